This is an optimization exercise on Yosys and OpenROAD, whose aim is small area, a short achievable clock period and few clock cycles per item, not a production implementation.
Where RTL was checked, it was by simulation tests only, not by an equivalence proof against the original.
Order is by start time. A run may have started before the one above it ended, and the first run may already hold edits.
Not every run is shown, and edits may drop behaviour that the tests do not exercise.
Only the layout flow was run in runs 2 to 5, 10, 13, 19 and 22; the RTL was not checked for function there.
No activity file was given, so power comes from the tool's default toggle rates.

==> run.sh <==
#!/bin/bash
# synth_recipe.tcl (not shown) runs the flow's synth.tcl, then flattens the netlist and writes it again
# the make line also repeats each setting of config.mk as NAME=value (left out here)
make -C /OpenROAD-flow-scripts/flow DESIGN_CONFIG=/design/flow/config.mk WORK_HOME=/design/flow/orfs CLKGATE_MAP_FILE= SYNTH_SCRIPT=/design/flow/synth_recipe.tcl finish
==> config.mk <==
export PLATFORM = sky130hd
export DESIGN_NAME = popcount256
export DESIGN_NICKNAME = popcount256
export VERILOG_FILES = /design/flow/design.v
export SDC_FILE = /design/flow/constraint.sdc
export NUM_CORES = 4
export LEC_CHECK = 0
export CAP_MARGIN = 20
export CORE_MARGIN = 2
export CORE_UTILIZATION = 40
export SLEW_MARGIN = 20
==> constraint.sdc <==
create_clock -name core_clock -period 9.5 [get_ports {clk_i}]
set_input_delay 1.9000 -clock core_clock [delete_from_list [all_inputs] [get_ports {clk_i}]]
set_output_delay 1.9000 -clock core_clock [all_outputs]
set_load 0.01 [all_outputs]
==> design.v <==
module popcount #(
    parameter int unsigned INPUT_WIDTH = 256,
    localparam int unsigned PopcountWidth = $clog2(INPUT_WIDTH)+1
) (
    input logic [INPUT_WIDTH-1:0]     data_i,
    output logic [PopcountWidth-1:0] popcount_o
);
   localparam int unsigned PaddedWidth = 1 << $clog2(INPUT_WIDTH);
   logic [PaddedWidth-1:0]           padded_input;
   logic [PopcountWidth-2:0]         left_child_result, right_child_result;
   always_comb begin
     padded_input = '0;
     padded_input[INPUT_WIDTH-1:0] = data_i;
   end
   if (INPUT_WIDTH == 1) begin : single_node
     assign left_child_result  = 1'b0;
     assign right_child_result = padded_input[0];
   end else if (INPUT_WIDTH == 2) begin : leaf_node
     assign left_child_result  = padded_input[1];
     assign right_child_result = padded_input[0];
   end else begin : non_leaf_node
     popcount #(.INPUT_WIDTH(PaddedWidth / 2))
         left_child(
                    .data_i(padded_input[PaddedWidth-1:PaddedWidth/2]),
                    .popcount_o(left_child_result));
     popcount #(.INPUT_WIDTH(PaddedWidth / 2))
         right_child(
                     .data_i(padded_input[PaddedWidth/2-1:0]),
                     .popcount_o(right_child_result));
   end
   assign popcount_o = left_child_result + right_child_result;
endmodule : popcount
module popcount256 (
  input  logic         clk_i,
  input  logic         rst_ni,
  input  logic         valid_i,
  input  logic [255:0] data_i,
  output logic         valid_o,
  output logic [8:0]   popcount_o
);
  logic [8:0] count;
  popcount #(.INPUT_WIDTH(256)) u_popcount (
    .data_i    (data_i),
    .popcount_o(count)
  );
  always_ff @(posedge clk_i or negedge rst_ni) begin
    if (!rst_ni) begin
      valid_o <= 1'b0;
    end else begin
      valid_o <= valid_i;
    end
  end
  always_ff @(posedge clk_i) begin
    popcount_o <= count;
  end
endmodule
==> results of run 1 <==
sequential cells by signal (all words and copies together), names as in the netlist:
signal,count
popcount_o,9
valid_o,1
synth_stat cells:
library cell	instances	share of area
dfxtp_1	9	0.025
xnor2_1	5	0.0062
inv_1	363	0.19
o21ai_1	1	0.00071
nor3b_2	1	0.0018
a21oi_1	4	0.0028
fa_1	242	0.68
nor2b_1	2	0.0018
xor2_1	1	0.0012
nor2_1	4	0.0021
nand2_1	3	0.0016
a311oi_2	1	0.0021
ha_1	39	0.069
o21ai_0	1	0.00071
nor4bb_1	1	0.0014
dfrtp_1	1	0.0035
a21oi_2	1	0.0012
o21a_1	1	0.0011
final timing paths:
check	slack, ns	cells after the start	endpoint
setup / recovery	0.36	24	popcount_o[7]
hold / removal	1.80	1	valid_o
max in group asynchronous	7.60	1	valid_o
min in group core_clock	2.10	1	valid_o
metrics by stage:
stage,std cells,hold WS [ns],setup slack [ns]
floorplan,680,1.60,0.616
global placement,1176,2.05,-0.0323
detailed placement,1176,2.05,-0.133
CTS,1180,1.80,0.107
global route,1180,1.81,-0.00361
finish,1180,1.80,0.362
worst max-delay path: stages:
cell and delay (ns):
clkdlybuf4s50_1 0.45, inv_1 0.05, fa_1 0.52, inv_1 0.05, fa_1 0.39, fa_1 0.57, fa_1 0.45, fa_2 0.57
inv_1 0.05, fa_1 0.48, inv_1 0.06, fa_1 0.54, fa_1 0.45, fa_1 0.52, fa_1 0.55, inv_1 0.06
fa_1 0.55, inv_1 0.05, ha_1 0.27, a21oi_1 0.12, nor2b_1 0.08, a311oi_2 0.29, a21oi_2 0.10, xor2_1 0.15
routing by layer:
metal / GRT usage / part of all wire / vias to the layer above
met2: 0.288 / 0.52 / 137
met1: 0.210 / 0.40 / 2255
met5: 0 / 0 / -
met3: 0.0248 / 0.067 / 11
li1: - / - / 2279
met4: 0.0178 / 0.011 / 0
what timing repair did:
| item | 4_1_cts | 5_1_grt |
|---|---|---|
| endpoints found under the setup margin | 0 | 3 |
| gates resized for setup | 0 | 12 |
| endpoints found under the hold margin | 0 | 0 |
cells by family after synthesis:
kind of cell / Yosys count
flops: 10
compound gates: 9
buf+inv: 363
fa+ha+maj: 281
simple gates: 11
xor+xnor: 6
area by class of cell:
| class | count | area share |
|---|---|---|
| Sequential cell | 10 | 0.0201 |
| Clock buffer | 4 | 0.00871 |
| Timing Repair Buffer | 271 | 0.265 |
| Inverter | 363 | 0.134 |
| Multi-Input combinational cell | 307 | 0.545 |
| Tap cell | 225 | 0.0276 |
==> results.tsv, run 1 <==
metric	value	unit
start_util	0.409	
start_kind	input pin	
yosysWarnings	9	
path_max_fanout	2	
synth.net_count	1220	
muxShareOfSynthArea	0	
grt_overflow_total	0	
drtIter0Drc	59	
synth.distinct_cells	18	
wire_per_inst	12.0	um
setup_violations	0	
io_pins	269	
htreeDepth	1	
mostFrequentLayoutCells	inv_1 (363), clkdlybuf4s50_1 (268), fa_1 (236)	
drc	0	
synthXorXnorAreaFrac	0.00743	
synth_cells	680	
drv_cap	0	
synth_top_family_by_area	adder cells	
slew_headroom	0.792	
clk_pin_slew	0.04	ns
synth-simple-area-share	0.00866	
via_per_inst	3.97	
fin_util	0.589	
dieArea	18800	sq um
grt_max_degree	7	
syn-cell-area	7080	sq um
hp-class	in -> async	
startpoint	data_i[149]	
n_antenna_cell	0	
coreArea	17300	sq um
cts-hold-fix-buffers	0	
synthToLayoutAreaGrowth	44.1	%
synth.avg_cell_area	10.4	sq um
worstMarginPinSlew	0.312	ns
dp_hpwl	14.3	mm
multi_input_area	5550	sq um
worstPathArrival	9.26	ns
cts_setup_buffers	0	
final_common_cell	inv_1	
end_kind	flip-flop	
yosysSeqAreaShare	0.0290	
fin_area	10200	sq um
finalMaxSlewViolations	0	
drive_above_1_share	0.0230	
clk_path_buf_depth	2	
post-route-min-period	9.14	ns
gp_congestion	0.773	
vias	4682	
synth_fa_ha_area_frac	0.754	
io_buffers	268	
grt_usage	0.160	
hold_violations	0	
placed_cell_area	10100	sq um
cts_sinks	10	
cts-root-buf	clkbuf_16	
rows	48	
first_pass_iters	4	
die_y	137	um
fin_crit_sh	0.962	
antenna_found_initial	0	
cts_tree	done	
cts_buffers	3	
ant_nets	0	
wl	14.1	mm
fillers	1553	
fmax	109	MHz
die_w	137	um
status	timing/DRC/antenna clean	
critPathKind	in -> reg	
final_nets	1496	
grt_pass1_wl	23.9	mm
synth_compound_area_frac	0.00866	
setup_tns	0	ns
ff_latch_area	205	sq um
ys_ff_latch	10	
grt_pass1_vias	5456	
crit_required	9.62	ns
Testbench counts, summed over its fixed seeds: cycles 16,000, items 16,000.
Power of run 1 is left out: the tool's default activity adds up to more than one toggle a clock period on the data nets, which glitch-free logic cannot reach.
==> inputs of run 2 (changes only) <==
==> design.v (replaced) <==
module popcount_pipe (
  input  logic         clk_i,
  input  logic [255:0] data_i,
  output logic [8:0]   count_o
);
  logic s0_1;
  logic c0_2;
  logic s0_3;
  logic c0_4;
  logic s0_5;
  logic c0_6;
  logic s0_7;
  logic c0_8;
  logic s0_9;
  logic c0_10;
  logic s0_11;
  logic c0_12;
  logic s0_13;
  logic c0_14;
  logic s0_15;
  logic c0_16;
  logic s0_17;
  logic c0_18;
  logic s0_19;
  logic c0_20;
  logic s0_21;
  logic c0_22;
  logic s0_23;
  logic c0_24;
  logic s0_25;
  logic c0_26;
  logic s0_27;
  logic c0_28;
  logic s0_29;
  logic c0_30;
  logic s0_31;
  logic c0_32;
  logic s0_33;
  logic c0_34;
  logic s0_35;
  logic c0_36;
  logic s0_37;
  logic c0_38;
  logic s0_39;
  logic c0_40;
  logic s0_41;
  logic c0_42;
  logic s0_43;
  logic c0_44;
  logic s0_45;
  logic c0_46;
  logic s0_47;
  logic c0_48;
  logic s0_49;
  logic c0_50;
  logic s0_51;
  logic c0_52;
  logic s0_53;
  logic c0_54;
  logic s0_55;
  logic c0_56;
  logic s0_57;
  logic c0_58;
  logic s0_59;
  logic c0_60;
  logic s0_61;
  logic c0_62;
  logic s0_63;
  logic c0_64;
  logic s0_65;
  logic c0_66;
  logic s0_67;
  logic c0_68;
  logic s0_69;
  logic c0_70;
  logic s0_71;
  logic c0_72;
  logic s0_73;
  logic c0_74;
  logic s0_75;
  logic c0_76;
  logic s0_77;
  logic c0_78;
  logic s0_79;
  logic c0_80;
  logic s0_81;
  logic c0_82;
  logic s0_83;
  logic c0_84;
  logic s0_85;
  logic c0_86;
  logic s0_87;
  logic c0_88;
  logic s0_89;
  logic c0_90;
  logic s0_91;
  logic c0_92;
  logic s0_93;
  logic c0_94;
  logic s0_95;
  logic c0_96;
  logic s0_97;
  logic c0_98;
  logic s0_99;
  logic c0_100;
  logic s0_101;
  logic c0_102;
  logic s0_103;
  logic c0_104;
  logic s0_105;
  logic c0_106;
  logic s0_107;
  logic c0_108;
  logic s0_109;
  logic c0_110;
  logic s0_111;
  logic c0_112;
  logic s0_113;
  logic c0_114;
  logic s0_115;
  logic c0_116;
  logic s0_117;
  logic c0_118;
  logic s0_119;
  logic c0_120;
  logic s0_121;
  logic c0_122;
  logic s0_123;
  logic c0_124;
  logic s0_125;
  logic c0_126;
  logic s0_127;
  logic c0_128;
  logic s0_129;
  logic c0_130;
  logic s0_131;
  logic c0_132;
  logic s0_133;
  logic c0_134;
  logic s0_135;
  logic c0_136;
  logic s0_137;
  logic c0_138;
  logic s0_139;
  logic c0_140;
  logic s0_141;
  logic c0_142;
  logic s0_143;
  logic c0_144;
  logic s0_145;
  logic c0_146;
  logic s0_147;
  logic c0_148;
  logic s0_149;
  logic c0_150;
  logic s0_151;
  logic c0_152;
  logic s0_153;
  logic c0_154;
  logic s0_155;
  logic c0_156;
  logic s0_157;
  logic c0_158;
  logic s0_159;
  logic c0_160;
  logic s0_161;
  logic c0_162;
  logic s0_163;
  logic c0_164;
  logic s0_165;
  logic c0_166;
  logic s0_167;
  logic c0_168;
  logic s0_169;
  logic c0_170;
  logic s0_171;
  logic c0_172;
  logic s0_173;
  logic c0_174;
  logic s0_175;
  logic c0_176;
  logic s0_177;
  logic c0_178;
  logic s0_179;
  logic c0_180;
  logic s0_181;
  logic c0_182;
  logic s0_183;
  logic c0_184;
  logic s0_185;
  logic c0_186;
  logic s0_187;
  logic c0_188;
  logic s0_189;
  logic c0_190;
  logic s0_191;
  logic c0_192;
  logic s0_193;
  logic c0_194;
  logic s0_195;
  logic c0_196;
  logic s0_197;
  logic c0_198;
  logic s0_199;
  logic c0_200;
  logic s0_201;
  logic c0_202;
  logic s0_203;
  logic c0_204;
  logic s0_205;
  logic c0_206;
  logic s0_207;
  logic c0_208;
  logic s0_209;
  logic c0_210;
  logic s0_211;
  logic c0_212;
  logic s0_213;
  logic c0_214;
  logic s0_215;
  logic c0_216;
  logic s0_217;
  logic c0_218;
  logic s0_219;
  logic c0_220;
  logic s0_221;
  logic c0_222;
  logic s0_223;
  logic c0_224;
  logic s0_225;
  logic c0_226;
  logic s0_227;
  logic c0_228;
  logic s0_229;
  logic c0_230;
  logic s0_231;
  logic c0_232;
  logic s0_233;
  logic c0_234;
  logic s0_235;
  logic c0_236;
  logic s0_237;
  logic c0_238;
  logic s0_239;
  logic c0_240;
  logic s0_241;
  logic c0_242;
  logic s0_243;
  logic c0_244;
  logic s0_245;
  logic c0_246;
  logic s0_247;
  logic c0_248;
  logic s0_249;
  logic c0_250;
  logic s0_251;
  logic c0_252;
  logic s0_253;
  logic c0_254;
  logic s0_255;
  logic c0_256;
  logic s0_257;
  logic c0_258;
  logic s0_259;
  logic c0_260;
  logic s0_261;
  logic c0_262;
  logic s0_263;
  logic c0_264;
  logic s0_265;
  logic c0_266;
  logic s0_267;
  logic c0_268;
  logic s0_269;
  logic c0_270;
  logic s0_271;
  logic c0_272;
  logic s0_273;
  logic c0_274;
  logic s0_275;
  logic c0_276;
  logic s0_277;
  logic c0_278;
  logic s0_279;
  logic c0_280;
  logic s0_281;
  logic c0_282;
  logic [114:0] p0_q;
  logic s1_283;
  logic c1_284;
  logic s1_285;
  logic c1_286;
  logic s1_287;
  logic c1_288;
  logic s1_289;
  logic c1_290;
  logic s1_291;
  logic c1_292;
  logic s1_293;
  logic c1_294;
  logic s1_295;
  logic c1_296;
  logic s1_297;
  logic c1_298;
  logic s1_299;
  logic c1_300;
  logic s1_301;
  logic c1_302;
  logic s1_303;
  logic c1_304;
  logic s1_305;
  logic c1_306;
  logic s1_307;
  logic c1_308;
  logic s1_309;
  logic c1_310;
  logic s1_311;
  logic c1_312;
  logic s1_313;
  logic c1_314;
  logic s1_315;
  logic c1_316;
  logic s1_317;
  logic c1_318;
  logic s1_319;
  logic c1_320;
  logic s1_321;
  logic c1_322;
  logic s1_323;
  logic c1_324;
  logic s1_325;
  logic c1_326;
  logic s1_327;
  logic c1_328;
  logic s1_329;
  logic c1_330;
  logic s1_331;
  logic c1_332;
  logic s1_333;
  logic c1_334;
  logic s1_335;
  logic c1_336;
  logic s1_337;
  logic c1_338;
  logic s1_339;
  logic c1_340;
  logic s1_341;
  logic c1_342;
  logic s1_343;
  logic c1_344;
  logic s1_345;
  logic c1_346;
  logic s1_347;
  logic c1_348;
  logic s1_349;
  logic c1_350;
  logic s1_351;
  logic c1_352;
  logic s1_353;
  logic c1_354;
  logic s1_355;
  logic c1_356;
  logic s1_357;
  logic c1_358;
  logic s1_359;
  logic c1_360;
  logic s1_361;
  logic c1_362;
  logic s1_363;
  logic c1_364;
  logic s1_365;
  logic c1_366;
  logic s1_367;
  logic c1_368;
  logic s1_369;
  logic c1_370;
  logic s1_371;
  logic c1_372;
  logic s1_373;
  logic c1_374;
  logic s1_375;
  logic c1_376;
  logic s1_377;
  logic c1_378;
  logic s1_379;
  logic c1_380;
  logic s1_381;
  logic c1_382;
  logic s1_383;
  logic c1_384;
  logic s1_385;
  logic c1_386;
  logic s1_387;
  logic c1_388;
  logic s1_389;
  logic c1_390;
  logic s1_391;
  logic c1_392;
  logic s1_393;
  logic c1_394;
  logic s1_395;
  logic c1_396;
  logic s1_397;
  logic c1_398;
  logic s1_399;
  logic c1_400;
  logic s1_401;
  logic c1_402;
  logic s1_403;
  logic c1_404;
  logic s1_405;
  logic c1_406;
  logic s1_407;
  logic c1_408;
  logic s1_409;
  logic c1_410;
  logic s1_411;
  logic c1_412;
  logic s1_413;
  logic c1_414;
  logic s1_415;
  logic c1_416;
  logic s1_417;
  logic c1_418;
  logic s1_419;
  logic c1_420;
  logic s1_421;
  logic c1_422;
  logic s1_423;
  logic c1_424;
  logic s1_425;
  logic c1_426;
  logic s1_427;
  logic c1_428;
  logic s1_429;
  logic c1_430;
  logic s1_431;
  logic c1_432;
  logic s1_433;
  logic c1_434;
  logic s1_435;
  logic c1_436;
  logic s1_437;
  logic c1_438;
  logic s1_439;
  logic c1_440;
  logic s1_441;
  logic c1_442;
  logic s1_443;
  logic c1_444;
  logic s1_445;
  logic c1_446;
  logic s1_447;
  logic c1_448;
  logic s1_449;
  logic c1_450;
  logic s1_451;
  logic c1_452;
  logic s1_453;
  logic c1_454;
  logic s1_455;
  logic c1_456;
  logic s1_457;
  logic c1_458;
  logic s1_459;
  logic c1_460;
  logic s1_461;
  logic c1_462;
  logic s1_463;
  logic c1_464;
  logic s1_465;
  logic c1_466;
  logic s1_467;
  logic c1_468;
  logic [21:0] p1_q;
  logic s2_469;
  logic c2_470;
  logic s2_471;
  logic c2_472;
  logic s2_473;
  logic c2_474;
  logic s2_475;
  logic c2_476;
  logic s2_477;
  logic c2_478;
  logic s2_479;
  logic c2_480;
  logic s2_481;
  logic c2_482;
  logic s2_483;
  logic c2_484;
  logic s2_485;
  logic c2_486;
  logic s2_487;
  logic c2_488;
  logic s2_489;
  logic c2_490;
  logic s2_491;
  logic c2_492;
  logic [9:0] p2_q;
  logic s3_493;
  logic c3_494;
  logic [8:0] row_a, row_b;
  fa u_fa2 (.a(data_i[0]), .b(data_i[100]), .c(data_i[101]), .s(s0_1), .co(c0_2));
  fa u_fa4 (.a(data_i[102]), .b(data_i[103]), .c(data_i[104]), .s(s0_3), .co(c0_4));
  fa u_fa6 (.a(data_i[105]), .b(data_i[106]), .c(data_i[107]), .s(s0_5), .co(c0_6));
  fa u_fa8 (.a(data_i[108]), .b(data_i[109]), .c(data_i[10]), .s(s0_7), .co(c0_8));
  fa u_fa10 (.a(data_i[110]), .b(data_i[111]), .c(data_i[112]), .s(s0_9), .co(c0_10));
  fa u_fa12 (.a(data_i[113]), .b(data_i[114]), .c(data_i[115]), .s(s0_11), .co(c0_12));
  fa u_fa14 (.a(data_i[116]), .b(data_i[117]), .c(data_i[118]), .s(s0_13), .co(c0_14));
  fa u_fa16 (.a(data_i[119]), .b(data_i[11]), .c(data_i[120]), .s(s0_15), .co(c0_16));
  fa u_fa18 (.a(data_i[121]), .b(data_i[122]), .c(data_i[123]), .s(s0_17), .co(c0_18));
  fa u_fa20 (.a(data_i[124]), .b(data_i[125]), .c(data_i[126]), .s(s0_19), .co(c0_20));
  fa u_fa22 (.a(data_i[127]), .b(data_i[128]), .c(data_i[129]), .s(s0_21), .co(c0_22));
  fa u_fa24 (.a(data_i[12]), .b(data_i[130]), .c(data_i[131]), .s(s0_23), .co(c0_24));
  fa u_fa26 (.a(data_i[132]), .b(data_i[133]), .c(data_i[134]), .s(s0_25), .co(c0_26));
  fa u_fa28 (.a(data_i[135]), .b(data_i[136]), .c(data_i[137]), .s(s0_27), .co(c0_28));
  fa u_fa30 (.a(data_i[138]), .b(data_i[139]), .c(data_i[13]), .s(s0_29), .co(c0_30));
  fa u_fa32 (.a(data_i[140]), .b(data_i[141]), .c(data_i[142]), .s(s0_31), .co(c0_32));
  fa u_fa34 (.a(data_i[143]), .b(data_i[144]), .c(data_i[145]), .s(s0_33), .co(c0_34));
  fa u_fa36 (.a(data_i[146]), .b(data_i[147]), .c(data_i[148]), .s(s0_35), .co(c0_36));
  fa u_fa38 (.a(data_i[149]), .b(data_i[14]), .c(data_i[150]), .s(s0_37), .co(c0_38));
  fa u_fa40 (.a(data_i[151]), .b(data_i[152]), .c(data_i[153]), .s(s0_39), .co(c0_40));
  fa u_fa42 (.a(data_i[154]), .b(data_i[155]), .c(data_i[156]), .s(s0_41), .co(c0_42));
  fa u_fa44 (.a(data_i[157]), .b(data_i[158]), .c(data_i[159]), .s(s0_43), .co(c0_44));
  fa u_fa46 (.a(data_i[15]), .b(data_i[160]), .c(data_i[161]), .s(s0_45), .co(c0_46));
  fa u_fa48 (.a(data_i[162]), .b(data_i[163]), .c(data_i[164]), .s(s0_47), .co(c0_48));
  fa u_fa50 (.a(data_i[165]), .b(data_i[166]), .c(data_i[167]), .s(s0_49), .co(c0_50));
  fa u_fa52 (.a(data_i[168]), .b(data_i[169]), .c(data_i[16]), .s(s0_51), .co(c0_52));
  fa u_fa54 (.a(data_i[170]), .b(data_i[171]), .c(data_i[172]), .s(s0_53), .co(c0_54));
  fa u_fa56 (.a(data_i[173]), .b(data_i[174]), .c(data_i[175]), .s(s0_55), .co(c0_56));
  fa u_fa58 (.a(data_i[176]), .b(data_i[177]), .c(data_i[178]), .s(s0_57), .co(c0_58));
  fa u_fa60 (.a(data_i[179]), .b(data_i[17]), .c(data_i[180]), .s(s0_59), .co(c0_60));
  fa u_fa62 (.a(data_i[181]), .b(data_i[182]), .c(data_i[183]), .s(s0_61), .co(c0_62));
  fa u_fa64 (.a(data_i[184]), .b(data_i[185]), .c(data_i[186]), .s(s0_63), .co(c0_64));
  fa u_fa66 (.a(data_i[187]), .b(data_i[188]), .c(data_i[189]), .s(s0_65), .co(c0_66));
  fa u_fa68 (.a(data_i[18]), .b(data_i[190]), .c(data_i[191]), .s(s0_67), .co(c0_68));
  fa u_fa70 (.a(data_i[192]), .b(data_i[193]), .c(data_i[194]), .s(s0_69), .co(c0_70));
  fa u_fa72 (.a(data_i[195]), .b(data_i[196]), .c(data_i[197]), .s(s0_71), .co(c0_72));
  fa u_fa74 (.a(data_i[198]), .b(data_i[199]), .c(data_i[19]), .s(s0_73), .co(c0_74));
  fa u_fa76 (.a(data_i[1]), .b(data_i[200]), .c(data_i[201]), .s(s0_75), .co(c0_76));
  fa u_fa78 (.a(data_i[202]), .b(data_i[203]), .c(data_i[204]), .s(s0_77), .co(c0_78));
  fa u_fa80 (.a(data_i[205]), .b(data_i[206]), .c(data_i[207]), .s(s0_79), .co(c0_80));
  fa u_fa82 (.a(data_i[208]), .b(data_i[209]), .c(data_i[20]), .s(s0_81), .co(c0_82));
  fa u_fa84 (.a(data_i[210]), .b(data_i[211]), .c(data_i[212]), .s(s0_83), .co(c0_84));
  fa u_fa86 (.a(data_i[213]), .b(data_i[214]), .c(data_i[215]), .s(s0_85), .co(c0_86));
  fa u_fa88 (.a(data_i[216]), .b(data_i[217]), .c(data_i[218]), .s(s0_87), .co(c0_88));
  fa u_fa90 (.a(data_i[219]), .b(data_i[21]), .c(data_i[220]), .s(s0_89), .co(c0_90));
  fa u_fa92 (.a(data_i[221]), .b(data_i[222]), .c(data_i[223]), .s(s0_91), .co(c0_92));
  fa u_fa94 (.a(data_i[224]), .b(data_i[225]), .c(data_i[226]), .s(s0_93), .co(c0_94));
  fa u_fa96 (.a(data_i[227]), .b(data_i[228]), .c(data_i[229]), .s(s0_95), .co(c0_96));
  fa u_fa98 (.a(data_i[22]), .b(data_i[230]), .c(data_i[231]), .s(s0_97), .co(c0_98));
  fa u_fa100 (.a(data_i[232]), .b(data_i[233]), .c(data_i[234]), .s(s0_99), .co(c0_100));
  fa u_fa102 (.a(data_i[235]), .b(data_i[236]), .c(data_i[237]), .s(s0_101), .co(c0_102));
  fa u_fa104 (.a(data_i[238]), .b(data_i[239]), .c(data_i[23]), .s(s0_103), .co(c0_104));
  fa u_fa106 (.a(data_i[240]), .b(data_i[241]), .c(data_i[242]), .s(s0_105), .co(c0_106));
  fa u_fa108 (.a(data_i[243]), .b(data_i[244]), .c(data_i[245]), .s(s0_107), .co(c0_108));
  fa u_fa110 (.a(data_i[246]), .b(data_i[247]), .c(data_i[248]), .s(s0_109), .co(c0_110));
  fa u_fa112 (.a(data_i[249]), .b(data_i[24]), .c(data_i[250]), .s(s0_111), .co(c0_112));
  fa u_fa114 (.a(data_i[251]), .b(data_i[252]), .c(data_i[253]), .s(s0_113), .co(c0_114));
  fa u_fa116 (.a(data_i[254]), .b(data_i[255]), .c(data_i[25]), .s(s0_115), .co(c0_116));
  fa u_fa118 (.a(data_i[26]), .b(data_i[27]), .c(data_i[28]), .s(s0_117), .co(c0_118));
  fa u_fa120 (.a(data_i[29]), .b(data_i[2]), .c(data_i[30]), .s(s0_119), .co(c0_120));
  fa u_fa122 (.a(data_i[31]), .b(data_i[32]), .c(data_i[33]), .s(s0_121), .co(c0_122));
  fa u_fa124 (.a(data_i[34]), .b(data_i[35]), .c(data_i[36]), .s(s0_123), .co(c0_124));
  fa u_fa126 (.a(data_i[37]), .b(data_i[38]), .c(data_i[39]), .s(s0_125), .co(c0_126));
  fa u_fa128 (.a(data_i[3]), .b(data_i[40]), .c(data_i[41]), .s(s0_127), .co(c0_128));
  fa u_fa130 (.a(data_i[42]), .b(data_i[43]), .c(data_i[44]), .s(s0_129), .co(c0_130));
  fa u_fa132 (.a(data_i[45]), .b(data_i[46]), .c(data_i[47]), .s(s0_131), .co(c0_132));
  fa u_fa134 (.a(data_i[48]), .b(data_i[49]), .c(data_i[4]), .s(s0_133), .co(c0_134));
  fa u_fa136 (.a(data_i[50]), .b(data_i[51]), .c(data_i[52]), .s(s0_135), .co(c0_136));
  fa u_fa138 (.a(data_i[53]), .b(data_i[54]), .c(data_i[55]), .s(s0_137), .co(c0_138));
  fa u_fa140 (.a(data_i[56]), .b(data_i[57]), .c(data_i[58]), .s(s0_139), .co(c0_140));
  fa u_fa142 (.a(data_i[59]), .b(data_i[5]), .c(data_i[60]), .s(s0_141), .co(c0_142));
  fa u_fa144 (.a(data_i[61]), .b(data_i[62]), .c(data_i[63]), .s(s0_143), .co(c0_144));
  fa u_fa146 (.a(data_i[64]), .b(data_i[65]), .c(data_i[66]), .s(s0_145), .co(c0_146));
  fa u_fa148 (.a(data_i[67]), .b(data_i[68]), .c(data_i[69]), .s(s0_147), .co(c0_148));
  fa u_fa150 (.a(data_i[6]), .b(data_i[70]), .c(data_i[71]), .s(s0_149), .co(c0_150));
  fa u_fa152 (.a(data_i[72]), .b(data_i[73]), .c(data_i[74]), .s(s0_151), .co(c0_152));
  fa u_fa154 (.a(data_i[75]), .b(data_i[76]), .c(data_i[77]), .s(s0_153), .co(c0_154));
  fa u_fa156 (.a(data_i[78]), .b(data_i[79]), .c(data_i[7]), .s(s0_155), .co(c0_156));
  fa u_fa158 (.a(data_i[80]), .b(data_i[81]), .c(data_i[82]), .s(s0_157), .co(c0_158));
  fa u_fa160 (.a(data_i[83]), .b(data_i[84]), .c(data_i[85]), .s(s0_159), .co(c0_160));
  fa u_fa162 (.a(data_i[86]), .b(data_i[87]), .c(data_i[88]), .s(s0_161), .co(c0_162));
  fa u_fa164 (.a(data_i[89]), .b(data_i[8]), .c(data_i[90]), .s(s0_163), .co(c0_164));
  fa u_fa166 (.a(data_i[91]), .b(data_i[92]), .c(data_i[93]), .s(s0_165), .co(c0_166));
  fa u_fa168 (.a(data_i[94]), .b(data_i[95]), .c(data_i[96]), .s(s0_167), .co(c0_168));
  fa u_fa170 (.a(data_i[97]), .b(data_i[98]), .c(data_i[99]), .s(s0_169), .co(c0_170));
  fa u_fa172 (.a(data_i[9]), .b(s0_1), .c(s0_101), .s(s0_171), .co(c0_172));
  fa u_fa174 (.a(s0_103), .b(s0_105), .c(s0_107), .s(s0_173), .co(c0_174));
  fa u_fa176 (.a(s0_109), .b(s0_11), .c(s0_111), .s(s0_175), .co(c0_176));
  fa u_fa178 (.a(s0_113), .b(s0_115), .c(s0_117), .s(s0_177), .co(c0_178));
  fa u_fa180 (.a(s0_119), .b(s0_121), .c(s0_123), .s(s0_179), .co(c0_180));
  fa u_fa182 (.a(s0_125), .b(s0_127), .c(s0_129), .s(s0_181), .co(c0_182));
  fa u_fa184 (.a(s0_13), .b(s0_131), .c(s0_133), .s(s0_183), .co(c0_184));
  fa u_fa186 (.a(s0_135), .b(s0_137), .c(s0_139), .s(s0_185), .co(c0_186));
  fa u_fa188 (.a(s0_141), .b(s0_143), .c(s0_145), .s(s0_187), .co(c0_188));
  fa u_fa190 (.a(s0_147), .b(s0_149), .c(s0_15), .s(s0_189), .co(c0_190));
  fa u_fa192 (.a(s0_151), .b(s0_153), .c(s0_155), .s(s0_191), .co(c0_192));
  fa u_fa194 (.a(s0_157), .b(s0_159), .c(s0_161), .s(s0_193), .co(c0_194));
  fa u_fa196 (.a(s0_163), .b(s0_165), .c(s0_167), .s(s0_195), .co(c0_196));
  fa u_fa198 (.a(s0_169), .b(s0_17), .c(s0_19), .s(s0_197), .co(c0_198));
  fa u_fa200 (.a(s0_21), .b(s0_23), .c(s0_25), .s(s0_199), .co(c0_200));
  fa u_fa202 (.a(s0_27), .b(s0_29), .c(s0_3), .s(s0_201), .co(c0_202));
  fa u_fa204 (.a(s0_31), .b(s0_33), .c(s0_35), .s(s0_203), .co(c0_204));
  fa u_fa206 (.a(s0_37), .b(s0_39), .c(s0_41), .s(s0_205), .co(c0_206));
  fa u_fa208 (.a(s0_43), .b(s0_45), .c(s0_47), .s(s0_207), .co(c0_208));
  fa u_fa210 (.a(s0_49), .b(s0_5), .c(s0_51), .s(s0_209), .co(c0_210));
  fa u_fa212 (.a(s0_53), .b(s0_55), .c(s0_57), .s(s0_211), .co(c0_212));
  fa u_fa214 (.a(s0_59), .b(s0_61), .c(s0_63), .s(s0_213), .co(c0_214));
  fa u_fa216 (.a(s0_65), .b(s0_67), .c(s0_69), .s(s0_215), .co(c0_216));
  fa u_fa218 (.a(s0_7), .b(s0_71), .c(s0_73), .s(s0_217), .co(c0_218));
  fa u_fa220 (.a(s0_75), .b(s0_77), .c(s0_79), .s(s0_219), .co(c0_220));
  fa u_fa222 (.a(s0_81), .b(s0_83), .c(s0_85), .s(s0_221), .co(c0_222));
  fa u_fa224 (.a(s0_87), .b(s0_89), .c(s0_9), .s(s0_223), .co(c0_224));
  fa u_fa226 (.a(s0_91), .b(s0_93), .c(s0_95), .s(s0_225), .co(c0_226));
  fa u_fa228 (.a(c0_10), .b(c0_100), .c(c0_102), .s(s0_227), .co(c0_228));
  fa u_fa230 (.a(c0_104), .b(c0_106), .c(c0_108), .s(s0_229), .co(c0_230));
  fa u_fa232 (.a(c0_110), .b(c0_112), .c(c0_114), .s(s0_231), .co(c0_232));
  fa u_fa234 (.a(c0_116), .b(c0_118), .c(c0_12), .s(s0_233), .co(c0_234));
  fa u_fa236 (.a(c0_120), .b(c0_122), .c(c0_124), .s(s0_235), .co(c0_236));
  fa u_fa238 (.a(c0_126), .b(c0_128), .c(c0_130), .s(s0_237), .co(c0_238));
  fa u_fa240 (.a(c0_132), .b(c0_134), .c(c0_136), .s(s0_239), .co(c0_240));
  fa u_fa242 (.a(c0_138), .b(c0_14), .c(c0_140), .s(s0_241), .co(c0_242));
  fa u_fa244 (.a(c0_142), .b(c0_144), .c(c0_146), .s(s0_243), .co(c0_244));
  fa u_fa246 (.a(c0_148), .b(c0_150), .c(c0_152), .s(s0_245), .co(c0_246));
  fa u_fa248 (.a(c0_154), .b(c0_156), .c(c0_158), .s(s0_247), .co(c0_248));
  fa u_fa250 (.a(c0_16), .b(c0_160), .c(c0_162), .s(s0_249), .co(c0_250));
  fa u_fa252 (.a(c0_164), .b(c0_166), .c(c0_168), .s(s0_251), .co(c0_252));
  fa u_fa254 (.a(c0_170), .b(c0_18), .c(c0_2), .s(s0_253), .co(c0_254));
  fa u_fa256 (.a(c0_20), .b(c0_22), .c(c0_24), .s(s0_255), .co(c0_256));
  fa u_fa258 (.a(c0_26), .b(c0_28), .c(c0_30), .s(s0_257), .co(c0_258));
  fa u_fa260 (.a(c0_32), .b(c0_34), .c(c0_36), .s(s0_259), .co(c0_260));
  fa u_fa262 (.a(c0_38), .b(c0_4), .c(c0_40), .s(s0_261), .co(c0_262));
  fa u_fa264 (.a(c0_42), .b(c0_44), .c(c0_46), .s(s0_263), .co(c0_264));
  fa u_fa266 (.a(c0_48), .b(c0_50), .c(c0_52), .s(s0_265), .co(c0_266));
  fa u_fa268 (.a(c0_54), .b(c0_56), .c(c0_58), .s(s0_267), .co(c0_268));
  fa u_fa270 (.a(c0_6), .b(c0_60), .c(c0_62), .s(s0_269), .co(c0_270));
  fa u_fa272 (.a(c0_64), .b(c0_66), .c(c0_68), .s(s0_271), .co(c0_272));
  fa u_fa274 (.a(c0_70), .b(c0_72), .c(c0_74), .s(s0_273), .co(c0_274));
  fa u_fa276 (.a(c0_76), .b(c0_78), .c(c0_8), .s(s0_275), .co(c0_276));
  fa u_fa278 (.a(c0_80), .b(c0_82), .c(c0_84), .s(s0_277), .co(c0_278));
  fa u_fa280 (.a(c0_86), .b(c0_88), .c(c0_90), .s(s0_279), .co(c0_280));
  fa u_fa282 (.a(c0_92), .b(c0_94), .c(c0_96), .s(s0_281), .co(c0_282));
  fa u_fa284 (.a(p0_q[0]), .b(p0_q[10]), .c(p0_q[11]), .s(s1_283), .co(c1_284));
  fa u_fa286 (.a(p0_q[12]), .b(p0_q[13]), .c(p0_q[14]), .s(s1_285), .co(c1_286));
  fa u_fa288 (.a(p0_q[15]), .b(p0_q[16]), .c(p0_q[17]), .s(s1_287), .co(c1_288));
  fa u_fa290 (.a(p0_q[18]), .b(p0_q[19]), .c(p0_q[1]), .s(s1_289), .co(c1_290));
  fa u_fa292 (.a(p0_q[20]), .b(p0_q[21]), .c(p0_q[22]), .s(s1_291), .co(c1_292));
  fa u_fa294 (.a(p0_q[23]), .b(p0_q[24]), .c(p0_q[25]), .s(s1_293), .co(c1_294));
  fa u_fa296 (.a(p0_q[26]), .b(p0_q[27]), .c(p0_q[28]), .s(s1_295), .co(c1_296));
  fa u_fa298 (.a(p0_q[29]), .b(p0_q[2]), .c(p0_q[3]), .s(s1_297), .co(c1_298));
  fa u_fa300 (.a(p0_q[4]), .b(p0_q[5]), .c(p0_q[6]), .s(s1_299), .co(c1_300));
  fa u_fa302 (.a(p0_q[7]), .b(p0_q[8]), .c(p0_q[9]), .s(s1_301), .co(c1_302));
  fa u_fa304 (.a(s1_283), .b(s1_285), .c(s1_287), .s(s1_303), .co(c1_304));
  fa u_fa306 (.a(s1_289), .b(s1_291), .c(s1_293), .s(s1_305), .co(c1_306));
  fa u_fa308 (.a(s1_295), .b(s1_297), .c(s1_299), .s(s1_307), .co(c1_308));
  fa u_fa310 (.a(s1_301), .b(s1_303), .c(s1_305), .s(s1_309), .co(c1_310));
  fa u_fa312 (.a(p0_q[30]), .b(p0_q[31]), .c(p0_q[32]), .s(s1_311), .co(c1_312));
  fa u_fa314 (.a(p0_q[33]), .b(p0_q[34]), .c(p0_q[35]), .s(s1_313), .co(c1_314));
  fa u_fa316 (.a(p0_q[36]), .b(p0_q[37]), .c(p0_q[38]), .s(s1_315), .co(c1_316));
  fa u_fa318 (.a(p0_q[39]), .b(p0_q[40]), .c(p0_q[41]), .s(s1_317), .co(c1_318));
  fa u_fa320 (.a(p0_q[42]), .b(p0_q[43]), .c(p0_q[44]), .s(s1_319), .co(c1_320));
  fa u_fa322 (.a(p0_q[45]), .b(p0_q[46]), .c(p0_q[47]), .s(s1_321), .co(c1_322));
  fa u_fa324 (.a(p0_q[48]), .b(p0_q[49]), .c(p0_q[50]), .s(s1_323), .co(c1_324));
  fa u_fa326 (.a(p0_q[51]), .b(p0_q[52]), .c(p0_q[53]), .s(s1_325), .co(c1_326));
  fa u_fa328 (.a(p0_q[54]), .b(p0_q[55]), .c(p0_q[56]), .s(s1_327), .co(c1_328));
  fa u_fa330 (.a(p0_q[57]), .b(p0_q[58]), .c(p0_q[59]), .s(s1_329), .co(c1_330));
  fa u_fa332 (.a(p0_q[60]), .b(p0_q[61]), .c(p0_q[62]), .s(s1_331), .co(c1_332));
  fa u_fa334 (.a(p0_q[63]), .b(p0_q[64]), .c(p0_q[65]), .s(s1_333), .co(c1_334));
  fa u_fa336 (.a(p0_q[66]), .b(p0_q[67]), .c(p0_q[68]), .s(s1_335), .co(c1_336));
  fa u_fa338 (.a(p0_q[69]), .b(p0_q[70]), .c(p0_q[71]), .s(s1_337), .co(c1_338));
  fa u_fa340 (.a(p0_q[72]), .b(p0_q[73]), .c(p0_q[74]), .s(s1_339), .co(c1_340));
  fa u_fa342 (.a(p0_q[75]), .b(p0_q[76]), .c(p0_q[77]), .s(s1_341), .co(c1_342));
  fa u_fa344 (.a(p0_q[78]), .b(p0_q[79]), .c(p0_q[80]), .s(s1_343), .co(c1_344));
  fa u_fa346 (.a(p0_q[81]), .b(p0_q[82]), .c(p0_q[83]), .s(s1_345), .co(c1_346));
  fa u_fa348 (.a(p0_q[84]), .b(p0_q[85]), .c(p0_q[86]), .s(s1_347), .co(c1_348));
  fa u_fa350 (.a(c1_284), .b(c1_286), .c(c1_288), .s(s1_349), .co(c1_350));
  fa u_fa352 (.a(c1_290), .b(c1_292), .c(c1_294), .s(s1_351), .co(c1_352));
  fa u_fa354 (.a(c1_296), .b(c1_298), .c(c1_300), .s(s1_353), .co(c1_354));
  fa u_fa356 (.a(c1_302), .b(s1_311), .c(s1_313), .s(s1_355), .co(c1_356));
  fa u_fa358 (.a(s1_315), .b(s1_317), .c(s1_319), .s(s1_357), .co(c1_358));
  fa u_fa360 (.a(s1_321), .b(s1_323), .c(s1_325), .s(s1_359), .co(c1_360));
  fa u_fa362 (.a(s1_327), .b(s1_329), .c(s1_331), .s(s1_361), .co(c1_362));
  fa u_fa364 (.a(s1_333), .b(s1_335), .c(s1_337), .s(s1_363), .co(c1_364));
  fa u_fa366 (.a(s1_339), .b(s1_341), .c(s1_343), .s(s1_365), .co(c1_366));
  fa u_fa368 (.a(s1_345), .b(s1_347), .c(c1_304), .s(s1_367), .co(c1_368));
  fa u_fa370 (.a(c1_306), .b(c1_308), .c(s1_349), .s(s1_369), .co(c1_370));
  fa u_fa372 (.a(s1_351), .b(s1_353), .c(s1_355), .s(s1_371), .co(c1_372));
  fa u_fa374 (.a(s1_357), .b(s1_359), .c(s1_361), .s(s1_373), .co(c1_374));
  fa u_fa376 (.a(s1_363), .b(s1_365), .c(c1_310), .s(s1_375), .co(c1_376));
  fa u_fa378 (.a(s1_367), .b(s1_369), .c(s1_371), .s(s1_377), .co(c1_378));
  fa u_fa380 (.a(p0_q[100]), .b(p0_q[101]), .c(p0_q[102]), .s(s1_379), .co(c1_380));
  fa u_fa382 (.a(p0_q[103]), .b(p0_q[104]), .c(p0_q[105]), .s(s1_381), .co(c1_382));
  fa u_fa384 (.a(p0_q[106]), .b(p0_q[107]), .c(p0_q[108]), .s(s1_383), .co(c1_384));
  fa u_fa386 (.a(p0_q[109]), .b(p0_q[110]), .c(p0_q[111]), .s(s1_385), .co(c1_386));
  fa u_fa388 (.a(p0_q[112]), .b(p0_q[113]), .c(p0_q[114]), .s(s1_387), .co(c1_388));
  fa u_fa390 (.a(p0_q[87]), .b(p0_q[88]), .c(p0_q[89]), .s(s1_389), .co(c1_390));
  fa u_fa392 (.a(p0_q[90]), .b(p0_q[91]), .c(p0_q[92]), .s(s1_391), .co(c1_392));
  fa u_fa394 (.a(p0_q[93]), .b(p0_q[94]), .c(p0_q[95]), .s(s1_393), .co(c1_394));
  fa u_fa396 (.a(p0_q[96]), .b(p0_q[97]), .c(p0_q[98]), .s(s1_395), .co(c1_396));
  fa u_fa398 (.a(p0_q[99]), .b(c1_312), .c(c1_314), .s(s1_397), .co(c1_398));
  fa u_fa400 (.a(c1_316), .b(c1_318), .c(c1_320), .s(s1_399), .co(c1_400));
  fa u_fa402 (.a(c1_322), .b(c1_324), .c(c1_326), .s(s1_401), .co(c1_402));
  fa u_fa404 (.a(c1_328), .b(c1_330), .c(c1_332), .s(s1_403), .co(c1_404));
  fa u_fa406 (.a(c1_334), .b(c1_336), .c(c1_338), .s(s1_405), .co(c1_406));
  fa u_fa408 (.a(c1_340), .b(c1_342), .c(c1_344), .s(s1_407), .co(c1_408));
  fa u_fa410 (.a(c1_346), .b(c1_348), .c(s1_379), .s(s1_409), .co(c1_410));
  fa u_fa412 (.a(s1_381), .b(s1_383), .c(s1_385), .s(s1_411), .co(c1_412));
  fa u_fa414 (.a(s1_387), .b(s1_389), .c(s1_391), .s(s1_413), .co(c1_414));
  fa u_fa416 (.a(s1_393), .b(s1_395), .c(c1_350), .s(s1_415), .co(c1_416));
  fa u_fa418 (.a(c1_352), .b(c1_354), .c(c1_356), .s(s1_417), .co(c1_418));
  fa u_fa420 (.a(c1_358), .b(c1_360), .c(c1_362), .s(s1_419), .co(c1_420));
  fa u_fa422 (.a(c1_364), .b(c1_366), .c(s1_397), .s(s1_421), .co(c1_422));
  fa u_fa424 (.a(s1_399), .b(s1_401), .c(s1_403), .s(s1_423), .co(c1_424));
  fa u_fa426 (.a(s1_405), .b(s1_407), .c(s1_409), .s(s1_425), .co(c1_426));
  fa u_fa428 (.a(s1_411), .b(s1_413), .c(c1_368), .s(s1_427), .co(c1_428));
  fa u_fa430 (.a(c1_370), .b(s1_415), .c(c1_372), .s(s1_429), .co(c1_430));
  fa u_fa432 (.a(c1_374), .b(s1_417), .c(s1_419), .s(s1_431), .co(c1_432));
  fa u_fa434 (.a(s1_421), .b(s1_423), .c(s1_425), .s(s1_433), .co(c1_434));
  fa u_fa436 (.a(c1_376), .b(s1_427), .c(c1_378), .s(s1_435), .co(c1_436));
  fa u_fa438 (.a(c1_380), .b(c1_382), .c(c1_384), .s(s1_437), .co(c1_438));
  fa u_fa440 (.a(c1_386), .b(c1_388), .c(c1_390), .s(s1_439), .co(c1_440));
  fa u_fa442 (.a(c1_392), .b(c1_394), .c(c1_396), .s(s1_441), .co(c1_442));
  fa u_fa444 (.a(c1_398), .b(c1_400), .c(c1_402), .s(s1_443), .co(c1_444));
  fa u_fa446 (.a(c1_404), .b(c1_406), .c(c1_408), .s(s1_445), .co(c1_446));
  fa u_fa448 (.a(c1_410), .b(c1_412), .c(c1_414), .s(s1_447), .co(c1_448));
  fa u_fa450 (.a(s1_437), .b(s1_439), .c(s1_441), .s(s1_449), .co(c1_450));
  fa u_fa452 (.a(c1_416), .b(c1_418), .c(c1_420), .s(s1_451), .co(c1_452));
  fa u_fa454 (.a(c1_422), .b(c1_424), .c(s1_443), .s(s1_453), .co(c1_454));
  fa u_fa456 (.a(s1_445), .b(c1_426), .c(s1_447), .s(s1_455), .co(c1_456));
  fa u_fa458 (.a(s1_449), .b(c1_428), .c(c1_430), .s(s1_457), .co(c1_458));
  fa u_fa460 (.a(c1_432), .b(s1_451), .c(s1_453), .s(s1_459), .co(c1_460));
  fa u_fa462 (.a(c1_438), .b(c1_440), .c(c1_442), .s(s1_461), .co(c1_462));
  fa u_fa464 (.a(c1_444), .b(c1_446), .c(c1_448), .s(s1_463), .co(c1_464));
  fa u_fa466 (.a(c1_450), .b(s1_461), .c(c1_452), .s(s1_465), .co(c1_466));
  fa u_fa468 (.a(c1_454), .b(c1_456), .c(s1_463), .s(s1_467), .co(c1_468));
  fa u_fa470 (.a(p1_q[2]), .b(p1_q[3]), .c(p1_q[4]), .s(s2_469), .co(c2_470));
  fa u_fa472 (.a(p1_q[5]), .b(p1_q[6]), .c(p1_q[7]), .s(s2_471), .co(c2_472));
  fa u_fa474 (.a(p1_q[8]), .b(c2_470), .c(s2_471), .s(s2_473), .co(c2_474));
  fa u_fa476 (.a(p1_q[10]), .b(p1_q[11]), .c(p1_q[12]), .s(s2_475), .co(c2_476));
  fa u_fa478 (.a(p1_q[13]), .b(p1_q[9]), .c(c2_472), .s(s2_477), .co(c2_478));
  fa u_fa480 (.a(s2_475), .b(c2_474), .c(s2_477), .s(s2_479), .co(c2_480));
  fa u_fa482 (.a(p1_q[14]), .b(p1_q[15]), .c(p1_q[16]), .s(s2_481), .co(c2_482));
  fa u_fa484 (.a(p1_q[17]), .b(c2_476), .c(s2_481), .s(s2_483), .co(c2_484));
  fa u_fa486 (.a(c2_478), .b(s2_483), .c(c2_480), .s(s2_485), .co(c2_486));
  fa u_fa488 (.a(p1_q[18]), .b(p1_q[19]), .c(p1_q[20]), .s(s2_487), .co(c2_488));
  fa u_fa490 (.a(p1_q[21]), .b(c2_482), .c(s2_487), .s(s2_489), .co(c2_490));
  fa u_fa492 (.a(c2_484), .b(s2_489), .c(c2_486), .s(s2_491), .co(c2_492));
  fa u_fa494 (.a(p2_q[7]), .b(p2_q[8]), .c(p2_q[9]), .s(s3_493), .co(c3_494));
  assign row_a = {1'b0, c3_494, s3_493, p2_q[6], p2_q[5], p2_q[4], p2_q[3], p2_q[2], p2_q[0]};
  assign row_b = {1'b0, 1'b0, 1'b0, 1'b0, 1'b0, 1'b0, 1'b0, 1'b0, p2_q[1]};
  assign count_o = row_a + row_b;
  always_ff @(posedge clk_i) begin
    p0_q[0] <= s0_97;
    p0_q[1] <= s0_99;
    p0_q[2] <= s0_171;
    p0_q[3] <= s0_173;
    p0_q[4] <= s0_175;
    p0_q[5] <= s0_177;
    p0_q[6] <= s0_179;
    p0_q[7] <= s0_181;
    p0_q[8] <= s0_183;
    p0_q[9] <= s0_185;
    p0_q[10] <= s0_187;
    p0_q[11] <= s0_189;
    p0_q[12] <= s0_191;
    p0_q[13] <= s0_193;
    p0_q[14] <= s0_195;
    p0_q[15] <= s0_197;
    p0_q[16] <= s0_199;
    p0_q[17] <= s0_201;
    p0_q[18] <= s0_203;
    p0_q[19] <= s0_205;
    p0_q[20] <= s0_207;
    p0_q[21] <= s0_209;
    p0_q[22] <= s0_211;
    p0_q[23] <= s0_213;
    p0_q[24] <= s0_215;
    p0_q[25] <= s0_217;
    p0_q[26] <= s0_219;
    p0_q[27] <= s0_221;
    p0_q[28] <= s0_223;
    p0_q[29] <= s0_225;
    p0_q[30] <= c0_98;
    p0_q[31] <= c0_172;
    p0_q[32] <= c0_174;
    p0_q[33] <= c0_176;
    p0_q[34] <= c0_178;
    p0_q[35] <= c0_180;
    p0_q[36] <= c0_182;
    p0_q[37] <= c0_184;
    p0_q[38] <= c0_186;
    p0_q[39] <= c0_188;
    p0_q[40] <= c0_190;
    p0_q[41] <= c0_192;
    p0_q[42] <= c0_194;
    p0_q[43] <= c0_196;
    p0_q[44] <= c0_198;
    p0_q[45] <= c0_200;
    p0_q[46] <= c0_202;
    p0_q[47] <= c0_204;
    p0_q[48] <= c0_206;
    p0_q[49] <= c0_208;
    p0_q[50] <= c0_210;
    p0_q[51] <= c0_212;
    p0_q[52] <= c0_214;
    p0_q[53] <= c0_216;
    p0_q[54] <= c0_218;
    p0_q[55] <= c0_220;
    p0_q[56] <= c0_222;
    p0_q[57] <= c0_224;
    p0_q[58] <= c0_226;
    p0_q[59] <= s0_227;
    p0_q[60] <= s0_229;
    p0_q[61] <= s0_231;
    p0_q[62] <= s0_233;
    p0_q[63] <= s0_235;
    p0_q[64] <= s0_237;
    p0_q[65] <= s0_239;
    p0_q[66] <= s0_241;
    p0_q[67] <= s0_243;
    p0_q[68] <= s0_245;
    p0_q[69] <= s0_247;
    p0_q[70] <= s0_249;
    p0_q[71] <= s0_251;
    p0_q[72] <= s0_253;
    p0_q[73] <= s0_255;
    p0_q[74] <= s0_257;
    p0_q[75] <= s0_259;
    p0_q[76] <= s0_261;
    p0_q[77] <= s0_263;
    p0_q[78] <= s0_265;
    p0_q[79] <= s0_267;
    p0_q[80] <= s0_269;
    p0_q[81] <= s0_271;
    p0_q[82] <= s0_273;
    p0_q[83] <= s0_275;
    p0_q[84] <= s0_277;
    p0_q[85] <= s0_279;
    p0_q[86] <= s0_281;
    p0_q[87] <= c0_228;
    p0_q[88] <= c0_230;
    p0_q[89] <= c0_232;
    p0_q[90] <= c0_234;
    p0_q[91] <= c0_236;
    p0_q[92] <= c0_238;
    p0_q[93] <= c0_240;
    p0_q[94] <= c0_242;
    p0_q[95] <= c0_244;
    p0_q[96] <= c0_246;
    p0_q[97] <= c0_248;
    p0_q[98] <= c0_250;
    p0_q[99] <= c0_252;
    p0_q[100] <= c0_254;
    p0_q[101] <= c0_256;
    p0_q[102] <= c0_258;
    p0_q[103] <= c0_260;
    p0_q[104] <= c0_262;
    p0_q[105] <= c0_264;
    p0_q[106] <= c0_266;
    p0_q[107] <= c0_268;
    p0_q[108] <= c0_270;
    p0_q[109] <= c0_272;
    p0_q[110] <= c0_274;
    p0_q[111] <= c0_276;
    p0_q[112] <= c0_278;
    p0_q[113] <= c0_280;
    p0_q[114] <= c0_282;
  end
  always_ff @(posedge clk_i) begin
    p1_q[0] <= s1_307;
    p1_q[1] <= s1_309;
    p1_q[2] <= s1_373;
    p1_q[3] <= s1_375;
    p1_q[4] <= s1_377;
    p1_q[5] <= s1_429;
    p1_q[6] <= s1_431;
    p1_q[7] <= s1_433;
    p1_q[8] <= s1_435;
    p1_q[9] <= c1_434;
    p1_q[10] <= s1_455;
    p1_q[11] <= s1_457;
    p1_q[12] <= s1_459;
    p1_q[13] <= c1_436;
    p1_q[14] <= c1_458;
    p1_q[15] <= c1_460;
    p1_q[16] <= s1_465;
    p1_q[17] <= s1_467;
    p1_q[18] <= c1_462;
    p1_q[19] <= c1_464;
    p1_q[20] <= c1_466;
    p1_q[21] <= c1_468;
  end
  always_ff @(posedge clk_i) begin
    p2_q[0] <= p1_q[0];
    p2_q[1] <= p1_q[1];
    p2_q[2] <= s2_469;
    p2_q[3] <= s2_473;
    p2_q[4] <= s2_479;
    p2_q[5] <= s2_485;
    p2_q[6] <= s2_491;
    p2_q[7] <= c2_488;
    p2_q[8] <= c2_490;
    p2_q[9] <= c2_492;
  end
endmodule
module fa (
  input  logic a, b, c,
  output logic s, co
);
  assign s  = a ^ b ^ c;
  assign co = (a & b) | (c & (a ^ b));
endmodule
module popcount256 (
  input  logic         clk_i,
  input  logic         rst_ni,
  input  logic         valid_i,
  input  logic [255:0] data_i,
  output logic         valid_o,
  output logic [8:0]   popcount_o
);
  localparam int unsigned Latency = 4;
  logic [8:0] count;
  popcount_pipe u_popcount (
    .clk_i  (clk_i),
    .data_i (data_i),
    .count_o(count)
  );
  logic [Latency-1:0] valid_q;
  always_ff @(posedge clk_i or negedge rst_ni) begin
    if (!rst_ni) begin
      valid_q <= '0;
    end else begin
      valid_q <= {valid_q[Latency-2:0], valid_i};
    end
  end
  assign valid_o = valid_q[Latency-1];
  always_ff @(posedge clk_i) begin
    popcount_o <= count;
  end
endmodule
--- a/config.mk
+++ b/config.mk
@@ -10,2 +10,3 @@
 export CORE_UTILIZATION = 40
 export SLEW_MARGIN = 20
+export SYNTH_HIERARCHICAL = 1
==> run 2 against run 1 <==
Maximum frequency grew to 2.8 times the previous value; wire length rose by 27%; count of clock-buffer cells in the layout up 16; first-iteration DRC count up 24%; final cell count down 16%; global-route usage rose by 2.1 points; critical path depth down 21; critical endpoint is now u_popcount.p0_q[2]; largest cell class unchanged; highest routed layer unchanged.
==> results.tsv, run 2 <==
metric	value	unit	change
cts-root-buf	clkbuf_16		
status	timing/DRC/antenna clean		
muxShareOfSynthArea	0		unchanged
io_buffers	268		unchanged
critPathKind	in -> reg		
ys_ff_latch	160		+150
start_kind	input pin		
cp_slowest_cell	fa_1		
fillers	1592		+2.5%
final_common_cell	clkdlybuf4s50_1		
drtIter0Drc	73		+24%
grt_pass1_vias	5648		+3.5%
ant_nets	0		unchanged
crit_path_frequent_cell	fa_1		
synth-simple-area-share	0.00573		-0.00293
hold_violations	0		unchanged
cts-hold-fix-buffers	0		unchanged
cp_num_buf_inv	1		-6
cts_buffers	17		+14
grt_usage	0.181		+0.0212
synth_top_area_frac	0.596		-0.0884
drive_above_1_share	0.0442		+0.0212
post-route-min-period	3.25	ns	-5.89 ns
ys_top_cells_by_area	fa_1 (60%), dfxtp_1 (38%), dfrtp_1 (1.2%)		
slew_headroom	0.828		+0.0366
syn-cell-area	8290	sq um	+17%
mostFrequentLayoutCells	clkdlybuf4s50_1 (268), fa_1 (247), dfxtp_1 (156)		
synthToLayoutAreaGrowth	44.2	%	
drv_cap	0		unchanged
die_y	148	um	+8.0%
async_reset_ff_frac	0.0250		-0.0750
synth_most_common_cell	fa_1		
dp_hpwl	16.5	mm	+15%
irDropWorstVdd	0.000192	V	
synth_cells	424		-38%
synth_top_family_by_area	adder cells		
worstMarginPinSlew	0.257	ns	-0.0551 ns
fin_util	0.589		about the same
synth.avg_cell_area	19.6	sq um	+88%
path_max_fanout	1		-1
synth_compound_area_frac	0		-0.00866
path_delay_family	adder cells		
synth_ff_type	dfxtp_1		
clock_skew	0.00982	ns	
wire_per_inst	18.0	um	+51%
fmax	308	MHz	+180%
synthXorXnorAreaFrac	0.00634		-0.00109
yosysWarnings	8		-1
grt_pass1_wl	29.0	mm	+21%
setup_violations	0		unchanged
setup_tns	0	ns	unchanged
gp_congestion	0.760		-1.7%
clk_path_buf_depth	2		unchanged
fin_crit_sh	0.342		-0.620
ys_top_cells_by_count	fa_1 (247), dfxtp_1 (156), xnor2_1 (5)		
grt_max_degree	17		+10
synth_edf_count	0		unchanged
crit_required	9.79	ns	+0.17 ns
cts_sinks	160		+150
grt_overflow_total	0		unchanged
power_density	325	nW/um^2	
htreeDepth	4		+3
synth_fa_ha_area_frac	0.599		-0.154
end_kind	flip-flop		
coreArea	20300	sq um	+17%
power.total	3890	uW	
die_w	148	um	+8.0%
worstPathArrival	3.53	ns	-5.73 ns
synth.distinct_cells	12		-6
largest_reg_flops	115		+106
clk_pin_slew	0.06	ns	+0.02 ns
via_per_inst	4.31		+8.5%
start_util	0.409		-0.000541
first_pass_iters	3		-1
drc	0		unchanged
rows	52		+8.3%
finalMaxSlewViolations	0		unchanged
io_pins	269		unchanged
final_nets	1219		-19%
reg_top3	u_popcount.p0_q: 115 flops, u_popcount.p1_q: 22 flops, u_popcount.p2_q: 10 flops		
hold_slack	0.332	ns	-1.47 ns
cts_resized	0		unchanged
critPathMaxStageDelay	0.70	ns	+0.13 ns
top_register	u_popcount.p0_q		
crit_chain	clkdlybuf4s50_1 > fa_1 > fa_1		
rsz0062_at_grt	no		
cts_tree	done		
synth.net_count	932		-24%
hp-class	reg -> reg		
antenna_found_initial	0		unchanged
n_antenna_cell	0		unchanged
synth_top_cell_by_area	fa_1		
clk_latency	0.42	ns	
dieArea	21900	sq um	+17%
p_leak	0.00458	uW	
vias	4280		-8.6%
yosysSeqAreaShare	0.389		+0.360
wl	17.9	mm	+27%
cts_setup_buffers	0		unchanged
## run 2: kinds of logic (layout without fill, tap and decap cells)
kind of cell               count (synthesis)  after routing
xor gates and xnor gates                   6              6
and+or+nand+nor                            9              9
buffers and inverters                      0            300
DFF                                      160            160
adders and majority gates                249            249
## run 2: layout make-up
| class | instances | area, sq um | area share |
|---|---|---|---|
| clock buffer | 20 | 478 | 0.0400 |
| clock inverter | 12 | 170 | 0.0142 |
| multi-input combinational | 264 | 5070 | 0.424 |
| sequential | 160 | 3220 | 0.269 |
| tap | 270 | 338 | 0.0282 |
| timing repair buffer | 268 | 2680 | 0.224 |
## run 2: per-module statistics from Yosys, one instance, submodules excluded
module         area, sq um  times used  flip-flops and latches  cells
fa                    20.0         247                       0      1
popcount_pipe         3070           1                     147    164
popcount256            280           1                      13     13
## run 2: metrics by stage
stage          std cells  worst slack (ns)  instance area (sq um)
2_1_floorplan        424              6.51                   8290
3_3_place_gp         962              5.81                  11300
3_5_place_dp         962              5.78                  11300
4_1_cts              994              6.23                  12000
5_1_grt              994              6.24                  12000
6_report             994              6.25                  12000
## run 2: per-layer routing
| metal | GRT usage | wire length [um] | vias up | part of all wire |
|---|---|---|---|---|
| met5 | 0 | 0 | - | 0 |
| met4 | 0.0329 | 121 | 0 | 0.0067 |
| met3 | 0.0451 | 823 | 11 | 0.046 |
| met2 | 0.331 | 10200 | 131 | 0.57 |
| met1 | 0.220 | 6800 | 2262 | 0.38 |
| li1 | - | - | 1876 | - |
## run 2: worst paths after layout
check | from | to | slack, ns | cells after the start
min | u_popcount.p1_q[0] | u_popcount.p2_q[0] | 0.33 | 0
max reg2reg | u_popcount.p0_q[45] | u_popcount.p1_q[12] | 6.56 | 5
min reg2reg | u_popcount.p1_q[0] | u_popcount.p2_q[0] | 0.33 | 0
min in group asynchronous | rst_ni | valid_q[2] | 1.68 | 1
max | data_i[0] | u_popcount.p0_q[2] | 6.25 | 3
max in group asynchronous | rst_ni | valid_q[3] | 7.66 | 1
## run 2: where the power goes
part	internal (uW)	total [uW]	leakage [uW]	switching [uW]
registers	975	1100	0.00136	123
clock network	450	728	0.000320	278
logic	1030	2060	0.00290	1030
## run 2: worst register-to-register path, cell delays in order, from the launching register on
cell and delay, ns:
dfxtp_1 0.32, fa_1 0.53, fa_1 0.57, fa_1 0.45
fa_1 0.46, fa_1 0.49
==> inputs of run 3 (changes only) <==
--- a/config.mk
+++ b/config.mk
@@ -8,5 +8,5 @@
 export CAP_MARGIN = 20
 export CORE_MARGIN = 2
-export CORE_UTILIZATION = 40
+export CORE_UTILIZATION = 65
 export SLEW_MARGIN = 20
 export SYNTH_HIERARCHICAL = 1
==> run 3 against run 2 <==
Synthesized cell count is the same; area after synthesis did not move; the run now fails in clock tree synthesis.
==> results.tsv, run 3 <==
metric	value	unit	change
status	did not finish		
lastStage	clock tree synthesis		
tool.error	[ERROR DPL-0033] detailed placement checks failed during check placement.		
synth.avg_cell_area	19.6	sq um	unchanged
cts_buffers	17		unchanged
rows	41		-21%
ys_ff_latch	160		unchanged
synth.net_count	932		unchanged
synth_top_cell_by_area	fa_1		
cts-hold-fix-buffers	0		unchanged
yosysSeqAreaShare	0.389		unchanged
clk_path_buf_depth	2		unchanged
die_y	117	um	-21%
cts_resized	0		unchanged
cts_sinks	160		unchanged
cts_setup_buffers	0		unchanged
start_util	0.663		+0.254
gp_congestion	0.834		+9.7%
synth_top_area_frac	0.596		unchanged
synth_edf_count	0		unchanged
io_buffers	268		unchanged
io_pins	269		unchanged
yosysWarnings	8		unchanged
ys_top_cells_by_count	fa_1 (247), dfxtp_1 (156), xnor2_1 (5)		
synth_cells	424		unchanged
dp_hpwl	18.9	mm	+14%
async_reset_ff_frac	0.0250		unchanged
syn-cell-area	8290	sq um	unchanged
ys_top_cells_by_area	fa_1 (60%), dfxtp_1 (38%), dfrtp_1 (1.2%)		
synth_ff_type	dfxtp_1		
htreeDepth	4		unchanged
die_w	117	um	-21%
synth_most_common_cell	fa_1		
synth.distinct_cells	12		unchanged
cts-root-buf	clkbuf_16		
placed_cell_area	11200	sq um	-1.1%
## run 3: worst max path at each step
stage,start,to,slack (ns),cells after the start
after detailed placement,data_i[0],u_popcount.p0_q[2],5.88,3
after global placement,data_i[0],u_popcount.p0_q[2],5.89,3
after floorplan,data_i[59],u_popcount.p0_q[10],6.51,2
## run 3: per-module statistics from Yosys (local to each module, per instance)
module,flops+latches,area (sq um),times used
fa,0,20.0,247
popcount_pipe,147,3070,1
popcount256,13,280,1
## run 3: cell families after synthesis
family / count (synthesis) / synth area share
XOR/XNOR: 6 / 0.00634
flip-flops: 160 / 0.389
AND/OR/NAND/NOR: 9 / 0.00573
adder cells (fa/ha/maj): 249 / 0.599
## run 3: through the flow
step	std cells	util	worst slack [ns]
floorplan	424	-	6.51
global placement	864	0.894	5.89
detailed placement	864	0.894	5.88
==> inputs of run 4 (changes only) <==
==> flow/run.sh (new file) <==
#!/bin/bash
# Own layout flow: the standard ORFS flow, with plain sky130 buf_1 cells
# as the port buffers and a clock tree without dummy balancing loads.
set -euo pipefail
cat >> config.mk <<'EOT'
export BUFFER_PORTS_ARGS = -buffer_cell sky130_fd_sc_hd__buf_1
export CTS_ARGS = -sink_clustering_enable -repair_clock_nets -dont_use_dummy_load
EOT
bash standard.sh finish > standard.log 2>&1
==> standard.sh (new file) <==
#!/bin/bash
# synth_recipe.tcl (not shown) runs the flow's synth.tcl, then flattens the netlist and writes it again
# the make line also repeats each setting of config.mk as NAME=value (left out here)
make -C /OpenROAD-flow-scripts/flow DESIGN_CONFIG=/design/flow/config.mk WORK_HOME=/design/flow/orfs CLKGATE_MAP_FILE= SYNTH_SCRIPT=/design/flow/synth_recipe.tcl "${@:-finish}"
--- a/config.mk
+++ b/config.mk
@@ -8,5 +8,7 @@
 export CAP_MARGIN = 20
 export CORE_MARGIN = 2
-export CORE_UTILIZATION = 65
+export CORE_UTILIZATION = 50
 export SLEW_MARGIN = 20
 export SYNTH_HIERARCHICAL = 1
+export BUFFER_PORTS_ARGS = -buffer_cell sky130_fd_sc_hd__buf_1
+export CTS_ARGS = -sink_clustering_enable -repair_clock_nets -dont_use_dummy_load
removed: run.sh
==> run 4 against run 3 <==
Now clean on timing, DRC and antenna; area after synthesis stayed put; synthesized cell count stayed put.
==> results.tsv, run 4 <==
metric	value	unit	change
path_delay_family	adder cells		
mostFrequentLayoutCells	buf_1 (268), fa_1 (247), dfxtp_1 (156)		
die_w	133	um	+14%
drtIter0Drc	119		
start_kind	flip-flop		
syn-cell-area	8290	sq um	unchanged
dieArea	17600	sq um	
grt_pass1_wl	25.8	mm	
p_int	2220	uW	
synth.avg_cell_area	19.6	sq um	unchanged
synth_top_area_frac	0.596		unchanged
clk_path_buf_depth	2		unchanged
yosysSeqAreaShare	0.389		unchanged
cts-hold-fix-buffers	0		unchanged
grt_usage	0.200		
synthToLayoutAreaGrowth	20.6	%	
worstPathArrival	3.25	ns	
coreArea	16400	sq um	
drc	0		
cts_tree	done		
p_clk_frac	0.148		
largest_reg_flops	115		
drive_above_1_share	0.0240		
drv_cap	0		
setup_violations	0		
via_per_inst	4.48		
top_register	u_popcount.p0_q		
holdCritStartpoint	u_popcount.p1_q[1]		
synth.distinct_cells	12		unchanged
combPwrFrac	0.544		
grt_max_degree	17		
htreeDepth	4		unchanged
clk_pin_slew	0.06	ns	
path_max_fanout	1		
first_pass_iters	4		
synth_cells	424		unchanged
clock_skew	0.0183	ns	
r2r-start	u_popcount.p0_q[36]		
wl	15.5	mm	
hp-class	reg -> reg		
ys_ff_latch	160		unchanged
ant_nets	0		
die_y	133	um	+14%
p_seq_frac	0.308		
ys_top_cells_by_count	fa_1 (247), dfxtp_1 (156), xnor2_1 (5)		
final_common_cell	buf_1		
clk_latency	0.41	ns	
cp_slowest_cell	fa_1		
reg_top3	u_popcount.p0_q: 115 flops, u_popcount.p1_q: 22 flops, u_popcount.p2_q: 10 flops		
cp_num_buf_inv	0		
dp_hpwl	14.3	mm	-25%
slew_headroom	0.809		
synth_edf_count	0		unchanged
start_util	0.505		-0.157
grt_overflow_total	0		
status	timing/DRC/antenna clean		
gp_congestion	0.764		-8.4%
p_leak	0.00374	uW	
crit_required	9.78	ns	
fmax	337	MHz	
io_buffers	268		unchanged
rows	47		+15%
crit_path_frequent_cell	fa_1		
end_kind	flip-flop		
cts_setup_buffers	0		unchanged
critPathMaxStageDelay	0.56	ns	
power_density	356	nW/um^2	
pre_cts_slack	6.16	ns	+0.283 ns
switching_share	0.377		
synth_top_cell_by_area	fa_1		
worstMarginPinSlew	0.286	ns	
setup_tns	0	ns	
critPathKind	reg -> reg		
cts-root-buf	clkbuf_16		
cts_resized	0		unchanged
p_switching	1340	uW	
synth_most_common_cell	fa_1		
antenna_found_initial	0		
crit_chain	fa_1 > fa_1 > fa_1 > fa_1 > fa_1		
io_pins	269		unchanged
grt_pass1_vias	5403		
synth_ff_type	dfxtp_1		
post-route-min-period	2.97	ns	
cts_sinks	160		unchanged
wire_per_inst	16.7	um	
rsz0062_at_grt	no		
async_reset_ff_frac	0.0250		unchanged
ys_top_cells_by_area	fa_1 (60%), dfxtp_1 (38%), dfrtp_1 (1.2%)		
n_antenna_cell	0		
fin_crit_sh	0.312		
vias	4162		
setup_slack	6.53	ns	
startpoint	u_popcount.p0_q[36]		
finalMaxSlewViolations	0		
hold_violations	0		
synth.net_count	932		unchanged
yosysWarnings	8		unchanged
cts_buffers	17		unchanged
irDropWorstVdd	0.000206	V	
final_nets	1219		
## run 4: cell counts after synthesis
Identical to the previous run, type by type.
## run 4: per-stage QoR
step                      cells  hold WS (ns)   util  cell area (sq um)  total power (uW)
after floorplan             424         0.310      -               8290              2390
after global placement      912         0.317  0.584               9570              3000
after detailed placement    912         0.315  0.584               9570              3100
after CTS                   929         0.322  0.609              10000              3650
after global routing        929         0.317  0.609              10000              4000
final                       929         0.321  0.609              10000              3560
## run 4: power groups by stage
| stage | registers [uW] | logic [uW] | clock network, uW |
|---|---|---|---|
| floorplan | 1090 | 1290 | 0 |
| global placement | 1110 | 1880 | 0 |
| detailed placement | 1110 | 1980 | 0 |
| CTS | 1100 | 2000 | 542 |
| global route | 1130 | 2300 | 573 |
| finish | 1100 | 1940 | 529 |
## run 4: area by class of cell
type                            count  area (sq um)
Fill cell                        1314          6410
Tap cell                          220           275
Timing Repair Buffer              268          1010
Multi-Input combinational cell    264          5070
Clock buffer                       17           425
Sequential cell                   160          3220
## run 4: worst reg2reg max path, delay by kind of cell (launching register included)
kind	cells	cell delay, ns
adder cells (fa/ha/maj)	5	2.52
flip-flops	1	0.32
## run 4: logic make-up (layout without fill, tap and decap cells)
logic type / Yosys count / after routing / synth area share
flip-flops: 160 / 160 / 0.389
adder cells (fa/ha/maj): 249 / 249 / 0.599
AND/OR/NAND/NOR: 9 / 9 / 0.00573
buffers and inverters: 0 / 285 / 0
XOR/XNOR: 6 / 6 / 0.00634
## run 4: modules after synthesis, one instance, submodules excluded
module | cells inside | flip-flops and latches | copies in the design
popcount_pipe | 164 | 147 | 1
popcount256 | 13 | 13 | 1
fa | 1 | 0 | 247
## run 4: final timing paths
check / endpoint / slack, ns / cells after the start
min reg2reg: u_popcount.p2_q[1] / 0.32 / 0
min in group asynchronous: valid_q[3] / 1.30 / 1
max: u_popcount.p1_q[12] / 6.53 / 5
max reg2reg: u_popcount.p1_q[12] / 6.53 / 5
max in group asynchronous: valid_q[1] / 8.03 / 1
min: u_popcount.p2_q[1] / 0.32 / 0
## run 4: metal layers
metal,GRT usage,vias up,share of wire
met4,0.0675,0,0.021
met5,0,-,0
met3,0.0437,18,0.057
met1,0.244,2117,0.39
met2,0.355,172,0.53
li1,-,1855,-
==> inputs of run 5 (changes only) <==
==> run.sh (new file) <==
#!/bin/bash
# synth_recipe.tcl (not shown) runs the flow's synth.tcl, then flattens the netlist and writes it again
# the make line also repeats each setting of config.mk as NAME=value (left out here)
make -C /OpenROAD-flow-scripts/flow DESIGN_CONFIG=/design/flow/config.mk WORK_HOME=/design/flow/orfs CLKGATE_MAP_FILE= SYNTH_SCRIPT=/design/flow/synth_recipe.tcl finish
==> config.mk (replaced) <==
export PLATFORM = sky130hd
export DESIGN_NAME = popcount256
export DESIGN_NICKNAME = popcount256
export VERILOG_FILES = /design/flow/design.v
export SDC_FILE = /design/flow/constraint.sdc
export NUM_CORES = 4
export LEC_CHECK = 0
export CAP_MARGIN = 20
export CORE_MARGIN = 2
export CORE_UTILIZATION = 55
export CTS_BUF_LIST = sky130_fd_sc_hd__clkbuf_8
export CTS_CLUSTER_SIZE = 24
export SLEW_MARGIN = 20
export SYNTH_HIERARCHICAL = 1
removed: flow/run.sh
removed: standard.sh
==> run 5 against run 4 <==
Clock power up 15%; area after synthesis did not move; worst hold slack improved by 0.0057 ns; global-route usage grew 4.1 points; sequential share of layout area shrank 4.7 points; critical path type is now reg -> out; critical endpoint is now popcount_o[0]; synthesized cell count did not move.
==> results.tsv, run 5 <==
metric	value	unit	change
async_reset_ff_frac	0.0250		unchanged
fmax	313	MHz	-7.1%
synth_top_cell_by_area	fa_1		
antenna_found_initial	0		unchanged
io_pins	269		unchanged
path_max_fanout	1		unchanged
clk_pin_slew	0.08	ns	+0.02 ns
grt_max_degree	17		unchanged
dpl.cell_count	876		-3.9%
critPathKind	reg -> out		
io_buffers	268		unchanged
cts-root-buf	clkbuf_8		
multi_input_area	5070	sq um	unchanged
die_y	127	um	-4.5%
met2_length	9.84	mm	+19%
first_pass_iters	4		unchanged
post-route-min-period	3.19	ns	+0.226 ns
wire_per_inst	19.0	um	+14%
die_w	127	um	-4.5%
synth_ff_type	dfxtp_1		
drc	0		unchanged
gp_congestion	0.808		+5.9%
synth_cells	424		unchanged
end_kind	primary output		
grt_usage	0.241		+0.0412
synth_most_common_cell	fa_1		
p_leak	0.00452	uW	+21%
ys_top_cells_by_count	fa_1 (247), dfxtp_1 (156), xnor2_1 (5)		
rows	44		-6.4%
hold_violations	0		unchanged
setup_tns	0	ns	unchanged
drv_cap	0		unchanged
r2r_end	u_popcount.p1_q[12]		
final_common_cell	clkdlybuf4s50_1		
dr.max_layer_used	met4		
drtIter0Drc	99		-17%
start_kind	flip-flop		
syn-cell-area	8290	sq um	unchanged
synth_edf_count	0		unchanged
yosysWarnings	8		unchanged
htreeDepth	4		unchanged
rsz0062_at_grt	no		
hp-class	reg -> reg		
grt_pass1_vias	5564		+3.0%
synth.avg_cell_area	19.6	sq um	unchanged
crit_end	popcount_o[0]		
start_util	0.566		+0.0608
grt_pass1_wl	28.1	mm	+8.7%
fillers	777		-41%
clock_skew	0.00764	ns	-0.0107 ns
startpoint	popcount_o[0]		
yosysSeqAreaShare	0.389		unchanged
reg_top3	u_popcount.p0_q: 115 flops, u_popcount.p1_q: 22 flops, u_popcount.p2_q: 10 flops		
drive_above_1_share	0.0401		+0.0161
wl_met3	950	um	+7.8%
cts_buffers	17		unchanged
cp_slowest_cell	clkdlybuf4s50_1		
r2r-start	u_popcount.p0_q[36]		
ys_top_cells_by_area	fa_1 (60%), dfxtp_1 (38%), dfrtp_1 (1.2%)		
worstMarginPinSlew	0.239	ns	-0.0475 ns
top_register	u_popcount.p0_q		
vias	4310		+3.6%
fin_crit_sh	0.336		+0.0238
finalMaxSlewViolations	0		unchanged
worst-path-stages	1		-4
clk_path_buf_depth	2		unchanged
power.total	3870	uW	+8.6%
cts_tree	done		
slew_headroom	0.841		+0.0317
worstPathArrival	1.29	ns	-1.96 ns
crit_chain	clkdlybuf4s50_1		
status	timing/DRC/antenna clean		
synth_top_area_frac	0.596		unchanged
cts_resized	0		unchanged
critPathMaxStageDelay	0.53	ns	-0.03 ns
cts_sinks	160		unchanged
irDropWorstVdd	0.000309	V	+50%
ff2ff_path_depth	5		unchanged
largest_reg_flops	115		unchanged
setup_violations	0		unchanged
synth.distinct_cells	12		unchanged
cts_setup_buffers	0		unchanged
mostFrequentLayoutCells	clkdlybuf4s50_1 (268), fa_1 (247), dfxtp_1 (156)		
grt_overflow_total	0		unchanged
path_delay_family	buffers and inverters		
ys_ff_latch	160		unchanged
coreArea	14600	sq um	-11%
synth.net_count	932		unchanged
ant_nets	0		unchanged
wl_met1	6.15	mm	+2.2%
dieArea	16100	sq um	-8.8%
crit_required	7.60	ns	-2.18 ns
n_antenna_cell	0		unchanged
fin_cells	907		-2.4%
final_nets	1219		unchanged
cp_num_buf_inv	1		+1
synthToLayoutAreaGrowth	41.2	%	
via_per_inst	4.75		+6.1%
ff_latch_area	3220	sq um	unchanged
dp_hpwl	15.4	mm	+7.8%
power_density	331	nW/um^2	-7.2%
fin_util	0.799		+0.190
reg2reg_slack	6.53	ns	about the same
cts-hold-fix-buffers	0		unchanged
clk_latency	0.44	ns	+0.03 ns
wl	17.2	mm	+11%
run 5: cell count changes in the layout (fill, tap and decap cells not counted), sizes merged:
cell | before | now
buf | 268 | 0
clkdlybuf4s50 | 0 | 268
bufinv | 0 | 7
clkbuf | 17 | 19
clkinv | 0 | 2
inv | 0 | 2
clkinvlp | 0 | 1
run 5: final cells by class:
type / count / area share
Timing Repair Buffer: 268 / 0.229
Multi-Input combinational cell: 264 / 0.433
Sequential cell: 160 / 0.275
Tap cell: 184 / 0.0197
Clock inverter: 12 / 0.0204
Clock buffer: 19 / 0.0223
run 5: kinds of logic after synthesis:
group | Yosys count | synth area share
XOR/XNOR | 6 | 0.00634
adder cells (fa/ha/maj) | 249 | 0.599
flip-flops | 160 | 0.389
AND/OR/NAND/NOR | 9 | 0.00573
run 5: worst min-delay path by stage:
stage	from	end	slack [ns]	cells after the start
final	u_popcount.p1_q[1]	u_popcount.p2_q[1]	0.33	0
after global routing	u_popcount.p1_q[0]	u_popcount.p2_q[0]	0.33	0
after detailed placement	u_popcount.p1_q[0]	u_popcount.p2_q[0]	0.31	0
after global placement	u_popcount.p1_q[1]	u_popcount.p2_q[1]	0.32	0
after CTS	u_popcount.p1_q[0]	u_popcount.p2_q[0]	0.33	0
after floorplan	u_popcount.p1_q[0]	u_popcount.p2_q[0]	0.31	0
run 5: power by group:
part	leakage (uW)	internal [uW]	switching [uW]	total (uW)
combinational	0.00290	1080	1080	2160
sequential	0.00136	974	127	1100
clock	0.000254	376	233	609
total	0.00452	2430	1440	3870
run 5: through the flow:
| stage | cell area [sq um] | setup WS (ns) | hold slack (ns) |
|---|---|---|---|
| 4_1_cts | 11700 | 6.27 | 0.326 |
| 3_3_place_gp | 11200 | 5.88 | 0.315 |
| 2_1_floorplan | 8290 | 6.51 | 0.310 |
| 5_1_grt | 11700 | 6.23 | 0.332 |
| 6_report | 11700 | 6.31 | 0.327 |
| 3_5_place_dp | 11200 | 5.86 | 0.314 |
run 5: routing by layer:
layer	vias to the layer above	track usage
met3	20	0.0540
met5	-	0
li1	1869	-
met1	2264	0.283
met2	157	0.448
met4	0	0.0685
run 5: modules after synthesis, one instance, submodules excluded:
module / times used / flops+latches / cells
popcount_pipe: 1 / 147 / 164
popcount256: 1 / 13 / 13
fa: 247 / 0 / 1
==> inputs of run 6 (changes only) <==
--- a/design.v
+++ b/design.v
@@ -465,13 +465,13 @@
   logic s1_459;
   logic c1_460;
-  logic s1_461;
-  logic c1_462;
-  logic s1_463;
-  logic c1_464;
-  logic s1_465;
-  logic c1_466;
-  logic s1_467;
-  logic c1_468;
-  logic [21:0] p1_q;
+  logic [25:0] p1_q;
+  logic s2_461;
+  logic c2_462;
+  logic s2_463;
+  logic c2_464;
+  logic s2_465;
+  logic c2_466;
+  logic s2_467;
+  logic c2_468;
   logic s2_469;
   logic c2_470;
@@ -496,7 +496,7 @@
   logic s2_489;
   logic c2_490;
-  logic s2_491;
-  logic c2_492;
-  logic [9:0] p2_q;
+  logic [10:0] p2_q;
+  logic s3_491;
+  logic c3_492;
   logic s3_493;
   logic c3_494;
@@ -689,6 +689,6 @@
   fa u_fa372 (.a(s1_351), .b(s1_353), .c(s1_355), .s(s1_371), .co(c1_372));
   fa u_fa374 (.a(s1_357), .b(s1_359), .c(s1_361), .s(s1_373), .co(c1_374));
-  fa u_fa376 (.a(s1_363), .b(s1_365), .c(c1_310), .s(s1_375), .co(c1_376));
-  fa u_fa378 (.a(s1_367), .b(s1_369), .c(s1_371), .s(s1_377), .co(c1_378));
+  fa u_fa376 (.a(s1_363), .b(s1_365), .c(s1_367), .s(s1_375), .co(c1_376));
+  fa u_fa378 (.a(c1_310), .b(s1_369), .c(s1_371), .s(s1_377), .co(c1_378));
   fa u_fa380 (.a(p0_q[100]), .b(p0_q[101]), .c(p0_q[102]), .s(s1_379), .co(c1_380));
   fa u_fa382 (.a(p0_q[103]), .b(p0_q[104]), .c(p0_q[105]), .s(s1_381), .co(c1_382));
@@ -710,44 +710,44 @@
   fa u_fa414 (.a(s1_387), .b(s1_389), .c(s1_391), .s(s1_413), .co(c1_414));
   fa u_fa416 (.a(s1_393), .b(s1_395), .c(c1_350), .s(s1_415), .co(c1_416));
-  fa u_fa418 (.a(c1_352), .b(c1_354), .c(c1_356), .s(s1_417), .co(c1_418));
-  fa u_fa420 (.a(c1_358), .b(c1_360), .c(c1_362), .s(s1_419), .co(c1_420));
-  fa u_fa422 (.a(c1_364), .b(c1_366), .c(s1_397), .s(s1_421), .co(c1_422));
+  fa u_fa418 (.a(c1_352), .b(c1_354), .c(s1_397), .s(s1_417), .co(c1_418));
+  fa u_fa420 (.a(c1_356), .b(c1_358), .c(c1_360), .s(s1_419), .co(c1_420));
+  fa u_fa422 (.a(c1_362), .b(c1_364), .c(c1_366), .s(s1_421), .co(c1_422));
   fa u_fa424 (.a(s1_399), .b(s1_401), .c(s1_403), .s(s1_423), .co(c1_424));
   fa u_fa426 (.a(s1_405), .b(s1_407), .c(s1_409), .s(s1_425), .co(c1_426));
   fa u_fa428 (.a(s1_411), .b(s1_413), .c(c1_368), .s(s1_427), .co(c1_428));
-  fa u_fa430 (.a(c1_370), .b(s1_415), .c(c1_372), .s(s1_429), .co(c1_430));
-  fa u_fa432 (.a(c1_374), .b(s1_417), .c(s1_419), .s(s1_431), .co(c1_432));
+  fa u_fa430 (.a(s1_415), .b(c1_370), .c(c1_372), .s(s1_429), .co(c1_430));
+  fa u_fa432 (.a(s1_417), .b(s1_419), .c(c1_374), .s(s1_431), .co(c1_432));
   fa u_fa434 (.a(s1_421), .b(s1_423), .c(s1_425), .s(s1_433), .co(c1_434));
-  fa u_fa436 (.a(c1_376), .b(s1_427), .c(c1_378), .s(s1_435), .co(c1_436));
-  fa u_fa438 (.a(c1_380), .b(c1_382), .c(c1_384), .s(s1_437), .co(c1_438));
-  fa u_fa440 (.a(c1_386), .b(c1_388), .c(c1_390), .s(s1_439), .co(c1_440));
-  fa u_fa442 (.a(c1_392), .b(c1_394), .c(c1_396), .s(s1_441), .co(c1_442));
-  fa u_fa444 (.a(c1_398), .b(c1_400), .c(c1_402), .s(s1_443), .co(c1_444));
-  fa u_fa446 (.a(c1_404), .b(c1_406), .c(c1_408), .s(s1_445), .co(c1_446));
-  fa u_fa448 (.a(c1_410), .b(c1_412), .c(c1_414), .s(s1_447), .co(c1_448));
-  fa u_fa450 (.a(s1_437), .b(s1_439), .c(s1_441), .s(s1_449), .co(c1_450));
-  fa u_fa452 (.a(c1_416), .b(c1_418), .c(c1_420), .s(s1_451), .co(c1_452));
-  fa u_fa454 (.a(c1_422), .b(c1_424), .c(s1_443), .s(s1_453), .co(c1_454));
-  fa u_fa456 (.a(s1_445), .b(c1_426), .c(s1_447), .s(s1_455), .co(c1_456));
-  fa u_fa458 (.a(s1_449), .b(c1_428), .c(c1_430), .s(s1_457), .co(c1_458));
-  fa u_fa460 (.a(c1_432), .b(s1_451), .c(s1_453), .s(s1_459), .co(c1_460));
-  fa u_fa462 (.a(c1_438), .b(c1_440), .c(c1_442), .s(s1_461), .co(c1_462));
-  fa u_fa464 (.a(c1_444), .b(c1_446), .c(c1_448), .s(s1_463), .co(c1_464));
-  fa u_fa466 (.a(c1_450), .b(s1_461), .c(c1_452), .s(s1_465), .co(c1_466));
-  fa u_fa468 (.a(c1_454), .b(c1_456), .c(s1_463), .s(s1_467), .co(c1_468));
-  fa u_fa470 (.a(p1_q[2]), .b(p1_q[3]), .c(p1_q[4]), .s(s2_469), .co(c2_470));
-  fa u_fa472 (.a(p1_q[5]), .b(p1_q[6]), .c(p1_q[7]), .s(s2_471), .co(c2_472));
-  fa u_fa474 (.a(p1_q[8]), .b(c2_470), .c(s2_471), .s(s2_473), .co(c2_474));
-  fa u_fa476 (.a(p1_q[10]), .b(p1_q[11]), .c(p1_q[12]), .s(s2_475), .co(c2_476));
-  fa u_fa478 (.a(p1_q[13]), .b(p1_q[9]), .c(c2_472), .s(s2_477), .co(c2_478));
-  fa u_fa480 (.a(s2_475), .b(c2_474), .c(s2_477), .s(s2_479), .co(c2_480));
-  fa u_fa482 (.a(p1_q[14]), .b(p1_q[15]), .c(p1_q[16]), .s(s2_481), .co(c2_482));
-  fa u_fa484 (.a(p1_q[17]), .b(c2_476), .c(s2_481), .s(s2_483), .co(c2_484));
-  fa u_fa486 (.a(c2_478), .b(s2_483), .c(c2_480), .s(s2_485), .co(c2_486));
-  fa u_fa488 (.a(p1_q[18]), .b(p1_q[19]), .c(p1_q[20]), .s(s2_487), .co(c2_488));
-  fa u_fa490 (.a(p1_q[21]), .b(c2_482), .c(s2_487), .s(s2_489), .co(c2_490));
-  fa u_fa492 (.a(c2_484), .b(s2_489), .c(c2_486), .s(s2_491), .co(c2_492));
-  fa u_fa494 (.a(p2_q[7]), .b(p2_q[8]), .c(p2_q[9]), .s(s3_493), .co(c3_494));
-  assign row_a = {1'b0, c3_494, s3_493, p2_q[6], p2_q[5], p2_q[4], p2_q[3], p2_q[2], p2_q[0]};
+  fa u_fa436 (.a(c1_380), .b(c1_382), .c(c1_384), .s(s1_435), .co(c1_436));
+  fa u_fa438 (.a(c1_386), .b(c1_388), .c(c1_390), .s(s1_437), .co(c1_438));
+  fa u_fa440 (.a(c1_392), .b(c1_394), .c(c1_396), .s(s1_439), .co(c1_440));
+  fa u_fa442 (.a(c1_398), .b(c1_400), .c(c1_402), .s(s1_441), .co(c1_442));
+  fa u_fa444 (.a(c1_404), .b(c1_406), .c(c1_408), .s(s1_443), .co(c1_444));
+  fa u_fa446 (.a(c1_410), .b(c1_412), .c(c1_414), .s(s1_445), .co(c1_446));
+  fa u_fa448 (.a(s1_435), .b(s1_437), .c(s1_439), .s(s1_447), .co(c1_448));
+  fa u_fa450 (.a(c1_416), .b(c1_418), .c(c1_420), .s(s1_449), .co(c1_450));
+  fa u_fa452 (.a(s1_441), .b(c1_422), .c(c1_424), .s(s1_451), .co(c1_452));
+  fa u_fa454 (.a(c1_426), .b(s1_443), .c(s1_445), .s(s1_453), .co(c1_454));
+  fa u_fa456 (.a(c1_436), .b(c1_438), .c(c1_440), .s(s1_455), .co(c1_456));
+  fa u_fa458 (.a(c1_442), .b(c1_444), .c(c1_446), .s(s1_457), .co(c1_458));
+  fa u_fa460 (.a(c1_448), .b(s1_455), .c(c1_450), .s(s1_459), .co(c1_460));
+  fa u_fa462 (.a(p1_q[2]), .b(p1_q[3]), .c(p1_q[4]), .s(s2_461), .co(c2_462));
+  fa u_fa464 (.a(p1_q[10]), .b(p1_q[5]), .c(p1_q[6]), .s(s2_463), .co(c2_464));
+  fa u_fa466 (.a(p1_q[7]), .b(p1_q[8]), .c(p1_q[9]), .s(s2_465), .co(c2_466));
+  fa u_fa468 (.a(c2_462), .b(s2_463), .c(s2_465), .s(s2_467), .co(c2_468));
+  fa u_fa470 (.a(p1_q[11]), .b(p1_q[12]), .c(p1_q[13]), .s(s2_469), .co(c2_470));
+  fa u_fa472 (.a(p1_q[14]), .b(p1_q[15]), .c(p1_q[16]), .s(s2_471), .co(c2_472));
+  fa u_fa474 (.a(p1_q[17]), .b(p1_q[18]), .c(c2_464), .s(s2_473), .co(c2_474));
+  fa u_fa476 (.a(c2_466), .b(s2_469), .c(s2_471), .s(s2_475), .co(c2_476));
+  fa u_fa478 (.a(s2_473), .b(c2_468), .c(s2_475), .s(s2_477), .co(c2_478));
+  fa u_fa480 (.a(p1_q[19]), .b(p1_q[20]), .c(p1_q[21]), .s(s2_479), .co(c2_480));
+  fa u_fa482 (.a(p1_q[22]), .b(c2_470), .c(c2_472), .s(s2_481), .co(c2_482));
+  fa u_fa484 (.a(s2_479), .b(c2_474), .c(s2_481), .s(s2_483), .co(c2_484));
+  fa u_fa486 (.a(c2_476), .b(c2_478), .c(s2_483), .s(s2_485), .co(c2_486));
+  fa u_fa488 (.a(p1_q[23]), .b(p1_q[24]), .c(p1_q[25]), .s(s2_487), .co(c2_488));
+  fa u_fa490 (.a(c2_480), .b(s2_487), .c(c2_482), .s(s2_489), .co(c2_490));
+  fa u_fa492 (.a(p2_q[6]), .b(p2_q[7]), .c(p2_q[8]), .s(s3_491), .co(c3_492));
+  fa u_fa494 (.a(p2_q[10]), .b(p2_q[9]), .c(c3_492), .s(s3_493), .co(c3_494));
+  assign row_a = {1'b0, c3_494, s3_493, s3_491, p2_q[5], p2_q[4], p2_q[3], p2_q[2], p2_q[0]};
   assign row_b = {1'b0, 1'b0, 1'b0, 1'b0, 1'b0, 1'b0, 1'b0, 1'b0, p2_q[1]};
   assign count_o = row_a + row_b;
@@ -875,33 +875,38 @@
     p1_q[3] <= s1_375;
     p1_q[4] <= s1_377;
-    p1_q[5] <= s1_429;
-    p1_q[6] <= s1_431;
-    p1_q[7] <= s1_433;
-    p1_q[8] <= s1_435;
-    p1_q[9] <= c1_434;
-    p1_q[10] <= s1_455;
-    p1_q[11] <= s1_457;
-    p1_q[12] <= s1_459;
-    p1_q[13] <= c1_436;
-    p1_q[14] <= c1_458;
-    p1_q[15] <= c1_460;
-    p1_q[16] <= s1_465;
-    p1_q[17] <= s1_467;
-    p1_q[18] <= c1_462;
-    p1_q[19] <= c1_464;
-    p1_q[20] <= c1_466;
-    p1_q[21] <= c1_468;
+    p1_q[5] <= c1_376;
+    p1_q[6] <= s1_427;
+    p1_q[7] <= s1_429;
+    p1_q[8] <= c1_378;
+    p1_q[9] <= s1_431;
+    p1_q[10] <= s1_433;
+    p1_q[11] <= s1_447;
+    p1_q[12] <= c1_428;
+    p1_q[13] <= c1_430;
+    p1_q[14] <= s1_449;
+    p1_q[15] <= c1_432;
+    p1_q[16] <= s1_451;
+    p1_q[17] <= c1_434;
+    p1_q[18] <= s1_453;
+    p1_q[19] <= c1_452;
+    p1_q[20] <= s1_457;
+    p1_q[21] <= c1_454;
+    p1_q[22] <= s1_459;
+    p1_q[23] <= c1_456;
+    p1_q[24] <= c1_458;
+    p1_q[25] <= c1_460;
   end
   always_ff @(posedge clk_i) begin
     p2_q[0] <= p1_q[0];
     p2_q[1] <= p1_q[1];
-    p2_q[2] <= s2_469;
-    p2_q[3] <= s2_473;
-    p2_q[4] <= s2_479;
+    p2_q[2] <= s2_461;
+    p2_q[3] <= s2_467;
+    p2_q[4] <= s2_477;
     p2_q[5] <= s2_485;
-    p2_q[6] <= s2_491;
-    p2_q[7] <= c2_488;
-    p2_q[8] <= c2_490;
-    p2_q[9] <= c2_492;
+    p2_q[6] <= c2_484;
+    p2_q[7] <= s2_489;
+    p2_q[8] <= c2_486;
+    p2_q[9] <= c2_488;
+    p2_q[10] <= c2_490;
   end
 endmodule
==> flow/run.sh (new file) <==
#!/bin/bash
# Own layout flow: the standard ORFS flow (standard.sh, standard synthesis
# unchanged), with sky130 buf_1 cells as the port buffers and a clock tree
# built without dummy balancing loads. Each tool's output is in the ORFS logs
# (orfs/logs/...); make's own output goes to standard.log.
set -euo pipefail
cat >> config.mk <<'EOF2'
export BUFFER_PORTS_ARGS = -buffer_cell sky130_fd_sc_hd__buf_1
export CTS_ARGS = -sink_clustering_enable -repair_clock_nets -dont_use_dummy_load 
EOF2
bash standard.sh finish > standard.log 2>&1
==> standard.sh (new file) <==
#!/bin/bash
# synth_recipe.tcl (not shown) runs the flow's synth.tcl, then flattens the netlist and writes it again
# the make line also repeats each setting of config.mk as NAME=value (left out here)
make -C /OpenROAD-flow-scripts/flow DESIGN_CONFIG=/design/flow/config.mk WORK_HOME=/design/flow/orfs CLKGATE_MAP_FILE= SYNTH_SCRIPT=/design/flow/synth_recipe.tcl "${@:-finish}"
--- a/config.mk
+++ b/config.mk
@@ -9,6 +9,6 @@
 export CORE_MARGIN = 2
 export CORE_UTILIZATION = 55
-export CTS_BUF_LIST = sky130_fd_sc_hd__clkbuf_8
-export CTS_CLUSTER_SIZE = 24
 export SLEW_MARGIN = 20
 export SYNTH_HIERARCHICAL = 1
+export BUFFER_PORTS_ARGS = -buffer_cell sky130_fd_sc_hd__buf_1
+export CTS_ARGS = -sink_clustering_enable -repair_clock_nets -dont_use_dummy_load 
removed: run.sh
==> run 6 against run 5 <==
Global-route usage down 3.0 points; worst hold slack worse by 0.0027 ns; final cell count down 0.55%; critical path type is now in -> reg; area after synthesis up 1.2%; register-to-register slack better by 0.23 ns; first-iteration DRC count up 17%; clock skew up 0.013 ns; die area up 1.2%; sequential cell count up 5; still clean on timing, DRC and antenna.
==> results.tsv, run 6 <==
metric	value	unit	change
status	timing/DRC/antenna clean		
die_w	128	um	+0.58%
cts_resized	0		unchanged
ff2ff_path_depth	5		unchanged
wire_per_inst	17.1	um	-9.8%
cts-root-buf	clkbuf_16		
clk_path_buf_depth	2		unchanged
critPathKind	in -> reg		
end_kind	flip-flop		
synthToLayoutAreaGrowth	19.9	%	
synth_top_cell_by_area	fa_1		
path_max_fanout	1		unchanged
cts_tree	done		
top_register	u_popcount.p0_q		
synth_top_area_frac	0.589		-0.00711
drive_above_1_share	0.0238		-0.0163
worstHoldPathCells	0		unchanged
dp_hpwl	14.3	mm	-6.9%
grt_max_degree	18		+1
synth.avg_cell_area	19.6	sq um	about the same
die_y	128	um	+0.58%
yosysSeqAreaShare	0.396		+0.00729
grt_usage	0.211		-0.0298
ant_nets	0		unchanged
r2r-start	u_popcount.p0_q[26]		
final_common_cell	buf_1		
power_density	350	nW/um^2	+6.0%
synth_edf_count	0		unchanged
start_kind	input pin		
synth.distinct_cells	12		unchanged
drv_cap	0		unchanged
p_leak	0.00378	uW	-16%
placed_cell_area	9630	sq um	-14%
ys_top_cells_by_count	fa_1 (247), dfxtp_1 (161), xnor2_1 (5)		
worstPathArrival	3.13	ns	+1.84 ns
irDropWorstVdd	0.000198	V	-36%
hold_violations	0		unchanged
slew_headroom	0.836		-0.00430
fillers	1156		+49%
worst_hold_path.endpoint	u_popcount.p2_q[1]		
ys_ff_latch	165		+3.1%
io_buffers	268		unchanged
clock_skew	0.0202	ns	+0.0125 ns
yosysWarnings	8		unchanged
hold_slack	0.324	ns	-0.00267 ns
start_util	0.558		-0.00800
io_pins	269		unchanged
mostFrequentLayoutCells	buf_1 (268), fa_1 (247), dfxtp_1 (161)		
setup_tns	0	ns	unchanged
htreeDepth	4		unchanged
synth.net_count	937		+0.54%
worstMarginPinSlew	0.245	ns	+0.00644 ns
ys_top_cells_by_area	fa_1 (59%), dfxtp_1 (38%), dfrtp_1 (1.2%)		
hp-class	reg -> reg		
setup_violations	0		unchanged
clk_latency	0.42	ns	-0.02 ns
post-route-min-period	2.85	ns	-0.346 ns
grt_pass1_wl	24.7	mm	-12%
rows	45		+2.3%
r2r_end	u_popcount.p1_q[22]		
cts-hold-fix-buffers	0		unchanged
fmax	351	MHz	+12%
rsz0062_at_grt	no		
fin_crit_sh	0.300		-0.0364
synth_most_common_cell	fa_1		
first_pass_iters	4		unchanged
largest_reg_flops	115		unchanged
fin_area	10100	sq um	-14%
n_antenna_cell	0		unchanged
wl	15.5	mm	-10%
drtIter0Drc	116		+17%
cts_setup_buffers	0		unchanged
drc	0		unchanged
synth_ff_type	dfxtp_1		
clk_pin_slew	0.07	ns	about the same
dieArea	16300	sq um	+1.2%
finalMaxSlewViolations	0		unchanged
syn-cell-area	8390	sq um	+1.2%
holdCritStartpoint	u_popcount.p1_q[1]		
gp_congestion	0.829		+2.6%
reg2reg_slack	6.76	ns	+0.23 ns
crit_required	9.78	ns	+2.18 ns
coreArea	15000	sq um	+2.7%
cts_buffers	17		unchanged
final_nets	1224		+0.41%
reg_top3	u_popcount.p0_q: 115 flops, u_popcount.p1_q: 26 flops, u_popcount.p2_q: 11 flops		
via_per_inst	4.69		-1.3%
async_reset_ff_frac	0.0242		-0.000758
synth_cells	429		+1.2%
grt_pass1_vias	5172		-7.0%
cts_sinks	165		+3.1%
vias	4232		-1.8%
antenna_found_initial	0		unchanged
grt_overflow_total	0		unchanged
-- run 6: cell count changes in the layout (fill, tap and decap cells not counted) --
cell,previous run,this run
inv_1,2,0
bufinv_16,7,0
clkdlybuf4s50_1,268,0
buf_1,0,268
clkbuf_8,19,0
clkbuf_16,0,17
clkinv_4,1,0
clkinv_2,1,0
dfxtp_1,156,161
clkinvlp_4,1,0
-- run 6: logic make-up (layout without fill, tap and decap cells) --
| logic type | Yosys count | in the layout | synth area share |
|---|---|---|---|
| fa+ha+maj | 249 | 249 | 0.592 |
| flops | 165 | 165 | 0.396 |
| simple gates | 9 | 9 | 0.00567 |
| xor+xnor | 6 | 6 | 0.00626 |
| buf+inv | 0 | 285 | 0 |
-- run 6: layer usage --
metal | vias up | routed length [um] | part of all wire | global-route usage
met2 | 195 | 7950 | 0.51 | 0.359
met5 | - | 0 | 0 | 0
met3 | 22 | 930 | 0.060 | 0.0427
met1 | 2143 | 6280 | 0.41 | 0.276
met4 | 0 | 295 | 0.019 | 0.0730
li1 | 1872 | - | - | -
-- run 6: final cells by class --
| cell class | instances | area, sq um | share of cell area |
|---|---|---|---|
| clock buffers | 17 | 425 | 0.0423 |
| well taps | 188 | 235 | 0.0234 |
| repair buffers | 268 | 1010 | 0.100 |
| multi-input cells | 264 | 5070 | 0.504 |
| flip-flops and latches | 165 | 3320 | 0.330 |
-- run 6: power by group --
| group | internal [uW] | leakage, uW | switching, uW |
|---|---|---|---|
| registers | 1000 | 0.00140 | 129 |
| clock network | 310 | 0.000209 | 228 |
| logic | 893 | 0.00217 | 963 |
-- run 6: per-stage QoR --
stage	cells	setup WS, ns	utilization	power, uW
2_1_floorplan	429	6.51	-	2300
3_3_place_gp	885	6.22	0.641	3000
3_5_place_dp	885	6.24	0.641	3070
4_1_cts	902	6.67	0.669	3620
5_1_grt	902	6.66	0.669	3850
6_report	902	6.65	0.669	3520
-- run 6: per-module statistics from Yosys, one instance, submodules excluded --
module         flops+latches  cell area, sq um  copies in the design
fa                         0              20.0                   247
popcount256               13               280                     1
popcount_pipe            152              3170                     1
-- run 6: worst max-delay path by stage --
stage                           to       start
3_3_place_gp    u_popcount.p0_q[2]   data_i[0]
3_5_place_dp    u_popcount.p0_q[2]   data_i[0]
4_1_cts         u_popcount.p0_q[2]   data_i[0]
2_1_floorplan  u_popcount.p0_q[10]  data_i[59]
6_report        u_popcount.p0_q[2]   data_i[0]
5_1_grt         u_popcount.p0_q[2]   data_i[0]
-- run 6: worst max-delay path: stages --
cell	delay [ns]
buf_1	0.09
fa_1	0.68
fa_1	0.45
Testbench counts for the RTL of run 6, summed over its fixed seeds: cycles 16,024, items 16,000.
==> inputs of run 7 (changes only) <==
--- a/flow/run.sh
+++ b/flow/run.sh
@@ -7,5 +7,5 @@
 cat >> config.mk <<'EOF2'
 export BUFFER_PORTS_ARGS = -buffer_cell sky130_fd_sc_hd__buf_1
-export CTS_ARGS = -sink_clustering_enable -repair_clock_nets -dont_use_dummy_load 
+export CTS_ARGS = -sink_clustering_enable -repair_clock_nets -dont_use_dummy_load -buf_list sky130_fd_sc_hd__clkbuf_8 -sink_clustering_size 20
 EOF2
 bash standard.sh finish > standard.log 2>&1
--- a/config.mk
+++ b/config.mk
@@ -8,7 +8,7 @@
 export CAP_MARGIN = 20
 export CORE_MARGIN = 2
-export CORE_UTILIZATION = 55
+export CORE_UTILIZATION = 68
 export SLEW_MARGIN = 20
 export SYNTH_HIERARCHICAL = 1
 export BUFFER_PORTS_ARGS = -buffer_cell sky130_fd_sc_hd__buf_1
-export CTS_ARGS = -sink_clustering_enable -repair_clock_nets -dont_use_dummy_load 
+export CTS_ARGS = -sink_clustering_enable -repair_clock_nets -dont_use_dummy_load -buf_list sky130_fd_sc_hd__clkbuf_8 -sink_clustering_size 20
==> run 7 against run 6 <==
Clock power decreased by 33%; first-iteration DRC count fell by 1.7%; count of clock-buffer cells in the layout did not move; synthesized cell count did not move; sequential share of layout area grew 0.82 points; utilization rose by 15 points; clock skew is 0.0028 ns higher; power is 6.3% lower; non-clock buffer count did not move; largest cell class unchanged; highest routed layer unchanged.
==> results.tsv, run 7 <==
metric	value	unit	change
cts_tree	done		
setup_violations	0		unchanged
synthToLayoutAreaGrowth	17.0	%	
cts_buffers	17		unchanged
setup_slack	6.66	ns	+0.00414 ns
p_switching	1270	uW	-3.8%
synth.distinct_cells	12		unchanged
worstMarginPinSlew	0.270	ns	+0.0244 ns
clock_skew	0.0230	ns	+0.00279 ns
die_w	115	um	-9.8%
reg_top3	u_popcount.p0_q: 115 flops, u_popcount.p1_q: 26 flops, u_popcount.p2_q: 11 flops		
cts-hold-fix-buffers	0		unchanged
ff_latch_area	3320	sq um	unchanged
final_common_cell	buf_1		
io_buffers	268		unchanged
mostFrequentLayoutCells	buf_1 (268), fa_1 (247), dfxtp_1 (161)		
worst_hold_path.endpoint	u_popcount.p2_q[1]		
clk_pin_slew	0.07	ns	about the same
p_seq_frac	0.342		+0.021
ys_top_cells_by_count	fa_1 (247), dfxtp_1 (161), xnor2_1 (5)		
wire_per_inst	18.0	um	+5.1%
ant_nets	0		unchanged
drtIter0Drc	114		-1.7%
yosysWarnings	8		unchanged
hp-class	reg -> reg		
ys_top_cells_by_area	fa_1 (59%), dfxtp_1 (38%), dfrtp_1 (1.2%)		
first_pass_iters	4		unchanged
power_density	336	nW/um^2	-3.9%
synth_cells	429		unchanged
cts_setup_buffers	0		unchanged
setup_tns	0	ns	unchanged
worstHoldPathCells	0		unchanged
top_register	u_popcount.p0_q		
multi_input_area	5070	sq um	unchanged
crit_path_frequent_cell	fa_1		
rows	40		-11%
cp_num_buf_inv	1		unchanged
vias	4282		+1.2%
power.total	3300	uW	-6.3%
post-route-min-period	2.84	ns	-0.00414 ns
coreArea	12000	sq um	-20%
status	timing/DRC/antenna clean		
ys_ff_latch	165		unchanged
gp_congestion	0.786		-5.2%
dpl.cell_count	844		-4.6%
clk_latency	0.43	ns	about the same
end_kind	flip-flop		
fin_cells	861		-4.5%
cts_sinks	165		unchanged
r2r-start	u_popcount.p0_q[20]		
worstPathArrival	3.15	ns	+0.02 ns
start_util	0.699		+0.140
cts_resized	0		unchanged
start_kind	input pin		
grt_pass1_wl	24.7	mm	about the same
largest_reg_flops	115		unchanged
cts-root-buf	clkbuf_8		
async_reset_ff_frac	0.0242		unchanged
pre_cts_slack	6.21	ns	-0.0271 ns
dp_hpwl	14.0	mm	-2.0%
fillers	645		-44%
finalMaxSlewViolations	0		unchanged
htreeDepth	4		unchanged
fin_crit_sh	0.299		-0.000436
rsz0062_at_grt	no		
synth_top_cell_by_area	fa_1		
switching_share	0.384		+0.00983
final_nets	1224		unchanged
hold_violations	0		unchanged
combPwrFrac	0.549		+0.022
wl	15.5	mm	+0.32%
synth_most_common_cell	fa_1		
die_y	115	um	-9.8%
n_antenna_cell	0		unchanged
grt_usage	0.264		+0.0528
ff2ff_path_depth	5		unchanged
p_clk_frac	0.109		-0.044
reg2reg_slack	6.78	ns	+0.02 ns
p_leak	0.00370	uW	-2.3%
slew_headroom	0.820		-0.0163
irDropWorstVdd	0.000232	V	+17%
synth_ff_type	dfxtp_1		
crit_chain	buf_1 > fa_1 > fa_1		
grt_overflow_total	0		unchanged
grt_max_degree	17		-1
synth_top_area_frac	0.589		unchanged
drv_cap	0		unchanged
holdCritStartpoint	u_popcount.p1_q[1]		
drive_above_1_share	0.0238		unchanged
via_per_inst	4.97		+6.0%
io_pins	269		unchanged
p_int	2030	uW	-7.7%
crit_required	9.81	ns	+0.03 ns
fmax	352	MHz	+0.15%
clk_path_buf_depth	2		unchanged
critPathKind	in -> reg		
synth.avg_cell_area	19.6	sq um	unchanged
grt_pass1_vias	5063		-2.1%
path_max_fanout	1		unchanged
r2r_end	u_popcount.p1_q[22]		
syn-cell-area	8390	sq um	unchanged
drc	0		unchanged
synth_edf_count	0		unchanged
antenna_found_initial	0		unchanged
cp_slowest_cell	fa_1		
path_delay_family	adder cells		
critPathMaxStageDelay	0.70	ns	+0.02 ns
synth.net_count	937		unchanged
dieArea	13200	sq um	-19%
yosysSeqAreaShare	0.396		unchanged
-- run 7: cell types whose count changed in the layout (fill, tap and decap cells not counted) --
cell,before,now
clkbuf_16,17,0
clkbuf_8,0,17
-- run 7: logic make-up after synthesis --
logic type / Yosys count / synth area share
adders and majority gates: 249 / 0.592
DFF: 165 / 0.396
and+or+nand+nor: 9 / 0.00567
xor gates and xnor gates: 6 / 0.00626
-- run 7: power by group through the flow --
stage               logic, uW  clock network [uW]  registers (uW)
CTS                      1870                 368            1140
detailed placement       1860                   0            1150
floorplan                1170                   0            1130
global placement         1740                   0            1140
finish                   1810                 361            1130
global route             2080                 396            1160
-- run 7: worst max-delay path by stage --
stage / end / startpoint / depth (start not counted) / slack (ns)
floorplan: u_popcount.p0_q[10] / data_i[59] / 2 / 6.51
global placement: u_popcount.p0_q[2] / data_i[0] / 3 / 6.24
detailed placement: u_popcount.p0_q[2] / data_i[0] / 3 / 6.21
CTS: popcount_o[7] / popcount_o[7] / 1 / 6.66
global route: valid_o / valid_q[3] / 1 / 6.64
finish: u_popcount.p0_q[2] / data_i[0] / 3 / 6.66
-- run 7: metal layers --
metal | share of wire | track usage
met5 | 0 | 0
met3 | 0.048 | 0.0432
met2 | 0.55 | 0.465
met4 | 0.017 | 0.0835
met1 | 0.38 | 0.344
-- run 7: per-stage QoR --
step | hold slack, ns | util | instance area, sq um
6_report | 0.318 | 0.817 | 9820
5_1_grt | 0.329 | 0.817 | 9820
4_1_cts | 0.319 | 0.817 | 9820
3_5_place_dp | 0.314 | 0.798 | 9580
3_3_place_gp | 0.315 | 0.798 | 9580
2_1_floorplan | 0.310 | - | 8390
-- run 7: Yosys stat by module (local to each module, per instance) --
module / times used / flip-flops and latches
popcount_pipe: 1 / 152
popcount256: 1 / 13
fa: 247 / 0
-- run 7: area by class of cell --
type                    instances  area share
well taps                     147      0.0187
clock buffers                  17      0.0238
repair buffers                268       0.102
multi-input cells             264       0.516
flip-flops and latches        165       0.339
==> inputs of run 8 (changes only) <==
--- a/flow/run.sh
+++ b/flow/run.sh
@@ -7,5 +7,5 @@
 cat >> config.mk <<'EOF2'
 export BUFFER_PORTS_ARGS = -buffer_cell sky130_fd_sc_hd__buf_1
-export CTS_ARGS = -sink_clustering_enable -repair_clock_nets -dont_use_dummy_load -buf_list sky130_fd_sc_hd__clkbuf_8 -sink_clustering_size 20
+export CTS_ARGS = -sink_clustering_enable -repair_clock_nets -dont_use_dummy_load -buf_list sky130_fd_sc_hd__clkbuf_8 -sink_clustering_size 40
 EOF2
 bash standard.sh finish > standard.log 2>&1
--- a/config.mk
+++ b/config.mk
@@ -8,7 +8,7 @@
 export CAP_MARGIN = 20
 export CORE_MARGIN = 2
-export CORE_UTILIZATION = 68
+export CORE_UTILIZATION = 60
 export SLEW_MARGIN = 20
 export SYNTH_HIERARCHICAL = 1
 export BUFFER_PORTS_ARGS = -buffer_cell sky130_fd_sc_hd__buf_1
-export CTS_ARGS = -sink_clustering_enable -repair_clock_nets -dont_use_dummy_load -buf_list sky130_fd_sc_hd__clkbuf_8 -sink_clustering_size 20
+export CTS_ARGS = -sink_clustering_enable -repair_clock_nets -dont_use_dummy_load -buf_list sky130_fd_sc_hd__clkbuf_8 -sink_clustering_size 40
==> run 8 against run 7 <==
First-iteration DRC count decreased by 26%; area after synthesis unchanged; setup slack improved by 0.018 ns; via count decreased by 0.91%; maximum frequency increased by 0.65%; die area increased by 13%; non-clock buffer count unchanged; clock skew decreased by 0.0093 ns; power decreased by 1.4%; largest cell class unchanged.
==> results.tsv, run 8 <==
metric	value	unit	change
start_kind	input pin		
first_pass_iters	4		unchanged
rows	43		+7.5%
via_per_inst	4.75		-4.6%
synth_edf_count	0		unchanged
synth_most_common_cell	fa_1		
worstPathArrival	3.13	ns	-0.02 ns
synth_top_area_frac	0.589		unchanged
wl	15.2	mm	-2.2%
die_w	122	um	+6.2%
fin_util	0.716		-0.102
synth_ff_type	dfxtp_1		
ys_ff_latch	165		unchanged
cts_tree	done		
grt_max_degree	17		unchanged
hold_slack	0.327	ns	+0.00950 ns
post-route-min-period	2.82	ns	-0.0182 ns
dp_hpwl	14.0	mm	about the same
gp_congestion	0.826		+5.0%
dieArea	15000	sq um	+13%
grt_pass1_wl	24.1	mm	-2.6%
hp-class	reg -> reg		
synth_top_cell_by_area	fa_1		
yosysWarnings	8		unchanged
grt_use_met2	0.389		-0.0762
setup_violations	0		unchanged
fmax	354	MHz	+0.65%
met1_usage	0.292		-0.0522
status	timing/DRC/antenna clean		
drive_above_1_share	0.0238		unchanged
cts-root-buf	clkbuf_8		
cts_sinks	165		unchanged
async_reset_ff_frac	0.0242		unchanged
mostFrequentLayoutCells	buf_1 (268), fa_1 (247), dfxtp_1 (161)		
vias	4243		-0.91%
drc	0		unchanged
cts_buffers	17		unchanged
reg_top3	u_popcount.p0_q: 115 flops, u_popcount.p1_q: 26 flops, u_popcount.p2_q: 11 flops		
critPathKind	in -> reg		
cts_resized	0		unchanged
power_density	331	nW/um^2	-1.8%
grt_overflow_total	0		unchanged
cts-hold-fix-buffers	0		unchanged
worstHoldPathCells	0		unchanged
grt_busiest_layer	met2		
setup_slack	6.68	ns	+0.0182 ns
worstMarginPinSlew	0.242	ns	-0.0274 ns
grt_usage	0.226		-0.0379
final_common_cell	buf_1		
top_register	u_popcount.p0_q		
synth.distinct_cells	12		unchanged
gr-usage-met3	0.0479		+0.00464
synth_cells	429		unchanged
start_util	0.609		-0.0894
n_antenna_cell	0		unchanged
finalMaxSlewViolations	0		unchanged
yosysSeqAreaShare	0.396		unchanged
clock_skew	0.0136	ns	-0.00935 ns
ant_nets	0		unchanged
grt_pass1_vias	5092		+0.57%
hold_violations	0		unchanged
htreeDepth	4		unchanged
pre_cts_slack	6.24	ns	+0.0304 ns
slew_headroom	0.838		+0.0183
crit_required	9.80	ns	about the same
wire_per_inst	17.0	um	-5.8%
path_max_fanout	1		unchanged
clk_pin_slew	0.07	ns	about the same
rsz0062_at_grt	no		
clk_path_buf_depth	2		unchanged
drv_cap	0		unchanged
synthToLayoutAreaGrowth	17.5	%	
largest_reg_flops	115		unchanged
dpl.cell_count	877		+3.9%
fin_crit_sh	0.297		-0.00192
syn-cell-area	8390	sq um	unchanged
synth.avg_cell_area	19.6	sq um	unchanged
ys_top_cells_by_count	fa_1 (247), dfxtp_1 (161), xnor2_1 (5)		
ys_top_cells_by_area	fa_1 (59%), dfxtp_1 (38%), dfrtp_1 (1.2%)		
irDropWorstVdd	0.000201	V	-13%
antenna_found_initial	0		unchanged
drtIter0Drc	84		-26%
die_y	122	um	+6.2%
fin_cells	894		+3.8%
setup_tns	0	ns	unchanged
p_leak	0.00370	uW	unchanged
coreArea	13800	sq um	+15%
io_pins	269		unchanged
synth.net_count	937		unchanged
ff2ff_path_depth	5		unchanged
cts_setup_buffers	0		unchanged
clk_latency	0.43	ns	about the same
end_kind	flip-flop		
io_buffers	268		unchanged
final_nets	1224		unchanged
run 8: cell counts after synthesis:
No cell type changed its count.
run 8: path summary, 6_finish.rpt:
check / from / to / slack, ns
max reg2reg: u_popcount.p0_q[7] / u_popcount.p1_q[22] / 6.77
max in group asynchronous: rst_ni / valid_q[2] / 8.02
min: u_popcount.p1_q[1] / u_popcount.p2_q[1] / 0.33
min reg2reg: u_popcount.p1_q[1] / u_popcount.p2_q[1] / 0.33
max: data_i[0] / u_popcount.p0_q[2] / 6.68
min in group asynchronous: rst_ni / valid_q[1] / 1.29
run 8: cell type report:
class / count / area (sq um)
clock buffer: 17 / 234
fill: 930 / 3920
multi-input combinational: 264 / 5070
sequential: 165 / 3320
tap: 180 / 225
timing repair buffer: 268 / 1010
run 8: per-module statistics from Yosys (local to each module, per instance):
module | area (sq um) | times used
fa | 20.0 | 247
popcount_pipe | 3170 | 1
popcount256 | 280 | 1
run 8: cells by family after synthesis:
group         after synthesis  share of synthesized area
xor+xnor                    6                    0.00626
simple gates                9                    0.00567
fa+ha+maj                 249                      0.592
flops                     165                      0.396
run 8: power breakdown:
part | internal, uW | switching [uW]
clock | 158 | 201
sequential | 1000 | 129
combinational | 852 | 918
total | 2010 | 1250
run 8: stage by stage:
stage | power [uW] | instance area, sq um
after floorplan | 2300 | 8390
after detailed placement | 2980 | 9620
after global placement | 2920 | 9620
final | 3260 | 9860
after CTS | 3340 | 9860
after global routing | 3600 | 9860
run 8: layer usage:
metal  wire length (um)  up-vias
li1                   -     1873
met2               8050      171
met4                210        0
met3                918       18
met5                  0        -
met1               5980     2181
run 8: critical path, stage by stage:
cell   delay (ns)
buf_1        0.09
fa_1         0.68
fa_1         0.46
==> inputs of run 9 (changes only) <==
--- a/flow/run.sh
+++ b/flow/run.sh
@@ -7,5 +7,5 @@
 cat >> config.mk <<'EOF2'
 export BUFFER_PORTS_ARGS = -buffer_cell sky130_fd_sc_hd__buf_1
-export CTS_ARGS = -sink_clustering_enable -repair_clock_nets -dont_use_dummy_load -buf_list sky130_fd_sc_hd__clkbuf_8 -sink_clustering_size 40
+export CTS_ARGS = -sink_clustering_enable -repair_clock_nets -dont_use_dummy_load -buf_list sky130_fd_sc_hd__clkbuf_8 -sink_clustering_size 20
 EOF2
 bash standard.sh finish > standard.log 2>&1
--- a/config.mk
+++ b/config.mk
@@ -8,7 +8,7 @@
 export CAP_MARGIN = 20
 export CORE_MARGIN = 2
-export CORE_UTILIZATION = 60
+export CORE_UTILIZATION = 55
 export SLEW_MARGIN = 20
 export SYNTH_HIERARCHICAL = 1
 export BUFFER_PORTS_ARGS = -buffer_cell sky130_fd_sc_hd__buf_1
-export CTS_ARGS = -sink_clustering_enable -repair_clock_nets -dont_use_dummy_load -buf_list sky130_fd_sc_hd__clkbuf_8 -sink_clustering_size 40
+export CTS_ARGS = -sink_clustering_enable -repair_clock_nets -dont_use_dummy_load -buf_list sky130_fd_sc_hd__clkbuf_8 -sink_clustering_size 20
==> run 9 against run 8 <==
Maximum frequency shrank 0.51%; still clean on timing, DRC and antenna; setup slack lost 0.015 ns; design area increased by 0.10%; area after synthesis unchanged; die area is 8.8% higher.
==> results.tsv, run 9 <==
metric	value	unit	change
grt_usage	0.212		-0.0147
yosysWarnings	8		unchanged
synth_top_cell_by_area	fa_1		
finalMaxSlewViolations	0		unchanged
coreArea	15000	sq um	+9.1%
p_leak	0.00370	uW	unchanged
grt_max_degree	18		+1
largest_reg_flops	115		unchanged
setup_tns	0	ns	unchanged
die_w	128	um	+4.3%
rsz0062_at_grt	no		
end_kind	primary output		
vias	4214		-0.68%
status	timing/DRC/antenna clean		
synth.avg_cell_area	19.6	sq um	unchanged
critPathMaxStageDelay	0.33	ns	-0.35 ns
critPathKind	reg -> out		
synth_ff_type	dfxtp_1		
clk_pin_slew	0.09	ns	+0.02 ns
via_per_inst	4.67		-1.6%
hold_slack	0.321	ns	-0.00666 ns
synthToLayoutAreaGrowth	17.6	%	
gp_congestion	0.829		+0.40%
wire_per_inst	17.0	um	+0.35%
path_delay_family	flip-flops		
synth.net_count	937		unchanged
crit_chain	buf_1		
pre_cts_slack	6.24	ns	-0.00329 ns
top_register	u_popcount.p0_q		
fmax	352	MHz	-0.51%
start_util	0.558		-0.0511
irDropWorstVdd	0.000181	V	-10%
drc	0		unchanged
io_buffers	268		unchanged
dp_hpwl	14.3	mm	+2.1%
grt_pass1_vias	5133		+0.81%
hp-class	reg -> reg		
ant_nets	0		unchanged
clk_latency	0.46	ns	+0.03 ns
ys_top_cells_by_count	fa_1 (247), dfxtp_1 (161), xnor2_1 (5)		
fin_crit_sh	0.299		+0.00153
cts_resized	0		unchanged
ys_top_cells_by_area	fa_1 (59%), dfxtp_1 (38%), dfrtp_1 (1.2%)		
ys_ff_latch	165		unchanged
cts_setup_buffers	0		unchanged
cts_sinks	165		unchanged
antenna_found_initial	0		unchanged
setup_violations	0		unchanged
cts_tree	done		
final_nets	1224		unchanged
slew_headroom	0.836		-0.00268
final_common_cell	buf_1		
setup_slack	6.66	ns	-0.0146 ns
first_pass_iters	4		unchanged
cp_slowest_cell	dfxtp_1		
async_reset_ff_frac	0.0242		unchanged
n_antenna_cell	0		unchanged
synth.distinct_cells	12		unchanged
clk_path_buf_depth	2		unchanged
hold_violations	0		unchanged
wl	15.3	mm	+1.2%
crit_required	7.60	ns	-2.20 ns
die_y	128	um	+4.3%
reg_top3	u_popcount.p0_q: 115 flops, u_popcount.p1_q: 26 flops, u_popcount.p2_q: 11 flops		
grt_overflow_total	0		unchanged
grt_pass1_wl	24.6	mm	+2.3%
synth_top_area_frac	0.589		unchanged
drive_above_1_share	0.0238		unchanged
drtIter0Drc	143		+70%
io_pins	269		unchanged
worstMarginPinSlew	0.246	ns	+0.00402 ns
mostFrequentLayoutCells	buf_1 (268), fa_1 (247), dfxtp_1 (161)		
dieArea	16300	sq um	+8.8%
fin_cells	902		+0.89%
fin_util	0.656		-0.0593
cts-root-buf	clkbuf_8		
drv_cap	0		unchanged
synth_most_common_cell	fa_1		
synth_cells	429		unchanged
path_max_fanout	1		unchanged
dpl.cell_count	885		+0.91%
start_kind	flip-flop		
htreeDepth	4		unchanged
rows	45		+4.7%
synth_edf_count	0		unchanged
clock_skew	0.0318	ns	+0.0182 ns
cts-hold-fix-buffers	0		unchanged
post-route-min-period	2.84	ns	+0.0146 ns
power_density	338	nW/um^2	+2.3%
worstPathArrival	0.94	ns	-2.19 ns
syn-cell-area	8390	sq um	unchanged
yosysSeqAreaShare	0.396		unchanged
cp_num_buf_inv	1		unchanged
cts_buffers	17		unchanged
[run 9: cell type report]
cell class | count | area (sq um)
clock buffers | 17 | 234
well taps | 188 | 235
repair buffers | 268 | 1010
flip-flops and latches | 165 | 3320
fillers | 1175 | 5160
multi-input cells | 264 | 5070
[run 9: power breakdown]
group / internal [uW] / switching (uW)
Sequential: 1000 / 127
Clock: 158 / 206
Combinational: 891 / 957
[run 9: worst paths after layout]
path,start,to,slack (ns),cells past startpoint
min in group asynchronous,rst_ni,valid_q[3],1.26,1
worst max-delay path,popcount_o[8],popcount_o[8],6.66,1
worst min register to register,u_popcount.p1_q[1],u_popcount.p2_q[1],0.32,0
worst min-delay path,u_popcount.p1_q[1],u_popcount.p2_q[1],0.32,0
worst max register to register,u_popcount.p0_q[26],u_popcount.p1_q[22],6.76,5
max in group asynchronous,rst_ni,valid_q[0],8.08,1
[run 9: modules after synthesis, one instance, submodules excluded]
module / times used / flops+latches / area, sq um
fa: 247 / 0 / 20.0
popcount_pipe: 1 / 152 / 3170
popcount256: 1 / 13 / 280
[run 9: cells by family (layout without fill, tap and decap cells)]
group / Yosys count / count (layout) / share of synthesized area
DFF: 165 / 165 / 0.396
xor gates and xnor gates: 6 / 6 / 0.00626
adders and majority gates: 249 / 249 / 0.592
buffers and inverters: 0 / 285 / 0
and+or+nand+nor: 9 / 9 / 0.00567
[run 9: through the flow]
step / power, uW / area [sq um]
final: 3340 / 9870
after CTS: 3440 / 9870
after detailed placement: 3070 / 9630
after global routing: 3670 / 9870
after floorplan: 2300 / 8390
after global placement: 3000 / 9630
[run 9: layer usage]
metal	GRT usage	up-vias	share of wire
met4	0.0692	0	0.014
met2	0.359	187	0.52
met1	0.276	2139	0.40
li1	-	1868	-
met5	0	-	0
met3	0.0461	20	0.064
==> inputs of run 10 (changes only) <==
==> design.v (replaced) <==
module popcount_pipe (
  input  logic         clk_i,
  input  logic [255:0] data_i,
  output logic [8:0]   count_o
);
  logic s0_1;
  logic c0_2;
  logic s0_3;
  logic c0_4;
  logic s0_5;
  logic c0_6;
  logic s0_7;
  logic c0_8;
  logic s0_9;
  logic c0_10;
  logic s0_11;
  logic c0_12;
  logic s0_13;
  logic c0_14;
  logic s0_15;
  logic c0_16;
  logic s0_17;
  logic c0_18;
  logic s0_19;
  logic c0_20;
  logic s0_21;
  logic c0_22;
  logic s0_23;
  logic c0_24;
  logic s0_25;
  logic c0_26;
  logic s0_27;
  logic c0_28;
  logic s0_29;
  logic c0_30;
  logic s0_31;
  logic c0_32;
  logic s0_33;
  logic c0_34;
  logic s0_35;
  logic c0_36;
  logic s0_37;
  logic c0_38;
  logic s0_39;
  logic c0_40;
  logic s0_41;
  logic c0_42;
  logic s0_43;
  logic c0_44;
  logic s0_45;
  logic c0_46;
  logic s0_47;
  logic c0_48;
  logic s0_49;
  logic c0_50;
  logic s0_51;
  logic c0_52;
  logic s0_53;
  logic c0_54;
  logic s0_55;
  logic c0_56;
  logic s0_57;
  logic c0_58;
  logic s0_59;
  logic c0_60;
  logic s0_61;
  logic c0_62;
  logic s0_63;
  logic c0_64;
  logic s0_65;
  logic c0_66;
  logic s0_67;
  logic c0_68;
  logic s0_69;
  logic c0_70;
  logic s0_71;
  logic c0_72;
  logic s0_73;
  logic c0_74;
  logic s0_75;
  logic c0_76;
  logic s0_77;
  logic c0_78;
  logic s0_79;
  logic c0_80;
  logic s0_81;
  logic c0_82;
  logic s0_83;
  logic c0_84;
  logic s0_85;
  logic c0_86;
  logic s0_87;
  logic c0_88;
  logic s0_89;
  logic c0_90;
  logic s0_91;
  logic c0_92;
  logic s0_93;
  logic c0_94;
  logic s0_95;
  logic c0_96;
  logic s0_97;
  logic c0_98;
  logic s0_99;
  logic c0_100;
  logic s0_101;
  logic c0_102;
  logic s0_103;
  logic c0_104;
  logic s0_105;
  logic c0_106;
  logic s0_107;
  logic c0_108;
  logic s0_109;
  logic c0_110;
  logic s0_111;
  logic c0_112;
  logic s0_113;
  logic c0_114;
  logic s0_115;
  logic c0_116;
  logic s0_117;
  logic c0_118;
  logic s0_119;
  logic c0_120;
  logic s0_121;
  logic c0_122;
  logic s0_123;
  logic c0_124;
  logic s0_125;
  logic c0_126;
  logic s0_127;
  logic c0_128;
  logic s0_129;
  logic c0_130;
  logic s0_131;
  logic c0_132;
  logic s0_133;
  logic c0_134;
  logic s0_135;
  logic c0_136;
  logic s0_137;
  logic c0_138;
  logic s0_139;
  logic c0_140;
  logic s0_141;
  logic c0_142;
  logic s0_143;
  logic c0_144;
  logic s0_145;
  logic c0_146;
  logic s0_147;
  logic c0_148;
  logic s0_149;
  logic c0_150;
  logic s0_151;
  logic c0_152;
  logic s0_153;
  logic c0_154;
  logic s0_155;
  logic c0_156;
  logic s0_157;
  logic c0_158;
  logic s0_159;
  logic c0_160;
  logic s0_161;
  logic c0_162;
  logic s0_163;
  logic c0_164;
  logic s0_165;
  logic c0_166;
  logic s0_167;
  logic c0_168;
  logic s0_169;
  logic c0_170;
  logic s0_171;
  logic c0_172;
  logic s0_173;
  logic c0_174;
  logic s0_175;
  logic c0_176;
  logic s0_177;
  logic c0_178;
  logic s0_179;
  logic c0_180;
  logic s0_181;
  logic c0_182;
  logic s0_183;
  logic c0_184;
  logic s0_185;
  logic c0_186;
  logic s0_187;
  logic c0_188;
  logic s0_189;
  logic c0_190;
  logic s0_191;
  logic c0_192;
  logic s0_193;
  logic c0_194;
  logic s0_195;
  logic c0_196;
  logic s0_197;
  logic c0_198;
  logic s0_199;
  logic c0_200;
  logic s0_201;
  logic c0_202;
  logic s0_203;
  logic c0_204;
  logic s0_205;
  logic c0_206;
  logic s0_207;
  logic c0_208;
  logic s0_209;
  logic c0_210;
  logic s0_211;
  logic c0_212;
  logic s0_213;
  logic c0_214;
  logic s0_215;
  logic c0_216;
  logic s0_217;
  logic c0_218;
  logic s0_219;
  logic c0_220;
  logic s0_221;
  logic c0_222;
  logic s0_223;
  logic c0_224;
  logic s0_225;
  logic c0_226;
  logic s0_227;
  logic c0_228;
  logic s0_229;
  logic c0_230;
  logic s0_231;
  logic c0_232;
  logic s0_233;
  logic c0_234;
  logic s0_235;
  logic c0_236;
  logic s0_237;
  logic c0_238;
  logic s0_239;
  logic c0_240;
  logic s0_241;
  logic c0_242;
  logic s0_243;
  logic c0_244;
  logic s0_245;
  logic c0_246;
  logic s0_247;
  logic c0_248;
  logic s0_249;
  logic c0_250;
  logic s0_251;
  logic c0_252;
  logic s0_253;
  logic c0_254;
  logic s0_255;
  logic c0_256;
  logic s0_257;
  logic c0_258;
  logic s0_259;
  logic c0_260;
  logic s0_261;
  logic c0_262;
  logic s0_263;
  logic c0_264;
  logic s0_265;
  logic c0_266;
  logic s0_267;
  logic c0_268;
  logic s0_269;
  logic c0_270;
  logic s0_271;
  logic c0_272;
  logic s0_273;
  logic c0_274;
  logic s0_275;
  logic c0_276;
  logic s0_277;
  logic c0_278;
  logic s0_279;
  logic c0_280;
  logic s0_281;
  logic c0_282;
  logic [114:0] p0_q;
  logic s1_283;
  logic c1_284;
  logic s1_285;
  logic c1_286;
  logic s1_287;
  logic c1_288;
  logic s1_289;
  logic c1_290;
  logic s1_291;
  logic c1_292;
  logic s1_293;
  logic c1_294;
  logic s1_295;
  logic c1_296;
  logic s1_297;
  logic c1_298;
  logic s1_299;
  logic c1_300;
  logic s1_301;
  logic c1_302;
  logic s1_303;
  logic c1_304;
  logic s1_305;
  logic c1_306;
  logic s1_307;
  logic c1_308;
  logic s1_309;
  logic c1_310;
  logic s1_311;
  logic c1_312;
  logic s1_313;
  logic c1_314;
  logic s1_315;
  logic c1_316;
  logic s1_317;
  logic c1_318;
  logic s1_319;
  logic c1_320;
  logic s1_321;
  logic c1_322;
  logic s1_323;
  logic c1_324;
  logic s1_325;
  logic c1_326;
  logic s1_327;
  logic c1_328;
  logic s1_329;
  logic c1_330;
  logic s1_331;
  logic c1_332;
  logic s1_333;
  logic c1_334;
  logic s1_335;
  logic c1_336;
  logic s1_337;
  logic c1_338;
  logic s1_339;
  logic c1_340;
  logic s1_341;
  logic c1_342;
  logic s1_343;
  logic c1_344;
  logic s1_345;
  logic c1_346;
  logic s1_347;
  logic c1_348;
  logic s1_349;
  logic c1_350;
  logic s1_351;
  logic c1_352;
  logic s1_353;
  logic c1_354;
  logic s1_355;
  logic c1_356;
  logic s1_357;
  logic c1_358;
  logic s1_359;
  logic c1_360;
  logic s1_361;
  logic c1_362;
  logic s1_363;
  logic c1_364;
  logic s1_365;
  logic c1_366;
  logic s1_367;
  logic c1_368;
  logic s1_369;
  logic c1_370;
  logic s1_371;
  logic c1_372;
  logic s1_373;
  logic c1_374;
  logic s1_375;
  logic c1_376;
  logic s1_377;
  logic c1_378;
  logic s1_379;
  logic c1_380;
  logic s1_381;
  logic c1_382;
  logic s1_383;
  logic c1_384;
  logic s1_385;
  logic c1_386;
  logic s1_387;
  logic c1_388;
  logic s1_389;
  logic c1_390;
  logic s1_391;
  logic c1_392;
  logic s1_393;
  logic c1_394;
  logic s1_395;
  logic c1_396;
  logic s1_397;
  logic c1_398;
  logic s1_399;
  logic c1_400;
  logic s1_401;
  logic c1_402;
  logic s1_403;
  logic c1_404;
  logic s1_405;
  logic c1_406;
  logic s1_407;
  logic c1_408;
  logic s1_409;
  logic c1_410;
  logic s1_411;
  logic c1_412;
  logic s1_413;
  logic c1_414;
  logic s1_415;
  logic c1_416;
  logic s1_417;
  logic c1_418;
  logic s1_419;
  logic c1_420;
  logic s1_421;
  logic c1_422;
  logic s1_423;
  logic c1_424;
  logic s1_425;
  logic c1_426;
  logic s1_427;
  logic c1_428;
  logic s1_429;
  logic c1_430;
  logic s1_431;
  logic c1_432;
  logic s1_433;
  logic c1_434;
  logic s1_435;
  logic c1_436;
  logic s1_437;
  logic c1_438;
  logic s1_439;
  logic c1_440;
  logic s1_441;
  logic c1_442;
  logic s1_443;
  logic c1_444;
  logic s1_445;
  logic c1_446;
  logic s1_447;
  logic c1_448;
  logic s1_449;
  logic c1_450;
  logic s1_451;
  logic c1_452;
  logic s1_453;
  logic c1_454;
  logic s1_455;
  logic c1_456;
  logic s1_457;
  logic c1_458;
  logic s1_459;
  logic c1_460;
  logic [25:0] p1_q;
  logic s2_461;
  logic c2_462;
  logic s2_463;
  logic c2_464;
  logic s2_465;
  logic c2_466;
  logic s2_467;
  logic c2_468;
  logic s2_469;
  logic c2_470;
  logic s2_471;
  logic c2_472;
  logic s2_473;
  logic c2_474;
  logic s2_475;
  logic c2_476;
  logic s2_477;
  logic c2_478;
  logic s2_479;
  logic c2_480;
  logic s2_481;
  logic c2_482;
  logic s2_483;
  logic c2_484;
  logic s2_485;
  logic c2_486;
  logic s2_487;
  logic c2_488;
  logic s2_489;
  logic c2_490;
  logic [10:0] p2_q;
  logic s3_491;
  logic c3_492;
  logic s3_493;
  logic c3_494;
  logic [8:0] row_a, row_b;
  fa u_fa2 (.a(data_i[0]), .b(data_i[1]), .c(data_i[2]), .s(s0_1), .co(c0_2));
  fa u_fa4 (.a(data_i[3]), .b(data_i[4]), .c(data_i[5]), .s(s0_3), .co(c0_4));
  fa u_fa6 (.a(data_i[6]), .b(data_i[7]), .c(data_i[8]), .s(s0_5), .co(c0_6));
  fa u_fa8 (.a(data_i[9]), .b(data_i[10]), .c(data_i[11]), .s(s0_7), .co(c0_8));
  fa u_fa10 (.a(data_i[12]), .b(data_i[13]), .c(data_i[14]), .s(s0_9), .co(c0_10));
  fa u_fa12 (.a(data_i[15]), .b(data_i[16]), .c(data_i[17]), .s(s0_11), .co(c0_12));
  fa u_fa14 (.a(data_i[18]), .b(data_i[19]), .c(data_i[20]), .s(s0_13), .co(c0_14));
  fa u_fa16 (.a(data_i[21]), .b(data_i[22]), .c(data_i[23]), .s(s0_15), .co(c0_16));
  fa u_fa18 (.a(data_i[24]), .b(data_i[25]), .c(data_i[26]), .s(s0_17), .co(c0_18));
  fa u_fa20 (.a(data_i[27]), .b(data_i[28]), .c(data_i[29]), .s(s0_19), .co(c0_20));
  fa u_fa22 (.a(data_i[30]), .b(data_i[31]), .c(data_i[32]), .s(s0_21), .co(c0_22));
  fa u_fa24 (.a(data_i[33]), .b(data_i[34]), .c(data_i[35]), .s(s0_23), .co(c0_24));
  fa u_fa26 (.a(data_i[36]), .b(data_i[37]), .c(data_i[38]), .s(s0_25), .co(c0_26));
  fa u_fa28 (.a(data_i[39]), .b(data_i[40]), .c(data_i[41]), .s(s0_27), .co(c0_28));
  fa u_fa30 (.a(data_i[42]), .b(data_i[43]), .c(data_i[44]), .s(s0_29), .co(c0_30));
  fa u_fa32 (.a(data_i[45]), .b(data_i[46]), .c(data_i[47]), .s(s0_31), .co(c0_32));
  fa u_fa34 (.a(data_i[48]), .b(data_i[49]), .c(data_i[50]), .s(s0_33), .co(c0_34));
  fa u_fa36 (.a(data_i[51]), .b(data_i[52]), .c(data_i[53]), .s(s0_35), .co(c0_36));
  fa u_fa38 (.a(data_i[54]), .b(data_i[55]), .c(data_i[56]), .s(s0_37), .co(c0_38));
  fa u_fa40 (.a(data_i[57]), .b(data_i[58]), .c(data_i[59]), .s(s0_39), .co(c0_40));
  fa u_fa42 (.a(data_i[60]), .b(data_i[61]), .c(data_i[62]), .s(s0_41), .co(c0_42));
  fa u_fa44 (.a(data_i[63]), .b(data_i[64]), .c(data_i[65]), .s(s0_43), .co(c0_44));
  fa u_fa46 (.a(data_i[66]), .b(data_i[67]), .c(data_i[68]), .s(s0_45), .co(c0_46));
  fa u_fa48 (.a(data_i[69]), .b(data_i[70]), .c(data_i[71]), .s(s0_47), .co(c0_48));
  fa u_fa50 (.a(data_i[72]), .b(data_i[73]), .c(data_i[74]), .s(s0_49), .co(c0_50));
  fa u_fa52 (.a(data_i[75]), .b(data_i[76]), .c(data_i[77]), .s(s0_51), .co(c0_52));
  fa u_fa54 (.a(data_i[78]), .b(data_i[79]), .c(data_i[80]), .s(s0_53), .co(c0_54));
  fa u_fa56 (.a(data_i[81]), .b(data_i[82]), .c(data_i[83]), .s(s0_55), .co(c0_56));
  fa u_fa58 (.a(data_i[84]), .b(data_i[85]), .c(data_i[86]), .s(s0_57), .co(c0_58));
  fa u_fa60 (.a(data_i[87]), .b(data_i[88]), .c(data_i[89]), .s(s0_59), .co(c0_60));
  fa u_fa62 (.a(data_i[90]), .b(data_i[91]), .c(data_i[92]), .s(s0_61), .co(c0_62));
  fa u_fa64 (.a(data_i[93]), .b(data_i[94]), .c(data_i[95]), .s(s0_63), .co(c0_64));
  fa u_fa66 (.a(data_i[96]), .b(data_i[97]), .c(data_i[98]), .s(s0_65), .co(c0_66));
  fa u_fa68 (.a(data_i[99]), .b(data_i[100]), .c(data_i[101]), .s(s0_67), .co(c0_68));
  fa u_fa70 (.a(data_i[102]), .b(data_i[103]), .c(data_i[104]), .s(s0_69), .co(c0_70));
  fa u_fa72 (.a(data_i[105]), .b(data_i[106]), .c(data_i[107]), .s(s0_71), .co(c0_72));
  fa u_fa74 (.a(data_i[108]), .b(data_i[109]), .c(data_i[110]), .s(s0_73), .co(c0_74));
  fa u_fa76 (.a(data_i[111]), .b(data_i[112]), .c(data_i[113]), .s(s0_75), .co(c0_76));
  fa u_fa78 (.a(data_i[114]), .b(data_i[115]), .c(data_i[116]), .s(s0_77), .co(c0_78));
  fa u_fa80 (.a(data_i[117]), .b(data_i[118]), .c(data_i[119]), .s(s0_79), .co(c0_80));
  fa u_fa82 (.a(data_i[120]), .b(data_i[121]), .c(data_i[122]), .s(s0_81), .co(c0_82));
  fa u_fa84 (.a(data_i[123]), .b(data_i[124]), .c(data_i[125]), .s(s0_83), .co(c0_84));
  fa u_fa86 (.a(data_i[126]), .b(data_i[127]), .c(data_i[128]), .s(s0_85), .co(c0_86));
  fa u_fa88 (.a(data_i[129]), .b(data_i[130]), .c(data_i[131]), .s(s0_87), .co(c0_88));
  fa u_fa90 (.a(data_i[132]), .b(data_i[133]), .c(data_i[134]), .s(s0_89), .co(c0_90));
  fa u_fa92 (.a(data_i[135]), .b(data_i[136]), .c(data_i[137]), .s(s0_91), .co(c0_92));
  fa u_fa94 (.a(data_i[138]), .b(data_i[139]), .c(data_i[140]), .s(s0_93), .co(c0_94));
  fa u_fa96 (.a(data_i[141]), .b(data_i[142]), .c(data_i[143]), .s(s0_95), .co(c0_96));
  fa u_fa98 (.a(data_i[144]), .b(data_i[145]), .c(data_i[146]), .s(s0_97), .co(c0_98));
  fa u_fa100 (.a(data_i[147]), .b(data_i[148]), .c(data_i[149]), .s(s0_99), .co(c0_100));
  fa u_fa102 (.a(data_i[150]), .b(data_i[151]), .c(data_i[152]), .s(s0_101), .co(c0_102));
  fa u_fa104 (.a(data_i[153]), .b(data_i[154]), .c(data_i[155]), .s(s0_103), .co(c0_104));
  fa u_fa106 (.a(data_i[156]), .b(data_i[157]), .c(data_i[158]), .s(s0_105), .co(c0_106));
  fa u_fa108 (.a(data_i[159]), .b(data_i[160]), .c(data_i[161]), .s(s0_107), .co(c0_108));
  fa u_fa110 (.a(data_i[162]), .b(data_i[163]), .c(data_i[164]), .s(s0_109), .co(c0_110));
  fa u_fa112 (.a(data_i[165]), .b(data_i[166]), .c(data_i[167]), .s(s0_111), .co(c0_112));
  fa u_fa114 (.a(data_i[168]), .b(data_i[169]), .c(data_i[170]), .s(s0_113), .co(c0_114));
  fa u_fa116 (.a(data_i[171]), .b(data_i[172]), .c(data_i[173]), .s(s0_115), .co(c0_116));
  fa u_fa118 (.a(data_i[174]), .b(data_i[175]), .c(data_i[176]), .s(s0_117), .co(c0_118));
  fa u_fa120 (.a(data_i[177]), .b(data_i[178]), .c(data_i[179]), .s(s0_119), .co(c0_120));
  fa u_fa122 (.a(data_i[180]), .b(data_i[181]), .c(data_i[182]), .s(s0_121), .co(c0_122));
  fa u_fa124 (.a(data_i[183]), .b(data_i[184]), .c(data_i[185]), .s(s0_123), .co(c0_124));
  fa u_fa126 (.a(data_i[186]), .b(data_i[187]), .c(data_i[188]), .s(s0_125), .co(c0_126));
  fa u_fa128 (.a(data_i[189]), .b(data_i[190]), .c(data_i[191]), .s(s0_127), .co(c0_128));
  fa u_fa130 (.a(data_i[192]), .b(data_i[193]), .c(data_i[194]), .s(s0_129), .co(c0_130));
  fa u_fa132 (.a(data_i[195]), .b(data_i[196]), .c(data_i[197]), .s(s0_131), .co(c0_132));
  fa u_fa134 (.a(data_i[198]), .b(data_i[199]), .c(data_i[200]), .s(s0_133), .co(c0_134));
  fa u_fa136 (.a(data_i[201]), .b(data_i[202]), .c(data_i[203]), .s(s0_135), .co(c0_136));
  fa u_fa138 (.a(data_i[204]), .b(data_i[205]), .c(data_i[206]), .s(s0_137), .co(c0_138));
  fa u_fa140 (.a(data_i[207]), .b(data_i[208]), .c(data_i[209]), .s(s0_139), .co(c0_140));
  fa u_fa142 (.a(data_i[210]), .b(data_i[211]), .c(data_i[212]), .s(s0_141), .co(c0_142));
  fa u_fa144 (.a(data_i[213]), .b(data_i[214]), .c(data_i[215]), .s(s0_143), .co(c0_144));
  fa u_fa146 (.a(data_i[216]), .b(data_i[217]), .c(data_i[218]), .s(s0_145), .co(c0_146));
  fa u_fa148 (.a(data_i[219]), .b(data_i[220]), .c(data_i[221]), .s(s0_147), .co(c0_148));
  fa u_fa150 (.a(data_i[222]), .b(data_i[223]), .c(data_i[224]), .s(s0_149), .co(c0_150));
  fa u_fa152 (.a(data_i[225]), .b(data_i[226]), .c(data_i[227]), .s(s0_151), .co(c0_152));
  fa u_fa154 (.a(data_i[228]), .b(data_i[229]), .c(data_i[230]), .s(s0_153), .co(c0_154));
  fa u_fa156 (.a(data_i[231]), .b(data_i[232]), .c(data_i[233]), .s(s0_155), .co(c0_156));
  fa u_fa158 (.a(data_i[234]), .b(data_i[235]), .c(data_i[236]), .s(s0_157), .co(c0_158));
  fa u_fa160 (.a(data_i[237]), .b(data_i[238]), .c(data_i[239]), .s(s0_159), .co(c0_160));
  fa u_fa162 (.a(data_i[240]), .b(data_i[241]), .c(data_i[242]), .s(s0_161), .co(c0_162));
  fa u_fa164 (.a(data_i[243]), .b(data_i[244]), .c(data_i[245]), .s(s0_163), .co(c0_164));
  fa u_fa166 (.a(data_i[246]), .b(data_i[247]), .c(data_i[248]), .s(s0_165), .co(c0_166));
  fa u_fa168 (.a(data_i[249]), .b(data_i[250]), .c(data_i[251]), .s(s0_167), .co(c0_168));
  fa u_fa170 (.a(data_i[252]), .b(data_i[253]), .c(data_i[254]), .s(s0_169), .co(c0_170));
  fa u_fa172 (.a(data_i[255]), .b(s0_1), .c(s0_3), .s(s0_171), .co(c0_172));
  fa u_fa174 (.a(s0_5), .b(s0_7), .c(s0_9), .s(s0_173), .co(c0_174));
  fa u_fa176 (.a(s0_11), .b(s0_13), .c(s0_15), .s(s0_175), .co(c0_176));
  fa u_fa178 (.a(s0_17), .b(s0_19), .c(s0_21), .s(s0_177), .co(c0_178));
  fa u_fa180 (.a(s0_23), .b(s0_25), .c(s0_27), .s(s0_179), .co(c0_180));
  fa u_fa182 (.a(s0_29), .b(s0_31), .c(s0_33), .s(s0_181), .co(c0_182));
  fa u_fa184 (.a(s0_35), .b(s0_37), .c(s0_39), .s(s0_183), .co(c0_184));
  fa u_fa186 (.a(s0_41), .b(s0_43), .c(s0_45), .s(s0_185), .co(c0_186));
  fa u_fa188 (.a(s0_47), .b(s0_49), .c(s0_51), .s(s0_187), .co(c0_188));
  fa u_fa190 (.a(s0_53), .b(s0_55), .c(s0_57), .s(s0_189), .co(c0_190));
  fa u_fa192 (.a(s0_59), .b(s0_61), .c(s0_63), .s(s0_191), .co(c0_192));
  fa u_fa194 (.a(s0_65), .b(s0_67), .c(s0_69), .s(s0_193), .co(c0_194));
  fa u_fa196 (.a(s0_71), .b(s0_73), .c(s0_75), .s(s0_195), .co(c0_196));
  fa u_fa198 (.a(s0_77), .b(s0_79), .c(s0_81), .s(s0_197), .co(c0_198));
  fa u_fa200 (.a(s0_83), .b(s0_85), .c(s0_87), .s(s0_199), .co(c0_200));
  fa u_fa202 (.a(s0_89), .b(s0_91), .c(s0_93), .s(s0_201), .co(c0_202));
  fa u_fa204 (.a(s0_95), .b(s0_97), .c(s0_99), .s(s0_203), .co(c0_204));
  fa u_fa206 (.a(s0_101), .b(s0_103), .c(s0_105), .s(s0_205), .co(c0_206));
  fa u_fa208 (.a(s0_107), .b(s0_109), .c(s0_111), .s(s0_207), .co(c0_208));
  fa u_fa210 (.a(s0_113), .b(s0_115), .c(s0_117), .s(s0_209), .co(c0_210));
  fa u_fa212 (.a(s0_119), .b(s0_121), .c(s0_123), .s(s0_211), .co(c0_212));
  fa u_fa214 (.a(s0_125), .b(s0_127), .c(s0_129), .s(s0_213), .co(c0_214));
  fa u_fa216 (.a(s0_131), .b(s0_133), .c(s0_135), .s(s0_215), .co(c0_216));
  fa u_fa218 (.a(s0_137), .b(s0_139), .c(s0_141), .s(s0_217), .co(c0_218));
  fa u_fa220 (.a(s0_143), .b(s0_145), .c(s0_147), .s(s0_219), .co(c0_220));
  fa u_fa222 (.a(s0_149), .b(s0_151), .c(s0_153), .s(s0_221), .co(c0_222));
  fa u_fa224 (.a(s0_155), .b(s0_157), .c(s0_159), .s(s0_223), .co(c0_224));
  fa u_fa226 (.a(s0_161), .b(s0_163), .c(s0_165), .s(s0_225), .co(c0_226));
  fa u_fa228 (.a(c0_2), .b(c0_4), .c(c0_6), .s(s0_227), .co(c0_228));
  fa u_fa230 (.a(c0_8), .b(c0_10), .c(c0_12), .s(s0_229), .co(c0_230));
  fa u_fa232 (.a(c0_14), .b(c0_16), .c(c0_18), .s(s0_231), .co(c0_232));
  fa u_fa234 (.a(c0_20), .b(c0_22), .c(c0_24), .s(s0_233), .co(c0_234));
  fa u_fa236 (.a(c0_26), .b(c0_28), .c(c0_30), .s(s0_235), .co(c0_236));
  fa u_fa238 (.a(c0_32), .b(c0_34), .c(c0_36), .s(s0_237), .co(c0_238));
  fa u_fa240 (.a(c0_38), .b(c0_40), .c(c0_42), .s(s0_239), .co(c0_240));
  fa u_fa242 (.a(c0_44), .b(c0_46), .c(c0_48), .s(s0_241), .co(c0_242));
  fa u_fa244 (.a(c0_50), .b(c0_52), .c(c0_54), .s(s0_243), .co(c0_244));
  fa u_fa246 (.a(c0_56), .b(c0_58), .c(c0_60), .s(s0_245), .co(c0_246));
  fa u_fa248 (.a(c0_62), .b(c0_64), .c(c0_66), .s(s0_247), .co(c0_248));
  fa u_fa250 (.a(c0_68), .b(c0_70), .c(c0_72), .s(s0_249), .co(c0_250));
  fa u_fa252 (.a(c0_74), .b(c0_76), .c(c0_78), .s(s0_251), .co(c0_252));
  fa u_fa254 (.a(c0_80), .b(c0_82), .c(c0_84), .s(s0_253), .co(c0_254));
  fa u_fa256 (.a(c0_86), .b(c0_88), .c(c0_90), .s(s0_255), .co(c0_256));
  fa u_fa258 (.a(c0_92), .b(c0_94), .c(c0_96), .s(s0_257), .co(c0_258));
  fa u_fa260 (.a(c0_98), .b(c0_100), .c(c0_102), .s(s0_259), .co(c0_260));
  fa u_fa262 (.a(c0_104), .b(c0_106), .c(c0_108), .s(s0_261), .co(c0_262));
  fa u_fa264 (.a(c0_110), .b(c0_112), .c(c0_114), .s(s0_263), .co(c0_264));
  fa u_fa266 (.a(c0_116), .b(c0_118), .c(c0_120), .s(s0_265), .co(c0_266));
  fa u_fa268 (.a(c0_122), .b(c0_124), .c(c0_126), .s(s0_267), .co(c0_268));
  fa u_fa270 (.a(c0_128), .b(c0_130), .c(c0_132), .s(s0_269), .co(c0_270));
  fa u_fa272 (.a(c0_134), .b(c0_136), .c(c0_138), .s(s0_271), .co(c0_272));
  fa u_fa274 (.a(c0_140), .b(c0_142), .c(c0_144), .s(s0_273), .co(c0_274));
  fa u_fa276 (.a(c0_146), .b(c0_148), .c(c0_150), .s(s0_275), .co(c0_276));
  fa u_fa278 (.a(c0_152), .b(c0_154), .c(c0_156), .s(s0_277), .co(c0_278));
  fa u_fa280 (.a(c0_158), .b(c0_160), .c(c0_162), .s(s0_279), .co(c0_280));
  fa u_fa282 (.a(c0_164), .b(c0_166), .c(c0_168), .s(s0_281), .co(c0_282));
  fa u_fa284 (.a(p0_q[0]), .b(p0_q[1]), .c(p0_q[2]), .s(s1_283), .co(c1_284));
  fa u_fa286 (.a(p0_q[3]), .b(p0_q[4]), .c(p0_q[5]), .s(s1_285), .co(c1_286));
  fa u_fa288 (.a(p0_q[6]), .b(p0_q[7]), .c(p0_q[8]), .s(s1_287), .co(c1_288));
  fa u_fa290 (.a(p0_q[9]), .b(p0_q[10]), .c(p0_q[11]), .s(s1_289), .co(c1_290));
  fa u_fa292 (.a(p0_q[12]), .b(p0_q[13]), .c(p0_q[14]), .s(s1_291), .co(c1_292));
  fa u_fa294 (.a(p0_q[15]), .b(p0_q[16]), .c(p0_q[17]), .s(s1_293), .co(c1_294));
  fa u_fa296 (.a(p0_q[18]), .b(p0_q[19]), .c(p0_q[20]), .s(s1_295), .co(c1_296));
  fa u_fa298 (.a(p0_q[21]), .b(p0_q[22]), .c(p0_q[23]), .s(s1_297), .co(c1_298));
  fa u_fa300 (.a(p0_q[24]), .b(p0_q[25]), .c(p0_q[26]), .s(s1_299), .co(c1_300));
  fa u_fa302 (.a(p0_q[27]), .b(p0_q[28]), .c(p0_q[29]), .s(s1_301), .co(c1_302));
  fa u_fa304 (.a(s1_283), .b(s1_285), .c(s1_287), .s(s1_303), .co(c1_304));
  fa u_fa306 (.a(s1_289), .b(s1_291), .c(s1_293), .s(s1_305), .co(c1_306));
  fa u_fa308 (.a(s1_295), .b(s1_297), .c(s1_299), .s(s1_307), .co(c1_308));
  fa u_fa310 (.a(s1_301), .b(s1_303), .c(s1_305), .s(s1_309), .co(c1_310));
  fa u_fa312 (.a(p0_q[30]), .b(p0_q[31]), .c(p0_q[32]), .s(s1_311), .co(c1_312));
  fa u_fa314 (.a(p0_q[33]), .b(p0_q[34]), .c(p0_q[35]), .s(s1_313), .co(c1_314));
  fa u_fa316 (.a(p0_q[36]), .b(p0_q[37]), .c(p0_q[38]), .s(s1_315), .co(c1_316));
  fa u_fa318 (.a(p0_q[39]), .b(p0_q[40]), .c(p0_q[41]), .s(s1_317), .co(c1_318));
  fa u_fa320 (.a(p0_q[42]), .b(p0_q[43]), .c(p0_q[44]), .s(s1_319), .co(c1_320));
  fa u_fa322 (.a(p0_q[45]), .b(p0_q[46]), .c(p0_q[47]), .s(s1_321), .co(c1_322));
  fa u_fa324 (.a(p0_q[48]), .b(p0_q[49]), .c(p0_q[50]), .s(s1_323), .co(c1_324));
  fa u_fa326 (.a(p0_q[51]), .b(p0_q[52]), .c(p0_q[53]), .s(s1_325), .co(c1_326));
  fa u_fa328 (.a(p0_q[54]), .b(p0_q[55]), .c(p0_q[56]), .s(s1_327), .co(c1_328));
  fa u_fa330 (.a(p0_q[57]), .b(p0_q[58]), .c(p0_q[59]), .s(s1_329), .co(c1_330));
  fa u_fa332 (.a(p0_q[60]), .b(p0_q[61]), .c(p0_q[62]), .s(s1_331), .co(c1_332));
  fa u_fa334 (.a(p0_q[63]), .b(p0_q[64]), .c(p0_q[65]), .s(s1_333), .co(c1_334));
  fa u_fa336 (.a(p0_q[66]), .b(p0_q[67]), .c(p0_q[68]), .s(s1_335), .co(c1_336));
  fa u_fa338 (.a(p0_q[69]), .b(p0_q[70]), .c(p0_q[71]), .s(s1_337), .co(c1_338));
  fa u_fa340 (.a(p0_q[72]), .b(p0_q[73]), .c(p0_q[74]), .s(s1_339), .co(c1_340));
  fa u_fa342 (.a(p0_q[75]), .b(p0_q[76]), .c(p0_q[77]), .s(s1_341), .co(c1_342));
  fa u_fa344 (.a(p0_q[78]), .b(p0_q[79]), .c(p0_q[80]), .s(s1_343), .co(c1_344));
  fa u_fa346 (.a(p0_q[81]), .b(p0_q[82]), .c(p0_q[83]), .s(s1_345), .co(c1_346));
  fa u_fa348 (.a(p0_q[84]), .b(p0_q[85]), .c(p0_q[86]), .s(s1_347), .co(c1_348));
  fa u_fa350 (.a(c1_284), .b(c1_286), .c(c1_288), .s(s1_349), .co(c1_350));
  fa u_fa352 (.a(c1_290), .b(c1_292), .c(c1_294), .s(s1_351), .co(c1_352));
  fa u_fa354 (.a(c1_296), .b(c1_298), .c(c1_300), .s(s1_353), .co(c1_354));
  fa u_fa356 (.a(c1_302), .b(s1_311), .c(s1_313), .s(s1_355), .co(c1_356));
  fa u_fa358 (.a(s1_315), .b(s1_317), .c(s1_319), .s(s1_357), .co(c1_358));
  fa u_fa360 (.a(s1_321), .b(s1_323), .c(s1_325), .s(s1_359), .co(c1_360));
  fa u_fa362 (.a(s1_327), .b(s1_329), .c(s1_331), .s(s1_361), .co(c1_362));
  fa u_fa364 (.a(s1_333), .b(s1_335), .c(s1_337), .s(s1_363), .co(c1_364));
  fa u_fa366 (.a(s1_339), .b(s1_341), .c(s1_343), .s(s1_365), .co(c1_366));
  fa u_fa368 (.a(s1_345), .b(s1_347), .c(c1_304), .s(s1_367), .co(c1_368));
  fa u_fa370 (.a(s1_349), .b(c1_306), .c(s1_351), .s(s1_369), .co(c1_370));
  fa u_fa372 (.a(c1_308), .b(s1_353), .c(s1_355), .s(s1_371), .co(c1_372));
  fa u_fa374 (.a(s1_357), .b(s1_359), .c(s1_361), .s(s1_373), .co(c1_374));
  fa u_fa376 (.a(s1_363), .b(s1_365), .c(s1_367), .s(s1_375), .co(c1_376));
  fa u_fa378 (.a(c1_310), .b(s1_369), .c(s1_371), .s(s1_377), .co(c1_378));
  fa u_fa380 (.a(p0_q[87]), .b(p0_q[88]), .c(p0_q[89]), .s(s1_379), .co(c1_380));
  fa u_fa382 (.a(p0_q[90]), .b(p0_q[91]), .c(p0_q[92]), .s(s1_381), .co(c1_382));
  fa u_fa384 (.a(p0_q[93]), .b(p0_q[94]), .c(p0_q[95]), .s(s1_383), .co(c1_384));
  fa u_fa386 (.a(p0_q[96]), .b(p0_q[97]), .c(p0_q[98]), .s(s1_385), .co(c1_386));
  fa u_fa388 (.a(p0_q[99]), .b(p0_q[100]), .c(p0_q[101]), .s(s1_387), .co(c1_388));
  fa u_fa390 (.a(p0_q[102]), .b(p0_q[103]), .c(p0_q[104]), .s(s1_389), .co(c1_390));
  fa u_fa392 (.a(p0_q[105]), .b(p0_q[106]), .c(p0_q[107]), .s(s1_391), .co(c1_392));
  fa u_fa394 (.a(p0_q[108]), .b(p0_q[109]), .c(p0_q[110]), .s(s1_393), .co(c1_394));
  fa u_fa396 (.a(p0_q[111]), .b(p0_q[112]), .c(p0_q[113]), .s(s1_395), .co(c1_396));
  fa u_fa398 (.a(p0_q[114]), .b(c1_312), .c(c1_314), .s(s1_397), .co(c1_398));
  fa u_fa400 (.a(c1_316), .b(c1_318), .c(c1_320), .s(s1_399), .co(c1_400));
  fa u_fa402 (.a(c1_322), .b(c1_324), .c(c1_326), .s(s1_401), .co(c1_402));
  fa u_fa404 (.a(c1_328), .b(c1_330), .c(c1_332), .s(s1_403), .co(c1_404));
  fa u_fa406 (.a(c1_334), .b(c1_336), .c(c1_338), .s(s1_405), .co(c1_406));
  fa u_fa408 (.a(c1_340), .b(c1_342), .c(c1_344), .s(s1_407), .co(c1_408));
  fa u_fa410 (.a(c1_346), .b(c1_348), .c(s1_379), .s(s1_409), .co(c1_410));
  fa u_fa412 (.a(s1_381), .b(s1_383), .c(s1_385), .s(s1_411), .co(c1_412));
  fa u_fa414 (.a(s1_387), .b(s1_389), .c(s1_391), .s(s1_413), .co(c1_414));
  fa u_fa416 (.a(s1_393), .b(s1_395), .c(c1_350), .s(s1_415), .co(c1_416));
  fa u_fa418 (.a(c1_352), .b(c1_354), .c(s1_397), .s(s1_417), .co(c1_418));
  fa u_fa420 (.a(c1_356), .b(c1_358), .c(s1_399), .s(s1_419), .co(c1_420));
  fa u_fa422 (.a(c1_360), .b(s1_401), .c(c1_362), .s(s1_421), .co(c1_422));
  fa u_fa424 (.a(s1_403), .b(c1_364), .c(s1_405), .s(s1_423), .co(c1_424));
  fa u_fa426 (.a(c1_366), .b(s1_407), .c(s1_409), .s(s1_425), .co(c1_426));
  fa u_fa428 (.a(s1_411), .b(s1_413), .c(c1_368), .s(s1_427), .co(c1_428));
  fa u_fa430 (.a(s1_415), .b(c1_370), .c(s1_417), .s(s1_429), .co(c1_430));
  fa u_fa432 (.a(c1_372), .b(s1_419), .c(c1_374), .s(s1_431), .co(c1_432));
  fa u_fa434 (.a(s1_421), .b(s1_423), .c(s1_425), .s(s1_433), .co(c1_434));
  fa u_fa436 (.a(c1_380), .b(c1_382), .c(c1_384), .s(s1_435), .co(c1_436));
  fa u_fa438 (.a(c1_386), .b(c1_388), .c(c1_390), .s(s1_437), .co(c1_438));
  fa u_fa440 (.a(c1_392), .b(c1_394), .c(c1_396), .s(s1_439), .co(c1_440));
  fa u_fa442 (.a(c1_398), .b(c1_400), .c(c1_402), .s(s1_441), .co(c1_442));
  fa u_fa444 (.a(c1_404), .b(c1_410), .c(c1_406), .s(s1_443), .co(c1_444));
  fa u_fa446 (.a(c1_408), .b(s1_435), .c(c1_412), .s(s1_445), .co(c1_446));
  fa u_fa448 (.a(s1_437), .b(c1_414), .c(s1_439), .s(s1_447), .co(c1_448));
  fa u_fa450 (.a(c1_416), .b(c1_418), .c(c1_420), .s(s1_449), .co(c1_450));
  fa u_fa452 (.a(s1_441), .b(c1_422), .c(s1_443), .s(s1_451), .co(c1_452));
  fa u_fa454 (.a(c1_424), .b(c1_426), .c(s1_445), .s(s1_453), .co(c1_454));
  fa u_fa456 (.a(c1_436), .b(c1_438), .c(c1_440), .s(s1_455), .co(c1_456));
  fa u_fa458 (.a(c1_442), .b(c1_444), .c(c1_446), .s(s1_457), .co(c1_458));
  fa u_fa460 (.a(s1_455), .b(c1_448), .c(c1_450), .s(s1_459), .co(c1_460));
  fa u_fa462 (.a(p1_q[2]), .b(p1_q[3]), .c(p1_q[4]), .s(s2_461), .co(c2_462));
  fa u_fa464 (.a(p1_q[5]), .b(p1_q[6]), .c(p1_q[7]), .s(s2_463), .co(c2_464));
  fa u_fa466 (.a(p1_q[8]), .b(p1_q[9]), .c(p1_q[10]), .s(s2_465), .co(c2_466));
  fa u_fa468 (.a(c2_462), .b(s2_463), .c(s2_465), .s(s2_467), .co(c2_468));
  fa u_fa470 (.a(p1_q[11]), .b(p1_q[12]), .c(p1_q[13]), .s(s2_469), .co(c2_470));
  fa u_fa472 (.a(p1_q[14]), .b(p1_q[15]), .c(p1_q[16]), .s(s2_471), .co(c2_472));
  fa u_fa474 (.a(p1_q[17]), .b(p1_q[18]), .c(c2_464), .s(s2_473), .co(c2_474));
  fa u_fa476 (.a(c2_466), .b(s2_469), .c(s2_471), .s(s2_475), .co(c2_476));
  fa u_fa478 (.a(s2_473), .b(c2_468), .c(s2_475), .s(s2_477), .co(c2_478));
  fa u_fa480 (.a(p1_q[19]), .b(p1_q[20]), .c(p1_q[21]), .s(s2_479), .co(c2_480));
  fa u_fa482 (.a(p1_q[22]), .b(c2_470), .c(c2_472), .s(s2_481), .co(c2_482));
  fa u_fa484 (.a(s2_479), .b(c2_474), .c(s2_481), .s(s2_483), .co(c2_484));
  fa u_fa486 (.a(c2_476), .b(c2_478), .c(s2_483), .s(s2_485), .co(c2_486));
  fa u_fa488 (.a(p1_q[23]), .b(p1_q[24]), .c(p1_q[25]), .s(s2_487), .co(c2_488));
  fa u_fa490 (.a(c2_480), .b(s2_487), .c(c2_482), .s(s2_489), .co(c2_490));
  fa u_fa492 (.a(p2_q[6]), .b(p2_q[7]), .c(p2_q[8]), .s(s3_491), .co(c3_492));
  fa u_fa494 (.a(p2_q[9]), .b(p2_q[10]), .c(c3_492), .s(s3_493), .co(c3_494));
  assign row_a = {1'b0, c3_494, s3_493, s3_491, p2_q[5], p2_q[4], p2_q[3], p2_q[2], p2_q[0]};
  assign row_b = {1'b0, 1'b0, 1'b0, 1'b0, 1'b0, 1'b0, 1'b0, 1'b0, p2_q[1]};
  assign count_o = row_a + row_b;
  always_ff @(posedge clk_i) begin
    p0_q[0] <= s0_173;
    p0_q[1] <= s0_175;
    p0_q[2] <= s0_177;
    p0_q[3] <= s0_179;
    p0_q[4] <= s0_181;
    p0_q[5] <= s0_183;
    p0_q[6] <= s0_185;
    p0_q[7] <= s0_187;
    p0_q[8] <= s0_189;
    p0_q[9] <= s0_171;
    p0_q[10] <= s0_191;
    p0_q[11] <= s0_193;
    p0_q[12] <= s0_195;
    p0_q[13] <= s0_197;
    p0_q[14] <= s0_199;
    p0_q[15] <= s0_201;
    p0_q[16] <= s0_203;
    p0_q[17] <= s0_205;
    p0_q[18] <= s0_207;
    p0_q[19] <= s0_209;
    p0_q[20] <= s0_211;
    p0_q[21] <= s0_213;
    p0_q[22] <= s0_215;
    p0_q[23] <= s0_217;
    p0_q[24] <= s0_219;
    p0_q[25] <= s0_221;
    p0_q[26] <= s0_223;
    p0_q[27] <= s0_225;
    p0_q[28] <= s0_167;
    p0_q[29] <= s0_169;
    p0_q[30] <= s0_227;
    p0_q[31] <= c0_174;
    p0_q[32] <= s0_229;
    p0_q[33] <= c0_176;
    p0_q[34] <= s0_231;
    p0_q[35] <= c0_178;
    p0_q[36] <= s0_233;
    p0_q[37] <= c0_180;
    p0_q[38] <= s0_235;
    p0_q[39] <= c0_182;
    p0_q[40] <= s0_237;
    p0_q[41] <= c0_184;
    p0_q[42] <= s0_239;
    p0_q[43] <= c0_186;
    p0_q[44] <= s0_241;
    p0_q[45] <= c0_188;
    p0_q[46] <= s0_243;
    p0_q[47] <= c0_190;
    p0_q[48] <= s0_245;
    p0_q[49] <= c0_172;
    p0_q[50] <= c0_192;
    p0_q[51] <= s0_247;
    p0_q[52] <= c0_194;
    p0_q[53] <= s0_249;
    p0_q[54] <= c0_196;
    p0_q[55] <= s0_251;
    p0_q[56] <= c0_198;
    p0_q[57] <= s0_253;
    p0_q[58] <= c0_200;
    p0_q[59] <= s0_255;
    p0_q[60] <= c0_202;
    p0_q[61] <= s0_257;
    p0_q[62] <= c0_204;
    p0_q[63] <= s0_259;
    p0_q[64] <= c0_206;
    p0_q[65] <= s0_261;
    p0_q[66] <= c0_208;
    p0_q[67] <= s0_263;
    p0_q[68] <= c0_210;
    p0_q[69] <= s0_265;
    p0_q[70] <= c0_212;
    p0_q[71] <= s0_267;
    p0_q[72] <= c0_214;
    p0_q[73] <= s0_269;
    p0_q[74] <= c0_216;
    p0_q[75] <= s0_271;
    p0_q[76] <= c0_218;
    p0_q[77] <= s0_273;
    p0_q[78] <= c0_220;
    p0_q[79] <= s0_275;
    p0_q[80] <= c0_222;
    p0_q[81] <= s0_277;
    p0_q[82] <= c0_224;
    p0_q[83] <= s0_279;
    p0_q[84] <= c0_226;
    p0_q[85] <= s0_281;
    p0_q[86] <= c0_170;
    p0_q[87] <= c0_228;
    p0_q[88] <= c0_230;
    p0_q[89] <= c0_232;
    p0_q[90] <= c0_234;
    p0_q[91] <= c0_236;
    p0_q[92] <= c0_238;
    p0_q[93] <= c0_240;
    p0_q[94] <= c0_242;
    p0_q[95] <= c0_244;
    p0_q[96] <= c0_246;
    p0_q[97] <= c0_248;
    p0_q[98] <= c0_250;
    p0_q[99] <= c0_252;
    p0_q[100] <= c0_254;
    p0_q[101] <= c0_256;
    p0_q[102] <= c0_258;
    p0_q[103] <= c0_260;
    p0_q[104] <= c0_262;
    p0_q[105] <= c0_264;
    p0_q[106] <= c0_266;
    p0_q[107] <= c0_268;
    p0_q[108] <= c0_270;
    p0_q[109] <= c0_272;
    p0_q[110] <= c0_274;
    p0_q[111] <= c0_276;
    p0_q[112] <= c0_278;
    p0_q[113] <= c0_280;
    p0_q[114] <= c0_282;
  end
  always_ff @(posedge clk_i) begin
    p1_q[0] <= s1_309;
    p1_q[1] <= s1_307;
    p1_q[2] <= s1_373;
    p1_q[3] <= s1_377;
    p1_q[4] <= s1_375;
    p1_q[5] <= s1_431;
    p1_q[6] <= s1_429;
    p1_q[7] <= s1_427;
    p1_q[8] <= c1_378;
    p1_q[9] <= s1_433;
    p1_q[10] <= c1_376;
    p1_q[11] <= c1_432;
    p1_q[12] <= s1_451;
    p1_q[13] <= s1_449;
    p1_q[14] <= c1_430;
    p1_q[15] <= c1_428;
    p1_q[16] <= c1_434;
    p1_q[17] <= s1_453;
    p1_q[18] <= s1_447;
    p1_q[19] <= c1_452;
    p1_q[20] <= s1_457;
    p1_q[21] <= s1_459;
    p1_q[22] <= c1_454;
    p1_q[23] <= c1_458;
    p1_q[24] <= c1_456;
    p1_q[25] <= c1_460;
  end
  always_ff @(posedge clk_i) begin
    p2_q[0] <= p1_q[0];
    p2_q[1] <= p1_q[1];
    p2_q[2] <= s2_461;
    p2_q[3] <= s2_467;
    p2_q[4] <= s2_477;
    p2_q[5] <= s2_485;
    p2_q[6] <= s2_489;
    p2_q[7] <= c2_484;
    p2_q[8] <= c2_486;
    p2_q[9] <= c2_488;
    p2_q[10] <= c2_490;
  end
endmodule
module fa (
  input  logic a, b, c,
  output logic s, co
);
  assign s  = a ^ b ^ c;
  assign co = (a & b) | (c & (a ^ b));
endmodule
module popcount256 (
  input  logic         clk_i,
  input  logic         rst_ni,
  input  logic         valid_i,
  input  logic [255:0] data_i,
  output logic         valid_o,
  output logic [8:0]   popcount_o
);
  localparam int unsigned Latency = 4;
  logic [8:0] count;
  popcount_pipe u_popcount (
    .clk_i  (clk_i),
    .data_i (data_i),
    .count_o(count)
  );
  logic [Latency-1:0] valid_q;
  always_ff @(posedge clk_i or negedge rst_ni) begin
    if (!rst_ni) begin
      valid_q <= '0;
    end else begin
      valid_q <= {valid_q[Latency-2:0], valid_i};
    end
  end
  assign valid_o = valid_q[Latency-1];
  always_ff @(posedge clk_i) begin
    popcount_o <= count;
  end
endmodule
--- a/flow/run.sh
+++ b/flow/run.sh
@@ -7,5 +7,5 @@
 cat >> config.mk <<'EOF2'
 export BUFFER_PORTS_ARGS = -buffer_cell sky130_fd_sc_hd__buf_1
-export CTS_ARGS = -sink_clustering_enable -repair_clock_nets -dont_use_dummy_load -buf_list sky130_fd_sc_hd__clkbuf_8 -sink_clustering_size 20
+export CTS_ARGS = -sink_clustering_enable -repair_clock_nets -dont_use_dummy_load -buf_list sky130_fd_sc_hd__clkbuf_8
 EOF2
 bash standard.sh finish > standard.log 2>&1
--- a/config.mk
+++ b/config.mk
@@ -12,3 +12,3 @@
 export SYNTH_HIERARCHICAL = 1
 export BUFFER_PORTS_ARGS = -buffer_cell sky130_fd_sc_hd__buf_1
-export CTS_ARGS = -sink_clustering_enable -repair_clock_nets -dont_use_dummy_load -buf_list sky130_fd_sc_hd__clkbuf_8 -sink_clustering_size 20
+export CTS_ARGS = -sink_clustering_enable -repair_clock_nets -dont_use_dummy_load -buf_list sky130_fd_sc_hd__clkbuf_8
==> run 10 against run 9 <==
Still clean on timing, DRC and antenna; power is 3.5% lower; sequential cell count stayed put; worst hold slack worse by 0.0041 ns; maximum frequency is 1.1% higher; synthesized cell count stayed put; combinational power is 6% lower; non-clock buffer count stayed put; utilization stayed put; critical path type unchanged; highest routed layer unchanged.
==> results.tsv, run 10 <==
metric	value	unit	change
power_density	326	nW/um^2	-3.5%
reg_top3	u_popcount.p0_q: 115 flops, u_popcount.p1_q: 26 flops, u_popcount.p2_q: 11 flops		
cts-hold-fix-buffers	0		unchanged
cp_slowest_cell	dfrtp_1		
p_int	2000	uW	-2.4%
synthToLayoutAreaGrowth	17.6	%	unchanged
grt_overflow_total	0		unchanged
cts_tree	done		
first_pass_iters	4		unchanged
drive_above_1_share	0.0238		unchanged
fmax	356	MHz	+1.1%
dpl.cell_count	885		unchanged
yosysSeqAreaShare	0.396		unchanged
antenna_found_initial	0		unchanged
rsz0062_at_grt	no		
synth_most_common_cell	fa_1		
worstMarginPinSlew	0.193	ns	-0.0528 ns
worstPathArrival	0.91	ns	-0.03 ns
placed_cell_area	9630	sq um	unchanged
vias	4144		-1.7%
synth_top_cell_by_area	fa_1		
cp_num_buf_inv	1		unchanged
dieArea	16300	sq um	unchanged
ff2ff_path_depth	5		unchanged
ff_latch_area	3320	sq um	unchanged
io_pins	269		unchanged
holdCritStartpoint	u_popcount.p1_q[1]		
hold_slack	0.317	ns	-0.00406 ns
grt_max_degree	17		-1
fin_crit_sh	0.296		-0.00320
p_switching	1220	uW	-5.1%
p_clk_frac	0.112		+0.003
rows	45		unchanged
fillers	1148		-2.3%
finalMaxSlewViolations	0		unchanged
path_max_fanout	1		unchanged
gp_congestion	0.761		-8.2%
clock_skew	0.0304	ns	-0.00136 ns
start_kind	flip-flop		
htreeDepth	4		unchanged
synth_cells	429		unchanged
post-route-min-period	2.81	ns	-0.0304 ns
crit_required	7.60	ns	about the same
drc	0		unchanged
worst_hold_path.endpoint	u_popcount.p2_q[1]		
crit_chain	buf_1		
p_leak	0.00370	uW	unchanged
die_y	128	um	unchanged
hold_violations	0		unchanged
setup_tns	0	ns	unchanged
fin_area	9870	sq um	unchanged
wl	13.8	mm	-9.9%
clk_pin_slew	0.08	ns	about the same
wire_per_inst	15.3	um	-9.9%
ys_top_cells_by_area	fa_1 (59%), dfxtp_1 (38%), dfrtp_1 (1.2%)		
setup_violations	0		unchanged
final_nets	1224		unchanged
cts-root-buf	clkbuf_8		
switching_share	0.380		-0.00658
grt_usage	0.194		-0.0176
fin_cells	902		unchanged
worstHoldPathCells	0		unchanged
combPwrFrac	0.539		-0.014
clk_path_buf_depth	2		unchanged
n_antenna_cell	0		unchanged
synth.net_count	937		unchanged
path_delay_family	flip-flops		
ys_ff_latch	165		unchanged
power.total	3220	uW	-3.5%
ys_top_cells_by_count	fa_1 (247), dfxtp_1 (161), xnor2_1 (5)		
io_buffers	268		unchanged
critPathMaxStageDelay	0.36	ns	+0.03 ns
cts_buffers	17		unchanged
r2r_end	u_popcount.p1_q[21]		
ant_nets	0		unchanged
syn-cell-area	8390	sq um	unchanged
yosysWarnings	8		unchanged
top_register	u_popcount.p0_q		
drv_cap	0		unchanged
dp_hpwl	12.8	mm	-11%
synth_ff_type	dfxtp_1		
synth.distinct_cells	12		unchanged
p_seq_frac	0.349		+0.011
cts_setup_buffers	0		unchanged
multi_input_area	5070	sq um	unchanged
r2r-start	u_popcount.p0_q[9]		
drtIter0Drc	106		-26%
coreArea	15000	sq um	unchanged
grt_pass1_wl	23.0	mm	-6.5%
async_reset_ff_frac	0.0242		unchanged
slew_headroom	0.871		+0.0354
status	timing/DRC/antenna clean		
via_per_inst	4.59		-1.7%
mostFrequentLayoutCells	buf_1 (268), fa_1 (247), dfxtp_1 (161)		
largest_reg_flops	115		unchanged
grt_pass1_vias	4983		-2.9%
critPathKind	reg -> out		
reg2reg_slack	6.71	ns	-0.05 ns
hp-class	reg -> reg		
synth_top_area_frac	0.589		unchanged
end_kind	primary output		
cts_resized	0		unchanged
start_util	0.558		unchanged
irDropWorstVdd	0.000146	V	-20%
final_common_cell	buf_1		
die_w	128	um	unchanged
clk_latency	0.44	ns	-0.02 ns
synth_edf_count	0		unchanged
synth.avg_cell_area	19.6	sq um	unchanged
cts_sinks	165		unchanged
-- run 10: cell counts in the layout (fill, tap and decap cells not counted) --
No cell type changed its count.
-- run 10: power by group through the flow --
| stage | Combinational, uW | Clock [uW] | Sequential (uW) |
|---|---|---|---|
| after floorplan | 1180 | 0 | 1130 |
| after global placement | 1750 | 0 | 1140 |
| after detailed placement | 1810 | 0 | 1150 |
| after CTS | 1810 | 377 | 1130 |
| after global routing | 2060 | 402 | 1160 |
| final | 1740 | 361 | 1130 |
-- run 10: final cells by class --
type                    instances  area share
well taps                     188      0.0238
repair buffers                268       0.102
clock buffers                  17      0.0237
flip-flops and latches        165       0.337
multi-input cells             264       0.514
-- run 10: modules after synthesis, one instance, submodules excluded --
module	area (sq um)	times used	cells
fa	20.0	247	1
popcount_pipe	3170	1	169
popcount256	280	1	13
-- run 10: worst max path at each step --
stage | from | end | slack, ns | cells after the start
3_5_place_dp | data_i[0] | u_popcount.p0_q[9] | 6.32 | 3
6_report | valid_q[3] | valid_o | 6.69 | 1
5_1_grt | popcount_o[7] | popcount_o[7] | 6.62 | 1
3_3_place_gp | data_i[0] | u_popcount.p0_q[9] | 6.31 | 3
4_1_cts | popcount_o[7] | popcount_o[7] | 6.64 | 1
2_1_floorplan | data_i[6] | u_popcount.p0_q[0] | 6.51 | 2
-- run 10: per-layer routing --
metal	share of wire	wire (um)	GRT usage
met1	0.41	5690	0.258
met2	0.53	7270	0.331
met3	0.055	759	0.0440
met4	0.0077	106	0.0465
met5	0	0	0
-- run 10: stage by stage --
stage	util	worst slack, ns
2_1_floorplan	-	6.51
3_3_place_gp	0.641	6.31
3_5_place_dp	0.641	6.32
4_1_cts	0.656	6.64
5_1_grt	0.656	6.62
6_report	0.656	6.69
-- run 10: cell families (layout without fill, tap and decap cells) --
family,count (synthesis),after routing,share of synthesized area
adders and majority gates,249,249,0.592
buffers and inverters,0,285,0
and+or+nand+nor,9,9,0.00567
DFF,165,165,0.396
xor gates and xnor gates,6,6,0.00626
-- run 10: worst reg2reg max path, delay by kind of cell (launching register included) --
family | cells | cell delay (ns)
adder cells (fa/ha/maj) | 5 | 2.33
flip-flops | 1 | 0.33
==> inputs of run 11 (changes only) <==
--- a/design.v
+++ b/design.v
@@ -926,5 +926,5 @@
   output logic [8:0]   popcount_o
 );
-  localparam int unsigned Latency = 4;
+  localparam integer Latency = 4;
   logic [8:0] count;
   popcount_pipe u_popcount (
--- a/config.mk
+++ b/config.mk
@@ -8,5 +8,5 @@
 export CAP_MARGIN = 20
 export CORE_MARGIN = 2
-export CORE_UTILIZATION = 55
+export CORE_UTILIZATION = 65
 export SLEW_MARGIN = 20
 export SYNTH_HIERARCHICAL = 1
==> run 11 against run 10 <==
Still clean on timing, DRC and antenna; register-to-register slack improved by 0.06 ns; via count is 0.22% higher; sequential share of layout area is 0.068 points higher; worst hold slack better by 0.012 ns; clock skew is 0.015 ns lower; design area decreased by 0.20%; combinational power barely moved; critical path depth up 2; maximum frequency is 1.8% lower; utilization increased by 12 points; area after synthesis is the same; sequential power is essentially flat; largest power group unchanged; highest routed layer unchanged.
==> results.tsv, run 11 <==
metric	value	unit	change
wl	14.4	mm	+4.1%
yosysSeqAreaShare	0.396		unchanged
synth.net_count	937		unchanged
synth_edf_count	0		unchanged
critPathMaxStageDelay	0.53	ns	+0.17 ns
async_reset_ff_frac	0.0242		unchanged
cts_tree	done		
first_pass_iters	4		unchanged
worstMarginPinSlew	0.235	ns	+0.0418 ns
final_nets	1224		unchanged
die_y	118	um	-7.8%
grt_busiest_layer	met2		
io_buffers	268		unchanged
cts_buffers	17		unchanged
irDropWorstVdd	0.000239	V	+64%
fillers	792		-31%
ys_ff_latch	165		unchanged
largest_reg_flops	115		unchanged
drive_above_1_share	0.0238		unchanged
rsz0062_at_grt	no		
drc	0		unchanged
crit_path_frequent_cell	fa_1		
ant_nets	0		unchanged
cts_sinks	165		unchanged
synthToLayoutAreaGrowth	17.3	%	
ff_latch_area	3320	sq um	unchanged
startpoint	data_i[151]		
synth_cells	429		unchanged
dp_hpwl	12.8	mm	about the same
via_per_inst	4.69		+2.0%
power_density	326	nW/um^2	-0.17%
setup_violations	0		unchanged
wire_per_inst	16.2	um	+6.0%
slew_headroom	0.843		-0.0279
start_util	0.665		+0.107
cts-root-buf	clkbuf_8		
drtIter0Drc	135		+27%
clk_latency	0.43	ns	about the same
reg2reg_slack	6.77	ns	+0.06 ns
holdCritStartpoint	u_popcount.p1_q[1]		
clock_skew	0.0156	ns	-0.0149 ns
synth.distinct_cells	12		unchanged
antenna_found_initial	0		unchanged
top_register	u_popcount.p0_q		
cts_resized	0		unchanged
syn-cell-area	8390	sq um	unchanged
grt_use_met2	0.424		+0.0928
placed_cell_area	9610	sq um	-0.21%
gr-usage-met3	0.0591		+0.0151
drv_cap	0		unchanged
grt_usage	0.244		+0.0502
p_leak	0.00370	uW	unchanged
synth_most_common_cell	fa_1		
n_antenna_cell	0		unchanged
r2r-start	u_popcount.p0_q[36]		
final_common_cell	buf_1		
clk_path_buf_depth	2		unchanged
synth_ff_type	dfxtp_1		
grt_overflow_total	0		unchanged
met1_usage	0.316		+0.0583
end_kind	flip-flop		
vias	4153		+0.22%
grt_pass1_wl	25.0	mm	+8.8%
gp_congestion	0.786		+3.3%
die_w	118	um	-7.8%
reg_top3	u_popcount.p0_q: 115 flops, u_popcount.p1_q: 26 flops, u_popcount.p2_q: 11 flops		
synth_top_cell_by_area	fa_1		
multi_input_area	5070	sq um	unchanged
synth.avg_cell_area	19.6	sq um	unchanged
ys_top_cells_by_count	fa_1 (247), dfxtp_1 (161), xnor2_1 (5)		
start_kind	input pin		
path_max_fanout	1		unchanged
synth_top_area_frac	0.589		unchanged
cts-hold-fix-buffers	0		unchanged
critPathKind	in -> reg		
fin_crit_sh	0.301		+0.00541
rows	41		-8.9%
grt_pass1_vias	5363		+7.6%
power.total	3210	uW	-0.37%
ys_top_cells_by_area	fa_1 (59%), dfxtp_1 (38%), dfrtp_1 (1.2%)		
finalMaxSlewViolations	0		unchanged
setup_tns	0	ns	unchanged
post-route-min-period	2.86	ns	+0.0514 ns
htreeDepth	4		unchanged
worstPathArrival	3.16	ns	+2.25 ns
clk_pin_slew	0.07	ns	about the same
crit_chain	buf_1 > fa_1 > fa_1		
path_delay_family	adder cells		
hp-class	reg -> reg		
mostFrequentLayoutCells	buf_1 (268), fa_1 (247), dfxtp_1 (161)		
cp_slowest_cell	fa_1		
grt_max_degree	17		unchanged
coreArea	12600	sq um	-16%
fmax	350	MHz	-1.8%
crit_required	9.80	ns	+2.20 ns
cts_setup_buffers	0		unchanged
status	timing/DRC/antenna clean		
io_pins	269		unchanged
cp_num_buf_inv	1		unchanged
dieArea	13800	sq um	-15%
yosysWarnings	8		unchanged
hold_violations	0		unchanged
fin_area	9850	sq um	-0.20%
[run 11: cell counts after synthesis]
Identical to the previous run, type by type.
[run 11: where the power goes]
part	internal, uW	switching, uW
clock	158	199
combinational	841	883
sequential	1000	129
[run 11: path summary, 6_finish.rpt]
kind,to,cells past startpoint
min in group asynchronous,valid_q[3],1
worst max-delay path,u_popcount.p0_q[17],3
worst min register to register,u_popcount.p2_q[1],0
worst min-delay path,u_popcount.p2_q[1],0
max in group asynchronous,valid_q[2],1
worst max register to register,u_popcount.p1_q[21],5
[run 11: cell families (layout without fill, tap and decap cells)]
group / after synthesis / count (layout) / share of synthesized area
adder cells (fa/ha/maj): 249 / 249 / 0.592
buffers and inverters: 0 / 285 / 0
flip-flops: 165 / 165 / 0.396
AND/OR/NAND/NOR: 9 / 9 / 0.00567
XOR/XNOR: 6 / 6 / 0.00626
[run 11: cell type report]
class                           count  share of cell area
Timing Repair Buffer              268               0.102
Clock buffer                       17              0.0238
Sequential cell                   165               0.337
Tap cell                          172              0.0219
Multi-Input combinational cell    264               0.515
[run 11: worst register-to-register path, cell delays in order, from the launching register on]
cell and delay, ns:
dfxtp_1 0.32, fa_1 0.55, fa_1 0.48, fa_1 0.43, fa_1 0.41, fa_1 0.43
[run 11: per-stage QoR]
step / cells / hold slack [ns] / setup WS [ns] / util
floorplan: 429 / 0.310 / 6.51 / -
global placement: 869 / 0.314 / 6.33 / 0.762
detailed placement: 869 / 0.313 / 6.32 / 0.762
CTS: 886 / 0.329 / 6.61 / 0.780
global route: 886 / 0.334 / 6.61 / 0.780
finish: 886 / 0.329 / 6.64 / 0.780
[run 11: modules after synthesis (local to each module, per instance)]
module / flip-flops and latches / area [sq um] / cells
fa: 0 / 20.0 / 1
popcount256: 13 / 280 / 13
popcount_pipe: 152 / 3170 / 169
[run 11: routing by layer]
layer / vias up / part of all wire
met5: - / 0
met4: 0 / 0.011
met3: 10 / 0.052
met2: 150 / 0.55
met1: 2124 / 0.39
li1: 1869 / -
Testbench counts for the RTL of run 11, summed over its fixed seeds: cycles 16,024, items 16,000.
==> inputs of run 12 (changes only) <==
--- a/flow/run.sh
+++ b/flow/run.sh
@@ -7,5 +7,5 @@
 cat >> config.mk <<'EOF2'
 export BUFFER_PORTS_ARGS = -buffer_cell sky130_fd_sc_hd__buf_1
-export CTS_ARGS = -sink_clustering_enable -repair_clock_nets -dont_use_dummy_load -buf_list sky130_fd_sc_hd__clkbuf_8
+export CTS_ARGS = -sink_clustering_enable -repair_clock_nets -dont_use_dummy_load -buf_list "sky130_fd_sc_hd__clkbuf_4 sky130_fd_sc_hd__clkbuf_8"
 EOF2
 bash standard.sh finish > standard.log 2>&1
--- a/config.mk
+++ b/config.mk
@@ -8,7 +8,7 @@
 export CAP_MARGIN = 20
 export CORE_MARGIN = 2
-export CORE_UTILIZATION = 65
+export CORE_UTILIZATION = 55
 export SLEW_MARGIN = 20
 export SYNTH_HIERARCHICAL = 1
 export BUFFER_PORTS_ARGS = -buffer_cell sky130_fd_sc_hd__buf_1
-export CTS_ARGS = -sink_clustering_enable -repair_clock_nets -dont_use_dummy_load -buf_list sky130_fd_sc_hd__clkbuf_8
+export CTS_ARGS = -sink_clustering_enable -repair_clock_nets -dont_use_dummy_load -buf_list "sky130_fd_sc_hd__clkbuf_4 sky130_fd_sc_hd__clkbuf_8"
==> run 12 against run 11 <==
Via count is 0.22% lower; clock power rose by 1%; largest power group unchanged; still clean on timing, DRC and antenna; worst hold slack lost 0.012 ns; setup slack improved by 0.051 ns; final cell count is 1.8% higher; sequential power about the same; critical path depth is 2 lower.
==> results.tsv, run 12 <==
metric	value	unit	change
slew_headroom	0.871		+0.0279
ant_nets	0		unchanged
hp-class	reg -> reg		
grt_usage	0.194		-0.0502
end_kind	primary output		
ys_top_cells_by_count	fa_1 (247), dfxtp_1 (161), xnor2_1 (5)		
path_max_fanout	1		unchanged
worst-path-stages	1		-2
die_y	128	um	+8.4%
drive_above_1_share	0.0238		unchanged
cp_num_buf_inv	1		unchanged
yosysSeqAreaShare	0.396		unchanged
fin_util	0.656		-0.124
r2r_end	u_popcount.p1_q[21]		
drv_cap	0		unchanged
grt_max_degree	17		unchanged
synth_cells	429		unchanged
grt_overflow_total	0		unchanged
cts_setup_buffers	0		unchanged
async_reset_ff_frac	0.0242		unchanged
crit_required	7.60	ns	-2.20 ns
irDropWorstVdd	0.000146	V	-39%
hold_violations	0		unchanged
synth_most_common_cell	fa_1		
synthToLayoutAreaGrowth	17.6	%	
top_register	u_popcount.p0_q		
worstMarginPinSlew	0.193	ns	-0.0418 ns
critPathKind	reg -> out		
cts_resized	0		unchanged
clk_pin_slew	0.08	ns	about the same
cts_tree	done		
die_w	128	um	+8.4%
power_density	326	nW/um^2	+0.17%
clk_latency	0.44	ns	about the same
crit_end	valid_o		
p_int	2000	uW	about the same
grt_pass1_vias	4983		-7.1%
final_nets	1224		unchanged
vias	4144		-0.22%
clock_skew	0.0304	ns	+0.0149 ns
io_buffers	268		unchanged
via_per_inst	4.59		-2.0%
finalMaxSlewViolations	0		unchanged
mostFrequentLayoutCells	buf_1 (268), fa_1 (247), dfxtp_1 (161)		
fmax	356	MHz	+1.8%
fin_area	9870	sq um	+0.20%
final_common_cell	buf_1		
synth.net_count	937		unchanged
synth_ff_type	dfxtp_1		
ff2ff_path_depth	5		unchanged
synth_top_cell_by_area	fa_1		
dpl.cell_count	885		+1.8%
reg2reg_slack	6.71	ns	-0.06 ns
critPathMaxStageDelay	0.36	ns	-0.17 ns
post-route-min-period	2.81	ns	-0.0514 ns
rsz0062_at_grt	no		
p_switching	1220	uW	+1.1%
ys_top_cells_by_area	fa_1 (59%), dfxtp_1 (38%), dfrtp_1 (1.2%)		
cts-hold-fix-buffers	0		unchanged
antenna_found_initial	0		unchanged
combPwrFrac	0.539		+0.002
rows	45		+9.8%
synth.distinct_cells	12		unchanged
synth_edf_count	0		unchanged
r2r-start	u_popcount.p0_q[9]		
synth_top_area_frac	0.589		unchanged
p_clk_frac	0.112		about the same
dieArea	16300	sq um	+18%
start_kind	flip-flop		
path_delay_family	flip-flops		
wire_per_inst	15.3	um	-5.7%
startpoint	valid_q[3]		
wl	13.8	mm	-4.0%
largest_reg_flops	115		unchanged
yosysWarnings	8		unchanged
gp_congestion	0.761		-3.2%
drtIter0Drc	106		-21%
placed_cell_area	9630	sq um	+0.21%
cp_slowest_cell	dfrtp_1		
fin_crit_sh	0.296		-0.00541
cts_buffers	17		unchanged
first_pass_iters	4		unchanged
coreArea	15000	sq um	+19%
reg_top3	u_popcount.p0_q: 115 flops, u_popcount.p1_q: 26 flops, u_popcount.p2_q: 11 flops		
io_pins	269		unchanged
synth.avg_cell_area	19.6	sq um	unchanged
drc	0		unchanged
n_antenna_cell	0		unchanged
setup_tns	0	ns	unchanged
worstPathArrival	0.91	ns	-2.25 ns
htreeDepth	4		unchanged
cts-root-buf	clkbuf_8		
grt_pass1_wl	23.0	mm	-8.1%
p_seq_frac	0.349		-0.003
ys_ff_latch	165		unchanged
start_util	0.558		-0.107
dp_hpwl	12.8	mm	about the same
status	timing/DRC/antenna clean		
fin_cells	902		+1.8%
cts_sinks	165		unchanged
crit_chain	buf_1		
switching_share	0.380		+0.00261
setup_violations	0		unchanged
power.total	3220	uW	+0.37%
p_leak	0.00370	uW	unchanged
clk_path_buf_depth	2		unchanged
syn-cell-area	8390	sq um	unchanged
run 12: worst min-delay path by stage:
| stage | start | endpoint | slack, ns | cells past startpoint |
|---|---|---|---|---|
| after floorplan | u_popcount.p1_q[0] | u_popcount.p2_q[0] | 0.31 | 0 |
| after global placement | u_popcount.p1_q[1] | u_popcount.p2_q[1] | 0.31 | 0 |
| after detailed placement | u_popcount.p1_q[1] | u_popcount.p2_q[1] | 0.31 | 0 |
| after CTS | u_popcount.p1_q[1] | u_popcount.p2_q[1] | 0.32 | 0 |
| after global routing | u_popcount.p1_q[1] | u_popcount.p2_q[1] | 0.33 | 0 |
| final | u_popcount.p1_q[1] | u_popcount.p2_q[1] | 0.32 | 0 |
run 12: final cells by class:
type | count | area [sq um]
Clock buffer | 17 | 234
Fill cell | 1148 | 5160
Multi-Input combinational cell | 264 | 5070
Sequential cell | 165 | 3320
Tap cell | 188 | 235
Timing Repair Buffer | 268 | 1010
run 12: kinds of logic after synthesis:
family | synth area share
XOR/XNOR | 0.00626
adder cells (fa/ha/maj) | 0.592
flip-flops | 0.396
AND/OR/NAND/NOR | 0.00567
run 12: power groups by stage:
stage	Clock (uW)	Combinational, uW	Sequential, uW
after global routing	402	2060	1160
after CTS	377	1810	1130
after floorplan	0	1180	1130
after detailed placement	0	1810	1150
after global placement	0	1750	1140
final	361	1740	1130
run 12: Yosys stat by module (local to each module, per instance):
module / flip-flops and latches / area, sq um / copies in the design
popcount256: 13 / 280 / 1
fa: 0 / 20.0 / 247
popcount_pipe: 152 / 3170 / 1
run 12: metrics by stage:
step           worst slack [ns]  hold WS (ns)
2_1_floorplan              6.51         0.310
3_3_place_gp               6.31         0.315
3_5_place_dp               6.32         0.314
4_1_cts                    6.64         0.320
5_1_grt                    6.62         0.327
6_report                   6.69         0.317
run 12: metal layers:
layer,GRT usage,up-vias,share of wire
met5,0,-,0
met4,0.0465,0,0.0077
li1,-,1868,-
met2,0.331,142,0.53
met1,0.258,2128,0.41
met3,0.0440,6,0.055
==> inputs of run 13 (changes only) <==
--- a/design.v
+++ b/design.v
@@ -463,7 +463,7 @@
   logic s1_457;
   logic c1_458;
-  logic s1_459;
-  logic c1_460;
-  logic [25:0] p1_q;
+  logic [26:0] p1_q;
+  logic s2_459;
+  logic c2_460;
   logic s2_461;
   logic c2_462;
@@ -731,20 +731,20 @@
   fa u_fa456 (.a(c1_436), .b(c1_438), .c(c1_440), .s(s1_455), .co(c1_456));
   fa u_fa458 (.a(c1_442), .b(c1_444), .c(c1_446), .s(s1_457), .co(c1_458));
-  fa u_fa460 (.a(s1_455), .b(c1_448), .c(c1_450), .s(s1_459), .co(c1_460));
-  fa u_fa462 (.a(p1_q[2]), .b(p1_q[3]), .c(p1_q[4]), .s(s2_461), .co(c2_462));
-  fa u_fa464 (.a(p1_q[5]), .b(p1_q[6]), .c(p1_q[7]), .s(s2_463), .co(c2_464));
-  fa u_fa466 (.a(p1_q[8]), .b(p1_q[9]), .c(p1_q[10]), .s(s2_465), .co(c2_466));
-  fa u_fa468 (.a(c2_462), .b(s2_463), .c(s2_465), .s(s2_467), .co(c2_468));
-  fa u_fa470 (.a(p1_q[11]), .b(p1_q[12]), .c(p1_q[13]), .s(s2_469), .co(c2_470));
-  fa u_fa472 (.a(p1_q[14]), .b(p1_q[15]), .c(p1_q[16]), .s(s2_471), .co(c2_472));
-  fa u_fa474 (.a(p1_q[17]), .b(p1_q[18]), .c(c2_464), .s(s2_473), .co(c2_474));
-  fa u_fa476 (.a(c2_466), .b(s2_469), .c(s2_471), .s(s2_475), .co(c2_476));
-  fa u_fa478 (.a(s2_473), .b(c2_468), .c(s2_475), .s(s2_477), .co(c2_478));
-  fa u_fa480 (.a(p1_q[19]), .b(p1_q[20]), .c(p1_q[21]), .s(s2_479), .co(c2_480));
-  fa u_fa482 (.a(p1_q[22]), .b(c2_470), .c(c2_472), .s(s2_481), .co(c2_482));
-  fa u_fa484 (.a(s2_479), .b(c2_474), .c(s2_481), .s(s2_483), .co(c2_484));
-  fa u_fa486 (.a(c2_476), .b(c2_478), .c(s2_483), .s(s2_485), .co(c2_486));
-  fa u_fa488 (.a(p1_q[23]), .b(p1_q[24]), .c(p1_q[25]), .s(s2_487), .co(c2_488));
-  fa u_fa490 (.a(c2_480), .b(s2_487), .c(c2_482), .s(s2_489), .co(c2_490));
+  fa u_fa460 (.a(p1_q[2]), .b(p1_q[3]), .c(p1_q[4]), .s(s2_459), .co(c2_460));
+  fa u_fa462 (.a(p1_q[5]), .b(p1_q[6]), .c(p1_q[7]), .s(s2_461), .co(c2_462));
+  fa u_fa464 (.a(p1_q[8]), .b(p1_q[9]), .c(p1_q[10]), .s(s2_463), .co(c2_464));
+  fa u_fa466 (.a(c2_460), .b(s2_461), .c(s2_463), .s(s2_465), .co(c2_466));
+  fa u_fa468 (.a(p1_q[11]), .b(p1_q[12]), .c(p1_q[13]), .s(s2_467), .co(c2_468));
+  fa u_fa470 (.a(p1_q[14]), .b(p1_q[15]), .c(p1_q[16]), .s(s2_469), .co(c2_470));
+  fa u_fa472 (.a(p1_q[17]), .b(p1_q[18]), .c(c2_462), .s(s2_471), .co(c2_472));
+  fa u_fa474 (.a(c2_464), .b(s2_467), .c(s2_469), .s(s2_473), .co(c2_474));
+  fa u_fa476 (.a(s2_471), .b(c2_466), .c(s2_473), .s(s2_475), .co(c2_476));
+  fa u_fa478 (.a(p1_q[19]), .b(p1_q[20]), .c(p1_q[21]), .s(s2_477), .co(c2_478));
+  fa u_fa480 (.a(p1_q[22]), .b(p1_q[23]), .c(p1_q[24]), .s(s2_479), .co(c2_480));
+  fa u_fa482 (.a(c2_468), .b(c2_470), .c(s2_477), .s(s2_481), .co(c2_482));
+  fa u_fa484 (.a(s2_479), .b(c2_472), .c(c2_474), .s(s2_483), .co(c2_484));
+  fa u_fa486 (.a(s2_481), .b(c2_476), .c(s2_483), .s(s2_485), .co(c2_486));
+  fa u_fa488 (.a(p1_q[25]), .b(p1_q[26]), .c(c2_478), .s(s2_487), .co(c2_488));
+  fa u_fa490 (.a(c2_480), .b(c2_482), .c(s2_487), .s(s2_489), .co(c2_490));
   fa u_fa492 (.a(p2_q[6]), .b(p2_q[7]), .c(p2_q[8]), .s(s3_491), .co(c3_492));
   fa u_fa494 (.a(p2_q[9]), .b(p2_q[10]), .c(c3_492), .s(s3_493), .co(c3_494));
@@ -891,20 +891,21 @@
     p1_q[19] <= c1_452;
     p1_q[20] <= s1_457;
-    p1_q[21] <= s1_459;
-    p1_q[22] <= c1_454;
-    p1_q[23] <= c1_458;
-    p1_q[24] <= c1_456;
-    p1_q[25] <= c1_460;
+    p1_q[21] <= c1_450;
+    p1_q[22] <= s1_455;
+    p1_q[23] <= c1_454;
+    p1_q[24] <= c1_448;
+    p1_q[25] <= c1_458;
+    p1_q[26] <= c1_456;
   end
   always_ff @(posedge clk_i) begin
     p2_q[0] <= p1_q[0];
     p2_q[1] <= p1_q[1];
-    p2_q[2] <= s2_461;
-    p2_q[3] <= s2_467;
-    p2_q[4] <= s2_477;
+    p2_q[2] <= s2_459;
+    p2_q[3] <= s2_465;
+    p2_q[4] <= s2_475;
     p2_q[5] <= s2_485;
     p2_q[6] <= s2_489;
-    p2_q[7] <= c2_484;
-    p2_q[8] <= c2_486;
+    p2_q[7] <= c2_486;
+    p2_q[8] <= c2_484;
     p2_q[9] <= c2_488;
     p2_q[10] <= c2_490;
--- a/flow/run.sh
+++ b/flow/run.sh
@@ -7,5 +7,5 @@
 cat >> config.mk <<'EOF2'
 export BUFFER_PORTS_ARGS = -buffer_cell sky130_fd_sc_hd__buf_1
-export CTS_ARGS = -sink_clustering_enable -repair_clock_nets -dont_use_dummy_load -buf_list "sky130_fd_sc_hd__clkbuf_4 sky130_fd_sc_hd__clkbuf_8"
+export CTS_ARGS = -sink_clustering_enable -repair_clock_nets -dont_use_dummy_load -buf_list sky130_fd_sc_hd__clkbuf_8
 EOF2
 bash standard.sh finish > standard.log 2>&1
--- a/config.mk
+++ b/config.mk
@@ -12,3 +12,3 @@
 export SYNTH_HIERARCHICAL = 1
 export BUFFER_PORTS_ARGS = -buffer_cell sky130_fd_sc_hd__buf_1
-export CTS_ARGS = -sink_clustering_enable -repair_clock_nets -dont_use_dummy_load -buf_list "sky130_fd_sc_hd__clkbuf_4 sky130_fd_sc_hd__clkbuf_8"
+export CTS_ARGS = -sink_clustering_enable -repair_clock_nets -dont_use_dummy_load -buf_list sky130_fd_sc_hd__clkbuf_8
==> run 13 against run 12 <==
Still clean; setup slack worse by 0.0040 ns; die area up 0.24%; sequential share of layout area up 0.13 points; critical path depth unchanged; non-clock buffer count unchanged; sequential cell count up 1; power down 0.52%; final cell count up 0.11%; register-to-register slack better by 0.29 ns; utilization down 0.11 points.
==> results.tsv, run 13 <==
metric	value	unit	change
htreeDepth	4		unchanged
io_pins	269		unchanged
fillers	1166		+1.6%
cts-root-buf	clkbuf_8		
syn-cell-area	8410	sq um	+0.24%
synth.distinct_cells	12		unchanged
yosysSeqAreaShare	0.397		+0.00144
die_y	128	um	+0.12%
p_clk_frac	0.112		about the same
mostFrequentLayoutCells	buf_1 (268), fa_1 (247), dfxtp_1 (162)		
worst-path-stages	1		unchanged
clock_skew	0.0230	ns	-0.00743 ns
final_common_cell	buf_1		
crit_chain	buf_1		
power.total	3210	uW	-0.52%
cts_tree	done		
finalMaxSlewViolations	0		unchanged
wire_per_inst	15.3	um	about the same
antenna_found_initial	0		unchanged
coreArea	15100	sq um	+0.37%
setup_violations	0		unchanged
gp_congestion	0.786		+3.3%
hold_violations	0		unchanged
cp_slowest_cell	dfrtp_1		
path_max_fanout	1		unchanged
cts-hold-fix-buffers	0		unchanged
drv_cap	0		unchanged
die_w	128	um	+0.12%
cts_buffers	17		unchanged
cts_resized	0		unchanged
start_util	0.558		-0.000757
grt_max_degree	17		unchanged
grt_overflow_total	0		unchanged
worstMarginPinSlew	0.245	ns	+0.0514 ns
cts_setup_buffers	0		unchanged
switching_share	0.379		-0.00106
hold_slack	0.316	ns	-0.000960 ns
combPwrFrac	0.533		-0.006
drive_above_1_share	0.0238		-0.0000333
p_leak	0.00370	uW	+0.23%
start_kind	flip-flop		
rows	45		unchanged
post-route-min-period	2.81	ns	+0.00399 ns
top_register	u_popcount.p0_q		
synth_top_area_frac	0.588		-0.00140
grt_pass1_vias	5020		+0.74%
power_density	324	nW/um^2	-0.72%
path_delay_family	flip-flops		
reg_top3	u_popcount.p0_q: 115 flops, u_popcount.p1_q: 27 flops, u_popcount.p2_q: 11 flops		
end_kind	primary output		
yosysWarnings	8		unchanged
vias	4157		+0.31%
crit_required	7.60	ns	about the same
clk_latency	0.44	ns	about the same
synth_edf_count	0		unchanged
dp_hpwl	12.8	mm	+0.43%
worstPathArrival	0.91	ns	about the same
wl	13.8	mm	+0.16%
ys_top_cells_by_area	fa_1 (59%), dfxtp_1 (39%), dfrtp_1 (1.2%)		
first_pass_iters	4		unchanged
via_per_inst	4.60		+0.20%
drtIter0Drc	78		-26%
synth.net_count	938		+0.11%
final_nets	1225		+0.082%
synth_ff_type	dfxtp_1		
synthToLayoutAreaGrowth	17.5	%	about the same
ant_nets	0		unchanged
irDropWorstVdd	0.000174	V	+19%
grt_pass1_wl	23.3	mm	+1.0%
ys_top_cells_by_count	fa_1 (247), dfxtp_1 (162), xnor2_1 (5)		
dieArea	16300	sq um	+0.24%
ys_ff_latch	166		+0.61%
synth_most_common_cell	fa_1		
drc	0		unchanged
slew_headroom	0.837		-0.0343
setup_tns	0	ns	unchanged
synth_cells	430		+0.23%
synth_top_cell_by_area	fa_1		
p_int	1990	uW	-0.35%
hp-class	reg -> reg		
worstHoldPathCells	0		unchanged
pre_cts_slack	6.31	ns	-0.00896 ns
p_seq_frac	0.354		+0.005
setup_slack	6.69	ns	-0.00399 ns
clk_path_buf_depth	2		unchanged
n_antenna_cell	0		unchanged
cp_num_buf_inv	1		unchanged
fmax	356	MHz	-0.14%
grt_usage	0.194		+0.000437
clk_pin_slew	0.08	ns	about the same
largest_reg_flops	115		unchanged
status	timing/DRC/antenna clean		
synth.avg_cell_area	19.6	sq um	about the same
async_reset_ff_frac	0.0241		-0.000146
rsz0062_at_grt	no		
p_switching	1210	uW	-0.79%
critPathKind	reg -> out		
ff2ff_path_depth	4		-1
critPathMaxStageDelay	0.36	ns	about the same
cts_sinks	166		+0.61%
io_buffers	268		unchanged
fin_crit_sh	0.296		+0.000420
run 13: changes by cell type in the layout (fill, tap and decap cells not counted), sizes merged:
| cell | change |
|---|---|
| dfxtp | +1 |
run 13: per-stage QoR:
step                       util  instances  area (sq um)
final                     0.655        903          9890
after global routing      0.655        903          9890
after CTS                 0.655        903          9890
after detailed placement  0.640        886          9650
after global placement    0.640        886          9650
after floorplan               -        430          8410
run 13: path summary, 6_finish.rpt:
kind / from / end / slack [ns]
setup / recovery: valid_q[3] / valid_o / 6.69
hold / removal: u_popcount.p1_q[1] / u_popcount.p2_q[1] / 0.32
setup reg to reg: u_popcount.p0_q[54] / u_popcount.p1_q[9] / 7.00
hold reg to reg: u_popcount.p1_q[1] / u_popcount.p2_q[1] / 0.32
max in group asynchronous: rst_ni / valid_q[1] / 8.06
min in group asynchronous: rst_ni / valid_q[3] / 1.27
run 13: metal layers:
metal | part of all wire | track usage
met2 | 0.52 | 0.333
met5 | 0 | 0
met3 | 0.055 | 0.0434
met1 | 0.42 | 0.260
met4 | 0.0085 | 0.0446
run 13: cell families after synthesis:
| group | after synthesis | synth area share |
|---|---|---|
| xor+xnor | 6 | 0.00625 |
| fa+ha+maj | 249 | 0.591 |
| flops | 166 | 0.397 |
| simple gates | 9 | 0.00565 |
run 13: cell type report:
class	count	area (sq um)	area share
timing repair buffer	268	1010	0.102
sequential	166	3340	0.338
multi-input combinational	264	5070	0.513
tap	188	235	0.0238
clock buffer	17	234	0.0237
run 13: Yosys stat by module, one instance, submodules excluded:
module	flops+latches	area, sq um	cells inside
popcount_pipe	153	3190	170
fa	0	20.0	1
popcount256	13	280	13
run 13: power by group through the flow:
| stage | Clock, uW | Combinational (uW) | Sequential (uW) |
|---|---|---|---|
| 5_1_grt | 400 | 2050 | 1170 |
| 3_3_place_gp | 0 | 1740 | 1150 |
| 2_1_floorplan | 0 | 1180 | 1130 |
| 6_report | 360 | 1710 | 1140 |
| 3_5_place_dp | 0 | 1780 | 1160 |
| 4_1_cts | 374 | 1790 | 1140 |
==> inputs of run 14 (changes only) <==
==> design.v: back to that of run 11 <==
==> flow/run.sh (replaced) <==
#!/bin/bash
# Own layout flow: the standard ORFS flow (standard.sh, standard synthesis
# unchanged), with sky130 buf_1 cells as the input port buffers, buf_2 as the
# output port buffers (flow/pre_global_place.tcl), and a clock tree
# built without dummy balancing loads. Each tool's output is in the ORFS logs
# (orfs/logs/...); make's own output goes to standard.log.
set -euo pipefail
cat >> config.mk <<EOF2
export BUFFER_PORTS_ARGS = -inputs -buffer_cell sky130_fd_sc_hd__buf_1
export PRE_GLOBAL_PLACE_TCL = $PWD/flow/pre_global_place.tcl
export CTS_ARGS = -sink_clustering_enable -repair_clock_nets -dont_use_dummy_load -buf_list sky130_fd_sc_hd__clkbuf_8
EOF2
bash standard.sh finish > standard.log 2>&1
==> flow/pre_global_place.tcl (new file) <==
# Buffer the output ports with buf_2 (the inputs get buf_1 from the
# flow's own buffer_ports call right after this hook).
buffer_ports -outputs -buffer_cell sky130_fd_sc_hd__buf_4
--- a/config.mk
+++ b/config.mk
@@ -11,4 +11,5 @@
 export SLEW_MARGIN = 20
 export SYNTH_HIERARCHICAL = 1
-export BUFFER_PORTS_ARGS = -buffer_cell sky130_fd_sc_hd__buf_1
+export BUFFER_PORTS_ARGS = -inputs -buffer_cell sky130_fd_sc_hd__buf_1
+export PRE_GLOBAL_PLACE_TCL = /design/flow/flow/pre_global_place.tcl
 export CTS_ARGS = -sink_clustering_enable -repair_clock_nets -dont_use_dummy_load -buf_list sky130_fd_sc_hd__clkbuf_8
==> run 14 against run 13 <==
Still clean; area after synthesis fell by 0.24%; maximum frequency up 0.80%; wire length is essentially flat; critical path type is now reg -> reg.
==> results.tsv, run 14 <==
metric	value	unit	change
vias	4144		-0.31%
start_kind	flip-flop		
rsz0062_at_grt	no		
io_buffers	268		unchanged
reg2reg_slack	6.71	ns	-0.29 ns
worstPathArrival	3.09	ns	+2.18 ns
wire_per_inst	15.5	um	+1.1%
p_int	1990	uW	+0.14%
post-route-min-period	2.79	ns	-0.0223 ns
cts_tree	done		
end_kind	flip-flop		
synth_most_common_cell	fa_1		
reg_top3	u_popcount.p0_q: 115 flops, u_popcount.p1_q: 26 flops, u_popcount.p2_q: 11 flops		
final_common_cell	buf_1		
slew_headroom	0.863		+0.0259
hold_violations	0		unchanged
via_per_inst	4.65		+0.92%
synthToLayoutAreaGrowth	17.1	%	
path_max_fanout	1		unchanged
start_util	0.558		+0.000757
fin_cells	892		-1.2%
synth_ff_type	dfxtp_1		
worstMarginPinSlew	0.206	ns	-0.0388 ns
r2r_end	u_popcount.p1_q[21]		
p_switching	1230	uW	+1.3%
syn-cell-area	8390	sq um	-0.24%
p_clk_frac	0.113		about the same
critPathMaxStageDelay	0.51	ns	+0.15 ns
r2r-start	u_popcount.p0_q[9]		
async_reset_ff_frac	0.0242		+0.000146
ys_top_cells_by_area	fa_1 (59%), dfxtp_1 (38%), dfrtp_1 (1.2%)		
top_register	u_popcount.p0_q		
ant_nets	0		unchanged
clk_path_buf_depth	2		unchanged
grt_overflow_total	0		unchanged
final_nets	1214		-0.90%
largest_reg_flops	115		unchanged
p_leak	0.00368	uW	-0.55%
synth.net_count	937		-0.11%
rows	45		unchanged
cts_buffers	17		unchanged
finalMaxSlewViolations	0		unchanged
die_w	128	um	-0.12%
wl	13.8	mm	about the same
cts-hold-fix-buffers	0		unchanged
worstHoldPathCells	0		unchanged
coreArea	15000	sq um	-0.37%
gp_congestion	0.771		-1.9%
holdCritStartpoint	u_popcount.p1_q[1]		
mostFrequentLayoutCells	buf_1 (258), fa_1 (247), dfxtp_1 (161)		
switching_share	0.381		+0.00263
crit_chain	fa_1 > fa_1 > fa_1 > fa_1 > fa_1		
synth_edf_count	0		unchanged
yosysWarnings	8		unchanged
first_pass_iters	4		unchanged
yosysSeqAreaShare	0.396		-0.00144
synth.avg_cell_area	19.6	sq um	about the same
clock_skew	0.0193	ns	-0.00370 ns
clk_pin_slew	0.08	ns	about the same
n_antenna_cell	0		unchanged
io_pins	269		unchanged
dieArea	16300	sq um	-0.23%
drv_cap	0		unchanged
die_y	128	um	-0.12%
cts_setup_buffers	0		unchanged
combPwrFrac	0.534		about the same
drive_above_1_share	0.0241		+0.000372
crit_required	9.80	ns	+2.20 ns
grt_usage	0.200		+0.00511
dpl.cell_count	875		-1.2%
grt_pass1_vias	5144		+2.5%
cts_resized	0		unchanged
clk_latency	0.44	ns	about the same
cp_slowest_cell	fa_1		
synth_top_area_frac	0.589		+0.00140
power_density	328	nW/um^2	+1.1%
crit_path_frequent_cell	fa_1		
synth.distinct_cells	12		unchanged
path_delay_family	adder cells		
setup_tns	0	ns	unchanged
grt_pass1_wl	23.7	mm	+1.9%
setup_violations	0		unchanged
fin_crit_sh	0.294		-0.00235
antenna_found_initial	0		unchanged
worst-path-stages	5		+4
ys_ff_latch	165		-0.60%
p_seq_frac	0.352		-0.002
dp_hpwl	12.8	mm	-0.64%
ff2ff_path_depth	5		+1
grt_max_degree	17		unchanged
hp-class	reg -> reg		
cp_num_buf_inv	0		-1
cts_sinks	165		-0.60%
hold_slack	0.332	ns	+0.0163 ns
synth_top_cell_by_area	fa_1		
worst_hold_path.endpoint	u_popcount.p2_q[1]		
cts-root-buf	clkbuf_8		
critPathKind	reg -> reg		
ys_top_cells_by_count	fa_1 (247), dfxtp_1 (161), xnor2_1 (5)		
status	timing/DRC/antenna clean		
drc	0		unchanged
htreeDepth	4		unchanged
drtIter0Drc	97		+24%
fmax	358	MHz	+0.80%
irDropWorstVdd	0.000183	V	+5.6%
synth_cells	429		-0.23%
## run 14: layer usage
layer / GRT usage / wire [um] / part of all wire
met5: 0 / 0 / 0
met4: 0.0685 / 224 / 0.016
met3: 0.0448 / 696 / 0.050
met2: 0.337 / 7210 / 0.52
met1: 0.259 / 5700 / 0.41
## run 14: how the worst max path moves through the flow
stage	startpoint	to	slack (ns)
after floorplan	data_i[6]	u_popcount.p0_q[0]	6.51
after global placement	data_i[0]	u_popcount.p0_q[9]	6.31
after detailed placement	data_i[0]	u_popcount.p0_q[9]	6.34
after CTS	u_popcount.p0_q[9]	u_popcount.p1_q[21]	6.69
after global routing	u_popcount.p0_q[9]	u_popcount.p1_q[21]	6.63
final	u_popcount.p0_q[9]	u_popcount.p1_q[21]	6.71
## run 14: final cells by class
| type | instances | area, sq um |
|---|---|---|
| clock buffers | 17 | 234 |
| fillers | 1140 | 5200 |
| multi-input cells | 264 | 5070 |
| flip-flops and latches | 165 | 3320 |
| well taps | 188 | 235 |
| repair buffers | 258 | 968 |
## run 14: worst reg2reg max path: cells and delay by family, from the launching register on
| kind | cells | cell delay (ns) |
|---|---|---|
| adder cells (fa/ha/maj) | 5 | 2.32 |
| flip-flops | 1 | 0.33 |
## run 14: logic make-up after synthesis
logic type	count (synthesis)	share of synthesized area
simple gates	9	0.00567
xor+xnor	6	0.00626
fa+ha+maj	249	0.592
flops	165	0.396
## run 14: stage by stage
stage / util / instance area, sq um / power, uW / worst slack [ns]
3_5_place_dp: 0.638 / 9600 / 2950 / 6.34
2_1_floorplan: - / 8390 / 2300 / 6.51
6_report: 0.654 / 9830 / 3220 / 6.71
5_1_grt: 0.654 / 9830 / 3650 / 6.63
3_3_place_gp: 0.638 / 9600 / 2880 / 6.31
4_1_cts: 0.654 / 9830 / 3320 / 6.69
## run 14: modules after synthesis, one instance, submodules excluded
| module | times used | flip-flops and latches | cells |
|---|---|---|---|
| fa | 247 | 0 | 1 |
| popcount256 | 1 | 13 | 13 |
| popcount_pipe | 1 | 152 | 169 |
## run 14: power by group through the flow
stage               Clock, uW  Sequential [uW]  Combinational [uW]
floorplan                   0             1130                1180
global placement            0             1160                1730
detailed placement          0             1160                1800
CTS                       380             1140                1800
global route              404             1170                2080
finish                    365             1140                1720
Testbench counts for the RTL of run 14, summed over its fixed seeds: cycles 16,024, items 16,000.
==> inputs of run 15 (changes only) <==
==> flow/pre_global_place.tcl (replaced) <==
# Buffer the output ports with buf_2 (the inputs get buf_1 from the
# flow's own buffer_ports call right after this hook).
buffer_ports -outputs -buffer_cell sky130_fd_sc_hd__buf_2
==> run 15 against run 14 <==
Still clean on timing, DRC and antenna; wire length unchanged; count of clock-buffer cells in the layout unchanged; sequential share of layout area stayed put; worst hold slack unchanged; design area is the same; synthesized cell count did not move; die area is the same; final cell count unchanged; critical endpoint unchanged; largest power group unchanged.
==> results.tsv, run 15 <==
metric	value	unit	change
io_buffers	268		unchanged
muxShareOfSynthArea	0		unchanged
setup_tns	0	ns	unchanged
r2r_end	u_popcount.p1_q[21]		
ff2ff_path_depth	5		unchanged
setup_violations	0		unchanged
cts_resized	0		unchanged
io_pins	269		unchanged
cts-root-buf	clkbuf_8		
start_kind	flip-flop		
gp_congestion	0.771		unchanged
ys_top_cells_by_area	fa_1 (59%), dfxtp_1 (38%), dfrtp_1 (1.2%)		
fillers	1140		unchanged
critPathMaxStageDelay	0.51	ns	about the same
synth_top_family_by_area	adder cells		
synth.net_count	937		unchanged
cts_tree	done		
wl	13.8	mm	unchanged
reg2reg_slack	6.71	ns	about the same
power.total	3220	uW	unchanged
yosysSeqAreaShare	0.396		unchanged
worst_hold_path.endpoint	u_popcount.p2_q[1]		
die_y	128	um	unchanged
combPwrFrac	0.534		about the same
ys_ff_latch	165		unchanged
synth_top_cell_by_area	fa_1		
die_w	128	um	unchanged
synth_compound_area_frac	0		unchanged
yosysWarnings	8		unchanged
crit_chain	fa_1 > fa_1 > fa_1 > fa_1 > fa_1		
ys_top_cells_by_count	fa_1 (247), dfxtp_1 (161), xnor2_1 (5)		
cts_buffers	17		unchanged
slew_headroom	0.863		unchanged
irDropWorstVdd	0.000183	V	unchanged
cts-hold-fix-buffers	0		unchanged
largest_reg_flops	115		unchanged
synth-simple-area-share	0.00566		unchanged
worstPathArrival	3.09	ns	about the same
p_leak	0.00368	uW	unchanged
p_seq_frac	0.352		about the same
first_pass_iters	4		unchanged
grt_pass1_vias	5144		unchanged
wire_per_inst	15.5	um	unchanged
cp_num_buf_inv	0		unchanged
drive_above_1_share	0.0241		unchanged
coreArea	15000	sq um	unchanged
fin_cells	892		unchanged
p_int	1990	uW	unchanged
start_util	0.558		unchanged
cp_slowest_cell	fa_1		
synth_cells	429		unchanged
antenna_found_initial	0		unchanged
crit_required	9.80	ns	about the same
synth_fa_ha_area_frac	0.592		unchanged
grt_usage	0.200		unchanged
n_antenna_cell	0		unchanged
worstMarginPinSlew	0.206	ns	unchanged
switching_share	0.381		unchanged
syn-cell-area	8390	sq um	unchanged
dp_hpwl	12.8	mm	unchanged
cts_sinks	165		unchanged
dpl.cell_count	875		unchanged
grt_overflow_total	0		unchanged
vias	4144		unchanged
via_per_inst	4.65		unchanged
mostFrequentLayoutCells	buf_1 (258), fa_1 (247), dfxtp_1 (161)		
setup_slack	6.71	ns	unchanged
ant_nets	0		unchanged
synth_most_common_cell	fa_1		
clock_skew	0.0193	ns	unchanged
synthXorXnorAreaFrac	0.00626		unchanged
fin_util	0.654		unchanged
critPathKind	reg -> reg		
end_kind	flip-flop		
ff_latch_area	3320	sq um	unchanged
drtIter0Drc	97		unchanged
multi_input_area	5070	sq um	unchanged
hp-class	reg -> reg		
worst-path-stages	5		unchanged
fmax	358	MHz	unchanged
path_delay_family	adder cells		
post-route-min-period	2.79	ns	unchanged
p_clk_frac	0.113		about the same
synth_ff_type	dfxtp_1		
dieArea	16300	sq um	unchanged
path_max_fanout	1		unchanged
rsz0062_at_grt	no		
crit_path_frequent_cell	fa_1		
drc	0		unchanged
finalMaxSlewViolations	0		unchanged
final_common_cell	buf_1		
clk_pin_slew	0.08	ns	about the same
fin_crit_sh	0.294		unchanged
htreeDepth	4		unchanged
worstHoldPathCells	0		unchanged
r2r-start	u_popcount.p0_q[9]		
status	timing/DRC/antenna clean		
synth.avg_cell_area	19.6	sq um	unchanged
clk_path_buf_depth	2		unchanged
clk_latency	0.44	ns	about the same
async_reset_ff_frac	0.0242		unchanged
synthToLayoutAreaGrowth	17.1	%	unchanged
grt_max_degree	17		unchanged
power_density	328	nW/um^2	unchanged
rows	45		unchanged
drv_cap	0		unchanged
holdCritStartpoint	u_popcount.p1_q[1]		
synth_top_area_frac	0.589		unchanged
p_switching	1230	uW	unchanged
synth_edf_count	0		unchanged
final_nets	1214		unchanged
cts_setup_buffers	0		unchanged
grt_pass1_wl	23.7	mm	unchanged
pre_cts_slack	6.34	ns	unchanged
synth.distinct_cells	12		unchanged
reg_top3	u_popcount.p0_q: 115 flops, u_popcount.p1_q: 26 flops, u_popcount.p2_q: 11 flops		
hold_violations	0		unchanged
top_register	u_popcount.p0_q		
## run 15: per-module statistics from Yosys, one instance, submodules excluded
module | cells inside | cell area (sq um) | copies in the design | flops+latches
popcount_pipe | 169 | 3170 | 1 | 152
popcount256 | 13 | 280 | 1 | 13
fa | 1 | 20.0 | 247 | 0
## run 15: power groups by stage
stage | registers (uW) | logic (uW) | clock network [uW]
floorplan | 1130 | 1180 | 0
global placement | 1160 | 1730 | 0
detailed placement | 1160 | 1800 | 0
CTS | 1140 | 1800 | 380
global route | 1170 | 2080 | 404
finish | 1140 | 1720 | 365
## run 15: worst max-delay path by stage
stage | from | endpoint | slack, ns
after CTS | u_popcount.p0_q[9] | u_popcount.p1_q[21] | 6.69
after floorplan | data_i[6] | u_popcount.p0_q[0] | 6.51
after global placement | data_i[0] | u_popcount.p0_q[9] | 6.31
final | u_popcount.p0_q[9] | u_popcount.p1_q[21] | 6.71
after global routing | u_popcount.p0_q[9] | u_popcount.p1_q[21] | 6.63
after detailed placement | data_i[0] | u_popcount.p0_q[9] | 6.34
## run 15: layout make-up
type | instances | area share
Timing Repair Buffer | 258 | 0.0985
Multi-Input combinational cell | 264 | 0.516
Tap cell | 188 | 0.0239
Sequential cell | 165 | 0.338
Clock buffer | 17 | 0.0238
## run 15: worst reg2reg max path, stage by stage, from the launching register on
cell,delay (ns)
dfxtp_1,0.33
fa_1,0.47
fa_1,0.51
fa_1,0.46
fa_1,0.43
fa_1,0.45
## run 15: layer usage
layer | vias up | wire length [um] | share of wire | track usage
li1 | 1847 | - | - | -
met1 | 2136 | 5700 | 0.41 | 0.259
met2 | 143 | 7210 | 0.52 | 0.337
met3 | 18 | 696 | 0.050 | 0.0448
met4 | 0 | 224 | 0.016 | 0.0685
met5 | - | 0 | 0 | 0
## run 15: stage by stage
| step | cell area (sq um) | hold WS [ns] |
|---|---|---|
| 6_report | 9830 | 0.332 |
| 5_1_grt | 9830 | 0.339 |
| 4_1_cts | 9830 | 0.333 |
| 3_5_place_dp | 9600 | 0.314 |
| 3_3_place_gp | 9600 | 0.315 |
| 2_1_floorplan | 8390 | 0.310 |
## run 15: cell families (layout without fill, tap and decap cells)
logic type / after synthesis / count (layout)
and+or+nand+nor: 9 / 9
xor gates and xnor gates: 6 / 6
buffers and inverters: 0 / 275
DFF: 165 / 165
adders and majority gates: 249 / 249
==> inputs of run 16 (changes only) <==
==> flow/run.sh (replaced) <==
#!/bin/bash
# Own layout flow: the standard ORFS flow (standard.sh, standard synthesis
# unchanged), with sky130 buf_1 cells as the port buffers and a clock tree
# built without dummy balancing loads. Each tool's output is in the ORFS logs
# (orfs/logs/...); make's own output goes to standard.log.
set -euo pipefail
cat >> config.mk <<'EOF2'
export BUFFER_PORTS_ARGS = -buffer_cell sky130_fd_sc_hd__buf_1
export CTS_ARGS = -sink_clustering_enable -repair_clock_nets -dont_use_dummy_load -buf_list sky130_fd_sc_hd__clkbuf_8
EOF2
bash standard.sh finish > standard.log 2>&1
--- a/config.mk
+++ b/config.mk
@@ -11,5 +11,4 @@
 export SLEW_MARGIN = 20
 export SYNTH_HIERARCHICAL = 1
-export BUFFER_PORTS_ARGS = -inputs -buffer_cell sky130_fd_sc_hd__buf_1
-export PRE_GLOBAL_PLACE_TCL = /design/flow/flow/pre_global_place.tcl
+export BUFFER_PORTS_ARGS = -buffer_cell sky130_fd_sc_hd__buf_1
 export CTS_ARGS = -sink_clustering_enable -repair_clock_nets -dont_use_dummy_load -buf_list sky130_fd_sc_hd__clkbuf_8
removed: flow/pre_global_place.tcl
==> run 16 against run 15 <==
Still clean; final cell count rose by 1.1%; global-route usage fell by 0.55 points; power barely moved; maximum frequency fell by 0.65%; non-clock buffer count rose by 10; critical path type is now reg -> out; largest power group unchanged.
==> results.tsv, run 16 <==
metric	value	unit	change
status	timing/DRC/antenna clean		
grt_usage	0.194		-0.00555
rsz0062_at_grt	no		
reg_top3	u_popcount.p0_q: 115 flops, u_popcount.p1_q: 26 flops, u_popcount.p2_q: 11 flops		
grt_pass1_vias	4983		-3.1%
clk_path_buf_depth	2		unchanged
p_switching	1220	uW	-0.45%
p_int	2000	uW	+0.21%
grt_busiest_layer	met2		
dieArea	16300	sq um	unchanged
grt_max_degree	17		unchanged
ys_top_cells_by_area	fa_1 (59%), dfxtp_1 (38%), dfrtp_1 (1.2%)		
clk_latency	0.44	ns	about the same
die_w	128	um	unchanged
synth.distinct_cells	12		unchanged
worstPathArrival	0.91	ns	-2.18 ns
synth_edf_count	0		unchanged
io_buffers	268		unchanged
antenna_found_initial	0		unchanged
irDropWorstVdd	0.000146	V	-21%
gp_congestion	0.761		-1.3%
worstMarginPinSlew	0.193	ns	-0.0126 ns
setup_slack	6.69	ns	-0.0183 ns
wire_per_inst	15.3	um	-1.2%
fin_area	9870	sq um	+0.38%
die_y	128	um	unchanged
hp-class	reg -> reg		
synth.net_count	937		unchanged
crit_chain	buf_1		
fillers	1148		+0.70%
drive_above_1_share	0.0238		-0.000338
n_antenna_cell	0		unchanged
end_kind	primary output		
crit_required	7.60	ns	-2.20 ns
io_pins	269		unchanged
grt_overflow_total	0		unchanged
start_kind	flip-flop		
switching_share	0.380		-0.00157
clock_skew	0.0304	ns	+0.0111 ns
p_leak	0.00370	uW	+0.32%
critPathKind	reg -> out		
p_clk_frac	0.112		about the same
placed_cell_area	9630	sq um	+0.39%
drc	0		unchanged
met1_usage	0.258		-0.00126
cts-hold-fix-buffers	0		unchanged
wl	13.8	mm	about the same
synth_most_common_cell	fa_1		
pre_cts_slack	6.32	ns	-0.0147 ns
final_nets	1224		+0.82%
yosysSeqAreaShare	0.396		unchanged
ant_nets	0		unchanged
synth_top_area_frac	0.589		unchanged
critPathMaxStageDelay	0.36	ns	-0.15 ns
slew_headroom	0.871		+0.00840
yosysWarnings	8		unchanged
clk_pin_slew	0.08	ns	about the same
path_max_fanout	1		unchanged
htreeDepth	4		unchanged
drv_cap	0		unchanged
async_reset_ff_frac	0.0242		unchanged
ys_ff_latch	165		unchanged
setup_violations	0		unchanged
synthToLayoutAreaGrowth	17.6	%	
fin_crit_sh	0.296		+0.00193
post-route-min-period	2.81	ns	+0.0183 ns
grt_pass1_wl	23.0	mm	-2.9%
synth_top_cell_by_area	fa_1		
cts_tree	done		
dp_hpwl	12.8	mm	+0.21%
top_register	u_popcount.p0_q		
gr-usage-met3	0.0440		-0.000838
power_density	326	nW/um^2	-0.42%
cp_num_buf_inv	1		+1
combPwrFrac	0.539		+0.005
cts_setup_buffers	0		unchanged
mostFrequentLayoutCells	buf_1 (268), fa_1 (247), dfxtp_1 (161)		
via_per_inst	4.59		-1.1%
cts_buffers	17		unchanged
drtIter0Drc	106		+9.3%
synth_ff_type	dfxtp_1		
finalMaxSlewViolations	0		unchanged
syn-cell-area	8390	sq um	unchanged
fmax	356	MHz	-0.65%
hold_violations	0		unchanged
coreArea	15000	sq um	unchanged
final_common_cell	buf_1		
largest_reg_flops	115		unchanged
path_delay_family	flip-flops		
vias	4144		unchanged
synth.avg_cell_area	19.6	sq um	unchanged
ys_top_cells_by_count	fa_1 (247), dfxtp_1 (161), xnor2_1 (5)		
cts_resized	0		unchanged
synth_cells	429		unchanged
rows	45		unchanged
cts_sinks	165		unchanged
start_util	0.558		unchanged
p_seq_frac	0.349		-0.003
cts-root-buf	clkbuf_8		
cp_slowest_cell	dfrtp_1		
setup_tns	0	ns	unchanged
grt_use_met2	0.331		-0.00598
first_pass_iters	4		unchanged
==> run 16: cell counts after synthesis <==
Identical to the previous run, type by type.
==> run 16: metal layers <==
metal / wire length [um] / vias up / part of all wire
met5: 0 / - / 0
met4: 106 / 0 / 0.0077
met3: 759 / 6 / 0.055
met2: 7270 / 142 / 0.53
met1: 5690 / 2128 / 0.41
li1: - / 1868 / -
==> run 16: power groups by stage <==
stage / Combinational, uW / Sequential, uW / Clock [uW]
global placement: 1750 / 1140 / 0
CTS: 1810 / 1130 / 377
global route: 2060 / 1160 / 402
detailed placement: 1810 / 1150 / 0
finish: 1740 / 1130 / 361
floorplan: 1180 / 1130 / 0
==> run 16: cell type report <==
type,count,area [sq um],share of cell area
Multi-Input combinational cell,264,5070,0.514
Tap cell,188,235,0.0238
Timing Repair Buffer,268,1010,0.102
Sequential cell,165,3320,0.337
Clock buffer,17,234,0.0237
==> run 16: cell families (layout without fill, tap and decap cells) <==
family,Yosys count,in the layout,synth area share
xor+xnor,6,6,0.00626
simple gates,9,9,0.00567
flops,165,165,0.396
buf+inv,0,285,0
fa+ha+maj,249,249,0.592
==> run 16: per-stage QoR <==
stage	utilization	cells	hold slack, ns	total power, uW
floorplan	-	429	0.310	2300
global placement	0.641	885	0.315	2890
detailed placement	0.641	885	0.314	2960
CTS	0.656	902	0.320	3320
global route	0.656	902	0.327	3620
finish	0.656	902	0.317	3220
==> run 16: modules after synthesis, one instance, submodules excluded <==
module | cells inside | copies in the design | flip-flops and latches | cell area (sq um)
popcount256 | 13 | 1 | 13 | 280
fa | 1 | 247 | 0 | 20.0
popcount_pipe | 169 | 1 | 152 | 3170
==> run 16: final timing paths <==
| check | end | from | slack [ns] | cells past startpoint |
|---|---|---|---|---|
| worst min-delay path | u_popcount.p2_q[1] | u_popcount.p1_q[1] | 0.32 | 0 |
| worst max-delay path | valid_o | valid_q[3] | 6.69 | 1 |
| min in group asynchronous | valid_q[0] | rst_ni | 1.27 | 1 |
| max in group asynchronous | valid_q[3] | rst_ni | 8.07 | 1 |
| worst min register to register | u_popcount.p2_q[1] | u_popcount.p1_q[1] | 0.32 | 0 |
| worst max register to register | u_popcount.p1_q[21] | u_popcount.p0_q[9] | 6.71 | 5 |
==> inputs of run 17 (changes only) <==
--- a/flow/run.sh
+++ b/flow/run.sh
@@ -7,5 +7,5 @@
 cat >> config.mk <<'EOF2'
 export BUFFER_PORTS_ARGS = -buffer_cell sky130_fd_sc_hd__buf_1
-export CTS_ARGS = -sink_clustering_enable -repair_clock_nets -dont_use_dummy_load -buf_list sky130_fd_sc_hd__clkbuf_8
+export CTS_ARGS = -sink_clustering_enable -repair_clock_nets -dont_use_dummy_load -buf_list sky130_fd_sc_hd__clkbuf_16 -sink_clustering_size 30 -sink_clustering_max_diameter 100
 EOF2
 bash standard.sh finish > standard.log 2>&1
--- a/config.mk
+++ b/config.mk
@@ -12,3 +12,3 @@
 export SYNTH_HIERARCHICAL = 1
 export BUFFER_PORTS_ARGS = -buffer_cell sky130_fd_sc_hd__buf_1
-export CTS_ARGS = -sink_clustering_enable -repair_clock_nets -dont_use_dummy_load -buf_list sky130_fd_sc_hd__clkbuf_8
+export CTS_ARGS = -sink_clustering_enable -repair_clock_nets -dont_use_dummy_load -buf_list sky130_fd_sc_hd__clkbuf_16 -sink_clustering_size 30 -sink_clustering_max_diameter 100
==> run 17 against run 16 <==
Still clean on timing, DRC and antenna; critical path depth increased by 4; wire length increased by 0.76%; synthesized cell count unchanged; final cell count unchanged; design area increased by 1.9%; highest routed layer unchanged.
==> results.tsv, run 17 <==
metric	value	unit	change
fin_cells	902		unchanged
cts-hold-fix-buffers	0		unchanged
drv_cap	0		unchanged
final_nets	1224		unchanged
end_kind	flip-flop		
dieArea	16300	sq um	unchanged
vias	4168		+0.58%
synth_ff_type	dfxtp_1		
worstHoldPathCells	0		unchanged
synthToLayoutAreaGrowth	19.9	%	
synth_most_common_cell	fa_1		
ys_top_cells_by_area	fa_1 (59%), dfxtp_1 (38%), dfrtp_1 (1.2%)		
n_antenna_cell	0		unchanged
synth.avg_cell_area	19.6	sq um	unchanged
grt_usage	0.196		+0.00162
mostFrequentLayoutCells	buf_1 (268), fa_1 (247), dfxtp_1 (161)		
cts-root-buf	clkbuf_16		
yosysWarnings	8		unchanged
synth_cells	429		unchanged
irDropWorstVdd	0.000155	V	+6.3%
start_kind	flip-flop		
critPathKind	reg -> reg		
hold_violations	0		unchanged
setup_violations	0		unchanged
cts_sinks	165		unchanged
clk_path_buf_depth	2		unchanged
ys_top_cells_by_count	fa_1 (247), dfxtp_1 (161), xnor2_1 (5)		
async_reset_ff_frac	0.0242		unchanged
cts_resized	0		unchanged
slew_headroom	0.875		+0.00371
syn-cell-area	8390	sq um	unchanged
worstPathArrival	3.06	ns	+2.15 ns
top_register	u_popcount.p0_q		
grt_pass1_wl	23.2	mm	+0.69%
cp_slowest_cell	fa_1		
synth_top_cell_by_area	fa_1		
post-route-min-period	2.79	ns	-0.0173 ns
start_util	0.558		unchanged
synth.net_count	937		unchanged
via_per_inst	4.62		+0.58%
grt_pass1_vias	4997		+0.28%
largest_reg_flops	115		unchanged
dp_hpwl	12.8	mm	unchanged
path_max_fanout	1		unchanged
die_y	128	um	unchanged
hp-class	reg -> reg		
crit_path_frequent_cell	fa_1		
rsz0062_at_grt	no		
worstMarginPinSlew	0.188	ns	-0.00556 ns
reg_top3	u_popcount.p0_q: 115 flops, u_popcount.p1_q: 26 flops, u_popcount.p2_q: 11 flops		
setup_tns	0	ns	unchanged
grt_max_degree	17		unchanged
grt_overflow_total	0		unchanged
crit_required	9.77	ns	+2.17 ns
clk_pin_slew	0.06	ns	-0.02 ns
rows	45		unchanged
power.total	3400	uW	+5.5%
die_w	128	um	unchanged
io_buffers	268		unchanged
cts_tree	done		
clk_latency	0.42	ns	-0.02 ns
cts_setup_buffers	0		unchanged
antenna_found_initial	0		unchanged
synth_top_area_frac	0.589		unchanged
cts_buffers	17		unchanged
drtIter0Drc	92		-13%
finalMaxSlewViolations	0		unchanged
clock_skew	0.0200	ns	-0.0104 ns
yosysSeqAreaShare	0.396		unchanged
wire_per_inst	15.4	um	+0.76%
drc	0		unchanged
wl	13.9	mm	+0.76%
fmax	358	MHz	+0.62%
htreeDepth	4		unchanged
synth_edf_count	0		unchanged
coreArea	15000	sq um	unchanged
crit_chain	fa_1 > fa_1 > fa_1 > fa_1 > fa_1		
dpl.cell_count	885		unchanged
synth.distinct_cells	12		unchanged
drive_above_1_share	0.0238		unchanged
power_density	338	nW/um^2	+3.5%
p_leak	0.00378	uW	+2.4%
fin_crit_sh	0.294		-0.00182
first_pass_iters	4		unchanged
ant_nets	0		unchanged
ys_ff_latch	165		unchanged
final_common_cell	buf_1		
status	timing/DRC/antenna clean		
io_pins	269		unchanged
critPathMaxStageDelay	0.52	ns	+0.16 ns
ff2ff_path_depth	5		unchanged
gp_congestion	0.761		unchanged
hold_slack	0.317	ns	+0.0000180 ns
## run 17: cell types whose count changed in the layout (fill, tap and decap cells not counted)
cell / before / now
clkbuf_8: 17 / 0
clkbuf_16: 0 / 17
## run 17: kinds of logic after synthesis
group         Yosys count  synth area share
simple gates            9           0.00567
xor+xnor                6           0.00626
flops                 165             0.396
fa+ha+maj             249             0.592
## run 17: report_power, final
group	total (uW)	switching (uW)	internal [uW]
clock	538	228	310
combinational	1740	896	840
sequential	1130	125	1000
total	3400	1250	2150
## run 17: metrics by stage
stage                     instance area [sq um]   util  setup slack, ns
after global placement                     9630  0.641             6.31
after global routing                      10100  0.669             6.62
after detailed placement                   9630  0.641             6.32
after floorplan                            8390      -             6.51
final                                     10100  0.669             6.71
after CTS                                 10100  0.669             6.68
## run 17: cell type report
cell class                      instances  area (sq um)
Fill cell                            1122          4970
Multi-Input combinational cell        264          5070
Tap cell                              188           235
Timing Repair Buffer                  268          1010
Clock buffer                           17           425
Sequential cell                       165          3320
## run 17: critical path: cells and delay by family, from the launching register on
family     cells  cell delay, ns
fa+ha+maj      5            2.33
flops          1            0.32
## run 17: worst paths after layout
path                       slack (ns)             endpoint               start
setup / recovery                 6.71  u_popcount.p1_q[21]  u_popcount.p0_q[9]
hold / removal                   0.32   u_popcount.p2_q[1]  u_popcount.p1_q[1]
setup reg to reg                 6.71  u_popcount.p1_q[21]  u_popcount.p0_q[9]
hold reg to reg                  0.32   u_popcount.p2_q[1]  u_popcount.p1_q[1]
max in group asynchronous        8.05           valid_q[2]              rst_ni
min in group asynchronous        1.29           valid_q[3]              rst_ni
## run 17: Yosys stat by module (local to each module, per instance)
module	cells	flip-flops and latches	cell area, sq um
popcount_pipe	169	152	3170
fa	1	0	20.0
popcount256	13	13	280
## run 17: per-layer routing
layer	GRT usage	vias up	routed length [um]
met1	0.258	2148	5710
met3	0.0440	10	718
met2	0.335	140	7360
met5	0	-	0
met4	0.0504	0	134
li1	-	1870	-
==> inputs of run 18 (changes only) <==
--- a/flow/run.sh
+++ b/flow/run.sh
@@ -7,5 +7,5 @@
 cat >> config.mk <<'EOF2'
 export BUFFER_PORTS_ARGS = -buffer_cell sky130_fd_sc_hd__buf_1
-export CTS_ARGS = -sink_clustering_enable -repair_clock_nets -dont_use_dummy_load -buf_list sky130_fd_sc_hd__clkbuf_16 -sink_clustering_size 30 -sink_clustering_max_diameter 100
+export CTS_ARGS = -sink_clustering_enable -repair_clock_nets -dont_use_dummy_load -buf_list sky130_fd_sc_hd__clkbuf_8 -sink_clustering_size 30 -sink_clustering_max_diameter 100 -sink_clustering_levels 1
 EOF2
 bash standard.sh finish > standard.log 2>&1
--- a/config.mk
+++ b/config.mk
@@ -12,3 +12,3 @@
 export SYNTH_HIERARCHICAL = 1
 export BUFFER_PORTS_ARGS = -buffer_cell sky130_fd_sc_hd__buf_1
-export CTS_ARGS = -sink_clustering_enable -repair_clock_nets -dont_use_dummy_load -buf_list sky130_fd_sc_hd__clkbuf_16 -sink_clustering_size 30 -sink_clustering_max_diameter 100
+export CTS_ARGS = -sink_clustering_enable -repair_clock_nets -dont_use_dummy_load -buf_list sky130_fd_sc_hd__clkbuf_8 -sink_clustering_size 30 -sink_clustering_max_diameter 100 -sink_clustering_levels 1
==> run 18 against run 17 <==
Area after synthesis did not move; still clean; count of clock-buffer cells in the layout did not move; sequential cell count did not move; worst hold slack barely moved; sequential share of layout area rose by 0.64 points; global-route usage fell by 0.16 points; synthesized cell count did not move; non-clock buffer count did not move; final cell count did not move; combinational power barely moved; maximum frequency fell by 0.62%; largest power group unchanged.
==> results.tsv, run 18 <==
metric	value	unit	change
wire_per_inst	15.3	um	-0.75%
muxShareOfSynthArea	0		unchanged
drv_cap	0		unchanged
final_nets	1224		unchanged
synth-simple-area-share	0.00566		unchanged
start_kind	flip-flop		
grt_pass1_wl	23.0	mm	-0.69%
antenna_found_initial	0		unchanged
synth_ff_type	dfxtp_1		
gp_congestion	0.761		unchanged
cts-hold-fix-buffers	0		unchanged
crit_chain	buf_1		
synthToLayoutAreaGrowth	17.6	%	
cts_resized	0		unchanged
fin_util	0.656		-0.0127
startpoint	valid_q[3]		
largest_reg_flops	115		unchanged
n_antenna_cell	0		unchanged
cts_tree	done		
coreArea	15000	sq um	unchanged
fmax	356	MHz	-0.62%
start_util	0.558		unchanged
critPathKind	reg -> out		
fin_crit_sh	0.296		+0.00182
fin_cells	902		unchanged
drtIter0Drc	106		+15%
synth_fa_ha_area_frac	0.592		unchanged
yosysWarnings	8		unchanged
path_delay_family	flip-flops		
yosysSeqAreaShare	0.396		unchanged
grt_max_degree	17		unchanged
synth_edf_count	0		unchanged
post-route-min-period	2.81	ns	+0.0173 ns
path_max_fanout	1		unchanged
ys_top_cells_by_area	fa_1 (59%), dfxtp_1 (38%), dfrtp_1 (1.2%)		
synth_most_common_cell	fa_1		
ys_ff_latch	165		unchanged
ant_nets	0		unchanged
worstMarginPinSlew	0.193	ns	+0.00556 ns
drc	0		unchanged
status	timing/DRC/antenna clean		
async_reset_ff_frac	0.0242		unchanged
ys_top_cells_by_count	fa_1 (247), dfxtp_1 (161), xnor2_1 (5)		
multi_input_area	5070	sq um	unchanged
dieArea	16300	sq um	unchanged
hold_slack	0.317	ns	-0.0000180 ns
reg_top3	u_popcount.p0_q: 115 flops, u_popcount.p1_q: 26 flops, u_popcount.p2_q: 11 flops		
via_per_inst	4.59		-0.58%
dp_hpwl	12.8	mm	unchanged
cts-root-buf	clkbuf_8		
grt_overflow_total	0		unchanged
clk_pin_slew	0.08	ns	+0.02 ns
io_pins	269		unchanged
grt_usage	0.194		-0.00162
hp-class	reg -> reg		
p_leak	0.00370	uW	-2.3%
cts_sinks	165		unchanged
vias	4144		-0.58%
drive_above_1_share	0.0238		unchanged
cts_buffers	17		unchanged
power_density	326	nW/um^2	-3.4%
synthXorXnorAreaFrac	0.00626		unchanged
cp_slowest_cell	dfrtp_1		
grt_pass1_vias	4983		-0.28%
clk_latency	0.44	ns	+0.02 ns
top_register	u_popcount.p0_q		
hold_violations	0		unchanged
synth_cells	429		unchanged
synth_top_family_by_area	adder cells		
clk_path_buf_depth	2		unchanged
critPathMaxStageDelay	0.36	ns	-0.16 ns
worstPathArrival	0.91	ns	-2.15 ns
first_pass_iters	4		unchanged
holdCritStartpoint	u_popcount.p1_q[1]		
die_w	128	um	unchanged
clock_skew	0.0304	ns	+0.0104 ns
fillers	1148		+2.3%
synth.distinct_cells	12		unchanged
synth_top_cell_by_area	fa_1		
r2r-start	u_popcount.p0_q[9]		
final_common_cell	buf_1		
rows	45		unchanged
htreeDepth	4		unchanged
wl	13.8	mm	-0.75%
synth_compound_area_frac	0		unchanged
power.total	3220	uW	-5.3%
slew_headroom	0.871		-0.00371
synth_top_area_frac	0.589		unchanged
syn-cell-area	8390	sq um	unchanged
setup_tns	0	ns	unchanged
io_buffers	268		unchanged
rsz0062_at_grt	no		
finalMaxSlewViolations	0		unchanged
dpl.cell_count	885		unchanged
die_y	128	um	unchanged
setup_violations	0		unchanged
synth.avg_cell_area	19.6	sq um	unchanged
cts_setup_buffers	0		unchanged
ff_latch_area	3320	sq um	unchanged
irDropWorstVdd	0.000146	V	-5.9%
mostFrequentLayoutCells	buf_1 (268), fa_1 (247), dfxtp_1 (161)		
cp_num_buf_inv	1		+1
synth.net_count	937		unchanged
crit_required	7.60	ns	-2.17 ns
end_kind	primary output		
[run 18: per-stage QoR]
step | setup WS (ns) | cell area (sq um)
floorplan | 6.51 | 8390
CTS | 6.64 | 9870
finish | 6.69 | 9870
detailed placement | 6.32 | 9630
global placement | 6.31 | 9630
global route | 6.62 | 9870
[run 18: kinds of logic after synthesis]
family / count (synthesis)
xor+xnor: 6
fa+ha+maj: 249
flops: 165
simple gates: 9
[run 18: per-layer routing]
layer | global-route usage | up-vias | part of all wire
met5 | 0 | - | 0
met4 | 0.0465 | 0 | 0.0077
met3 | 0.0440 | 6 | 0.055
met2 | 0.331 | 142 | 0.53
met1 | 0.258 | 2128 | 0.41
li1 | - | 1868 | -
[run 18: where the power goes]
| part | internal, uW | switching, uW |
|---|---|---|
| sequential | 1000 | 125 |
| clock | 158 | 203 |
| combinational | 840 | 896 |
| total | 2000 | 1220 |
[run 18: modules after synthesis (local to each module, per instance)]
| module | flip-flops and latches | area [sq um] | copies in the design |
|---|---|---|---|
| fa | 0 | 20.0 | 247 |
| popcount256 | 13 | 280 | 1 |
| popcount_pipe | 152 | 3170 | 1 |
[run 18: cell type report]
class	count	area share
clock buffer	17	0.0237
timing repair buffer	268	0.102
tap	188	0.0238
multi-input combinational	264	0.514
sequential	165	0.337
[run 18: worst paths after layout]
| kind | endpoint | slack, ns | depth (start not counted) |
|---|---|---|---|
| max | valid_o | 6.69 | 1 |
| min | u_popcount.p2_q[1] | 0.32 | 0 |
| max reg2reg | u_popcount.p1_q[21] | 6.71 | 5 |
| min reg2reg | u_popcount.p2_q[1] | 0.32 | 0 |
| max in group asynchronous | valid_q[3] | 8.07 | 1 |
| min in group asynchronous | valid_q[0] | 1.27 | 1 |
==> inputs of run 19 (changes only) <==
==> design.v: back to that of run 13 <==
==> flow/run.sh (replaced) <==
#!/bin/bash
# Own layout flow: the standard ORFS flow (standard.sh, standard synthesis
# unchanged), with sky130 buf_1 cells as the port buffers (buf_2 on the
# outputs, flow/pre_resize.tcl) and a clock tree
# built without dummy balancing loads. Each tool's output is in the ORFS logs
# (orfs/logs/...); make's own output goes to standard.log.
set -euo pipefail
cat >> config.mk <<EOF2
export BUFFER_PORTS_ARGS = -buffer_cell sky130_fd_sc_hd__buf_1
export PRE_RESIZE_TCL = $PWD/flow/pre_resize.tcl
export CTS_ARGS = -sink_clustering_enable -repair_clock_nets -dont_use_dummy_load -buf_list sky130_fd_sc_hd__clkbuf_8
EOF2
bash standard.sh finish > standard.log 2>&1
==> flow/pre_resize.tcl (new file) <==
# Drive each output port with a buf_2 instead of the buf_1 that
# buffer_ports gave it (outputs see 10 fF and an output delay).
foreach bterm [[ord::get_db_block] getBTerms] {
  if { [$bterm getIoType] != "OUTPUT" } { continue }
  foreach it [[$bterm getNet] getITerms] {
    if { [$it isOutputSignal] } {
      set inst [$it getInst]
      if { [[$inst getMaster] getName] == "sky130_fd_sc_hd__buf_1" } {
        replace_cell [$inst getName] sky130_fd_sc_hd__buf_2
      }
    }
  }
}
--- a/config.mk
+++ b/config.mk
@@ -12,3 +12,4 @@
 export SYNTH_HIERARCHICAL = 1
 export BUFFER_PORTS_ARGS = -buffer_cell sky130_fd_sc_hd__buf_1
-export CTS_ARGS = -sink_clustering_enable -repair_clock_nets -dont_use_dummy_load -buf_list sky130_fd_sc_hd__clkbuf_8 -sink_clustering_size 30 -sink_clustering_max_diameter 100 -sink_clustering_levels 1
+export PRE_RESIZE_TCL = /design/flow/flow/pre_resize.tcl
+export CTS_ARGS = -sink_clustering_enable -repair_clock_nets -dont_use_dummy_load -buf_list sky130_fd_sc_hd__clkbuf_8
==> run 19 against run 18 <==
Clock skew down 0.0057 ns; die area rose by 0.24%; design area grew 0.33%; largest cell class unchanged.
==> results.tsv, run 19 <==
metric	value	unit	change
p_leak	0.00373	uW	+1.0%
hp-class	reg -> reg		
synth_fa_ha_area_frac	0.591		-0.00141
grt_max_degree	17		unchanged
clock_skew	0.0248	ns	-0.00565 ns
ff_latch_area	3340	sq um	+0.60%
synth_cells	430		+0.23%
rows	45		unchanged
grt_pass1_vias	4977		-0.12%
coreArea	15100	sq um	+0.37%
finalMaxSlewViolations	0		unchanged
drtIter0Drc	105		-0.94%
final_common_cell	buf_1		
start_kind	flip-flop		
grt_overflow_total	0		unchanged
hold_violations	0		unchanged
r2r-start	u_popcount.p0_q[0]		
gp_congestion	0.786		+3.3%
dieArea	16300	sq um	+0.24%
startpoint	valid_q[3]		
drv_cap	0		unchanged
htreeDepth	4		unchanged
clk_path_buf_depth	2		unchanged
drive_above_1_share	0.0378		+0.0140
worstPathArrival	0.92	ns	about the same
wl	13.9	mm	+0.42%
final_nets	1225		+0.082%
synth.avg_cell_area	19.6	sq um	about the same
hold_slack	0.327	ns	+0.0103 ns
vias	4162		+0.43%
critPathKind	reg -> out		
yosysWarnings	8		unchanged
fin_cells	903		+0.11%
cts_setup_buffers	0		unchanged
reg_top3	u_popcount.p0_q: 115 flops, u_popcount.p1_q: 27 flops, u_popcount.p2_q: 11 flops		
setup_tns	0	ns	unchanged
synth.distinct_cells	12		unchanged
start_util	0.558		-0.000757
die_y	128	um	+0.12%
mostFrequentLayoutCells	buf_1 (258), fa_1 (247), dfxtp_1 (162)		
rsz0062_at_grt	no		
dp_hpwl	12.9	mm	+0.76%
synth_ff_type	dfxtp_1		
status	timing/DRC/antenna clean		
cts_buffers	17		unchanged
antenna_found_initial	0		unchanged
holdCritStartpoint	u_popcount.p1_q[1]		
ant_nets	0		unchanged
largest_reg_flops	115		unchanged
irDropWorstVdd	0.000174	V	+19%
path_max_fanout	1		unchanged
cts_sinks	166		+0.61%
cp_slowest_cell	dfrtp_1		
post-route-min-period	2.82	ns	+0.0145 ns
crit_chain	buf_2		
critPathMaxStageDelay	0.36	ns	about the same
n_antenna_cell	0		unchanged
cts-hold-fix-buffers	0		unchanged
fin_util	0.656		about the same
first_pass_iters	4		unchanged
fmax	354	MHz	-0.51%
cts_tree	done		
die_w	128	um	+0.12%
cts_resized	0		unchanged
cts-root-buf	clkbuf_8		
syn-cell-area	8410	sq um	+0.24%
synth_compound_area_frac	0		unchanged
setup_violations	0		unchanged
grt_usage	0.195		+0.00144
synth_most_common_cell	fa_1		
top_register	u_popcount.p0_q		
worstMarginPinSlew	0.233	ns	+0.0399 ns
ys_top_cells_by_count	fa_1 (247), dfxtp_1 (162), xnor2_1 (5)		
muxShareOfSynthArea	0		unchanged
dpl.cell_count	886		+0.11%
synth_top_family_by_area	adder cells		
cp_num_buf_inv	1		unchanged
via_per_inst	4.61		+0.32%
synth_edf_count	0		unchanged
synthToLayoutAreaGrowth	17.7	%	about the same
synth_top_cell_by_area	fa_1		
fillers	1150		+0.17%
synthXorXnorAreaFrac	0.00625		-0.0000149
grt_pass1_wl	23.3	mm	+1.4%
ys_top_cells_by_area	fa_1 (59%), dfxtp_1 (39%), dfrtp_1 (1.2%)		
slew_headroom	0.844		-0.0266
power.total	3230	uW	+0.20%
power_density	326	nW/um^2	-0.13%
ys_ff_latch	166		+0.61%
multi_input_area	5070	sq um	unchanged
drc	0		unchanged
crit_required	7.60	ns	about the same
io_buffers	268		unchanged
async_reset_ff_frac	0.0241		-0.000146
synth.net_count	938		+0.11%
path_delay_family	flip-flops		
clk_pin_slew	0.08	ns	about the same
io_pins	269		unchanged
yosysSeqAreaShare	0.397		+0.00144
clk_latency	0.44	ns	about the same
synth-simple-area-share	0.00565		-0.0000135
fin_crit_sh	0.297		+0.00152
end_kind	primary output		
wire_per_inst	15.4	um	+0.31%
synth_top_area_frac	0.588		-0.00140
run 19: cells by family (layout without fill, tap and decap cells):
| logic type | count (synthesis) | after routing |
|---|---|---|
| AND/OR/NAND/NOR | 9 | 9 |
| adder cells (fa/ha/maj) | 249 | 249 |
| flip-flops | 166 | 166 |
| XOR/XNOR | 6 | 6 |
| buffers and inverters | 0 | 285 |
run 19: path summary, 6_finish.rpt:
check                                endpoint  slack [ns]  depth (start not counted)
setup / recovery                      valid_o        6.68                          1
hold / removal             u_popcount.p2_q[1]        0.33                          0
setup reg to reg           u_popcount.p1_q[3]        7.00                          4
hold reg to reg            u_popcount.p2_q[1]        0.33                          0
max in group asynchronous          valid_q[1]        8.07                          1
min in group asynchronous          valid_q[3]        1.27                          1
run 19: cell type report:
type / instances / share of cell area
Sequential cell: 166 / 0.338
Tap cell: 188 / 0.0238
Timing Repair Buffer: 268 / 0.103
Clock buffer: 17 / 0.0236
Multi-Input combinational cell: 264 / 0.512
run 19: per-stage QoR:
stage	setup WS [ns]	instance area (sq um)
final	6.68	9900
after global routing	6.62	9900
after CTS	6.63	9900
after detailed placement	6.31	9670
after global placement	6.31	9650
after floorplan	6.51	8410
run 19: metal layers:
layer,vias up,global-route usage,wire [um]
met1,2132,0.261,5790
met2,147,0.333,7170
met4,0,0.0427,120
li1,1873,-,-
met5,-,0,0
met3,10,0.0467,804
run 19: power by group:
| part | switching [uW] | internal (uW) | leakage, uW |
|---|---|---|---|
| sequential | 128 | 1010 | 0.00141 |
| combinational | 893 | 841 | 0.00220 |
| clock | 201 | 158 | 0.000122 |
| total | 1220 | 2010 | 0.00373 |
run 19: Yosys stat by module, one instance, submodules excluded:
module         flip-flops and latches  times used
popcount_pipe                     153           1
popcount256                        13           1
fa                                  0         247
==> inputs of run 20 (changes only) <==
==> design.v: back to that of run 11 <==
==> flow/run.sh (replaced) <==
#!/bin/bash
# Own layout flow: the standard ORFS flow (standard.sh, standard synthesis
# unchanged), with sky130 buf_1 cells as the port buffers and a clock tree
# built without dummy balancing loads. Each tool's output is in the ORFS logs
# (orfs/logs/...); make's own output goes to standard.log.
set -euo pipefail
cat >> config.mk <<'EOF2'
export BUFFER_PORTS_ARGS = -buffer_cell sky130_fd_sc_hd__buf_1
export CTS_ARGS = -sink_clustering_enable -repair_clock_nets -dont_use_dummy_load -buf_list sky130_fd_sc_hd__clkbuf_8 -sink_clustering_levels 2 -sink_clustering_size 25
EOF2
bash standard.sh finish > standard.log 2>&1
--- a/config.mk
+++ b/config.mk
@@ -12,4 +12,3 @@
 export SYNTH_HIERARCHICAL = 1
 export BUFFER_PORTS_ARGS = -buffer_cell sky130_fd_sc_hd__buf_1
-export PRE_RESIZE_TCL = /design/flow/flow/pre_resize.tcl
-export CTS_ARGS = -sink_clustering_enable -repair_clock_nets -dont_use_dummy_load -buf_list sky130_fd_sc_hd__clkbuf_8
+export CTS_ARGS = -sink_clustering_enable -repair_clock_nets -dont_use_dummy_load -buf_list sky130_fd_sc_hd__clkbuf_8 -sink_clustering_levels 2 -sink_clustering_size 25
removed: flow/pre_resize.tcl
==> run 20 against run 19 <==
Critical path depth is the same; sequential cell count down 1; combinational power hardly changed; design area down 0.33%; power decreased by 0.20%; via count shrank 0.43%; clock skew up 0.0057 ns; sequential power about the same; sequential share of layout area decreased by 0.092 points; area after synthesis shrank 0.24%; wire length fell by 0.42%; largest cell class unchanged.
==> results.tsv, run 20 <==
metric	value	unit	change
status	timing/DRC/antenna clean		
irDropWorstVdd	0.000146	V	-16%
yosysWarnings	8		unchanged
ys_top_cells_by_count	fa_1 (247), dfxtp_1 (161), xnor2_1 (5)		
mostFrequentLayoutCells	buf_1 (268), fa_1 (247), dfxtp_1 (161)		
critPathMaxStageDelay	0.36	ns	about the same
path_delay_family	flip-flops		
synth_top_cell_by_area	fa_1		
via_per_inst	4.59		-0.32%
io_buffers	268		unchanged
setup_violations	0		unchanged
p_leak	0.00370	uW	-1.0%
vias	4144		-0.43%
yosysSeqAreaShare	0.396		-0.00144
synth_cells	429		-0.23%
hp-class	reg -> reg		
fin_area	9870	sq um	-0.33%
coreArea	15000	sq um	-0.37%
synth_fa_ha_area_frac	0.592		+0.00141
antenna_found_initial	0		unchanged
worstMarginPinSlew	0.193	ns	-0.0399 ns
die_y	128	um	-0.12%
synth_most_common_cell	fa_1		
htreeDepth	4		unchanged
end_kind	primary output		
clk_pin_slew	0.08	ns	about the same
clk_latency	0.44	ns	about the same
setup_tns	0	ns	unchanged
synth_ff_type	dfxtp_1		
final_nets	1224		-0.082%
synthToLayoutAreaGrowth	17.6	%	about the same
synth_top_area_frac	0.589		+0.00140
post-route-min-period	2.81	ns	-0.0145 ns
io_pins	269		unchanged
synth_top_family_by_area	adder cells		
grt_pass1_wl	23.0	mm	-1.4%
critPathKind	reg -> out		
switching_share	0.380		+0.00128
drv_cap	0		unchanged
n_antenna_cell	0		unchanged
synthXorXnorAreaFrac	0.00626		+0.0000149
cts-root-buf	clkbuf_8		
grt_usage	0.194		-0.00144
power_density	326	nW/um^2	+0.13%
dp_hpwl	12.8	mm	-0.75%
drc	0		unchanged
crit_required	7.60	ns	about the same
wl	13.8	mm	-0.42%
p_seq_frac	0.349		-0.003
slew_headroom	0.871		+0.0266
rows	45		unchanged
grt_max_degree	17		unchanged
rsz0062_at_grt	no		
synth_edf_count	0		unchanged
die_w	128	um	-0.12%
first_pass_iters	4		unchanged
cts_setup_buffers	0		unchanged
cts_sinks	165		-0.60%
drive_above_1_share	0.0238		-0.0140
final_common_cell	buf_1		
cts_tree	done		
drtIter0Drc	106		+0.95%
power.total	3220	uW	-0.20%
synth-simple-area-share	0.00566		+0.0000135
ant_nets	0		unchanged
p_clk_frac	0.112		about the same
crit_chain	buf_1		
p_int	2000	uW	-0.40%
cts-hold-fix-buffers	0		unchanged
path_max_fanout	1		unchanged
combPwrFrac	0.539		+0.002
gp_congestion	0.761		-3.2%
async_reset_ff_frac	0.0242		+0.000146
clk_path_buf_depth	2		unchanged
muxShareOfSynthArea	0		unchanged
cts_buffers	17		unchanged
hold_violations	0		unchanged
cts_resized	0		unchanged
fmax	356	MHz	+0.51%
placed_cell_area	9630	sq um	-0.34%
start_kind	flip-flop		
p_switching	1220	uW	+0.14%
reg_top3	u_popcount.p0_q: 115 flops, u_popcount.p1_q: 26 flops, u_popcount.p2_q: 11 flops		
syn-cell-area	8390	sq um	-0.24%
cp_slowest_cell	dfrtp_1		
finalMaxSlewViolations	0		unchanged
dieArea	16300	sq um	-0.23%
synth.distinct_cells	12		unchanged
synth.avg_cell_area	19.6	sq um	about the same
start_util	0.558		+0.000757
ys_top_cells_by_area	fa_1 (59%), dfxtp_1 (38%), dfrtp_1 (1.2%)		
grt_overflow_total	0		unchanged
wire_per_inst	15.3	um	-0.31%
synth_compound_area_frac	0		unchanged
cp_num_buf_inv	1		unchanged
fin_crit_sh	0.296		-0.00152
worstPathArrival	0.91	ns	about the same
largest_reg_flops	115		unchanged
clock_skew	0.0304	ns	+0.00565 ns
synth.net_count	937		-0.11%
top_register	u_popcount.p0_q		
ys_ff_latch	165		-0.60%
grt_pass1_vias	4983		+0.12%
-- run 20: cell count changes in the layout (fill, tap and decap cells not counted) --
| cell | delta |
|---|---|
| buf_1 | +10 |
| buf_2 | -10 |
| dfxtp_1 | -1 |
-- run 20: final cells by class --
type | instances | area [sq um]
Clock buffer | 17 | 234
Timing Repair Buffer | 268 | 1010
Sequential cell | 165 | 3320
Fill cell | 1148 | 5160
Multi-Input combinational cell | 264 | 5070
Tap cell | 188 | 235
-- run 20: path summary, 6_finish.rpt --
path / start / to / slack (ns) / cells past startpoint
max: valid_q[3] / valid_o / 6.69 / 1
min: u_popcount.p1_q[1] / u_popcount.p2_q[1] / 0.32 / 0
max reg2reg: u_popcount.p0_q[9] / u_popcount.p1_q[21] / 6.71 / 5
min reg2reg: u_popcount.p1_q[1] / u_popcount.p2_q[1] / 0.32 / 0
max in group asynchronous: rst_ni / valid_q[3] / 8.07 / 1
min in group asynchronous: rst_ni / valid_q[0] / 1.27 / 1
-- run 20: logic make-up after synthesis --
| group | after synthesis |
|---|---|
| xor gates and xnor gates | 6 |
| adders and majority gates | 249 |
| and+or+nand+nor | 9 |
| DFF | 165 |
-- run 20: power by group through the flow --
stage | sequential, uW | clock (uW) | combinational [uW]
after floorplan | 1130 | 0 | 1180
after global placement | 1140 | 0 | 1750
after detailed placement | 1150 | 0 | 1810
after CTS | 1130 | 377 | 1810
after global routing | 1160 | 402 | 2060
final | 1130 | 361 | 1740
-- run 20: layer usage --
layer / part of all wire / vias up / track usage
met1: 0.41 / 2128 / 0.258
met4: 0.0077 / 0 / 0.0465
met2: 0.53 / 142 / 0.331
met5: 0 / - / 0
met3: 0.055 / 6 / 0.0440
li1: - / 1868 / -
-- run 20: Yosys stat by module, one instance, submodules excluded --
module | area [sq um] | flops+latches
popcount256 | 280 | 13
fa | 20.0 | 0
popcount_pipe | 3170 | 152
-- run 20: per-stage QoR --
| stage | util | instances | worst slack [ns] | hold slack [ns] |
|---|---|---|---|---|
| 2_1_floorplan | - | 429 | 6.51 | 0.310 |
| 3_3_place_gp | 0.641 | 885 | 6.31 | 0.315 |
| 3_5_place_dp | 0.641 | 885 | 6.32 | 0.314 |
| 4_1_cts | 0.656 | 902 | 6.64 | 0.320 |
| 5_1_grt | 0.656 | 902 | 6.62 | 0.327 |
| 6_report | 0.656 | 902 | 6.69 | 0.317 |
Testbench counts for the RTL of run 20, summed over its fixed seeds: cycles 16,024, items 16,000.
==> inputs of run 21 (changes only) <==
--- a/flow/run.sh
+++ b/flow/run.sh
@@ -7,5 +7,5 @@
 cat >> config.mk <<'EOF2'
 export BUFFER_PORTS_ARGS = -buffer_cell sky130_fd_sc_hd__buf_1
-export CTS_ARGS = -sink_clustering_enable -repair_clock_nets -dont_use_dummy_load -buf_list sky130_fd_sc_hd__clkbuf_8 -sink_clustering_levels 2 -sink_clustering_size 25
+export CTS_ARGS = -sink_clustering_enable -repair_clock_nets -dont_use_dummy_load -buf_list sky130_fd_sc_hd__clkbuf_8 -sink_buffer_max_cap_derate 1.0 -sink_clustering_size 25
 EOF2
 bash standard.sh finish > standard.log 2>&1
--- a/config.mk
+++ b/config.mk
@@ -12,3 +12,3 @@
 export SYNTH_HIERARCHICAL = 1
 export BUFFER_PORTS_ARGS = -buffer_cell sky130_fd_sc_hd__buf_1
-export CTS_ARGS = -sink_clustering_enable -repair_clock_nets -dont_use_dummy_load -buf_list sky130_fd_sc_hd__clkbuf_8 -sink_clustering_levels 2 -sink_clustering_size 25
+export CTS_ARGS = -sink_clustering_enable -repair_clock_nets -dont_use_dummy_load -buf_list sky130_fd_sc_hd__clkbuf_8 -sink_buffer_max_cap_derate 1.0 -sink_clustering_size 25
==> run 21 against run 20 <==
Register-to-register slack barely moved; final cell count did not move; design area did not move; global-route usage did not move; critical path depth did not move; first-iteration DRC count did not move; critical endpoint unchanged; worst hold slack did not move; sequential share of layout area did not move; synthesized cell count did not move; largest cell class unchanged.
==> results.tsv, run 21 <==
metric	value	unit	change
yosysSeqAreaShare	0.396		unchanged
p_switching	1220	uW	unchanged
synthToLayoutAreaGrowth	17.6	%	unchanged
crit_chain	buf_1		
synth.avg_cell_area	19.6	sq um	unchanged
io_buffers	268		unchanged
die_y	128	um	unchanged
grt_max_degree	17		unchanged
htreeDepth	4		unchanged
synth_top_cell_by_area	fa_1		
fin_crit_sh	0.296		unchanged
worst_hold_path.endpoint	u_popcount.p2_q[1]		
n_antenna_cell	0		unchanged
hold_violations	0		unchanged
setup_violations	0		unchanged
startpoint	valid_q[3]		
critPathMaxStageDelay	0.36	ns	about the same
vias	4144		unchanged
start_util	0.558		unchanged
grt_overflow_total	0		unchanged
start_kind	flip-flop		
synth_cells	429		unchanged
rsz0062_at_grt	no		
irDropWorstVdd	0.000146	V	unchanged
placed_cell_area	9630	sq um	unchanged
dp_hpwl	12.8	mm	unchanged
antenna_found_initial	0		unchanged
die_w	128	um	unchanged
critPathKind	reg -> out		
clk_pin_slew	0.08	ns	about the same
largest_reg_flops	115		unchanged
r2r_end	u_popcount.p1_q[21]		
p_leak	0.00370	uW	unchanged
top_register	u_popcount.p0_q		
mostFrequentLayoutCells	buf_1 (268), fa_1 (247), dfxtp_1 (161)		
hp-class	reg -> reg		
cp_slowest_cell	dfrtp_1		
drtIter0Drc	106		unchanged
cts-root-buf	clkbuf_8		
synth.distinct_cells	12		unchanged
worstPathArrival	0.91	ns	about the same
drive_above_1_share	0.0238		unchanged
cts-hold-fix-buffers	0		unchanged
ys_top_cells_by_count	fa_1 (247), dfxtp_1 (161), xnor2_1 (5)		
path_delay_family	flip-flops		
synth.net_count	937		unchanged
clk_path_buf_depth	2		unchanged
r2r-start	u_popcount.p0_q[9]		
power_density	326	nW/um^2	unchanged
crit_required	7.60	ns	about the same
synth_ff_type	dfxtp_1		
first_pass_iters	4		unchanged
slew_headroom	0.871		unchanged
drv_cap	0		unchanged
wl	13.8	mm	unchanged
cp_num_buf_inv	1		unchanged
post-route-min-period	2.81	ns	unchanged
ant_nets	0		unchanged
status	timing/DRC/antenna clean		
dieArea	16300	sq um	unchanged
final_nets	1224		unchanged
grt_pass1_wl	23.0	mm	unchanged
ys_top_cells_by_area	fa_1 (59%), dfxtp_1 (38%), dfrtp_1 (1.2%)		
fin_util	0.656		unchanged
drc	0		unchanged
p_clk_frac	0.112		about the same
fin_area	9870	sq um	unchanged
grt_pass1_vias	4983		unchanged
combPwrFrac	0.539		about the same
finalMaxSlewViolations	0		unchanged
reg2reg_slack	6.71	ns	about the same
path_max_fanout	1		unchanged
final_common_cell	buf_1		
cts_buffers	17		unchanged
switching_share	0.380		unchanged
reg_top3	u_popcount.p0_q: 115 flops, u_popcount.p1_q: 26 flops, u_popcount.p2_q: 11 flops		
p_int	2000	uW	unchanged
ys_ff_latch	165		unchanged
synth_most_common_cell	fa_1		
cts_resized	0		unchanged
holdCritStartpoint	u_popcount.p1_q[1]		
coreArea	15000	sq um	unchanged
cts_setup_buffers	0		unchanged
end_kind	primary output		
cts_tree	done		
worstMarginPinSlew	0.193	ns	unchanged
wire_per_inst	15.3	um	unchanged
async_reset_ff_frac	0.0242		unchanged
clock_skew	0.0304	ns	unchanged
fmax	356	MHz	unchanged
via_per_inst	4.59		unchanged
io_pins	269		unchanged
grt_usage	0.194		unchanged
setup_tns	0	ns	unchanged
synth_edf_count	0		unchanged
ff2ff_path_depth	5		unchanged
yosysWarnings	8		unchanged
worstHoldPathCells	0		unchanged
clk_latency	0.44	ns	about the same
rows	45		unchanged
syn-cell-area	8390	sq um	unchanged
gp_congestion	0.761		unchanged
cts_sinks	165		unchanged
p_seq_frac	0.349		about the same
synth_top_area_frac	0.589		unchanged
==> run 21: cell counts after synthesis <==
No cell type changed its count.
==> run 21: cells by family (layout without fill, tap and decap cells) <==
group	count (synthesis)	after routing	synth area share
adder cells (fa/ha/maj)	249	249	0.592
buffers and inverters	0	285	0
XOR/XNOR	6	6	0.00626
AND/OR/NAND/NOR	9	9	0.00567
flip-flops	165	165	0.396
==> run 21: worst max path at each step <==
stage,end,cells after the start,slack (ns)
after floorplan,u_popcount.p0_q[0],2,6.51
after global placement,u_popcount.p0_q[9],3,6.31
after detailed placement,u_popcount.p0_q[9],3,6.32
after CTS,popcount_o[7],1,6.64
after global routing,popcount_o[7],1,6.62
final,valid_o,1,6.69
==> run 21: power groups by stage <==
| stage | clock, uW | sequential, uW | combinational (uW) |
|---|---|---|---|
| floorplan | 0 | 1130 | 1180 |
| global route | 402 | 1160 | 2060 |
| detailed placement | 0 | 1150 | 1810 |
| finish | 361 | 1130 | 1740 |
| global placement | 0 | 1140 | 1750 |
| CTS | 377 | 1130 | 1810 |
==> run 21: worst register-to-register path, delay by kind of cell (launching register included) <==
family	cells	cell delay, ns
adder cells (fa/ha/maj)	5	2.33
flip-flops	1	0.33
==> run 21: cell type report <==
type	instances	area, sq um
fill	1148	5160
timing repair buffer	268	1010
clock buffer	17	234
multi-input combinational	264	5070
tap	188	235
sequential	165	3320
==> run 21: layer usage <==
| metal | vias up | part of all wire | routed length (um) | global-route usage |
|---|---|---|---|---|
| li1 | 1868 | - | - | - |
| met1 | 2128 | 0.41 | 5690 | 0.258 |
| met5 | - | 0 | 0 | 0 |
| met2 | 142 | 0.53 | 7270 | 0.331 |
| met3 | 6 | 0.055 | 759 | 0.0440 |
| met4 | 0 | 0.0077 | 106 | 0.0465 |
==> run 21: per-stage QoR <==
stage / hold slack [ns] / std cells / worst slack [ns] / total power [uW]
after global routing: 0.327 / 902 / 6.62 / 3620
after floorplan: 0.310 / 429 / 6.51 / 2300
after global placement: 0.315 / 885 / 6.31 / 2890
final: 0.317 / 902 / 6.69 / 3220
after detailed placement: 0.314 / 885 / 6.32 / 2960
after CTS: 0.320 / 902 / 6.64 / 3320
==> run 21: per-module statistics from Yosys (local to each module, per instance) <==
module,cell area [sq um],flops+latches
popcount_pipe,3170,152
popcount256,280,13
fa,20.0,0
==> inputs of run 22 (changes only) <==
==> design.v (replaced) <==
module popcount_pipe (
  input  logic         clk_i,
  input  logic [255:0] data_i,
  output logic [8:0]   count_o
);
  logic s0_1;
  logic c0_2;
  logic s0_3;
  logic c0_4;
  logic s0_5;
  logic c0_6;
  logic s0_7;
  logic c0_8;
  logic s0_9;
  logic c0_10;
  logic s0_11;
  logic c0_12;
  logic s0_13;
  logic c0_14;
  logic s0_15;
  logic c0_16;
  logic s0_17;
  logic c0_18;
  logic s0_19;
  logic c0_20;
  logic s0_21;
  logic c0_22;
  logic s0_23;
  logic c0_24;
  logic s0_25;
  logic c0_26;
  logic s0_27;
  logic c0_28;
  logic s0_29;
  logic c0_30;
  logic s0_31;
  logic c0_32;
  logic s0_33;
  logic c0_34;
  logic s0_35;
  logic c0_36;
  logic s0_37;
  logic c0_38;
  logic s0_39;
  logic c0_40;
  logic s0_41;
  logic c0_42;
  logic s0_43;
  logic c0_44;
  logic s0_45;
  logic c0_46;
  logic s0_47;
  logic c0_48;
  logic s0_49;
  logic c0_50;
  logic s0_51;
  logic c0_52;
  logic s0_53;
  logic c0_54;
  logic s0_55;
  logic c0_56;
  logic s0_57;
  logic c0_58;
  logic s0_59;
  logic c0_60;
  logic s0_61;
  logic c0_62;
  logic s0_63;
  logic c0_64;
  logic s0_65;
  logic c0_66;
  logic s0_67;
  logic c0_68;
  logic s0_69;
  logic c0_70;
  logic s0_71;
  logic c0_72;
  logic s0_73;
  logic c0_74;
  logic s0_75;
  logic c0_76;
  logic s0_77;
  logic c0_78;
  logic s0_79;
  logic c0_80;
  logic s0_81;
  logic c0_82;
  logic s0_83;
  logic c0_84;
  logic s0_85;
  logic c0_86;
  logic s0_87;
  logic c0_88;
  logic s0_89;
  logic c0_90;
  logic s0_91;
  logic c0_92;
  logic s0_93;
  logic c0_94;
  logic s0_95;
  logic c0_96;
  logic s0_97;
  logic c0_98;
  logic s0_99;
  logic c0_100;
  logic s0_101;
  logic c0_102;
  logic s0_103;
  logic c0_104;
  logic s0_105;
  logic c0_106;
  logic s0_107;
  logic c0_108;
  logic s0_109;
  logic c0_110;
  logic s0_111;
  logic c0_112;
  logic s0_113;
  logic c0_114;
  logic s0_115;
  logic c0_116;
  logic s0_117;
  logic c0_118;
  logic s0_119;
  logic c0_120;
  logic s0_121;
  logic c0_122;
  logic s0_123;
  logic c0_124;
  logic s0_125;
  logic c0_126;
  logic s0_127;
  logic c0_128;
  logic s0_129;
  logic c0_130;
  logic s0_131;
  logic c0_132;
  logic s0_133;
  logic c0_134;
  logic s0_135;
  logic c0_136;
  logic s0_137;
  logic c0_138;
  logic s0_139;
  logic c0_140;
  logic s0_141;
  logic c0_142;
  logic s0_143;
  logic c0_144;
  logic s0_145;
  logic c0_146;
  logic s0_147;
  logic c0_148;
  logic s0_149;
  logic c0_150;
  logic s0_151;
  logic c0_152;
  logic s0_153;
  logic c0_154;
  logic s0_155;
  logic c0_156;
  logic s0_157;
  logic c0_158;
  logic s0_159;
  logic c0_160;
  logic s0_161;
  logic c0_162;
  logic s0_163;
  logic c0_164;
  logic s0_165;
  logic c0_166;
  logic s0_167;
  logic c0_168;
  logic s0_169;
  logic c0_170;
  logic s0_171;
  logic c0_172;
  logic s0_173;
  logic c0_174;
  logic s0_175;
  logic c0_176;
  logic s0_177;
  logic c0_178;
  logic s0_179;
  logic c0_180;
  logic s0_181;
  logic c0_182;
  logic s0_183;
  logic c0_184;
  logic s0_185;
  logic c0_186;
  logic s0_187;
  logic c0_188;
  logic s0_189;
  logic c0_190;
  logic s0_191;
  logic c0_192;
  logic s0_193;
  logic c0_194;
  logic s0_195;
  logic c0_196;
  logic s0_197;
  logic c0_198;
  logic s0_199;
  logic c0_200;
  logic s0_201;
  logic c0_202;
  logic s0_203;
  logic c0_204;
  logic s0_205;
  logic c0_206;
  logic s0_207;
  logic c0_208;
  logic s0_209;
  logic c0_210;
  logic s0_211;
  logic c0_212;
  logic s0_213;
  logic c0_214;
  logic s0_215;
  logic c0_216;
  logic s0_217;
  logic c0_218;
  logic s0_219;
  logic c0_220;
  logic s0_221;
  logic c0_222;
  logic s0_223;
  logic c0_224;
  logic s0_225;
  logic c0_226;
  logic s0_227;
  logic c0_228;
  logic s0_229;
  logic c0_230;
  logic s0_231;
  logic c0_232;
  logic s0_233;
  logic c0_234;
  logic s0_235;
  logic c0_236;
  logic s0_237;
  logic c0_238;
  logic s0_239;
  logic c0_240;
  logic s0_241;
  logic c0_242;
  logic s0_243;
  logic c0_244;
  logic s0_245;
  logic c0_246;
  logic s0_247;
  logic c0_248;
  logic s0_249;
  logic c0_250;
  logic s0_251;
  logic c0_252;
  logic s0_253;
  logic c0_254;
  logic s0_255;
  logic c0_256;
  logic s0_257;
  logic c0_258;
  logic s0_259;
  logic c0_260;
  logic s0_261;
  logic c0_262;
  logic s0_263;
  logic c0_264;
  logic s0_265;
  logic c0_266;
  logic s0_267;
  logic c0_268;
  logic s0_269;
  logic c0_270;
  logic s0_271;
  logic c0_272;
  logic s0_273;
  logic c0_274;
  logic s0_275;
  logic c0_276;
  logic s0_277;
  logic c0_278;
  logic s0_279;
  logic c0_280;
  logic s0_281;
  logic c0_282;
  logic s0_283;
  logic c0_284;
  logic s0_285;
  logic c0_286;
  logic s0_287;
  logic c0_288;
  logic s0_289;
  logic c0_290;
  logic s0_291;
  logic c0_292;
  logic s0_293;
  logic c0_294;
  logic s0_295;
  logic c0_296;
  logic s0_297;
  logic c0_298;
  logic s0_299;
  logic c0_300;
  logic s0_301;
  logic c0_302;
  logic s0_303;
  logic c0_304;
  logic s0_305;
  logic c0_306;
  logic s0_307;
  logic c0_308;
  logic s0_309;
  logic c0_310;
  logic s0_311;
  logic c0_312;
  logic s0_313;
  logic c0_314;
  logic s0_315;
  logic c0_316;
  logic s0_317;
  logic c0_318;
  logic s0_319;
  logic c0_320;
  logic s0_321;
  logic c0_322;
  logic s0_323;
  logic c0_324;
  logic s0_325;
  logic c0_326;
  logic s0_327;
  logic c0_328;
  logic s0_329;
  logic c0_330;
  logic s0_331;
  logic c0_332;
  logic s0_333;
  logic c0_334;
  logic s0_335;
  logic c0_336;
  logic s0_337;
  logic c0_338;
  logic s0_339;
  logic c0_340;
  logic s0_341;
  logic c0_342;
  logic s0_343;
  logic c0_344;
  logic s0_345;
  logic c0_346;
  logic s0_347;
  logic c0_348;
  logic s0_349;
  logic c0_350;
  logic s0_351;
  logic c0_352;
  logic s0_353;
  logic c0_354;
  logic s0_355;
  logic c0_356;
  logic s0_357;
  logic c0_358;
  logic [76:0] p0_q;
  logic s1_359;
  logic c1_360;
  logic s1_361;
  logic c1_362;
  logic s1_363;
  logic c1_364;
  logic s1_365;
  logic c1_366;
  logic s1_367;
  logic c1_368;
  logic s1_369;
  logic c1_370;
  logic s1_371;
  logic c1_372;
  logic s1_373;
  logic c1_374;
  logic s1_375;
  logic c1_376;
  logic s1_377;
  logic c1_378;
  logic s1_379;
  logic c1_380;
  logic s1_381;
  logic c1_382;
  logic s1_383;
  logic c1_384;
  logic s1_385;
  logic c1_386;
  logic s1_387;
  logic c1_388;
  logic s1_389;
  logic c1_390;
  logic s1_391;
  logic c1_392;
  logic s1_393;
  logic c1_394;
  logic s1_395;
  logic c1_396;
  logic s1_397;
  logic c1_398;
  logic s1_399;
  logic c1_400;
  logic s1_401;
  logic c1_402;
  logic s1_403;
  logic c1_404;
  logic s1_405;
  logic c1_406;
  logic s1_407;
  logic c1_408;
  logic s1_409;
  logic c1_410;
  logic s1_411;
  logic c1_412;
  logic s1_413;
  logic c1_414;
  logic s1_415;
  logic c1_416;
  logic s1_417;
  logic c1_418;
  logic s1_419;
  logic c1_420;
  logic s1_421;
  logic c1_422;
  logic s1_423;
  logic c1_424;
  logic s1_425;
  logic c1_426;
  logic s1_427;
  logic c1_428;
  logic s1_429;
  logic c1_430;
  logic s1_431;
  logic c1_432;
  logic s1_433;
  logic c1_434;
  logic s1_435;
  logic c1_436;
  logic s1_437;
  logic c1_438;
  logic s1_439;
  logic c1_440;
  logic s1_441;
  logic c1_442;
  logic s1_443;
  logic c1_444;
  logic s1_445;
  logic c1_446;
  logic s1_447;
  logic c1_448;
  logic s1_449;
  logic c1_450;
  logic s1_451;
  logic c1_452;
  logic s1_453;
  logic c1_454;
  logic s1_455;
  logic c1_456;
  logic s1_457;
  logic c1_458;
  logic s1_459;
  logic c1_460;
  logic s1_461;
  logic c1_462;
  logic s1_463;
  logic c1_464;
  logic s1_465;
  logic c1_466;
  logic s1_467;
  logic c1_468;
  logic s1_469;
  logic c1_470;
  logic s1_471;
  logic c1_472;
  logic s1_473;
  logic c1_474;
  logic s1_475;
  logic c1_476;
  logic s1_477;
  logic c1_478;
  logic s1_479;
  logic c1_480;
  logic s1_481;
  logic c1_482;
  logic s1_483;
  logic c1_484;
  logic [13:0] p1_q;
  logic s2_485;
  logic c2_486;
  logic s2_487;
  logic c2_488;
  logic s2_489;
  logic c2_490;
  logic s2_491;
  logic c2_492;
  logic s2_493;
  logic c2_494;
  logic [8:0] row_a, row_b;
  fa u_fa2 (.a(data_i[0]), .b(data_i[1]), .c(data_i[2]), .s(s0_1), .co(c0_2));
  fa u_fa4 (.a(data_i[3]), .b(data_i[4]), .c(data_i[5]), .s(s0_3), .co(c0_4));
  fa u_fa6 (.a(data_i[6]), .b(data_i[7]), .c(data_i[8]), .s(s0_5), .co(c0_6));
  fa u_fa8 (.a(data_i[9]), .b(data_i[10]), .c(data_i[11]), .s(s0_7), .co(c0_8));
  fa u_fa10 (.a(data_i[12]), .b(data_i[13]), .c(data_i[14]), .s(s0_9), .co(c0_10));
  fa u_fa12 (.a(data_i[15]), .b(data_i[16]), .c(data_i[17]), .s(s0_11), .co(c0_12));
  fa u_fa14 (.a(data_i[18]), .b(data_i[19]), .c(data_i[20]), .s(s0_13), .co(c0_14));
  fa u_fa16 (.a(data_i[21]), .b(data_i[22]), .c(data_i[23]), .s(s0_15), .co(c0_16));
  fa u_fa18 (.a(data_i[24]), .b(data_i[25]), .c(data_i[26]), .s(s0_17), .co(c0_18));
  fa u_fa20 (.a(data_i[27]), .b(data_i[28]), .c(data_i[29]), .s(s0_19), .co(c0_20));
  fa u_fa22 (.a(data_i[30]), .b(data_i[31]), .c(data_i[32]), .s(s0_21), .co(c0_22));
  fa u_fa24 (.a(data_i[33]), .b(data_i[34]), .c(data_i[35]), .s(s0_23), .co(c0_24));
  fa u_fa26 (.a(data_i[36]), .b(data_i[37]), .c(data_i[38]), .s(s0_25), .co(c0_26));
  fa u_fa28 (.a(data_i[39]), .b(data_i[40]), .c(data_i[41]), .s(s0_27), .co(c0_28));
  fa u_fa30 (.a(data_i[42]), .b(data_i[43]), .c(data_i[44]), .s(s0_29), .co(c0_30));
  fa u_fa32 (.a(data_i[45]), .b(data_i[46]), .c(data_i[47]), .s(s0_31), .co(c0_32));
  fa u_fa34 (.a(data_i[48]), .b(data_i[49]), .c(data_i[50]), .s(s0_33), .co(c0_34));
  fa u_fa36 (.a(data_i[51]), .b(data_i[52]), .c(data_i[53]), .s(s0_35), .co(c0_36));
  fa u_fa38 (.a(data_i[54]), .b(data_i[55]), .c(data_i[56]), .s(s0_37), .co(c0_38));
  fa u_fa40 (.a(data_i[57]), .b(data_i[58]), .c(data_i[59]), .s(s0_39), .co(c0_40));
  fa u_fa42 (.a(data_i[60]), .b(data_i[61]), .c(data_i[62]), .s(s0_41), .co(c0_42));
  fa u_fa44 (.a(data_i[63]), .b(data_i[64]), .c(data_i[65]), .s(s0_43), .co(c0_44));
  fa u_fa46 (.a(data_i[66]), .b(data_i[67]), .c(data_i[68]), .s(s0_45), .co(c0_46));
  fa u_fa48 (.a(data_i[69]), .b(data_i[70]), .c(data_i[71]), .s(s0_47), .co(c0_48));
  fa u_fa50 (.a(data_i[72]), .b(data_i[73]), .c(data_i[74]), .s(s0_49), .co(c0_50));
  fa u_fa52 (.a(data_i[75]), .b(data_i[76]), .c(data_i[77]), .s(s0_51), .co(c0_52));
  fa u_fa54 (.a(data_i[78]), .b(data_i[79]), .c(data_i[80]), .s(s0_53), .co(c0_54));
  fa u_fa56 (.a(data_i[81]), .b(data_i[82]), .c(data_i[83]), .s(s0_55), .co(c0_56));
  fa u_fa58 (.a(data_i[84]), .b(data_i[85]), .c(data_i[86]), .s(s0_57), .co(c0_58));
  fa u_fa60 (.a(data_i[87]), .b(data_i[88]), .c(data_i[89]), .s(s0_59), .co(c0_60));
  fa u_fa62 (.a(data_i[90]), .b(data_i[91]), .c(data_i[92]), .s(s0_61), .co(c0_62));
  fa u_fa64 (.a(data_i[93]), .b(data_i[94]), .c(data_i[95]), .s(s0_63), .co(c0_64));
  fa u_fa66 (.a(data_i[96]), .b(data_i[97]), .c(data_i[98]), .s(s0_65), .co(c0_66));
  fa u_fa68 (.a(data_i[99]), .b(data_i[100]), .c(data_i[101]), .s(s0_67), .co(c0_68));
  fa u_fa70 (.a(data_i[102]), .b(data_i[103]), .c(data_i[104]), .s(s0_69), .co(c0_70));
  fa u_fa72 (.a(data_i[105]), .b(data_i[106]), .c(data_i[107]), .s(s0_71), .co(c0_72));
  fa u_fa74 (.a(data_i[108]), .b(data_i[109]), .c(data_i[110]), .s(s0_73), .co(c0_74));
  fa u_fa76 (.a(data_i[111]), .b(data_i[112]), .c(data_i[113]), .s(s0_75), .co(c0_76));
  fa u_fa78 (.a(data_i[114]), .b(data_i[115]), .c(data_i[116]), .s(s0_77), .co(c0_78));
  fa u_fa80 (.a(data_i[117]), .b(data_i[118]), .c(data_i[119]), .s(s0_79), .co(c0_80));
  fa u_fa82 (.a(data_i[120]), .b(data_i[121]), .c(data_i[122]), .s(s0_81), .co(c0_82));
  fa u_fa84 (.a(data_i[123]), .b(data_i[124]), .c(data_i[125]), .s(s0_83), .co(c0_84));
  fa u_fa86 (.a(data_i[126]), .b(data_i[127]), .c(data_i[128]), .s(s0_85), .co(c0_86));
  fa u_fa88 (.a(data_i[129]), .b(data_i[130]), .c(data_i[131]), .s(s0_87), .co(c0_88));
  fa u_fa90 (.a(data_i[132]), .b(data_i[133]), .c(data_i[134]), .s(s0_89), .co(c0_90));
  fa u_fa92 (.a(data_i[135]), .b(data_i[136]), .c(data_i[137]), .s(s0_91), .co(c0_92));
  fa u_fa94 (.a(data_i[138]), .b(data_i[139]), .c(data_i[140]), .s(s0_93), .co(c0_94));
  fa u_fa96 (.a(data_i[141]), .b(data_i[142]), .c(data_i[143]), .s(s0_95), .co(c0_96));
  fa u_fa98 (.a(data_i[144]), .b(data_i[145]), .c(data_i[146]), .s(s0_97), .co(c0_98));
  fa u_fa100 (.a(data_i[147]), .b(data_i[148]), .c(data_i[149]), .s(s0_99), .co(c0_100));
  fa u_fa102 (.a(data_i[150]), .b(data_i[151]), .c(data_i[152]), .s(s0_101), .co(c0_102));
  fa u_fa104 (.a(data_i[153]), .b(data_i[154]), .c(data_i[155]), .s(s0_103), .co(c0_104));
  fa u_fa106 (.a(data_i[156]), .b(data_i[157]), .c(data_i[158]), .s(s0_105), .co(c0_106));
  fa u_fa108 (.a(data_i[159]), .b(data_i[160]), .c(data_i[161]), .s(s0_107), .co(c0_108));
  fa u_fa110 (.a(data_i[162]), .b(data_i[163]), .c(data_i[164]), .s(s0_109), .co(c0_110));
  fa u_fa112 (.a(data_i[165]), .b(data_i[166]), .c(data_i[167]), .s(s0_111), .co(c0_112));
  fa u_fa114 (.a(data_i[168]), .b(data_i[169]), .c(data_i[170]), .s(s0_113), .co(c0_114));
  fa u_fa116 (.a(data_i[171]), .b(data_i[172]), .c(data_i[173]), .s(s0_115), .co(c0_116));
  fa u_fa118 (.a(data_i[174]), .b(data_i[175]), .c(data_i[176]), .s(s0_117), .co(c0_118));
  fa u_fa120 (.a(data_i[177]), .b(data_i[178]), .c(data_i[179]), .s(s0_119), .co(c0_120));
  fa u_fa122 (.a(data_i[180]), .b(data_i[181]), .c(data_i[182]), .s(s0_121), .co(c0_122));
  fa u_fa124 (.a(data_i[183]), .b(data_i[184]), .c(data_i[185]), .s(s0_123), .co(c0_124));
  fa u_fa126 (.a(data_i[186]), .b(data_i[187]), .c(data_i[188]), .s(s0_125), .co(c0_126));
  fa u_fa128 (.a(data_i[189]), .b(data_i[190]), .c(data_i[191]), .s(s0_127), .co(c0_128));
  fa u_fa130 (.a(data_i[192]), .b(data_i[193]), .c(data_i[194]), .s(s0_129), .co(c0_130));
  fa u_fa132 (.a(data_i[195]), .b(data_i[196]), .c(data_i[197]), .s(s0_131), .co(c0_132));
  fa u_fa134 (.a(data_i[198]), .b(data_i[199]), .c(data_i[200]), .s(s0_133), .co(c0_134));
  fa u_fa136 (.a(data_i[201]), .b(data_i[202]), .c(data_i[203]), .s(s0_135), .co(c0_136));
  fa u_fa138 (.a(data_i[204]), .b(data_i[205]), .c(data_i[206]), .s(s0_137), .co(c0_138));
  fa u_fa140 (.a(data_i[207]), .b(data_i[208]), .c(data_i[209]), .s(s0_139), .co(c0_140));
  fa u_fa142 (.a(data_i[210]), .b(data_i[211]), .c(data_i[212]), .s(s0_141), .co(c0_142));
  fa u_fa144 (.a(data_i[213]), .b(data_i[214]), .c(data_i[215]), .s(s0_143), .co(c0_144));
  fa u_fa146 (.a(data_i[216]), .b(data_i[217]), .c(data_i[218]), .s(s0_145), .co(c0_146));
  fa u_fa148 (.a(data_i[219]), .b(data_i[220]), .c(data_i[221]), .s(s0_147), .co(c0_148));
  fa u_fa150 (.a(data_i[222]), .b(data_i[223]), .c(data_i[224]), .s(s0_149), .co(c0_150));
  fa u_fa152 (.a(data_i[225]), .b(data_i[226]), .c(data_i[227]), .s(s0_151), .co(c0_152));
  fa u_fa154 (.a(data_i[228]), .b(data_i[229]), .c(data_i[230]), .s(s0_153), .co(c0_154));
  fa u_fa156 (.a(data_i[231]), .b(data_i[232]), .c(data_i[233]), .s(s0_155), .co(c0_156));
  fa u_fa158 (.a(data_i[234]), .b(data_i[235]), .c(data_i[236]), .s(s0_157), .co(c0_158));
  fa u_fa160 (.a(data_i[237]), .b(data_i[238]), .c(data_i[239]), .s(s0_159), .co(c0_160));
  fa u_fa162 (.a(data_i[240]), .b(data_i[241]), .c(data_i[242]), .s(s0_161), .co(c0_162));
  fa u_fa164 (.a(data_i[243]), .b(data_i[244]), .c(data_i[245]), .s(s0_163), .co(c0_164));
  fa u_fa166 (.a(data_i[246]), .b(data_i[247]), .c(data_i[248]), .s(s0_165), .co(c0_166));
  fa u_fa168 (.a(data_i[249]), .b(data_i[250]), .c(data_i[251]), .s(s0_167), .co(c0_168));
  fa u_fa170 (.a(data_i[252]), .b(data_i[253]), .c(data_i[254]), .s(s0_169), .co(c0_170));
  fa u_fa172 (.a(data_i[255]), .b(s0_1), .c(s0_3), .s(s0_171), .co(c0_172));
  fa u_fa174 (.a(s0_5), .b(s0_7), .c(s0_9), .s(s0_173), .co(c0_174));
  fa u_fa176 (.a(s0_11), .b(s0_13), .c(s0_15), .s(s0_175), .co(c0_176));
  fa u_fa178 (.a(s0_17), .b(s0_19), .c(s0_21), .s(s0_177), .co(c0_178));
  fa u_fa180 (.a(s0_23), .b(s0_25), .c(s0_27), .s(s0_179), .co(c0_180));
  fa u_fa182 (.a(s0_29), .b(s0_31), .c(s0_33), .s(s0_181), .co(c0_182));
  fa u_fa184 (.a(s0_35), .b(s0_37), .c(s0_39), .s(s0_183), .co(c0_184));
  fa u_fa186 (.a(s0_41), .b(s0_43), .c(s0_45), .s(s0_185), .co(c0_186));
  fa u_fa188 (.a(s0_47), .b(s0_49), .c(s0_51), .s(s0_187), .co(c0_188));
  fa u_fa190 (.a(s0_53), .b(s0_55), .c(s0_57), .s(s0_189), .co(c0_190));
  fa u_fa192 (.a(s0_59), .b(s0_61), .c(s0_63), .s(s0_191), .co(c0_192));
  fa u_fa194 (.a(s0_65), .b(s0_67), .c(s0_69), .s(s0_193), .co(c0_194));
  fa u_fa196 (.a(s0_71), .b(s0_73), .c(s0_75), .s(s0_195), .co(c0_196));
  fa u_fa198 (.a(s0_77), .b(s0_79), .c(s0_81), .s(s0_197), .co(c0_198));
  fa u_fa200 (.a(s0_83), .b(s0_85), .c(s0_87), .s(s0_199), .co(c0_200));
  fa u_fa202 (.a(s0_89), .b(s0_91), .c(s0_93), .s(s0_201), .co(c0_202));
  fa u_fa204 (.a(s0_95), .b(s0_97), .c(s0_99), .s(s0_203), .co(c0_204));
  fa u_fa206 (.a(s0_101), .b(s0_103), .c(s0_105), .s(s0_205), .co(c0_206));
  fa u_fa208 (.a(s0_107), .b(s0_109), .c(s0_111), .s(s0_207), .co(c0_208));
  fa u_fa210 (.a(s0_113), .b(s0_115), .c(s0_117), .s(s0_209), .co(c0_210));
  fa u_fa212 (.a(s0_119), .b(s0_121), .c(s0_123), .s(s0_211), .co(c0_212));
  fa u_fa214 (.a(s0_125), .b(s0_127), .c(s0_129), .s(s0_213), .co(c0_214));
  fa u_fa216 (.a(s0_131), .b(s0_133), .c(s0_135), .s(s0_215), .co(c0_216));
  fa u_fa218 (.a(s0_137), .b(s0_139), .c(s0_141), .s(s0_217), .co(c0_218));
  fa u_fa220 (.a(s0_143), .b(s0_145), .c(s0_147), .s(s0_219), .co(c0_220));
  fa u_fa222 (.a(s0_149), .b(s0_151), .c(s0_153), .s(s0_221), .co(c0_222));
  fa u_fa224 (.a(s0_155), .b(s0_157), .c(s0_159), .s(s0_223), .co(c0_224));
  fa u_fa226 (.a(s0_161), .b(s0_163), .c(s0_165), .s(s0_225), .co(c0_226));
  fa u_fa228 (.a(s0_167), .b(s0_169), .c(s0_171), .s(s0_227), .co(c0_228));
  fa u_fa230 (.a(s0_173), .b(s0_175), .c(s0_177), .s(s0_229), .co(c0_230));
  fa u_fa232 (.a(s0_179), .b(s0_181), .c(s0_183), .s(s0_231), .co(c0_232));
  fa u_fa234 (.a(s0_185), .b(s0_187), .c(s0_189), .s(s0_233), .co(c0_234));
  fa u_fa236 (.a(s0_191), .b(s0_193), .c(s0_195), .s(s0_235), .co(c0_236));
  fa u_fa238 (.a(s0_197), .b(s0_199), .c(s0_201), .s(s0_237), .co(c0_238));
  fa u_fa240 (.a(s0_203), .b(s0_205), .c(s0_207), .s(s0_239), .co(c0_240));
  fa u_fa242 (.a(s0_209), .b(s0_211), .c(s0_213), .s(s0_241), .co(c0_242));
  fa u_fa244 (.a(s0_215), .b(s0_217), .c(s0_219), .s(s0_243), .co(c0_244));
  fa u_fa246 (.a(s0_221), .b(s0_223), .c(s0_225), .s(s0_245), .co(c0_246));
  fa u_fa248 (.a(c0_2), .b(c0_4), .c(c0_6), .s(s0_247), .co(c0_248));
  fa u_fa250 (.a(c0_8), .b(c0_10), .c(c0_12), .s(s0_249), .co(c0_250));
  fa u_fa252 (.a(c0_14), .b(c0_16), .c(c0_18), .s(s0_251), .co(c0_252));
  fa u_fa254 (.a(c0_20), .b(c0_22), .c(c0_24), .s(s0_253), .co(c0_254));
  fa u_fa256 (.a(c0_26), .b(c0_28), .c(c0_30), .s(s0_255), .co(c0_256));
  fa u_fa258 (.a(c0_32), .b(c0_34), .c(c0_36), .s(s0_257), .co(c0_258));
  fa u_fa260 (.a(c0_38), .b(c0_40), .c(c0_42), .s(s0_259), .co(c0_260));
  fa u_fa262 (.a(c0_44), .b(c0_46), .c(c0_48), .s(s0_261), .co(c0_262));
  fa u_fa264 (.a(c0_50), .b(c0_52), .c(c0_54), .s(s0_263), .co(c0_264));
  fa u_fa266 (.a(c0_56), .b(c0_58), .c(c0_60), .s(s0_265), .co(c0_266));
  fa u_fa268 (.a(c0_62), .b(c0_64), .c(c0_66), .s(s0_267), .co(c0_268));
  fa u_fa270 (.a(c0_68), .b(c0_70), .c(c0_72), .s(s0_269), .co(c0_270));
  fa u_fa272 (.a(c0_74), .b(c0_76), .c(c0_78), .s(s0_271), .co(c0_272));
  fa u_fa274 (.a(c0_80), .b(c0_82), .c(c0_84), .s(s0_273), .co(c0_274));
  fa u_fa276 (.a(c0_86), .b(c0_88), .c(c0_90), .s(s0_275), .co(c0_276));
  fa u_fa278 (.a(c0_92), .b(c0_94), .c(c0_96), .s(s0_277), .co(c0_278));
  fa u_fa280 (.a(c0_98), .b(c0_100), .c(c0_102), .s(s0_279), .co(c0_280));
  fa u_fa282 (.a(c0_104), .b(c0_106), .c(c0_108), .s(s0_281), .co(c0_282));
  fa u_fa284 (.a(c0_110), .b(c0_112), .c(c0_114), .s(s0_283), .co(c0_284));
  fa u_fa286 (.a(c0_116), .b(c0_118), .c(c0_120), .s(s0_285), .co(c0_286));
  fa u_fa288 (.a(c0_122), .b(c0_124), .c(c0_126), .s(s0_287), .co(c0_288));
  fa u_fa290 (.a(c0_128), .b(c0_130), .c(c0_132), .s(s0_289), .co(c0_290));
  fa u_fa292 (.a(c0_134), .b(c0_136), .c(c0_138), .s(s0_291), .co(c0_292));
  fa u_fa294 (.a(c0_140), .b(c0_142), .c(c0_144), .s(s0_293), .co(c0_294));
  fa u_fa296 (.a(c0_146), .b(c0_148), .c(c0_150), .s(s0_295), .co(c0_296));
  fa u_fa298 (.a(c0_152), .b(c0_154), .c(c0_156), .s(s0_297), .co(c0_298));
  fa u_fa300 (.a(c0_158), .b(c0_160), .c(c0_162), .s(s0_299), .co(c0_300));
  fa u_fa302 (.a(c0_164), .b(c0_166), .c(c0_168), .s(s0_301), .co(c0_302));
  fa u_fa304 (.a(c0_170), .b(c0_172), .c(s0_247), .s(s0_303), .co(c0_304));
  fa u_fa306 (.a(c0_174), .b(s0_249), .c(c0_176), .s(s0_305), .co(c0_306));
  fa u_fa308 (.a(s0_251), .b(c0_178), .c(s0_253), .s(s0_307), .co(c0_308));
  fa u_fa310 (.a(c0_180), .b(s0_255), .c(c0_182), .s(s0_309), .co(c0_310));
  fa u_fa312 (.a(s0_257), .b(c0_184), .c(s0_259), .s(s0_311), .co(c0_312));
  fa u_fa314 (.a(c0_186), .b(s0_261), .c(c0_188), .s(s0_313), .co(c0_314));
  fa u_fa316 (.a(s0_263), .b(c0_190), .c(s0_265), .s(s0_315), .co(c0_316));
  fa u_fa318 (.a(c0_192), .b(s0_267), .c(c0_194), .s(s0_317), .co(c0_318));
  fa u_fa320 (.a(s0_269), .b(c0_196), .c(s0_271), .s(s0_319), .co(c0_320));
  fa u_fa322 (.a(c0_198), .b(s0_273), .c(c0_200), .s(s0_321), .co(c0_322));
  fa u_fa324 (.a(s0_275), .b(c0_202), .c(s0_277), .s(s0_323), .co(c0_324));
  fa u_fa326 (.a(c0_204), .b(s0_279), .c(c0_206), .s(s0_325), .co(c0_326));
  fa u_fa328 (.a(s0_281), .b(c0_208), .c(s0_283), .s(s0_327), .co(c0_328));
  fa u_fa330 (.a(c0_210), .b(s0_285), .c(c0_212), .s(s0_329), .co(c0_330));
  fa u_fa332 (.a(s0_287), .b(c0_214), .c(s0_289), .s(s0_331), .co(c0_332));
  fa u_fa334 (.a(c0_216), .b(s0_291), .c(c0_218), .s(s0_333), .co(c0_334));
  fa u_fa336 (.a(s0_293), .b(c0_220), .c(s0_295), .s(s0_335), .co(c0_336));
  fa u_fa338 (.a(c0_222), .b(s0_297), .c(c0_224), .s(s0_337), .co(c0_338));
  fa u_fa340 (.a(s0_299), .b(c0_226), .c(s0_301), .s(s0_339), .co(c0_340));
  fa u_fa342 (.a(c0_248), .b(c0_250), .c(c0_252), .s(s0_341), .co(c0_342));
  fa u_fa344 (.a(c0_254), .b(c0_256), .c(c0_258), .s(s0_343), .co(c0_344));
  fa u_fa346 (.a(c0_260), .b(c0_262), .c(c0_264), .s(s0_345), .co(c0_346));
  fa u_fa348 (.a(c0_266), .b(c0_268), .c(c0_270), .s(s0_347), .co(c0_348));
  fa u_fa350 (.a(c0_272), .b(c0_274), .c(c0_276), .s(s0_349), .co(c0_350));
  fa u_fa352 (.a(c0_278), .b(c0_280), .c(c0_282), .s(s0_351), .co(c0_352));
  fa u_fa354 (.a(c0_284), .b(c0_286), .c(c0_288), .s(s0_353), .co(c0_354));
  fa u_fa356 (.a(c0_290), .b(c0_292), .c(c0_294), .s(s0_355), .co(c0_356));
  fa u_fa358 (.a(c0_296), .b(c0_298), .c(c0_300), .s(s0_357), .co(c0_358));
  fa u_fa360 (.a(p0_q[0]), .b(p0_q[1]), .c(p0_q[2]), .s(s1_359), .co(c1_360));
  fa u_fa362 (.a(p0_q[3]), .b(p0_q[4]), .c(p0_q[5]), .s(s1_361), .co(c1_362));
  fa u_fa364 (.a(p0_q[6]), .b(p0_q[7]), .c(p0_q[8]), .s(s1_363), .co(c1_364));
  fa u_fa366 (.a(p0_q[9]), .b(s1_359), .c(s1_361), .s(s1_365), .co(c1_366));
  fa u_fa368 (.a(p0_q[10]), .b(p0_q[11]), .c(p0_q[12]), .s(s1_367), .co(c1_368));
  fa u_fa370 (.a(p0_q[13]), .b(p0_q[14]), .c(p0_q[15]), .s(s1_369), .co(c1_370));
  fa u_fa372 (.a(p0_q[16]), .b(p0_q[17]), .c(p0_q[18]), .s(s1_371), .co(c1_372));
  fa u_fa374 (.a(p0_q[19]), .b(p0_q[20]), .c(p0_q[21]), .s(s1_373), .co(c1_374));
  fa u_fa376 (.a(p0_q[22]), .b(p0_q[23]), .c(p0_q[24]), .s(s1_375), .co(c1_376));
  fa u_fa378 (.a(p0_q[25]), .b(p0_q[26]), .c(p0_q[27]), .s(s1_377), .co(c1_378));
  fa u_fa380 (.a(p0_q[28]), .b(p0_q[29]), .c(p0_q[30]), .s(s1_379), .co(c1_380));
  fa u_fa382 (.a(p0_q[31]), .b(p0_q[32]), .c(p0_q[33]), .s(s1_381), .co(c1_382));
  fa u_fa384 (.a(p0_q[34]), .b(p0_q[35]), .c(p0_q[36]), .s(s1_383), .co(c1_384));
  fa u_fa386 (.a(p0_q[37]), .b(p0_q[38]), .c(c1_360), .s(s1_385), .co(c1_386));
  fa u_fa388 (.a(c1_362), .b(c1_364), .c(s1_367), .s(s1_387), .co(c1_388));
  fa u_fa390 (.a(s1_369), .b(s1_371), .c(s1_373), .s(s1_389), .co(c1_390));
  fa u_fa392 (.a(s1_375), .b(s1_377), .c(s1_379), .s(s1_391), .co(c1_392));
  fa u_fa394 (.a(s1_381), .b(s1_383), .c(s1_385), .s(s1_393), .co(c1_394));
  fa u_fa396 (.a(c1_366), .b(s1_387), .c(s1_389), .s(s1_395), .co(c1_396));
  fa u_fa398 (.a(s1_391), .b(s1_393), .c(s1_395), .s(s1_397), .co(c1_398));
  fa u_fa400 (.a(p0_q[39]), .b(p0_q[40]), .c(p0_q[41]), .s(s1_399), .co(c1_400));
  fa u_fa402 (.a(p0_q[42]), .b(p0_q[43]), .c(p0_q[44]), .s(s1_401), .co(c1_402));
  fa u_fa404 (.a(p0_q[45]), .b(p0_q[46]), .c(p0_q[47]), .s(s1_403), .co(c1_404));
  fa u_fa406 (.a(p0_q[48]), .b(p0_q[49]), .c(p0_q[50]), .s(s1_405), .co(c1_406));
  fa u_fa408 (.a(p0_q[51]), .b(p0_q[52]), .c(p0_q[53]), .s(s1_407), .co(c1_408));
  fa u_fa410 (.a(p0_q[54]), .b(p0_q[55]), .c(p0_q[56]), .s(s1_409), .co(c1_410));
  fa u_fa412 (.a(p0_q[57]), .b(p0_q[58]), .c(p0_q[59]), .s(s1_411), .co(c1_412));
  fa u_fa414 (.a(p0_q[60]), .b(p0_q[61]), .c(p0_q[62]), .s(s1_413), .co(c1_414));
  fa u_fa416 (.a(p0_q[63]), .b(p0_q[64]), .c(p0_q[65]), .s(s1_415), .co(c1_416));
  fa u_fa418 (.a(p0_q[66]), .b(p0_q[67]), .c(c1_368), .s(s1_417), .co(c1_418));
  fa u_fa420 (.a(c1_370), .b(c1_372), .c(c1_374), .s(s1_419), .co(c1_420));
  fa u_fa422 (.a(c1_376), .b(c1_378), .c(c1_380), .s(s1_421), .co(c1_422));
  fa u_fa424 (.a(c1_382), .b(c1_384), .c(s1_399), .s(s1_423), .co(c1_424));
  fa u_fa426 (.a(s1_401), .b(s1_403), .c(s1_405), .s(s1_425), .co(c1_426));
  fa u_fa428 (.a(s1_407), .b(s1_409), .c(s1_411), .s(s1_427), .co(c1_428));
  fa u_fa430 (.a(s1_413), .b(s1_415), .c(c1_386), .s(s1_429), .co(c1_430));
  fa u_fa432 (.a(c1_388), .b(s1_417), .c(c1_390), .s(s1_431), .co(c1_432));
  fa u_fa434 (.a(s1_419), .b(c1_392), .c(s1_421), .s(s1_433), .co(c1_434));
  fa u_fa436 (.a(s1_423), .b(s1_425), .c(s1_427), .s(s1_435), .co(c1_436));
  fa u_fa438 (.a(c1_394), .b(s1_429), .c(c1_396), .s(s1_437), .co(c1_438));
  fa u_fa440 (.a(s1_431), .b(s1_433), .c(s1_435), .s(s1_439), .co(c1_440));
  fa u_fa442 (.a(c1_398), .b(s1_437), .c(s1_439), .s(s1_441), .co(c1_442));
  fa u_fa444 (.a(p0_q[68]), .b(p0_q[69]), .c(p0_q[70]), .s(s1_443), .co(c1_444));
  fa u_fa446 (.a(p0_q[71]), .b(p0_q[72]), .c(p0_q[73]), .s(s1_445), .co(c1_446));
  fa u_fa448 (.a(p0_q[74]), .b(p0_q[75]), .c(p0_q[76]), .s(s1_447), .co(c1_448));
  fa u_fa450 (.a(c1_400), .b(c1_402), .c(c1_404), .s(s1_449), .co(c1_450));
  fa u_fa452 (.a(c1_406), .b(c1_408), .c(c1_410), .s(s1_451), .co(c1_452));
  fa u_fa454 (.a(c1_412), .b(c1_414), .c(c1_416), .s(s1_453), .co(c1_454));
  fa u_fa456 (.a(s1_443), .b(s1_445), .c(s1_447), .s(s1_455), .co(c1_456));
  fa u_fa458 (.a(c1_418), .b(c1_420), .c(c1_424), .s(s1_457), .co(c1_458));
  fa u_fa460 (.a(c1_422), .b(s1_449), .c(c1_426), .s(s1_459), .co(c1_460));
  fa u_fa462 (.a(s1_451), .b(c1_428), .c(s1_453), .s(s1_461), .co(c1_462));
  fa u_fa464 (.a(s1_455), .b(c1_430), .c(c1_432), .s(s1_463), .co(c1_464));
  fa u_fa466 (.a(s1_457), .b(c1_434), .c(s1_459), .s(s1_465), .co(c1_466));
  fa u_fa468 (.a(c1_436), .b(s1_461), .c(c1_438), .s(s1_467), .co(c1_468));
  fa u_fa470 (.a(s1_463), .b(s1_465), .c(c1_440), .s(s1_469), .co(c1_470));
  fa u_fa472 (.a(c1_444), .b(c1_446), .c(c1_448), .s(s1_471), .co(c1_472));
  fa u_fa474 (.a(c1_450), .b(c1_452), .c(c1_454), .s(s1_473), .co(c1_474));
  fa u_fa476 (.a(c1_456), .b(s1_471), .c(c1_458), .s(s1_475), .co(c1_476));
  fa u_fa478 (.a(c1_460), .b(s1_473), .c(c1_462), .s(s1_477), .co(c1_478));
  fa u_fa480 (.a(c1_464), .b(s1_475), .c(c1_466), .s(s1_479), .co(c1_480));
  fa u_fa482 (.a(c1_472), .b(c1_474), .c(c1_476), .s(s1_481), .co(c1_482));
  fa u_fa484 (.a(c1_478), .b(s1_481), .c(c1_480), .s(s1_483), .co(c1_484));
  fa u_fa486 (.a(p1_q[4]), .b(p1_q[5]), .c(p1_q[6]), .s(s2_485), .co(c2_486));
  fa u_fa488 (.a(p1_q[7]), .b(p1_q[8]), .c(p1_q[9]), .s(s2_487), .co(c2_488));
  fa u_fa490 (.a(p1_q[10]), .b(c2_486), .c(s2_487), .s(s2_489), .co(c2_490));
  fa u_fa492 (.a(p1_q[11]), .b(c2_488), .c(c2_490), .s(s2_491), .co(c2_492));
  fa u_fa494 (.a(p1_q[12]), .b(p1_q[13]), .c(c2_492), .s(s2_493), .co(c2_494));
  assign row_a = {1'b0, c2_494, s2_493, s2_491, s2_489, s2_485, p1_q[3], p1_q[2], p1_q[0]};
  assign row_b = {1'b0, 1'b0, 1'b0, 1'b0, 1'b0, 1'b0, 1'b0, 1'b0, p1_q[1]};
  assign count_o = row_a + row_b;
  always_ff @(posedge clk_i) begin
    p0_q[0] <= s0_229;
    p0_q[1] <= s0_231;
    p0_q[2] <= s0_233;
    p0_q[3] <= s0_235;
    p0_q[4] <= s0_237;
    p0_q[5] <= s0_239;
    p0_q[6] <= s0_241;
    p0_q[7] <= s0_227;
    p0_q[8] <= s0_243;
    p0_q[9] <= s0_245;
    p0_q[10] <= s0_305;
    p0_q[11] <= c0_230;
    p0_q[12] <= s0_307;
    p0_q[13] <= s0_309;
    p0_q[14] <= c0_232;
    p0_q[15] <= s0_311;
    p0_q[16] <= s0_313;
    p0_q[17] <= c0_234;
    p0_q[18] <= s0_315;
    p0_q[19] <= s0_317;
    p0_q[20] <= c0_236;
    p0_q[21] <= s0_319;
    p0_q[22] <= s0_303;
    p0_q[23] <= s0_321;
    p0_q[24] <= c0_238;
    p0_q[25] <= s0_323;
    p0_q[26] <= s0_325;
    p0_q[27] <= c0_240;
    p0_q[28] <= s0_327;
    p0_q[29] <= s0_329;
    p0_q[30] <= c0_242;
    p0_q[31] <= s0_331;
    p0_q[32] <= c0_228;
    p0_q[33] <= s0_333;
    p0_q[34] <= c0_244;
    p0_q[35] <= s0_335;
    p0_q[36] <= s0_337;
    p0_q[37] <= c0_246;
    p0_q[38] <= s0_339;
    p0_q[39] <= s0_341;
    p0_q[40] <= c0_306;
    p0_q[41] <= c0_308;
    p0_q[42] <= s0_343;
    p0_q[43] <= c0_310;
    p0_q[44] <= c0_312;
    p0_q[45] <= s0_345;
    p0_q[46] <= c0_314;
    p0_q[47] <= c0_316;
    p0_q[48] <= s0_347;
    p0_q[49] <= c0_318;
    p0_q[50] <= c0_320;
    p0_q[51] <= c0_304;
    p0_q[52] <= s0_349;
    p0_q[53] <= c0_322;
    p0_q[54] <= c0_324;
    p0_q[55] <= s0_351;
    p0_q[56] <= c0_326;
    p0_q[57] <= c0_328;
    p0_q[58] <= s0_353;
    p0_q[59] <= c0_330;
    p0_q[60] <= c0_332;
    p0_q[61] <= s0_355;
    p0_q[62] <= c0_334;
    p0_q[63] <= c0_336;
    p0_q[64] <= s0_357;
    p0_q[65] <= c0_338;
    p0_q[66] <= c0_340;
    p0_q[67] <= c0_302;
    p0_q[68] <= c0_342;
    p0_q[69] <= c0_344;
    p0_q[70] <= c0_346;
    p0_q[71] <= c0_348;
    p0_q[72] <= c0_350;
    p0_q[73] <= c0_352;
    p0_q[74] <= c0_354;
    p0_q[75] <= c0_356;
    p0_q[76] <= c0_358;
  end
  always_ff @(posedge clk_i) begin
    p1_q[0] <= s1_365;
    p1_q[1] <= s1_363;
    p1_q[2] <= s1_397;
    p1_q[3] <= s1_441;
    p1_q[4] <= s1_469;
    p1_q[5] <= c1_442;
    p1_q[6] <= s1_467;
    p1_q[7] <= s1_477;
    p1_q[8] <= c1_470;
    p1_q[9] <= s1_479;
    p1_q[10] <= c1_468;
    p1_q[11] <= s1_483;
    p1_q[12] <= c1_482;
    p1_q[13] <= c1_484;
  end
endmodule
module fa (
  input  logic a, b, c,
  output logic s, co
);
  assign s  = a ^ b ^ c;
  assign co = (a & b) | (c & (a ^ b));
endmodule
module popcount256 (
  input  logic         clk_i,
  input  logic         rst_ni,
  input  logic         valid_i,
  input  logic [255:0] data_i,
  output logic         valid_o,
  output logic [8:0]   popcount_o
);
  localparam integer Latency = 3;
  logic [8:0] count;
  popcount_pipe u_popcount (
    .clk_i  (clk_i),
    .data_i (data_i),
    .count_o(count)
  );
  logic [Latency-1:0] valid_q;
  always_ff @(posedge clk_i or negedge rst_ni) begin
    if (!rst_ni) begin
      valid_q <= '0;
    end else begin
      valid_q <= {valid_q[Latency-2:0], valid_i};
    end
  end
  assign valid_o = valid_q[Latency-1];
  always_ff @(posedge clk_i) begin
    popcount_o <= count;
  end
endmodule
--- a/flow/run.sh
+++ b/flow/run.sh
@@ -7,5 +7,5 @@
 cat >> config.mk <<'EOF2'
 export BUFFER_PORTS_ARGS = -buffer_cell sky130_fd_sc_hd__buf_1
-export CTS_ARGS = -sink_clustering_enable -repair_clock_nets -dont_use_dummy_load -buf_list sky130_fd_sc_hd__clkbuf_8 -sink_buffer_max_cap_derate 1.0 -sink_clustering_size 25
+export CTS_ARGS = -sink_clustering_enable -repair_clock_nets -dont_use_dummy_load -buf_list sky130_fd_sc_hd__clkbuf_8
 EOF2
 bash standard.sh finish > standard.log 2>&1
--- a/config.mk
+++ b/config.mk
@@ -12,3 +12,3 @@
 export SYNTH_HIERARCHICAL = 1
 export BUFFER_PORTS_ARGS = -buffer_cell sky130_fd_sc_hd__buf_1
-export CTS_ARGS = -sink_clustering_enable -repair_clock_nets -dont_use_dummy_load -buf_list sky130_fd_sc_hd__clkbuf_8 -sink_buffer_max_cap_derate 1.0 -sink_clustering_size 25
+export CTS_ARGS = -sink_clustering_enable -repair_clock_nets -dont_use_dummy_load -buf_list sky130_fd_sc_hd__clkbuf_8
==> run 22 against run 21 <==
Setup slack got worse by 0.49 ns; still clean; sequential cell count fell by 62; largest power group unchanged; clock power fell by 42%; count of clock-buffer cells in the layout fell by 8; largest cell class unchanged.
==> results.tsv, run 22 <==
metric	value	unit	change
reg_top3	u_popcount.p0_q: 77 flops, u_popcount.p1_q: 14 flops, popcount_o: 9 flops		
htreeDepth	3		-1
cts_tree	done		
grt_pass1_wl	21.5	mm	-6.8%
cts_resized	0		unchanged
synth.avg_cell_area	19.5	sq um	-0.46%
drtIter0Drc	68		-36%
io_buffers	268		unchanged
clk_path_buf_depth	2		unchanged
grt_usage	0.200		+0.00588
yosysWarnings	8		unchanged
clk_latency	0.35	ns	-0.09 ns
io_pins	269		unchanged
wire_per_inst	14.8	um	-3.2%
ys_top_cells_by_count	fa_1 (247), dfxtp_1 (100), xnor2_1 (5)		
synth.distinct_cells	12		unchanged
worstPathArrival	3.51	ns	+2.60 ns
fmax	303	MHz	-15%
start_util	0.564		+0.00573
synth_cells	367		-14%
p_leak	0.00311	uW	-16%
hold_violations	0		unchanged
die_w	118	um	-7.5%
cts_setup_buffers	0		unchanged
wl	12.1	mm	-12%
crit_chain	buf_1 > fa_1 > fa_1 > fa_1		
fin_crit_sh	0.347		+0.0514
final_nets	1154		-5.7%
final_common_cell	buf_1		
critPathMaxStageDelay	0.59	ns	+0.23 ns
synth_top_cell_by_area	fa_1		
drive_above_1_share	0.0140		-0.00983
largest_reg_flops	77		-33%
drc	0		unchanged
ant_nets	0		unchanged
multi_input_area	5070	sq um	unchanged
vias	3773		-9.0%
setup_tns	0	ns	unchanged
crit_required	9.71	ns	+2.11 ns
die_y	118	um	-7.5%
cp_slowest_cell	fa_1		
first_pass_iters	4		unchanged
synth_most_common_cell	fa_1		
irDropWorstVdd	0.000360	V	+150%
yosysSeqAreaShare	0.291		-0.105
cts-hold-fix-buffers	0		unchanged
setup_violations	0		unchanged
antenna_found_initial	0		unchanged
synthToLayoutAreaGrowth	18.8	%	
hp-class	reg -> reg		
synth_top_area_frac	0.692		+0.103
dieArea	13900	sq um	-14%
top_register	u_popcount.p0_q		
mostFrequentLayoutCells	buf_1 (268), fa_1 (247), dfxtp_1 (100)		
cts_buffers	9		-8
cts_sinks	103		-38%
path_max_fanout	1		unchanged
hold_slack	0.357	ns	+0.0406 ns
ff_latch_area	2080	sq um	-38%
n_antenna_cell	0		unchanged
post-route-min-period	3.30	ns	+0.489 ns
synth_ff_type	dfxtp_1		
clk_pin_slew	0.09	ns	about the same
async_reset_ff_frac	0.0291		+0.00488
grt_pass1_vias	4719		-5.3%
ys_ff_latch	103		-38%
clock_skew	0.0245	ns	-0.00598 ns
synth.net_count	875		-6.6%
power_density	393	nW/um^2	+20%
gp_congestion	0.762		+0.20%
grt_overflow_total	0		unchanged
rsz0062_at_grt	no		
dp_hpwl	11.6	mm	-9.3%
pre_cts_slack	5.84	ns	-0.485 ns
critPathKind	in -> reg		
via_per_inst	4.62		+0.64%
fillers	952		-17%
ys_top_cells_by_area	fa_1 (69%), dfxtp_1 (28%), dfrtp_1 (1.1%)		
setup_slack	6.20	ns	-0.489 ns
worstMarginPinSlew	0.181	ns	-0.0129 ns
coreArea	12700	sq um	-16%
finalMaxSlewViolations	0		unchanged
syn-cell-area	7150	sq um	-15%
status	timing/DRC/antenna clean		
rows	41		-8.9%
end_kind	flip-flop		
crit_path_frequent_cell	fa_1		
cts-root-buf	clkbuf_8		
start_kind	input pin		
slew_headroom	0.880		+0.00860
synth_edf_count	0		unchanged
grt_max_degree	17		unchanged
drv_cap	0		unchanged
[run 22: worst paths after layout]
path / startpoint / to / slack, ns / depth (start not counted)
worst max-delay path: data_i[24] / u_popcount.p0_q[0] / 6.20 / 4
worst min-delay path: valid_q[1] / valid_q[2] / 0.36 / 0
worst max register to register: u_popcount.p0_q[13] / u_popcount.p1_q[11] / 6.30 / 6
worst min register to register: valid_q[1] / valid_q[2] / 0.36 / 0
max in group asynchronous: rst_ni / valid_q[0] / 8.03 / 1
min in group asynchronous: rst_ni / valid_q[2] / 1.33 / 1
[run 22: area by class of cell]
cell class | instances | area share
flip-flops and latches | 103 | 0.245
well taps | 172 | 0.0253
clock buffers | 9 | 0.0146
repair buffers | 268 | 0.118
multi-input cells | 264 | 0.597
[run 22: cell families (layout without fill, tap and decap cells)]
family,count (synthesis),count (layout),share of synthesized area
flops,103,103,0.291
xor+xnor,6,6,0.00735
buf+inv,0,277,0
simple gates,9,9,0.00665
fa+ha+maj,249,249,0.695
[run 22: critical path, delay by kind of cell]
kind                     cells  cell delay, ns
adder cells (fa/ha/maj)      3            1.51
buffers and inverters        1            0.10
[run 22: modules after synthesis (local to each module, per instance)]
module         cells inside  cell area [sq um]  times used
popcount_pipe           108               1950           1
popcount256              12                255           1
fa                        1               20.0         247
[run 22: metal layers]
metal,wire [um],up-vias,track usage
li1,-,1667,-
met1,4680,1948,0.258
met2,6630,149,0.358
met3,671,9,0.0300
met4,127,0,0.0520
met5,0,-,0
[run 22: through the flow]
step	std cells	total power (uW)	cell area, sq um	util
2_1_floorplan	367	2480	7150	-
3_3_place_gp	807	3080	8370	0.660
3_5_place_dp	807	3220	8370	0.660
4_1_cts	816	3440	8490	0.670
5_1_grt	816	3840	8490	0.670
6_report	816	3330	8490	0.670
[run 22: power by group]
part / switching [uW] / internal (uW)
clock network: 123 / 85.3
logic: 1170 / 1130
registers: 109 / 718
total: 1400 / 1940
==> inputs of run 23 (changes only) <==
==> design.v: back to that of run 11 <==
--- a/config.mk
+++ b/config.mk
@@ -9,4 +9,5 @@
 export CORE_MARGIN = 2
 export CORE_UTILIZATION = 55
+export PLACE_DENSITY = 0.8
 export SLEW_MARGIN = 20
 export SYNTH_HIERARCHICAL = 1
==> run 23 against run 22 <==
Utilization down 1.4 points; still clean on timing, DRC and antenna; first-iteration DRC count up 50%; highest routed layer unchanged; setup slack gained 0.50 ns; critical path depth shrank 3; via count increased by 14%; worst hold slack got worse by 0.030 ns.
==> results.tsv, run 23 <==
metric	value	unit	change
final_common_cell	buf_1		
cts-root-buf	clkbuf_8		
ant_nets	0		unchanged
yosysWarnings	8		unchanged
synth_most_common_cell	fa_1		
ys_ff_latch	165		+60%
cts_buffers	17		+8
io_pins	269		unchanged
finalMaxSlewViolations	0		unchanged
drv_cap	0		unchanged
synthToLayoutAreaGrowth	17.6	%	
worstPathArrival	0.90	ns	-2.61 ns
switching_share	0.383		-0.0355
synth.net_count	937		+7.1%
fin_crit_sh	0.295		-0.0524
setup_slack	6.70	ns	+0.498 ns
hold_violations	0		unchanged
syn-cell-area	8390	sq um	+17%
grt_max_degree	17		unchanged
wire_per_inst	17.1	um	+15%
ys_top_cells_by_count	fa_1 (247), dfxtp_1 (161), xnor2_1 (5)		
cp_num_buf_inv	1		unchanged
p_seq_frac	0.345		+0.097
worstMarginPinSlew	0.210	ns	+0.0294 ns
ys_top_cells_by_area	fa_1 (59%), dfxtp_1 (38%), dfrtp_1 (1.2%)		
grt_overflow_total	0		unchanged
mostFrequentLayoutCells	buf_1 (268), fa_1 (247), dfxtp_1 (161)		
rows	45		+9.8%
p_int	2010	uW	+3.8%
cp_slowest_cell	dfrtp_1		
end_kind	primary output		
drtIter0Drc	102		+50%
reg_top3	u_popcount.p0_q: 115 flops, u_popcount.p1_q: 26 flops, u_popcount.p2_q: 11 flops		
p_leak	0.00370	uW	+19%
clk_pin_slew	0.06	ns	-0.03 ns
p_clk_frac	0.111		+0.049
clk_latency	0.44	ns	+0.09 ns
start_util	0.558		-0.00573
setup_tns	0	ns	unchanged
cts_tree	done		
cts_resized	0		unchanged
n_antenna_cell	0		unchanged
pre_cts_slack	6.30	ns	+0.461 ns
critPathMaxStageDelay	0.35	ns	-0.24 ns
gp_congestion	0.834		+9.4%
clock_skew	0.0152	ns	-0.00926 ns
fin_util	0.656		-0.0138
power.total	3260	uW	-2.1%
vias	4294		+14%
p_switching	1250	uW	-10%
rsz0062_at_grt	no		
clk_path_buf_depth	2		unchanged
irDropWorstVdd	0.000209	V	-42%
synth_ff_type	dfxtp_1		
grt_usage	0.221		+0.0212
path_max_fanout	1		unchanged
wl	15.4	mm	+27%
die_y	128	um	+8.1%
post-route-min-period	2.80	ns	-0.498 ns
critPathKind	reg -> out		
crit_required	7.60	ns	-2.11 ns
yosysSeqAreaShare	0.396		+0.105
dp_hpwl	14.1	mm	+21%
antenna_found_initial	0		unchanged
status	timing/DRC/antenna clean		
coreArea	15000	sq um	+19%
cts-hold-fix-buffers	0		unchanged
start_kind	flip-flop		
async_reset_ff_frac	0.0242		-0.00488
drive_above_1_share	0.0238		+0.00983
synth.distinct_cells	12		unchanged
via_per_inst	4.76		+3.0%
fillers	1082		+14%
grt_pass1_vias	5476		+16%
hp-class	reg -> reg		
drc	0		unchanged
crit_chain	buf_1		
setup_violations	0		unchanged
die_w	128	um	+8.1%
power_density	331	nW/um^2	-16%
largest_reg_flops	115		+49%
htreeDepth	4		+1
synth_top_area_frac	0.589		-0.103
synth_cells	429		+17%
top_register	u_popcount.p0_q		
io_buffers	268		unchanged
synth_edf_count	0		unchanged
cts_setup_buffers	0		unchanged
synth_top_cell_by_area	fa_1		
first_pass_iters	4		unchanged
dieArea	16300	sq um	+17%
final_nets	1224		+6.1%
slew_headroom	0.860		-0.0196
cts_sinks	165		+60%
synth.avg_cell_area	19.6	sq um	+0.46%
hold_slack	0.327	ns	-0.0303 ns
grt_pass1_wl	26.1	mm	+22%
combPwrFrac	0.543		-0.147
path_delay_family	flip-flops		
fmax	357	MHz	+18%
-- run 23: cells by family after synthesis --
family | synth area share
XOR/XNOR | 0.00626
flip-flops | 0.396
AND/OR/NAND/NOR | 0.00567
adder cells (fa/ha/maj) | 0.592
-- run 23: path summary, 6_finish.rpt --
check / from / slack, ns / depth (start not counted) / endpoint
max in group asynchronous: rst_ni / 8.04 / 1 / valid_q[0]
min in group asynchronous: rst_ni / 1.29 / 1 / valid_q[2]
min reg2reg: u_popcount.p1_q[1] / 0.33 / 0 / u_popcount.p2_q[1]
max reg2reg: u_popcount.p0_q[9] / 6.77 / 5 / u_popcount.p1_q[21]
min: u_popcount.p1_q[1] / 0.33 / 0 / u_popcount.p2_q[1]
max: valid_q[3] / 6.70 / 1 / valid_o
-- run 23: stage by stage --
stage / instances / instance area, sq um
CTS: 902 / 9870
detailed placement: 885 / 9630
global route: 902 / 9870
finish: 902 / 9870
floorplan: 429 / 8390
global placement: 885 / 9630
-- run 23: layout make-up --
class	count	area, sq um	area share
multi-input cells	264	5070	0.514
flip-flops and latches	165	3320	0.337
repair buffers	268	1010	0.102
well taps	188	235	0.0238
clock buffers	17	234	0.0237
-- run 23: power by group through the flow --
stage / clock (uW) / sequential [uW] / combinational (uW)
2_1_floorplan: 0 / 1130 / 1180
3_3_place_gp: 0 / 1140 / 1720
3_5_place_dp: 0 / 1150 / 1840
4_1_cts: 380 / 1130 / 1840
5_1_grt: 409 / 1160 / 2110
6_report: 364 / 1130 / 1770
-- run 23: per-layer routing --
layer	GRT usage	wire length [um]
met5	0	0
met4	0.0789	313
met3	0.0578	755
met2	0.391	8750
met1	0.263	5570
-- run 23: worst reg2reg max path, cell delays in order, from the launching register on --
cell and delay (ns):
dfxtp_1 0.32, fa_1 0.45, fa_1 0.51, fa_1 0.46, fa_1 0.44, fa_1 0.43
-- run 23: per-module statistics from Yosys, one instance, submodules excluded --
module / cells / flip-flops and latches / times used / area [sq um]
popcount_pipe: 169 / 152 / 1 / 3170
popcount256: 13 / 13 / 1 / 280
fa: 1 / 0 / 247 / 20.0
Testbench counts for the RTL of run 23, summed over its fixed seeds: cycles 16,024, items 16,000.
==> inputs of run 24 (changes only) <==
--- a/config.mk
+++ b/config.mk
@@ -8,6 +8,7 @@
 export CAP_MARGIN = 20
 export CORE_MARGIN = 2
-export CORE_UTILIZATION = 55
-export PLACE_DENSITY = 0.8
+export CORE_UTILIZATION = 45
+export GPL_ROUTABILITY_DRIVEN = 0
+export PLACE_DENSITY = 0.9
 export SLEW_MARGIN = 20
 export SYNTH_HIERARCHICAL = 1
==> run 24 against run 23 <==
Synthesized cell count did not move; register-to-register slack worse by 0.03 ns; die area up 21%; critical path depth is the same; sequential share of layout area decreased by 0.17 points; first-iteration DRC count unchanged; worst hold slack hardly changed; power up 1.4%; largest cell class unchanged.
==> results.tsv, run 24 <==
metric	value	unit	change
largest_reg_flops	115		unchanged
die_y	141	um	+10%
cts_resized	0		unchanged
crit_chain	buf_1		
hold_slack	0.327	ns	+0.000419 ns
fin_crit_sh	0.294		-0.000307
critPathKind	reg -> out		
r2r_end	u_popcount.p1_q[21]		
hp-class	reg -> reg		
power_density	334	nW/um^2	+0.87%
fmax	358	MHz	+0.10%
pre_cts_slack	6.30	ns	+0.00258 ns
met1_usage	0.214		-0.0490
synth_cells	429		unchanged
multi_input_area	5070	sq um	unchanged
grt_busiest_layer	met2		
dieArea	19800	sq um	+21%
holdCritStartpoint	u_popcount.p1_q[0]		
start_kind	flip-flop		
drtIter0Drc	102		unchanged
grt_usage	0.186		-0.0348
cts_sinks	165		unchanged
ff_latch_area	3320	sq um	unchanged
synth_top_area_frac	0.589		unchanged
slew_headroom	0.857		-0.00347
ys_top_cells_by_count	fa_1 (247), dfxtp_1 (161), xnor2_1 (5)		
synth_most_common_cell	fa_1		
ys_top_cells_by_area	fa_1 (59%), dfxtp_1 (38%), dfrtp_1 (1.2%)		
setup_tns	0	ns	unchanged
wl	16.7	mm	+8.7%
grt_use_met2	0.349		-0.0422
final_nets	1224		unchanged
fin_area	9920	sq um	+0.52%
grt_pass1_vias	5448		-0.51%
mostFrequentLayoutCells	buf_1 (268), fa_1 (247), dfxtp_1 (161)		
synth_top_cell_by_area	fa_1		
io_buffers	268		unchanged
syn-cell-area	8390	sq um	unchanged
reg_top3	u_popcount.p0_q: 115 flops, u_popcount.p1_q: 26 flops, u_popcount.p2_q: 11 flops		
grt_pass1_wl	26.9	mm	+2.9%
grt_overflow_total	0		unchanged
setup_slack	6.70	ns	+0.00292 ns
drive_above_1_share	0.0238		unchanged
worstMarginPinSlew	0.215	ns	+0.00521 ns
critPathMaxStageDelay	0.36	ns	about the same
synth_edf_count	0		unchanged
cp_num_buf_inv	1		unchanged
cts-root-buf	clkbuf_8		
end_kind	primary output		
first_pass_iters	4		unchanged
path_delay_family	flip-flops		
clock_skew	0.0203	ns	+0.00511 ns
grt_max_degree	17		unchanged
p_leak	0.00370	uW	unchanged
die_w	141	um	+10%
n_antenna_cell	0		unchanged
htreeDepth	4		unchanged
placed_cell_area	9690	sq um	+0.53%
reg2reg_slack	6.74	ns	-0.03 ns
post-route-min-period	2.80	ns	-0.00292 ns
cp_slowest_cell	dfrtp_1		
ys_ff_latch	165		unchanged
async_reset_ff_frac	0.0242		unchanged
clk_pin_slew	0.07	ns	about the same
path_max_fanout	1		unchanged
setup_violations	0		unchanged
cts-hold-fix-buffers	0		unchanged
final_common_cell	buf_1		
io_pins	269		unchanged
coreArea	18100	sq um	+21%
dp_hpwl	15.5	mm	+10%
synth_ff_type	dfxtp_1		
top_register	u_popcount.p0_q		
wire_per_inst	17.7	um	+4.0%
ff2ff_path_depth	5		unchanged
yosysSeqAreaShare	0.396		unchanged
irDropWorstVdd	0.000176	V	-16%
synth.avg_cell_area	19.6	sq um	unchanged
hold_violations	0		unchanged
cts_setup_buffers	0		unchanged
rsz0062_at_grt	no		
clk_path_buf_depth	2		unchanged
cts_buffers	17		unchanged
r2r-start	u_popcount.p0_q[30]		
ant_nets	0		unchanged
dpl.cell_count	926		+4.6%
yosysWarnings	8		unchanged
vias	4289		-0.12%
synthToLayoutAreaGrowth	18.2	%	
worstHoldPathCells	0		unchanged
fillers	1446		+34%
finalMaxSlewViolations	0		unchanged
drv_cap	0		unchanged
rows	49		+8.9%
synth.net_count	937		unchanged
fin_cells	943		+4.5%
via_per_inst	4.55		-4.5%
antenna_found_initial	0		unchanged
worstPathArrival	0.90	ns	about the same
gr-usage-met3	0.0455		-0.0123
cts_tree	done		
drc	0		unchanged
worst_hold_path.endpoint	u_popcount.p2_q[0]		
status	timing/DRC/antenna clean		
synth.distinct_cells	12		unchanged
start_util	0.462		-0.0958
crit_required	7.60	ns	about the same
clk_latency	0.43	ns	about the same
==> run 24: cell counts after synthesis <==
No cell type changed its count.
==> run 24: how the worst max path moves through the flow <==
stage | from | end | slack, ns | cells past startpoint
after CTS | popcount_o[0] | popcount_o[0] | 6.66 | 1
after global placement | data_i[15] | u_popcount.p0_q[1] | 6.34 | 3
after detailed placement | data_i[33] | u_popcount.p0_q[3] | 6.30 | 3
final | valid_q[3] | valid_o | 6.70 | 1
after floorplan | data_i[6] | u_popcount.p0_q[0] | 6.51 | 2
after global routing | popcount_o[0] | popcount_o[0] | 6.63 | 1
==> run 24: report_power, final <==
group	leakage (uW)	internal, uW	total [uW]	switching (uW)
Clock	0.000122	158	360	202
Combinational	0.00217	871	1820	948
Sequential	0.00140	1000	1130	130
Total	0.00370	2030	3310	1280
==> run 24: cell type report <==
cell class,count,share of cell area
clock buffer,17,0.0236
multi-input combinational,264,0.511
sequential,165,0.335
tap,229,0.0289
timing repair buffer,268,0.101
==> run 24: through the flow <==
step / util / total power, uW
final: 0.547 / 3310
after CTS: 0.547 / 3420
after global placement: 0.534 / 2870
after detailed placement: 0.534 / 3060
after global routing: 0.547 / 3700
after floorplan: - / 2300
==> run 24: Yosys stat by module, one instance, submodules excluded <==
module	copies in the design	cells	cell area [sq um]	flops+latches
popcount_pipe	1	169	3170	152
fa	247	1	20.0	0
popcount256	1	13	280	13
==> run 24: metal layers <==
| metal | wire length (um) | part of all wire |
|---|---|---|
| met5 | 0 | 0 |
| met2 | 9770 | 0.58 |
| met4 | 269 | 0.016 |
| met3 | 726 | 0.043 |
| met1 | 5960 | 0.36 |
==> run 24: cell families after synthesis <==
family                     count (synthesis)  share of synthesized area
and+or+nand+nor                            9                    0.00567
xor gates and xnor gates                   6                    0.00626
adders and majority gates                249                      0.592
DFF                                      165                      0.396

[static timing again, ports no longer ideal]
In the flow no input, the clock included, has a driving cell. The finished layouts below were timed again as built, in two steps.
Step 1 sets driving cells, clkbuf_16 on the clock port and buf_2 on the other inputs (assumed; they add their load-dependent delay and slew).
Step 2 moves the port delays by t, midway between the first and last clock arrival at a register: inputs arrive t later, outputs are due t later. That takes back most of the time a late clock gives input paths.
a / b / c = ideal / step 1 / step 2; a / b = the first two.
| run | t, ns | setup WS [ns] | worst setup path after step 2 | latest minus earliest clock arrival (ns) | cell pins on the clock port's net |
|---|---|---|---|---|---|
| run 1 | 0.261 | 0.362 / 0.365 / 0.104 | input to register | 0.000 / 0.001 | 1 |
| run 2 | 0.457 | 6.252 / 6.272 / 5.815 | input to register | 0.010 / 0.010 | 1 |
| run 4 | 0.447 | 6.534 / 6.534 / 6.158 | input to register | 0.019 / 0.018 | 1 |
| run 5 | 0.480 | 6.308 / 6.267 / 5.904 | input to register | 0.009 / 0.010 | 1 |
| run 6 | 0.454 | 6.653 / 6.666 / 6.214 | input to register | 0.022 / 0.022 | 1 |
| run 7 | 0.458 | 6.657 / 6.653 / 6.217 | input to register | 0.024 / 0.024 | 1 |
| run 8 | 0.464 | 6.675 / 6.649 / 6.228 | input to register | 0.016 / 0.016 | 1 |
| run 9 | 0.484 | 6.661 / 6.622 / 6.212 | input to register | 0.033 / 0.033 | 1 |
| run 10 | 0.456 | 6.691 / 6.656 / 6.311 | input to register | 0.031 / 0.030 | 1 |
| run 11 | 0.462 | 6.640 / 6.630 / 6.190 | input to register | 0.019 / 0.019 | 1 |
| run 12 | 0.456 | 6.691 / 6.656 / 6.311 | input to register | 0.031 / 0.030 | 1 |
| run 13 | 0.465 | 6.687 / 6.651 / 6.289 | input to register | 0.023 / 0.023 | 1 |
| run 14 | 0.471 | 6.710 / 6.710 / 6.334 | input to register | 0.019 / 0.020 | 1 |
| run 15 | 0.471 | 6.710 / 6.710 / 6.334 | input to register | 0.019 / 0.020 | 1 |
| run 16 | 0.456 | 6.691 / 6.656 / 6.311 | input to register | 0.031 / 0.030 | 1 |
| run 17 | 0.445 | 6.709 / 6.675 / 6.302 | input to register | 0.020 / 0.021 | 1 |
| run 18 | 0.456 | 6.691 / 6.656 / 6.311 | input to register | 0.031 / 0.030 | 1 |
| run 19 | 0.459 | 6.677 / 6.642 / 6.302 | input to register | 0.025 / 0.025 | 1 |
| run 20 | 0.456 | 6.691 / 6.656 / 6.311 | input to register | 0.031 / 0.030 | 1 |
| run 21 | 0.456 | 6.691 / 6.656 / 6.311 | input to register | 0.031 / 0.030 | 1 |
| run 22 | 0.376 | 6.203 / 6.215 / 5.840 | input to register | 0.025 / 0.025 | 1 |
| run 23 | 0.470 | 6.701 / 6.660 / 6.315 | input to register | 0.015 / 0.016 | 1 |
| run 24 | 0.462 | 6.704 / 6.665 / 6.287 | input to register | 0.021 / 0.021 | 1 |
After both steps setup and hold are still met in every run listed. For run 11, which loses most, drivers alone change the setup slack by -0.010 ns; drivers and shift together by -0.450 ns.
